This design comes from an exercise in tuning for small area, a short achievable clock period and few clock cycles on the open sky130 flow, not from production work.
The RTL was checked by simulation tests, not by an equivalence proof against the original design.
The runs stand in the order in which they began. Some may have run side by side, so a run need not build on the results above it, and the first need not be the original design.
Not every run is shown, and edits may drop behaviour that the tests do not exercise.
Power is estimated from default activity; no workload was simulated.

==> flow/design.v <==
module alu (
  input      [2:0]  sel,
  input      [31:0] a,
  input      [31:0] b,
  input      [4:0]  shamt,
  output reg [31:0] y
);
  localparam ADD = 3'd0, SUB = 3'd1, XOR = 3'd2, MUL = 3'd3, SLL = 3'd4, LUI = 3'd5;
  always @(*) begin
    case (sel)
      ADD:     y = a + b;
      SUB:     y = a - b;
      XOR:     y = a ^ b;
      MUL:     y = a * b;
      SLL:     y = b << shamt;
      LUI:     y = {b[15:0], 16'd0};
      default: y = a + b;
    endcase
  end
endmodule
module regfile (
  input             clk,
  input      [4:0]  ra1,
  input      [4:0]  ra2,
  output     [31:0] rd1,
  output     [31:0] rd2,
  input             we,
  input      [4:0]  wa,
  input      [31:0] wd
);
  reg [31:0] regs [1:31];
  always @(posedge clk) begin
    if (we && wa != 5'd0)
      regs[wa] <= wd;
  end
  assign rd1 = (ra1 == 5'd0) ? 32'd0 : (we && wa == ra1) ? wd : regs[ra1];
  assign rd2 = (ra2 == 5'd0) ? 32'd0 : (we && wa == ra2) ? wd : regs[ra2];
endmodule
module mips_cpu (
  input         clk,
  input         reset,
  output [31:0] imem_addr,
  input  [31:0] imem_rdata,
  output [31:0] dmem_addr,
  output [31:0] dmem_wdata,
  output        dmem_we,
  output        dmem_re,
  input  [31:0] dmem_rdata
);
  localparam OP_R    = 6'b000000;
  localparam OP_J    = 6'b000010;
  localparam OP_BEQ  = 6'b000100;
  localparam OP_BNE  = 6'b000101;
  localparam OP_ADDI = 6'b001000;
  localparam OP_LUI  = 6'b001111;
  localparam OP_LW   = 6'b100011;
  localparam OP_SW   = 6'b101011;
  localparam F_SLL   = 6'b000000;
  localparam F_MULTU = 6'b011001;
  localparam F_ADD   = 6'b100000;
  localparam F_ADDU  = 6'b100001;
  localparam F_SUB   = 6'b100010;
  localparam F_SUBU  = 6'b100011;
  localparam F_XOR   = 6'b100110;
  localparam ALU_ADD = 3'd0, ALU_SUB = 3'd1, ALU_XOR = 3'd2, ALU_MUL = 3'd3,
             ALU_SLL = 3'd4, ALU_LUI = 3'd5;
  reg  [31:0] pc;
  assign imem_addr = pc;
  reg         id_valid;
  reg  [31:0] id_inst;
  reg  [31:0] id_pc;
  reg         ex_valid;
  reg  [31:0] ex_pc;
  reg  [4:0]  ex_rs, ex_rt, ex_dest;
  reg  [31:0] ex_rs_val, ex_rt_val, ex_imm;
  reg  [4:0]  ex_shamt;
  reg  [2:0]  ex_alu;
  reg         ex_use_imm, ex_is_lw, ex_is_sw, ex_is_beq, ex_is_bne;
  reg         mem_valid;
  reg  [4:0]  mem_dest;
  reg  [31:0] mem_result, mem_sdata;
  reg         mem_is_lw, mem_is_sw;
  reg         wb_wen;
  reg  [4:0]  wb_dest;
  reg  [31:0] wb_val;
  wire [5:0]  op    = id_inst[31:26];
  wire [4:0]  rs    = id_inst[25:21];
  wire [4:0]  rt    = id_inst[20:16];
  wire [4:0]  rd    = id_inst[15:11];
  wire [5:0]  funct = id_inst[5:0];
  wire is_r    = (op == OP_R);
  wire r_ok    = is_r & (funct == F_ADD | funct == F_ADDU | funct == F_SUB |
                         funct == F_SUBU | funct == F_XOR | funct == F_MULTU |
                         funct == F_SLL);
  wire is_addi = (op == OP_ADDI);
  wire is_lui  = (op == OP_LUI);
  wire is_lw   = (op == OP_LW);
  wire is_sw   = (op == OP_SW);
  wire is_beq  = (op == OP_BEQ);
  wire is_bne  = (op == OP_BNE);
  wire is_j    = (op == OP_J);
  wire use_rs  = (r_ok & funct != F_SLL) | is_addi | is_lw | is_sw | is_beq | is_bne;
  wire use_rt  = r_ok | is_sw | is_beq | is_bne;
  wire [4:0] dest = r_ok ? rd : (is_addi | is_lui | is_lw) ? rt : 5'd0;
  reg [2:0] alu_sel;
  always @(*) begin
    alu_sel = ALU_ADD;
    if (r_ok) begin
      case (funct)
        F_SUB, F_SUBU: alu_sel = ALU_SUB;
        F_XOR:         alu_sel = ALU_XOR;
        F_MULTU:       alu_sel = ALU_MUL;
        F_SLL:         alu_sel = ALU_SLL;
        default:       alu_sel = ALU_ADD;
      endcase
    end else if (is_lui)
      alu_sel = ALU_LUI;
  end
  wire [31:0] simm = {{16{id_inst[15]}}, id_inst[15:0]};
  wire [31:0] rf_rs, rf_rt;
  regfile REG (
    .clk(clk),
    .ra1(rs), .ra2(rt), .rd1(rf_rs), .rd2(rf_rt),
    .we(wb_wen), .wa(wb_dest), .wd(wb_val)
  );
  wire stall = id_valid & ex_valid & ex_is_lw & (ex_dest != 5'd0) &
               ((use_rs & rs == ex_dest) | (use_rt & rt == ex_dest));
  wire fwd_mem_rs = mem_valid & (mem_dest != 5'd0) & (mem_dest == ex_rs);
  wire fwd_mem_rt = mem_valid & (mem_dest != 5'd0) & (mem_dest == ex_rt);
  wire fwd_wb_rs  = wb_wen & (wb_dest == ex_rs);
  wire fwd_wb_rt  = wb_wen & (wb_dest == ex_rt);
  wire [31:0] a = fwd_mem_rs ? mem_result : fwd_wb_rs ? wb_val : ex_rs_val;
  wire [31:0] b = fwd_mem_rt ? mem_result : fwd_wb_rt ? wb_val : ex_rt_val;
  wire [31:0] alu_y;
  alu ALU (
    .sel(ex_alu), .a(a), .b(ex_use_imm ? ex_imm : b), .shamt(ex_shamt), .y(alu_y)
  );
  wire        br_taken  = ex_valid & ((ex_is_beq & (a == b)) | (ex_is_bne & (a != b)));
  wire [31:0] br_target = ex_pc + 32'd4 + {ex_imm[29:0], 2'b00};
  wire        id_jump   = id_valid & is_j;
  wire [31:0] j_target  = {id_pc[31:28], id_inst[25:0], 2'b00};
  assign dmem_addr  = mem_result;
  assign dmem_wdata = mem_sdata;
  assign dmem_we    = mem_valid & mem_is_sw;
  assign dmem_re    = mem_valid & mem_is_lw;
  always @(posedge clk) begin
    if (reset) begin
      pc        <= 32'd0;
      id_valid  <= 1'b0;
      ex_valid  <= 1'b0;
      mem_valid <= 1'b0;
      wb_wen    <= 1'b0;
    end else begin
      if (br_taken) begin
        pc       <= br_target;
        id_valid <= 1'b0;
      end else if (stall) begin
        pc       <= pc;
      end else if (id_jump) begin
        pc       <= j_target;
        id_valid <= 1'b0;
      end else begin
        pc       <= pc + 32'd4;
        id_valid <= 1'b1;
      end
      ex_valid  <= id_valid & ~br_taken & ~stall;
      mem_valid <= ex_valid;
      wb_wen    <= mem_valid & (mem_dest != 5'd0);
    end
    if (!br_taken && !stall && !id_jump) begin
      id_inst <= imem_rdata;
      id_pc   <= pc;
    end
    ex_pc      <= id_pc;
    ex_rs      <= rs;
    ex_rt      <= rt;
    ex_dest    <= dest;
    ex_rs_val  <= rf_rs;
    ex_rt_val  <= rf_rt;
    ex_imm     <= simm;
    ex_shamt   <= id_inst[10:6];
    ex_alu     <= alu_sel;
    ex_use_imm <= is_addi | is_lw | is_sw | is_lui;
    ex_is_lw   <= is_lw;
    ex_is_sw   <= is_sw;
    ex_is_beq  <= is_beq;
    ex_is_bne  <= is_bne;
    mem_dest   <= ex_dest;
    mem_result <= alu_y;
    mem_sdata  <= b;
    mem_is_lw  <= ex_is_lw;
    mem_is_sw  <= ex_is_sw;
    wb_dest    <= mem_dest;
    wb_val     <= mem_is_lw ? dmem_rdata : mem_result;
  end
endmodule
==> flow/run.sh <==
#!/bin/bash
# synth_recipe.tcl (not shown) runs the flow's synth.tcl, then flattens the netlist and writes it again
# the make line also repeats each setting of config.mk as NAME=value (left out here)
make -C /OpenROAD-flow-scripts/flow DESIGN_CONFIG=/design/flow/config.mk WORK_HOME=/design/flow/orfs CLKGATE_MAP_FILE= SYNTH_SCRIPT=/design/flow/synth_recipe.tcl finish
==> flow/config.mk <==
export PLATFORM = sky130hd
export DESIGN_NAME = mips_cpu
export DESIGN_NICKNAME = mips_cpu
export VERILOG_FILES = /design/flow/design.v
export SDC_FILE = /design/flow/constraint.sdc
export NUM_CORES = 4
export LEC_CHECK = 0
export CAP_MARGIN = 20
export CORE_MARGIN = 2
export CORE_UTILIZATION = 40
export SLEW_MARGIN = 20
==> flow/constraint.sdc <==
create_clock -name core_clock -period 11.5 [get_ports {clk}]
set_input_delay 2.3000 -clock core_clock [delete_from_list [all_inputs] [get_ports {clk}]]
set_output_delay 2.3000 -clock core_clock [all_outputs]
set_load 0.01 [all_outputs]
==> reports/results.txt, run 1 <==
outcome: finished clean
drt pass-1 iters: 6
Setup crit end: mem_result[31]
multiplexer share of the synthesized area: 19.65%
Post-Layout Cell Count: 9032
type of the most critical hold path: reg2reg
I/O Buffers: 163
DRT iter0 DRCs: 6564
CTS buffer count: 144
CORE AREA: 202100 um2
CP startpoint kind: flop
Critical R2R Capture: mem_result[31]
number of global-route vias before repair: 55390
largest stage delay on the critical path: 0.61 ns
layout cells sized above 1: 18.82%
area delta synth->final: 12.85%
die height: 454.8 um
WP data required: 12.16 ns
adder-cell share of the synthesized area: 13.62%
GR peak layer: met2
cts repair resizes: 0
Final Setup Violations: 0
via/cell ratio: 6.105
Die Area: 206900 um2
count of buffer and inverter cells on the critical path: 4
worst path arrival time: 11.08 ns
Tmin final: 10.43 ns
commonest non-fill, non-tap cell in the layout: edfxtp_1
commonest cells after routing, fill and taps aside: 1056 x edfxtp_1, 606 x nor2_1, 594 x mux4_2, 437 x inv_1, 410 x fa_1
Final nets: 6942
Final Util: 45.40%
largest net degree at the start of global routing: 124
CTS tree: yes
Final ANT Viol Nets: 0
Hold Fails Final Rpt: 0
Main synth FF type: edfxtp_1
period utilization: 90.68%
Ports: 164
simple-gate share of the synthesized area: 7.223%
max_slew headroom: 20.41%
fin. max-slew vios: 0
DRC errors left: 0
reg2reg start: wb_dest[3]
CP Class: reg2reg
critical path's slowest cell: dfxtp_1
Routed WL: 282200 um
global route total overflow: 0
GRT met1 Usage: 35.43%
Stages on worst setup path: 30
CP endpoint kind: flop
global-route wire length before repair: 401900 um
R2R cell count: 30
met3 Use GR: 5.309%
RSZ-0062 raised after global routing: false
Seq/Total Area, Yosys: 45.87%
DP Wirelength: 186600 um
chip width: 454.8 um
Clock transition at path regs: 0.07 ns
setup bufs post-CTS: 0
Synth Area per Inst: 13.30 um2
Compound-Gate Fraction of Synth Area: 6.781%
GRT Overall Usage: 27.17%
Max Cap Viol: 0
GPL Wtd Cong: 0.9882
Yosys cell types: 87
Syn Inst Count: 6114
GR Util met2: 43.19%
Worst path top cell family by delay: adder cells
post-synthesis instance area: 81300 um2
xor/xnor cell area share of the yosys netlist: 2.775%
placed cells: 8763
Initial Util: 40.22%
EDFF count, synth: 1056
Clock Sinks: 1335
clk_skew: 0.06447 ns
FFs w/ async S/R, synth: 0%
number of synthesized register bits: 1335
Longest Clk Path Bufs: 3
Avg WL per Cell: 31.24 um
Critical Path Most Common Cell: fa_1
root cell of the clock tree: clkbuf_16
H-tree levels: 4
clock latency (worst-skew pair): 0.80 ns
yosys warns: 3
Fmax: 95.89 MHz
largest family of logic cells by synthesized area: multiplexers
total vias in the final route: 55140
row count: 165
antenna violations before repair: 16
cts hold-fix bufs: 0
CP max FO: 13
Worst Setup SP: wb_dest[3]
setup_tns: 0 ns
Worst-Margin Slew: 1.188 ns
reg-to-reg slack, setup: 1.07 ns
-- layer usage --
metal	wire length (um)	share of wire, %	vias to the layer above
li1	-	-	22980
met1	107900	38	28580
met2	132500	47	2916
met3	24950	8.8	651
met4	16780	5.9	8
met5	43	0.015	-
-- through the flow --
stage | setup slack, ns | hold slack, ns | instance area [um2]
2_1_floorplan | 2.460 | 0.3096 | 81300
3_3_place_gp | 1.286 | 0.3169 | 86820
3_5_place_dp | 1.169 | 0.3150 | 86830
4_1_cts | 1.164 | 0.3281 | 91720
5_1_grt | 0.7914 | 0.3336 | 91740
6_report | 1.072 | 0.3274 | 91750
-- how the worst min path moves through the flow --
stage / startpoint / to / cells past startpoint
finish: ex_is_sw / mem_is_sw / 0
global route: ex_is_sw / mem_is_sw / 0
CTS: ex_is_sw / mem_is_sw / 0
detailed placement: ex_is_sw / mem_is_sw / 0
global placement: ex_is_sw / mem_is_sw / 0
floorplan: ex_is_sw / mem_is_sw / 0
-- cells in the mapped netlist, types with 25 or more instances --
master	instances	area [um2]
nor4_1	25	156.4
nand3_1	82	410.4
o221ai_1	32	280.3
inv_1	437	1640
clkbuf_1	315	1182
xor2_1	61	534.3
a21o_1	40	300.3
buf_1	64	240.2
mux2i_1	199	1992
o22ai_1	29	181.4
dfxtp_1	279	5585
o21ai_0	139	695.7
a211oi_1	89	668.1
mux2_2	48	540.5
fa_1	410	8208
nor3_1	69	345.3
nand2b_1	32	200.2
a21oi_1	270	1351
xnor2_1	176	1541
and2_1	49	306.5
ha_1	229	2865
mux4_2	594	13380
a31oi_1	52	325.3
nor2_1	644	2417
edfxtp_1	1056	31710
nand2_1	306	1149
-- cell type report --
cell class,count,area (um2)
Fill cell,17820,110400
Multi-Input combinational cell,3912,41040
Sequential cell,1335,37310
Clock buffer,186,3915
Timing Repair Buffer,385,3423
Tap cell,2672,3343
Inverter,459,1723
Clock inverter,77,980.9
Antenna cell,6,15.01
-- state kept, by name, indices dropped and copies added (netlist names), 12 cells and up --
register    flops
REG.regs      992
ex_imm         12
ex_pc          32
ex_rs_val      32
ex_rt_val      32
id_inst        32
id_pc          32
mem_result     32
mem_sdata      32
pc             32
wb_val         32
-- cells by family (layout without fill, tap and decap cells) --
logic type      after synthesis  after routing
flops                      1335           1335
simple gates               1334           1334
buf+inv                     867           1107
compound gates              849            849
mux                         845            845
fa+ha+maj                   639            639
xor+xnor                    245            245
other cells                   0              6
Testbench counts, summed over its fixed seeds: cycles 73,176.
Power of run 1 is not shown: default switching activity piles up to over one toggle a cycle in this logic, so the estimate is an artifact.
==> inputs of run 2 (changes only) <==
==> flow/design.v (replaced) <==
module alu (
  input             sub,
  input             sel_xor,
  input             sel_sll,
  input      [31:0] a,
  input      [31:0] b,
  input      [4:0]  shamt,
  output     [31:0] y
);
  wire [31:0] sum = a + (b ^ {32{sub}}) + {31'd0, sub};
  wire [31:0] xo  = a ^ b;
  wire [31:0] sh  = b << shamt;
  assign y = sel_xor ? xo : sel_sll ? sh : sum;
endmodule
module mul_tree (
  input  [31:0] a,
  input  [31:0] a3,
  input  [31:0] b,
  output [31:0] s,
  output [31:0] c
);
  wire m1_0 = (~b[2] & ~b[1] & b[0]) | (b[2] & b[1] & b[0]);
  wire m2_0 = (~b[2] & b[1] & ~b[0]) | (b[2] & b[1] & ~b[0]);
  wire m3_0 = (~b[2] & b[1] & b[0]) | (b[2] & ~b[1] & b[0]);
  wire m4_0 = (b[2] & ~b[1] & ~b[0]);
  wire n_0 = b[2];
  wire m1_1 = (~b[5] & ~b[4] & ~b[3] & b[2]) | (~b[5] & ~b[4] & b[3] & ~b[2]) | (b[5] & b[4] & ~b[3] & b[2]) | (b[5] & b[4] & b[3] & ~b[2]);
  wire m2_1 = (~b[5] & ~b[4] & b[3] & b[2]) | (~b[5] & b[4] & ~b[3] & ~b[2]) | (b[5] & ~b[4] & b[3] & b[2]) | (b[5] & b[4] & ~b[3] & ~b[2]);
  wire m3_1 = (~b[5] & b[4] & ~b[3] & b[2]) | (~b[5] & b[4] & b[3] & ~b[2]) | (b[5] & ~b[4] & ~b[3] & b[2]) | (b[5] & ~b[4] & b[3] & ~b[2]);
  wire m4_1 = (~b[5] & b[4] & b[3] & b[2]) | (b[5] & ~b[4] & ~b[3] & ~b[2]);
  wire n_1 = b[5];
  wire m1_2 = (~b[8] & ~b[7] & ~b[6] & b[5]) | (~b[8] & ~b[7] & b[6] & ~b[5]) | (b[8] & b[7] & ~b[6] & b[5]) | (b[8] & b[7] & b[6] & ~b[5]);
  wire m2_2 = (~b[8] & ~b[7] & b[6] & b[5]) | (~b[8] & b[7] & ~b[6] & ~b[5]) | (b[8] & ~b[7] & b[6] & b[5]) | (b[8] & b[7] & ~b[6] & ~b[5]);
  wire m3_2 = (~b[8] & b[7] & ~b[6] & b[5]) | (~b[8] & b[7] & b[6] & ~b[5]) | (b[8] & ~b[7] & ~b[6] & b[5]) | (b[8] & ~b[7] & b[6] & ~b[5]);
  wire m4_2 = (~b[8] & b[7] & b[6] & b[5]) | (b[8] & ~b[7] & ~b[6] & ~b[5]);
  wire n_2 = b[8];
  wire m1_3 = (~b[11] & ~b[10] & ~b[9] & b[8]) | (~b[11] & ~b[10] & b[9] & ~b[8]) | (b[11] & b[10] & ~b[9] & b[8]) | (b[11] & b[10] & b[9] & ~b[8]);
  wire m2_3 = (~b[11] & ~b[10] & b[9] & b[8]) | (~b[11] & b[10] & ~b[9] & ~b[8]) | (b[11] & ~b[10] & b[9] & b[8]) | (b[11] & b[10] & ~b[9] & ~b[8]);
  wire m3_3 = (~b[11] & b[10] & ~b[9] & b[8]) | (~b[11] & b[10] & b[9] & ~b[8]) | (b[11] & ~b[10] & ~b[9] & b[8]) | (b[11] & ~b[10] & b[9] & ~b[8]);
  wire m4_3 = (~b[11] & b[10] & b[9] & b[8]) | (b[11] & ~b[10] & ~b[9] & ~b[8]);
  wire n_3 = b[11];
  wire m1_4 = (~b[14] & ~b[13] & ~b[12] & b[11]) | (~b[14] & ~b[13] & b[12] & ~b[11]) | (b[14] & b[13] & ~b[12] & b[11]) | (b[14] & b[13] & b[12] & ~b[11]);
  wire m2_4 = (~b[14] & ~b[13] & b[12] & b[11]) | (~b[14] & b[13] & ~b[12] & ~b[11]) | (b[14] & ~b[13] & b[12] & b[11]) | (b[14] & b[13] & ~b[12] & ~b[11]);
  wire m3_4 = (~b[14] & b[13] & ~b[12] & b[11]) | (~b[14] & b[13] & b[12] & ~b[11]) | (b[14] & ~b[13] & ~b[12] & b[11]) | (b[14] & ~b[13] & b[12] & ~b[11]);
  wire m4_4 = (~b[14] & b[13] & b[12] & b[11]) | (b[14] & ~b[13] & ~b[12] & ~b[11]);
  wire n_4 = b[14];
  wire m1_5 = (~b[17] & ~b[16] & ~b[15] & b[14]) | (~b[17] & ~b[16] & b[15] & ~b[14]) | (b[17] & b[16] & ~b[15] & b[14]) | (b[17] & b[16] & b[15] & ~b[14]);
  wire m2_5 = (~b[17] & ~b[16] & b[15] & b[14]) | (~b[17] & b[16] & ~b[15] & ~b[14]) | (b[17] & ~b[16] & b[15] & b[14]) | (b[17] & b[16] & ~b[15] & ~b[14]);
  wire m3_5 = (~b[17] & b[16] & ~b[15] & b[14]) | (~b[17] & b[16] & b[15] & ~b[14]) | (b[17] & ~b[16] & ~b[15] & b[14]) | (b[17] & ~b[16] & b[15] & ~b[14]);
  wire m4_5 = (~b[17] & b[16] & b[15] & b[14]) | (b[17] & ~b[16] & ~b[15] & ~b[14]);
  wire n_5 = b[17];
  wire m1_6 = (~b[20] & ~b[19] & ~b[18] & b[17]) | (~b[20] & ~b[19] & b[18] & ~b[17]) | (b[20] & b[19] & ~b[18] & b[17]) | (b[20] & b[19] & b[18] & ~b[17]);
  wire m2_6 = (~b[20] & ~b[19] & b[18] & b[17]) | (~b[20] & b[19] & ~b[18] & ~b[17]) | (b[20] & ~b[19] & b[18] & b[17]) | (b[20] & b[19] & ~b[18] & ~b[17]);
  wire m3_6 = (~b[20] & b[19] & ~b[18] & b[17]) | (~b[20] & b[19] & b[18] & ~b[17]) | (b[20] & ~b[19] & ~b[18] & b[17]) | (b[20] & ~b[19] & b[18] & ~b[17]);
  wire m4_6 = (~b[20] & b[19] & b[18] & b[17]) | (b[20] & ~b[19] & ~b[18] & ~b[17]);
  wire n_6 = b[20];
  wire m1_7 = (~b[23] & ~b[22] & ~b[21] & b[20]) | (~b[23] & ~b[22] & b[21] & ~b[20]) | (b[23] & b[22] & ~b[21] & b[20]) | (b[23] & b[22] & b[21] & ~b[20]);
  wire m2_7 = (~b[23] & ~b[22] & b[21] & b[20]) | (~b[23] & b[22] & ~b[21] & ~b[20]) | (b[23] & ~b[22] & b[21] & b[20]) | (b[23] & b[22] & ~b[21] & ~b[20]);
  wire m3_7 = (~b[23] & b[22] & ~b[21] & b[20]) | (~b[23] & b[22] & b[21] & ~b[20]) | (b[23] & ~b[22] & ~b[21] & b[20]) | (b[23] & ~b[22] & b[21] & ~b[20]);
  wire m4_7 = (~b[23] & b[22] & b[21] & b[20]) | (b[23] & ~b[22] & ~b[21] & ~b[20]);
  wire n_7 = b[23];
  wire m1_8 = (~b[26] & ~b[25] & ~b[24] & b[23]) | (~b[26] & ~b[25] & b[24] & ~b[23]) | (b[26] & b[25] & ~b[24] & b[23]) | (b[26] & b[25] & b[24] & ~b[23]);
  wire m2_8 = (~b[26] & ~b[25] & b[24] & b[23]) | (~b[26] & b[25] & ~b[24] & ~b[23]) | (b[26] & ~b[25] & b[24] & b[23]) | (b[26] & b[25] & ~b[24] & ~b[23]);
  wire m3_8 = (~b[26] & b[25] & ~b[24] & b[23]) | (~b[26] & b[25] & b[24] & ~b[23]) | (b[26] & ~b[25] & ~b[24] & b[23]) | (b[26] & ~b[25] & b[24] & ~b[23]);
  wire m4_8 = (~b[26] & b[25] & b[24] & b[23]) | (b[26] & ~b[25] & ~b[24] & ~b[23]);
  wire n_8 = b[26];
  wire m1_9 = (~b[29] & ~b[28] & ~b[27] & b[26]) | (~b[29] & ~b[28] & b[27] & ~b[26]) | (b[29] & b[28] & ~b[27] & b[26]) | (b[29] & b[28] & b[27] & ~b[26]);
  wire m2_9 = (~b[29] & ~b[28] & b[27] & b[26]) | (~b[29] & b[28] & ~b[27] & ~b[26]) | (b[29] & ~b[28] & b[27] & b[26]) | (b[29] & b[28] & ~b[27] & ~b[26]);
  wire m3_9 = (~b[29] & b[28] & ~b[27] & b[26]) | (~b[29] & b[28] & b[27] & ~b[26]) | (b[29] & ~b[28] & ~b[27] & b[26]) | (b[29] & ~b[28] & b[27] & ~b[26]);
  wire m4_9 = (~b[29] & b[28] & b[27] & b[26]) | (b[29] & ~b[28] & ~b[27] & ~b[26]);
  wire n_9 = b[29];
  wire m1_10 = (~b[31] & ~b[30] & b[29]) | (~b[31] & b[30] & ~b[29]);
  wire m2_10 = (~b[31] & b[30] & b[29]) | (b[31] & ~b[30] & ~b[29]);
  wire m3_10 = (b[31] & ~b[30] & b[29]) | (b[31] & b[30] & ~b[29]);
  wire m4_10 = (b[31] & b[30] & b[29]);
  wire n_10 = 1'b0;
  wire p_0_0 = ((m1_0 & a[0]) | (m3_0 & a3[0])) ^ n_0;
  wire p_0_1 = ((m1_0 & a[1]) | (m3_0 & a3[1]) | (m2_0 & a[0])) ^ n_0;
  wire p_0_2 = ((m1_0 & a[2]) | (m3_0 & a3[2]) | (m2_0 & a[1]) | (m4_0 & a[0])) ^ n_0;
  wire p_0_3 = ((m1_0 & a[3]) | (m3_0 & a3[3]) | (m2_0 & a[2]) | (m4_0 & a[1])) ^ n_0;
  wire p_0_4 = ((m1_0 & a[4]) | (m3_0 & a3[4]) | (m2_0 & a[3]) | (m4_0 & a[2])) ^ n_0;
  wire p_0_5 = ((m1_0 & a[5]) | (m3_0 & a3[5]) | (m2_0 & a[4]) | (m4_0 & a[3])) ^ n_0;
  wire p_0_6 = ((m1_0 & a[6]) | (m3_0 & a3[6]) | (m2_0 & a[5]) | (m4_0 & a[4])) ^ n_0;
  wire p_0_7 = ((m1_0 & a[7]) | (m3_0 & a3[7]) | (m2_0 & a[6]) | (m4_0 & a[5])) ^ n_0;
  wire p_0_8 = ((m1_0 & a[8]) | (m3_0 & a3[8]) | (m2_0 & a[7]) | (m4_0 & a[6])) ^ n_0;
  wire p_0_9 = ((m1_0 & a[9]) | (m3_0 & a3[9]) | (m2_0 & a[8]) | (m4_0 & a[7])) ^ n_0;
  wire p_0_10 = ((m1_0 & a[10]) | (m3_0 & a3[10]) | (m2_0 & a[9]) | (m4_0 & a[8])) ^ n_0;
  wire p_0_11 = ((m1_0 & a[11]) | (m3_0 & a3[11]) | (m2_0 & a[10]) | (m4_0 & a[9])) ^ n_0;
  wire p_0_12 = ((m1_0 & a[12]) | (m3_0 & a3[12]) | (m2_0 & a[11]) | (m4_0 & a[10])) ^ n_0;
  wire p_0_13 = ((m1_0 & a[13]) | (m3_0 & a3[13]) | (m2_0 & a[12]) | (m4_0 & a[11])) ^ n_0;
  wire p_0_14 = ((m1_0 & a[14]) | (m3_0 & a3[14]) | (m2_0 & a[13]) | (m4_0 & a[12])) ^ n_0;
  wire p_0_15 = ((m1_0 & a[15]) | (m3_0 & a3[15]) | (m2_0 & a[14]) | (m4_0 & a[13])) ^ n_0;
  wire p_0_16 = ((m1_0 & a[16]) | (m3_0 & a3[16]) | (m2_0 & a[15]) | (m4_0 & a[14])) ^ n_0;
  wire p_0_17 = ((m1_0 & a[17]) | (m3_0 & a3[17]) | (m2_0 & a[16]) | (m4_0 & a[15])) ^ n_0;
  wire p_0_18 = ((m1_0 & a[18]) | (m3_0 & a3[18]) | (m2_0 & a[17]) | (m4_0 & a[16])) ^ n_0;
  wire p_0_19 = ((m1_0 & a[19]) | (m3_0 & a3[19]) | (m2_0 & a[18]) | (m4_0 & a[17])) ^ n_0;
  wire p_0_20 = ((m1_0 & a[20]) | (m3_0 & a3[20]) | (m2_0 & a[19]) | (m4_0 & a[18])) ^ n_0;
  wire p_0_21 = ((m1_0 & a[21]) | (m3_0 & a3[21]) | (m2_0 & a[20]) | (m4_0 & a[19])) ^ n_0;
  wire p_0_22 = ((m1_0 & a[22]) | (m3_0 & a3[22]) | (m2_0 & a[21]) | (m4_0 & a[20])) ^ n_0;
  wire p_0_23 = ((m1_0 & a[23]) | (m3_0 & a3[23]) | (m2_0 & a[22]) | (m4_0 & a[21])) ^ n_0;
  wire p_0_24 = ((m1_0 & a[24]) | (m3_0 & a3[24]) | (m2_0 & a[23]) | (m4_0 & a[22])) ^ n_0;
  wire p_0_25 = ((m1_0 & a[25]) | (m3_0 & a3[25]) | (m2_0 & a[24]) | (m4_0 & a[23])) ^ n_0;
  wire p_0_26 = ((m1_0 & a[26]) | (m3_0 & a3[26]) | (m2_0 & a[25]) | (m4_0 & a[24])) ^ n_0;
  wire p_0_27 = ((m1_0 & a[27]) | (m3_0 & a3[27]) | (m2_0 & a[26]) | (m4_0 & a[25])) ^ n_0;
  wire p_0_28 = ((m1_0 & a[28]) | (m3_0 & a3[28]) | (m2_0 & a[27]) | (m4_0 & a[26])) ^ n_0;
  wire p_0_29 = ((m1_0 & a[29]) | (m3_0 & a3[29]) | (m2_0 & a[28]) | (m4_0 & a[27])) ^ n_0;
  wire p_0_30 = ((m1_0 & a[30]) | (m3_0 & a3[30]) | (m2_0 & a[29]) | (m4_0 & a[28])) ^ n_0;
  wire p_0_31 = ((m1_0 & a[31]) | (m3_0 & a3[31]) | (m2_0 & a[30]) | (m4_0 & a[29])) ^ n_0;
  wire p_1_0 = ((m1_1 & a[0]) | (m3_1 & a3[0])) ^ n_1;
  wire p_1_1 = ((m1_1 & a[1]) | (m3_1 & a3[1]) | (m2_1 & a[0])) ^ n_1;
  wire p_1_2 = ((m1_1 & a[2]) | (m3_1 & a3[2]) | (m2_1 & a[1]) | (m4_1 & a[0])) ^ n_1;
  wire p_1_3 = ((m1_1 & a[3]) | (m3_1 & a3[3]) | (m2_1 & a[2]) | (m4_1 & a[1])) ^ n_1;
  wire p_1_4 = ((m1_1 & a[4]) | (m3_1 & a3[4]) | (m2_1 & a[3]) | (m4_1 & a[2])) ^ n_1;
  wire p_1_5 = ((m1_1 & a[5]) | (m3_1 & a3[5]) | (m2_1 & a[4]) | (m4_1 & a[3])) ^ n_1;
  wire p_1_6 = ((m1_1 & a[6]) | (m3_1 & a3[6]) | (m2_1 & a[5]) | (m4_1 & a[4])) ^ n_1;
  wire p_1_7 = ((m1_1 & a[7]) | (m3_1 & a3[7]) | (m2_1 & a[6]) | (m4_1 & a[5])) ^ n_1;
  wire p_1_8 = ((m1_1 & a[8]) | (m3_1 & a3[8]) | (m2_1 & a[7]) | (m4_1 & a[6])) ^ n_1;
  wire p_1_9 = ((m1_1 & a[9]) | (m3_1 & a3[9]) | (m2_1 & a[8]) | (m4_1 & a[7])) ^ n_1;
  wire p_1_10 = ((m1_1 & a[10]) | (m3_1 & a3[10]) | (m2_1 & a[9]) | (m4_1 & a[8])) ^ n_1;
  wire p_1_11 = ((m1_1 & a[11]) | (m3_1 & a3[11]) | (m2_1 & a[10]) | (m4_1 & a[9])) ^ n_1;
  wire p_1_12 = ((m1_1 & a[12]) | (m3_1 & a3[12]) | (m2_1 & a[11]) | (m4_1 & a[10])) ^ n_1;
  wire p_1_13 = ((m1_1 & a[13]) | (m3_1 & a3[13]) | (m2_1 & a[12]) | (m4_1 & a[11])) ^ n_1;
  wire p_1_14 = ((m1_1 & a[14]) | (m3_1 & a3[14]) | (m2_1 & a[13]) | (m4_1 & a[12])) ^ n_1;
  wire p_1_15 = ((m1_1 & a[15]) | (m3_1 & a3[15]) | (m2_1 & a[14]) | (m4_1 & a[13])) ^ n_1;
  wire p_1_16 = ((m1_1 & a[16]) | (m3_1 & a3[16]) | (m2_1 & a[15]) | (m4_1 & a[14])) ^ n_1;
  wire p_1_17 = ((m1_1 & a[17]) | (m3_1 & a3[17]) | (m2_1 & a[16]) | (m4_1 & a[15])) ^ n_1;
  wire p_1_18 = ((m1_1 & a[18]) | (m3_1 & a3[18]) | (m2_1 & a[17]) | (m4_1 & a[16])) ^ n_1;
  wire p_1_19 = ((m1_1 & a[19]) | (m3_1 & a3[19]) | (m2_1 & a[18]) | (m4_1 & a[17])) ^ n_1;
  wire p_1_20 = ((m1_1 & a[20]) | (m3_1 & a3[20]) | (m2_1 & a[19]) | (m4_1 & a[18])) ^ n_1;
  wire p_1_21 = ((m1_1 & a[21]) | (m3_1 & a3[21]) | (m2_1 & a[20]) | (m4_1 & a[19])) ^ n_1;
  wire p_1_22 = ((m1_1 & a[22]) | (m3_1 & a3[22]) | (m2_1 & a[21]) | (m4_1 & a[20])) ^ n_1;
  wire p_1_23 = ((m1_1 & a[23]) | (m3_1 & a3[23]) | (m2_1 & a[22]) | (m4_1 & a[21])) ^ n_1;
  wire p_1_24 = ((m1_1 & a[24]) | (m3_1 & a3[24]) | (m2_1 & a[23]) | (m4_1 & a[22])) ^ n_1;
  wire p_1_25 = ((m1_1 & a[25]) | (m3_1 & a3[25]) | (m2_1 & a[24]) | (m4_1 & a[23])) ^ n_1;
  wire p_1_26 = ((m1_1 & a[26]) | (m3_1 & a3[26]) | (m2_1 & a[25]) | (m4_1 & a[24])) ^ n_1;
  wire p_1_27 = ((m1_1 & a[27]) | (m3_1 & a3[27]) | (m2_1 & a[26]) | (m4_1 & a[25])) ^ n_1;
  wire p_1_28 = ((m1_1 & a[28]) | (m3_1 & a3[28]) | (m2_1 & a[27]) | (m4_1 & a[26])) ^ n_1;
  wire p_2_0 = ((m1_2 & a[0]) | (m3_2 & a3[0])) ^ n_2;
  wire p_2_1 = ((m1_2 & a[1]) | (m3_2 & a3[1]) | (m2_2 & a[0])) ^ n_2;
  wire p_2_2 = ((m1_2 & a[2]) | (m3_2 & a3[2]) | (m2_2 & a[1]) | (m4_2 & a[0])) ^ n_2;
  wire p_2_3 = ((m1_2 & a[3]) | (m3_2 & a3[3]) | (m2_2 & a[2]) | (m4_2 & a[1])) ^ n_2;
  wire p_2_4 = ((m1_2 & a[4]) | (m3_2 & a3[4]) | (m2_2 & a[3]) | (m4_2 & a[2])) ^ n_2;
  wire p_2_5 = ((m1_2 & a[5]) | (m3_2 & a3[5]) | (m2_2 & a[4]) | (m4_2 & a[3])) ^ n_2;
  wire p_2_6 = ((m1_2 & a[6]) | (m3_2 & a3[6]) | (m2_2 & a[5]) | (m4_2 & a[4])) ^ n_2;
  wire p_2_7 = ((m1_2 & a[7]) | (m3_2 & a3[7]) | (m2_2 & a[6]) | (m4_2 & a[5])) ^ n_2;
  wire p_2_8 = ((m1_2 & a[8]) | (m3_2 & a3[8]) | (m2_2 & a[7]) | (m4_2 & a[6])) ^ n_2;
  wire p_2_9 = ((m1_2 & a[9]) | (m3_2 & a3[9]) | (m2_2 & a[8]) | (m4_2 & a[7])) ^ n_2;
  wire p_2_10 = ((m1_2 & a[10]) | (m3_2 & a3[10]) | (m2_2 & a[9]) | (m4_2 & a[8])) ^ n_2;
  wire p_2_11 = ((m1_2 & a[11]) | (m3_2 & a3[11]) | (m2_2 & a[10]) | (m4_2 & a[9])) ^ n_2;
  wire p_2_12 = ((m1_2 & a[12]) | (m3_2 & a3[12]) | (m2_2 & a[11]) | (m4_2 & a[10])) ^ n_2;
  wire p_2_13 = ((m1_2 & a[13]) | (m3_2 & a3[13]) | (m2_2 & a[12]) | (m4_2 & a[11])) ^ n_2;
  wire p_2_14 = ((m1_2 & a[14]) | (m3_2 & a3[14]) | (m2_2 & a[13]) | (m4_2 & a[12])) ^ n_2;
  wire p_2_15 = ((m1_2 & a[15]) | (m3_2 & a3[15]) | (m2_2 & a[14]) | (m4_2 & a[13])) ^ n_2;
  wire p_2_16 = ((m1_2 & a[16]) | (m3_2 & a3[16]) | (m2_2 & a[15]) | (m4_2 & a[14])) ^ n_2;
  wire p_2_17 = ((m1_2 & a[17]) | (m3_2 & a3[17]) | (m2_2 & a[16]) | (m4_2 & a[15])) ^ n_2;
  wire p_2_18 = ((m1_2 & a[18]) | (m3_2 & a3[18]) | (m2_2 & a[17]) | (m4_2 & a[16])) ^ n_2;
  wire p_2_19 = ((m1_2 & a[19]) | (m3_2 & a3[19]) | (m2_2 & a[18]) | (m4_2 & a[17])) ^ n_2;
  wire p_2_20 = ((m1_2 & a[20]) | (m3_2 & a3[20]) | (m2_2 & a[19]) | (m4_2 & a[18])) ^ n_2;
  wire p_2_21 = ((m1_2 & a[21]) | (m3_2 & a3[21]) | (m2_2 & a[20]) | (m4_2 & a[19])) ^ n_2;
  wire p_2_22 = ((m1_2 & a[22]) | (m3_2 & a3[22]) | (m2_2 & a[21]) | (m4_2 & a[20])) ^ n_2;
  wire p_2_23 = ((m1_2 & a[23]) | (m3_2 & a3[23]) | (m2_2 & a[22]) | (m4_2 & a[21])) ^ n_2;
  wire p_2_24 = ((m1_2 & a[24]) | (m3_2 & a3[24]) | (m2_2 & a[23]) | (m4_2 & a[22])) ^ n_2;
  wire p_2_25 = ((m1_2 & a[25]) | (m3_2 & a3[25]) | (m2_2 & a[24]) | (m4_2 & a[23])) ^ n_2;
  wire p_3_0 = ((m1_3 & a[0]) | (m3_3 & a3[0])) ^ n_3;
  wire p_3_1 = ((m1_3 & a[1]) | (m3_3 & a3[1]) | (m2_3 & a[0])) ^ n_3;
  wire p_3_2 = ((m1_3 & a[2]) | (m3_3 & a3[2]) | (m2_3 & a[1]) | (m4_3 & a[0])) ^ n_3;
  wire p_3_3 = ((m1_3 & a[3]) | (m3_3 & a3[3]) | (m2_3 & a[2]) | (m4_3 & a[1])) ^ n_3;
  wire p_3_4 = ((m1_3 & a[4]) | (m3_3 & a3[4]) | (m2_3 & a[3]) | (m4_3 & a[2])) ^ n_3;
  wire p_3_5 = ((m1_3 & a[5]) | (m3_3 & a3[5]) | (m2_3 & a[4]) | (m4_3 & a[3])) ^ n_3;
  wire p_3_6 = ((m1_3 & a[6]) | (m3_3 & a3[6]) | (m2_3 & a[5]) | (m4_3 & a[4])) ^ n_3;
  wire p_3_7 = ((m1_3 & a[7]) | (m3_3 & a3[7]) | (m2_3 & a[6]) | (m4_3 & a[5])) ^ n_3;
  wire p_3_8 = ((m1_3 & a[8]) | (m3_3 & a3[8]) | (m2_3 & a[7]) | (m4_3 & a[6])) ^ n_3;
  wire p_3_9 = ((m1_3 & a[9]) | (m3_3 & a3[9]) | (m2_3 & a[8]) | (m4_3 & a[7])) ^ n_3;
  wire p_3_10 = ((m1_3 & a[10]) | (m3_3 & a3[10]) | (m2_3 & a[9]) | (m4_3 & a[8])) ^ n_3;
  wire p_3_11 = ((m1_3 & a[11]) | (m3_3 & a3[11]) | (m2_3 & a[10]) | (m4_3 & a[9])) ^ n_3;
  wire p_3_12 = ((m1_3 & a[12]) | (m3_3 & a3[12]) | (m2_3 & a[11]) | (m4_3 & a[10])) ^ n_3;
  wire p_3_13 = ((m1_3 & a[13]) | (m3_3 & a3[13]) | (m2_3 & a[12]) | (m4_3 & a[11])) ^ n_3;
  wire p_3_14 = ((m1_3 & a[14]) | (m3_3 & a3[14]) | (m2_3 & a[13]) | (m4_3 & a[12])) ^ n_3;
  wire p_3_15 = ((m1_3 & a[15]) | (m3_3 & a3[15]) | (m2_3 & a[14]) | (m4_3 & a[13])) ^ n_3;
  wire p_3_16 = ((m1_3 & a[16]) | (m3_3 & a3[16]) | (m2_3 & a[15]) | (m4_3 & a[14])) ^ n_3;
  wire p_3_17 = ((m1_3 & a[17]) | (m3_3 & a3[17]) | (m2_3 & a[16]) | (m4_3 & a[15])) ^ n_3;
  wire p_3_18 = ((m1_3 & a[18]) | (m3_3 & a3[18]) | (m2_3 & a[17]) | (m4_3 & a[16])) ^ n_3;
  wire p_3_19 = ((m1_3 & a[19]) | (m3_3 & a3[19]) | (m2_3 & a[18]) | (m4_3 & a[17])) ^ n_3;
  wire p_3_20 = ((m1_3 & a[20]) | (m3_3 & a3[20]) | (m2_3 & a[19]) | (m4_3 & a[18])) ^ n_3;
  wire p_3_21 = ((m1_3 & a[21]) | (m3_3 & a3[21]) | (m2_3 & a[20]) | (m4_3 & a[19])) ^ n_3;
  wire p_3_22 = ((m1_3 & a[22]) | (m3_3 & a3[22]) | (m2_3 & a[21]) | (m4_3 & a[20])) ^ n_3;
  wire p_4_0 = ((m1_4 & a[0]) | (m3_4 & a3[0])) ^ n_4;
  wire p_4_1 = ((m1_4 & a[1]) | (m3_4 & a3[1]) | (m2_4 & a[0])) ^ n_4;
  wire p_4_2 = ((m1_4 & a[2]) | (m3_4 & a3[2]) | (m2_4 & a[1]) | (m4_4 & a[0])) ^ n_4;
  wire p_4_3 = ((m1_4 & a[3]) | (m3_4 & a3[3]) | (m2_4 & a[2]) | (m4_4 & a[1])) ^ n_4;
  wire p_4_4 = ((m1_4 & a[4]) | (m3_4 & a3[4]) | (m2_4 & a[3]) | (m4_4 & a[2])) ^ n_4;
  wire p_4_5 = ((m1_4 & a[5]) | (m3_4 & a3[5]) | (m2_4 & a[4]) | (m4_4 & a[3])) ^ n_4;
  wire p_4_6 = ((m1_4 & a[6]) | (m3_4 & a3[6]) | (m2_4 & a[5]) | (m4_4 & a[4])) ^ n_4;
  wire p_4_7 = ((m1_4 & a[7]) | (m3_4 & a3[7]) | (m2_4 & a[6]) | (m4_4 & a[5])) ^ n_4;
  wire p_4_8 = ((m1_4 & a[8]) | (m3_4 & a3[8]) | (m2_4 & a[7]) | (m4_4 & a[6])) ^ n_4;
  wire p_4_9 = ((m1_4 & a[9]) | (m3_4 & a3[9]) | (m2_4 & a[8]) | (m4_4 & a[7])) ^ n_4;
  wire p_4_10 = ((m1_4 & a[10]) | (m3_4 & a3[10]) | (m2_4 & a[9]) | (m4_4 & a[8])) ^ n_4;
  wire p_4_11 = ((m1_4 & a[11]) | (m3_4 & a3[11]) | (m2_4 & a[10]) | (m4_4 & a[9])) ^ n_4;
  wire p_4_12 = ((m1_4 & a[12]) | (m3_4 & a3[12]) | (m2_4 & a[11]) | (m4_4 & a[10])) ^ n_4;
  wire p_4_13 = ((m1_4 & a[13]) | (m3_4 & a3[13]) | (m2_4 & a[12]) | (m4_4 & a[11])) ^ n_4;
  wire p_4_14 = ((m1_4 & a[14]) | (m3_4 & a3[14]) | (m2_4 & a[13]) | (m4_4 & a[12])) ^ n_4;
  wire p_4_15 = ((m1_4 & a[15]) | (m3_4 & a3[15]) | (m2_4 & a[14]) | (m4_4 & a[13])) ^ n_4;
  wire p_4_16 = ((m1_4 & a[16]) | (m3_4 & a3[16]) | (m2_4 & a[15]) | (m4_4 & a[14])) ^ n_4;
  wire p_4_17 = ((m1_4 & a[17]) | (m3_4 & a3[17]) | (m2_4 & a[16]) | (m4_4 & a[15])) ^ n_4;
  wire p_4_18 = ((m1_4 & a[18]) | (m3_4 & a3[18]) | (m2_4 & a[17]) | (m4_4 & a[16])) ^ n_4;
  wire p_4_19 = ((m1_4 & a[19]) | (m3_4 & a3[19]) | (m2_4 & a[18]) | (m4_4 & a[17])) ^ n_4;
  wire p_5_0 = ((m1_5 & a[0]) | (m3_5 & a3[0])) ^ n_5;
  wire p_5_1 = ((m1_5 & a[1]) | (m3_5 & a3[1]) | (m2_5 & a[0])) ^ n_5;
  wire p_5_2 = ((m1_5 & a[2]) | (m3_5 & a3[2]) | (m2_5 & a[1]) | (m4_5 & a[0])) ^ n_5;
  wire p_5_3 = ((m1_5 & a[3]) | (m3_5 & a3[3]) | (m2_5 & a[2]) | (m4_5 & a[1])) ^ n_5;
  wire p_5_4 = ((m1_5 & a[4]) | (m3_5 & a3[4]) | (m2_5 & a[3]) | (m4_5 & a[2])) ^ n_5;
  wire p_5_5 = ((m1_5 & a[5]) | (m3_5 & a3[5]) | (m2_5 & a[4]) | (m4_5 & a[3])) ^ n_5;
  wire p_5_6 = ((m1_5 & a[6]) | (m3_5 & a3[6]) | (m2_5 & a[5]) | (m4_5 & a[4])) ^ n_5;
  wire p_5_7 = ((m1_5 & a[7]) | (m3_5 & a3[7]) | (m2_5 & a[6]) | (m4_5 & a[5])) ^ n_5;
  wire p_5_8 = ((m1_5 & a[8]) | (m3_5 & a3[8]) | (m2_5 & a[7]) | (m4_5 & a[6])) ^ n_5;
  wire p_5_9 = ((m1_5 & a[9]) | (m3_5 & a3[9]) | (m2_5 & a[8]) | (m4_5 & a[7])) ^ n_5;
  wire p_5_10 = ((m1_5 & a[10]) | (m3_5 & a3[10]) | (m2_5 & a[9]) | (m4_5 & a[8])) ^ n_5;
  wire p_5_11 = ((m1_5 & a[11]) | (m3_5 & a3[11]) | (m2_5 & a[10]) | (m4_5 & a[9])) ^ n_5;
  wire p_5_12 = ((m1_5 & a[12]) | (m3_5 & a3[12]) | (m2_5 & a[11]) | (m4_5 & a[10])) ^ n_5;
  wire p_5_13 = ((m1_5 & a[13]) | (m3_5 & a3[13]) | (m2_5 & a[12]) | (m4_5 & a[11])) ^ n_5;
  wire p_5_14 = ((m1_5 & a[14]) | (m3_5 & a3[14]) | (m2_5 & a[13]) | (m4_5 & a[12])) ^ n_5;
  wire p_5_15 = ((m1_5 & a[15]) | (m3_5 & a3[15]) | (m2_5 & a[14]) | (m4_5 & a[13])) ^ n_5;
  wire p_5_16 = ((m1_5 & a[16]) | (m3_5 & a3[16]) | (m2_5 & a[15]) | (m4_5 & a[14])) ^ n_5;
  wire p_6_0 = ((m1_6 & a[0]) | (m3_6 & a3[0])) ^ n_6;
  wire p_6_1 = ((m1_6 & a[1]) | (m3_6 & a3[1]) | (m2_6 & a[0])) ^ n_6;
  wire p_6_2 = ((m1_6 & a[2]) | (m3_6 & a3[2]) | (m2_6 & a[1]) | (m4_6 & a[0])) ^ n_6;
  wire p_6_3 = ((m1_6 & a[3]) | (m3_6 & a3[3]) | (m2_6 & a[2]) | (m4_6 & a[1])) ^ n_6;
  wire p_6_4 = ((m1_6 & a[4]) | (m3_6 & a3[4]) | (m2_6 & a[3]) | (m4_6 & a[2])) ^ n_6;
  wire p_6_5 = ((m1_6 & a[5]) | (m3_6 & a3[5]) | (m2_6 & a[4]) | (m4_6 & a[3])) ^ n_6;
  wire p_6_6 = ((m1_6 & a[6]) | (m3_6 & a3[6]) | (m2_6 & a[5]) | (m4_6 & a[4])) ^ n_6;
  wire p_6_7 = ((m1_6 & a[7]) | (m3_6 & a3[7]) | (m2_6 & a[6]) | (m4_6 & a[5])) ^ n_6;
  wire p_6_8 = ((m1_6 & a[8]) | (m3_6 & a3[8]) | (m2_6 & a[7]) | (m4_6 & a[6])) ^ n_6;
  wire p_6_9 = ((m1_6 & a[9]) | (m3_6 & a3[9]) | (m2_6 & a[8]) | (m4_6 & a[7])) ^ n_6;
  wire p_6_10 = ((m1_6 & a[10]) | (m3_6 & a3[10]) | (m2_6 & a[9]) | (m4_6 & a[8])) ^ n_6;
  wire p_6_11 = ((m1_6 & a[11]) | (m3_6 & a3[11]) | (m2_6 & a[10]) | (m4_6 & a[9])) ^ n_6;
  wire p_6_12 = ((m1_6 & a[12]) | (m3_6 & a3[12]) | (m2_6 & a[11]) | (m4_6 & a[10])) ^ n_6;
  wire p_6_13 = ((m1_6 & a[13]) | (m3_6 & a3[13]) | (m2_6 & a[12]) | (m4_6 & a[11])) ^ n_6;
  wire p_7_0 = ((m1_7 & a[0]) | (m3_7 & a3[0])) ^ n_7;
  wire p_7_1 = ((m1_7 & a[1]) | (m3_7 & a3[1]) | (m2_7 & a[0])) ^ n_7;
  wire p_7_2 = ((m1_7 & a[2]) | (m3_7 & a3[2]) | (m2_7 & a[1]) | (m4_7 & a[0])) ^ n_7;
  wire p_7_3 = ((m1_7 & a[3]) | (m3_7 & a3[3]) | (m2_7 & a[2]) | (m4_7 & a[1])) ^ n_7;
  wire p_7_4 = ((m1_7 & a[4]) | (m3_7 & a3[4]) | (m2_7 & a[3]) | (m4_7 & a[2])) ^ n_7;
  wire p_7_5 = ((m1_7 & a[5]) | (m3_7 & a3[5]) | (m2_7 & a[4]) | (m4_7 & a[3])) ^ n_7;
  wire p_7_6 = ((m1_7 & a[6]) | (m3_7 & a3[6]) | (m2_7 & a[5]) | (m4_7 & a[4])) ^ n_7;
  wire p_7_7 = ((m1_7 & a[7]) | (m3_7 & a3[7]) | (m2_7 & a[6]) | (m4_7 & a[5])) ^ n_7;
  wire p_7_8 = ((m1_7 & a[8]) | (m3_7 & a3[8]) | (m2_7 & a[7]) | (m4_7 & a[6])) ^ n_7;
  wire p_7_9 = ((m1_7 & a[9]) | (m3_7 & a3[9]) | (m2_7 & a[8]) | (m4_7 & a[7])) ^ n_7;
  wire p_7_10 = ((m1_7 & a[10]) | (m3_7 & a3[10]) | (m2_7 & a[9]) | (m4_7 & a[8])) ^ n_7;
  wire p_8_0 = ((m1_8 & a[0]) | (m3_8 & a3[0])) ^ n_8;
  wire p_8_1 = ((m1_8 & a[1]) | (m3_8 & a3[1]) | (m2_8 & a[0])) ^ n_8;
  wire p_8_2 = ((m1_8 & a[2]) | (m3_8 & a3[2]) | (m2_8 & a[1]) | (m4_8 & a[0])) ^ n_8;
  wire p_8_3 = ((m1_8 & a[3]) | (m3_8 & a3[3]) | (m2_8 & a[2]) | (m4_8 & a[1])) ^ n_8;
  wire p_8_4 = ((m1_8 & a[4]) | (m3_8 & a3[4]) | (m2_8 & a[3]) | (m4_8 & a[2])) ^ n_8;
  wire p_8_5 = ((m1_8 & a[5]) | (m3_8 & a3[5]) | (m2_8 & a[4]) | (m4_8 & a[3])) ^ n_8;
  wire p_8_6 = ((m1_8 & a[6]) | (m3_8 & a3[6]) | (m2_8 & a[5]) | (m4_8 & a[4])) ^ n_8;
  wire p_8_7 = ((m1_8 & a[7]) | (m3_8 & a3[7]) | (m2_8 & a[6]) | (m4_8 & a[5])) ^ n_8;
  wire p_9_0 = ((m1_9 & a[0]) | (m3_9 & a3[0])) ^ n_9;
  wire p_9_1 = ((m1_9 & a[1]) | (m3_9 & a3[1]) | (m2_9 & a[0])) ^ n_9;
  wire p_9_2 = ((m1_9 & a[2]) | (m3_9 & a3[2]) | (m2_9 & a[1]) | (m4_9 & a[0])) ^ n_9;
  wire p_9_3 = ((m1_9 & a[3]) | (m3_9 & a3[3]) | (m2_9 & a[2]) | (m4_9 & a[1])) ^ n_9;
  wire p_9_4 = ((m1_9 & a[4]) | (m3_9 & a3[4]) | (m2_9 & a[3]) | (m4_9 & a[2])) ^ n_9;
  wire p_10_0 = ((m1_10 & a[0]) | (m3_10 & a3[0])) ^ n_10;
  wire p_10_1 = ((m1_10 & a[1]) | (m3_10 & a3[1]) | (m2_10 & a[0])) ^ n_10;
  wire hs1 = p_0_24 ^ p_1_21;
  wire hc2 = p_0_24 & p_1_21;
  wire hs3 = p_0_25 ^ p_1_22;
  wire hc4 = p_0_25 & p_1_22;
  wire hs5 = p_0_26 ^ p_1_23;
  wire hc6 = p_0_26 & p_1_23;
  wire fs7 = p_0_27 ^ p_1_24 ^ p_2_21;
  wire fc8 = (p_0_27 & p_1_24) | (p_0_27 & p_2_21) | (p_1_24 & p_2_21);
  wire hs9 = p_3_18 ^ p_4_15;
  wire hc10 = p_3_18 & p_4_15;
  wire fs11 = p_0_28 ^ p_1_25 ^ p_2_22;
  wire fc12 = (p_0_28 & p_1_25) | (p_0_28 & p_2_22) | (p_1_25 & p_2_22);
  wire hs13 = p_3_19 ^ p_4_16;
  wire hc14 = p_3_19 & p_4_16;
  wire fs15 = p_0_29 ^ p_1_26 ^ p_2_23;
  wire fc16 = (p_0_29 & p_1_26) | (p_0_29 & p_2_23) | (p_1_26 & p_2_23);
  wire hs17 = p_3_20 ^ p_4_17;
  wire hc18 = p_3_20 & p_4_17;
  wire fs19 = p_0_30 ^ p_1_27 ^ p_2_24;
  wire fc20 = (p_0_30 & p_1_27) | (p_0_30 & p_2_24) | (p_1_27 & p_2_24);
  wire fs21 = p_3_21 ^ p_4_18 ^ p_5_15;
  wire fc22 = (p_3_21 & p_4_18) | (p_3_21 & p_5_15) | (p_4_18 & p_5_15);
  wire hs23 = p_6_12 ^ p_7_9;
  wire hc24 = p_6_12 & p_7_9;
  wire fs25 = p_0_31 ^ p_1_28 ^ p_2_25;
  wire fs26 = p_3_22 ^ p_4_19 ^ p_5_16;
  wire hs27 = p_6_13 ^ p_7_10;
  wire hs28 = p_0_15 ^ p_1_12;
  wire hc29 = p_0_15 & p_1_12;
  wire hs30 = p_0_16 ^ p_1_13;
  wire hc31 = p_0_16 & p_1_13;
  wire hs32 = p_0_17 ^ p_1_14;
  wire hc33 = p_0_17 & p_1_14;
  wire fs34 = p_0_18 ^ p_1_15 ^ p_2_12;
  wire fc35 = (p_0_18 & p_1_15) | (p_0_18 & p_2_12) | (p_1_15 & p_2_12);
  wire hs36 = p_3_9 ^ p_4_6;
  wire hc37 = p_3_9 & p_4_6;
  wire fs38 = p_0_19 ^ p_1_16 ^ p_2_13;
  wire fc39 = (p_0_19 & p_1_16) | (p_0_19 & p_2_13) | (p_1_16 & p_2_13);
  wire hs40 = p_3_10 ^ p_4_7;
  wire hc41 = p_3_10 & p_4_7;
  wire fs42 = p_0_20 ^ p_1_17 ^ p_2_14;
  wire fc43 = (p_0_20 & p_1_17) | (p_0_20 & p_2_14) | (p_1_17 & p_2_14);
  wire hs44 = p_3_11 ^ p_4_8;
  wire hc45 = p_3_11 & p_4_8;
  wire fs46 = p_0_21 ^ p_1_18 ^ p_2_15;
  wire fc47 = (p_0_21 & p_1_18) | (p_0_21 & p_2_15) | (p_1_18 & p_2_15);
  wire fs48 = p_3_12 ^ p_4_9 ^ p_5_6;
  wire fc49 = (p_3_12 & p_4_9) | (p_3_12 & p_5_6) | (p_4_9 & p_5_6);
  wire hs50 = p_6_3 ^ p_7_0;
  wire hc51 = p_6_3 & p_7_0;
  wire fs52 = p_0_22 ^ p_1_19 ^ p_2_16;
  wire fc53 = (p_0_22 & p_1_19) | (p_0_22 & p_2_16) | (p_1_19 & p_2_16);
  wire fs54 = p_3_13 ^ p_4_10 ^ p_5_7;
  wire fc55 = (p_3_13 & p_4_10) | (p_3_13 & p_5_7) | (p_4_10 & p_5_7);
  wire hs56 = p_6_4 ^ p_7_1;
  wire hc57 = p_6_4 & p_7_1;
  wire fs58 = p_0_23 ^ p_1_20 ^ p_2_17;
  wire fc59 = (p_0_23 & p_1_20) | (p_0_23 & p_2_17) | (p_1_20 & p_2_17);
  wire fs60 = p_3_14 ^ p_4_11 ^ p_5_8;
  wire fc61 = (p_3_14 & p_4_11) | (p_3_14 & p_5_8) | (p_4_11 & p_5_8);
  wire hs62 = p_6_5 ^ p_7_2;
  wire hc63 = p_6_5 & p_7_2;
  wire fs64 = hs1 ^ p_2_18 ^ p_3_15;
  wire fc65 = (hs1 & p_2_18) | (hs1 & p_3_15) | (p_2_18 & p_3_15);
  wire fs66 = p_4_12 ^ p_5_9 ^ p_6_6;
  wire fc67 = (p_4_12 & p_5_9) | (p_4_12 & p_6_6) | (p_5_9 & p_6_6);
  wire fs68 = p_7_3 ^ p_8_0 ^ n_8;
  wire fc69 = (p_7_3 & p_8_0) | (p_7_3 & n_8) | (p_8_0 & n_8);
  wire fs70 = hc2 ^ hs3 ^ p_2_19;
  wire fc71 = (hc2 & hs3) | (hc2 & p_2_19) | (hs3 & p_2_19);
  wire fs72 = p_3_16 ^ p_4_13 ^ p_5_10;
  wire fc73 = (p_3_16 & p_4_13) | (p_3_16 & p_5_10) | (p_4_13 & p_5_10);
  wire fs74 = p_6_7 ^ p_7_4 ^ p_8_1;
  wire fc75 = (p_6_7 & p_7_4) | (p_6_7 & p_8_1) | (p_7_4 & p_8_1);
  wire fs76 = hc4 ^ hs5 ^ p_2_20;
  wire fc77 = (hc4 & hs5) | (hc4 & p_2_20) | (hs5 & p_2_20);
  wire fs78 = p_3_17 ^ p_4_14 ^ p_5_11;
  wire fc79 = (p_3_17 & p_4_14) | (p_3_17 & p_5_11) | (p_4_14 & p_5_11);
  wire fs80 = p_6_8 ^ p_7_5 ^ p_8_2;
  wire fc81 = (p_6_8 & p_7_5) | (p_6_8 & p_8_2) | (p_7_5 & p_8_2);
  wire fs82 = hc6 ^ fs7 ^ hs9;
  wire fc83 = (hc6 & fs7) | (hc6 & hs9) | (fs7 & hs9);
  wire fs84 = p_5_12 ^ p_6_9 ^ p_7_6;
  wire fc85 = (p_5_12 & p_6_9) | (p_5_12 & p_7_6) | (p_6_9 & p_7_6);
  wire fs86 = p_8_3 ^ p_9_0 ^ n_9;
  wire fc87 = (p_8_3 & p_9_0) | (p_8_3 & n_9) | (p_9_0 & n_9);
  wire fs88 = fc8 ^ hc10 ^ fs11;
  wire fc89 = (fc8 & hc10) | (fc8 & fs11) | (hc10 & fs11);
  wire fs90 = hs13 ^ p_5_13 ^ p_6_10;
  wire fc91 = (hs13 & p_5_13) | (hs13 & p_6_10) | (p_5_13 & p_6_10);
  wire fs92 = p_7_7 ^ p_8_4 ^ p_9_1;
  wire fc93 = (p_7_7 & p_8_4) | (p_7_7 & p_9_1) | (p_8_4 & p_9_1);
  wire fs94 = fc12 ^ hc14 ^ fs15;
  wire fc95 = (fc12 & hc14) | (fc12 & fs15) | (hc14 & fs15);
  wire fs96 = hs17 ^ p_5_14 ^ p_6_11;
  wire fc97 = (hs17 & p_5_14) | (hs17 & p_6_11) | (p_5_14 & p_6_11);
  wire fs98 = p_7_8 ^ p_8_5 ^ p_9_2;
  wire fc99 = (p_7_8 & p_8_5) | (p_7_8 & p_9_2) | (p_8_5 & p_9_2);
  wire fs100 = fc16 ^ hc18 ^ fs19;
  wire fc101 = (fc16 & hc18) | (fc16 & fs19) | (hc18 & fs19);
  wire fs102 = fs21 ^ hs23 ^ p_8_6;
  wire fc103 = (fs21 & hs23) | (fs21 & p_8_6) | (hs23 & p_8_6);
  wire fs104 = p_9_3 ^ p_10_0 ^ n_10;
  wire fc105 = (p_9_3 & p_10_0) | (p_9_3 & n_10) | (p_10_0 & n_10);
  wire fs106 = fc20 ^ fc22 ^ hc24;
  wire fs107 = fs25 ^ fs26 ^ hs27;
  wire fs108 = p_8_7 ^ p_9_4 ^ p_10_1;
  wire hs109 = p_0_9 ^ p_1_6;
  wire hc110 = p_0_9 & p_1_6;
  wire hs111 = p_0_10 ^ p_1_7;
  wire hc112 = p_0_10 & p_1_7;
  wire hs113 = p_0_11 ^ p_1_8;
  wire hc114 = p_0_11 & p_1_8;
  wire fs115 = p_0_12 ^ p_1_9 ^ p_2_6;
  wire fc116 = (p_0_12 & p_1_9) | (p_0_12 & p_2_6) | (p_1_9 & p_2_6);
  wire hs117 = p_3_3 ^ p_4_0;
  wire hc118 = p_3_3 & p_4_0;
  wire fs119 = p_0_13 ^ p_1_10 ^ p_2_7;
  wire fc120 = (p_0_13 & p_1_10) | (p_0_13 & p_2_7) | (p_1_10 & p_2_7);
  wire hs121 = p_3_4 ^ p_4_1;
  wire hc122 = p_3_4 & p_4_1;
  wire fs123 = p_0_14 ^ p_1_11 ^ p_2_8;
  wire fc124 = (p_0_14 & p_1_11) | (p_0_14 & p_2_8) | (p_1_11 & p_2_8);
  wire hs125 = p_3_5 ^ p_4_2;
  wire hc126 = p_3_5 & p_4_2;
  wire fs127 = hs28 ^ p_2_9 ^ p_3_6;
  wire fc128 = (hs28 & p_2_9) | (hs28 & p_3_6) | (p_2_9 & p_3_6);
  wire fs129 = p_4_3 ^ p_5_0 ^ n_5;
  wire fc130 = (p_4_3 & p_5_0) | (p_4_3 & n_5) | (p_5_0 & n_5);
  wire fs131 = hc29 ^ hs30 ^ p_2_10;
  wire fc132 = (hc29 & hs30) | (hc29 & p_2_10) | (hs30 & p_2_10);
  wire fs133 = p_3_7 ^ p_4_4 ^ p_5_1;
  wire fc134 = (p_3_7 & p_4_4) | (p_3_7 & p_5_1) | (p_4_4 & p_5_1);
  wire fs135 = hc31 ^ hs32 ^ p_2_11;
  wire fc136 = (hc31 & hs32) | (hc31 & p_2_11) | (hs32 & p_2_11);
  wire fs137 = p_3_8 ^ p_4_5 ^ p_5_2;
  wire fc138 = (p_3_8 & p_4_5) | (p_3_8 & p_5_2) | (p_4_5 & p_5_2);
  wire fs139 = hc33 ^ fs34 ^ hs36;
  wire fc140 = (hc33 & fs34) | (hc33 & hs36) | (fs34 & hs36);
  wire fs141 = p_5_3 ^ p_6_0 ^ n_6;
  wire fc142 = (p_5_3 & p_6_0) | (p_5_3 & n_6) | (p_6_0 & n_6);
  wire fs143 = fc35 ^ hc37 ^ fs38;
  wire fc144 = (fc35 & hc37) | (fc35 & fs38) | (hc37 & fs38);
  wire fs145 = hs40 ^ p_5_4 ^ p_6_1;
  wire fc146 = (hs40 & p_5_4) | (hs40 & p_6_1) | (p_5_4 & p_6_1);
  wire fs147 = fc39 ^ hc41 ^ fs42;
  wire fc148 = (fc39 & hc41) | (fc39 & fs42) | (hc41 & fs42);
  wire fs149 = hs44 ^ p_5_5 ^ p_6_2;
  wire fc150 = (hs44 & p_5_5) | (hs44 & p_6_2) | (p_5_5 & p_6_2);
  wire fs151 = fc43 ^ hc45 ^ fs46;
  wire fc152 = (fc43 & hc45) | (fc43 & fs46) | (hc45 & fs46);
  wire fs153 = fs48 ^ hs50 ^ n_7;
  wire fc154 = (fs48 & hs50) | (fs48 & n_7) | (hs50 & n_7);
  wire fs155 = fc47 ^ fc49 ^ hc51;
  wire fc156 = (fc47 & fc49) | (fc47 & hc51) | (fc49 & hc51);
  wire fs157 = fs52 ^ fs54 ^ hs56;
  wire fc158 = (fs52 & fs54) | (fs52 & hs56) | (fs54 & hs56);
  wire fs159 = fc53 ^ fc55 ^ hc57;
  wire fc160 = (fc53 & fc55) | (fc53 & hc57) | (fc55 & hc57);
  wire fs161 = fs58 ^ fs60 ^ hs62;
  wire fc162 = (fs58 & fs60) | (fs58 & hs62) | (fs60 & hs62);
  wire fs163 = fc59 ^ fc61 ^ hc63;
  wire fc164 = (fc59 & fc61) | (fc59 & hc63) | (fc61 & hc63);
  wire fs165 = fs64 ^ fs66 ^ fs68;
  wire fc166 = (fs64 & fs66) | (fs64 & fs68) | (fs66 & fs68);
  wire fs167 = fc65 ^ fc67 ^ fc69;
  wire fc168 = (fc65 & fc67) | (fc65 & fc69) | (fc67 & fc69);
  wire fs169 = fs70 ^ fs72 ^ fs74;
  wire fc170 = (fs70 & fs72) | (fs70 & fs74) | (fs72 & fs74);
  wire fs171 = fc71 ^ fc73 ^ fc75;
  wire fc172 = (fc71 & fc73) | (fc71 & fc75) | (fc73 & fc75);
  wire fs173 = fs76 ^ fs78 ^ fs80;
  wire fc174 = (fs76 & fs78) | (fs76 & fs80) | (fs78 & fs80);
  wire fs175 = fc77 ^ fc79 ^ fc81;
  wire fc176 = (fc77 & fc79) | (fc77 & fc81) | (fc79 & fc81);
  wire fs177 = fs82 ^ fs84 ^ fs86;
  wire fc178 = (fs82 & fs84) | (fs82 & fs86) | (fs84 & fs86);
  wire fs179 = fc83 ^ fc85 ^ fc87;
  wire fc180 = (fc83 & fc85) | (fc83 & fc87) | (fc85 & fc87);
  wire fs181 = fs88 ^ fs90 ^ fs92;
  wire fc182 = (fs88 & fs90) | (fs88 & fs92) | (fs90 & fs92);
  wire fs183 = fc89 ^ fc91 ^ fc93;
  wire fc184 = (fc89 & fc91) | (fc89 & fc93) | (fc91 & fc93);
  wire fs185 = fs94 ^ fs96 ^ fs98;
  wire fc186 = (fs94 & fs96) | (fs94 & fs98) | (fs96 & fs98);
  wire fs187 = fc95 ^ fc97 ^ fc99;
  wire fc188 = (fc95 & fc97) | (fc95 & fc99) | (fc97 & fc99);
  wire fs189 = fs100 ^ fs102 ^ fs104;
  wire fc190 = (fs100 & fs102) | (fs100 & fs104) | (fs102 & fs104);
  wire fs191 = fc101 ^ fc103 ^ fc105;
  wire fs192 = fs106 ^ fs107 ^ fs108;
  wire hs193 = p_0_6 ^ p_1_3;
  wire hc194 = p_0_6 & p_1_3;
  wire hs195 = p_0_7 ^ p_1_4;
  wire hc196 = p_0_7 & p_1_4;
  wire hs197 = p_0_8 ^ p_1_5;
  wire hc198 = p_0_8 & p_1_5;
  wire fs199 = hs109 ^ p_2_3 ^ p_3_0;
  wire fc200 = (hs109 & p_2_3) | (hs109 & p_3_0) | (p_2_3 & p_3_0);
  wire fs201 = hc110 ^ hs111 ^ p_2_4;
  wire fc202 = (hc110 & hs111) | (hc110 & p_2_4) | (hs111 & p_2_4);
  wire fs203 = hc112 ^ hs113 ^ p_2_5;
  wire fc204 = (hc112 & hs113) | (hc112 & p_2_5) | (hs113 & p_2_5);
  wire fs205 = hc114 ^ fs115 ^ hs117;
  wire fc206 = (hc114 & fs115) | (hc114 & hs117) | (fs115 & hs117);
  wire fs207 = fc116 ^ hc118 ^ fs119;
  wire fc208 = (fc116 & hc118) | (fc116 & fs119) | (hc118 & fs119);
  wire fs209 = fc120 ^ hc122 ^ fs123;
  wire fc210 = (fc120 & hc122) | (fc120 & fs123) | (hc122 & fs123);
  wire fs211 = fc124 ^ hc126 ^ fs127;
  wire fc212 = (fc124 & hc126) | (fc124 & fs127) | (hc126 & fs127);
  wire fs213 = fc128 ^ fc130 ^ fs131;
  wire fc214 = (fc128 & fc130) | (fc128 & fs131) | (fc130 & fs131);
  wire fs215 = fc132 ^ fc134 ^ fs135;
  wire fc216 = (fc132 & fc134) | (fc132 & fs135) | (fc134 & fs135);
  wire fs217 = fc136 ^ fc138 ^ fs139;
  wire fc218 = (fc136 & fc138) | (fc136 & fs139) | (fc138 & fs139);
  wire fs219 = fc140 ^ fc142 ^ fs143;
  wire fc220 = (fc140 & fc142) | (fc140 & fs143) | (fc142 & fs143);
  wire fs221 = fc144 ^ fc146 ^ fs147;
  wire fc222 = (fc144 & fc146) | (fc144 & fs147) | (fc146 & fs147);
  wire fs223 = fc148 ^ fc150 ^ fs151;
  wire fc224 = (fc148 & fc150) | (fc148 & fs151) | (fc150 & fs151);
  wire fs225 = fc152 ^ fc154 ^ fs155;
  wire fc226 = (fc152 & fc154) | (fc152 & fs155) | (fc154 & fs155);
  wire fs227 = fc156 ^ fc158 ^ fs159;
  wire fc228 = (fc156 & fc158) | (fc156 & fs159) | (fc158 & fs159);
  wire fs229 = fc160 ^ fc162 ^ fs163;
  wire fc230 = (fc160 & fc162) | (fc160 & fs163) | (fc162 & fs163);
  wire fs231 = fc164 ^ fc166 ^ fs167;
  wire fc232 = (fc164 & fc166) | (fc164 & fs167) | (fc166 & fs167);
  wire fs233 = fc168 ^ fc170 ^ fs171;
  wire fc234 = (fc168 & fc170) | (fc168 & fs171) | (fc170 & fs171);
  wire fs235 = fc172 ^ fc174 ^ fs175;
  wire fc236 = (fc172 & fc174) | (fc172 & fs175) | (fc174 & fs175);
  wire fs237 = fc176 ^ fc178 ^ fs179;
  wire fc238 = (fc176 & fc178) | (fc176 & fs179) | (fc178 & fs179);
  wire fs239 = fc180 ^ fc182 ^ fs183;
  wire fc240 = (fc180 & fc182) | (fc180 & fs183) | (fc182 & fs183);
  wire fs241 = fc184 ^ fc186 ^ fs187;
  wire fc242 = (fc184 & fc186) | (fc184 & fs187) | (fc186 & fs187);
  wire fs243 = fc188 ^ fc190 ^ fs191;
  wire hs244 = p_0_3 ^ p_1_0;
  wire hc245 = p_0_3 & p_1_0;
  wire hs246 = p_0_4 ^ p_1_1;
  wire hc247 = p_0_4 & p_1_1;
  wire hs248 = p_0_5 ^ p_1_2;
  wire hc249 = p_0_5 & p_1_2;
  wire fs250 = hs193 ^ p_2_0 ^ n_2;
  wire fc251 = (hs193 & p_2_0) | (hs193 & n_2) | (p_2_0 & n_2);
  wire fs252 = hc194 ^ hs195 ^ p_2_1;
  wire fc253 = (hc194 & hs195) | (hc194 & p_2_1) | (hs195 & p_2_1);
  wire fs254 = hc196 ^ hs197 ^ p_2_2;
  wire fc255 = (hc196 & hs197) | (hc196 & p_2_2) | (hs197 & p_2_2);
  wire fs256 = hc198 ^ fs199 ^ n_3;
  wire fc257 = (hc198 & fs199) | (hc198 & n_3) | (fs199 & n_3);
  wire fs258 = fc200 ^ fs201 ^ p_3_1;
  wire fc259 = (fc200 & fs201) | (fc200 & p_3_1) | (fs201 & p_3_1);
  wire fs260 = fc202 ^ fs203 ^ p_3_2;
  wire fc261 = (fc202 & fs203) | (fc202 & p_3_2) | (fs203 & p_3_2);
  wire fs262 = fc204 ^ fs205 ^ n_4;
  wire fc263 = (fc204 & fs205) | (fc204 & n_4) | (fs205 & n_4);
  wire fs264 = fc206 ^ fs207 ^ hs121;
  wire fc265 = (fc206 & fs207) | (fc206 & hs121) | (fs207 & hs121);
  wire fs266 = fc208 ^ fs209 ^ hs125;
  wire fc267 = (fc208 & fs209) | (fc208 & hs125) | (fs209 & hs125);
  wire fs268 = fc210 ^ fs211 ^ fs129;
  wire fc269 = (fc210 & fs211) | (fc210 & fs129) | (fs211 & fs129);
  wire fs270 = fc212 ^ fs213 ^ fs133;
  wire fc271 = (fc212 & fs213) | (fc212 & fs133) | (fs213 & fs133);
  wire fs272 = fc214 ^ fs215 ^ fs137;
  wire fc273 = (fc214 & fs215) | (fc214 & fs137) | (fs215 & fs137);
  wire fs274 = fc216 ^ fs217 ^ fs141;
  wire fc275 = (fc216 & fs217) | (fc216 & fs141) | (fs217 & fs141);
  wire fs276 = fc218 ^ fs219 ^ fs145;
  wire fc277 = (fc218 & fs219) | (fc218 & fs145) | (fs219 & fs145);
  wire fs278 = fc220 ^ fs221 ^ fs149;
  wire fc279 = (fc220 & fs221) | (fc220 & fs149) | (fs221 & fs149);
  wire fs280 = fc222 ^ fs223 ^ fs153;
  wire fc281 = (fc222 & fs223) | (fc222 & fs153) | (fs223 & fs153);
  wire fs282 = fc224 ^ fs225 ^ fs157;
  wire fc283 = (fc224 & fs225) | (fc224 & fs157) | (fs225 & fs157);
  wire fs284 = fc226 ^ fs227 ^ fs161;
  wire fc285 = (fc226 & fs227) | (fc226 & fs161) | (fs227 & fs161);
  wire fs286 = fc228 ^ fs229 ^ fs165;
  wire fc287 = (fc228 & fs229) | (fc228 & fs165) | (fs229 & fs165);
  wire fs288 = fc230 ^ fs231 ^ fs169;
  wire fc289 = (fc230 & fs231) | (fc230 & fs169) | (fs231 & fs169);
  wire fs290 = fc232 ^ fs233 ^ fs173;
  wire fc291 = (fc232 & fs233) | (fc232 & fs173) | (fs233 & fs173);
  wire fs292 = fc234 ^ fs235 ^ fs177;
  wire fc293 = (fc234 & fs235) | (fc234 & fs177) | (fs235 & fs177);
  wire fs294 = fc236 ^ fs237 ^ fs181;
  wire fc295 = (fc236 & fs237) | (fc236 & fs181) | (fs237 & fs181);
  wire fs296 = fc238 ^ fs239 ^ fs185;
  wire fc297 = (fc238 & fs239) | (fc238 & fs185) | (fs239 & fs185);
  wire fs298 = fc240 ^ fs241 ^ fs189;
  wire fc299 = (fc240 & fs241) | (fc240 & fs189) | (fs241 & fs189);
  wire fs300 = fc242 ^ fs243 ^ fs192;
  assign s[0] = p_0_0;
  assign c[0] = n_0;
  assign s[1] = p_0_1;
  assign c[1] = 1'b0;
  assign s[2] = p_0_2;
  assign c[2] = 1'b0;
  assign s[3] = hs244;
  assign c[3] = n_1;
  assign s[4] = hc245;
  assign c[4] = hs246;
  assign s[5] = hc247;
  assign c[5] = hs248;
  assign s[6] = hc249;
  assign c[6] = fs250;
  assign s[7] = fc251;
  assign c[7] = fs252;
  assign s[8] = fc253;
  assign c[8] = fs254;
  assign s[9] = fc255;
  assign c[9] = fs256;
  assign s[10] = fc257;
  assign c[10] = fs258;
  assign s[11] = fc259;
  assign c[11] = fs260;
  assign s[12] = fc261;
  assign c[12] = fs262;
  assign s[13] = fc263;
  assign c[13] = fs264;
  assign s[14] = fc265;
  assign c[14] = fs266;
  assign s[15] = fc267;
  assign c[15] = fs268;
  assign s[16] = fc269;
  assign c[16] = fs270;
  assign s[17] = fc271;
  assign c[17] = fs272;
  assign s[18] = fc273;
  assign c[18] = fs274;
  assign s[19] = fc275;
  assign c[19] = fs276;
  assign s[20] = fc277;
  assign c[20] = fs278;
  assign s[21] = fc279;
  assign c[21] = fs280;
  assign s[22] = fc281;
  assign c[22] = fs282;
  assign s[23] = fc283;
  assign c[23] = fs284;
  assign s[24] = fc285;
  assign c[24] = fs286;
  assign s[25] = fc287;
  assign c[25] = fs288;
  assign s[26] = fc289;
  assign c[26] = fs290;
  assign s[27] = fc291;
  assign c[27] = fs292;
  assign s[28] = fc293;
  assign c[28] = fs294;
  assign s[29] = fc295;
  assign c[29] = fs296;
  assign s[30] = fc297;
  assign c[30] = fs298;
  assign s[31] = fc299;
  assign c[31] = fs300;
endmodule
module regfile (
  input             clk,
  input      [4:0]  ra1,
  input      [4:0]  ra2,
  output     [31:0] rd1,
  output     [31:0] rd2,
  input             we,
  input      [4:0]  wa,
  input      [31:0] wd
);
  reg [31:0] regs [1:31];
  always @(posedge clk) begin
    if (we && wa != 5'd0)
      regs[wa] <= wd;
  end
  assign rd1 = (ra1 == 5'd0) ? 32'd0 : (we && wa == ra1) ? wd : regs[ra1];
  assign rd2 = (ra2 == 5'd0) ? 32'd0 : (we && wa == ra2) ? wd : regs[ra2];
endmodule
module mips_cpu (
  input         clk,
  input         reset,
  output [31:0] imem_addr,
  input  [31:0] imem_rdata,
  output [31:0] dmem_addr,
  output [31:0] dmem_wdata,
  output        dmem_we,
  output        dmem_re,
  input  [31:0] dmem_rdata
);
  localparam OP_R    = 6'b000000;
  localparam OP_J    = 6'b000010;
  localparam OP_BEQ  = 6'b000100;
  localparam OP_BNE  = 6'b000101;
  localparam OP_ADDI = 6'b001000;
  localparam OP_LUI  = 6'b001111;
  localparam OP_LW   = 6'b100011;
  localparam OP_SW   = 6'b101011;
  localparam F_SLL   = 6'b000000;
  localparam F_MULTU = 6'b011001;
  localparam F_ADD   = 6'b100000;
  localparam F_ADDU  = 6'b100001;
  localparam F_SUB   = 6'b100010;
  localparam F_SUBU  = 6'b100011;
  localparam F_XOR   = 6'b100110;
  reg  [29:0] pc;                  
  reg         id_valid;
  reg  [31:0] id_inst;
  reg         id_pred;             
  reg  [29:0] id_alt;              
  reg  [4:0]  ex_dest;             
  reg  [31:0] ex_a, ex_b, ex_sd;
  reg         fa_mem, fa_wb, fb_mem, fb_wb, fs_mem, fs_wb;
  reg  [4:0]  ex_shamt;
  reg         ex_sub, ex_xor, ex_sll;
  reg         ex_lw, ex_sw, ex_mul, ex_br, ex_bne, ex_pred;
  reg  [29:0] ex_alt;
  reg  [4:0]  mem_dest;
  reg  [31:0] mem_result, mem_sdata, mem_a3;
  reg         mem_we, mem_re, mem_mul;
  reg  [4:0]  wb_dest;
  reg  [31:0] wb_val, wb_c;
  wire        mispredict;
  wire [29:0] ex_target;
  wire        stall;
  assign imem_addr = {pc, 2'b00};
  wire [31:0] fi     = imem_rdata;
  wire [5:0]  f_op   = fi[31:26];
  wire        f_j    = (f_op == OP_J);
  wire        f_br   = (f_op[5:1] == 5'b00010);
  wire        f_pred = f_br & (f_op[0] ^ (fi[25:21] == fi[20:16]));
  wire [29:0] pc1    = pc + 30'd1;
  wire [16:0] t_lo   = {1'b0, pc1[15:0]} + {1'b0, fi[15:0]};
  wire [13:0] hi_p   = pc1[29:16] + 14'd1;
  wire [13:0] hi_m   = pc1[29:16] - 14'd1;
  wire [13:0] t_hi   = (fi[15] == t_lo[16]) ? pc1[29:16] : t_lo[16] ? hi_p : hi_m;
  wire [29:0] f_tgt  = {t_hi, t_lo[15:0]};
  reg  [29:0] npc;
  always @(*) begin
    if (mispredict)  npc = ex_alt;
    else if (stall)  npc = pc;
    else if (f_j)    npc = {pc[29:26], fi[25:0]};
    else if (f_pred) npc = f_tgt;
    else             npc = pc1;
  end
  wire [5:0]  op    = id_inst[31:26];
  wire [4:0]  rs    = id_inst[25:21];
  wire [4:0]  rt    = id_inst[20:16];
  wire [4:0]  rd    = id_inst[15:11];
  wire [5:0]  funct = id_inst[5:0];
  wire is_r    = (op == OP_R);
  wire r_ok    = is_r & (funct == F_ADD | funct == F_ADDU | funct == F_SUB |
                         funct == F_SUBU | funct == F_XOR | funct == F_MULTU |
                         funct == F_SLL);
  wire is_sub  = is_r & (funct == F_SUB | funct == F_SUBU);
  wire is_xor  = is_r & (funct == F_XOR);
  wire is_sll  = is_r & (funct == F_SLL);
  wire is_mul  = is_r & (funct == F_MULTU);
  wire is_addi = (op == OP_ADDI);
  wire is_lui  = (op == OP_LUI);
  wire is_lw   = (op == OP_LW);
  wire is_sw   = (op == OP_SW);
  wire is_beq  = (op == OP_BEQ);
  wire is_bne  = (op == OP_BNE);
  wire use_rs  = (r_ok & ~is_sll) | is_addi | is_lw | is_sw | is_beq | is_bne;
  wire use_rt  = r_ok | is_sw | is_beq | is_bne;
  wire use_imm = is_addi | is_lui | is_lw | is_sw | is_mul;
  wire [4:0] dest = r_ok ? rd : (is_addi | is_lui | is_lw) ? rt : 5'd0;
  wire [31:0] imm_val = is_lui ? {id_inst[15:0], 16'd0} :
                        is_mul ? 32'd0 : {{16{id_inst[15]}}, id_inst[15:0]};
  wire [31:0] wd = wb_val + wb_c;
  wire [31:0] rf_rs, rf_rt;
  regfile REG (
    .clk(clk),
    .ra1(rs), .ra2(rt), .rd1(rf_rs), .rd2(rf_rt),
    .we(wb_dest != 5'd0), .wa(wb_dest), .wd(wd)
  );
  wire ex_long  = ex_lw | ex_mul;
  wire hz_ex    = ex_long & (ex_dest != 5'd0) &
                  ((use_rs & rs == ex_dest) | (use_rt & rt == ex_dest));
  wire hz_mem   = mem_mul & (mem_dest != 5'd0) &
                  ((use_rs & rs == mem_dest) | (use_rt & rt == mem_dest));
  assign stall  = id_valid & (hz_ex | hz_mem);
  wire go = id_valid & ~stall & ~mispredict;
  wire [31:0] a  = fa_mem ? mem_result : fa_wb ? wb_val : ex_a;
  wire [31:0] b  = fb_mem ? mem_result : fb_wb ? wb_val : ex_b;
  wire [31:0] sd = fs_mem ? mem_result : fs_wb ? wb_val : ex_sd;
  wire [31:0] alu_y;
  alu ALU (
    .sub(ex_sub), .sel_xor(ex_xor), .sel_sll(ex_sll),
    .a(a), .b(b), .shamt(ex_shamt), .y(alu_y)
  );
  wire [31:0] a3 = a + {a[30:0], 1'b0};
  wire br_eq = (a == b);
  assign mispredict = ex_br & ((br_eq ^ ex_bne) ^ ex_pred);
  assign dmem_addr  = mem_result;
  assign dmem_wdata = mem_sdata;
  assign dmem_we    = mem_we;
  assign dmem_re    = mem_re;
  wire [31:0] mul_s, mul_c;
  mul_tree MUL (.a(mem_result), .a3(mem_a3), .b(mem_sdata), .s(mul_s), .c(mul_c));
  always @(posedge clk) begin
    if (reset) begin
      pc       <= 30'd0;
      id_valid <= 1'b0;
      ex_dest  <= 5'd0;
      ex_lw    <= 1'b0;
      ex_sw    <= 1'b0;
      ex_mul   <= 1'b0;
      ex_br    <= 1'b0;
      mem_dest <= 5'd0;
      mem_we   <= 1'b0;
      mem_re   <= 1'b0;
      mem_mul  <= 1'b0;
      wb_dest  <= 5'd0;
    end else begin
      pc <= npc;
      if (mispredict)  id_valid <= 1'b0;
      else if (!stall) id_valid <= 1'b1;
      ex_dest  <= go ? dest : 5'd0;
      ex_lw    <= go & is_lw;
      ex_sw    <= go & is_sw;
      ex_mul   <= go & is_mul;
      ex_br    <= go & (is_beq | is_bne);
      mem_dest <= ex_dest;
      mem_we   <= ex_sw;
      mem_re   <= ex_lw;
      mem_mul  <= ex_mul;
      wb_dest  <= mem_dest;
    end
    if (!stall) begin
      id_inst <= fi;
      id_pred <= f_pred;
      id_alt  <= f_pred ? pc1 : f_tgt;
    end
    ex_a     <= use_rs ? rf_rs : 32'd0;
    ex_b     <= use_imm ? imm_val : rf_rt;
    ex_sd    <= rf_rt;
    fa_mem   <= use_rs & (ex_dest != 5'd0) & (rs == ex_dest);
    fa_wb    <= use_rs & (mem_dest != 5'd0) & (rs == mem_dest);
    fb_mem   <= ~use_imm & (ex_dest != 5'd0) & (rt == ex_dest);
    fb_wb    <= ~use_imm & (mem_dest != 5'd0) & (rt == mem_dest);
    fs_mem   <= (ex_dest != 5'd0) & (rt == ex_dest);
    fs_wb    <= (mem_dest != 5'd0) & (rt == mem_dest);
    ex_shamt <= id_inst[10:6];
    ex_sub   <= is_sub;
    ex_xor   <= is_xor;
    ex_sll   <= is_sll;
    ex_bne   <= is_bne;
    ex_pred  <= id_pred;
    ex_alt   <= id_alt;
    mem_result <= alu_y;
    mem_sdata  <= sd;
    mem_a3     <= a3;
    wb_val <= mem_mul ? mul_s : mem_re ? dmem_rdata : mem_result;
    wb_c   <= mem_mul ? mul_c : 32'd0;
  end
endmodule
==> run 2 against run 1 <==
  * Non-clock buffer count shrank 22
  * Via count grew 5.3%
  * Flip-flop and latch count grew 78
  * Wire length is essentially flat
  * Synthesized area shrank 0.71%
  * Cell area shrank 0.83%
  * First-iteration DRC count grew 8.2%
  * Clock skew shrank 0.0045 ns
  * Critical endpoint is now id_alt[28]
  * Largest cell class unchanged
==> reports/results.txt, run 2 <==
placed inst area: 85720 um2 (-1.3%)
Clock Sinks: 1413 (+5.8%)
simple-gate share of the synthesized area: 6.628% (-0.59 points)
EDFF count, synth: 1055 (-0.095%)
GRT Overall Usage: 27.04% (-0.14 points)
largest family of logic cells by synthesized area: multiplexers
GR peak layer: met2
WP data required: 12.09 ns (-0.07 ns)
Power Density: 189.7 nW/um2
DP Wirelength: 182100 um (-2.4%)
Avg WL per Cell: 30.62 um (-2.0%)
outcome: finished clean
Compound-Gate Fraction of Synth Area: 12.48% (+5.7 points)
CP max FO: 17 (+4)
DRC errors left: 0 (unchanged)
clk_skew: 0.05994 ns (-0.004525 ns)
Final ANT Viol Nets: 0 (unchanged)
die height: 453.2 um (-0.36%)
cts repair resizes: 0 (unchanged)
Clock Power Share: 29.7%
register area: 38890 um2 (+4.2%)
Tmin final: 6.478 ns (-3.951 ns)
number of flip-flops in the largest register: 992 (unchanged)
setup_tns: 0 ns (unchanged)
maximum VDD drop: 0.2209 mV
yosys warns: 2 (-1)
Longest Clk Path Bufs: 3 (unchanged)
Commonest cells post-synth: 1055 x edfxtp_1, 480 x mux4_2, 430 x mux2i_1
Max Cap Viol: 0 (unchanged)
drt pass-1 iters: 8 (+2)
number of synthesized register bits: 1413 (+5.8%)
largest net degree at the start of global routing: 122 (-1.6%)
top cell type's share of synthesized area: 39.25% (+0.24 points)
design area: 90990 um2 (-0.83%)
Switching Power: 6.116 mW
commonest cells after routing, fill and taps aside: 1055 x edfxtp_1, 480 x mux4_2, 430 x mux2i_1, 385 x nor2_1, 346 x nand2_1
fin. max-slew vios: 0 (unchanged)
CP endpoint kind: flop
max_slew headroom: 9.515% (-11 points)
top-count cell post-synth: edfxtp_1
Seq/Total Area, Yosys: 48.13% (+2.3 points)
Main synth FF type: edfxtp_1
Fmax: 154.4 MHz (+61%)
Hold Fails Final Rpt: 0 (unchanged)
GRT met1 Usage: 36.51% (+1.1 points)
DRT iter0 DRCs: 7105 (+8.2%)
cts hold-fix bufs: 0 (unchanged)
H-tree levels: 4 (unchanged)
CP startpoint kind: input pin
largest stage delay on the critical path: 0.50 ns (-0.11 ns)
period utilization: 56.33% (-34 points)
via/cell ratio: 6.298 (+3.2%)
Comb power frac: 35.1%
RSZ-0062 raised after global routing: false
layout cells sized above 1: 16.83% (-2.0 points)
fillcell total: 17830 (+0.095%)
met3 Use GR: 4.659% (-0.65 points)
leak pwr: 32.07 nW
global-route wire length before repair: 408000 um (+1.5%)
FFs w/ async S/R, synth: 0% (unchanged)
multi-input logic area: 39570 um2 (-3.6%)
clock latency (worst-skew pair): 0.83 ns (+0.03 ns)
Worst-Margin Slew: 1.349 ns (+0.1609 ns)
Final nets: 6754 (-2.7%)
commonest non-fill, non-tap cell in the layout: edfxtp_1
type of the most critical hold path: reg2reg
Place WS: 4.182 ns (+3.013 ns)
final worst slack: 5.022 ns (+3.951 ns)
Die Area: 205400 um2 (-0.71%)
Synth Area per Inst: 12.54 um2 (-5.7%)
CORE AREA: 200100 um2 (-1.0%)
Ports: 164 (unchanged)
setup bufs post-CTS: 0 (unchanged)
xor/xnor cell area share of the yosys netlist: 4.655% (+1.9 points)
total vias in the final route: 58080 (+5.3%)
Post-Layout Cell Count: 9222 (+2.1%)
number of global-route vias before repair: 56710 (+2.4%)
crit-path cells: clkdlybuf4s50_1, ha_1, inv_1, fa_1, nor2b_1, o31a_1, o31ai_1, o211ai_1, buf_4, inv_1, ha_1, a221oi_2, nand2_2, a221o_1, a31oi_1, mux2i_1, nand2_1, xnor2_1
root cell of the clock tree: clkbuf_16
Reg with most FFs: REG.regs
Sw Share: 35.43%
Reg power frac: 35.2%
Power Internal: 11.14 mW
chip width: 453.2 um (-0.36%)
area delta synth->final: 12.72%
Clock transition at path regs: 0.06 ns (about the same)
row count: 164 (-0.61%)
I/O Buffers: 161 (-1.2%)
Routed WL: 282400 um (about the same)
GR Util met2: 42.05% (-1.1 points)
Syn Inst Count: 6439 (+5.3%)
post-synthesis instance area: 80720 um2 (-0.71%)
adder-cell share of the synthesized area: 5.056% (-8.6 points)
worst path arrival time: 7.06 ns (-4.02 ns)
Initial Util: 40.35% (+0.12 points)
area leader, netlist: edfxtp_1
placed cells: 8925 (+1.8%)
ranking of synthesized cells by area: edfxtp_1 39%, mux4_2 13%, dfxtp_1 8.9%
antenna violations before repair: 9 (-7)
global route total overflow: 0 (unchanged)
GPL Wtd Cong: 0.9667 (-2.2%)
Final Setup Violations: 0 (unchanged)
CTS tree: yes
multiplexer share of the synthesized area: 19.58% (-0.073 points)
Yosys cell types: 91 (+4.6%)
minimum hold slack: 0.3386 ns (+0.01121 ns)
CTS buffer count: 160 (+11%)
CP Class: in2reg
critical path's slowest cell: o31ai_1
-- run 2: cell types whose count changed after synthesis, moves of 84 or more --
cell and change:
o21ai_0 +135, ha_1 -86, clkbuf_1 +92, nor2_1 -225, xnor2_1 +84, xor2_1 +103
a221oi_1 +163, inv_1 -234, mux2i_1 +231, mux4_2 -114, a22o_1 +172, fa_1 -296
-- run 2: cell families after synthesis --
kind of cell | count (synthesis)
adders and majority gates | 258
xor gates and xnor gates | 426
and+or+nand+nor | 1159
muxes | 971
other | 1
DFF | 1413
buffers and inverters | 740
AOI/OAI and AO/OA | 1471
-- run 2: final cells by class --
| class | count | share of cell area (%) |
|---|---|---|
| diodes | 2 | 0.005501 |
| clock buffers | 208 | 4.795 |
| clock inverters | 87 | 0.9695 |
| inverters | 206 | 0.8512 |
| multi-input cells | 4287 | 43.48 |
| flip-flops and latches | 1413 | 42.74 |
| well taps | 2656 | 3.652 |
| repair buffers | 363 | 3.501 |
-- run 2: through the flow --
step / util, % / power [mW]
finish: 45.48 / 17.26
global route: 45.48 / 18.12
CTS: 45.47 / 17.27
detailed placement: 42.85 / 12.13
global placement: 42.84 / 12.10
floorplan: - / 9.890
-- run 2: path summary, 6_finish.rpt --
| check | start | to | slack [ns] | depth (start not counted) |
|---|---|---|---|---|
| setup / recovery | imem_rdata[0] | id_alt[28] | 5.02 | 18 |
| setup reg to reg | pc[0] | id_alt[28] | 5.59 | 21 |
| hold / removal | id_alt[16] | ex_alt[16] | 0.34 | 0 |
| hold reg to reg | id_alt[16] | ex_alt[16] | 0.34 | 0 |
-- run 2: power groups by stage --
stage	combinational, mW	sequential (mW)	clock [mW]
after floorplan	3.85	6.04	0
after global placement	5.93	6.17	0
after detailed placement	5.96	6.17	0
after CTS	6.02	6.06	5.18
after global routing	6.64	6.08	5.39
final	6.06	6.07	5.13
-- run 2: worst max-delay path, delay by kind of cell --
family,cells,cell delay [ns]
buffers and inverters,4,1.27
XOR/XNOR,1,0.16
multiplexers,1,0.30
adder cells (fa/ha/maj),3,0.82
AO/OA/AOI/OAI,6,1.89
AND/OR/NAND/NOR,3,0.31
-- run 2: metal layers --
layer | vias up | part of all wire (%)
met2 | 3123 | 46
met1 | 29450 | 40
li1 | 24820 | -
met5 | - | 0.0099
met4 | 4 | 5.6
met3 | 679 | 8.8
Testbench counts for the RTL of run 2, summed over its fixed seeds: cycles 63,778.
==> inputs of run 3 (changes only) <==
==> flow/design.v (replaced) <==
module alu (
  input             sub,
  input             sel_xor,
  input             sel_sll,
  input      [31:0] a,
  input      [31:0] b,
  input      [4:0]  shamt,
  output     [31:0] y
);
  wire [31:0] sum = a + (b ^ {32{sub}}) + {31'd0, sub};
  wire [31:0] xo  = a ^ b;
  wire [31:0] sh  = b << shamt;
  assign y = sel_xor ? xo : sel_sll ? sh : sum;
endmodule
module booth_enc (
  input      [31:0] b,
  output     [10:0] m1,
  output     [10:0] m2,
  output     [10:0] m3,
  output     [10:0] m4,
  output     [10:0] n
);
  wire [35:0] bx = {3'b000, b, 1'b0};
  genvar i;
  generate
    for (i = 0; i < 11; i = i + 1) begin : dig
      wire x2 = bx[3*i+3], x1 = bx[3*i+2], x0 = bx[3*i+1], xm = bx[3*i];
      wire e1 = x0 ^ xm;                   
      assign m1[i] = e1 & ~(x1 ^ x2);      
      assign m3[i] = e1 &  (x1 ^ x2);      
      assign m2[i] = ~e1 & (x0 ^ x1);        
      assign m4[i] = ~e1 & ~(x0 ^ x1) & (x1 ^ x2);   
      assign n[i]  = x2;
    end
  endgenerate
endmodule
module add3 (
  input      [31:0] x,
  input      [31:0] y,
  input      [31:0] z,
  output     [31:0] s
);
  wire [31:0] ps = x ^ y ^ z;
  wire [31:0] pc = (x & y) | (x & z) | (y & z);
  assign s = ps + {pc[30:0], 1'b0};
endmodule
module mul_tree (
  input  [31:0] a,
  input  [31:0] a3,
  input  [10:0] m1, m2, m3, m4, n,
  output [31:0] r0,
  output [31:0] r1,
  output [31:0] r2
);
  wire p_0_0 = ((m1[0] & a[0]) | (m3[0] & a3[0])) ^ n[0];
  wire p_0_1 = ((m1[0] & a[1]) | (m3[0] & a3[1]) | (m2[0] & a[0])) ^ n[0];
  wire p_0_2 = ((m1[0] & a[2]) | (m3[0] & a3[2]) | (m2[0] & a[1]) | (m4[0] & a[0])) ^ n[0];
  wire p_0_3 = ((m1[0] & a[3]) | (m3[0] & a3[3]) | (m2[0] & a[2]) | (m4[0] & a[1])) ^ n[0];
  wire p_0_4 = ((m1[0] & a[4]) | (m3[0] & a3[4]) | (m2[0] & a[3]) | (m4[0] & a[2])) ^ n[0];
  wire p_0_5 = ((m1[0] & a[5]) | (m3[0] & a3[5]) | (m2[0] & a[4]) | (m4[0] & a[3])) ^ n[0];
  wire p_0_6 = ((m1[0] & a[6]) | (m3[0] & a3[6]) | (m2[0] & a[5]) | (m4[0] & a[4])) ^ n[0];
  wire p_0_7 = ((m1[0] & a[7]) | (m3[0] & a3[7]) | (m2[0] & a[6]) | (m4[0] & a[5])) ^ n[0];
  wire p_0_8 = ((m1[0] & a[8]) | (m3[0] & a3[8]) | (m2[0] & a[7]) | (m4[0] & a[6])) ^ n[0];
  wire p_0_9 = ((m1[0] & a[9]) | (m3[0] & a3[9]) | (m2[0] & a[8]) | (m4[0] & a[7])) ^ n[0];
  wire p_0_10 = ((m1[0] & a[10]) | (m3[0] & a3[10]) | (m2[0] & a[9]) | (m4[0] & a[8])) ^ n[0];
  wire p_0_11 = ((m1[0] & a[11]) | (m3[0] & a3[11]) | (m2[0] & a[10]) | (m4[0] & a[9])) ^ n[0];
  wire p_0_12 = ((m1[0] & a[12]) | (m3[0] & a3[12]) | (m2[0] & a[11]) | (m4[0] & a[10])) ^ n[0];
  wire p_0_13 = ((m1[0] & a[13]) | (m3[0] & a3[13]) | (m2[0] & a[12]) | (m4[0] & a[11])) ^ n[0];
  wire p_0_14 = ((m1[0] & a[14]) | (m3[0] & a3[14]) | (m2[0] & a[13]) | (m4[0] & a[12])) ^ n[0];
  wire p_0_15 = ((m1[0] & a[15]) | (m3[0] & a3[15]) | (m2[0] & a[14]) | (m4[0] & a[13])) ^ n[0];
  wire p_0_16 = ((m1[0] & a[16]) | (m3[0] & a3[16]) | (m2[0] & a[15]) | (m4[0] & a[14])) ^ n[0];
  wire p_0_17 = ((m1[0] & a[17]) | (m3[0] & a3[17]) | (m2[0] & a[16]) | (m4[0] & a[15])) ^ n[0];
  wire p_0_18 = ((m1[0] & a[18]) | (m3[0] & a3[18]) | (m2[0] & a[17]) | (m4[0] & a[16])) ^ n[0];
  wire p_0_19 = ((m1[0] & a[19]) | (m3[0] & a3[19]) | (m2[0] & a[18]) | (m4[0] & a[17])) ^ n[0];
  wire p_0_20 = ((m1[0] & a[20]) | (m3[0] & a3[20]) | (m2[0] & a[19]) | (m4[0] & a[18])) ^ n[0];
  wire p_0_21 = ((m1[0] & a[21]) | (m3[0] & a3[21]) | (m2[0] & a[20]) | (m4[0] & a[19])) ^ n[0];
  wire p_0_22 = ((m1[0] & a[22]) | (m3[0] & a3[22]) | (m2[0] & a[21]) | (m4[0] & a[20])) ^ n[0];
  wire p_0_23 = ((m1[0] & a[23]) | (m3[0] & a3[23]) | (m2[0] & a[22]) | (m4[0] & a[21])) ^ n[0];
  wire p_0_24 = ((m1[0] & a[24]) | (m3[0] & a3[24]) | (m2[0] & a[23]) | (m4[0] & a[22])) ^ n[0];
  wire p_0_25 = ((m1[0] & a[25]) | (m3[0] & a3[25]) | (m2[0] & a[24]) | (m4[0] & a[23])) ^ n[0];
  wire p_0_26 = ((m1[0] & a[26]) | (m3[0] & a3[26]) | (m2[0] & a[25]) | (m4[0] & a[24])) ^ n[0];
  wire p_0_27 = ((m1[0] & a[27]) | (m3[0] & a3[27]) | (m2[0] & a[26]) | (m4[0] & a[25])) ^ n[0];
  wire p_0_28 = ((m1[0] & a[28]) | (m3[0] & a3[28]) | (m2[0] & a[27]) | (m4[0] & a[26])) ^ n[0];
  wire p_0_29 = ((m1[0] & a[29]) | (m3[0] & a3[29]) | (m2[0] & a[28]) | (m4[0] & a[27])) ^ n[0];
  wire p_0_30 = ((m1[0] & a[30]) | (m3[0] & a3[30]) | (m2[0] & a[29]) | (m4[0] & a[28])) ^ n[0];
  wire p_0_31 = ((m1[0] & a[31]) | (m3[0] & a3[31]) | (m2[0] & a[30]) | (m4[0] & a[29])) ^ n[0];
  wire p_1_0 = ((m1[1] & a[0]) | (m3[1] & a3[0])) ^ n[1];
  wire p_1_1 = ((m1[1] & a[1]) | (m3[1] & a3[1]) | (m2[1] & a[0])) ^ n[1];
  wire p_1_2 = ((m1[1] & a[2]) | (m3[1] & a3[2]) | (m2[1] & a[1]) | (m4[1] & a[0])) ^ n[1];
  wire p_1_3 = ((m1[1] & a[3]) | (m3[1] & a3[3]) | (m2[1] & a[2]) | (m4[1] & a[1])) ^ n[1];
  wire p_1_4 = ((m1[1] & a[4]) | (m3[1] & a3[4]) | (m2[1] & a[3]) | (m4[1] & a[2])) ^ n[1];
  wire p_1_5 = ((m1[1] & a[5]) | (m3[1] & a3[5]) | (m2[1] & a[4]) | (m4[1] & a[3])) ^ n[1];
  wire p_1_6 = ((m1[1] & a[6]) | (m3[1] & a3[6]) | (m2[1] & a[5]) | (m4[1] & a[4])) ^ n[1];
  wire p_1_7 = ((m1[1] & a[7]) | (m3[1] & a3[7]) | (m2[1] & a[6]) | (m4[1] & a[5])) ^ n[1];
  wire p_1_8 = ((m1[1] & a[8]) | (m3[1] & a3[8]) | (m2[1] & a[7]) | (m4[1] & a[6])) ^ n[1];
  wire p_1_9 = ((m1[1] & a[9]) | (m3[1] & a3[9]) | (m2[1] & a[8]) | (m4[1] & a[7])) ^ n[1];
  wire p_1_10 = ((m1[1] & a[10]) | (m3[1] & a3[10]) | (m2[1] & a[9]) | (m4[1] & a[8])) ^ n[1];
  wire p_1_11 = ((m1[1] & a[11]) | (m3[1] & a3[11]) | (m2[1] & a[10]) | (m4[1] & a[9])) ^ n[1];
  wire p_1_12 = ((m1[1] & a[12]) | (m3[1] & a3[12]) | (m2[1] & a[11]) | (m4[1] & a[10])) ^ n[1];
  wire p_1_13 = ((m1[1] & a[13]) | (m3[1] & a3[13]) | (m2[1] & a[12]) | (m4[1] & a[11])) ^ n[1];
  wire p_1_14 = ((m1[1] & a[14]) | (m3[1] & a3[14]) | (m2[1] & a[13]) | (m4[1] & a[12])) ^ n[1];
  wire p_1_15 = ((m1[1] & a[15]) | (m3[1] & a3[15]) | (m2[1] & a[14]) | (m4[1] & a[13])) ^ n[1];
  wire p_1_16 = ((m1[1] & a[16]) | (m3[1] & a3[16]) | (m2[1] & a[15]) | (m4[1] & a[14])) ^ n[1];
  wire p_1_17 = ((m1[1] & a[17]) | (m3[1] & a3[17]) | (m2[1] & a[16]) | (m4[1] & a[15])) ^ n[1];
  wire p_1_18 = ((m1[1] & a[18]) | (m3[1] & a3[18]) | (m2[1] & a[17]) | (m4[1] & a[16])) ^ n[1];
  wire p_1_19 = ((m1[1] & a[19]) | (m3[1] & a3[19]) | (m2[1] & a[18]) | (m4[1] & a[17])) ^ n[1];
  wire p_1_20 = ((m1[1] & a[20]) | (m3[1] & a3[20]) | (m2[1] & a[19]) | (m4[1] & a[18])) ^ n[1];
  wire p_1_21 = ((m1[1] & a[21]) | (m3[1] & a3[21]) | (m2[1] & a[20]) | (m4[1] & a[19])) ^ n[1];
  wire p_1_22 = ((m1[1] & a[22]) | (m3[1] & a3[22]) | (m2[1] & a[21]) | (m4[1] & a[20])) ^ n[1];
  wire p_1_23 = ((m1[1] & a[23]) | (m3[1] & a3[23]) | (m2[1] & a[22]) | (m4[1] & a[21])) ^ n[1];
  wire p_1_24 = ((m1[1] & a[24]) | (m3[1] & a3[24]) | (m2[1] & a[23]) | (m4[1] & a[22])) ^ n[1];
  wire p_1_25 = ((m1[1] & a[25]) | (m3[1] & a3[25]) | (m2[1] & a[24]) | (m4[1] & a[23])) ^ n[1];
  wire p_1_26 = ((m1[1] & a[26]) | (m3[1] & a3[26]) | (m2[1] & a[25]) | (m4[1] & a[24])) ^ n[1];
  wire p_1_27 = ((m1[1] & a[27]) | (m3[1] & a3[27]) | (m2[1] & a[26]) | (m4[1] & a[25])) ^ n[1];
  wire p_1_28 = ((m1[1] & a[28]) | (m3[1] & a3[28]) | (m2[1] & a[27]) | (m4[1] & a[26])) ^ n[1];
  wire p_2_0 = ((m1[2] & a[0]) | (m3[2] & a3[0])) ^ n[2];
  wire p_2_1 = ((m1[2] & a[1]) | (m3[2] & a3[1]) | (m2[2] & a[0])) ^ n[2];
  wire p_2_2 = ((m1[2] & a[2]) | (m3[2] & a3[2]) | (m2[2] & a[1]) | (m4[2] & a[0])) ^ n[2];
  wire p_2_3 = ((m1[2] & a[3]) | (m3[2] & a3[3]) | (m2[2] & a[2]) | (m4[2] & a[1])) ^ n[2];
  wire p_2_4 = ((m1[2] & a[4]) | (m3[2] & a3[4]) | (m2[2] & a[3]) | (m4[2] & a[2])) ^ n[2];
  wire p_2_5 = ((m1[2] & a[5]) | (m3[2] & a3[5]) | (m2[2] & a[4]) | (m4[2] & a[3])) ^ n[2];
  wire p_2_6 = ((m1[2] & a[6]) | (m3[2] & a3[6]) | (m2[2] & a[5]) | (m4[2] & a[4])) ^ n[2];
  wire p_2_7 = ((m1[2] & a[7]) | (m3[2] & a3[7]) | (m2[2] & a[6]) | (m4[2] & a[5])) ^ n[2];
  wire p_2_8 = ((m1[2] & a[8]) | (m3[2] & a3[8]) | (m2[2] & a[7]) | (m4[2] & a[6])) ^ n[2];
  wire p_2_9 = ((m1[2] & a[9]) | (m3[2] & a3[9]) | (m2[2] & a[8]) | (m4[2] & a[7])) ^ n[2];
  wire p_2_10 = ((m1[2] & a[10]) | (m3[2] & a3[10]) | (m2[2] & a[9]) | (m4[2] & a[8])) ^ n[2];
  wire p_2_11 = ((m1[2] & a[11]) | (m3[2] & a3[11]) | (m2[2] & a[10]) | (m4[2] & a[9])) ^ n[2];
  wire p_2_12 = ((m1[2] & a[12]) | (m3[2] & a3[12]) | (m2[2] & a[11]) | (m4[2] & a[10])) ^ n[2];
  wire p_2_13 = ((m1[2] & a[13]) | (m3[2] & a3[13]) | (m2[2] & a[12]) | (m4[2] & a[11])) ^ n[2];
  wire p_2_14 = ((m1[2] & a[14]) | (m3[2] & a3[14]) | (m2[2] & a[13]) | (m4[2] & a[12])) ^ n[2];
  wire p_2_15 = ((m1[2] & a[15]) | (m3[2] & a3[15]) | (m2[2] & a[14]) | (m4[2] & a[13])) ^ n[2];
  wire p_2_16 = ((m1[2] & a[16]) | (m3[2] & a3[16]) | (m2[2] & a[15]) | (m4[2] & a[14])) ^ n[2];
  wire p_2_17 = ((m1[2] & a[17]) | (m3[2] & a3[17]) | (m2[2] & a[16]) | (m4[2] & a[15])) ^ n[2];
  wire p_2_18 = ((m1[2] & a[18]) | (m3[2] & a3[18]) | (m2[2] & a[17]) | (m4[2] & a[16])) ^ n[2];
  wire p_2_19 = ((m1[2] & a[19]) | (m3[2] & a3[19]) | (m2[2] & a[18]) | (m4[2] & a[17])) ^ n[2];
  wire p_2_20 = ((m1[2] & a[20]) | (m3[2] & a3[20]) | (m2[2] & a[19]) | (m4[2] & a[18])) ^ n[2];
  wire p_2_21 = ((m1[2] & a[21]) | (m3[2] & a3[21]) | (m2[2] & a[20]) | (m4[2] & a[19])) ^ n[2];
  wire p_2_22 = ((m1[2] & a[22]) | (m3[2] & a3[22]) | (m2[2] & a[21]) | (m4[2] & a[20])) ^ n[2];
  wire p_2_23 = ((m1[2] & a[23]) | (m3[2] & a3[23]) | (m2[2] & a[22]) | (m4[2] & a[21])) ^ n[2];
  wire p_2_24 = ((m1[2] & a[24]) | (m3[2] & a3[24]) | (m2[2] & a[23]) | (m4[2] & a[22])) ^ n[2];
  wire p_2_25 = ((m1[2] & a[25]) | (m3[2] & a3[25]) | (m2[2] & a[24]) | (m4[2] & a[23])) ^ n[2];
  wire p_3_0 = ((m1[3] & a[0]) | (m3[3] & a3[0])) ^ n[3];
  wire p_3_1 = ((m1[3] & a[1]) | (m3[3] & a3[1]) | (m2[3] & a[0])) ^ n[3];
  wire p_3_2 = ((m1[3] & a[2]) | (m3[3] & a3[2]) | (m2[3] & a[1]) | (m4[3] & a[0])) ^ n[3];
  wire p_3_3 = ((m1[3] & a[3]) | (m3[3] & a3[3]) | (m2[3] & a[2]) | (m4[3] & a[1])) ^ n[3];
  wire p_3_4 = ((m1[3] & a[4]) | (m3[3] & a3[4]) | (m2[3] & a[3]) | (m4[3] & a[2])) ^ n[3];
  wire p_3_5 = ((m1[3] & a[5]) | (m3[3] & a3[5]) | (m2[3] & a[4]) | (m4[3] & a[3])) ^ n[3];
  wire p_3_6 = ((m1[3] & a[6]) | (m3[3] & a3[6]) | (m2[3] & a[5]) | (m4[3] & a[4])) ^ n[3];
  wire p_3_7 = ((m1[3] & a[7]) | (m3[3] & a3[7]) | (m2[3] & a[6]) | (m4[3] & a[5])) ^ n[3];
  wire p_3_8 = ((m1[3] & a[8]) | (m3[3] & a3[8]) | (m2[3] & a[7]) | (m4[3] & a[6])) ^ n[3];
  wire p_3_9 = ((m1[3] & a[9]) | (m3[3] & a3[9]) | (m2[3] & a[8]) | (m4[3] & a[7])) ^ n[3];
  wire p_3_10 = ((m1[3] & a[10]) | (m3[3] & a3[10]) | (m2[3] & a[9]) | (m4[3] & a[8])) ^ n[3];
  wire p_3_11 = ((m1[3] & a[11]) | (m3[3] & a3[11]) | (m2[3] & a[10]) | (m4[3] & a[9])) ^ n[3];
  wire p_3_12 = ((m1[3] & a[12]) | (m3[3] & a3[12]) | (m2[3] & a[11]) | (m4[3] & a[10])) ^ n[3];
  wire p_3_13 = ((m1[3] & a[13]) | (m3[3] & a3[13]) | (m2[3] & a[12]) | (m4[3] & a[11])) ^ n[3];
  wire p_3_14 = ((m1[3] & a[14]) | (m3[3] & a3[14]) | (m2[3] & a[13]) | (m4[3] & a[12])) ^ n[3];
  wire p_3_15 = ((m1[3] & a[15]) | (m3[3] & a3[15]) | (m2[3] & a[14]) | (m4[3] & a[13])) ^ n[3];
  wire p_3_16 = ((m1[3] & a[16]) | (m3[3] & a3[16]) | (m2[3] & a[15]) | (m4[3] & a[14])) ^ n[3];
  wire p_3_17 = ((m1[3] & a[17]) | (m3[3] & a3[17]) | (m2[3] & a[16]) | (m4[3] & a[15])) ^ n[3];
  wire p_3_18 = ((m1[3] & a[18]) | (m3[3] & a3[18]) | (m2[3] & a[17]) | (m4[3] & a[16])) ^ n[3];
  wire p_3_19 = ((m1[3] & a[19]) | (m3[3] & a3[19]) | (m2[3] & a[18]) | (m4[3] & a[17])) ^ n[3];
  wire p_3_20 = ((m1[3] & a[20]) | (m3[3] & a3[20]) | (m2[3] & a[19]) | (m4[3] & a[18])) ^ n[3];
  wire p_3_21 = ((m1[3] & a[21]) | (m3[3] & a3[21]) | (m2[3] & a[20]) | (m4[3] & a[19])) ^ n[3];
  wire p_3_22 = ((m1[3] & a[22]) | (m3[3] & a3[22]) | (m2[3] & a[21]) | (m4[3] & a[20])) ^ n[3];
  wire p_4_0 = ((m1[4] & a[0]) | (m3[4] & a3[0])) ^ n[4];
  wire p_4_1 = ((m1[4] & a[1]) | (m3[4] & a3[1]) | (m2[4] & a[0])) ^ n[4];
  wire p_4_2 = ((m1[4] & a[2]) | (m3[4] & a3[2]) | (m2[4] & a[1]) | (m4[4] & a[0])) ^ n[4];
  wire p_4_3 = ((m1[4] & a[3]) | (m3[4] & a3[3]) | (m2[4] & a[2]) | (m4[4] & a[1])) ^ n[4];
  wire p_4_4 = ((m1[4] & a[4]) | (m3[4] & a3[4]) | (m2[4] & a[3]) | (m4[4] & a[2])) ^ n[4];
  wire p_4_5 = ((m1[4] & a[5]) | (m3[4] & a3[5]) | (m2[4] & a[4]) | (m4[4] & a[3])) ^ n[4];
  wire p_4_6 = ((m1[4] & a[6]) | (m3[4] & a3[6]) | (m2[4] & a[5]) | (m4[4] & a[4])) ^ n[4];
  wire p_4_7 = ((m1[4] & a[7]) | (m3[4] & a3[7]) | (m2[4] & a[6]) | (m4[4] & a[5])) ^ n[4];
  wire p_4_8 = ((m1[4] & a[8]) | (m3[4] & a3[8]) | (m2[4] & a[7]) | (m4[4] & a[6])) ^ n[4];
  wire p_4_9 = ((m1[4] & a[9]) | (m3[4] & a3[9]) | (m2[4] & a[8]) | (m4[4] & a[7])) ^ n[4];
  wire p_4_10 = ((m1[4] & a[10]) | (m3[4] & a3[10]) | (m2[4] & a[9]) | (m4[4] & a[8])) ^ n[4];
  wire p_4_11 = ((m1[4] & a[11]) | (m3[4] & a3[11]) | (m2[4] & a[10]) | (m4[4] & a[9])) ^ n[4];
  wire p_4_12 = ((m1[4] & a[12]) | (m3[4] & a3[12]) | (m2[4] & a[11]) | (m4[4] & a[10])) ^ n[4];
  wire p_4_13 = ((m1[4] & a[13]) | (m3[4] & a3[13]) | (m2[4] & a[12]) | (m4[4] & a[11])) ^ n[4];
  wire p_4_14 = ((m1[4] & a[14]) | (m3[4] & a3[14]) | (m2[4] & a[13]) | (m4[4] & a[12])) ^ n[4];
  wire p_4_15 = ((m1[4] & a[15]) | (m3[4] & a3[15]) | (m2[4] & a[14]) | (m4[4] & a[13])) ^ n[4];
  wire p_4_16 = ((m1[4] & a[16]) | (m3[4] & a3[16]) | (m2[4] & a[15]) | (m4[4] & a[14])) ^ n[4];
  wire p_4_17 = ((m1[4] & a[17]) | (m3[4] & a3[17]) | (m2[4] & a[16]) | (m4[4] & a[15])) ^ n[4];
  wire p_4_18 = ((m1[4] & a[18]) | (m3[4] & a3[18]) | (m2[4] & a[17]) | (m4[4] & a[16])) ^ n[4];
  wire p_4_19 = ((m1[4] & a[19]) | (m3[4] & a3[19]) | (m2[4] & a[18]) | (m4[4] & a[17])) ^ n[4];
  wire p_5_0 = ((m1[5] & a[0]) | (m3[5] & a3[0])) ^ n[5];
  wire p_5_1 = ((m1[5] & a[1]) | (m3[5] & a3[1]) | (m2[5] & a[0])) ^ n[5];
  wire p_5_2 = ((m1[5] & a[2]) | (m3[5] & a3[2]) | (m2[5] & a[1]) | (m4[5] & a[0])) ^ n[5];
  wire p_5_3 = ((m1[5] & a[3]) | (m3[5] & a3[3]) | (m2[5] & a[2]) | (m4[5] & a[1])) ^ n[5];
  wire p_5_4 = ((m1[5] & a[4]) | (m3[5] & a3[4]) | (m2[5] & a[3]) | (m4[5] & a[2])) ^ n[5];
  wire p_5_5 = ((m1[5] & a[5]) | (m3[5] & a3[5]) | (m2[5] & a[4]) | (m4[5] & a[3])) ^ n[5];
  wire p_5_6 = ((m1[5] & a[6]) | (m3[5] & a3[6]) | (m2[5] & a[5]) | (m4[5] & a[4])) ^ n[5];
  wire p_5_7 = ((m1[5] & a[7]) | (m3[5] & a3[7]) | (m2[5] & a[6]) | (m4[5] & a[5])) ^ n[5];
  wire p_5_8 = ((m1[5] & a[8]) | (m3[5] & a3[8]) | (m2[5] & a[7]) | (m4[5] & a[6])) ^ n[5];
  wire p_5_9 = ((m1[5] & a[9]) | (m3[5] & a3[9]) | (m2[5] & a[8]) | (m4[5] & a[7])) ^ n[5];
  wire p_5_10 = ((m1[5] & a[10]) | (m3[5] & a3[10]) | (m2[5] & a[9]) | (m4[5] & a[8])) ^ n[5];
  wire p_5_11 = ((m1[5] & a[11]) | (m3[5] & a3[11]) | (m2[5] & a[10]) | (m4[5] & a[9])) ^ n[5];
  wire p_5_12 = ((m1[5] & a[12]) | (m3[5] & a3[12]) | (m2[5] & a[11]) | (m4[5] & a[10])) ^ n[5];
  wire p_5_13 = ((m1[5] & a[13]) | (m3[5] & a3[13]) | (m2[5] & a[12]) | (m4[5] & a[11])) ^ n[5];
  wire p_5_14 = ((m1[5] & a[14]) | (m3[5] & a3[14]) | (m2[5] & a[13]) | (m4[5] & a[12])) ^ n[5];
  wire p_5_15 = ((m1[5] & a[15]) | (m3[5] & a3[15]) | (m2[5] & a[14]) | (m4[5] & a[13])) ^ n[5];
  wire p_5_16 = ((m1[5] & a[16]) | (m3[5] & a3[16]) | (m2[5] & a[15]) | (m4[5] & a[14])) ^ n[5];
  wire p_6_0 = ((m1[6] & a[0]) | (m3[6] & a3[0])) ^ n[6];
  wire p_6_1 = ((m1[6] & a[1]) | (m3[6] & a3[1]) | (m2[6] & a[0])) ^ n[6];
  wire p_6_2 = ((m1[6] & a[2]) | (m3[6] & a3[2]) | (m2[6] & a[1]) | (m4[6] & a[0])) ^ n[6];
  wire p_6_3 = ((m1[6] & a[3]) | (m3[6] & a3[3]) | (m2[6] & a[2]) | (m4[6] & a[1])) ^ n[6];
  wire p_6_4 = ((m1[6] & a[4]) | (m3[6] & a3[4]) | (m2[6] & a[3]) | (m4[6] & a[2])) ^ n[6];
  wire p_6_5 = ((m1[6] & a[5]) | (m3[6] & a3[5]) | (m2[6] & a[4]) | (m4[6] & a[3])) ^ n[6];
  wire p_6_6 = ((m1[6] & a[6]) | (m3[6] & a3[6]) | (m2[6] & a[5]) | (m4[6] & a[4])) ^ n[6];
  wire p_6_7 = ((m1[6] & a[7]) | (m3[6] & a3[7]) | (m2[6] & a[6]) | (m4[6] & a[5])) ^ n[6];
  wire p_6_8 = ((m1[6] & a[8]) | (m3[6] & a3[8]) | (m2[6] & a[7]) | (m4[6] & a[6])) ^ n[6];
  wire p_6_9 = ((m1[6] & a[9]) | (m3[6] & a3[9]) | (m2[6] & a[8]) | (m4[6] & a[7])) ^ n[6];
  wire p_6_10 = ((m1[6] & a[10]) | (m3[6] & a3[10]) | (m2[6] & a[9]) | (m4[6] & a[8])) ^ n[6];
  wire p_6_11 = ((m1[6] & a[11]) | (m3[6] & a3[11]) | (m2[6] & a[10]) | (m4[6] & a[9])) ^ n[6];
  wire p_6_12 = ((m1[6] & a[12]) | (m3[6] & a3[12]) | (m2[6] & a[11]) | (m4[6] & a[10])) ^ n[6];
  wire p_6_13 = ((m1[6] & a[13]) | (m3[6] & a3[13]) | (m2[6] & a[12]) | (m4[6] & a[11])) ^ n[6];
  wire p_7_0 = ((m1[7] & a[0]) | (m3[7] & a3[0])) ^ n[7];
  wire p_7_1 = ((m1[7] & a[1]) | (m3[7] & a3[1]) | (m2[7] & a[0])) ^ n[7];
  wire p_7_2 = ((m1[7] & a[2]) | (m3[7] & a3[2]) | (m2[7] & a[1]) | (m4[7] & a[0])) ^ n[7];
  wire p_7_3 = ((m1[7] & a[3]) | (m3[7] & a3[3]) | (m2[7] & a[2]) | (m4[7] & a[1])) ^ n[7];
  wire p_7_4 = ((m1[7] & a[4]) | (m3[7] & a3[4]) | (m2[7] & a[3]) | (m4[7] & a[2])) ^ n[7];
  wire p_7_5 = ((m1[7] & a[5]) | (m3[7] & a3[5]) | (m2[7] & a[4]) | (m4[7] & a[3])) ^ n[7];
  wire p_7_6 = ((m1[7] & a[6]) | (m3[7] & a3[6]) | (m2[7] & a[5]) | (m4[7] & a[4])) ^ n[7];
  wire p_7_7 = ((m1[7] & a[7]) | (m3[7] & a3[7]) | (m2[7] & a[6]) | (m4[7] & a[5])) ^ n[7];
  wire p_7_8 = ((m1[7] & a[8]) | (m3[7] & a3[8]) | (m2[7] & a[7]) | (m4[7] & a[6])) ^ n[7];
  wire p_7_9 = ((m1[7] & a[9]) | (m3[7] & a3[9]) | (m2[7] & a[8]) | (m4[7] & a[7])) ^ n[7];
  wire p_7_10 = ((m1[7] & a[10]) | (m3[7] & a3[10]) | (m2[7] & a[9]) | (m4[7] & a[8])) ^ n[7];
  wire p_8_0 = ((m1[8] & a[0]) | (m3[8] & a3[0])) ^ n[8];
  wire p_8_1 = ((m1[8] & a[1]) | (m3[8] & a3[1]) | (m2[8] & a[0])) ^ n[8];
  wire p_8_2 = ((m1[8] & a[2]) | (m3[8] & a3[2]) | (m2[8] & a[1]) | (m4[8] & a[0])) ^ n[8];
  wire p_8_3 = ((m1[8] & a[3]) | (m3[8] & a3[3]) | (m2[8] & a[2]) | (m4[8] & a[1])) ^ n[8];
  wire p_8_4 = ((m1[8] & a[4]) | (m3[8] & a3[4]) | (m2[8] & a[3]) | (m4[8] & a[2])) ^ n[8];
  wire p_8_5 = ((m1[8] & a[5]) | (m3[8] & a3[5]) | (m2[8] & a[4]) | (m4[8] & a[3])) ^ n[8];
  wire p_8_6 = ((m1[8] & a[6]) | (m3[8] & a3[6]) | (m2[8] & a[5]) | (m4[8] & a[4])) ^ n[8];
  wire p_8_7 = ((m1[8] & a[7]) | (m3[8] & a3[7]) | (m2[8] & a[6]) | (m4[8] & a[5])) ^ n[8];
  wire p_9_0 = ((m1[9] & a[0]) | (m3[9] & a3[0])) ^ n[9];
  wire p_9_1 = ((m1[9] & a[1]) | (m3[9] & a3[1]) | (m2[9] & a[0])) ^ n[9];
  wire p_9_2 = ((m1[9] & a[2]) | (m3[9] & a3[2]) | (m2[9] & a[1]) | (m4[9] & a[0])) ^ n[9];
  wire p_9_3 = ((m1[9] & a[3]) | (m3[9] & a3[3]) | (m2[9] & a[2]) | (m4[9] & a[1])) ^ n[9];
  wire p_9_4 = ((m1[9] & a[4]) | (m3[9] & a3[4]) | (m2[9] & a[3]) | (m4[9] & a[2])) ^ n[9];
  wire p_10_0 = ((m1[10] & a[0]) | (m3[10] & a3[0])) ^ n[10];
  wire p_10_1 = ((m1[10] & a[1]) | (m3[10] & a3[1]) | (m2[10] & a[0])) ^ n[10];
  wire hs1 = p_0_24 ^ p_1_21;
  wire hc2 = p_0_24 & p_1_21;
  wire hs3 = p_0_25 ^ p_1_22;
  wire hc4 = p_0_25 & p_1_22;
  wire hs5 = p_0_26 ^ p_1_23;
  wire hc6 = p_0_26 & p_1_23;
  wire fs7 = p_0_27 ^ p_1_24 ^ p_2_21;
  wire fc8 = (p_0_27 & p_1_24) | (p_0_27 & p_2_21) | (p_1_24 & p_2_21);
  wire hs9 = p_3_18 ^ p_4_15;
  wire hc10 = p_3_18 & p_4_15;
  wire fs11 = p_0_28 ^ p_1_25 ^ p_2_22;
  wire fc12 = (p_0_28 & p_1_25) | (p_0_28 & p_2_22) | (p_1_25 & p_2_22);
  wire hs13 = p_3_19 ^ p_4_16;
  wire hc14 = p_3_19 & p_4_16;
  wire fs15 = p_0_29 ^ p_1_26 ^ p_2_23;
  wire fc16 = (p_0_29 & p_1_26) | (p_0_29 & p_2_23) | (p_1_26 & p_2_23);
  wire hs17 = p_3_20 ^ p_4_17;
  wire hc18 = p_3_20 & p_4_17;
  wire fs19 = p_0_30 ^ p_1_27 ^ p_2_24;
  wire fc20 = (p_0_30 & p_1_27) | (p_0_30 & p_2_24) | (p_1_27 & p_2_24);
  wire fs21 = p_3_21 ^ p_4_18 ^ p_5_15;
  wire fc22 = (p_3_21 & p_4_18) | (p_3_21 & p_5_15) | (p_4_18 & p_5_15);
  wire hs23 = p_6_12 ^ p_7_9;
  wire hc24 = p_6_12 & p_7_9;
  wire fs25 = p_0_31 ^ p_1_28 ^ p_2_25;
  wire fs26 = p_3_22 ^ p_4_19 ^ p_5_16;
  wire hs27 = p_6_13 ^ p_7_10;
  wire hs28 = p_0_15 ^ p_1_12;
  wire hc29 = p_0_15 & p_1_12;
  wire hs30 = p_0_16 ^ p_1_13;
  wire hc31 = p_0_16 & p_1_13;
  wire hs32 = p_0_17 ^ p_1_14;
  wire hc33 = p_0_17 & p_1_14;
  wire fs34 = p_0_18 ^ p_1_15 ^ p_2_12;
  wire fc35 = (p_0_18 & p_1_15) | (p_0_18 & p_2_12) | (p_1_15 & p_2_12);
  wire hs36 = p_3_9 ^ p_4_6;
  wire hc37 = p_3_9 & p_4_6;
  wire fs38 = p_0_19 ^ p_1_16 ^ p_2_13;
  wire fc39 = (p_0_19 & p_1_16) | (p_0_19 & p_2_13) | (p_1_16 & p_2_13);
  wire hs40 = p_3_10 ^ p_4_7;
  wire hc41 = p_3_10 & p_4_7;
  wire fs42 = p_0_20 ^ p_1_17 ^ p_2_14;
  wire fc43 = (p_0_20 & p_1_17) | (p_0_20 & p_2_14) | (p_1_17 & p_2_14);
  wire hs44 = p_3_11 ^ p_4_8;
  wire hc45 = p_3_11 & p_4_8;
  wire fs46 = p_0_21 ^ p_1_18 ^ p_2_15;
  wire fc47 = (p_0_21 & p_1_18) | (p_0_21 & p_2_15) | (p_1_18 & p_2_15);
  wire fs48 = p_3_12 ^ p_4_9 ^ p_5_6;
  wire fc49 = (p_3_12 & p_4_9) | (p_3_12 & p_5_6) | (p_4_9 & p_5_6);
  wire hs50 = p_6_3 ^ p_7_0;
  wire hc51 = p_6_3 & p_7_0;
  wire fs52 = p_0_22 ^ p_1_19 ^ p_2_16;
  wire fc53 = (p_0_22 & p_1_19) | (p_0_22 & p_2_16) | (p_1_19 & p_2_16);
  wire fs54 = p_3_13 ^ p_4_10 ^ p_5_7;
  wire fc55 = (p_3_13 & p_4_10) | (p_3_13 & p_5_7) | (p_4_10 & p_5_7);
  wire hs56 = p_6_4 ^ p_7_1;
  wire hc57 = p_6_4 & p_7_1;
  wire fs58 = p_0_23 ^ p_1_20 ^ p_2_17;
  wire fc59 = (p_0_23 & p_1_20) | (p_0_23 & p_2_17) | (p_1_20 & p_2_17);
  wire fs60 = p_3_14 ^ p_4_11 ^ p_5_8;
  wire fc61 = (p_3_14 & p_4_11) | (p_3_14 & p_5_8) | (p_4_11 & p_5_8);
  wire hs62 = p_6_5 ^ p_7_2;
  wire hc63 = p_6_5 & p_7_2;
  wire fs64 = hs1 ^ p_2_18 ^ p_3_15;
  wire fc65 = (hs1 & p_2_18) | (hs1 & p_3_15) | (p_2_18 & p_3_15);
  wire fs66 = p_4_12 ^ p_5_9 ^ p_6_6;
  wire fc67 = (p_4_12 & p_5_9) | (p_4_12 & p_6_6) | (p_5_9 & p_6_6);
  wire fs68 = p_7_3 ^ p_8_0 ^ n[8];
  wire fc69 = (p_7_3 & p_8_0) | (p_7_3 & n[8]) | (p_8_0 & n[8]);
  wire fs70 = hc2 ^ hs3 ^ p_2_19;
  wire fc71 = (hc2 & hs3) | (hc2 & p_2_19) | (hs3 & p_2_19);
  wire fs72 = p_3_16 ^ p_4_13 ^ p_5_10;
  wire fc73 = (p_3_16 & p_4_13) | (p_3_16 & p_5_10) | (p_4_13 & p_5_10);
  wire fs74 = p_6_7 ^ p_7_4 ^ p_8_1;
  wire fc75 = (p_6_7 & p_7_4) | (p_6_7 & p_8_1) | (p_7_4 & p_8_1);
  wire fs76 = hc4 ^ hs5 ^ p_2_20;
  wire fc77 = (hc4 & hs5) | (hc4 & p_2_20) | (hs5 & p_2_20);
  wire fs78 = p_3_17 ^ p_4_14 ^ p_5_11;
  wire fc79 = (p_3_17 & p_4_14) | (p_3_17 & p_5_11) | (p_4_14 & p_5_11);
  wire fs80 = p_6_8 ^ p_7_5 ^ p_8_2;
  wire fc81 = (p_6_8 & p_7_5) | (p_6_8 & p_8_2) | (p_7_5 & p_8_2);
  wire fs82 = hc6 ^ fs7 ^ hs9;
  wire fc83 = (hc6 & fs7) | (hc6 & hs9) | (fs7 & hs9);
  wire fs84 = p_5_12 ^ p_6_9 ^ p_7_6;
  wire fc85 = (p_5_12 & p_6_9) | (p_5_12 & p_7_6) | (p_6_9 & p_7_6);
  wire fs86 = p_8_3 ^ p_9_0 ^ n[9];
  wire fc87 = (p_8_3 & p_9_0) | (p_8_3 & n[9]) | (p_9_0 & n[9]);
  wire fs88 = fc8 ^ hc10 ^ fs11;
  wire fc89 = (fc8 & hc10) | (fc8 & fs11) | (hc10 & fs11);
  wire fs90 = hs13 ^ p_5_13 ^ p_6_10;
  wire fc91 = (hs13 & p_5_13) | (hs13 & p_6_10) | (p_5_13 & p_6_10);
  wire fs92 = p_7_7 ^ p_8_4 ^ p_9_1;
  wire fc93 = (p_7_7 & p_8_4) | (p_7_7 & p_9_1) | (p_8_4 & p_9_1);
  wire fs94 = fc12 ^ hc14 ^ fs15;
  wire fc95 = (fc12 & hc14) | (fc12 & fs15) | (hc14 & fs15);
  wire fs96 = hs17 ^ p_5_14 ^ p_6_11;
  wire fc97 = (hs17 & p_5_14) | (hs17 & p_6_11) | (p_5_14 & p_6_11);
  wire fs98 = p_7_8 ^ p_8_5 ^ p_9_2;
  wire fc99 = (p_7_8 & p_8_5) | (p_7_8 & p_9_2) | (p_8_5 & p_9_2);
  wire fs100 = fc16 ^ hc18 ^ fs19;
  wire fc101 = (fc16 & hc18) | (fc16 & fs19) | (hc18 & fs19);
  wire fs102 = fs21 ^ hs23 ^ p_8_6;
  wire fc103 = (fs21 & hs23) | (fs21 & p_8_6) | (hs23 & p_8_6);
  wire fs104 = p_9_3 ^ p_10_0 ^ n[10];
  wire fc105 = (p_9_3 & p_10_0) | (p_9_3 & n[10]) | (p_10_0 & n[10]);
  wire fs106 = fc20 ^ fc22 ^ hc24;
  wire fs107 = fs25 ^ fs26 ^ hs27;
  wire fs108 = p_8_7 ^ p_9_4 ^ p_10_1;
  wire hs109 = p_0_9 ^ p_1_6;
  wire hc110 = p_0_9 & p_1_6;
  wire hs111 = p_0_10 ^ p_1_7;
  wire hc112 = p_0_10 & p_1_7;
  wire hs113 = p_0_11 ^ p_1_8;
  wire hc114 = p_0_11 & p_1_8;
  wire fs115 = p_0_12 ^ p_1_9 ^ p_2_6;
  wire fc116 = (p_0_12 & p_1_9) | (p_0_12 & p_2_6) | (p_1_9 & p_2_6);
  wire hs117 = p_3_3 ^ p_4_0;
  wire hc118 = p_3_3 & p_4_0;
  wire fs119 = p_0_13 ^ p_1_10 ^ p_2_7;
  wire fc120 = (p_0_13 & p_1_10) | (p_0_13 & p_2_7) | (p_1_10 & p_2_7);
  wire hs121 = p_3_4 ^ p_4_1;
  wire hc122 = p_3_4 & p_4_1;
  wire fs123 = p_0_14 ^ p_1_11 ^ p_2_8;
  wire fc124 = (p_0_14 & p_1_11) | (p_0_14 & p_2_8) | (p_1_11 & p_2_8);
  wire hs125 = p_3_5 ^ p_4_2;
  wire hc126 = p_3_5 & p_4_2;
  wire fs127 = hs28 ^ p_2_9 ^ p_3_6;
  wire fc128 = (hs28 & p_2_9) | (hs28 & p_3_6) | (p_2_9 & p_3_6);
  wire fs129 = p_4_3 ^ p_5_0 ^ n[5];
  wire fc130 = (p_4_3 & p_5_0) | (p_4_3 & n[5]) | (p_5_0 & n[5]);
  wire fs131 = hc29 ^ hs30 ^ p_2_10;
  wire fc132 = (hc29 & hs30) | (hc29 & p_2_10) | (hs30 & p_2_10);
  wire fs133 = p_3_7 ^ p_4_4 ^ p_5_1;
  wire fc134 = (p_3_7 & p_4_4) | (p_3_7 & p_5_1) | (p_4_4 & p_5_1);
  wire fs135 = hc31 ^ hs32 ^ p_2_11;
  wire fc136 = (hc31 & hs32) | (hc31 & p_2_11) | (hs32 & p_2_11);
  wire fs137 = p_3_8 ^ p_4_5 ^ p_5_2;
  wire fc138 = (p_3_8 & p_4_5) | (p_3_8 & p_5_2) | (p_4_5 & p_5_2);
  wire fs139 = hc33 ^ fs34 ^ hs36;
  wire fc140 = (hc33 & fs34) | (hc33 & hs36) | (fs34 & hs36);
  wire fs141 = p_5_3 ^ p_6_0 ^ n[6];
  wire fc142 = (p_5_3 & p_6_0) | (p_5_3 & n[6]) | (p_6_0 & n[6]);
  wire fs143 = fc35 ^ hc37 ^ fs38;
  wire fc144 = (fc35 & hc37) | (fc35 & fs38) | (hc37 & fs38);
  wire fs145 = hs40 ^ p_5_4 ^ p_6_1;
  wire fc146 = (hs40 & p_5_4) | (hs40 & p_6_1) | (p_5_4 & p_6_1);
  wire fs147 = fc39 ^ hc41 ^ fs42;
  wire fc148 = (fc39 & hc41) | (fc39 & fs42) | (hc41 & fs42);
  wire fs149 = hs44 ^ p_5_5 ^ p_6_2;
  wire fc150 = (hs44 & p_5_5) | (hs44 & p_6_2) | (p_5_5 & p_6_2);
  wire fs151 = fc43 ^ hc45 ^ fs46;
  wire fc152 = (fc43 & hc45) | (fc43 & fs46) | (hc45 & fs46);
  wire fs153 = fs48 ^ hs50 ^ n[7];
  wire fc154 = (fs48 & hs50) | (fs48 & n[7]) | (hs50 & n[7]);
  wire fs155 = fc47 ^ fc49 ^ hc51;
  wire fc156 = (fc47 & fc49) | (fc47 & hc51) | (fc49 & hc51);
  wire fs157 = fs52 ^ fs54 ^ hs56;
  wire fc158 = (fs52 & fs54) | (fs52 & hs56) | (fs54 & hs56);
  wire fs159 = fc53 ^ fc55 ^ hc57;
  wire fc160 = (fc53 & fc55) | (fc53 & hc57) | (fc55 & hc57);
  wire fs161 = fs58 ^ fs60 ^ hs62;
  wire fc162 = (fs58 & fs60) | (fs58 & hs62) | (fs60 & hs62);
  wire fs163 = fc59 ^ fc61 ^ hc63;
  wire fc164 = (fc59 & fc61) | (fc59 & hc63) | (fc61 & hc63);
  wire fs165 = fs64 ^ fs66 ^ fs68;
  wire fc166 = (fs64 & fs66) | (fs64 & fs68) | (fs66 & fs68);
  wire fs167 = fc65 ^ fc67 ^ fc69;
  wire fc168 = (fc65 & fc67) | (fc65 & fc69) | (fc67 & fc69);
  wire fs169 = fs70 ^ fs72 ^ fs74;
  wire fc170 = (fs70 & fs72) | (fs70 & fs74) | (fs72 & fs74);
  wire fs171 = fc71 ^ fc73 ^ fc75;
  wire fc172 = (fc71 & fc73) | (fc71 & fc75) | (fc73 & fc75);
  wire fs173 = fs76 ^ fs78 ^ fs80;
  wire fc174 = (fs76 & fs78) | (fs76 & fs80) | (fs78 & fs80);
  wire fs175 = fc77 ^ fc79 ^ fc81;
  wire fc176 = (fc77 & fc79) | (fc77 & fc81) | (fc79 & fc81);
  wire fs177 = fs82 ^ fs84 ^ fs86;
  wire fc178 = (fs82 & fs84) | (fs82 & fs86) | (fs84 & fs86);
  wire fs179 = fc83 ^ fc85 ^ fc87;
  wire fc180 = (fc83 & fc85) | (fc83 & fc87) | (fc85 & fc87);
  wire fs181 = fs88 ^ fs90 ^ fs92;
  wire fc182 = (fs88 & fs90) | (fs88 & fs92) | (fs90 & fs92);
  wire fs183 = fc89 ^ fc91 ^ fc93;
  wire fc184 = (fc89 & fc91) | (fc89 & fc93) | (fc91 & fc93);
  wire fs185 = fs94 ^ fs96 ^ fs98;
  wire fc186 = (fs94 & fs96) | (fs94 & fs98) | (fs96 & fs98);
  wire fs187 = fc95 ^ fc97 ^ fc99;
  wire fc188 = (fc95 & fc97) | (fc95 & fc99) | (fc97 & fc99);
  wire fs189 = fs100 ^ fs102 ^ fs104;
  wire fc190 = (fs100 & fs102) | (fs100 & fs104) | (fs102 & fs104);
  wire fs191 = fc101 ^ fc103 ^ fc105;
  wire fs192 = fs106 ^ fs107 ^ fs108;
  wire hs193 = p_0_6 ^ p_1_3;
  wire hc194 = p_0_6 & p_1_3;
  wire hs195 = p_0_7 ^ p_1_4;
  wire hc196 = p_0_7 & p_1_4;
  wire hs197 = p_0_8 ^ p_1_5;
  wire hc198 = p_0_8 & p_1_5;
  wire fs199 = hs109 ^ p_2_3 ^ p_3_0;
  wire fc200 = (hs109 & p_2_3) | (hs109 & p_3_0) | (p_2_3 & p_3_0);
  wire fs201 = hc110 ^ hs111 ^ p_2_4;
  wire fc202 = (hc110 & hs111) | (hc110 & p_2_4) | (hs111 & p_2_4);
  wire fs203 = hc112 ^ hs113 ^ p_2_5;
  wire fc204 = (hc112 & hs113) | (hc112 & p_2_5) | (hs113 & p_2_5);
  wire fs205 = hc114 ^ fs115 ^ hs117;
  wire fc206 = (hc114 & fs115) | (hc114 & hs117) | (fs115 & hs117);
  wire fs207 = fc116 ^ hc118 ^ fs119;
  wire fc208 = (fc116 & hc118) | (fc116 & fs119) | (hc118 & fs119);
  wire fs209 = fc120 ^ hc122 ^ fs123;
  wire fc210 = (fc120 & hc122) | (fc120 & fs123) | (hc122 & fs123);
  wire fs211 = fc124 ^ hc126 ^ fs127;
  wire fc212 = (fc124 & hc126) | (fc124 & fs127) | (hc126 & fs127);
  wire fs213 = fc128 ^ fc130 ^ fs131;
  wire fc214 = (fc128 & fc130) | (fc128 & fs131) | (fc130 & fs131);
  wire fs215 = fc132 ^ fc134 ^ fs135;
  wire fc216 = (fc132 & fc134) | (fc132 & fs135) | (fc134 & fs135);
  wire fs217 = fc136 ^ fc138 ^ fs139;
  wire fc218 = (fc136 & fc138) | (fc136 & fs139) | (fc138 & fs139);
  wire fs219 = fc140 ^ fc142 ^ fs143;
  wire fc220 = (fc140 & fc142) | (fc140 & fs143) | (fc142 & fs143);
  wire fs221 = fc144 ^ fc146 ^ fs147;
  wire fc222 = (fc144 & fc146) | (fc144 & fs147) | (fc146 & fs147);
  wire fs223 = fc148 ^ fc150 ^ fs151;
  wire fc224 = (fc148 & fc150) | (fc148 & fs151) | (fc150 & fs151);
  wire fs225 = fc152 ^ fc154 ^ fs155;
  wire fc226 = (fc152 & fc154) | (fc152 & fs155) | (fc154 & fs155);
  wire fs227 = fc156 ^ fc158 ^ fs159;
  wire fc228 = (fc156 & fc158) | (fc156 & fs159) | (fc158 & fs159);
  wire fs229 = fc160 ^ fc162 ^ fs163;
  wire fc230 = (fc160 & fc162) | (fc160 & fs163) | (fc162 & fs163);
  wire fs231 = fc164 ^ fc166 ^ fs167;
  wire fc232 = (fc164 & fc166) | (fc164 & fs167) | (fc166 & fs167);
  wire fs233 = fc168 ^ fc170 ^ fs171;
  wire fc234 = (fc168 & fc170) | (fc168 & fs171) | (fc170 & fs171);
  wire fs235 = fc172 ^ fc174 ^ fs175;
  wire fc236 = (fc172 & fc174) | (fc172 & fs175) | (fc174 & fs175);
  wire fs237 = fc176 ^ fc178 ^ fs179;
  wire fc238 = (fc176 & fc178) | (fc176 & fs179) | (fc178 & fs179);
  wire fs239 = fc180 ^ fc182 ^ fs183;
  wire fc240 = (fc180 & fc182) | (fc180 & fs183) | (fc182 & fs183);
  wire fs241 = fc184 ^ fc186 ^ fs187;
  wire fc242 = (fc184 & fc186) | (fc184 & fs187) | (fc186 & fs187);
  wire fs243 = fc188 ^ fc190 ^ fs191;
  assign r0[0] = p_0_0;
  assign r1[0] = n[0];
  assign r2[0] = 1'b0;
  assign r0[1] = p_0_1;
  assign r1[1] = 1'b0;
  assign r2[1] = 1'b0;
  assign r0[2] = p_0_2;
  assign r1[2] = 1'b0;
  assign r2[2] = 1'b0;
  assign r0[3] = p_0_3;
  assign r1[3] = p_1_0;
  assign r2[3] = n[1];
  assign r0[4] = p_0_4;
  assign r1[4] = p_1_1;
  assign r2[4] = 1'b0;
  assign r0[5] = p_0_5;
  assign r1[5] = p_1_2;
  assign r2[5] = 1'b0;
  assign r0[6] = hs193;
  assign r1[6] = p_2_0;
  assign r2[6] = n[2];
  assign r0[7] = hc194;
  assign r1[7] = hs195;
  assign r2[7] = p_2_1;
  assign r0[8] = hc196;
  assign r1[8] = hs197;
  assign r2[8] = p_2_2;
  assign r0[9] = hc198;
  assign r1[9] = fs199;
  assign r2[9] = n[3];
  assign r0[10] = fc200;
  assign r1[10] = fs201;
  assign r2[10] = p_3_1;
  assign r0[11] = fc202;
  assign r1[11] = fs203;
  assign r2[11] = p_3_2;
  assign r0[12] = fc204;
  assign r1[12] = fs205;
  assign r2[12] = n[4];
  assign r0[13] = fc206;
  assign r1[13] = fs207;
  assign r2[13] = hs121;
  assign r0[14] = fc208;
  assign r1[14] = fs209;
  assign r2[14] = hs125;
  assign r0[15] = fc210;
  assign r1[15] = fs211;
  assign r2[15] = fs129;
  assign r0[16] = fc212;
  assign r1[16] = fs213;
  assign r2[16] = fs133;
  assign r0[17] = fc214;
  assign r1[17] = fs215;
  assign r2[17] = fs137;
  assign r0[18] = fc216;
  assign r1[18] = fs217;
  assign r2[18] = fs141;
  assign r0[19] = fc218;
  assign r1[19] = fs219;
  assign r2[19] = fs145;
  assign r0[20] = fc220;
  assign r1[20] = fs221;
  assign r2[20] = fs149;
  assign r0[21] = fc222;
  assign r1[21] = fs223;
  assign r2[21] = fs153;
  assign r0[22] = fc224;
  assign r1[22] = fs225;
  assign r2[22] = fs157;
  assign r0[23] = fc226;
  assign r1[23] = fs227;
  assign r2[23] = fs161;
  assign r0[24] = fc228;
  assign r1[24] = fs229;
  assign r2[24] = fs165;
  assign r0[25] = fc230;
  assign r1[25] = fs231;
  assign r2[25] = fs169;
  assign r0[26] = fc232;
  assign r1[26] = fs233;
  assign r2[26] = fs173;
  assign r0[27] = fc234;
  assign r1[27] = fs235;
  assign r2[27] = fs177;
  assign r0[28] = fc236;
  assign r1[28] = fs237;
  assign r2[28] = fs181;
  assign r0[29] = fc238;
  assign r1[29] = fs239;
  assign r2[29] = fs185;
  assign r0[30] = fc240;
  assign r1[30] = fs241;
  assign r2[30] = fs189;
  assign r0[31] = fc242;
  assign r1[31] = fs243;
  assign r2[31] = fs192;
endmodule
module regfile (
  input             clk,
  input      [4:0]  ra1,
  input      [4:0]  ra2,
  output     [31:0] rd1,
  output     [31:0] rd2,
  input             we,
  input      [4:0]  wa,
  input      [31:0] wd,
  input      [31:0] bd       
);
  reg [31:0] regs [1:31];
  always @(posedge clk) begin
    if (we && wa != 5'd0)
      regs[wa] <= wd;
  end
  assign rd1 = (ra1 == 5'd0) ? 32'd0 : (we && wa == ra1) ? bd : regs[ra1];
  assign rd2 = (ra2 == 5'd0) ? 32'd0 : (we && wa == ra2) ? bd : regs[ra2];
endmodule
module mips_cpu (
  input         clk,
  input         reset,
  output [31:0] imem_addr,
  input  [31:0] imem_rdata,
  output [31:0] dmem_addr,
  output [31:0] dmem_wdata,
  output        dmem_we,
  output        dmem_re,
  input  [31:0] dmem_rdata
);
  localparam OP_R    = 6'b000000;
  localparam OP_J    = 6'b000010;
  localparam OP_BEQ  = 6'b000100;
  localparam OP_BNE  = 6'b000101;
  localparam OP_ADDI = 6'b001000;
  localparam OP_LUI  = 6'b001111;
  localparam OP_LW   = 6'b100011;
  localparam OP_SW   = 6'b101011;
  localparam F_SLL   = 6'b000000;
  localparam F_MULTU = 6'b011001;
  localparam F_ADD   = 6'b100000;
  localparam F_ADDU  = 6'b100001;
  localparam F_SUB   = 6'b100010;
  localparam F_SUBU  = 6'b100011;
  localparam F_XOR   = 6'b100110;
  reg  [29:0] pc;                  
  reg         id_valid;
  reg  [31:0] id_inst;
  reg         id_pred;             
  reg  [29:0] id_pc1;              
  reg  [4:0]  ex_dest;             
  reg  [31:0] ex_a, ex_b, ex_sd;
  reg         fa_mem, fa_wb, fb_mem, fb_wb, fs_mem, fs_wb;
  reg  [4:0]  ex_shamt;
  reg         ex_sub, ex_xor, ex_sll;
  reg         ex_lw, ex_sw, ex_mul, ex_br, ex_bne, ex_pred;
  reg  [29:0] ex_alt;
  reg  [4:0]  mem_dest;
  reg  [31:0] mem_result, mem_sdata, mem_a3;
  reg  [10:0] mem_m1, mem_m2, mem_m3, mem_m4, mem_n;
  reg         mem_we, mem_re, mem_mul;
  reg  [4:0]  wb_dest;
  reg  [31:0] wb_val, wb_c, wb_d;
  wire        mispredict;
  wire [29:0] ex_target;
  wire        stall;
  assign imem_addr = {pc, 2'b00};
  wire [31:0] fi = imem_rdata;
  wire [29:0] pc1;
  wire [21:0] hi_p, hi_m, n0, n1;
  wire [7:0]  t_lo, npc_lo;
  wire        c8, f_pred;
  fetch_add FA (.pc(pc), .pc1(pc1), .hi_p(hi_p), .hi_m(hi_m));
  ks_add8 LO (.x(pc1[7:0]), .y(fi[7:0]), .s(t_lo), .co(c8));
  fetch_next FN (
    .pc(pc), .pc1(pc1), .hi_p(hi_p), .hi_m(hi_m), .fi(fi),
    .stall(stall), .t_lo(t_lo), .npc_lo(npc_lo), .n0(n0), .n1(n1),
    .pred(f_pred)
  );
  wire [29:0] npc_f = {c8 ? n1 : n0, npc_lo};
  wire [29:0] npc   = mispredict ? ex_alt : npc_f;
  wire [5:0]  op    = id_inst[31:26];
  wire [4:0]  rs    = id_inst[25:21];
  wire [4:0]  rt    = id_inst[20:16];
  wire [4:0]  rd    = id_inst[15:11];
  wire [5:0]  funct = id_inst[5:0];
  wire is_r    = (op == OP_R);
  wire r_ok    = is_r & (funct == F_ADD | funct == F_ADDU | funct == F_SUB |
                         funct == F_SUBU | funct == F_XOR | funct == F_MULTU |
                         funct == F_SLL);
  wire is_sub  = is_r & (funct == F_SUB | funct == F_SUBU);
  wire is_xor  = is_r & (funct == F_XOR);
  wire is_sll  = is_r & (funct == F_SLL);
  wire is_mul  = is_r & (funct == F_MULTU);
  wire is_addi = (op == OP_ADDI);
  wire is_lui  = (op == OP_LUI);
  wire is_lw   = (op == OP_LW);
  wire is_sw   = (op == OP_SW);
  wire is_beq  = (op == OP_BEQ);
  wire is_bne  = (op == OP_BNE);
  wire use_rs  = (r_ok & ~is_sll) | is_addi | is_lw | is_sw | is_beq | is_bne;
  wire use_rt  = r_ok | is_sw | is_beq | is_bne;
  wire use_imm = is_addi | is_lui | is_lw | is_sw | is_mul;
  wire [4:0] dest = r_ok ? rd : (is_addi | is_lui | is_lw) ? rt : 5'd0;
  wire [31:0] imm_val = is_lui ? {id_inst[15:0], 16'd0} :
                        is_mul ? 32'd0 : {{16{id_inst[15]}}, id_inst[15:0]};
  wire [31:0] wd;
  add3 WD (.x(wb_val), .y(wb_c), .z(wb_d), .s(wd));
  wire [29:0] id_tgt = id_pc1 + {{14{id_inst[15]}}, id_inst[15:0]};
  wire [31:0] rf_rs, rf_rt;
  regfile REG (
    .clk(clk),
    .ra1(rs), .ra2(rt), .rd1(rf_rs), .rd2(rf_rt),
    .we(wb_dest != 5'd0), .wa(wb_dest), .wd(wd), .bd(wb_val)
  );
  wire hit_id_fi, hit_ex_fi, hit_mem_fi, hit_ex_id, hit_mem_id;
  reads_reg H0 (.inst(fi),      .d(dest),     .hit(hit_id_fi));
  reads_reg H1 (.inst(fi),      .d(ex_dest),  .hit(hit_ex_fi));
  reads_reg H2 (.inst(fi),      .d(mem_dest), .hit(hit_mem_fi));
  reads_reg H3 (.inst(id_inst), .d(ex_dest),  .hit(hit_ex_id));
  reads_reg H4 (.inst(id_inst), .d(mem_dest), .hit(hit_mem_id));
  wire id_long  = id_valid & (is_lw | is_mul);
  wire stall_n  = stall ? ((ex_mul & hit_ex_id) | (mem_mul & hit_mem_id))
                        : ((id_long & hit_id_fi) | (ex_mul & hit_ex_fi) |
                           (mem_mul & hit_mem_fi));
  reg  stall_r;
  assign stall  = id_valid & stall_r;
  wire go = id_valid & ~stall & ~mispredict;
  wire [31:0] a  = fa_mem ? mem_result : fa_wb ? wb_val : ex_a;
  wire [31:0] b  = fb_mem ? mem_result : fb_wb ? wb_val : ex_b;
  wire [31:0] sd = fs_mem ? mem_result : fs_wb ? wb_val : ex_sd;
  wire [31:0] alu_y;
  alu ALU (
    .sub(ex_sub), .sel_xor(ex_xor), .sel_sll(ex_sll),
    .a(a), .b(b), .shamt(ex_shamt), .y(alu_y)
  );
  wire [31:0] a3 = a + {a[30:0], 1'b0};
  wire [10:0] bm1, bm2, bm3, bm4, bn;
  booth_enc BE (.b(sd), .m1(bm1), .m2(bm2), .m3(bm3), .m4(bm4), .n(bn));
  wire br_eq = (a == b);
  assign mispredict = ex_br & ((br_eq ^ ex_bne) ^ ex_pred);
  assign dmem_addr  = mem_result;
  assign dmem_wdata = mem_sdata;
  assign dmem_we    = mem_we;
  assign dmem_re    = mem_re;
  wire [31:0] mul_r0, mul_r1, mul_r2;
  mul_tree MUL (
    .a(mem_result), .a3(mem_a3),
    .m1(mem_m1), .m2(mem_m2), .m3(mem_m3), .m4(mem_m4), .n(mem_n),
    .r0(mul_r0), .r1(mul_r1), .r2(mul_r2)
  );
  always @(posedge clk) begin
    if (reset) begin
      pc       <= 30'd0;
      id_valid <= 1'b0;
      stall_r  <= 1'b0;
      ex_dest  <= 5'd0;
      ex_lw    <= 1'b0;
      ex_sw    <= 1'b0;
      ex_mul   <= 1'b0;
      ex_br    <= 1'b0;
      mem_dest <= 5'd0;
      mem_we   <= 1'b0;
      mem_re   <= 1'b0;
      mem_mul  <= 1'b0;
      wb_dest  <= 5'd0;
    end else begin
      pc <= npc;
      stall_r <= stall_n;
      if (mispredict)  id_valid <= 1'b0;
      else if (!stall) id_valid <= 1'b1;
      ex_dest  <= go ? dest : 5'd0;
      ex_lw    <= go & is_lw;
      ex_sw    <= go & is_sw;
      ex_mul   <= go & is_mul;
      ex_br    <= go & (is_beq | is_bne);
      mem_dest <= ex_dest;
      mem_we   <= ex_sw;
      mem_re   <= ex_lw;
      mem_mul  <= ex_mul;
      wb_dest  <= mem_dest;
    end
    if (!stall) begin
      id_inst <= fi;
      id_pred <= f_pred;
      id_pc1  <= pc1;
    end
    ex_a     <= use_rs ? rf_rs : 32'd0;
    ex_b     <= use_imm ? imm_val : rf_rt;
    ex_sd    <= rf_rt;
    fa_mem   <= use_rs & (ex_dest != 5'd0) & (rs == ex_dest);
    fa_wb    <= use_rs & (mem_dest != 5'd0) & (rs == mem_dest);
    fb_mem   <= ~use_imm & (ex_dest != 5'd0) & (rt == ex_dest);
    fb_wb    <= ~use_imm & (mem_dest != 5'd0) & (rt == mem_dest);
    fs_mem   <= (ex_dest != 5'd0) & (rt == ex_dest);
    fs_wb    <= (mem_dest != 5'd0) & (rt == mem_dest);
    ex_shamt <= id_inst[10:6];
    ex_sub   <= is_sub;
    ex_xor   <= is_xor;
    ex_sll   <= is_sll;
    ex_bne   <= is_bne;
    ex_pred  <= id_pred;
    ex_alt   <= id_pred ? id_pc1 : id_tgt;
    mem_result <= alu_y;
    mem_sdata  <= sd;
    mem_a3     <= a3;
    mem_m1     <= bm1;
    mem_m2     <= bm2;
    mem_m3     <= bm3;
    mem_m4     <= bm4;
    mem_n      <= bn;
    wb_val <= mem_mul ? mul_r0 : mem_re ? dmem_rdata : mem_result;
    wb_c   <= mem_mul ? mul_r1 : 32'd0;
    wb_d   <= mem_mul ? mul_r2 : 32'd0;
  end
endmodule
module reads_reg (
  input  [31:0] inst,
  input  [4:0]  d,
  output        hit
);
  wire [5:0] op = inst[31:26];
  wire [5:0] f  = inst[5:0];
  wire r_ok  = (op == 6'b000000) &
               (f == 6'b100000 | f == 6'b100001 | f == 6'b100010 | f == 6'b100011 |
                f == 6'b100110 | f == 6'b011001 | f == 6'b000000);
  wire other = (op == 6'b001000) | (op == 6'b100011);             
  wire two   = (op == 6'b101011) | (op[5:1] == 5'b00010);         
  wire use_rs = (r_ok & f != 6'b000000) | other | two;
  wire use_rt = r_ok | two;
  assign hit = (d != 5'd0) & ((use_rs & inst[25:21] == d) | (use_rt & inst[20:16] == d));
endmodule
module fetch_next (
  input      [29:0] pc,
  input      [29:0] pc1,
  input      [21:0] hi_p,
  input      [21:0] hi_m,
  input      [31:0] fi,
  input             stall,
  input      [7:0]  t_lo,
  output     [7:0]  npc_lo,
  output     [21:0] n0,
  output     [21:0] n1,
  output            pred
);
  wire [5:0] op    = fi[31:26];
  wire       j     = (op == 6'b000010);
  wire       br    = (op[5:1] == 5'b00010);
  wire       short = (fi[15:7] == 9'h000) | (fi[15:7] == 9'h1ff);
  assign pred = br & short & (op[0] ^ (fi[25:21] == fi[20:16]));
  wire [21:0] hi = pc1[29:8];
  wire        s_s = stall;
  wire        s_j = ~stall & j;
  wire        s_t = ~stall & ~j & pred;
  wire        s_n = ~stall & ~j & ~pred;
  wire [21:0] base = ({22{s_s}} & pc[29:8]) | ({22{s_j}} & {pc[29:26], fi[25:8]}) |
                     ({22{s_n}} & hi);
  assign n0 = base | ({22{s_t}} & (fi[7] ? hi_m : hi));
  assign n1 = base | ({22{s_t}} & (fi[7] ? hi : hi_p));
  assign npc_lo = ({8{s_s}} & pc[7:0]) | ({8{s_j}} & fi[7:0]) |
                  ({8{s_n}} & pc1[7:0]) | ({8{s_t}} & t_lo);
endmodule
module ks_add8 (
  input  [7:0] x,
  input  [7:0] y,
  output [7:0] s,
  output       co
);
  wire [7:0] g0 = x & y, p0 = x ^ y;
  wire [7:0] g1, p1, g2, p2, g3;
  genvar i;
  generate
    for (i = 0; i < 8; i = i + 1) begin : l1
      if (i >= 1) begin : a
        assign g1[i] = g0[i] | (p0[i] & g0[i-1]);
        assign p1[i] = p0[i] & p0[i-1];
      end else begin : b
        assign g1[i] = g0[i];
        assign p1[i] = p0[i];
      end
    end
    for (i = 0; i < 8; i = i + 1) begin : l2
      if (i >= 2) begin : a
        assign g2[i] = g1[i] | (p1[i] & g1[i-2]);
        assign p2[i] = p1[i] & p1[i-2];
      end else begin : b
        assign g2[i] = g1[i];
        assign p2[i] = p1[i];
      end
    end
    for (i = 0; i < 8; i = i + 1) begin : l3
      if (i >= 4) begin : a
        assign g3[i] = g2[i] | (p2[i] & g2[i-4]);
      end else begin : b
        assign g3[i] = g2[i];
      end
    end
  endgenerate
  assign s  = p0 ^ {g3[6:0], 1'b0};
  assign co = g3[7];
endmodule
module fetch_add (
  input      [29:0] pc,
  output     [29:0] pc1,
  output     [21:0] hi_p,
  output     [21:0] hi_m
);
  assign pc1  = pc + 30'd1;
  assign hi_p = pc1[29:8] + 22'd1;
  assign hi_m = pc1[29:8] - 22'd1;
endmodule
--- a/flow/config.mk
+++ b/flow/config.mk
@@ -9,3 +9,4 @@
 export CORE_MARGIN = 2
 export CORE_UTILIZATION = 40
 export SLEW_MARGIN = 20
+export SYNTH_HIERARCHICAL = 1
==> run 3 against run 2 <==
  * Flip-flop and latch count rose by 84
  * Hold slack better by 0.097 ns
  * Utilization fell by 0.82 points
  * Synthesized cell count rose by 14%
  * Via count grew 14%
==> reports/results.txt, run 3 <==
GRT met1 Usage: 38.33% (+1.8 points)
number of flip-flops in the largest register: 992 (unchanged)
reg2reg start: id_inst[17]
Reg with most FFs: REG.regs
Final ANT Viol Nets: 0 (unchanged)
Initial Util: 40.25% (-0.097 points)
CP endpoint kind: flop
DP Wirelength: 220900 um (+21%)
WP data required: 12.16 ns (+0.07 ns)
CP Class: in2reg
worst path arrival time: 5.76 ns (-1.30 ns)
largest net degree at the start of global routing: 123 (+0.82%)
post-synthesis instance area: 88440 um2 (+9.6%)
Clock Power Share: 31.1% (+1.4 points)
clock latency (worst-skew pair): 0.83 ns (about the same)
global-route wire length before repair: 471800 um (+16%)
Clock transition at path regs: 0.06 ns (about the same)
Avg WL per Cell: 32.07 um (+4.7%)
Syn Inst Count: 7344 (+14%)
commonest cells after routing, fill and taps aside: 1055 x edfxtp_1, 527 x nand2_1, 520 x mux2i_1, 427 x dfxtp_1, 380 x xnor2_1
Synth Area per Inst: 12.04 um2 (-3.9%)
global route total overflow: 0 (unchanged)
Ports: 164 (unchanged)
minimum hold slack: 0.4360 ns (+0.09736 ns)
Fmax: 196.2 MHz (+27%)
Place WS: 5.601 ns (+1.420 ns)
Max Cap Viol: 0 (unchanged)
GPL Wtd Cong: 0.9814 (+1.5%)
R2R cell count: 9 (-57%)
multi-input logic area: 44210 um2 (+12%)
hold_sp: ex_lw
Sw Share: 35.26% (-0.17 points)
cts hold-fix bufs: 0 (unchanged)
Clock Sinks: 1497 (+5.9%)
Pwr Total: 17.26 mW (unchanged)
cts repair resizes: 0 (unchanged)
Power Internal: 11.17 mW (+0.27%)
root cell of the clock tree: clkbuf_16
area delta synth->final: 10.96%
Hold Fails Final Rpt: 0 (unchanged)
maximum VDD drop: 0.2418 mV (+9.4%)
Hold Path Cell Cnt: 1 (+1)
final worst slack: 6.403 ns (+1.380 ns)
GRT Overall Usage: 28.86% (+1.8 points)
clk_skew: 0.03197 ns (-0.02797 ns)
Comb power frac: 31.5% (-3.6 points)
placed inst area: 92630 um2 (+8.1%)
Routed WL: 331300 um (+17%)
type of the most critical hold path: reg2reg
Reg power frac: 37.4% (+2.2 points)
Power Density: 175.9 nW/um2 (-7.3%)
DRC errors left: 0 (unchanged)
CP max FO: 36 (+19)
I/O Buffers: 161 (unchanged)
setup bufs post-CTS: 0 (unchanged)
met3 Use GR: 6.777% (+2.1 points)
Critical R2R Capture: ex_b[26]
H-tree levels: 4 (unchanged)
period utilization: 44.32% (-12 points)
leak pwr: 34.73 nW (+8.3%)
fillcell total: 19930 (+12%)
register area: 40550 um2 (+4.3%)
die height: 474.2 um (+4.6%)
outcome: finished clean
Die Area: 224900 um2 (+9.5%)
Switching Power: 6.086 mW (-0.49%)
Final nets: 7576 (+12%)
CTS tree: yes
Worst-Margin Slew: 1.233 ns (-0.1166 ns)
max_slew headroom: 17.28% (+7.8 points)
Tmin final: 5.097 ns (-1.380 ns)
commonest non-fill, non-tap cell in the layout: edfxtp_1
CORE AREA: 219700 um2 (+9.8%)
GR peak layer: met2
total vias in the final route: 66280 (+14%)
via/cell ratio: 6.416 (+1.9%)
design area: 98130 um2 (+7.8%)
antenna violations before repair: 22 (+13)
layout cells sized above 1: 15.68% (-1.2 points)
Longest Clk Path Bufs: 3 (unchanged)
RSZ-0062 raised after global routing: false
CP startpoint kind: input pin
Final Setup Violations: 0 (unchanged)
setup_tns: 0 ns (unchanged)
reg-to-reg slack, setup: 6.75 ns (+1.16 ns)
drt pass-1 iters: 8 (unchanged)
Endpoint, Worst Hold: mem_re
number of global-route vias before repair: 64870 (+14%)
fin. max-slew vios: 0 (unchanged)
row count: 172 (+4.9%)
yosys warns: 8 (+6)
chip width: 474.2 um (+4.6%)
DRT iter0 DRCs: 8424 (+19%)
CTS buffer count: 165 (+3.1%)
GR Util met2: 43.56% (+1.5 points)
==> run 3: how the worst max path moves through the flow <==
stage | start | to
final | imem_rdata[29] | pc[10]
after global routing | imem_rdata[29] | pc[14]
after CTS | imem_rdata[29] | pc[10]
after detailed placement | imem_rdata[29] | pc[8]
after global placement | imem_rdata[29] | pc[14]
after floorplan | imem_rdata[0] | pc[10]
==> run 3: area by class of cell <==
| cell class | count | share of cell area [%] |
|---|---|---|
| Antenna cell | 5 | 0.01275 |
| Clock buffer | 216 | 4.631 |
| Timing Repair Buffer | 381 | 3.422 |
| Multi-Input combinational cell | 4948 | 45.05 |
| Inverter | 236 | 0.9028 |
| Sequential cell | 1497 | 41.33 |
| Clock inverter | 89 | 0.8836 |
| Tap cell | 2958 | 3.772 |
==> run 3: metrics by stage <==
| step | utilization [%] | std cells |
|---|---|---|
| after floorplan | - | 7351 |
| after global placement | 42.15 | 10020 |
| after detailed placement | 42.16 | 10020 |
| after CTS | 44.62 | 10320 |
| after global routing | 44.66 | 10330 |
| final | 44.66 | 10330 |
==> run 3: routing by layer <==
metal / up-vias / wire length [um]
met5: - / 257
met4: 16 / 20100
met3: 863 / 36750
met2: 4128 / 145200
met1: 33400 / 129000
li1: 27870 / -
==> run 3: power groups by stage <==
stage          Clock (mW)  Sequential (mW)  Combinational (mW)
2_1_floorplan           0             6.36                3.91
5_1_grt              5.62             6.45                5.65
6_report             5.36             6.46                5.44
3_3_place_gp            0             6.55                5.30
3_5_place_dp            0             6.55                5.33
4_1_cts              5.42             6.44                5.35
==> run 3: critical path: stages <==
cell and delay (ns):
clkdlybuf4s50_1 0.67, nor3_1 0.31, and3_1 0.21, buf_4 0.35
or2_2 0.77, nor4_4 0.03, buf_4 0.27, a221o_1 0.38
mux2_2 0.26, nand2_1 0.07, mux2i_1 0.08
Testbench counts for the RTL of run 3, summed over its fixed seeds: cycles 64,177.
==> inputs of run 4 (changes only) <==
--- a/flow/design.v
+++ b/flow/design.v
@@ -595,8 +595,41 @@
     if (we && wa != 5'd0)
       regs[wa] <= wd;
   end
-  assign rd1 = (ra1 == 5'd0) ? 32'd0 : (we && wa == ra1) ? bd : regs[ra1];
-  assign rd2 = (ra2 == 5'd0) ? 32'd0 : (we && wa == ra2) ? bd : regs[ra2];
+  wire [30:0] s1, s2;
+  rf_dec D1 (.a(ra1), .s(s1));
+  rf_dec D2 (.a(ra2), .s(s2));
+  wire [31:0] m1, m2;
+  genvar b, r;
+  generate
+    for (b = 0; b < 32; b = b + 1) begin : bits
+      wire [30:0] col;
+      for (r = 1; r < 32; r = r + 1) begin : reg_
+        assign col[r-1] = regs[r][b];
+      end
+      rf_mux31 X1 (.d(col), .s(s1), .y(m1[b]));
+      rf_mux31 X2 (.d(col), .s(s2), .y(m2[b]));
+    end
+  endgenerate
+  assign rd1 = (we && wa == ra1 && ra1 != 5'd0) ? bd : m1;
+  assign rd2 = (we && wa == ra2 && ra2 != 5'd0) ? bd : m2;
+endmodule
+module rf_dec (
+  input      [4:0]  a,
+  output     [30:0] s
+);
+  genvar i;
+  generate
+    for (i = 1; i < 32; i = i + 1) begin : d
+      assign s[i-1] = (a == i);
+    end
+  endgenerate
+endmodule
+module rf_mux31 (
+  input      [30:0] d,
+  input      [30:0] s,
+  output            y
+);
+  assign y = |(d & s);
 endmodule
 module mips_cpu (
   input         clk,
@@ -627,7 +660,7 @@
   reg  [29:0] pc;                  
   reg         id_valid;
   reg  [31:0] id_inst;
-  reg         id_pred;             
+  reg         id_fastok;           
   reg  [29:0] id_pc1;              
   reg  [4:0]  ex_dest;             
   reg  [31:0] ex_a, ex_b, ex_sd;
@@ -637,9 +670,9 @@
   reg         ex_lw, ex_sw, ex_mul, ex_br, ex_bne, ex_pred;
   reg  [29:0] ex_alt;
   reg  [4:0]  mem_dest;
-  reg  [31:0] mem_result, mem_sdata, mem_a3;
+  reg  [31:0] mem_result, mem_sdata, mem_ma, mem_a3;
   reg  [10:0] mem_m1, mem_m2, mem_m3, mem_m4, mem_n;
-  reg         mem_we, mem_re, mem_mul;
+  reg         mem_we, mem_re, mem_ld, mem_mul;
   reg  [4:0]  wb_dest;
   reg  [31:0] wb_val, wb_c, wb_d;
   wire        mispredict;
@@ -648,18 +681,25 @@
   assign imem_addr = {pc, 2'b00};
   wire [31:0] fi = imem_rdata;
   wire [29:0] pc1;
-  wire [21:0] hi_p, hi_m, n0, n1;
   wire [7:0]  t_lo, npc_lo;
   wire        c8, f_pred;
-  fetch_add FA (.pc(pc), .pc1(pc1), .hi_p(hi_p), .hi_m(hi_m));
+  wire        fix;
+  assign pc1 = pc + 30'd1;
   ks_add8 LO (.x(pc1[7:0]), .y(fi[7:0]), .s(t_lo), .co(c8));
-  fetch_next FN (
-    .pc(pc), .pc1(pc1), .hi_p(hi_p), .hi_m(hi_m), .fi(fi),
-    .stall(stall), .t_lo(t_lo), .npc_lo(npc_lo), .n0(n0), .n1(n1),
-    .pred(f_pred)
+  wire [29:0] jt = {pc[29:26], fi[25:0]};
+  fetch_lo FL (
+    .fi(fi), .stall(stall), .pc_s(pc[7:0]), .pc1_s(pc1[7:0]), .t_lo(t_lo),
+    .npc_lo(npc_lo), .pred(f_pred)
+  );
+  wire [21:0] n_hi;
+  fetch_hi #(11) FH0 (
+    .fi(fi), .stall(stall), .pc_s(pc[18:8]), .hi(pc1[18:8]), .jt(jt[18:8]), .n(n_hi[10:0])
   );
-  wire [29:0] npc_f = {c8 ? n1 : n0, npc_lo};
-  wire [29:0] npc   = mispredict ? ex_alt : npc_f;
+  fetch_hi #(11) FH1 (
+    .fi(fi), .stall(stall), .pc_s(pc[29:19]), .hi(pc1[29:19]), .jt(jt[29:19]), .n(n_hi[21:11])
+  );
+  wire [29:0] npc_f = {n_hi, npc_lo};
+  wire [29:0] npc   = mispredict ? ex_alt : fix ? id_tgt : npc_f;
   wire [5:0]  op    = id_inst[31:26];
   wire [4:0]  rs    = id_inst[25:21];
   wire [4:0]  rt    = id_inst[20:16];
@@ -688,18 +728,27 @@
   wire [31:0] wd;
   add3 WD (.x(wb_val), .y(wb_c), .z(wb_d), .s(wd));
   wire [29:0] id_tgt = id_pc1 + {{14{id_inst[15]}}, id_inst[15:0]};
+  wire id_pred = (is_beq | is_bne) & (op[0] ^ (rs == rt));
+  assign fix   = id_valid & id_pred & ~id_fastok & ~stall;
   wire [31:0] rf_rs, rf_rt;
   regfile REG (
     .clk(clk),
     .ra1(rs), .ra2(rt), .rd1(rf_rs), .rd2(rf_rt),
     .we(wb_dest != 5'd0), .wa(wb_dest), .wd(wd), .bd(wb_val)
   );
-  wire hit_id_fi, hit_ex_fi, hit_mem_fi, hit_ex_id, hit_mem_id;
-  reads_reg H0 (.inst(fi),      .d(dest),     .hit(hit_id_fi));
-  reads_reg H1 (.inst(fi),      .d(ex_dest),  .hit(hit_ex_fi));
-  reads_reg H2 (.inst(fi),      .d(mem_dest), .hit(hit_mem_fi));
-  reads_reg H3 (.inst(id_inst), .d(ex_dest),  .hit(hit_ex_id));
-  reads_reg H4 (.inst(id_inst), .d(mem_dest), .hit(hit_mem_id));
+  wire f_use_rs, f_use_rt;
+  src_use FU (.inst(fi), .use_rs(f_use_rs), .use_rt(f_use_rt));
+  wire [4:0] f_rs = fi[25:21], f_rt = fi[20:16];
+  wire hit_id_fi  = (dest != 5'd0) &
+                    ((f_use_rs & f_rs == dest) | (f_use_rt & f_rt == dest));
+  wire hit_ex_fi  = (ex_dest != 5'd0) &
+                    ((f_use_rs & f_rs == ex_dest) | (f_use_rt & f_rt == ex_dest));
+  wire hit_mem_fi = (mem_dest != 5'd0) &
+                    ((f_use_rs & f_rs == mem_dest) | (f_use_rt & f_rt == mem_dest));
+  wire hit_ex_id  = (ex_dest != 5'd0) &
+                    ((use_rs & rs == ex_dest) | (use_rt & rt == ex_dest));
+  wire hit_mem_id = (mem_dest != 5'd0) &
+                    ((use_rs & rs == mem_dest) | (use_rt & rt == mem_dest));
   wire id_long  = id_valid & (is_lw | is_mul);
   wire stall_n  = stall ? ((ex_mul & hit_ex_id) | (mem_mul & hit_mem_id))
                         : ((id_long & hit_id_fi) | (ex_mul & hit_ex_fi) |
@@ -726,7 +775,7 @@
   assign dmem_re    = mem_re;
   wire [31:0] mul_r0, mul_r1, mul_r2;
   mul_tree MUL (
-    .a(mem_result), .a3(mem_a3),
+    .a(mem_ma), .a3(mem_a3),
     .m1(mem_m1), .m2(mem_m2), .m3(mem_m3), .m4(mem_m4), .n(mem_n),
     .r0(mul_r0), .r1(mul_r1), .r2(mul_r2)
   );
@@ -743,13 +792,14 @@
       mem_dest <= 5'd0;
       mem_we   <= 1'b0;
       mem_re   <= 1'b0;
+      mem_ld   <= 1'b0;
       mem_mul  <= 1'b0;
       wb_dest  <= 5'd0;
     end else begin
       pc <= npc;
       stall_r <= stall_n;
-      if (mispredict)  id_valid <= 1'b0;
-      else if (!stall) id_valid <= 1'b1;
+      if (mispredict | fix) id_valid <= 1'b0;
+      else if (!stall)      id_valid <= 1'b1;
       ex_dest  <= go ? dest : 5'd0;
       ex_lw    <= go & is_lw;
       ex_sw    <= go & is_sw;
@@ -758,12 +808,13 @@
       mem_dest <= ex_dest;
       mem_we   <= ex_sw;
       mem_re   <= ex_lw;
+      mem_ld   <= ex_lw & ~ex_mul;    
       mem_mul  <= ex_mul;
       wb_dest  <= mem_dest;
     end
     if (!stall) begin
       id_inst <= fi;
-      id_pred <= f_pred;
+      id_fastok <= f_pred & (c8 ~^ fi[7]);
       id_pc1  <= pc1;
     end
     ex_a     <= use_rs ? rf_rs : 32'd0;
@@ -783,6 +834,7 @@
     ex_pred  <= id_pred;
     ex_alt   <= id_pred ? id_pc1 : id_tgt;
     mem_result <= alu_y;
+    mem_ma     <= a;
     mem_sdata  <= sd;
     mem_a3     <= a3;
     mem_m1     <= bm1;
@@ -790,15 +842,15 @@
     mem_m3     <= bm3;
     mem_m4     <= bm4;
     mem_n      <= bn;
-    wb_val <= mem_mul ? mul_r0 : mem_re ? dmem_rdata : mem_result;
+    wb_val <= mem_mul ? mul_r0 : mem_ld ? dmem_rdata : mem_result;
     wb_c   <= mem_mul ? mul_r1 : 32'd0;
     wb_d   <= mem_mul ? mul_r2 : 32'd0;
   end
 endmodule
-module reads_reg (
+module src_use (
   input  [31:0] inst,
-  input  [4:0]  d,
-  output        hit
+  output        use_rs,
+  output        use_rt
 );
   wire [5:0] op = inst[31:26];
   wire [5:0] f  = inst[5:0];
@@ -807,39 +859,54 @@
                 f == 6'b100110 | f == 6'b011001 | f == 6'b000000);
   wire other = (op == 6'b001000) | (op == 6'b100011);             
   wire two   = (op == 6'b101011) | (op[5:1] == 5'b00010);         
-  wire use_rs = (r_ok & f != 6'b000000) | other | two;
-  wire use_rt = r_ok | two;
-  assign hit = (d != 5'd0) & ((use_rs & inst[25:21] == d) | (use_rt & inst[20:16] == d));
+  assign use_rs = (r_ok & f != 6'b000000) | other | two;
+  assign use_rt = r_ok | two;
 endmodule
-module fetch_next (
-  input      [29:0] pc,
-  input      [29:0] pc1,
-  input      [21:0] hi_p,
-  input      [21:0] hi_m,
-  input      [31:0] fi,
-  input             stall,
-  input      [7:0]  t_lo,
-  output     [7:0]  npc_lo,
-  output     [21:0] n0,
-  output     [21:0] n1,
-  output            pred
+module fetch_dec (
+  input  [31:0] fi,
+  input         stall,
+  output        s_s,         
+  output        s_j,         
+  output        s_t,         
+  output        s_n,         
+  output        pred
 );
   wire [5:0] op    = fi[31:26];
   wire       j     = (op == 6'b000010);
   wire       br    = (op[5:1] == 5'b00010);
   wire       short = (fi[15:7] == 9'h000) | (fi[15:7] == 9'h1ff);
   assign pred = br & short & (op[0] ^ (fi[25:21] == fi[20:16]));
-  wire [21:0] hi = pc1[29:8];
-  wire        s_s = stall;
-  wire        s_j = ~stall & j;
-  wire        s_t = ~stall & ~j & pred;
-  wire        s_n = ~stall & ~j & ~pred;
-  wire [21:0] base = ({22{s_s}} & pc[29:8]) | ({22{s_j}} & {pc[29:26], fi[25:8]}) |
-                     ({22{s_n}} & hi);
-  assign n0 = base | ({22{s_t}} & (fi[7] ? hi_m : hi));
-  assign n1 = base | ({22{s_t}} & (fi[7] ? hi : hi_p));
-  assign npc_lo = ({8{s_s}} & pc[7:0]) | ({8{s_j}} & fi[7:0]) |
-                  ({8{s_n}} & pc1[7:0]) | ({8{s_t}} & t_lo);
+  assign s_s = stall;
+  assign s_j = ~stall & j;
+  assign s_t = ~stall & ~j & pred;
+  assign s_n = ~stall & ~j & ~pred;
+endmodule
+module fetch_hi #(parameter W = 8) (
+  input  [31:0]  fi,
+  input          stall,
+  input  [W-1:0] pc_s,       
+  input  [W-1:0] hi,         
+  input  [W-1:0] jt,         
+  output [W-1:0] n
+);
+  wire j   = (fi[31:26] == 6'b000010);
+  wire s_j = ~stall & j;
+  wire s_n = ~stall & ~j;
+  assign n = ({W{stall}} & pc_s) | ({W{s_j}} & jt) | ({W{s_n}} & hi);
+endmodule
+module fetch_lo (
+  input  [31:0] fi,
+  input         stall,
+  input  [7:0]  pc_s,
+  input  [7:0]  pc1_s,
+  input  [7:0]  t_lo,        
+  output [7:0]  npc_lo,
+  output        pred
+);
+  wire s_s, s_j, s_t, s_n;
+  fetch_dec D (.fi(fi), .stall(stall), .s_s(s_s), .s_j(s_j), .s_t(s_t), .s_n(s_n), .pred(pred));
+  assign npc_lo = ({8{s_s}} & pc_s) | ({8{s_j}} & fi[7:0]) |
+                  ({8{s_n}} & pc1_s) | ({8{s_t}} & t_lo);
 endmodule
 module ks_add8 (
   input  [7:0] x,
@@ -880,13 +947,3 @@
   assign s  = p0 ^ {g3[6:0], 1'b0};
   assign co = g3[7];
 endmodule
-module fetch_add (
-  input      [29:0] pc,
-  output     [29:0] pc1,
-  output     [21:0] hi_p,
-  output     [21:0] hi_m
-);
-  assign pc1  = pc + 30'd1;
-  assign hi_p = pc1[29:8] + 22'd1;
-  assign hi_m = pc1[29:8] - 22'd1;
-endmodule
==> run 4 against run 3 <==
  * Critical endpoint is now mem_a3[29]
  * Highest routed layer unchanged
  * Synthesized area is 9.4% lower
  * Setup slack worse by 0.32 ns
  * Non-clock buffer count increased by 17
  * Global-route usage is 0.63 points higher
==> reports/results.txt, run 4 <==
post-synthesis instance area: 80120 um2 (-9.4%)
fin. max-slew vios: 0 (unchanged)
hold_sp: ex_alt[7]
DRC errors left: 0 (unchanged)
Final Setup Violations: 0 (unchanged)
via/cell ratio: 6.517 (+1.6%)
global-route wire length before repair: 439700 um (-6.8%)
Synth Area per Inst: 11.80 um2 (-2.0%)
Max Cap Viol: 0 (unchanged)
Ports: 164 (unchanged)
WP data required: 12.23 ns (+0.07 ns)
max_slew headroom: 17.67% (+0.39 points)
R2R cell count: 16 (+7)
placed inst area: 85170 um2 (-8.1%)
CP Class: reg2reg
design area: 90760 um2 (-7.5%)
Max Used Layer: met5
reg-to-reg slack, setup: 6.09 ns (-0.66 ns)
Avg WL per Cell: 31.94 um (-0.41%)
fillcell total: 18210 (-8.6%)
GRT Overall Usage: 29.49% (+0.63 points)
Fmax: 184.7 MHz (-5.8%)
Initial Util: 40.17% (-0.081 points)
met3 WL post-DR: 32290 um (-12%)
maximum VDD drop: 0.1477 mV (-39%)
setup bufs post-CTS: 0 (unchanged)
reg2reg start: fa_wb
Routed WL: 310700 um (-6.2%)
DRT iter0 DRCs: 8545 (+1.4%)
layout cells sized above 1: 12.16% (-3.5 points)
met1 wire length: 121100 um (-6.1%)
H-tree levels: 4 (unchanged)
CTS buffer count: 167 (+1.2%)
number of global-route vias before repair: 60050 (-7.4%)
Longest Clk Path Bufs: 3 (unchanged)
worst path arrival time: 6.14 ns (+0.38 ns)
Worst-Margin Slew: 1.222 ns (-0.01054 ns)
global route total overflow: 0 (unchanged)
Hold Path Cell Cnt: 2 (+1)
setup_tns: 0 ns (unchanged)
total vias in the final route: 63400 (-4.3%)
Hold Fails Final Rpt: 0 (unchanged)
Final nets: 7266 (-4.1%)
row count: 164 (-4.7%)
GPL Wtd Cong: 0.9399 (-4.2%)
CTS tree: yes
outcome: finished clean
Clock Sinks: 1529 (+2.1%)
commonest non-fill, non-tap cell in the layout: edfxtp_1
die height: 451.5 um (-4.8%)
cts repair resizes: 0 (unchanged)
period utilization: 47.07% (+2.7 points)
Die Area: 203900 um2 (-9.3%)
area delta synth->final: 13.28%
Endpoint, Worst Hold: pc[7]
CP startpoint kind: flop
drt pass-1 iters: 8 (unchanged)
Final ANT Viol Nets: 0 (unchanged)
Clock transition at path regs: 0.06 ns (about the same)
RSZ-0062 raised after global routing: false
number of flip-flops in the largest register: 992 (unchanged)
CP max FO: 32 (-11%)
largest net degree at the start of global routing: 121 (-1.6%)
met2 routed WL: 138300 um (-4.8%)
root cell of the clock tree: clkbuf_16
leak pwr: 31.29 nW (-9.9%)
Tmin final: 5.413 ns (+0.3160 ns)
Power Density: 168.3 nW/um2 (-4.3%)
type of the most critical hold path: reg2reg
cts hold-fix bufs: 0 (unchanged)
antenna violations before repair: 11 (-50%)
clock latency (worst-skew pair): 0.87 ns (+0.04 ns)
commonest cells after routing, fill and taps aside: 1055 x edfxtp_1, 797 x a22oi_1, 461 x dfxtp_1, 345 x nand2_1, 309 x xnor2_1
CP endpoint kind: flop
CORE AREA: 199500 um2 (-9.2%)
chip width: 451.5 um (-4.8%)
DP Wirelength: 207800 um (-6.0%)
Syn Inst Count: 6792 (-7.5%)
Critical R2R Capture: mem_a3[29]
clk_skew: 0.05680 ns (+0.02483 ns)
Reg with most FFs: REG.regs
I/O Buffers: 161 (unchanged)
yosys warns: 8 (unchanged)
run 4: how the worst max path moves through the flow:
stage | startpoint | endpoint | slack, ns | cells after the start
after floorplan | imem_rdata[18] | pc[7] | 7.47 | 10
after global placement | imem_rdata[16] | pc[7] | 6.09 | 10
after detailed placement | imem_rdata[16] | pc[7] | 6.14 | 10
after CTS | fa_wb | mem_a3[29] | 6.15 | 16
after global routing | fa_wb | mem_a3[31] | 5.77 | 16
final | fa_wb | mem_a3[29] | 6.09 | 16
run 4: worst max-delay path, stage by stage, from the launching register on:
cell and delay (ns):
dfxtp_2 1.05, mux2i_1 0.16, o21ai_0 0.74, ha_1 0.30, inv_1 0.06, fa_1 0.42
nor2b_1 0.14, o21ai_0 0.10, a21oi_1 0.32, o31a_1 0.27, a21oi_1 0.17, o21ai_0 0.61
a211oi_1 0.16, nor3_1 0.32, a41oi_1 0.18, nor2b_1 0.17, xnor2_1 0.12
run 4: area by class of cell:
class                      instances  area [um2]  area share, %
clock inverter                    96        1114          1.227
antenna                            8       20.02        0.02206
timing repair buffer             398        3386          3.731
inverter                         152       570.5         0.6287
sequential                      1529       41190          45.38
clock buffer                     216        4444          4.897
tap                             2656        3323          3.662
multi-input combinational       4673       36710          40.45
run 4: metal layers:
layer	vias up	global-route usage (%)
li1	26900	-
met2	4085	44.97
met3	789	5.689
met4	6	15.78
met5	-	0
met1	31620	39.67
run 4: power by group:
group | switching (mW) | internal (mW)
sequential | 0.452 | 6.26
combinational | 1.98 | 1.11
clock | 2.39 | 3.08
run 4: through the flow:
step                      total power [mW]  setup slack, ns  instances  utilization (%)  hold slack [ns]
final                                15.27            6.087       9728            45.50           0.4443
after global routing                 15.70            5.769       9721            45.49           0.4639
after CTS                            15.26            6.152       9720            45.49           0.4448
after detailed placement             9.846            6.137       9408            42.70           0.4309
after global placement               9.833            6.093       9408            42.70           0.4479
after floorplan                      8.735            7.475       6799                -           0.3992
Testbench counts for the RTL of run 4, summed over its fixed seeds: cycles 64,223.
==> inputs of run 5 (changes only) <==
==> flow/flow/run.sh (new file) <==
#!/bin/bash
# The standard layout (standard.sh: standard synthesis, floorplan,
# placement, CTS, routing) with two changes:
# - the buffers that placement puts on every input and output port are
#   buf_4 cells (the platform's MIN_BUF_CELL_AND_PORTS) rather than the
#   default choice;
# - repair_timing works to a setup margin of 7.5 ns, so that it improves
#   paths that already meet the clock period (the SDC is unchanged).
set -euo pipefail
export BUFFER_PORTS_ARGS="-buffer_cell sky130_fd_sc_hd__buf_4"
export SETUP_SLACK_MARGIN=7.5
bash standard.sh > standard_flow.log 2>&1
==> flow/standard.sh (new file) <==
#!/bin/bash
# synth_recipe.tcl (not shown) runs the flow's synth.tcl, then flattens the netlist and writes it again
# the make line also repeats each setting of config.mk as NAME=value (left out here)
make -C /OpenROAD-flow-scripts/flow DESIGN_CONFIG=/design/flow/config.mk WORK_HOME=/design/flow/orfs CLKGATE_MAP_FILE= SYNTH_SCRIPT=/design/flow/synth_recipe.tcl "${@:-finish}"
removed: flow/run.sh
==> run 5 against run 4 <==
  * First-iteration DRC count rose by 11%
  * Largest power group unchanged
  * Hold slack improved by 0.0089 ns
  * Fmax rose by 33%
  * Setup slack improved by 1.3 ns
  * Wire length rose by 3.8%
  * Clock skew fell by 0.0013 ns
  * Total power fell by 0.46%
  * Synthesized area did not move
==> reports/results.txt, run 5 <==
outcome: finished clean
CP endpoint kind: flop
Clock Power Share: 34.8% (-1.0 points)
CTS buffer count: 163 (-2.4%)
Final nets: 7278 (+0.17%)
number of flip-flops in the largest register: 992 (unchanged)
CP Class: reg2reg
fin. max-slew vios: 0 (unchanged)
Die Area: 203900 um2 (unchanged)
Reg with most FFs: REG.regs
Final Setup Violations: 0 (unchanged)
worst path arrival time: 4.75 ns (-1.39 ns)
leak pwr: 31.60 nW (+0.99%)
total vias in the final route: 63980 (+0.92%)
Tmin final: 4.070 ns (-1.344 ns)
GRT Overall Usage: 30.60% (+1.1 points)
DRC errors left: 0 (unchanged)
hold_sp: ex_alt[16]
Hold Path Cell Cnt: 2 (unchanged)
number of global-route vias before repair: 60760 (+1.2%)
R2R cell count: 9 (-7)
Switching Power: 4.860 mW (+0.82%)
antenna violations before repair: 20 (+9)
crit-path cells: or3b_4, nor2_2, buf_4, a22o_1, a221oi_2, nand3_1, or4_1, mux2_1, a221o_1
Stages on worst setup path: 9 (-7)
commonest cells after routing, fill and taps aside: 1055 x edfxtp_1, 797 x a22oi_1, 416 x dfxtp_1, 400 x buf_4, 345 x nand2_1
WP data required: 12.18 ns (-0.05 ns)
global-route wire length before repair: 452200 um (+2.8%)
largest stage delay on the critical path: 0.83 ns (-0.22 ns)
Fmax: 245.7 MHz (+33%)
Critical R2R Capture: ex_b[17]
Power Density: 167.7 nW/um2 (-0.39%)
Reg power frac: 44.4% (+0.5 points)
drt pass-1 iters: 9 (+1)
max_slew headroom: 17.89% (+0.22 points)
placed inst area: 84640 um2 (-0.63%)
area delta synth->final: 13.20% (about the same)
design area: 90690 um2 (about the same)
type of the most critical hold path: reg2reg
Worst path top cell family by delay: simple AND/OR/NAND/NOR gates
clock latency (worst-skew pair): 0.85 ns (-0.02 ns)
Power Internal: 10.34 mW (-1.1%)
via/cell ratio: 6.576 (+0.90%)
Endpoint, Worst Hold: pc[16]
Clock transition at path regs: 0.06 ns (about the same)
DP Wirelength: 213700 um (+2.9%)
Final ANT Viol Nets: 0 (unchanged)
cts hold-fix bufs: 0 (unchanged)
Syn Inst Count: 6792 (unchanged)
Synth Area per Inst: 11.80 um2 (unchanged)
Comb power frac: 20.8% (+0.6 points)
H-tree levels: 4 (unchanged)
period utilization: 35.39% (-12 points)
critical path's slowest cell: edfxtp_1
maximum VDD drop: 0.1369 mV (-7.3%)
Worst-Margin Slew: 1.219 ns (-0.003264 ns)
CORE AREA: 199500 um2 (unchanged)
Max Cap Viol: 0 (unchanged)
setup_tns: 0 ns (unchanged)
DRT iter0 DRCs: 9458 (+11%)
Worst Setup SP: id_inst[18]
die height: 451.5 um (unchanged)
global route total overflow: 0 (unchanged)
CP startpoint kind: flop
reg-to-reg slack, setup: 7.43 ns (+1.34 ns)
chip width: 451.5 um (unchanged)
CP max FO: 32 (unchanged)
count of buffer and inverter cells on the critical path: 1 (unchanged)
clk_skew: 0.05553 ns (-0.001266 ns)
Clock Sinks: 1529 (unchanged)
Sw Share: 31.97% (+0.41 points)
largest net degree at the start of global routing: 69 (-43%)
GPL Wtd Cong: 0.9819 (+4.5%)
reg2reg start: id_inst[18]
post-synthesis instance area: 80120 um2 (unchanged)
CTS tree: yes
RSZ-0062 raised after global routing: true
yosys warns: 8 (unchanged)
layout cells sized above 1: 15.82% (+3.7 points)
Hold Fails Final Rpt: 0 (unchanged)
Routed WL: 322600 um (+3.8%)
commonest non-fill, non-tap cell in the layout: edfxtp_1
Longest Clk Path Bufs: 3 (unchanged)
Initial Util: 40.17% (unchanged)
I/O Buffers: 161 (unchanged)
root cell of the clock tree: clkbuf_16
Ports: 164 (unchanged)
row count: 164 (unchanged)
Avg WL per Cell: 33.15 um (+3.8%)
==> run 5: repair_timing <==
item / 4_1_cts / 5_1_grt
setup buffers: 17 / 20
endpoints found under the setup margin: 261 / 313
pin swaps: 3 / 4
gates resized for setup: 104 / 43
gates cloned: 1 / 0
hold endpoints to repair: 0 / 0
==> run 5: per-layer routing <==
| metal | vias up | routed length [um] | track usage (%) |
|---|---|---|---|
| met5 | - | 115 | 0 |
| met3 | 901 | 36730 | 7.293 |
| met1 | 31830 | 125600 | 40.96 |
| met2 | 4301 | 138500 | 45.31 |
| met4 | 18 | 21690 | 17.53 |
| li1 | 26930 | - | - |
==> run 5: power groups by stage <==
stage	Clock, mW	Sequential (mW)	Combinational (mW)
global route	5.52	6.74	3.33
finish	5.29	6.76	3.16
floorplan	0	6.52	2.22
global placement	0	6.84	3.05
CTS	5.33	6.72	3.09
detailed placement	0	6.84	3.06
==> run 5: how the worst max path moves through the flow <==
stage | slack [ns] | endpoint
3_5_place_dp | 6.26 | mem_a3[31]
4_1_cts | 7.49 | mem_a3[31]
2_1_floorplan | 7.53 | pc[7]
5_1_grt | 7.46 | mem_a3[31]
3_3_place_gp | 6.34 | mem_a3[31]
6_report | 7.43 | ex_b[17]
==> run 5: area by class of cell <==
type / count / area [um2]
antenna: 9 / 22.52
clock buffer: 211 / 4413
sequential: 1529 / 41250
tap: 2656 / 3323
fill: 18250 / 108800
inverter: 152 / 570.5
multi-input combinational: 4674 / 36990
clock inverter: 86 / 858.3
timing repair buffer: 413 / 3257
==> run 5: worst reg2reg max path, stage by stage, from the launching register on <==
cell and delay, ns:
edfxtp_1 0.83, or3b_4 0.33, nor2_2 0.05, buf_4 0.29, a22o_1 0.32, a221oi_2 0.28, nand3_1 0.31, or4_1 0.69
mux2_1 0.47, a221o_1 0.36
==> run 5: through the flow <==
stage	total power [mW]	hold slack (ns)	worst slack (ns)	util, %	std cells
floorplan	8.735	0.3992	7.528	-	6799
global placement	9.888	0.4329	6.339	42.43	9386
detailed placement	9.903	0.4328	6.261	42.44	9386
CTS	15.15	0.4537	7.487	45.28	9701
global route	15.59	0.4669	7.456	45.46	9722
finish	15.20	0.4532	7.430	45.47	9730
==> inputs of run 6 (changes only) <==
--- a/flow/design.v
+++ b/flow/design.v
@@ -34,6 +34,12 @@
     end
   endgenerate
 endmodule
+module add_x3 (
+  input      [31:0] a,
+  output     [31:0] y
+);
+  assign y = a + {a[30:0], 1'b0};
+endmodule
 module add3 (
   input      [31:0] x,
   input      [31:0] y,
@@ -764,7 +770,8 @@
     .sub(ex_sub), .sel_xor(ex_xor), .sel_sll(ex_sll),
     .a(a), .b(b), .shamt(ex_shamt), .y(alu_y)
   );
-  wire [31:0] a3 = a + {a[30:0], 1'b0};
+  wire [31:0] a3;
+  add_x3 A3 (.a(a), .y(a3));
   wire [10:0] bm1, bm2, bm3, bm4, bn;
   booth_enc BE (.b(sd), .m1(bm1), .m2(bm2), .m3(bm3), .m4(bm4), .n(bn));
   wire br_eq = (a == b);
==> run 6 against run 5 <==
  * Still clean on timing, DRC and antenna
  * Cell area grew 0.79%
  * Hold slack lost 0.025 ns
  * Sequential power hardly changed
  * Critical endpoint is now dmem_addr[31]
  * Highest routed layer unchanged
==> reports/results.txt, run 6 <==
die height: 453.4 um (+0.40%)
global route total overflow: 0 (unchanged)
WP data required: 9.20 ns (-2.98 ns)
RSZ-0062 raised after global routing: true
Routed WL: 310100 um (-3.9%)
Final ANT Viol Nets: 0 (unchanged)
Clock Sinks: 1530 (+0.065%)
total vias in the final route: 63880 (-0.16%)
post-synthesis instance area: 80770 um2 (+0.81%)
type of the most critical hold path: reg2reg
commonest cells after routing, fill and taps aside: 1055 x edfxtp_1, 794 x a22oi_1, 432 x dfxtp_1, 414 x buf_4, 377 x nand2_1
Avg WL per Cell: 31.56 um (-4.8%)
maximum VDD drop: 0.1221 mV (-11%)
Post-Layout Cell Count: 9825 (+0.98%)
Fmax: 251.3 MHz (+2.3%)
DRC errors left: 0 (unchanged)
CP endpoint kind: output pin
Max Cap Viol: 0 (unchanged)
Clock transition at path regs: 0.06 ns (about the same)
period utilization: 34.60% (-0.79 points)
CTS buffer count: 165 (+1.2%)
drt pass-1 iters: 8 (-1)
antenna violations before repair: 11 (-45%)
Pwr Total: 15.27 mW (+0.42%)
Place WS: 6.789 ns (+0.5278 ns)
Worst path top cell family by delay: flip-flops
Worst-Margin Slew: 1.267 ns (+0.04784 ns)
GRT Overall Usage: 29.32% (-1.3 points)
crit-path cells: buf_4
chip width: 453.4 um (+0.40%)
Longest Clk Path Bufs: 3 (unchanged)
Synth Area per Inst: 11.74 um2 (-0.50%)
area delta synth->final: 13.18% (about the same)
count of buffer and inverter cells on the critical path: 1 (unchanged)
Die Area: 205500 um2 (+0.81%)
CP Class: reg2out
DRT iter0 DRCs: 8833 (-6.6%)
largest net degree at the start of global routing: 83 (+20%)
Hold Fails Final Rpt: 0 (unchanged)
yosys warns: 8 (unchanged)
CTS tree: yes
minimum hold slack: 0.4278 ns (-0.02538 ns)
DP Wirelength: 209800 um (-1.9%)
cts hold-fix bufs: 0 (unchanged)
global-route wire length before repair: 440400 um (-2.6%)
CORE AREA: 200300 um2 (+0.41%)
fin. max-slew vios: 0 (unchanged)
GPL Wtd Cong: 0.9689 (-1.3%)
setup_tns: 0 ns (unchanged)
leak pwr: 31.80 nW (+0.64%)
Syn Inst Count: 6882 (+1.3%)
via/cell ratio: 6.502 (-1.1%)
Power Density: 167.0 nW/um2 (-0.37%)
outcome: finished clean
I/O Buffers: 161 (unchanged)
number of global-route vias before repair: 60580 (-0.29%)
Reg with most FFs: REG.regs
Ports: 164 (unchanged)
commonest non-fill, non-tap cell in the layout: edfxtp_1
critical path's slowest cell: dfxtp_1
largest stage delay on the critical path: 0.64 ns (-0.19 ns)
Final Setup Violations: 0 (unchanged)
GR Util met2: 43.85% (-1.5 points)
number of flip-flops in the largest register: 992 (unchanged)
final worst slack: 7.521 ns (+0.09047 ns)
GR peak layer: met2
placed cells: 9503 (+1.2%)
CP max FO: 5 (-84%)
H-tree levels: 4 (unchanged)
layout cells sized above 1: 15.63% (-0.19 points)
root cell of the clock tree: clkbuf_16
worst path arrival time: 1.68 ns (-3.07 ns)
met3 Use GR: 5.700% (-1.6 points)
Tmin final: 3.979 ns (-0.09047 ns)
clk_skew: 0.03278 ns (-0.02276 ns)
Initial Util: 40.33% (+0.16 points)
Final nets: 7367 (+1.2%)
clock latency (worst-skew pair): 0.83 ns (-0.02 ns)
CP startpoint kind: flop
row count: 164 (unchanged)
GRT met1 Usage: 39.94% (-1.0 points)
max_slew headroom: 14.67% (-3.2 points)
## run 6: routing by layer
metal  share of wire, %  wire length (um)
met1                 39            122400
met2                 44            135800
met3                 10             32170
met4                6.3             19660
met5              0.027                83
## run 6: final timing paths
kind / startpoint / slack, ns / to / cells after the start
setup / recovery: mem_result[31] / 7.52 / dmem_addr[31] / 1
hold / removal: ex_alt[13] / 0.43 / pc[13] / 2
setup reg to reg: id_inst[16] / 7.55 / ex_b[20] / 10
hold reg to reg: ex_alt[13] / 0.43 / pc[13] / 2
## run 6: cell type report
class,count,area (um2)
fill,18290,108900
sequential,1530,41250
multi-input combinational,4743,37350
clock buffer,228,4646
tap,2656,3323
timing repair buffer,424,3239
clock inverter,76,983.4
inverter,158,593.1
antenna,10,25.02
## run 6: where the power goes
group          internal, mW  switching [mW]  total (mW)
sequential             6.27           0.460        6.73
combinational          1.09            1.90        2.99
clock                  3.23            2.32        5.55
## run 6: timing repair
item / CTS / global route
endpoints found under the hold margin: 0 / 0
gates resized for setup: 37 / 29
cloned: 0 / 0
setup buffers: 1 / 6
pin swaps: 0 / 1
endpoints found under the setup margin: 216 / 324
## run 6: per-stage QoR
stage,util (%),instance area (um2)
2_1_floorplan,-,80790
3_3_place_gp,42.69,85500
3_5_place_dp,42.70,85510
4_1_cts,45.55,91230
5_1_grt,45.63,91390
6_report,45.64,91410
Testbench counts for the RTL of run 6, summed over its fixed seeds: cycles 64,223.
==> inputs of run 7 (changes only) <==
==> flow/flow/run.sh (replaced) <==
#!/bin/bash
# The standard layout (standard.sh: standard synthesis, floorplan,
# placement, CTS, routing) with two changes:
# - the buffers that placement puts on every input and output port are
#   buf_4 cells (the platform's MIN_BUF_CELL_AND_PORTS) rather than the
#   default choice;
# - repair_timing works to a setup margin of 8.0 ns, so that it improves
#   paths that already meet the clock period (the SDC is unchanged).
set -euo pipefail
export BUFFER_PORTS_ARGS="-buffer_cell sky130_fd_sc_hd__buf_4"
export SETUP_SLACK_MARGIN=8.0
bash standard.sh > standard_flow.log 2>&1
==> run 7 against run 6 <==
  * Total power rose by 2.2%
  * Flip-flop and latch count did not move
  * Sequential power fell by 2%
  * Combinational power rose by 18%
  * Wire length rose by 4.4%
  * Largest cell class unchanged
  * Sequential share of layout area fell by 1.6 points
  * Via count rose by 3.0%
==> reports/results.txt, run 7 <==
outcome: finished clean
DRT iter0 DRCs: 8949 (+1.3%)
Power Density: 163.4 nW/um2 (-2.2%)
area delta synth->final: 18.30%
clock latency (worst-skew pair): 0.84 ns (about the same)
Syn Inst Count: 6882 (unchanged)
Fmax: 270.0 MHz (+7.5%)
Synth Area per Inst: 11.74 um2 (unchanged)
DP Wirelength: 209200 um (-0.26%)
crit-path cells: buf_6
worst path arrival time: 1.40 ns (-0.28 ns)
Worst path top cell family by delay: flip-flops
commonest non-fill, non-tap cell in the layout: edfxtp_1
CP startpoint kind: flop
Avg WL per Cell: 32.26 um (+2.2%)
CP endpoint kind: output pin
H-tree levels: 4 (unchanged)
fin. max-slew vios: 0 (unchanged)
Longest Clk Path Bufs: 3 (unchanged)
yosys warns: 8 (unchanged)
CP Class: reg2out
Worst-Margin Slew: 1.149 ns (-0.1175 ns)
Final ANT Viol Nets: 0 (unchanged)
met3 Use GR: 7.212% (+1.5 points)
Final Setup Violations: 0 (unchanged)
number of flip-flops in the largest register: 992 (unchanged)
global-route wire length before repair: 455200 um (+3.3%)
type of the most critical hold path: reg2reg
Final Util: 47.71% (+2.1 points)
number of global-route vias before repair: 63070 (+4.1%)
Pwr Total: 15.61 mW (+2.2%)
setup_tns: 0 ns (unchanged)
RSZ-0062 raised after global routing: true
reg-to-reg slack, setup: 7.99 ns (+0.44 ns)
root cell of the clock tree: clkbuf_16
row count: 164 (unchanged)
period utilization: 32.20% (-2.4 points)
via/cell ratio: 6.558 (+0.86%)
leak pwr: 33.35 nW (+4.9%)
total vias in the final route: 65830 (+3.0%)
Die Area: 205500 um2 (unchanged)
largest net degree at the start of global routing: 70 (-16%)
Clock transition at path regs: 0.06 ns (about the same)
CORE AREA: 200300 um2 (unchanged)
Final nets: 7581 (+2.9%)
antenna violations before repair: 21 (+10)
commonest cells after routing, fill and taps aside: 1055 x edfxtp_1, 789 x a22oi_1, 476 x buf_4, 372 x nand2_1, 329 x xnor2_1
WP data required: 9.20 ns (about the same)
CTS buffer count: 166 (+0.61%)
Ports: 164 (unchanged)
max_slew headroom: 22.58% (+7.9 points)
GR peak layer: met2
placed cells: 9511 (+0.084%)
CTS tree: yes
cts hold-fix bufs: 0 (unchanged)
chip width: 453.4 um (unchanged)
Routed WL: 323800 um (+4.4%)
I/O Buffers: 161 (unchanged)
Clock Sinks: 1530 (unchanged)
Max Cap Viol: 0 (unchanged)
DRC errors left: 0 (unchanged)
GR Util met2: 45.20% (+1.3 points)
Hold Fails Final Rpt: 0 (unchanged)
layout cells sized above 1: 22.06% (+6.4 points)
critical path's slowest cell: dfxtp_4
Post-Layout Cell Count: 10040 (+2.2%)
GRT Overall Usage: 30.31% (+0.99 points)
GRT met1 Usage: 39.54% (-0.40 points)
GPL Wtd Cong: 0.9489 (-2.1%)
Initial Util: 40.33% (unchanged)
Tmin final: 3.703 ns (-0.2760 ns)
largest stage delay on the critical path: 0.44 ns (-0.20 ns)
clk_skew: 0.04243 ns (+0.009650 ns)
CP max FO: 1 (-4)
maximum VDD drop: 0.1637 mV (+34%)
drt pass-1 iters: 7 (-1)
post-synthesis instance area: 80770 um2 (unchanged)
die height: 453.4 um (unchanged)
Reg with most FFs: REG.regs
count of buffer and inverter cells on the critical path: 1 (unchanged)
global route total overflow: 0 (unchanged)
==> run 7: changes by cell type in the layout (fill, tap and decap cells not counted), moves of 19 or more <==
cell,change
a21oi_1,-19
a221oi_1,-21
a221oi_2,+21
buf_12,+21
buf_4,+62
buf_6,+111
dfxtp_1,-111
dfxtp_2,+35
dfxtp_4,+76
ha_1,-36
ha_2,+19
==> run 7: worst register-to-register path: stages (launching register included) <==
cell and delay (ns):
edfxtp_1 0.43, buf_12 0.17, or3b_4 0.33, nor2_4 0.06, buf_6 0.24, a22o_1 0.29, a221oi_2 0.22, nand3_1 0.24
or4_1 0.71, mux2_1 0.48, a21o_1 0.21
==> run 7: what timing repair did <==
action,in CTS,in global routing
cloned,3,7
gates resized for setup,410,250
setup buffers,120,82
endpoints found under the setup margin,799,589
pin swaps,35,62
==> run 7: metrics by stage <==
stage	hold slack [ns]	instance area [um2]	worst slack, ns
floorplan	0.3992	80940	7.448
finish	0.4423	95540	7.797
global route	0.4532	95530	7.772
detailed placement	0.4342	85720	6.850
CTS	0.4407	93550	7.751
global placement	0.4190	85710	6.819
==> run 7: power breakdown <==
group / internal, mW / leakage, nW / switching, mW / total (mW)
combinational: 1.31 / 17.0 / 2.23 / 3.54
clock: 3.13 / 2.66 / 2.35 / 5.47
sequential: 6.28 / 13.7 / 0.314 / 6.59
==> run 7: final cells by class <==
cell class / instances / area [um2]
tap: 2656 / 3323
timing repair buffer: 635 / 5734
clock inverter: 84 / 1015
inverter: 158 / 593.1
antenna: 6 / 15.01
sequential: 1530 / 41580
multi-input combinational: 4745 / 38760
clock buffer: 224 / 4524
fill: 17990 / 104700
==> run 7: worst paths after layout <==
path / to / start / cells after the start
setup / recovery: dmem_wdata[24] / mem_sdata[24] / 1
setup reg to reg: ex_b[15] / id_inst[16] / 10
hold / removal: pc[3] / ex_alt[3] / 2
hold reg to reg: pc[3] / ex_alt[3] / 2
==> run 7: per-layer routing <==
| metal | vias up | routed length (um) |
|---|---|---|
| li1 | 27680 | - |
| met1 | 32810 | 123800 |
| met2 | 4327 | 140200 |
| met3 | 994 | 35740 |
| met4 | 16 | 23920 |
| met5 | - | 102 |
==> inputs of run 8 (changes only) <==
--- a/flow/design.v
+++ b/flow/design.v
@@ -740,7 +740,7 @@
   regfile REG (
     .clk(clk),
     .ra1(rs), .ra2(rt), .rd1(rf_rs), .rd2(rf_rt),
-    .we(wb_dest != 5'd0), .wa(wb_dest), .wd(wd), .bd(wb_val)
+    .we(wb_dest != 5'd0), .wa(wb_dest), .wd(wd), .bd(wd)
   );
   wire f_use_rs, f_use_rt;
   src_use FU (.inst(fi), .use_rs(f_use_rs), .use_rt(f_use_rt));
@@ -749,16 +749,11 @@
                     ((f_use_rs & f_rs == dest) | (f_use_rt & f_rt == dest));
   wire hit_ex_fi  = (ex_dest != 5'd0) &
                     ((f_use_rs & f_rs == ex_dest) | (f_use_rt & f_rt == ex_dest));
-  wire hit_mem_fi = (mem_dest != 5'd0) &
-                    ((f_use_rs & f_rs == mem_dest) | (f_use_rt & f_rt == mem_dest));
   wire hit_ex_id  = (ex_dest != 5'd0) &
                     ((use_rs & rs == ex_dest) | (use_rt & rt == ex_dest));
-  wire hit_mem_id = (mem_dest != 5'd0) &
-                    ((use_rs & rs == mem_dest) | (use_rt & rt == mem_dest));
   wire id_long  = id_valid & (is_lw | is_mul);
-  wire stall_n  = stall ? ((ex_mul & hit_ex_id) | (mem_mul & hit_mem_id))
-                        : ((id_long & hit_id_fi) | (ex_mul & hit_ex_fi) |
-                           (mem_mul & hit_mem_fi));
+  wire stall_n  = stall ? (ex_mul & hit_ex_id)
+                        : ((id_long & hit_id_fi) | (ex_mul & hit_ex_fi));
   reg  stall_r;
   assign stall  = id_valid & stall_r;
   wire go = id_valid & ~stall & ~mispredict;
==> run 8 against run 7 <==
  * Via count rose by 0.58%
  * Critical path depth did not move
  * Still clean
  * Setup slack improved by 0.036 ns
  * Cell area rose by 2.4%
  * Highest routed layer unchanged
  * Total power rose by 2.1%
  * Global-route usage rose by 0.82 points
  * Fmax rose by 0.98%
  * Utilization rose by 0.81 points
  * Clock power rose by 0.7%
  * Synthesized area rose by 0.21%
==> reports/results.txt, run 8 <==
Worst-Margin Slew: 1.237 ns (+0.08758 ns)
type of the most critical hold path: reg2reg
Worst Setup SP: mem_result[24]
hold_sp: ex_alt[24]
Longest Clk Path Bufs: 3 (unchanged)
Syn Inst Count: 6822 (-0.87%)
maximum VDD drop: 0.1635 mV (-0.16%)
Hold Fails Final Rpt: 0 (unchanged)
chip width: 453.8 um (+0.10%)
Place WS: 6.779 ns (-0.07072 ns)
reg-to-reg slack, setup: 7.90 ns (-0.09 ns)
Initial Util: 40.13% (-0.20 points)
placed inst area: 85600 um2 (-0.14%)
antenna violations before repair: 29 (+38%)
commonest non-fill, non-tap cell in the layout: edfxtp_1
Power Density: 162.8 nW/um2 (-0.32%)
CTS buffer count: 163 (-1.8%)
Clock Sinks: 1530 (unchanged)
fillcell total: 17600 (-2.1%)
H-tree levels: 4 (unchanged)
drt pass-1 iters: 13 (+6)
root cell of the clock tree: clkbuf_16
design area: 97850 um2 (+2.4%)
minimum hold slack: 0.4355 ns (-0.006822 ns)
I/O Buffers: 161 (unchanged)
CORE AREA: 201700 um2 (+0.71%)
CP max FO: 2 (+1)
total vias in the final route: 66210 (+0.58%)
multi-input logic area: 40470 um2 (+4.4%)
Post-Layout Cell Count: 10010 (-0.29%)
global route total overflow: 0 (unchanged)
largest stage delay on the critical path: 0.40 ns (-0.04 ns)
RSZ-0062 raised after global routing: true
Max Cap Viol: 0 (unchanged)
register area: 41580 um2 (about the same)
fin. max-slew vios: 0 (unchanged)
DP Wirelength: 207300 um (-0.91%)
WP data required: 9.20 ns (about the same)
post-synthesis instance area: 80940 um2 (+0.21%)
final worst slack: 7.833 ns (+0.03579 ns)
crit-path cells: buf_6
critical path's slowest cell: dfxtp_4
number of global-route vias before repair: 63330 (+0.42%)
Fmax: 272.7 MHz (+0.98%)
count of buffer and inverter cells on the critical path: 1 (unchanged)
area delta synth->final: 20.90%
Routed WL: 333100 um (+2.8%)
commonest cells after routing, fill and taps aside: 1055 x edfxtp_1, 789 x a22oi_1, 444 x buf_4, 312 x xnor2_1, 312 x dfxtp_1
GPL Wtd Cong: 1.003 (+5.7%)
via/cell ratio: 6.615 (+0.87%)
CP startpoint kind: flop
CP Class: reg2out
row count: 165 (+0.61%)
Clock transition at path regs: 0.07 ns (about the same)
leak pwr: 34.40 nW (+3.1%)
DRT iter0 DRCs: 9332 (+4.3%)
Synth Area per Inst: 11.86 um2 (+1.1%)
CP endpoint kind: output pin
GRT Overall Usage: 31.13% (+0.82 points)
reg2reg start: wb_val[10]
max_slew headroom: 16.68% (-5.9 points)
Avg WL per Cell: 33.28 um (+3.1%)
clock latency (worst-skew pair): 0.85 ns (about the same)
clk_skew: 0.07778 ns (+0.03536 ns)
period utilization: 31.89% (-0.31 points)
outcome: finished clean
placed cells: 9400 (-1.2%)
largest net degree at the start of global routing: 98 (+40%)
Die Area: 206000 um2 (+0.21%)
die height: 453.8 um (+0.10%)
Ports: 164 (unchanged)
layout cells sized above 1: 25.50% (+3.4 points)
Final nets: 7539 (-0.55%)
cts hold-fix bufs: 0 (unchanged)
Tmin final: 3.667 ns (-0.03579 ns)
yosys warns: 8 (unchanged)
Final Setup Violations: 0 (unchanged)
Reg with most FFs: REG.regs
worst path arrival time: 1.37 ns (-0.03 ns)
setup_tns: 0 ns (unchanged)
number of flip-flops in the largest register: 992 (unchanged)
global-route wire length before repair: 464700 um (+2.1%)
CTS tree: yes
DRC errors left: 0 (unchanged)
Final ANT Viol Nets: 0 (unchanged)
Worst path top cell family by delay: flip-flops
==> run 8: path summary, 6_finish.rpt <==
check                                endpoint  depth (start not counted)
worst max-delay path            dmem_addr[24]                          1
worst min-delay path                   pc[24]                          2
worst max register to register       ex_b[24]                         12
worst min register to register         pc[24]                          2
==> run 8: power breakdown <==
part	total, mW	switching (mW)	internal [mW]	leakage, nW
sequential	6.63	0.341	6.29	13.7
combinational	3.79	2.34	1.46	18.0
clock	5.51	2.36	3.15	2.70
total	15.9	5.04	10.9	34.4
==> run 8: layer usage <==
metal / routed length [um] / global-route usage [%] / vias to the layer above / part of all wire (%)
li1: - / - / 27540 / -
met1: 121500 / 39.55 / 32980 / 36
met2: 143900 / 46.10 / 4571 / 43
met3: 40860 / 9.096 / 1113 / 12
met4: 26730 / 20.39 / 12 / 8.0
met5: 79 / 0 / - / 0.024
==> run 8: what timing repair did <==
action                                 CTS  global route
cloned                                  19             7
setup endpoints to repair              854           409
endpoints found under the hold margin    0             0
gates resized for setup                707           300
pin swaps                               85           112
buffers inserted                       177            97
==> run 8: cell type report <==
| cell class | instances | area share (%) |
|---|---|---|
| flip-flops and latches | 1530 | 42.49 |
| multi-input cells | 4659 | 41.36 |
| repair buffers | 631 | 6.185 |
| clock buffers | 196 | 4.358 |
| well taps | 2672 | 3.417 |
| clock inverters | 104 | 1.304 |
| inverters | 209 | 0.8631 |
| diodes | 8 | 0.02046 |
==> run 8: stage by stage <==
step	power [mW]	utilization, %
6_report	15.93	48.51
5_1_grt	16.35	48.50
4_1_cts	15.63	47.33
3_5_place_dp	9.763	42.44
3_3_place_gp	9.747	42.44
2_1_floorplan	8.801	-
Testbench counts for the RTL of run 8, summed over its fixed seeds: cycles 63,824.
==> inputs of run 9 (changes only) <==
--- a/flow/config.mk
+++ b/flow/config.mk
@@ -8,5 +8,7 @@
 export CAP_MARGIN = 20
 export CORE_MARGIN = 2
 export CORE_UTILIZATION = 40
+export CTS_CLUSTER_DIAMETER = 100
+export CTS_CLUSTER_SIZE = 30
 export SLEW_MARGIN = 20
 export SYNTH_HIERARCHICAL = 1
==> run 9 against run 8 <==
  * Fmax increased by 1.3%
  * Highest routed layer unchanged
  * Sequential share of layout area is 1.5 points higher
  * Utilization is 1.6 points lower
  * Still clean
  * Global-route usage shrank 0.52 points
  * Critical path depth rose by 14
  * First-iteration DRC count increased by 2.1%
  * Register-to-register slack lost 0.02 ns
  * Count of clock-buffer cells in the layout shrank 107
  * Wire length is 0.89% lower
==> reports/results.txt, run 9 <==
R2R cell count: 15 (+3)
placed inst area: 85600 um2 (unchanged)
Fmax: 276.1 MHz (+1.3%)
global route total overflow: 0 (unchanged)
post-synthesis instance area: 80940 um2 (unchanged)
Final ANT Viol Nets: 0 (unchanged)
multi-input logic area: 40480 um2 (about the same)
total vias in the final route: 65360 (-1.3%)
outcome: finished clean
root cell of the clock tree: clkbuf_16
row count: 165 (unchanged)
global-route wire length before repair: 457400 um (-1.6%)
Longest Clk Path Bufs: 3 (unchanged)
design area: 94610 um2 (-3.3%)
RSZ-0062 raised after global routing: true
Hold Fails Final Rpt: 0 (unchanged)
register area: 41610 um2 (about the same)
Synth Area per Inst: 11.86 um2 (unchanged)
WP data required: 12.12 ns (+2.92 ns)
clock latency (worst-skew pair): 0.77 ns (-0.08 ns)
DRT iter0 DRCs: 9530 (+2.1%)
yosys warns: 8 (unchanged)
Endpoint, Worst Hold: pc[26]
type of the most critical hold path: reg2reg
CP max FO: 5 (+3)
CP endpoint kind: flop
Tmin final: 3.622 ns (-0.04575 ns)
Final Setup Violations: 0 (unchanged)
GPL Wtd Cong: 1.003 (unchanged)
Worst-Margin Slew: 1.295 ns (+0.05796 ns)
Routed WL: 330100 um (-0.89%)
Place WS: 6.779 ns (unchanged)
number of global-route vias before repair: 61640 (-2.7%)
H-tree levels: 3 (-1)
Post-Layout Cell Count: 9842 (-1.7%)
GRT Overall Usage: 30.61% (-0.52 points)
minimum hold slack: 0.4278 ns (-0.007673 ns)
reg2reg start: wb_val[1]
Pwr Total: 13.48 mW (-15%)
chip width: 453.8 um (unchanged)
leak pwr: 32.84 nW (-4.5%)
Die Area: 206000 um2 (unchanged)
Avg WL per Cell: 33.54 um (+0.80%)
worst path arrival time: 4.24 ns (+2.87 ns)
antenna violations before repair: 27 (-6.9%)
Clock Sinks: 1530 (unchanged)
setup_tns: 0 ns (unchanged)
Reg with most FFs: REG.regs
CP Class: reg2reg
CTS buffer count: 66 (-60%)
hold_sp: ex_alt[26]
fin. max-slew vios: 0 (unchanged)
commonest cells after routing, fill and taps aside: 1055 x edfxtp_1, 792 x a22oi_1, 461 x buf_4, 312 x xnor2_1, 307 x dfxtp_1
Final Util: 46.90% (-1.6 points)
I/O Buffers: 161 (unchanged)
Ports: 164 (unchanged)
Syn Inst Count: 6822 (unchanged)
Critical R2R Capture: ex_a[25]
Hold Path Cell Cnt: 2 (unchanged)
number of flip-flops in the largest register: 992 (unchanged)
maximum VDD drop: 0.1174 mV (-28%)
drt pass-1 iters: 10 (-3)
clk_skew: 0.1030 ns (+0.02523 ns)
layout cells sized above 1: 24.43% (-1.1 points)
Max Cap Viol: 0 (unchanged)
Clock transition at path regs: 0.12 ns (+0.05 ns)
reg-to-reg slack, setup: 7.88 ns (-0.02 ns)
CORE AREA: 201700 um2 (unchanged)
period utilization: 31.49% (-0.40 points)
placed cells: 9400 (unchanged)
DRC errors left: 0 (unchanged)
commonest non-fill, non-tap cell in the layout: edfxtp_1
Power Density: 142.5 nW/um2 (-13%)
area delta synth->final: 16.89%
CTS tree: yes
largest net degree at the start of global routing: 98 (unchanged)
final worst slack: 7.878 ns (+0.04575 ns)
Final nets: 7464 (-0.99%)
DP Wirelength: 207300 um (unchanged)
Initial Util: 40.13% (unchanged)
die height: 453.8 um (unchanged)
CP startpoint kind: flop
via/cell ratio: 6.641 (+0.39%)
max_slew headroom: 12.78% (-3.9 points)
fillcell total: 17920 (+1.8%)
-- run 9: how the worst max path moves through the flow --
| stage | from | endpoint | depth (start not counted) | slack (ns) |
|---|---|---|---|---|
| 6_report | wb_val[1] | ex_a[25] | 15 | 7.88 |
| 5_1_grt | fb_wb | mem_result[25] | 15 | 7.79 |
| 4_1_cts | mem_result[1] | dmem_addr[1] | 1 | 7.85 |
| 3_5_place_dp | imem_rdata[19] | pc[0] | 10 | 6.78 |
| 3_3_place_gp | imem_rdata[19] | pc[0] | 10 | 6.74 |
| 2_1_floorplan | imem_rdata[0] | pc[6] | 13 | 7.62 |
-- run 9: per-layer routing --
metal	part of all wire (%)	track usage (%)	wire length, um
met1	37	39.81	122700
met2	43	45.75	143500
met3	12	7.609	38690
met4	7.6	18.96	25080
met5	0.018	0	59
-- run 9: cell type report --
cell class	instances	share of cell area [%]
sequential	1530	43.99
multi-input combinational	4660	42.79
timing repair buffer	652	6.514
tap	2672	3.534
clock buffer	89	1.904
inverter	209	0.8782
clock inverter	18	0.3611
antenna	12	0.03174
-- run 9: worst max-delay path, cell delays in order, from the launching register on --
cell and delay (ns):
dfxtp_4 0.38, fa_2 0.45, ha_4 0.18, fa_2 0.38, a211oi_4 0.31, o21ai_4 0.13, a32oi_2 0.20, nand2_2 0.11
a221oi_4 0.30, buf_12 0.17, buf_6 0.10, o21bai_4 0.09, xor2_4 0.18, buf_6 0.13, mux2_4 0.24, nor2b_1 0.13
-- run 9: what timing repair did --
item / CTS / global route
gates cloned: 17 / 9
setup endpoints to repair: 871 / 395
gates resized for setup: 658 / 360
setup buffers: 175 / 121
endpoints found under the hold margin: 0 / 0
pin swaps: 71 / 144
hold buffers: 0 / 0
-- run 9: where the power goes --
group / switching [mW] / leakage (nW) / internal [mW] / total (mW)
Clock: 1.89 / 1.02 / 1.20 / 3.09
Sequential: 0.334 / 13.7 / 6.28 / 6.62
Combinational: 2.33 / 18.2 / 1.45 / 3.78
==> inputs of run 10 (changes only) <==
--- a/flow/design.v
+++ b/flow/design.v
@@ -740,7 +740,7 @@
   regfile REG (
     .clk(clk),
     .ra1(rs), .ra2(rt), .rd1(rf_rs), .rd2(rf_rt),
-    .we(wb_dest != 5'd0), .wa(wb_dest), .wd(wd), .bd(wd)
+    .we(wb_dest != 5'd0), .wa(wb_dest), .wd(wd), .bd(wb_val)
   );
   wire f_use_rs, f_use_rt;
   src_use FU (.inst(fi), .use_rs(f_use_rs), .use_rt(f_use_rt));
@@ -749,11 +749,16 @@
                     ((f_use_rs & f_rs == dest) | (f_use_rt & f_rt == dest));
   wire hit_ex_fi  = (ex_dest != 5'd0) &
                     ((f_use_rs & f_rs == ex_dest) | (f_use_rt & f_rt == ex_dest));
+  wire hit_mem_fi = (mem_dest != 5'd0) &
+                    ((f_use_rs & f_rs == mem_dest) | (f_use_rt & f_rt == mem_dest));
   wire hit_ex_id  = (ex_dest != 5'd0) &
                     ((use_rs & rs == ex_dest) | (use_rt & rt == ex_dest));
+  wire hit_mem_id = (mem_dest != 5'd0) &
+                    ((use_rs & rs == mem_dest) | (use_rt & rt == mem_dest));
   wire id_long  = id_valid & (is_lw | is_mul);
-  wire stall_n  = stall ? (ex_mul & hit_ex_id)
-                        : ((id_long & hit_id_fi) | (ex_mul & hit_ex_fi));
+  wire stall_n  = stall ? ((ex_mul & hit_ex_id) | (mem_mul & hit_mem_id))
+                        : ((id_long & hit_id_fi) | (ex_mul & hit_ex_fi) |
+                           (mem_mul & hit_mem_fi));
   reg  stall_r;
   assign stall  = id_valid & stall_r;
   wire go = id_valid & ~stall & ~mispredict;
==> flow/flow/run.sh (replaced) <==
#!/bin/bash
# The standard layout (standard.sh: standard synthesis, floorplan,
# placement, CTS, routing) with two changes:
# - the buffers that placement puts on every input and output port are
#   buf_4 cells (the platform's MIN_BUF_CELL_AND_PORTS) rather than the
#   default choice;
# - repair_timing works to a setup margin of 7.85 ns, so that it improves
#   paths that already meet the clock period (the SDC is unchanged).
set -euo pipefail
export BUFFER_PORTS_ARGS="-buffer_cell sky130_fd_sc_hd__buf_4"
export SETUP_SLACK_MARGIN=7.85
bash standard.sh > standard_flow.log 2>&1
--- a/flow/config.mk
+++ b/flow/config.mk
@@ -8,7 +8,7 @@
 export CAP_MARGIN = 20
 export CORE_MARGIN = 2
 export CORE_UTILIZATION = 40
-export CTS_CLUSTER_DIAMETER = 100
-export CTS_CLUSTER_SIZE = 30
+export CTS_CLUSTER_DIAMETER = 80
+export CTS_CLUSTER_SIZE = 24
 export SLEW_MARGIN = 20
 export SYNTH_HIERARCHICAL = 1
==> run 10 against run 9 <==
  * Global-route usage about the same
  * Combinational power down 9.0%
  * Critical endpoint is now ex_b[11]
  * Still clean
  * Synthesized cell count grew 0.88%
  * Hold slack improved by 0.0060 ns
  * Cell area decreased by 3.7%
  * Count of clock-buffer cells in the layout grew 20
  * Synthesized area shrank 0.21%
  * Total power is 3.2% higher
  * Die area is 0.20% lower
  * Flip-flop and latch count unchanged
==> reports/results.txt, run 10 <==
outcome: finished clean
CTS buffer count: 94 (+42%)
via/cell ratio: 6.627 (-0.20%)
I/O Buffers: 161 (unchanged)
root cell of the clock tree: clkbuf_16
Routed WL: 326400 um (-1.1%)
Reg with most FFs: REG.regs
Worst-Margin Slew: 1.209 ns (-0.08542 ns)
fin. max-slew vios: 0 (unchanged)
CP endpoint kind: flop
RSZ-0062 raised after global routing: true
Endpoint, Worst Hold: pc[15]
leak pwr: 31.54 nW (-4.0%)
multi-input logic area: 38090 um2 (-5.9%)
Comb power frac: 24.7% (-3.3 points)
yosys warns: 8 (unchanged)
Syn Inst Count: 6882 (+0.88%)
CP Class: reg2reg
commonest cells after routing, fill and taps aside: 1055 x edfxtp_1, 789 x a22oi_1, 479 x buf_4, 377 x nand2_1, 361 x dfxtp_1
largest net degree at the start of global routing: 109 (+11%)
Tmin final: 3.711 ns (+0.08936 ns)
WP data required: 12.19 ns (+0.07 ns)
DRT iter0 DRCs: 10250 (+7.6%)
post-synthesis instance area: 80770 um2 (-0.21%)
hold_sp: ex_alt[15]
GRT Overall Usage: 30.63% (about the same)
cts hold-fix bufs: 0 (unchanged)
row count: 164 (-0.61%)
DP Wirelength: 218200 um (+5.2%)
number of flip-flops in the largest register: 992 (unchanged)
Hold Fails Final Rpt: 0 (unchanged)
type of the most critical hold path: reg2reg
register area: 41490 um2 (-0.29%)
commonest non-fill, non-tap cell in the layout: edfxtp_1
Power Density: 152.8 nW/um2 (+7.2%)
global route total overflow: 0 (unchanged)
Sw Share: 33.92% (+0.15 points)
CORE AREA: 200300 um2 (-0.71%)
Hold Path Cell Cnt: 2 (unchanged)
reg2reg start: id_inst[19]
worst path arrival time: 4.40 ns (+0.16 ns)
CP max FO: 32 (+27)
area delta synth->final: 12.75%
Synth Area per Inst: 11.74 um2 (-1.1%)
fillcell total: 18420 (+2.8%)
Clock transition at path regs: 0.10 ns (-0.02 ns)
R2R cell count: 10 (-5)
clock latency (worst-skew pair): 0.80 ns (+0.03 ns)
design area: 91060 um2 (-3.7%)
H-tree levels: 3 (unchanged)
global-route wire length before repair: 455800 um (-0.36%)
Final Setup Violations: 0 (unchanged)
Reg power frac: 47.7% (-1.4 points)
Fmax: 269.5 MHz (-2.4%)
die height: 453.4 um (-0.10%)
Final nets: 7400 (-0.86%)
layout cells sized above 1: 18.44% (-6.0 points)
reg-to-reg slack, setup: 7.79 ns (-0.09 ns)
number of global-route vias before repair: 60640 (-1.6%)
Longest Clk Path Bufs: 3 (unchanged)
total vias in the final route: 64940 (-0.64%)
placed inst area: 85620 um2 (about the same)
Die Area: 205500 um2 (-0.20%)
Max Cap Viol: 0 (unchanged)
Initial Util: 40.33% (+0.20 points)
Clock Sinks: 1530 (unchanged)
clk_skew: 0.05307 ns (-0.04994 ns)
max_slew headroom: 18.53% (+5.8 points)
maximum VDD drop: 0.1153 mV (-1.8%)
Switching Power: 4.719 mW (+3.7%)
CP startpoint kind: flop
antenna violations before repair: 32 (+19%)
setup_tns: 0 ns (unchanged)
GPL Wtd Cong: 1.036 (+3.3%)
Power Internal: 9.192 mW (+3.0%)
Avg WL per Cell: 33.31 um (-0.68%)
chip width: 453.4 um (-0.10%)
DRC errors left: 0 (unchanged)
period utilization: 32.27% (+0.78 points)
Final ANT Viol Nets: 0 (unchanged)
Clock Power Share: 27.6% (+4.7 points)
Critical R2R Capture: ex_b[11]
CTS tree: yes
drt pass-1 iters: 16 (+6)
Ports: 164 (unchanged)
## run 10: critical path: stages (launching register included)
cell and delay, ns:
edfxtp_1 0.55, buf_4 0.23, nand2b_4 0.19, nor2_2 0.05, buf_4 0.29, a22o_1 0.28, a221oi_2 0.18, nand3_1 0.32
or4_1 0.79, mux2_1 0.44, a22o_1 0.23
## run 10: layer usage
metal  vias up  routed length (um)  global-route usage [%]
met4        20               21980                   17.04
li1      27290                   -                       -
met1     32260              124100                   40.54
met3       889               39750                   8.152
met5         -                 205                  0.3498
met2      4487              140400                   45.38
## run 10: how the worst max path moves through the flow
stage | from | end
2_1_floorplan | imem_rdata[0] | stall_r
3_3_place_gp | imem_rdata[4] | stall_r
3_5_place_dp | imem_rdata[4] | stall_r
4_1_cts | wb_val[23] | mem_result[30]
5_1_grt | fb_mem | mem_result[30]
6_report | id_inst[19] | ex_b[11]
## run 10: what timing repair did
action,in CTS,in global routing
buffers inserted,70,31
pin swaps,10,24
resized for setup,248,152
cloned,0,3
setup endpoints to repair,713,471
## run 10: through the flow
| stage | utilization, % | total power [mW] | worst slack (ns) | hold slack, ns | instances |
|---|---|---|---|---|---|
| 2_1_floorplan | - | 8.741 | 7.448 | 0.3992 | 6889 |
| 3_3_place_gp | 42.74 | 9.895 | 6.779 | 0.4374 | 9508 |
| 3_5_place_dp | 42.75 | 9.921 | 6.753 | 0.4308 | 9510 |
| 4_1_cts | 44.96 | 13.78 | 7.802 | 0.4352 | 9745 |
| 5_1_grt | 45.45 | 14.28 | 7.798 | 0.4564 | 9781 |
| 6_report | 45.47 | 13.91 | 7.789 | 0.4338 | 9799 |
## run 10: area by class of cell
cell class                 count  area share (%)
clock buffer                 109           2.726
tap                         2656           3.649
clock inverter                56          0.7983
timing repair buffer         527           4.739
antenna                       19         0.05221
sequential                  1530           45.56
multi-input combinational   4744           41.82
inverter                     158          0.6513
## run 10: power groups by stage
stage	Clock, mW	Combinational (mW)	Sequential, mW
final	3.84	3.44	6.63
after global routing	4.05	3.60	6.63
after CTS	3.86	3.33	6.60
after detailed placement	0	3.16	6.76
after global placement	0	3.13	6.76
after floorplan	0	2.22	6.52
Testbench counts for the RTL of run 10, summed over its fixed seeds: cycles 64,223.
==> inputs of run 11 (changes only) <==
--- a/flow/config.mk
+++ b/flow/config.mk
@@ -7,7 +7,7 @@
 export LEC_CHECK = 0
 export CAP_MARGIN = 20
 export CORE_MARGIN = 2
-export CORE_UTILIZATION = 40
+export CORE_UTILIZATION = 60
 export CTS_CLUSTER_DIAMETER = 80
 export CTS_CLUSTER_SIZE = 24
 export SLEW_MARGIN = 20
==> run 11 against run 10 <==
  * Critical endpoint is now ex_b[8]
  * Flip-flop and latch count unchanged
  * Critical path type unchanged
  * Highest routed layer unchanged
  * Clock skew grew 0.0042 ns
  * Still clean on timing, DRC and antenna
  * Setup slack worse by 0.051 ns
==> reports/results.txt, run 11 <==
commonest cells after routing, fill and taps aside: 1055 x edfxtp_1, 789 x a22oi_1, 437 x buf_4, 377 x nand2_1, 364 x dfxtp_1
Hold Path Cell Cnt: 2 (unchanged)
R2R cell count: 9 (-1)
multi-input logic area: 37820 um2 (-0.70%)
H-tree levels: 3 (unchanged)
crit-path cells: buf_4, or3b_4, nor2_2, buf_4, a22oi_1, nand4_1, or4_1, mux2_1, a22o_1
max_slew headroom: 15.70% (-2.8 points)
via/cell ratio: 7.419 (+12%)
root cell of the clock tree: clkbuf_16
largest net degree at the start of global routing: 90 (-17%)
CORE AREA: 133500 um2 (-33%)
DRC errors left: 0 (unchanged)
CTS buffer count: 86 (-8.5%)
CP endpoint kind: flop
outcome: finished clean
type of the most critical hold path: reg2reg
Worst Setup SP: id_inst[18]
clock latency (worst-skew pair): 0.77 ns (-0.03 ns)
chip width: 370.9 um (-18%)
fillcell total: 10160 (-45%)
critical path's slowest cell: nor2_2
RSZ-0062 raised after global routing: true
Initial Util: 60.52% (+20 points)
Final ANT Viol Nets: 0 (unchanged)
leak pwr: 30.81 nW (-2.3%)
post-synthesis instance area: 80770 um2 (unchanged)
fin. max-slew vios: 0 (unchanged)
DRT iter0 DRCs: 10450 (+2.0%)
reg2reg start: id_inst[18]
yosys warns: 8 (unchanged)
Pwr Total: 13.38 mW (-3.8%)
Fmax: 265.8 MHz (-1.3%)
CTS tree: yes
area delta synth->final: 9.617%
register area: 41430 um2 (-0.15%)
GPL Wtd Cong: 1.016 (-2.0%)
Syn Inst Count: 6882 (unchanged)
row count: 134 (-18%)
design area: 88530 um2 (-2.8%)
I/O Buffers: 161 (unchanged)
largest stage delay on the critical path: 0.75 ns (-0.04 ns)
Clock Sinks: 1530 (unchanged)
die height: 370.9 um (-18%)
drt pass-1 iters: 12 (-4)
CP Class: reg2reg
CP startpoint kind: flop
Tmin final: 3.762 ns (+0.05076 ns)
global-route wire length before repair: 438000 um (-3.9%)
number of global-route vias before repair: 61950 (+2.2%)
Worst path top cell family by delay: simple AND/OR/NAND/NOR gates
CP max FO: 19 (-41%)
layout cells sized above 1: 16.71% (-1.7 points)
Worst-Margin Slew: 1.256 ns (+0.04689 ns)
Power Density: 151.2 nW/um2 (-1.0%)
commonest non-fill, non-tap cell in the layout: edfxtp_1
number of flip-flops in the largest register: 992 (unchanged)
hold_sp: ex_alt[3]
Final nets: 7327 (-0.99%)
maximum VDD drop: 0.1909 mV (+66%)
Critical Path Most Common Cell: buf_4
Avg WL per Cell: 35.37 um (+6.2%)
period utilization: 32.71% (+0.44 points)
Max Cap Viol: 0 (unchanged)
clk_skew: 0.05730 ns (+0.004233 ns)
Clock transition at path regs: 0.09 ns (about the same)
Hold Fails Final Rpt: 0 (unchanged)
Longest Clk Path Bufs: 3 (unchanged)
global route total overflow: 0 (unchanged)
Final Setup Violations: 0 (unchanged)
Synth Area per Inst: 11.74 um2 (unchanged)
placed inst area: 84420 um2 (-1.4%)
total vias in the final route: 65400 (+0.71%)
WP data required: 12.18 ns (about the same)
worst path arrival time: 4.44 ns (+0.04 ns)
GRT Overall Usage: 44.28% (+14 points)
Routed WL: 311800 um (-4.5%)
Stages on worst setup path: 9 (-1)
setup_tns: 0 ns (unchanged)
Die Area: 137600 um2 (-33%)
cts hold-fix bufs: 0 (unchanged)
Reg with most FFs: REG.regs
antenna violations before repair: 31 (-3.1%)
DP Wirelength: 205000 um (-6.0%)
count of buffer and inverter cells on the critical path: 2 (unchanged)
Ports: 164 (unchanged)
run 11: final timing paths:
| check | end | slack, ns |
|---|---|---|
| min reg2reg | pc[3] | 0.44 |
| min | pc[3] | 0.44 |
| max | ex_b[8] | 7.74 |
| max reg2reg | ex_b[8] | 7.74 |
run 11: per-stage QoR:
stage,std cells,utilization [%],worst slack [ns],hold slack (ns)
floorplan,6889,-,7.448,0.3992
global placement,8607,63.25,6.776,0.4218
detailed placement,8607,63.25,6.760,0.4285
CTS,8784,65.84,7.755,0.4272
global route,8809,66.33,7.672,0.4471
finish,8815,66.34,7.738,0.4351
run 11: cell type report:
type                    count  area share (%)
multi-input cells        4743           42.72
clock buffers             106           2.599
clock inverters            36          0.4975
diodes                     11         0.03109
inverters                 158          0.6699
flip-flops and latches   1530           46.79
repair buffers            463           4.192
well taps                1768           2.499
run 11: repair_timing:
action | in CTS | in global routing
endpoints found under the setup margin | 595 | 414
cloned | 0 | 2
resized for setup | 150 | 129
pin swaps | 6 | 29
setup buffers | 35 | 18
run 11: per-layer routing:
metal | GRT usage [%] | share of wire, % | up-vias
met5 | 0.3147 | 0.093 | -
met4 | 27.55 | 7.6 | 30
met3 | 14.79 | 15 | 1153
met2 | 64.95 | 43 | 5114
met1 | 56.57 | 35 | 32000
li1 | - | - | 27100
run 11: where the power goes:
group	switching [mW]	total [mW]	internal [mW]
clock network	1.96	3.45	1.49
logic	2.14	3.31	1.17
registers	0.353	6.62	6.27
total	4.45	13.4	8.93
run 11: worst register-to-register path, delay by kind of cell (launching register included):
kind | cells | cell delay (ns)
compound gates | 2 | 0.39
simple gates | 4 | 1.69
mux | 1 | 0.27
flops | 1 | 0.55
buf+inv | 2 | 0.80
==> inputs of run 12 (changes only) <==
==> flow/flow/run.sh (replaced) <==
#!/bin/bash
# The standard layout (standard.sh: standard synthesis, floorplan,
# placement, CTS, routing) with two changes:
# - the buffers that placement puts on every input and output port are
#   buf_4 cells (the platform's MIN_BUF_CELL_AND_PORTS) rather than the
#   default choice;
# - repair_timing works to a setup margin of 8.0 ns, so that it improves
#   paths that already meet the clock period (the SDC is unchanged).
set -euo pipefail
export BUFFER_PORTS_ARGS="-buffer_cell sky130_fd_sc_hd__buf_4"
export SETUP_SLACK_MARGIN=8.0
bash standard.sh > standard_flow.log 2>&1
==> run 12 against run 11 <==
  * Still clean on timing, DRC and antenna
  * Total power increased by 2.3%
  * Die area unchanged
  * Setup slack improved by 0.18 ns
  * Combinational power increased by 8.2%
  * Flip-flop and latch count unchanged
  * First-iteration DRC count increased by 0.22%
  * Synthesized area unchanged
  * Clock skew decreased by 0.0012 ns
  * Cell count increased by 1.3%
  * Count of clock-buffer cells in the layout decreased by 9
  * Highest routed layer unchanged
==> reports/results.txt, run 12 <==
number of flip-flops in the largest register: 992 (unchanged)
leak pwr: 31.80 nW (+3.2%)
minimum hold slack: 0.4348 ns (-0.0002160 ns)
setup_tns: 0 ns (unchanged)
row count: 134 (unchanged)
Longest Clk Path Bufs: 3 (unchanged)
DRT iter0 DRCs: 10480 (+0.22%)
CTS buffer count: 84 (-2.3%)
commonest non-fill, non-tap cell in the layout: edfxtp_1
H-tree levels: 3 (unchanged)
Max Cap Viol: 0 (unchanged)
GRT Overall Usage: 44.19% (-0.089 points)
CTS tree: yes
DP Wirelength: 205200 um (+0.11%)
crit-path cells: buf_8, or3_4, buf_4, nor4_2, or3_1, o22ai_2, nand3_1, nand2_1, nand3b_1, o311ai_2, a311oi_1, nor4_1
reg-to-reg slack, setup: 7.92 ns (+0.18 ns)
Hold Fails Final Rpt: 0 (unchanged)
Clock transition at path regs: 0.09 ns (about the same)
area delta synth->final: 12.81%
Final nets: 7452 (+1.7%)
Routed WL: 314400 um (+0.82%)
outcome: finished clean
RSZ-0062 raised after global routing: true
Ports: 164 (unchanged)
root cell of the clock tree: clkbuf_16
global route total overflow: 0 (unchanged)
Reg with most FFs: REG.regs
Power Density: 150.2 nW/um2 (-0.64%)
fin. max-slew vios: 0 (unchanged)
Final Util: 68.27% (+1.9 points)
total vias in the final route: 66270 (+1.3%)
GPL Wtd Cong: 1.014 (-0.15%)
CP Class: in2reg
yosys warns: 8 (unchanged)
Syn Inst Count: 6882 (unchanged)
Avg WL per Cell: 35.19 um (-0.51%)
Die Area: 137600 um2 (unchanged)
antenna violations before repair: 27 (-13%)
Initial Util: 60.52% (unchanged)
Fmax: 279.1 MHz (+5.0%)
CORE AREA: 133500 um2 (unchanged)
clk_skew: 0.05613 ns (-0.001172 ns)
CP startpoint kind: input pin
largest net degree at the start of global routing: 120 (+33%)
WP data required: 12.12 ns (-0.06 ns)
Pwr Total: 13.68 mW (+2.3%)
global-route wire length before repair: 438400 um (about the same)
clock latency (worst-skew pair): 0.77 ns (about the same)
type of the most critical hold path: reg2reg
via/cell ratio: 7.419 (about the same)
period utilization: 31.15% (-1.6 points)
drt pass-1 iters: 10 (-2)
I/O Buffers: 161 (unchanged)
CP max FO: 3 (-16)
DRC errors left: 0 (unchanged)
maximum VDD drop: 0.1481 mV (-22%)
worst path arrival time: 4.21 ns (-0.23 ns)
number of global-route vias before repair: 61720 (-0.36%)
largest stage delay on the critical path: 0.39 ns (-0.36 ns)
Tmin final: 3.582 ns (-0.1794 ns)
chip width: 370.9 um (unchanged)
max_slew headroom: 18.13% (+2.4 points)
layout cells sized above 1: 20.56% (+3.8 points)
commonest cells after routing, fill and taps aside: 1055 x edfxtp_1, 789 x a22oi_1, 433 x buf_4, 373 x nand2_1, 327 x xnor2_1
die height: 370.9 um (unchanged)
Clock Sinks: 1530 (unchanged)
CP endpoint kind: flop
Worst-Margin Slew: 1.215 ns (-0.04089 ns)
Final ANT Viol Nets: 0 (unchanged)
Final Setup Violations: 0 (unchanged)
Synth Area per Inst: 11.74 um2 (unchanged)
critical path's slowest cell: or3_4
post-synthesis instance area: 80770 um2 (unchanged)
-- run 12: cell types whose count changed in the layout (fill, tap and decap cells not counted), moves of 17 or more --
cell,change
dfxtp_2,+17
dfxtp_4,+34
buf_6,+108
ha_2,+18
ha_1,-28
dfxtp_1,-51
-- run 12: where the power goes --
part | switching (mW) | total (mW) | internal [mW]
clock | 1.98 | 3.50 | 1.52
combinational | 2.27 | 3.58 | 1.31
sequential | 0.335 | 6.61 | 6.27
total | 4.58 | 13.7 | 9.11
-- run 12: final timing paths --
kind / depth (start not counted) / to / from
max: 12 / stall_r / imem_rdata[3]
min: 2 / pc[18] / ex_alt[18]
max reg2reg: 10 / ex_b[16] / id_inst[17]
min reg2reg: 2 / pc[18] / ex_alt[18]
-- run 12: final cells by class --
class                   count  area (um2)
repair buffers            588        5333
clock inverters            36       545.5
diodes                     11       27.53
inverters                 158       593.1
fillers                  9872       42340
multi-input cells        4745       38610
clock buffers              97        2213
flip-flops and latches   1530       41580
well taps                1768        2212
-- run 12: critical path, delay by kind of cell --
kind	cells	cell delay [ns]
and+or+nand+nor	7	1.14
AOI/OAI and AO/OA	3	0.52
buffers and inverters	2	0.24
-- run 12: metal layers --
metal | GRT usage, % | wire (um) | vias to the layer above | share of wire [%]
met5 | 0 | 105 | - | 0.033
met4 | 27.42 | 24320 | 16 | 7.7
met3 | 14.04 | 46600 | 1190 | 15
met2 | 64.45 | 134000 | 5416 | 43
met1 | 57.32 | 109400 | 32330 | 35
li1 | - | - | 27320 | -
-- run 12: timing repair --
action                                  in CTS  in global routing
resized for setup                          380                283
cloned                                       3                  5
hold buffers                                 0                  0
setup buffers                              120                 69
pin swaps                                   32                 68
endpoints found under the setup margin     795                653
-- run 12: through the flow --
stage                     worst slack [ns]  cells  instance area [um2]
after floorplan                      7.448   6889                80940
after global placement               6.795   8590                84310
after detailed placement             6.772   8591                84340
after CTS                            7.890   8847                89300
after global routing                 7.856   8925                91090
final                                7.918   8933                91110
==> inputs of run 13 (changes only) <==
--- a/flow/design.v
+++ b/flow/design.v
@@ -676,7 +676,7 @@
   reg         ex_lw, ex_sw, ex_mul, ex_br, ex_bne, ex_pred;
   reg  [29:0] ex_alt;
   reg  [4:0]  mem_dest;
-  reg  [31:0] mem_result, mem_sdata, mem_ma, mem_a3;
+  reg  [31:0] mem_result, mem_sdata, mem_a3;
   reg  [10:0] mem_m1, mem_m2, mem_m3, mem_m4, mem_n;
   reg         mem_we, mem_re, mem_ld, mem_mul;
   reg  [4:0]  wb_dest;
@@ -782,7 +782,7 @@
   assign dmem_re    = mem_re;
   wire [31:0] mul_r0, mul_r1, mul_r2;
   mul_tree MUL (
-    .a(mem_ma), .a3(mem_a3),
+    .a(mem_result), .a3(mem_a3),
     .m1(mem_m1), .m2(mem_m2), .m3(mem_m3), .m4(mem_m4), .n(mem_n),
     .r0(mul_r0), .r1(mul_r1), .r2(mul_r2)
   );
@@ -841,7 +841,6 @@
     ex_pred  <= id_pred;
     ex_alt   <= id_pred ? id_pc1 : id_tgt;
     mem_result <= alu_y;
-    mem_ma     <= a;
     mem_sdata  <= sd;
     mem_a3     <= a3;
     mem_m1     <= bm1;
==> flow/flow/run.sh (replaced) <==
#!/bin/bash
# The standard layout (standard.sh: standard synthesis, floorplan,
# placement, CTS, routing) with two changes:
# - the buffers that placement puts on every input and output port are
#   buf_4 cells (the platform's MIN_BUF_CELL_AND_PORTS) rather than the
#   default choice;
# - repair_timing works to a setup margin of 7.85 ns, so that it improves
#   paths that already meet the clock period (the SDC is unchanged).
set -euo pipefail
export BUFFER_PORTS_ARGS="-buffer_cell sky130_fd_sc_hd__buf_4"
export SETUP_SLACK_MARGIN=7.85
bash standard.sh > standard_flow.log 2>&1
==> run 13 against run 12 <==
  * Still clean
  * Clock skew decreased by 0.0098 ns
  * Cell count decreased by 0.15%
  * Clock power barely moved
==> reports/results.txt, run 13 <==
CP Class: reg2out
leak pwr: 31.79 nW (about the same)
GPL Wtd Cong: 0.9967 (-1.7%)
CORE AREA: 133000 um2 (-0.38%)
Synth Area per Inst: 11.70 um2 (-0.33%)
Post-Layout Cell Count: 8920 (-0.15%)
Final ANT Viol Nets: 0 (unchanged)
drt pass-1 iters: 12 (+2)
maximum VDD drop: 0.3925 mV (+170%)
max_slew headroom: 10.21% (-7.9 points)
outcome: finished clean
root cell of the clock tree: clkbuf_16
total vias in the final route: 66210 (-0.089%)
multi-input logic area: 37940 um2 (-1.7%)
Fmax: 265.7 MHz (-4.8%)
Comb power frac: 36.7% (+11 points)
die height: 369.4 um (-0.39%)
Power Density: 175.3 nW/um2 (+17%)
Switching Power: 5.778 mW (+26%)
yosys warns: 8 (unchanged)
clock latency (worst-skew pair): 0.76 ns (about the same)
Syn Inst Count: 6850 (-0.46%)
Place WS: 6.732 ns (-0.03966 ns)
placed cells: 8596 (+0.058%)
crit-path cells: buf_12, buf_6
fin. max-slew vios: 0 (unchanged)
CP max FO: 2 (-1)
layout cells sized above 1: 18.66% (-1.9 points)
Longest Clk Path Bufs: 3 (unchanged)
clk_skew: 0.04636 ns (-0.009772 ns)
CP startpoint kind: flop
GRT Overall Usage: 44.64% (+0.45 points)
GR Util met2: 63.99% (-0.46 points)
count of buffer and inverter cells on the critical path: 2 (unchanged)
register area: 40760 um2 (-2.0%)
Die Area: 136500 um2 (-0.79%)
Tmin final: 3.764 ns (+0.1812 ns)
Max Cap Viol: 0 (unchanged)
minimum hold slack: 0.4277 ns (-0.007160 ns)
GRT met1 Usage: 59.05% (+1.7 points)
period utilization: 32.73% (+1.6 points)
number of flip-flops in the largest register: 992 (unchanged)
Power Internal: 9.987 mW (+9.7%)
Sw Share: 36.65% (+3.2 points)
largest stage delay on the critical path: 0.46 ns (+0.07 ns)
critical path's slowest cell: dfxtp_4
Pwr Total: 15.77 mW (+15%)
Worst path top cell family by delay: flip-flops
number of global-route vias before repair: 61860 (+0.23%)
area delta synth->final: 12.23%
Ports: 164 (unchanged)
antenna violations before repair: 24 (-11%)
met3 Use GR: 14.24% (+0.21 points)
cts hold-fix bufs: 0 (unchanged)
Clock transition at path regs: 0.09 ns (about the same)
Reg power frac: 41.2% (-7.1 points)
commonest non-fill, non-tap cell in the layout: edfxtp_1
Reg with most FFs: REG.regs
CP endpoint kind: output pin
design area: 89930 um2 (-1.3%)
CTS buffer count: 85 (+1.2%)
H-tree levels: 3 (unchanged)
DP Wirelength: 197300 um (-3.9%)
post-synthesis instance area: 80130 um2 (-0.79%)
Clock Sinks: 1498 (-2.1%)
placed inst area: 83910 um2 (-0.51%)
via/cell ratio: 7.423 (about the same)
Clock Power Share: 22.1% (-3.4 points)
fillcell total: 9962 (+0.91%)
Hold Fails Final Rpt: 0 (unchanged)
Avg WL per Cell: 35.27 um (+0.21%)
global-route wire length before repair: 439400 um (+0.22%)
CTS tree: yes
DRC errors left: 0 (unchanged)
final worst slack: 7.736 ns (-0.1812 ns)
Initial Util: 60.27% (-0.25 points)
Final Util: 67.64% (-0.63 points)
DRT iter0 DRCs: 10950 (+4.5%)
global route total overflow: 0 (unchanged)
setup_tns: 0 ns (unchanged)
Final nets: 7434 (-0.24%)
type of the most critical hold path: reg2reg
RSZ-0062 raised after global routing: true
worst path arrival time: 1.46 ns (-2.75 ns)
Routed WL: 314600 um (about the same)
GR peak layer: met2
row count: 134 (unchanged)
commonest cells after routing, fill and taps aside: 1055 x edfxtp_1, 789 x a22oi_1, 495 x buf_4, 373 x nand2_1, 341 x dfxtp_1
I/O Buffers: 161 (unchanged)
Final Setup Violations: 0 (unchanged)
largest net degree at the start of global routing: 89 (-26%)
Worst-Margin Slew: 1.333 ns (+0.1176 ns)
WP data required: 9.20 ns (-2.92 ns)
chip width: 369.4 um (-0.39%)
==> run 13: power groups by stage <==
stage / registers (mW) / logic [mW] / clock network (mW)
after global routing: 6.49 / 6.04 / 3.66
after global placement: 6.58 / 4.83 / 0
after CTS: 6.46 / 5.36 / 3.48
after detailed placement: 6.58 / 4.89 / 0
after floorplan: 6.41 / 4.02 / 0
final: 6.49 / 5.78 / 3.49
==> run 13: final cells by class <==
class / instances / area share (%)
Sequential cell: 1498 / 45.33
Multi-Input combinational cell: 4745 / 42.19
Timing Repair Buffer: 601 / 6.232
Clock buffer: 101 / 2.549
Tap cell: 1768 / 2.460
Inverter: 158 / 0.6595
Clock inverter: 40 / 0.5524
Antenna cell: 9 / 0.02504
==> run 13: repair_timing <==
item	in CTS	in global routing
gates cloned	17	2
gates resized for setup	247	155
pin swaps	13	37
endpoints found under the hold margin	0	0
setup endpoints to repair	575	472
buffers inserted	133	22
==> run 13: path summary, 6_finish.rpt <==
kind / startpoint / to / slack (ns) / depth (start not counted)
max: mem_result[2] / dmem_addr[2] / 7.74 / 2
min: ex_alt[0] / pc[0] / 0.43 / 2
max reg2reg: id_inst[19] / ex_b[24] / 7.80 / 9
min reg2reg: ex_alt[0] / pc[0] / 0.43 / 2
==> run 13: routing by layer <==
| layer | wire length [um] | vias to the layer above |
|---|---|---|
| met2 | 131500 | 5406 |
| met4 | 23640 | 30 |
| li1 | - | 27280 |
| met5 | 345 | - |
| met1 | 112500 | 32280 |
| met3 | 46580 | 1223 |
==> run 13: tightest hold or removal path, delay by kind of cell (launching register included) <==
kind	cells	cell delay (ns)
flip-flops	1	0.31
AND/OR/NAND/NOR	1	0.05
AO/OA/AOI/OAI	1	0.05
Testbench counts for the RTL of run 13, summed over its fixed seeds: cycles 64,223.
==> inputs of run 14 (changes only) <==
--- a/flow/design.v
+++ b/flow/design.v
@@ -676,7 +676,7 @@
   reg         ex_lw, ex_sw, ex_mul, ex_br, ex_bne, ex_pred;
   reg  [29:0] ex_alt;
   reg  [4:0]  mem_dest;
-  reg  [31:0] mem_result, mem_sdata, mem_a3;
+  reg  [31:0] mem_result, mem_sdata, mem_ma, mem_a3;
   reg  [10:0] mem_m1, mem_m2, mem_m3, mem_m4, mem_n;
   reg         mem_we, mem_re, mem_ld, mem_mul;
   reg  [4:0]  wb_dest;
@@ -782,7 +782,7 @@
   assign dmem_re    = mem_re;
   wire [31:0] mul_r0, mul_r1, mul_r2;
   mul_tree MUL (
-    .a(mem_result), .a3(mem_a3),
+    .a(mem_ma), .a3(mem_a3),
     .m1(mem_m1), .m2(mem_m2), .m3(mem_m3), .m4(mem_m4), .n(mem_n),
     .r0(mul_r0), .r1(mul_r1), .r2(mul_r2)
   );
@@ -841,6 +841,7 @@
     ex_pred  <= id_pred;
     ex_alt   <= id_pred ? id_pc1 : id_tgt;
     mem_result <= alu_y;
+    mem_ma     <= a;
     mem_sdata  <= sd;
     mem_a3     <= a3;
     mem_m1     <= bm1;
==> flow/flow/run.sh (replaced) <==
#!/bin/bash
# The standard layout (standard.sh: standard synthesis, floorplan,
# placement, CTS, routing) with two changes:
# - the buffers that placement puts on every input and output port are
#   buf_4 cells (the platform's MIN_BUF_CELL_AND_PORTS) rather than the
#   default choice;
# - repair_timing works to a setup margin of 8.0 ns, so that it improves
#   paths that already meet the clock period (the SDC is unchanged).
set -euo pipefail
export BUFFER_PORTS_ARGS="-buffer_cell sky130_fd_sc_hd__buf_4"
export SETUP_SLACK_MARGIN=8.0
bash standard.sh > standard_flow.log 2>&1
--- a/flow/config.mk
+++ b/flow/config.mk
@@ -7,7 +7,7 @@
 export LEC_CHECK = 0
 export CAP_MARGIN = 20
 export CORE_MARGIN = 2
-export CORE_UTILIZATION = 60
+export CORE_UTILIZATION = 70
 export CTS_CLUSTER_DIAMETER = 80
 export CTS_CLUSTER_SIZE = 24
 export SLEW_MARGIN = 20
==> run 14 against run 13 <==
  * Cell area increased by 0.67%
  * Combinational power decreased by 37%
  * Register-to-register slack improved by 0.08 ns
  * Count of clock-buffer cells in the layout increased by 18
  * Total power decreased by 14%
  * First-iteration DRC count increased by 21%
  * Critical path depth increased by 8
  * Synthesized area increased by 0.80%
  * Highest routed layer unchanged
  * Sequential share of layout area increased by 0.57 points
  * Clock power decreased by 4%
  * Non-clock buffer count decreased by 19
  * Utilization increased by 12 points
==> reports/results.txt, run 14 <==
GR Util met2: 73.06% (+9.1 points)
area delta synth->final: 12.09%
clock latency (worst-skew pair): 0.74 ns (-0.02 ns)
Hold Fails Final Rpt: 0 (unchanged)
H-tree levels: 3 (unchanged)
outcome: finished clean
CP Class: in2reg
Die Area: 118100 um2 (-13%)
crit-path cells: buf_8, or3_4, a211oi_4, o21ai_2, a21oi_2, and3_1, a31oi_1, o311ai_2, nor2_1, nor4_1
leak pwr: 31.61 nW (-0.58%)
post-synthesis instance area: 80770 um2 (+0.80%)
number of global-route vias before repair: 64550 (+4.3%)
Clock Sinks: 1530 (+2.1%)
Hold Path Cell Cnt: 2 (unchanged)
Max Cap Viol: 0 (unchanged)
cts hold-fix bufs: 0 (unchanged)
number of flip-flops in the largest register: 992 (unchanged)
drt pass-1 iters: 11 (-1)
maximum VDD drop: 0.1591 mV (-59%)
CTS tree: yes
die height: 343.7 um (-7.0%)
type of the most critical hold path: reg2reg
GPL Wtd Cong: 1.042 (+4.5%)
global route total overflow: 0 (unchanged)
period utilization: 31.88% (-0.85 points)
setup_tns: 0 ns (unchanged)
Routed WL: 312900 um (-0.52%)
GRT met1 Usage: 62.55% (+3.5 points)
commonest non-fill, non-tap cell in the layout: edfxtp_1
met3 Use GR: 22.03% (+7.8 points)
row count: 124 (-7.5%)
fin. max-slew vios: 0 (unchanged)
chip width: 343.7 um (-7.0%)
R2R cell count: 9 (unchanged)
Final ANT Viol Nets: 0 (unchanged)
count of buffer and inverter cells on the critical path: 1 (-1)
largest stage delay on the critical path: 0.39 ns (-0.07 ns)
Synth Area per Inst: 11.74 um2 (+0.33%)
Fmax: 272.7 MHz (+2.7%)
minimum hold slack: 0.4374 ns (+0.009724 ns)
Worst-Margin Slew: 1.435 ns (+0.1018 ns)
CP endpoint kind: flop
Clock transition at path regs: 0.10 ns (about the same)
root cell of the clock tree: clkbuf_16
max_slew headroom: 3.720% (-6.5 points)
I/O Buffers: 161 (unchanged)
DRT iter0 DRCs: 13220 (+21%)
DRC errors left: 0 (unchanged)
Longest Clk Path Bufs: 3 (unchanged)
design area: 90530 um2 (+0.67%)
placed inst area: 83980 um2 (about the same)
CP max FO: 3 (+1)
Pwr Total: 13.63 mW (-14%)
critical path's slowest cell: or3_4
clk_skew: 0.03739 ns (-0.008968 ns)
total vias in the final route: 68590 (+3.6%)
Initial Util: 70.64% (+10 points)
largest net degree at the start of global routing: 102 (+15%)
Ports: 164 (unchanged)
Syn Inst Count: 6882 (+0.47%)
reg-to-reg slack, setup: 7.88 ns (+0.08 ns)
Stages on worst setup path: 10 (+8)
Power Density: 150.5 nW/um2 (-14%)
worst path arrival time: 4.29 ns (+2.83 ns)
commonest cells after routing, fill and taps aside: 1055 x edfxtp_1, 789 x a22oi_1, 450 x buf_4, 373 x nand2_1, 338 x dfxtp_1
layout cells sized above 1: 19.78% (+1.1 points)
Worst path top cell family by delay: compound AO/OA/AOI/OAI gates
Final Setup Violations: 0 (unchanged)
Avg WL per Cell: 36.04 um (+2.2%)
final worst slack: 7.834 ns (+0.09724 ns)
GRT Overall Usage: 51.15% (+6.5 points)
Place WS: 6.760 ns (+0.02734 ns)
Reg with most FFs: REG.regs
Tmin final: 3.666 ns (-0.09724 ns)
CTS buffer count: 81 (-4.7%)
DP Wirelength: 200000 um (+1.4%)
Final nets: 7443 (+0.12%)
GR peak layer: met2
global-route wire length before repair: 436900 um (-0.58%)
WP data required: 12.13 ns (+2.93 ns)
RSZ-0062 raised after global routing: true
yosys warns: 8 (unchanged)
CP startpoint kind: input pin
CORE AREA: 114300 um2 (-14%)
antenna violations before repair: 45 (+88%)
via/cell ratio: 7.900 (+6.4%)
-- run 14: through the flow --
stage | std cells | util (%)
2_1_floorplan | 6889 | -
3_3_place_gp | 8330 | 73.42
3_5_place_dp | 8331 | 73.45
4_1_cts | 8581 | 77.53
5_1_grt | 8669 | 79.15
6_report | 8683 | 79.18
-- run 14: routing by layer --
layer	up-vias	wire, um
met5	-	441
met4	46	29600
met3	1914	56250
met2	6869	129000
met1	32410	97660
li1	27350	-
-- run 14: worst min-delay path, delay by kind of cell, from the launching register on --
| family | cells | cell delay, ns |
|---|---|---|
| AOI/OAI and AO/OA | 1 | 0.05 |
| DFF | 1 | 0.31 |
| and+or+nand+nor | 1 | 0.04 |
-- run 14: power by group --
part           internal, mW  leakage [nW]  switching (mW)
logic                  1.32          16.7            2.31
registers              6.27          13.7           0.377
clock network          1.43          1.23            1.92
total                  9.02          31.6            4.61
-- run 14: layout make-up --
class	count	area [um2]
diodes	19	47.55
clock buffers	119	2253
clock inverters	18	297.8
fillers	6931	23810
inverters	158	593.1
multi-input cells	4745	38690
flip-flops and latches	1530	41550
well taps	1512	1892
repair buffers	582	5211
-- run 14: repair_timing --
action / CTS / global route
setup endpoints to repair: 763 / 548
setup buffers: 109 / 75
pin swaps: 29 / 70
gates cloned: 4 / 5
gates resized for setup: 375 / 258
hold endpoints to repair: 0 / 0
-- run 14: final timing paths --
kind	from	endpoint
worst max-delay path	imem_rdata[3]	stall_r
worst min-delay path	ex_alt[5]	pc[5]
worst max register to register	id_inst[18]	ex_b[14]
worst min register to register	ex_alt[5]	pc[5]
Testbench counts for the RTL of run 14, summed over its fixed seeds: cycles 64,223.
==> inputs of run 15 (changes only) <==
==> flow/flow/run.sh (replaced) <==
#!/bin/bash
# The standard layout (standard.sh: standard synthesis, floorplan,
# placement, CTS, routing) with two changes:
# - the buffers that placement puts on every input and output port are
#   buf_4 cells (the platform's MIN_BUF_CELL_AND_PORTS) rather than the
#   default choice;
# - repair_timing works to a setup margin of 8.2 ns, so that it improves
#   paths that already meet the clock period (the SDC is unchanged).
set -euo pipefail
export BUFFER_PORTS_ARGS="-buffer_cell sky130_fd_sc_hd__buf_4"
export SETUP_SLACK_MARGIN=8.2
bash standard.sh > standard_flow.log 2>&1
--- a/flow/config.mk
+++ b/flow/config.mk
@@ -7,7 +7,7 @@
 export LEC_CHECK = 0
 export CAP_MARGIN = 20
 export CORE_MARGIN = 2
-export CORE_UTILIZATION = 70
+export CORE_UTILIZATION = 60
 export CTS_CLUSTER_DIAMETER = 80
 export CTS_CLUSTER_SIZE = 24
 export SLEW_MARGIN = 20
==> run 15 against run 14 <==
  * Cell count increased by 5.7%
  * Critical endpoint is now REG.regs[26][21]
  * Highest routed layer unchanged
  * Cell area increased by 7.1%
  * Still clean
  * Sequential share of layout area decreased by 3.0 points
  * Count of clock-buffer cells in the layout decreased by 16
  * Clock power increased by 6.0%
  * Largest cell class unchanged
==> reports/results.txt, run 15 <==
outcome: finished clean
placed inst area: 84430 um2 (+0.53%)
type of the most critical hold path: reg2reg
CORE AREA: 133500 um2 (+17%)
clock latency (worst-skew pair): 0.78 ns (+0.04 ns)
CP startpoint kind: flop
Place WS: 6.783 ns (+0.02368 ns)
minimum hold slack: 0.4303 ns (-0.007121 ns)
GRT Overall Usage: 46.53% (-4.6 points)
period utilization: 31.79% (-0.088 points)
Fmax: 273.5 MHz (+0.28%)
multi-input logic area: 41290 um2 (+6.7%)
worst path arrival time: 4.28 ns (about the same)
Final Util: 72.67% (-6.5 points)
Final ANT Viol Nets: 0 (unchanged)
leak pwr: 33.87 nW (+7.2%)
fillcell total: 9057 (+31%)
global route total overflow: 0 (unchanged)
Routed WL: 340900 um (+8.9%)
cts hold-fix bufs: 0 (unchanged)
Post-Layout Cell Count: 9178 (+5.7%)
CP max FO: 8 (+5)
Worst-Margin Slew: 1.151 ns (-0.2840 ns)
CTS buffer count: 84 (+3.7%)
Tmin final: 3.656 ns (-0.01012 ns)
design area: 96990 um2 (+7.1%)
yosys warns: 8 (unchanged)
Syn Inst Count: 6882 (unchanged)
CP endpoint kind: flop
number of global-route vias before repair: 62970 (-2.4%)
root cell of the clock tree: clkbuf_16
H-tree levels: 3 (unchanged)
CP Class: reg2reg
Reg with most FFs: REG.regs
Clock transition at path regs: 0.10 ns (about the same)
GPL Wtd Cong: 1.026 (-1.5%)
Longest Clk Path Bufs: 3 (unchanged)
maximum VDD drop: 0.1727 mV (+8.5%)
Initial Util: 60.52% (-10 points)
Max Cap Viol: 0 (unchanged)
setup_tns: 0 ns (unchanged)
Die Area: 137600 um2 (+16%)
Clock Sinks: 1530 (unchanged)
fin. max-slew vios: 0 (unchanged)
DRT iter0 DRCs: 13260 (+0.32%)
die height: 370.9 um (+7.9%)
RSZ-0062 raised after global routing: true
Synth Area per Inst: 11.74 um2 (unchanged)
global-route wire length before repair: 457100 um (+4.6%)
placed cells: 8577 (+3.0%)
max_slew headroom: 22.49% (+19 points)
number of flip-flops in the largest register: 992 (unchanged)
register area: 41640 um2 (+0.22%)
antenna violations before repair: 48 (+6.7%)
area delta synth->final: 20.09%
CTS tree: yes
Hold Fails Final Rpt: 0 (unchanged)
via/cell ratio: 7.526 (-4.7%)
Avg WL per Cell: 37.14 um (+3.1%)
post-synthesis instance area: 80770 um2 (unchanged)
Final Setup Violations: 0 (unchanged)
DRC errors left: 0 (unchanged)
drt pass-1 iters: 14 (+3)
final worst slack: 7.844 ns (+0.01012 ns)
largest net degree at the start of global routing: 70 (-31%)
row count: 134 (+8.1%)
clk_skew: 0.05648 ns (+0.01909 ns)
I/O Buffers: 161 (unchanged)
Pwr Total: 14.39 mW (+5.6%)
Power Density: 148.4 nW/um2 (-1.4%)
Ports: 164 (unchanged)
layout cells sized above 1: 27.12% (+7.3 points)
total vias in the final route: 69070 (+0.70%)
DP Wirelength: 204700 um (+2.3%)
Final nets: 7681 (+3.2%)
commonest cells after routing, fill and taps aside: 1055 x edfxtp_1, 737 x a22oi_1, 509 x buf_4, 363 x nand2_1, 313 x xnor2_1
chip width: 370.9 um (+7.9%)
commonest non-fill, non-tap cell in the layout: edfxtp_1
WP data required: 12.13 ns (about the same)
run 15: cell count changes in the layout (fill, tap and decap cells not counted), sizes merged:
cell,previous run,this run
buf,574,779
clkinv,8,19
clkbuf,125,116
bufbuf,2,10
xnor2,354,362
xor2,176,181
diode,19,23
bufinv,0,3
and2,81,82
clkinvlp,1,2
inv,167,168
or3,15,16
run 15: worst paths after layout:
| kind | endpoint | from | slack [ns] | cells past startpoint |
|---|---|---|---|---|
| setup / recovery | REG.regs[26][21] | wb_val[10] | 7.84 | 12 |
| hold / removal | pc[24] | ex_alt[24] | 0.43 | 2 |
| setup reg to reg | REG.regs[26][21] | wb_val[10] | 7.84 | 12 |
| hold reg to reg | pc[24] | ex_alt[24] | 0.43 | 2 |
run 15: final cells by class:
| type | count | area share [%] |
|---|---|---|
| timing repair buffer | 802 | 8.652 |
| inverter | 158 | 0.6205 |
| antenna | 23 | 0.05934 |
| multi-input combinational | 4760 | 42.57 |
| tap | 1768 | 2.281 |
| clock inverter | 34 | 0.5586 |
| sequential | 1530 | 42.93 |
| clock buffer | 103 | 2.327 |
run 15: worst max-delay path, cell delays in order (launching register included):
cell,delay (ns)
dfxtp_4,0.47
fa_1,0.45
ha_1,0.38
a21oi_1,0.32
o21ai_1,0.20
a32oi_2,0.26
nand2_2,0.11
a221oi_4,0.29
buf_6,0.18
buf_6,0.11
o21ai_4,0.09
xor2_4,0.39
clkbuf_16,0.27
run 15: power by group:
part / leakage, nW / switching (mW) / total, mW / internal (mW)
combinational: 18.8 / 2.60 / 4.22 / 1.62
sequential: 13.7 / 0.346 / 6.62 / 6.28
clock: 1.35 / 2.01 / 3.55 / 1.54
total: 33.9 / 4.96 / 14.4 / 9.44
run 15: repair_timing:
action,in CTS,in global routing
gates cloned,28,18
setup buffers,202,191
resized for setup,731,539
hold endpoints to repair,0,0
setup endpoints to repair,976,765
pin swaps,133,226
run 15: routing by layer:
metal,part of all wire [%],routed length [um],global-route usage [%]
met5,0.21,722,3.427
met4,7.5,25450,27.65
met3,17,59520,21.39
met2,41,139700,64.44
met1,34,115500,59.13
==> inputs of run 16 (changes only) <==
==> flow/flow/run.sh (replaced) <==
#!/bin/bash
# The standard layout (standard.sh: standard synthesis, floorplan,
# placement, CTS, routing) with two changes:
# - the buffers that placement puts on every input and output port are
#   buf_4 cells (the platform's MIN_BUF_CELL_AND_PORTS) rather than the
#   default choice;
# - repair_timing works to a setup margin of 8.0 ns, so that it improves
#   paths that already meet the clock period (the SDC is unchanged).
set -euo pipefail
export BUFFER_PORTS_ARGS="-buffer_cell sky130_fd_sc_hd__buf_4"
export SETUP_SLACK_MARGIN=8.0
bash standard.sh > standard_flow.log 2>&1
--- a/flow/config.mk
+++ b/flow/config.mk
@@ -12,3 +12,4 @@
 export CTS_CLUSTER_SIZE = 24
 export SLEW_MARGIN = 20
 export SYNTH_HIERARCHICAL = 1
+export TNS_END_PERCENT = 50
==> run 16 against run 15 <==
  * Cell area down 6.0%
  * Sequential share of layout area up 2.6 points
  * Clock skew down 0.0054 ns
  * Flip-flop and latch count unchanged
  * Critical endpoint is now dmem_addr[9]
  * Largest power group unchanged
  * Highest routed layer unchanged
==> reports/results.txt, run 16 <==
number of global-route vias before repair: 61190 (-2.8%)
post-synthesis instance area: 80770 um2 (unchanged)
reg2reg start: id_inst[17]
Sw Share: 33.69% (-0.74 points)
Longest Clk Path Bufs: 3 (unchanged)
Pwr Total: 13.92 mW (-3.3%)
GR peak layer: met2
Switching Power: 4.690 mW (-5.4%)
Hold Fails Final Rpt: 0 (unchanged)
Routed WL: 319000 um (-6.4%)
drt pass-1 iters: 12 (-2)
CORE AREA: 133500 um2 (unchanged)
yosys warns: 8 (unchanged)
Ports: 164 (unchanged)
CTS buffer count: 86 (+2.4%)
clock latency (worst-skew pair): 0.79 ns (about the same)
fillcell total: 10020 (+11%)
minimum hold slack: 0.4314 ns (+0.001076 ns)
Worst path top cell family by delay: flip-flops
area delta synth->final: 12.86%
outcome: finished clean
largest net degree at the start of global routing: 76 (+8.6%)
Critical R2R Capture: ex_b[23]
DRC errors left: 0 (unchanged)
DP Wirelength: 203100 um (-0.77%)
clk_skew: 0.05110 ns (-0.005382 ns)
Worst-Margin Slew: 1.201 ns (+0.05049 ns)
commonest cells after routing, fill and taps aside: 1055 x edfxtp_1, 791 x a22oi_1, 473 x buf_4, 368 x nand2_1, 355 x dfxtp_1
max_slew headroom: 19.40% (-3.1 points)
maximum VDD drop: 0.1630 mV (-5.6%)
Syn Inst Count: 6882 (unchanged)
CP max FO: 5 (-3)
largest stage delay on the critical path: 0.46 ns (about the same)
Max Cap Viol: 0 (unchanged)
crit-path cells: buf_4
Final nets: 7455 (-2.9%)
count of buffer and inverter cells on the critical path: 1 (-2)
RSZ-0062 raised after global routing: true
Clock Power Share: 25.9% (+1.2 points)
layout cells sized above 1: 19.75% (-7.4 points)
Initial Util: 60.52% (unchanged)
cts hold-fix bufs: 0 (unchanged)
total vias in the final route: 66230 (-4.1%)
chip width: 370.9 um (unchanged)
number of flip-flops in the largest register: 992 (unchanged)
GRT met1 Usage: 57.97% (-1.2 points)
GPL Wtd Cong: 1.022 (-0.45%)
CP endpoint kind: output pin
antenna violations before repair: 36 (-25%)
global route total overflow: 0 (unchanged)
GRT Overall Usage: 44.61% (-1.9 points)
Avg WL per Cell: 35.60 um (-4.2%)
Die Area: 137600 um2 (unchanged)
I/O Buffers: 161 (unchanged)
Power Density: 152.7 nW/um2 (+2.9%)
met3 Use GR: 18.92% (-2.5 points)
Reg power frac: 47.8% (+1.8 points)
Final Setup Violations: 0 (unchanged)
worst path arrival time: 1.38 ns (-2.90 ns)
placed cells: 8590 (+0.15%)
commonest non-fill, non-tap cell in the layout: edfxtp_1
Final ANT Viol Nets: 0 (unchanged)
CTS tree: yes
CP Class: reg2out
Clock Sinks: 1530 (unchanged)
Post-Layout Cell Count: 8961 (-2.4%)
period utilization: 32.04% (+0.25 points)
setup_tns: 0 ns (unchanged)
Tmin final: 3.685 ns (+0.02832 ns)
Power Internal: 9.231 mW (-2.2%)
CP startpoint kind: flop
fin. max-slew vios: 0 (unchanged)
reg-to-reg slack, setup: 7.82 ns (-0.03 ns)
leak pwr: 31.83 nW (-6.0%)
row count: 134 (unchanged)
Endpoint, Worst Hold: pc[23]
type of the most critical hold path: reg2reg
via/cell ratio: 7.391 (-1.8%)
Hold Path Cell Cnt: 2 (unchanged)
root cell of the clock tree: clkbuf_16
DRT iter0 DRCs: 10980 (-17%)
Clock transition at path regs: 0.10 ns (about the same)
hold_sp: ex_alt[23]
R2R cell count: 10 (-2)
GR Util met2: 62.45% (-2.0 points)
Fmax: 271.4 MHz (-0.77%)
H-tree levels: 3 (unchanged)
Synth Area per Inst: 11.74 um2 (unchanged)
Comb power frac: 26.3% (-3.0 points)
critical path's slowest cell: dfxtp_2
Reg with most FFs: REG.regs
global-route wire length before repair: 440400 um (-3.7%)
WP data required: 9.20 ns (-2.93 ns)
die height: 370.9 um (unchanged)
-- run 16: repair_timing --
action / in CTS / in global routing
endpoints found under the hold margin: 0 / 0
gates resized for setup: 246 / 298
setup buffers: 64 / 117
endpoints found under the setup margin: 788 / 667
pin swaps: 23 / 80
gates cloned: 7 / 11
-- run 16: metal layers --
layer,wire (um),share of wire (%)
met1,113200,35
met2,131200,41
met3,51610,16
met4,22730,7.1
met5,277,0.087
-- run 16: worst max path at each step --
stage	from	end	slack, ns	cells after the start
floorplan	imem_rdata[0]	stall_r	7.45	9
global placement	imem_rdata[7]	pc[2]	6.76	11
detailed placement	imem_rdata[7]	pc[1]	6.76	11
CTS	pc[1]	imem_addr[3]	7.78	1
global route	imem_rdata[3]	stall_r	7.72	10
finish	mem_result[9]	dmem_addr[9]	7.82	1
-- run 16: power groups by stage --
stage / combinational, mW / clock [mW] / sequential (mW)
finish: 3.67 / 3.60 / 6.65
global route: 3.80 / 3.76 / 6.65
CTS: 3.32 / 3.58 / 6.63
detailed placement: 3.10 / 0 / 6.78
global placement: 3.07 / 0 / 6.77
floorplan: 2.22 / 0 / 6.52
-- run 16: final cells by class --
type / instances / area, um2 / share of cell area [%]
clock buffers: 104 / 2281 / 2.502
inverters: 158 / 593.1 / 0.6506
multi-input cells: 4747 / 38590 / 42.34
flip-flops and latches: 1530 / 41490 / 45.52
diodes: 27 / 67.56 / 0.07412
clock inverters: 40 / 596.8 / 0.6547
well taps: 1768 / 2212 / 2.427
repair buffers: 587 / 5314 / 5.830
-- run 16: through the flow --
stage	setup WS, ns	util [%]	area (um2)
finish	7.815	68.30	91150
detailed placement	6.764	63.17	84310
CTS	7.782	66.49	88740
floorplan	7.448	-	80870
global route	7.716	68.28	91120
global placement	6.762	63.17	84300
==> inputs of run 17 (changes only) <==
--- a/flow/design.v
+++ b/flow/design.v
@@ -694,7 +694,7 @@
   ks_add8 LO (.x(pc1[7:0]), .y(fi[7:0]), .s(t_lo), .co(c8));
   wire [29:0] jt = {pc[29:26], fi[25:0]};
   fetch_lo FL (
-    .fi(fi), .stall(stall), .pc_s(pc[7:0]), .pc1_s(pc1[7:0]), .t_lo(t_lo),
+    .fi(fi), .stall(stall), .lpexit(f_lpexit), .pc_s(pc[7:0]), .pc1_s(pc1[7:0]), .t_lo(t_lo),
     .npc_lo(npc_lo), .pred(f_pred)
   );
   wire [21:0] n_hi;
@@ -706,6 +706,14 @@
   );
   wire [29:0] npc_f = {n_hi, npc_lo};
   wire [29:0] npc   = mispredict ? ex_alt : fix ? id_tgt : npc_f;
+  reg  [11:0] lp_tag;              
+  reg  [3:0]  lp_cnt, lp_trip;
+  reg         lp_valid;
+  reg         id_lphit, id_lpexit, ex_lphit, ex_bwd;
+  reg         lu_hit, lu_alloc, lu_taken;
+  reg  [11:0] lu_tag;
+  wire        f_lphit  = (pc1[11:0] == lp_tag);
+  wire        f_lpexit = f_lphit & lp_valid & (lp_cnt == lp_trip);
   wire [5:0]  op    = id_inst[31:26];
   wire [4:0]  rs    = id_inst[25:21];
   wire [4:0]  rt    = id_inst[20:16];
@@ -734,7 +742,7 @@
   wire [31:0] wd;
   add3 WD (.x(wb_val), .y(wb_c), .z(wb_d), .s(wd));
   wire [29:0] id_tgt = id_pc1 + {{14{id_inst[15]}}, id_inst[15:0]};
-  wire id_pred = (is_beq | is_bne) & (op[0] ^ (rs == rt));
+  wire id_pred = (is_beq | is_bne) & (op[0] ^ (rs == rt)) & ~id_lpexit;
   assign fix   = id_valid & id_pred & ~id_fastok & ~stall;
   wire [31:0] rf_rs, rf_rt;
   regfile REG (
@@ -791,6 +799,10 @@
       pc       <= 30'd0;
       id_valid <= 1'b0;
       stall_r  <= 1'b0;
+      lp_valid <= 1'b0;
+      lp_cnt   <= 4'd0;
+      lu_hit   <= 1'b0;
+      lu_alloc <= 1'b0;
       ex_dest  <= 5'd0;
       ex_lw    <= 1'b0;
       ex_sw    <= 1'b0;
@@ -804,6 +816,21 @@
       wb_dest  <= 5'd0;
     end else begin
       pc <= npc;
+      lu_hit   <= ex_br & ex_lphit;
+      lu_alloc <= ex_br & ~ex_lphit & ex_bwd & ex_pred;
+      lu_taken <= br_eq ^ ex_bne;
+      if (lu_hit) begin
+        if (lu_taken) lp_cnt <= lp_cnt + 4'd1;
+        else begin
+          lp_cnt   <= 4'd0;
+          lp_trip  <= lp_cnt;
+          lp_valid <= 1'b1;
+        end
+      end else if (lu_alloc & ~lu_taken) begin
+        lp_tag   <= lu_tag;
+        lp_cnt   <= 4'd0;
+        lp_valid <= 1'b0;
+      end
       stall_r <= stall_n;
       if (mispredict | fix) id_valid <= 1'b0;
       else if (!stall)      id_valid <= 1'b1;
@@ -821,7 +848,9 @@
     end
     if (!stall) begin
       id_inst <= fi;
-      id_fastok <= f_pred & (c8 ~^ fi[7]);
+      id_fastok <= f_pred & ~f_lpexit & (c8 ~^ fi[7]);
+      id_lphit  <= f_lphit;
+      id_lpexit <= f_lpexit;
       id_pc1  <= pc1;
     end
     ex_a     <= use_rs ? rf_rs : 32'd0;
@@ -839,6 +868,9 @@
     ex_sll   <= is_sll;
     ex_bne   <= is_bne;
     ex_pred  <= id_pred;
+    ex_lphit <= id_lphit;
+    ex_bwd   <= id_inst[15];
+    lu_tag   <= ex_alt[11:0];
     ex_alt   <= id_pred ? id_pc1 : id_tgt;
     mem_result <= alu_y;
     mem_ma     <= a;
@@ -906,12 +938,15 @@
   input         stall,
   input  [7:0]  pc_s,
   input  [7:0]  pc1_s,
+  input         lpexit,      
   input  [7:0]  t_lo,        
   output [7:0]  npc_lo,
   output        pred
 );
-  wire s_s, s_j, s_t, s_n;
-  fetch_dec D (.fi(fi), .stall(stall), .s_s(s_s), .s_j(s_j), .s_t(s_t), .s_n(s_n), .pred(pred));
+  wire s_s, s_j, s_t0, s_n0;
+  fetch_dec D (.fi(fi), .stall(stall), .s_s(s_s), .s_j(s_j), .s_t(s_t0), .s_n(s_n0), .pred(pred));
+  wire s_t = s_t0 & ~lpexit;
+  wire s_n = s_n0 | (s_t0 & lpexit);
   assign npc_lo = ({8{s_s}} & pc_s) | ({8{s_j}} & fi[7:0]) |
                   ({8{s_n}} & pc1_s) | ({8{s_t}} & t_lo);
 endmodule
--- a/flow/config.mk
+++ b/flow/config.mk
@@ -12,4 +12,3 @@
 export CTS_CLUSTER_SIZE = 24
 export SLEW_MARGIN = 20
 export SYNTH_HIERARCHICAL = 1
-export TNS_END_PERCENT = 50
==> run 17 against run 16 <==
  * Still clean
  * Cell area rose by 2.4%
  * Wire length rose by 3.0%
  * Fmax rose by 0.35%
  * Hold slack got worse by 0.087 ns
  * Synthesized cell count rose by 1.1%
  * Setup slack improved by 0.013 ns
  * Utilization rose by 0.43 points
  * Sequential power rose by 2%
  * Count of clock-buffer cells in the layout fell by 5
  * Sequential share of layout area rose by 0.094 points
  * Critical endpoint is now dmem_addr[3]
  * Largest power group unchanged
==> reports/results.txt, run 17 <==
largest stage delay on the critical path: 0.47 ns (about the same)
total vias in the final route: 67410 (+1.8%)
Worst Setup SP: mem_result[3]
H-tree levels: 3 (unchanged)
Max Cap Viol: 0 (unchanged)
Ports: 164 (unchanged)
max_slew headroom: 17.02% (-2.4 points)
leak pwr: 32.37 nW (+1.7%)
commonest cells after routing, fill and taps aside: 1074 x edfxtp_1, 776 x a22oi_1, 417 x buf_4, 362 x nand2_1, 340 x dfxtp_1
number of flip-flops in the largest register: 992 (unchanged)
DP Wirelength: 209400 um (+3.1%)
CORE AREA: 135800 um2 (+1.8%)
Final nets: 7526 (+0.95%)
global route total overflow: 0 (unchanged)
Reg with most FFs: REG.regs
Syn Inst Count: 6957 (+1.1%)
CP Class: reg2out
largest net degree at the start of global routing: 120 (+58%)
count of buffer and inverter cells on the critical path: 1 (unchanged)
commonest non-fill, non-tap cell in the layout: edfxtp_1
crit-path cells: buf_6
design area: 93340 um2 (+2.4%)
post-synthesis instance area: 82280 um2 (+1.9%)
worst path arrival time: 1.37 ns (about the same)
CP endpoint kind: output pin
Clock Sinks: 1570 (+2.6%)
period utilization: 31.93% (-0.11 points)
chip width: 374.3 um (+0.92%)
Clock transition at path regs: 0.11 ns (about the same)
layout cells sized above 1: 21.29% (+1.5 points)
Longest Clk Path Bufs: 3 (unchanged)
DRT iter0 DRCs: 11930 (+8.6%)
Fmax: 272.4 MHz (+0.35%)
hold_sp: ex_alt[2]
Worst-Margin Slew: 1.232 ns (+0.03072 ns)
WP data required: 9.20 ns (about the same)
CP startpoint kind: flop
global-route wire length before repair: 453800 um (+3.0%)
Final ANT Viol Nets: 0 (unchanged)
fin. max-slew vios: 0 (unchanged)
Final Util: 68.73% (+0.43 points)
yosys warns: 8 (unchanged)
DRC errors left: 0 (unchanged)
CP max FO: 5 (unchanged)
clock latency (worst-skew pair): 0.77 ns (-0.02 ns)
Synth Area per Inst: 11.83 um2 (+0.77%)
Die Area: 140100 um2 (+1.9%)
Tmin final: 3.672 ns (-0.01289 ns)
outcome: finished clean
Power Density: 152.4 nW/um2 (-0.22%)
cts hold-fix bufs: 0 (unchanged)
area delta synth->final: 13.44%
final worst slack: 7.828 ns (+0.01289 ns)
GPL Wtd Cong: 1.015 (-0.63%)
GRT Overall Usage: 45.00% (+0.39 points)
I/O Buffers: 161 (unchanged)
Initial Util: 60.59% (+0.068 points)
CTS buffer count: 87 (+1.2%)
critical path's slowest cell: dfxtp_4
placed inst area: 85910 um2 (+1.9%)
clk_skew: 0.04731 ns (-0.003784 ns)
Place WS: 6.763 ns (-0.001420 ns)
number of global-route vias before repair: 62410 (+2.0%)
antenna violations before repair: 36 (unchanged)
via/cell ratio: 7.459 (+0.92%)
Worst path top cell family by delay: flip-flops
drt pass-1 iters: 14 (+2)
reg2reg start: id_inst[17]
Routed WL: 328600 um (+3.0%)
maximum VDD drop: 0.2457 mV (+51%)
Hold Fails Final Rpt: 0 (unchanged)
die height: 374.3 um (+0.92%)
type of the most critical hold path: reg2reg
Avg WL per Cell: 36.37 um (+2.2%)
setup_tns: 0 ns (unchanged)
CTS tree: yes
RSZ-0062 raised after global routing: true
row count: 135 (+0.75%)
Final Setup Violations: 0 (unchanged)
root cell of the clock tree: clkbuf_16
==> run 17: final cells by class <==
type	count	area, um2
clock inverters	43	550.5
multi-input cells	4781	39620
fillers	10100	42460
well taps	1781	2228
clock buffers	99	2263
inverters	157	591.8
repair buffers	583	5451
diodes	23	57.56
flip-flops and latches	1570	42580
==> run 17: worst paths after layout <==
check / slack (ns) / endpoint / cells past startpoint
worst max-delay path: 7.83 / dmem_addr[3] / 1
worst min-delay path: 0.34 / lu_tag[2] / 0
worst max register to register: 7.91 / ex_b[18] / 9
worst min register to register: 0.34 / lu_tag[2] / 0
==> run 17: power by group <==
part           leakage, nW  switching, mW  internal [mW]
combinational         17.0           2.45           1.40
clock                 1.36           2.04           1.53
sequential            14.0          0.362           6.43
total                 32.4           4.85           9.37
==> run 17: repair_timing <==
| action | 4_1_cts | 5_1_grt |
|---|---|---|
| pin swaps | 57 | 92 |
| resized for setup | 475 | 275 |
| buffers inserted | 123 | 59 |
| cloned | 6 | 11 |
| hold endpoints to repair | 0 | 0 |
| endpoints found under the setup margin | 847 | 660 |
==> run 17: metal layers <==
metal / track usage [%] / up-vias / wire length [um]
met5: 0.8576 / - / 449
met4: 25.72 / 24 / 24390
met3: 18.81 / 1219 / 53090
met2: 64.15 / 5602 / 136800
met1: 57.47 / 32880 / 113900
li1: - / 27690 / -
==> run 17: through the flow <==
stage	hold slack, ns	power [mW]	std cells
floorplan	0.3233	8.936	6964
global placement	0.3291	10.15	8672
detailed placement	0.3354	10.17	8672
CTS	0.3436	13.86	8943
global route	0.3494	14.49	9022
finish	0.3449	14.22	9037
Testbench counts for the RTL of run 17, summed over its fixed seeds: cycles 63,547.

## what the ideal ports hide
No port has a modelled driver above. Below, the same layouts with a new extraction and two added sets of constraints.
Step 1: set_driving_cell puts a clkbuf_16 on clk and a buf_2 on each other input, an assumption about the parent block.
Step 2 moves the port delays by t, midway between the first and last clock arrival at a register: inputs arrive t later, outputs are due t later. That takes back most of the time a late clock gives input paths.
Three values: ideal, step 1, step 2; two values: the first two.
| run | t, ns | slack for setup (ns) | worst setup path at the end | worst register clock-pin slew, ns | worst slew at a driven data input, ns |
|---|---|---|---|---|---|
| run 1 | 0.849 | 1.072 / 1.072 / 1.072 | register to register | 0.07 / 0.07 | 0.12 |
| run 2 | 0.890 | 5.022 / 5.079 / 4.189 | input to register | 0.07 / 0.07 | 0.09 |
| run 3 | 0.901 | 6.403 / 6.445 / 5.564 | input to register | 0.07 / 0.07 | 0.11 |
| run 4 | 0.917 | 6.087 / 6.087 / 6.087 | register to register | 0.07 / 0.07 | 0.08 |
| run 5 | 0.913 | 7.430 / 7.428 / 6.799 | input to register | 0.07 / 0.07 | 0.10 |
| run 6 | 0.897 | 7.521 / 7.436 / 6.770 | input to register | 0.07 / 0.07 | 0.09 |
| run 7 | 0.897 | 7.797 / 7.717 / 7.163 | input to register | 0.07 / 0.07 | 0.11 |
| run 8 | 0.904 | 7.833 / 7.744 / 7.122 | input to register | 0.07 / 0.07 | 0.10 |
| run 9 | 0.810 | 7.878 / 7.800 / 7.358 | input to register | 0.12 / 0.12 | 0.10 |
| run 10 | 0.851 | 7.789 / 7.755 / 7.131 | input to register | 0.10 / 0.10 | 0.09 |
| run 11 | 0.820 | 7.738 / 7.738 / 7.025 | input to register | 0.10 / 0.10 | 0.11 |
| run 12 | 0.827 | 7.918 / 7.850 / 7.124 | input to register | 0.11 / 0.11 | 0.09 |
| run 13 | 0.818 | 7.736 / 7.657 / 7.111 | input to register | 0.10 / 0.10 | 0.06 |
| run 14 | 0.801 | 7.834 / 7.814 / 7.074 | input to register | 0.11 / 0.11 | 0.10 |
| run 15 | 0.837 | 7.844 / 7.803 / 7.113 | input to register | 0.10 / 0.10 | 0.08 |
| run 16 | 0.839 | 7.815 / 7.739 / 7.055 | input to register | 0.10 / 0.10 | 0.10 |
| run 17 | 0.828 | 7.828 / 7.751 / 7.169 | input to register | 0.11 / 0.11 | 0.07 |
After both steps every run listed still meets setup and hold. For run 3, which loses most, drivers alone change the setup slack by +0.042 ns; drivers and shift together by -0.839 ns.
